This is an optimization exercise on Yosys and OpenROAD, whose aim is small area, not a production implementation. Where RTL was checked, it was by simulation tests only, not by an equivalence proof against the original. Runs are listed by start time; runs that overlapped did not see each other's results, and the first one shown may already differ from the original design. Some runs may be left out. An edit can pass the tests and still lose a function that they never use. No functional check of the RTL was part of runs 1 to 7 and 9 to 13. The flow treats the clock pin as an ideal source, which a real chip does not have. Power is estimated from default activity; no workload was simulated.

===== design/flow/config.mk =====
export PLATFORM = sky130hd
export DESIGN_NAME = conv_layer
export DESIGN_NICKNAME = conv_layer
export VERILOG_FILES = /design/flow/design.v
export SDC_FILE = /design/flow/constraint.sdc
export NUM_CORES = 8
export LEC_CHECK = 0
export ABC_AREA = 1
export CAP_MARGIN = 20
export CORE_MARGIN = 2
export CORE_UTILIZATION = 55
export SLEW_MARGIN = 20

===== design/flow/constraint.sdc =====
create_clock -name core_clock -period 7.0 [get_ports {clk}]
set_input_delay 1.4000 -clock core_clock [delete_from_list [all_inputs] [get_ports {clk}]]
set_output_delay 1.4000 -clock core_clock [all_outputs]
set_load 0.01 [all_outputs]

===== design/flow/design.v =====
module cv_lane(clk, rst, first, s2, ld_sh, ld_out, w, one, two, neg, out);
input clk, rst, first, s2, ld_sh, ld_out;
input [15:0] w;
input [7:0] one, two, neg;
output reg [15:0] out;
reg [23:0] acc;
reg cr6;
reg cr12;
reg cr18;
reg [15:0] sh;
wire p1;
wire p2;
wire p3;
wire p4;
wire p5;
wire p6;
wire p7;
wire p8;
wire p9;
wire p10;
wire p11;
wire p12;
wire p13;
wire p14;
wire p15;
wire p16;
wire p17;
wire p18;
wire p19;
wire p20;
wire p21;
wire p22;
wire p23;
wire p24;
wire p25;
wire p26;
wire p27;
wire p28;
wire p29;
wire p30;
wire p31;
wire p32;
wire p33;
wire p34;
wire p35;
wire p36;
wire p37;
wire p38;
wire p39;
wire p40;
wire p41;
wire p42;
wire p43;
wire p44;
wire p45;
wire p46;
wire p47;
wire p48;
wire p49;
wire p50;
wire p51;
wire p52;
wire p53;
wire p54;
wire p55;
wire p56;
wire p57;
wire p58;
wire p59;
wire p60;
wire p61;
wire p62;
wire p63;
wire p64;
wire p65;
wire p66;
wire p67;
wire p68;
wire p69;
wire p70;
wire p71;
wire p72;
wire p73;
wire p74;
wire p75;
wire p76;
wire p77;
wire p78;
wire p79;
wire p80;
wire p81;
wire p82;
wire p83;
wire p84;
wire p85;
wire p86;
wire p87;
wire p88;
wire p89;
wire p90;
wire p91;
wire p92;
wire p93;
wire p94;
wire p95;
wire p96;
wire p97;
wire p98;
wire p99;
wire p100;
wire p101;
wire p102;
wire p103;
wire p104;
wire p105;
wire p106;
wire p107;
wire p108;
wire p109;
wire p110;
wire p111;
wire p112;
wire p113;
wire p114;
wire p115;
wire p116;
wire p117;
wire p118;
wire p119;
wire p120;
wire s121;
wire c122;
wire s123;
wire c124;
wire s125;
wire c126;
wire s127;
wire c128;
wire s129;
wire c130;
wire s131;
wire c132;
wire s133;
wire c134;
wire s135;
wire c136;
wire s137;
wire c138;
wire s139;
wire c140;
wire s141;
wire c142;
wire s143;
wire c144;
wire s145;
wire c146;
wire s147;
wire c148;
wire s149;
wire c150;
wire s151;
wire c152;
wire s153;
wire c154;
wire s155;
wire c156;
wire s157;
wire c158;
wire s159;
wire c160;
wire s161;
wire c162;
wire s163;
wire c164;
wire s165;
wire c166;
wire s167;
wire c168;
wire s169;
wire c170;
wire s171;
wire c172;
wire s173;
wire c174;
wire s175;
wire c176;
wire s177;
wire c178;
wire s179;
wire c180;
wire s181;
wire c182;
wire s183;
wire c184;
wire s185;
wire c186;
wire s187;
wire c188;
wire s189;
wire c190;
wire s191;
wire c192;
wire s193;
wire c194;
wire s195;
wire c196;
wire s197;
wire c198;
wire s199;
wire c200;
wire s201;
wire c202;
wire s203;
wire c204;
wire s205;
wire c206;
wire s207;
wire c208;
wire s209;
wire c210;
wire s211;
wire c212;
wire s213;
wire c214;
wire s215;
wire c216;
wire s217;
wire c218;
wire s219;
wire c220;
wire s221;
wire c222;
wire s223;
wire c224;
wire s225;
wire c226;
wire s227;
wire c228;
wire s229;
wire c230;
wire s231;
wire c232;
wire s233;
wire c234;
wire s235;
wire c236;
wire s237;
wire c238;
wire s239;
wire c240;
wire s241;
wire c242;
wire s243;
wire c244;
wire s245;
wire c246;
wire s247;
wire c248;
wire s249;
wire c250;
wire s251;
wire c252;
wire s253;
wire c254;
wire s255;
wire c256;
wire s257;
wire c258;
wire s259;
wire c260;
wire s261;
wire c262;
wire s263;
wire c264;
wire s265;
wire c266;
wire s267;
wire c268;
wire s269;
wire c270;
wire s271;
wire c272;
wire s273;
wire c274;
wire s275;
wire c276;
wire s277;
wire c278;
wire s279;
wire c280;
wire s281;
wire c282;
wire s283;
wire c284;
wire s285;
wire c286;
wire s287;
wire c288;
wire s289;
wire c290;
wire s291;
wire c292;
wire s293;
wire c294;
wire s295;
wire c296;
wire s297;
wire c298;
wire s299;
wire c300;
wire s301;
wire c302;
wire s303;
wire c304;
wire s305;
wire c306;
wire s307;
wire c308;
wire s309;
wire c310;
wire s311;
wire c312;
wire s313;
wire c314;
wire s315;
wire c316;
wire s317;
wire c318;
wire s319;
wire c320;
wire s321;
wire c322;
wire s323;
wire c324;
wire s325;
wire c326;
wire s327;
wire c328;
wire s329;
wire c330;
wire s331;
wire c332;
wire s333;
wire c334;
wire s335;
wire c336;
wire s337;
wire c338;
wire s339;
wire c340;
wire s341;
wire c342;
wire s343;
wire c344;
wire s345;
wire c346;
wire s347;
wire c348;
wire s349;
wire c350;
wire s351;
wire c352;
wire s353;
wire c354;
wire s355;
wire c356;
wire s357;
wire c358;
wire s359;
wire c360;
wire s361;
wire c362;
wire s363;
wire c364;
wire s365;
wire c366;
wire s367;
wire c368;
wire s369;
wire c370;
wire s371;
wire c372;
wire s373;
wire c374;
wire s375;
wire c376;
wire s377;
wire c378;
wire s379;
wire c380;
wire s381;
wire c382;
wire s383;
wire c384;
wire s385;
wire c386;
wire s387;
wire c388;
wire s389;
wire c390;
wire s391;
wire c392;
wire s393;
wire c394;
wire s395;
wire c396;
assign p1 = (one[0] & w[0]) ^ neg[0];
assign p2 = ((one[0] & w[1]) | (two[0] & w[0])) ^ neg[0];
assign p3 = ((one[0] & w[2]) | (two[0] & w[1])) ^ neg[0];
assign p4 = ((one[0] & w[3]) | (two[0] & w[2])) ^ neg[0];
assign p5 = ((one[0] & w[4]) | (two[0] & w[3])) ^ neg[0];
assign p6 = ((one[0] & w[5]) | (two[0] & w[4])) ^ neg[0];
assign p7 = ((one[0] & w[6]) | (two[0] & w[5])) ^ neg[0];
assign p8 = ((one[0] & w[7]) | (two[0] & w[6])) ^ neg[0];
assign p9 = ((one[0] & w[8]) | (two[0] & w[7])) ^ neg[0];
assign p10 = ((one[0] & w[9]) | (two[0] & w[8])) ^ neg[0];
assign p11 = ((one[0] & w[10]) | (two[0] & w[9])) ^ neg[0];
assign p12 = ((one[0] & w[11]) | (two[0] & w[10])) ^ neg[0];
assign p13 = ((one[0] & w[12]) | (two[0] & w[11])) ^ neg[0];
assign p14 = ((one[0] & w[13]) | (two[0] & w[12])) ^ neg[0];
assign p15 = ((one[0] & w[14]) | (two[0] & w[13])) ^ neg[0];
assign p16 = ((one[0] & w[15]) | (two[0] & w[14])) ^ neg[0];
assign p17 = ~(((one[0] & w[15]) | (two[0] & w[15])) ^ neg[0]);
assign p18 = (one[1] & w[0]) ^ neg[1];
assign p19 = ((one[1] & w[1]) | (two[1] & w[0])) ^ neg[1];
assign p20 = ((one[1] & w[2]) | (two[1] & w[1])) ^ neg[1];
assign p21 = ((one[1] & w[3]) | (two[1] & w[2])) ^ neg[1];
assign p22 = ((one[1] & w[4]) | (two[1] & w[3])) ^ neg[1];
assign p23 = ((one[1] & w[5]) | (two[1] & w[4])) ^ neg[1];
assign p24 = ((one[1] & w[6]) | (two[1] & w[5])) ^ neg[1];
assign p25 = ((one[1] & w[7]) | (two[1] & w[6])) ^ neg[1];
assign p26 = ((one[1] & w[8]) | (two[1] & w[7])) ^ neg[1];
assign p27 = ((one[1] & w[9]) | (two[1] & w[8])) ^ neg[1];
assign p28 = ((one[1] & w[10]) | (two[1] & w[9])) ^ neg[1];
assign p29 = ((one[1] & w[11]) | (two[1] & w[10])) ^ neg[1];
assign p30 = ((one[1] & w[12]) | (two[1] & w[11])) ^ neg[1];
assign p31 = ((one[1] & w[13]) | (two[1] & w[12])) ^ neg[1];
assign p32 = ((one[1] & w[14]) | (two[1] & w[13])) ^ neg[1];
assign p33 = ((one[1] & w[15]) | (two[1] & w[14])) ^ neg[1];
assign p34 = ~(((one[1] & w[15]) | (two[1] & w[15])) ^ neg[1]);
assign p35 = (one[2] & w[0]) ^ neg[2];
assign p36 = ((one[2] & w[1]) | (two[2] & w[0])) ^ neg[2];
assign p37 = ((one[2] & w[2]) | (two[2] & w[1])) ^ neg[2];
assign p38 = ((one[2] & w[3]) | (two[2] & w[2])) ^ neg[2];
assign p39 = ((one[2] & w[4]) | (two[2] & w[3])) ^ neg[2];
assign p40 = ((one[2] & w[5]) | (two[2] & w[4])) ^ neg[2];
assign p41 = ((one[2] & w[6]) | (two[2] & w[5])) ^ neg[2];
assign p42 = ((one[2] & w[7]) | (two[2] & w[6])) ^ neg[2];
assign p43 = ((one[2] & w[8]) | (two[2] & w[7])) ^ neg[2];
assign p44 = ((one[2] & w[9]) | (two[2] & w[8])) ^ neg[2];
assign p45 = ((one[2] & w[10]) | (two[2] & w[9])) ^ neg[2];
assign p46 = ((one[2] & w[11]) | (two[2] & w[10])) ^ neg[2];
assign p47 = ((one[2] & w[12]) | (two[2] & w[11])) ^ neg[2];
assign p48 = ((one[2] & w[13]) | (two[2] & w[12])) ^ neg[2];
assign p49 = ((one[2] & w[14]) | (two[2] & w[13])) ^ neg[2];
assign p50 = ((one[2] & w[15]) | (two[2] & w[14])) ^ neg[2];
assign p51 = ~(((one[2] & w[15]) | (two[2] & w[15])) ^ neg[2]);
assign p52 = (one[3] & w[0]) ^ neg[3];
assign p53 = ((one[3] & w[1]) | (two[3] & w[0])) ^ neg[3];
assign p54 = ((one[3] & w[2]) | (two[3] & w[1])) ^ neg[3];
assign p55 = ((one[3] & w[3]) | (two[3] & w[2])) ^ neg[3];
assign p56 = ((one[3] & w[4]) | (two[3] & w[3])) ^ neg[3];
assign p57 = ((one[3] & w[5]) | (two[3] & w[4])) ^ neg[3];
assign p58 = ((one[3] & w[6]) | (two[3] & w[5])) ^ neg[3];
assign p59 = ((one[3] & w[7]) | (two[3] & w[6])) ^ neg[3];
assign p60 = ((one[3] & w[8]) | (two[3] & w[7])) ^ neg[3];
assign p61 = ((one[3] & w[9]) | (two[3] & w[8])) ^ neg[3];
assign p62 = ((one[3] & w[10]) | (two[3] & w[9])) ^ neg[3];
assign p63 = ((one[3] & w[11]) | (two[3] & w[10])) ^ neg[3];
assign p64 = ((one[3] & w[12]) | (two[3] & w[11])) ^ neg[3];
assign p65 = ((one[3] & w[13]) | (two[3] & w[12])) ^ neg[3];
assign p66 = ((one[3] & w[14]) | (two[3] & w[13])) ^ neg[3];
assign p67 = ((one[3] & w[15]) | (two[3] & w[14])) ^ neg[3];
assign p68 = ~(((one[3] & w[15]) | (two[3] & w[15])) ^ neg[3]);
assign p69 = (one[4] & w[0]) ^ neg[4];
assign p70 = ((one[4] & w[1]) | (two[4] & w[0])) ^ neg[4];
assign p71 = ((one[4] & w[2]) | (two[4] & w[1])) ^ neg[4];
assign p72 = ((one[4] & w[3]) | (two[4] & w[2])) ^ neg[4];
assign p73 = ((one[4] & w[4]) | (two[4] & w[3])) ^ neg[4];
assign p74 = ((one[4] & w[5]) | (two[4] & w[4])) ^ neg[4];
assign p75 = ((one[4] & w[6]) | (two[4] & w[5])) ^ neg[4];
assign p76 = ((one[4] & w[7]) | (two[4] & w[6])) ^ neg[4];
assign p77 = ((one[4] & w[8]) | (two[4] & w[7])) ^ neg[4];
assign p78 = ((one[4] & w[9]) | (two[4] & w[8])) ^ neg[4];
assign p79 = ((one[4] & w[10]) | (two[4] & w[9])) ^ neg[4];
assign p80 = ((one[4] & w[11]) | (two[4] & w[10])) ^ neg[4];
assign p81 = ((one[4] & w[12]) | (two[4] & w[11])) ^ neg[4];
assign p82 = ((one[4] & w[13]) | (two[4] & w[12])) ^ neg[4];
assign p83 = ((one[4] & w[14]) | (two[4] & w[13])) ^ neg[4];
assign p84 = ((one[4] & w[15]) | (two[4] & w[14])) ^ neg[4];
assign p85 = (one[5] & w[0]) ^ neg[5];
assign p86 = ((one[5] & w[1]) | (two[5] & w[0])) ^ neg[5];
assign p87 = ((one[5] & w[2]) | (two[5] & w[1])) ^ neg[5];
assign p88 = ((one[5] & w[3]) | (two[5] & w[2])) ^ neg[5];
assign p89 = ((one[5] & w[4]) | (two[5] & w[3])) ^ neg[5];
assign p90 = ((one[5] & w[5]) | (two[5] & w[4])) ^ neg[5];
assign p91 = ((one[5] & w[6]) | (two[5] & w[5])) ^ neg[5];
assign p92 = ((one[5] & w[7]) | (two[5] & w[6])) ^ neg[5];
assign p93 = ((one[5] & w[8]) | (two[5] & w[7])) ^ neg[5];
assign p94 = ((one[5] & w[9]) | (two[5] & w[8])) ^ neg[5];
assign p95 = ((one[5] & w[10]) | (two[5] & w[9])) ^ neg[5];
assign p96 = ((one[5] & w[11]) | (two[5] & w[10])) ^ neg[5];
assign p97 = ((one[5] & w[12]) | (two[5] & w[11])) ^ neg[5];
assign p98 = ((one[5] & w[13]) | (two[5] & w[12])) ^ neg[5];
assign p99 = (one[6] & w[0]) ^ neg[6];
assign p100 = ((one[6] & w[1]) | (two[6] & w[0])) ^ neg[6];
assign p101 = ((one[6] & w[2]) | (two[6] & w[1])) ^ neg[6];
assign p102 = ((one[6] & w[3]) | (two[6] & w[2])) ^ neg[6];
assign p103 = ((one[6] & w[4]) | (two[6] & w[3])) ^ neg[6];
assign p104 = ((one[6] & w[5]) | (two[6] & w[4])) ^ neg[6];
assign p105 = ((one[6] & w[6]) | (two[6] & w[5])) ^ neg[6];
assign p106 = ((one[6] & w[7]) | (two[6] & w[6])) ^ neg[6];
assign p107 = ((one[6] & w[8]) | (two[6] & w[7])) ^ neg[6];
assign p108 = ((one[6] & w[9]) | (two[6] & w[8])) ^ neg[6];
assign p109 = ((one[6] & w[10]) | (two[6] & w[9])) ^ neg[6];
assign p110 = ((one[6] & w[11]) | (two[6] & w[10])) ^ neg[6];
assign p111 = (one[7] & w[0]) ^ neg[7];
assign p112 = ((one[7] & w[1]) | (two[7] & w[0])) ^ neg[7];
assign p113 = ((one[7] & w[2]) | (two[7] & w[1])) ^ neg[7];
assign p114 = ((one[7] & w[3]) | (two[7] & w[2])) ^ neg[7];
assign p115 = ((one[7] & w[4]) | (two[7] & w[3])) ^ neg[7];
assign p116 = ((one[7] & w[5]) | (two[7] & w[4])) ^ neg[7];
assign p117 = ((one[7] & w[6]) | (two[7] & w[5])) ^ neg[7];
assign p118 = ((one[7] & w[7]) | (two[7] & w[6])) ^ neg[7];
assign p119 = ((one[7] & w[8]) | (two[7] & w[7])) ^ neg[7];
assign p120 = ((one[7] & w[9]) | (two[7] & w[8])) ^ neg[7];
wire [23:0] kinit = s2 ? 24'd7929856 : 24'd2359296;
wire [23:0] accfb = first ? kinit : acc;
assign s121 = accfb[0] ^ neg[0] ^ p1;
assign c122 = (accfb[0] & neg[0]) | (accfb[0] & p1) | (neg[0] & p1);
assign s123 = accfb[1] ^ p2 ^ c122;
assign c124 = (accfb[1] & p2) | (accfb[1] & c122) | (p2 & c122);
assign s125 = accfb[2] ^ neg[1] ^ p18;
assign c126 = (accfb[2] & neg[1]) | (accfb[2] & p18) | (neg[1] & p18);
assign s127 = p3 ^ s125 ^ c124;
assign c128 = (p3 & s125) | (p3 & c124) | (s125 & c124);
assign s129 = accfb[3] ^ p19 ^ p4;
assign c130 = (accfb[3] & p19) | (accfb[3] & p4) | (p19 & p4);
assign s131 = c126 ^ s129 ^ c128;
assign c132 = (c126 & s129) | (c126 & c128) | (s129 & c128);
assign s133 = accfb[4] ^ neg[2] ^ p20;
assign c134 = (accfb[4] & neg[2]) | (accfb[4] & p20) | (neg[2] & p20);
assign s135 = p35 ^ p5 ^ c130;
assign c136 = (p35 & p5) | (p35 & c130) | (p5 & c130);
assign s137 = s133 ^ s135 ^ c132;
assign c138 = (s133 & s135) | (s133 & c132) | (s135 & c132);
assign s139 = accfb[5] ^ p21 ^ p36;
assign c140 = (accfb[5] & p21) | (accfb[5] & p36) | (p21 & p36);
assign s141 = p6 ^ c134 ^ s139;
assign c142 = (p6 & c134) | (p6 & s139) | (c134 & s139);
assign s143 = c136 ^ s141 ^ c138;
assign c144 = (c136 & s141) | (c136 & c138) | (s141 & c138);
assign s145 = (cr6 & ~first) ^ accfb[6] ^ neg[3];
assign c146 = ((cr6 & ~first) & accfb[6]) | ((cr6 & ~first) & neg[3]) | (accfb[6] & neg[3]);
assign s147 = p22 ^ p37 ^ p52;
assign c148 = (p22 & p37) | (p22 & p52) | (p37 & p52);
assign s149 = p7 ^ s145 ^ c140;
assign c150 = (p7 & s145) | (p7 & c140) | (s145 & c140);
assign s151 = s147 ^ c142 ^ s149;
assign c152 = (s147 & c142) | (s147 & s149) | (c142 & s149);
assign s153 = accfb[7] ^ p23 ^ p38;
assign c154 = (accfb[7] & p23) | (accfb[7] & p38) | (p23 & p38);
assign s155 = p53 ^ p8 ^ c146;
assign c156 = (p53 & p8) | (p53 & c146) | (p8 & c146);
assign s157 = c148 ^ s153 ^ s155;
assign c158 = (c148 & s153) | (c148 & s155) | (s153 & s155);
assign s159 = c150 ^ s157 ^ c152;
assign c160 = (c150 & s157) | (c150 & c152) | (s157 & c152);
assign s161 = accfb[8] ^ neg[4] ^ p24;
assign c162 = (accfb[8] & neg[4]) | (accfb[8] & p24) | (neg[4] & p24);
assign s163 = p39 ^ p54 ^ p69;
assign c164 = (p39 & p54) | (p39 & p69) | (p54 & p69);
assign s165 = p9 ^ c154 ^ c156;
assign c166 = (p9 & c154) | (p9 & c156) | (c154 & c156);
assign s167 = s161 ^ s163 ^ c158;
assign c168 = (s161 & s163) | (s161 & c158) | (s163 & c158);
assign s169 = s165 ^ s167 ^ c160;
assign c170 = (s165 & s167) | (s165 & c160) | (s167 & c160);
assign s171 = accfb[9] ^ p10 ^ p25;
assign c172 = (accfb[9] & p10) | (accfb[9] & p25) | (p10 & p25);
assign s173 = p40 ^ p55 ^ p70;
assign c174 = (p40 & p55) | (p40 & p70) | (p55 & p70);
assign s175 = c162 ^ c164 ^ s171;
assign c176 = (c162 & c164) | (c162 & s171) | (c164 & s171);
assign s177 = s173 ^ c166 ^ s175;
assign c178 = (s173 & c166) | (s173 & s175) | (c166 & s175);
assign s179 = c168 ^ s177 ^ c170;
assign c180 = (c168 & s177) | (c168 & c170) | (s177 & c170);
assign s181 = accfb[10] ^ neg[5] ^ p11;
assign c182 = (accfb[10] & neg[5]) | (accfb[10] & p11) | (neg[5] & p11);
assign s183 = p26 ^ p41 ^ p56;
assign c184 = (p26 & p41) | (p26 & p56) | (p41 & p56);
assign s185 = p71 ^ p85 ^ c172;
assign c186 = (p71 & p85) | (p71 & c172) | (p85 & c172);
assign s187 = c174 ^ s181 ^ s183;
assign c188 = (c174 & s181) | (c174 & s183) | (s181 & s183);
assign s189 = c176 ^ s185 ^ s187;
assign c190 = (c176 & s185) | (c176 & s187) | (s185 & s187);
assign s191 = c178 ^ s189 ^ c180;
assign c192 = (c178 & s189) | (c178 & c180) | (s189 & c180);
assign s193 = accfb[11] ^ p12 ^ p27;
assign c194 = (accfb[11] & p12) | (accfb[11] & p27) | (p12 & p27);
assign s195 = p42 ^ p57 ^ p72;
assign c196 = (p42 & p57) | (p42 & p72) | (p57 & p72);
assign s197 = p86 ^ c182 ^ c184;
assign c198 = (p86 & c182) | (p86 & c184) | (c182 & c184);
assign s199 = s193 ^ s195 ^ c186;
assign c200 = (s193 & s195) | (s193 & c186) | (s195 & c186);
assign s201 = c188 ^ s197 ^ s199;
assign c202 = (c188 & s197) | (c188 & s199) | (s197 & s199);
assign s203 = c190 ^ s201 ^ c192;
assign c204 = (c190 & s201) | (c190 & c192) | (s201 & c192);
assign s205 = (cr12 & ~first) ^ accfb[12] ^ neg[6];
assign c206 = ((cr12 & ~first) & accfb[12]) | ((cr12 & ~first) & neg[6]) | (accfb[12] & neg[6]);
assign s207 = p13 ^ p28 ^ p43;
assign c208 = (p13 & p28) | (p13 & p43) | (p28 & p43);
assign s209 = p58 ^ p73 ^ p87;
assign c210 = (p58 & p73) | (p58 & p87) | (p73 & p87);
assign s211 = p99 ^ s205 ^ c194;
assign c212 = (p99 & s205) | (p99 & c194) | (s205 & c194);
assign s213 = c196 ^ s207 ^ s209;
assign c214 = (c196 & s207) | (c196 & s209) | (s207 & s209);
assign s215 = c198 ^ s211 ^ s213;
assign c216 = (c198 & s211) | (c198 & s213) | (s211 & s213);
assign s217 = c200 ^ s215 ^ c202;
assign c218 = (c200 & s215) | (c200 & c202) | (s215 & c202);
assign s219 = accfb[13] ^ p100 ^ p14;
assign c220 = (accfb[13] & p100) | (accfb[13] & p14) | (p100 & p14);
assign s221 = p29 ^ p44 ^ p59;
assign c222 = (p29 & p44) | (p29 & p59) | (p44 & p59);
assign s223 = p74 ^ p88 ^ c206;
assign c224 = (p74 & p88) | (p74 & c206) | (p88 & c206);
assign s225 = c208 ^ c210 ^ s219;
assign c226 = (c208 & c210) | (c208 & s219) | (c210 & s219);
assign s227 = s221 ^ s223 ^ c212;
assign c228 = (s221 & s223) | (s221 & c212) | (s223 & c212);
assign s229 = c214 ^ s225 ^ s227;
assign c230 = (c214 & s225) | (c214 & s227) | (s225 & s227);
assign s231 = c216 ^ s229 ^ c218;
assign c232 = (c216 & s229) | (c216 & c218) | (s229 & c218);
assign s233 = accfb[14] ^ neg[7] ^ p101;
assign c234 = (accfb[14] & neg[7]) | (accfb[14] & p101) | (neg[7] & p101);
assign s235 = p111 ^ p15 ^ p30;
assign c236 = (p111 & p15) | (p111 & p30) | (p15 & p30);
assign s237 = p45 ^ p60 ^ p75;
assign c238 = (p45 & p60) | (p45 & p75) | (p60 & p75);
assign s239 = p89 ^ c220 ^ c222;
assign c240 = (p89 & c220) | (p89 & c222) | (c220 & c222);
assign s241 = c224 ^ s233 ^ s235;
assign c242 = (c224 & s233) | (c224 & s235) | (s233 & s235);
assign s243 = s237 ^ c226 ^ s239;
assign c244 = (s237 & c226) | (s237 & s239) | (c226 & s239);
assign s245 = s241 ^ c228 ^ s243;
assign c246 = (s241 & c228) | (s241 & s243) | (c228 & s243);
assign s247 = c230 ^ s245 ^ c232;
assign c248 = (c230 & s245) | (c230 & c232) | (s245 & c232);
assign s249 = accfb[15] ^ p102 ^ p112;
assign c250 = (accfb[15] & p102) | (accfb[15] & p112) | (p102 & p112);
assign s251 = p16 ^ p31 ^ p46;
assign c252 = (p16 & p31) | (p16 & p46) | (p31 & p46);
assign s253 = p61 ^ p76 ^ p90;
assign c254 = (p61 & p76) | (p61 & p90) | (p76 & p90);
assign s255 = c234 ^ c236 ^ c238;
assign c256 = (c234 & c236) | (c234 & c238) | (c236 & c238);
assign s257 = s249 ^ s251 ^ s253;
assign c258 = (s249 & s251) | (s249 & s253) | (s251 & s253);
assign s259 = c240 ^ c242 ^ s255;
assign c260 = (c240 & c242) | (c240 & s255) | (c242 & s255);
assign s261 = s257 ^ c244 ^ s259;
assign c262 = (s257 & c244) | (s257 & s259) | (c244 & s259);
assign s263 = c246 ^ s261 ^ c248;
assign c264 = (c246 & s261) | (c246 & c248) | (s261 & c248);
assign s265 = accfb[16] ^ p103 ^ p113;
assign c266 = (accfb[16] & p103) | (accfb[16] & p113) | (p103 & p113);
assign s267 = p17 ^ p32 ^ p47;
assign c268 = (p17 & p32) | (p17 & p47) | (p32 & p47);
assign s269 = p62 ^ p77 ^ p91;
assign c270 = (p62 & p77) | (p62 & p91) | (p77 & p91);
assign s271 = c250 ^ c252 ^ c254;
assign c272 = (c250 & c252) | (c250 & c254) | (c252 & c254);
assign s273 = s265 ^ s267 ^ s269;
assign c274 = (s265 & s267) | (s265 & s269) | (s267 & s269);
assign s275 = c256 ^ c258 ^ s271;
assign c276 = (c256 & c258) | (c256 & s271) | (c258 & s271);
assign s277 = s273 ^ c260 ^ s275;
assign c278 = (s273 & c260) | (s273 & s275) | (c260 & s275);
assign s279 = c262 ^ s277 ^ c264;
assign c280 = (c262 & s277) | (c262 & c264) | (s277 & c264);
assign s281 = accfb[17] ^ p104 ^ p114;
assign c282 = (accfb[17] & p104) | (accfb[17] & p114) | (p104 & p114);
assign s283 = p33 ^ p48 ^ p63;
assign c284 = (p33 & p48) | (p33 & p63) | (p48 & p63);
assign s285 = p78 ^ p92 ^ c266;
assign c286 = (p78 & p92) | (p78 & c266) | (p92 & c266);
assign s287 = c268 ^ c270 ^ s281;
assign c288 = (c268 & c270) | (c268 & s281) | (c270 & s281);
assign s289 = s283 ^ c272 ^ c274;
assign c290 = (s283 & c272) | (s283 & c274) | (c272 & c274);
assign s291 = s285 ^ s287 ^ c276;
assign c292 = (s285 & s287) | (s285 & c276) | (s287 & c276);
assign s293 = s289 ^ c278 ^ s291;
assign c294 = (s289 & c278) | (s289 & s291) | (c278 & s291);
assign s295 = (cr18 & ~first) ^ accfb[18] ^ p105;
assign c296 = ((cr18 & ~first) & accfb[18]) | ((cr18 & ~first) & p105) | (accfb[18] & p105);
assign s297 = p115 ^ p34 ^ p49;
assign c298 = (p115 & p34) | (p115 & p49) | (p34 & p49);
assign s299 = p64 ^ p79 ^ p93;
assign c300 = (p64 & p79) | (p64 & p93) | (p79 & p93);
assign s301 = c282 ^ c284 ^ s295;
assign c302 = (c282 & c284) | (c282 & s295) | (c284 & s295);
assign s303 = s297 ^ s299 ^ c286;
assign c304 = (s297 & s299) | (s297 & c286) | (s299 & c286);
assign s305 = c288 ^ s301 ^ c290;
assign c306 = (c288 & s301) | (c288 & c290) | (s301 & c290);
assign s307 = s303 ^ c292 ^ s305;
assign c308 = (s303 & c292) | (s303 & s305) | (c292 & s305);
assign s309 = accfb[19] ^ p106 ^ p116;
assign c310 = (accfb[19] & p106) | (accfb[19] & p116) | (p106 & p116);
assign s311 = p50 ^ p65 ^ p80;
assign c312 = (p50 & p65) | (p50 & p80) | (p65 & p80);
assign s313 = p94 ^ c296 ^ c298;
assign c314 = (p94 & c296) | (p94 & c298) | (c296 & c298);
assign s315 = c300 ^ s309 ^ s311;
assign c316 = (c300 & s309) | (c300 & s311) | (s309 & s311);
assign s317 = c302 ^ s313 ^ s315;
assign c318 = (c302 & s313) | (c302 & s315) | (s313 & s315);
assign s319 = c304 ^ s317 ^ c306;
assign c320 = (c304 & s317) | (c304 & c306) | (s317 & c306);
assign s321 = accfb[20] ^ p107 ^ p117;
assign c322 = (accfb[20] & p107) | (accfb[20] & p117) | (p107 & p117);
assign s323 = p51 ^ p66 ^ p81;
assign c324 = (p51 & p66) | (p51 & p81) | (p66 & p81);
assign s325 = p95 ^ c310 ^ c312;
assign c326 = (p95 & c310) | (p95 & c312) | (c310 & c312);
assign s327 = s321 ^ s323 ^ c314;
assign c328 = (s321 & s323) | (s321 & c314) | (s323 & c314);
assign s329 = c316 ^ s325 ^ s327;
assign c330 = (c316 & s325) | (c316 & s327) | (s325 & s327);
assign s331 = c318 ^ s329 ^ c320;
assign c332 = (c318 & s329) | (c318 & c320) | (s329 & c320);
assign s333 = accfb[21] ^ p108 ^ p118;
assign c334 = (accfb[21] & p108) | (accfb[21] & p118) | (p108 & p118);
assign s335 = p67 ^ p82 ^ p96;
assign c336 = (p67 & p82) | (p67 & p96) | (p82 & p96);
assign s337 = c322 ^ c324 ^ s333;
assign c338 = (c322 & c324) | (c322 & s333) | (c324 & s333);
assign s339 = s335 ^ c326 ^ s337;
assign c340 = (s335 & c326) | (s335 & s337) | (c326 & s337);
assign s341 = c328 ^ s339 ^ c330;
assign c342 = (c328 & s339) | (c328 & c330) | (s339 & c330);
assign s343 = accfb[22] ^ p109 ^ p119;
assign c344 = (accfb[22] & p109) | (accfb[22] & p119) | (p109 & p119);
assign s345 = p68 ^ p83 ^ p97;
assign c346 = (p68 & p83) | (p68 & p97) | (p83 & p97);
assign s347 = c334 ^ c336 ^ s343;
assign c348 = (c334 & c336) | (c334 & s343) | (c336 & s343);
assign s349 = s345 ^ c338 ^ s347;
assign c350 = (s345 & c338) | (s345 & s347) | (c338 & s347);
assign s351 = c340 ^ s349 ^ c342;
assign c352 = (c340 & s349) | (c340 & c342) | (s349 & c342);
assign s353 = accfb[23] ^ p110 ^ p120;
assign c354 = (accfb[23] & p110) | (accfb[23] & p120) | (p110 & p120);
assign s355 = p84 ^ p98 ^ c344;
assign c356 = (p84 & p98) | (p84 & c344) | (p98 & c344);
assign s357 = c346 ^ s353 ^ c348;
assign c358 = (c346 & s353) | (c346 & c348) | (s353 & c348);
assign s359 = s355 ^ c350 ^ s357;
assign c360 = (s355 & c350) | (s355 & s357) | (c350 & s357);
wire cin6 = 1'b0;
assign s361 = c144 ^ s151;
assign c362 = c144 & s151;
assign s363 = s159 ^ c362;
assign c364 = s159 & c362;
assign s365 = s169 ^ c364;
assign c366 = s169 & c364;
assign s367 = s179 ^ c366;
assign c368 = s179 & c366;
assign s369 = s191 ^ c368;
assign c370 = s191 & c368;
assign s371 = s203 ^ c370;
assign c372 = s203 & c370;
wire cin12 = c372;
assign s373 = c204 ^ s217;
assign c374 = c204 & s217;
assign s375 = s231 ^ c374;
assign c376 = s231 & c374;
assign s377 = s247 ^ c376;
assign c378 = s247 & c376;
assign s379 = s263 ^ c378;
assign c380 = s263 & c378;
assign s381 = s279 ^ c380;
assign c382 = s279 & c380;
assign s383 = c280 ^ s293 ^ c382;
assign c384 = (c280 & s293) | (c280 & c382) | (s293 & c382);
wire cin18 = c384;
assign s385 = c294 ^ s307;
assign c386 = c294 & s307;
assign s387 = c308 ^ s319 ^ c386;
assign c388 = (c308 & s319) | (c308 & c386) | (s319 & c386);
assign s389 = s331 ^ c388;
assign c390 = s331 & c388;
assign s391 = c332 ^ s341 ^ c390;
assign c392 = (c332 & s341) | (c332 & c390) | (s341 & c390);
assign s393 = s351 ^ c392;
assign c394 = s351 & c392;
assign s395 = c352 ^ s359 ^ c394;
assign c396 = (c352 & s359) | (c352 & c394) | (s359 & c394);
wire [23:0] sum = {s395, s393, s391, s389, s387, s385, s383, s381, s379, s377, s375, s373, s371, s369, s367, s365, s363, s361, s143, s137, s131, s127, s123, s121};
wire [23:0] full = acc + ({24'd0, cr6} << 6) + ({24'd0, cr12} << 12) + ({24'd0, cr18} << 18);
always @(posedge clk) begin
  acc <= sum;
  cr6 <= cin6;
  cr12 <= cin12;
  cr18 <= cin18;
  if (ld_sh) sh <= full[23:8];
  if (!rst) out <= 16'd0;
  else if (ld_out) out <= sh;
end
endmodule
module conv_layer(out, activations, weights, clk, rst);
output [255:0] out;
input [63:0] activations;
input [63:0] weights;
input clk, rst;
reg [63:0] a_r, w_r;
reg [6:0] c;
reg s1, s2, v;
always @(posedge clk) begin
  a_r <= activations;
  w_r <= weights;
  s2 <= s1;
  if (!rst) begin
    c <= 7'd0;
    s1 <= 1'b1;
    v <= 1'b0;
  end else begin
    c <= (c == 7'd107) ? 7'd0 : c + 7'd1;
    s1 <= 1'b0;
    if (c == 7'd107) v <= 1'b1;
  end
end
wire first = (c == 7'd0) | s2;
wire ld_sh = (c == 7'd0);
wire ld_out = (c == 7'd6) & v;
wire [7:0] one [0:3];
wire [7:0] two [0:3];
wire [7:0] neg [0:3];
genvar p, f, j;
generate
for (p = 0; p < 4; p = p + 1) begin : enc
  wire [16:0] ax = {a_r[16*p +: 16], 1'b0};
  for (j = 0; j < 8; j = j + 1) begin : dig
    assign one[p][j] = ax[2*j+1] ^ ax[2*j];
    assign two[p][j] = (ax[2*j+2] & ~ax[2*j+1] & ~ax[2*j]) | (~ax[2*j+2] & ax[2*j+1] & ax[2*j]);
    assign neg[p][j] = ax[2*j+2];
  end
end
for (f = 0; f < 4; f = f + 1) begin : fl
  for (p = 0; p < 4; p = p + 1) begin : px
    cv_lane lane (.clk(clk), .rst(rst), .first(first), .s2(s2), .ld_sh(ld_sh), .ld_out(ld_out),
                  .w(w_r[16*f +: 16]), .one(one[p]), .two(two[p]), .neg(neg[p]),
                  .out(out[16*(4*f+p) +: 16]));
  end
end
endgenerate
endmodule

===== design/flow/run.sh =====
#!/bin/bash
# synth_recipe.tcl (not shown) runs the flow's synth.tcl, then flattens the netlist and writes it again
# the make line also repeats each setting of config.mk as NAME=value (left out here)
make -C /OpenROAD-flow-scripts/flow DESIGN_CONFIG=/design/flow/config.mk WORK_HOME=/design/flow/orfs CLKGATE_MAP_FILE= SYNTH_SCRIPT=/design/flow/synth_recipe.tcl finish

==> results of run 1 <==
report_power, final:
group,total (mW),internal (mW),switching [mW]
logic,48.4,20.0,28.4
clock network,7.25,4.22,3.03
registers,11.3,9.81,1.47
total,66.9,34.0,32.9
state kept, by name (all words and copies together), names as in the netlist:
signal and count:
fl.px.lane.cr12 16, s1 1, s2 1, v 1, fl.px.lane.out 256, fl.px.lane.cr18 16, fl.px.lane.acc 384, fl.px.lane.sh 256
a_r 64, w_r 64, c 7
per-stage QoR:
stage	instances	utilization
after detailed placement	15470	0.5965
after floorplan	12620	-
after CTS	15710	0.6178
after global placement	15470	0.5965
after global routing	15720	0.6182
final	15740	0.6184
worst max-delay path, cell delays in order, from the launching register on:
cell      delay [ns]
dfxtp_1         0.41
inv_2           0.60
buf_4           0.52
o22ai_1         0.20
xor2_1          0.20
fa_1            0.51
fa_1            0.51
fa_1            0.48
fa_1            0.55
inv_1           0.06
fa_1            0.43
ha_1            0.22
fa_1            0.42
ha_1            0.24
fa_1            0.44
ha_1            0.28
inv_1           0.08
nand2_1         0.05
nand2_1         0.08
inv_1           0.04
nand2_1         0.07
nand3b_1        0.08
nand2_1         0.10
inv_1           0.04
nand2_1         0.05
nand2_1         0.04
final timing paths:
kind | cells past startpoint | endpoint | from
worst max-delay path | 25 | fl[0].px[1].lane.acc[23] | w_r[10]
worst min-delay path | 0 | s2 | s1
worst max register to register | 25 | fl[0].px[1].lane.acc[23] | w_r[10]
worst min register to register | 0 | s2 | s1
cell families after synthesis:
kind of cell    Yosys count  share of synthesized area
fa+ha+maj              2147                     0.3479
xor+xnor               1998                     0.1493
simple gates           2048                    0.07162
compound gates         2188                     0.1176
mux                      12                   0.001152
buf+inv                3165                     0.1087
flops                  1066                     0.2038
layout by cell type, fill, tap and decap left out, types with 13 or more instances in the layout:
cell | netlist | layout
nand4_1 | 15 | 15
o21ai_0 | 355 | 354
a21oi_1 | 75 | 75
nand3b_1 | 22 | 22
dfxtp_2 | 0 | 22
diode_2 | 0 | 31
buf_12 | 0 | 100
xnor2_1 | 70 | 70
clkbuf_1 | 421 | 18
clkdlybuf4s50_1 | 0 | 384
nor2_1 | 869 | 868
clkinv_2 | 0 | 18
nand2_1 | 877 | 854
inv_2 | 71 | 83
dfxtp_1 | 810 | 788
ha_1 | 291 | 291
fa_1 | 1856 | 1856
nand3_1 | 167 | 167
clkbuf_8 | 0 | 15
nand2_2 | 32 | 52
o21ai_1 | 32 | 23
bufinv_16 | 0 | 13
o22ai_1 | 1555 | 1555
o22ai_2 | 101 | 101
a31oi_1 | 46 | 46
nor3_1 | 18 | 18
buf_4 | 35 | 582
clkbuf_16 | 0 | 136
clkinv_1 | 15 | 21
inv_1 | 2024 | 2012
edfxtp_1 | 256 | 256
xor2_1 | 1927 | 1926
timing repair:
action,in CTS,in global routing
hold buffers,0,0
gates resized for setup,0,5
setup endpoints to repair,0,9
setup buffers,0,1
routing by layer:
| layer | track usage | share of wire | up-vias |
|---|---|---|---|
| li1 | - | - | 40240 |
| met1 | 0.5723 | 0.38 | 48410 |
| met2 | 0.6132 | 0.41 | 6847 |
| met3 | 0.1524 | 0.14 | 1610 |
| met4 | 0.2329 | 0.065 | 36 |
| met5 | 0.002855 | 0.00069 | - |
layout make-up:
| type | instances | area [sq um] | area share |
|---|---|---|---|
| multi-input cells | 8394 | 80850 | 0.6165 |
| flip-flops and latches | 1066 | 23930 | 0.1825 |
| repair buffers | 1068 | 10240 | 0.07807 |
| inverters | 2122 | 8008 | 0.06105 |
| clock buffers | 168 | 3664 | 0.02793 |
| well taps | 2821 | 3530 | 0.02691 |
| clock inverters | 72 | 853.3 | 0.006506 |
| diodes | 31 | 77.57 | 0.0005915 |
==> reports/qor.yml, run 1 <==
fp.dieArea_sq_um: 216900
grt_max_degree: 150
viasPerCell: 6.171
grt-ovfl-total: 0
yosysWarnings: 2
drv_cap: 0
coreArea_sq_um: 212100
status: "finished clean"
grt_pass1_wl_microns: 680300
finalCritPeriodShare: 0.9752
async_reset_ff_frac: 0
synth_top_area_cell: "fa_1"
crit_arrival_ns: 7.53
syn_inst: 12620
layout-drive-gt1-share: 0.09612
regToRegSetupSlack_ns: 0.17
die_h_microns: 465.8
placed_area_sq_um: 126500
synth_edf_count: 256
finalWorstSetupSlack_ns: 0.1738
synth.top_cell.area_share: 0.3168
crit_path_max_fanout: 17
grt_use_total: 0.4303
insertion_delay_ns: 0.83
drtIter0Drc: 11960
yosys.cell_types.count: 51
synth_area_per_cell_sq_um: 9.290
final_cell_area_sq_um: 131200
worst_pin_slew_ns: 1.298
ys_seq_elements: 1066
p_per_area_nw_per_um2: 510.0
synth_most_common_cell: "inv_1"
gp_congestion: 1.021
die_w_microns: 465.8
critPathLaunchType: "register"
finalHoldViolCount: 0
ir_drop_mv: 0.5192
hold_ws_ns: 0.3420
cts.clk_slew.worst_paths_ns: 0.06
ant_nets: 0
initial_core_util: 0.5529
slew_headroom: 0.1286
fin_tns_setup_ns: 0
critical_path_class: "reg -> reg"
syn-cell-area_sq_um: 117300
synthFlopType: "dfxtp_1"
antenna_found_initial: 43
yosys-top-cells-area: "fa_1 32%, xor2_1 14%, dfxtp_1 14%"
synthToLayoutAreaGrowth_pct: 11.84
placementRows: 169
fmax_ghz: 0.1465
p_leak_nw: 59.44
root_buffer: "clkbuf_16"
finalSetupViolCount: 0
cp-end-kind: "register"
numCtsBuffers: 131
drcViolationCount: 0
period_minus_slack_ns: 6.826
finalWirelength_microns: 465600
yosysSeqAreaShare: 0.2038
wl_per_cell_microns: 29.57
cts_sinks: 1066
slew_viol_final: 0
grt_pass1_vias: 99780
hpwl_microns: 347900
drt_first_pass_iters: 25
io_buffers: 385
fin_skew_ns: 0.03557
post-place-ws_ns: 0.2696
nFillCells: 18040
fin_nets: 15060
io_pins: 386
htree_levels: 4
totalPowerFinal_mw: 66.89
hold_path.class: "reg -> reg"
cp.required_ns: 7.71
cts_tree: "done"
cts.path.max_buffers: 3
yosys-top-cells-count: "2024 x inv_1, 1927 x xor2_1, 1856 x fa_1, 1555 x o22ai_1, 877 x nand2_1"
rsz0062_at_grt: "false"
vias: 97140
==> run 2, diff against run 1 <==
==> design/flow/design.v (replaced) <==
module cv_fa(a, b, c, s, co);
input a, b, c;
output s, co;
assign s = a ^ b ^ c;
assign co = (a & b) | (a & c) | (b & c);
endmodule
module cv_ha(a, b, s, co);
input a, b;
output s, co;
assign s = a ^ b;
assign co = a & b;
endmodule
module cv_pp(on, tn, wn, wm1n, neg, p);
input on, tn, wn, wm1n, neg;
output p;
assign p = ~((on | wn) & (tn | wm1n)) ^ neg;
endmodule
module cv_pp1(an, wn, neg, p);
input an, wn, neg;
output p;
assign p = ~(an | wn) ^ neg;
endmodule
module cv_mac(wn, onen, twon, nzn, neg, negn, accfb, crfb, sum, cout);
input [15:0] wn;
input [7:0] onen, twon, nzn, neg, negn;
input [23:0] accfb;
input [2:0] crfb;
output [23:0] sum;
output [2:0] cout;
wire p1;
wire p2;
wire p3;
wire p4;
wire p5;
wire p6;
wire p7;
wire p8;
wire p9;
wire p10;
wire p11;
wire p12;
wire p13;
wire p14;
wire p15;
wire p16;
wire p17;
wire p18;
wire p19;
wire p20;
wire p21;
wire p22;
wire p23;
wire p24;
wire p25;
wire p26;
wire p27;
wire p28;
wire p29;
wire p30;
wire p31;
wire p32;
wire p33;
wire p34;
wire p35;
wire p36;
wire p37;
wire p38;
wire p39;
wire p40;
wire p41;
wire p42;
wire p43;
wire p44;
wire p45;
wire p46;
wire p47;
wire p48;
wire p49;
wire p50;
wire p51;
wire p52;
wire p53;
wire p54;
wire p55;
wire p56;
wire p57;
wire p58;
wire p59;
wire p60;
wire p61;
wire p62;
wire p63;
wire p64;
wire p65;
wire p66;
wire p67;
wire p68;
wire p69;
wire p70;
wire p71;
wire p72;
wire p73;
wire p74;
wire p75;
wire p76;
wire p77;
wire p78;
wire p79;
wire p80;
wire p81;
wire p82;
wire p83;
wire p84;
wire p85;
wire p86;
wire p87;
wire p88;
wire p89;
wire p90;
wire p91;
wire p92;
wire p93;
wire p94;
wire p95;
wire p96;
wire p97;
wire p98;
wire p99;
wire p100;
wire p101;
wire p102;
wire p103;
wire p104;
wire p105;
wire p106;
wire p107;
wire p108;
wire p109;
wire p110;
wire p111;
wire p112;
wire p113;
wire p114;
wire p115;
wire p116;
wire p117;
wire p118;
wire p119;
wire p120;
wire s121;
wire c122;
wire s123;
wire c124;
wire s125;
wire c126;
wire s127;
wire c128;
wire s129;
wire c130;
wire s131;
wire c132;
wire s133;
wire c134;
wire s135;
wire c136;
wire s137;
wire c138;
wire s139;
wire c140;
wire s141;
wire c142;
wire s143;
wire c144;
wire s145;
wire c146;
wire s147;
wire c148;
wire s149;
wire c150;
wire s151;
wire c152;
wire s153;
wire c154;
wire s155;
wire c156;
wire s157;
wire c158;
wire s159;
wire c160;
wire s161;
wire c162;
wire s163;
wire c164;
wire s165;
wire c166;
wire s167;
wire c168;
wire s169;
wire c170;
wire s171;
wire c172;
wire s173;
wire c174;
wire s175;
wire c176;
wire s177;
wire c178;
wire s179;
wire c180;
wire s181;
wire c182;
wire s183;
wire c184;
wire s185;
wire c186;
wire s187;
wire c188;
wire s189;
wire c190;
wire s191;
wire c192;
wire s193;
wire c194;
wire s195;
wire c196;
wire s197;
wire c198;
wire s199;
wire c200;
wire s201;
wire c202;
wire s203;
wire c204;
wire s205;
wire c206;
wire s207;
wire c208;
wire s209;
wire c210;
wire s211;
wire c212;
wire s213;
wire c214;
wire s215;
wire c216;
wire s217;
wire c218;
wire s219;
wire c220;
wire s221;
wire c222;
wire s223;
wire c224;
wire s225;
wire c226;
wire s227;
wire c228;
wire s229;
wire c230;
wire s231;
wire c232;
wire s233;
wire c234;
wire s235;
wire c236;
wire s237;
wire c238;
wire s239;
wire c240;
wire s241;
wire c242;
wire s243;
wire c244;
wire s245;
wire c246;
wire s247;
wire c248;
wire s249;
wire c250;
wire s251;
wire c252;
wire s253;
wire c254;
wire s255;
wire c256;
wire s257;
wire c258;
wire s259;
wire c260;
wire s261;
wire c262;
wire s263;
wire c264;
wire s265;
wire c266;
wire s267;
wire c268;
wire s269;
wire c270;
wire s271;
wire c272;
wire s273;
wire c274;
wire s275;
wire c276;
wire s277;
wire c278;
wire s279;
wire c280;
wire s281;
wire c282;
wire s283;
wire c284;
wire s285;
wire c286;
wire s287;
wire c288;
wire s289;
wire c290;
wire s291;
wire c292;
wire s293;
wire c294;
wire s295;
wire c296;
wire s297;
wire c298;
wire s299;
wire c300;
wire s301;
wire c302;
wire s303;
wire c304;
wire s305;
wire c306;
wire s307;
wire c308;
wire s309;
wire c310;
wire s311;
wire c312;
wire s313;
wire c314;
wire s315;
wire c316;
wire s317;
wire c318;
wire s319;
wire c320;
wire s321;
wire c322;
wire s323;
wire c324;
wire s325;
wire c326;
wire s327;
wire c328;
wire s329;
wire c330;
wire s331;
wire c332;
wire s333;
wire c334;
wire s335;
wire c336;
wire s337;
wire c338;
wire s339;
wire c340;
wire s341;
wire c342;
wire s343;
wire c344;
wire s345;
wire c346;
wire s347;
wire c348;
wire s349;
wire c350;
wire s351;
wire c352;
wire s353;
wire c354;
wire s355;
wire c356;
wire s357;
wire c358;
wire s359;
wire c360;
wire s361;
wire c362;
wire s363;
wire c364;
wire s365;
wire c366;
wire s367;
wire c368;
wire s369;
wire c370;
wire s371;
wire c372;
wire s373;
wire c374;
wire s375;
wire c376;
wire s377;
wire c378;
wire s379;
wire c380;
wire s381;
wire c382;
wire s383;
wire c384;
wire s385;
wire c386;
wire s387;
wire c388;
wire s389;
wire c390;
wire s391;
wire c392;
wire s393;
wire c394;
wire s395;
wire c396;
cv_pp1 up1 (.an(onen[0]), .wn(wn[0]), .neg(neg[0]), .p(p1));
cv_pp up2 (.on(onen[0]), .tn(twon[0]), .wn(wn[1]), .wm1n(wn[0]), .neg(neg[0]), .p(p2));
cv_pp up3 (.on(onen[0]), .tn(twon[0]), .wn(wn[2]), .wm1n(wn[1]), .neg(neg[0]), .p(p3));
cv_pp up4 (.on(onen[0]), .tn(twon[0]), .wn(wn[3]), .wm1n(wn[2]), .neg(neg[0]), .p(p4));
cv_pp up5 (.on(onen[0]), .tn(twon[0]), .wn(wn[4]), .wm1n(wn[3]), .neg(neg[0]), .p(p5));
cv_pp up6 (.on(onen[0]), .tn(twon[0]), .wn(wn[5]), .wm1n(wn[4]), .neg(neg[0]), .p(p6));
cv_pp up7 (.on(onen[0]), .tn(twon[0]), .wn(wn[6]), .wm1n(wn[5]), .neg(neg[0]), .p(p7));
cv_pp up8 (.on(onen[0]), .tn(twon[0]), .wn(wn[7]), .wm1n(wn[6]), .neg(neg[0]), .p(p8));
cv_pp up9 (.on(onen[0]), .tn(twon[0]), .wn(wn[8]), .wm1n(wn[7]), .neg(neg[0]), .p(p9));
cv_pp up10 (.on(onen[0]), .tn(twon[0]), .wn(wn[9]), .wm1n(wn[8]), .neg(neg[0]), .p(p10));
cv_pp up11 (.on(onen[0]), .tn(twon[0]), .wn(wn[10]), .wm1n(wn[9]), .neg(neg[0]), .p(p11));
cv_pp up12 (.on(onen[0]), .tn(twon[0]), .wn(wn[11]), .wm1n(wn[10]), .neg(neg[0]), .p(p12));
cv_pp up13 (.on(onen[0]), .tn(twon[0]), .wn(wn[12]), .wm1n(wn[11]), .neg(neg[0]), .p(p13));
cv_pp up14 (.on(onen[0]), .tn(twon[0]), .wn(wn[13]), .wm1n(wn[12]), .neg(neg[0]), .p(p14));
cv_pp up15 (.on(onen[0]), .tn(twon[0]), .wn(wn[14]), .wm1n(wn[13]), .neg(neg[0]), .p(p15));
cv_pp up16 (.on(onen[0]), .tn(twon[0]), .wn(wn[15]), .wm1n(wn[14]), .neg(neg[0]), .p(p16));
cv_pp1 up17 (.an(nzn[0]), .wn(wn[15]), .neg(negn[0]), .p(p17));
cv_pp1 up18 (.an(onen[1]), .wn(wn[0]), .neg(neg[1]), .p(p18));
cv_pp up19 (.on(onen[1]), .tn(twon[1]), .wn(wn[1]), .wm1n(wn[0]), .neg(neg[1]), .p(p19));
cv_pp up20 (.on(onen[1]), .tn(twon[1]), .wn(wn[2]), .wm1n(wn[1]), .neg(neg[1]), .p(p20));
cv_pp up21 (.on(onen[1]), .tn(twon[1]), .wn(wn[3]), .wm1n(wn[2]), .neg(neg[1]), .p(p21));
cv_pp up22 (.on(onen[1]), .tn(twon[1]), .wn(wn[4]), .wm1n(wn[3]), .neg(neg[1]), .p(p22));
cv_pp up23 (.on(onen[1]), .tn(twon[1]), .wn(wn[5]), .wm1n(wn[4]), .neg(neg[1]), .p(p23));
cv_pp up24 (.on(onen[1]), .tn(twon[1]), .wn(wn[6]), .wm1n(wn[5]), .neg(neg[1]), .p(p24));
cv_pp up25 (.on(onen[1]), .tn(twon[1]), .wn(wn[7]), .wm1n(wn[6]), .neg(neg[1]), .p(p25));
cv_pp up26 (.on(onen[1]), .tn(twon[1]), .wn(wn[8]), .wm1n(wn[7]), .neg(neg[1]), .p(p26));
cv_pp up27 (.on(onen[1]), .tn(twon[1]), .wn(wn[9]), .wm1n(wn[8]), .neg(neg[1]), .p(p27));
cv_pp up28 (.on(onen[1]), .tn(twon[1]), .wn(wn[10]), .wm1n(wn[9]), .neg(neg[1]), .p(p28));
cv_pp up29 (.on(onen[1]), .tn(twon[1]), .wn(wn[11]), .wm1n(wn[10]), .neg(neg[1]), .p(p29));
cv_pp up30 (.on(onen[1]), .tn(twon[1]), .wn(wn[12]), .wm1n(wn[11]), .neg(neg[1]), .p(p30));
cv_pp up31 (.on(onen[1]), .tn(twon[1]), .wn(wn[13]), .wm1n(wn[12]), .neg(neg[1]), .p(p31));
cv_pp up32 (.on(onen[1]), .tn(twon[1]), .wn(wn[14]), .wm1n(wn[13]), .neg(neg[1]), .p(p32));
cv_pp up33 (.on(onen[1]), .tn(twon[1]), .wn(wn[15]), .wm1n(wn[14]), .neg(neg[1]), .p(p33));
cv_pp1 up34 (.an(nzn[1]), .wn(wn[15]), .neg(negn[1]), .p(p34));
cv_pp1 up35 (.an(onen[2]), .wn(wn[0]), .neg(neg[2]), .p(p35));
cv_pp up36 (.on(onen[2]), .tn(twon[2]), .wn(wn[1]), .wm1n(wn[0]), .neg(neg[2]), .p(p36));
cv_pp up37 (.on(onen[2]), .tn(twon[2]), .wn(wn[2]), .wm1n(wn[1]), .neg(neg[2]), .p(p37));
cv_pp up38 (.on(onen[2]), .tn(twon[2]), .wn(wn[3]), .wm1n(wn[2]), .neg(neg[2]), .p(p38));
cv_pp up39 (.on(onen[2]), .tn(twon[2]), .wn(wn[4]), .wm1n(wn[3]), .neg(neg[2]), .p(p39));
cv_pp up40 (.on(onen[2]), .tn(twon[2]), .wn(wn[5]), .wm1n(wn[4]), .neg(neg[2]), .p(p40));
cv_pp up41 (.on(onen[2]), .tn(twon[2]), .wn(wn[6]), .wm1n(wn[5]), .neg(neg[2]), .p(p41));
cv_pp up42 (.on(onen[2]), .tn(twon[2]), .wn(wn[7]), .wm1n(wn[6]), .neg(neg[2]), .p(p42));
cv_pp up43 (.on(onen[2]), .tn(twon[2]), .wn(wn[8]), .wm1n(wn[7]), .neg(neg[2]), .p(p43));
cv_pp up44 (.on(onen[2]), .tn(twon[2]), .wn(wn[9]), .wm1n(wn[8]), .neg(neg[2]), .p(p44));
cv_pp up45 (.on(onen[2]), .tn(twon[2]), .wn(wn[10]), .wm1n(wn[9]), .neg(neg[2]), .p(p45));
cv_pp up46 (.on(onen[2]), .tn(twon[2]), .wn(wn[11]), .wm1n(wn[10]), .neg(neg[2]), .p(p46));
cv_pp up47 (.on(onen[2]), .tn(twon[2]), .wn(wn[12]), .wm1n(wn[11]), .neg(neg[2]), .p(p47));
cv_pp up48 (.on(onen[2]), .tn(twon[2]), .wn(wn[13]), .wm1n(wn[12]), .neg(neg[2]), .p(p48));
cv_pp up49 (.on(onen[2]), .tn(twon[2]), .wn(wn[14]), .wm1n(wn[13]), .neg(neg[2]), .p(p49));
cv_pp up50 (.on(onen[2]), .tn(twon[2]), .wn(wn[15]), .wm1n(wn[14]), .neg(neg[2]), .p(p50));
cv_pp1 up51 (.an(nzn[2]), .wn(wn[15]), .neg(negn[2]), .p(p51));
cv_pp1 up52 (.an(onen[3]), .wn(wn[0]), .neg(neg[3]), .p(p52));
cv_pp up53 (.on(onen[3]), .tn(twon[3]), .wn(wn[1]), .wm1n(wn[0]), .neg(neg[3]), .p(p53));
cv_pp up54 (.on(onen[3]), .tn(twon[3]), .wn(wn[2]), .wm1n(wn[1]), .neg(neg[3]), .p(p54));
cv_pp up55 (.on(onen[3]), .tn(twon[3]), .wn(wn[3]), .wm1n(wn[2]), .neg(neg[3]), .p(p55));
cv_pp up56 (.on(onen[3]), .tn(twon[3]), .wn(wn[4]), .wm1n(wn[3]), .neg(neg[3]), .p(p56));
cv_pp up57 (.on(onen[3]), .tn(twon[3]), .wn(wn[5]), .wm1n(wn[4]), .neg(neg[3]), .p(p57));
cv_pp up58 (.on(onen[3]), .tn(twon[3]), .wn(wn[6]), .wm1n(wn[5]), .neg(neg[3]), .p(p58));
cv_pp up59 (.on(onen[3]), .tn(twon[3]), .wn(wn[7]), .wm1n(wn[6]), .neg(neg[3]), .p(p59));
cv_pp up60 (.on(onen[3]), .tn(twon[3]), .wn(wn[8]), .wm1n(wn[7]), .neg(neg[3]), .p(p60));
cv_pp up61 (.on(onen[3]), .tn(twon[3]), .wn(wn[9]), .wm1n(wn[8]), .neg(neg[3]), .p(p61));
cv_pp up62 (.on(onen[3]), .tn(twon[3]), .wn(wn[10]), .wm1n(wn[9]), .neg(neg[3]), .p(p62));
cv_pp up63 (.on(onen[3]), .tn(twon[3]), .wn(wn[11]), .wm1n(wn[10]), .neg(neg[3]), .p(p63));
cv_pp up64 (.on(onen[3]), .tn(twon[3]), .wn(wn[12]), .wm1n(wn[11]), .neg(neg[3]), .p(p64));
cv_pp up65 (.on(onen[3]), .tn(twon[3]), .wn(wn[13]), .wm1n(wn[12]), .neg(neg[3]), .p(p65));
cv_pp up66 (.on(onen[3]), .tn(twon[3]), .wn(wn[14]), .wm1n(wn[13]), .neg(neg[3]), .p(p66));
cv_pp up67 (.on(onen[3]), .tn(twon[3]), .wn(wn[15]), .wm1n(wn[14]), .neg(neg[3]), .p(p67));
cv_pp1 up68 (.an(nzn[3]), .wn(wn[15]), .neg(negn[3]), .p(p68));
cv_pp1 up69 (.an(onen[4]), .wn(wn[0]), .neg(neg[4]), .p(p69));
cv_pp up70 (.on(onen[4]), .tn(twon[4]), .wn(wn[1]), .wm1n(wn[0]), .neg(neg[4]), .p(p70));
cv_pp up71 (.on(onen[4]), .tn(twon[4]), .wn(wn[2]), .wm1n(wn[1]), .neg(neg[4]), .p(p71));
cv_pp up72 (.on(onen[4]), .tn(twon[4]), .wn(wn[3]), .wm1n(wn[2]), .neg(neg[4]), .p(p72));
cv_pp up73 (.on(onen[4]), .tn(twon[4]), .wn(wn[4]), .wm1n(wn[3]), .neg(neg[4]), .p(p73));
cv_pp up74 (.on(onen[4]), .tn(twon[4]), .wn(wn[5]), .wm1n(wn[4]), .neg(neg[4]), .p(p74));
cv_pp up75 (.on(onen[4]), .tn(twon[4]), .wn(wn[6]), .wm1n(wn[5]), .neg(neg[4]), .p(p75));
cv_pp up76 (.on(onen[4]), .tn(twon[4]), .wn(wn[7]), .wm1n(wn[6]), .neg(neg[4]), .p(p76));
cv_pp up77 (.on(onen[4]), .tn(twon[4]), .wn(wn[8]), .wm1n(wn[7]), .neg(neg[4]), .p(p77));
cv_pp up78 (.on(onen[4]), .tn(twon[4]), .wn(wn[9]), .wm1n(wn[8]), .neg(neg[4]), .p(p78));
cv_pp up79 (.on(onen[4]), .tn(twon[4]), .wn(wn[10]), .wm1n(wn[9]), .neg(neg[4]), .p(p79));
cv_pp up80 (.on(onen[4]), .tn(twon[4]), .wn(wn[11]), .wm1n(wn[10]), .neg(neg[4]), .p(p80));
cv_pp up81 (.on(onen[4]), .tn(twon[4]), .wn(wn[12]), .wm1n(wn[11]), .neg(neg[4]), .p(p81));
cv_pp up82 (.on(onen[4]), .tn(twon[4]), .wn(wn[13]), .wm1n(wn[12]), .neg(neg[4]), .p(p82));
cv_pp up83 (.on(onen[4]), .tn(twon[4]), .wn(wn[14]), .wm1n(wn[13]), .neg(neg[4]), .p(p83));
cv_pp up84 (.on(onen[4]), .tn(twon[4]), .wn(wn[15]), .wm1n(wn[14]), .neg(neg[4]), .p(p84));
cv_pp1 up85 (.an(onen[5]), .wn(wn[0]), .neg(neg[5]), .p(p85));
cv_pp up86 (.on(onen[5]), .tn(twon[5]), .wn(wn[1]), .wm1n(wn[0]), .neg(neg[5]), .p(p86));
cv_pp up87 (.on(onen[5]), .tn(twon[5]), .wn(wn[2]), .wm1n(wn[1]), .neg(neg[5]), .p(p87));
cv_pp up88 (.on(onen[5]), .tn(twon[5]), .wn(wn[3]), .wm1n(wn[2]), .neg(neg[5]), .p(p88));
cv_pp up89 (.on(onen[5]), .tn(twon[5]), .wn(wn[4]), .wm1n(wn[3]), .neg(neg[5]), .p(p89));
cv_pp up90 (.on(onen[5]), .tn(twon[5]), .wn(wn[5]), .wm1n(wn[4]), .neg(neg[5]), .p(p90));
cv_pp up91 (.on(onen[5]), .tn(twon[5]), .wn(wn[6]), .wm1n(wn[5]), .neg(neg[5]), .p(p91));
cv_pp up92 (.on(onen[5]), .tn(twon[5]), .wn(wn[7]), .wm1n(wn[6]), .neg(neg[5]), .p(p92));
cv_pp up93 (.on(onen[5]), .tn(twon[5]), .wn(wn[8]), .wm1n(wn[7]), .neg(neg[5]), .p(p93));
cv_pp up94 (.on(onen[5]), .tn(twon[5]), .wn(wn[9]), .wm1n(wn[8]), .neg(neg[5]), .p(p94));
cv_pp up95 (.on(onen[5]), .tn(twon[5]), .wn(wn[10]), .wm1n(wn[9]), .neg(neg[5]), .p(p95));
cv_pp up96 (.on(onen[5]), .tn(twon[5]), .wn(wn[11]), .wm1n(wn[10]), .neg(neg[5]), .p(p96));
cv_pp up97 (.on(onen[5]), .tn(twon[5]), .wn(wn[12]), .wm1n(wn[11]), .neg(neg[5]), .p(p97));
cv_pp up98 (.on(onen[5]), .tn(twon[5]), .wn(wn[13]), .wm1n(wn[12]), .neg(neg[5]), .p(p98));
cv_pp1 up99 (.an(onen[6]), .wn(wn[0]), .neg(neg[6]), .p(p99));
cv_pp up100 (.on(onen[6]), .tn(twon[6]), .wn(wn[1]), .wm1n(wn[0]), .neg(neg[6]), .p(p100));
cv_pp up101 (.on(onen[6]), .tn(twon[6]), .wn(wn[2]), .wm1n(wn[1]), .neg(neg[6]), .p(p101));
cv_pp up102 (.on(onen[6]), .tn(twon[6]), .wn(wn[3]), .wm1n(wn[2]), .neg(neg[6]), .p(p102));
cv_pp up103 (.on(onen[6]), .tn(twon[6]), .wn(wn[4]), .wm1n(wn[3]), .neg(neg[6]), .p(p103));
cv_pp up104 (.on(onen[6]), .tn(twon[6]), .wn(wn[5]), .wm1n(wn[4]), .neg(neg[6]), .p(p104));
cv_pp up105 (.on(onen[6]), .tn(twon[6]), .wn(wn[6]), .wm1n(wn[5]), .neg(neg[6]), .p(p105));
cv_pp up106 (.on(onen[6]), .tn(twon[6]), .wn(wn[7]), .wm1n(wn[6]), .neg(neg[6]), .p(p106));
cv_pp up107 (.on(onen[6]), .tn(twon[6]), .wn(wn[8]), .wm1n(wn[7]), .neg(neg[6]), .p(p107));
cv_pp up108 (.on(onen[6]), .tn(twon[6]), .wn(wn[9]), .wm1n(wn[8]), .neg(neg[6]), .p(p108));
cv_pp up109 (.on(onen[6]), .tn(twon[6]), .wn(wn[10]), .wm1n(wn[9]), .neg(neg[6]), .p(p109));
cv_pp up110 (.on(onen[6]), .tn(twon[6]), .wn(wn[11]), .wm1n(wn[10]), .neg(neg[6]), .p(p110));
cv_pp1 up111 (.an(onen[7]), .wn(wn[0]), .neg(neg[7]), .p(p111));
cv_pp up112 (.on(onen[7]), .tn(twon[7]), .wn(wn[1]), .wm1n(wn[0]), .neg(neg[7]), .p(p112));
cv_pp up113 (.on(onen[7]), .tn(twon[7]), .wn(wn[2]), .wm1n(wn[1]), .neg(neg[7]), .p(p113));
cv_pp up114 (.on(onen[7]), .tn(twon[7]), .wn(wn[3]), .wm1n(wn[2]), .neg(neg[7]), .p(p114));
cv_pp up115 (.on(onen[7]), .tn(twon[7]), .wn(wn[4]), .wm1n(wn[3]), .neg(neg[7]), .p(p115));
cv_pp up116 (.on(onen[7]), .tn(twon[7]), .wn(wn[5]), .wm1n(wn[4]), .neg(neg[7]), .p(p116));
cv_pp up117 (.on(onen[7]), .tn(twon[7]), .wn(wn[6]), .wm1n(wn[5]), .neg(neg[7]), .p(p117));
cv_pp up118 (.on(onen[7]), .tn(twon[7]), .wn(wn[7]), .wm1n(wn[6]), .neg(neg[7]), .p(p118));
cv_pp up119 (.on(onen[7]), .tn(twon[7]), .wn(wn[8]), .wm1n(wn[7]), .neg(neg[7]), .p(p119));
cv_pp up120 (.on(onen[7]), .tn(twon[7]), .wn(wn[9]), .wm1n(wn[8]), .neg(neg[7]), .p(p120));
cv_fa us121 (.a(accfb[0]), .b(neg[0]), .c(p1), .s(s121), .co(c122));
cv_fa us123 (.a(accfb[1]), .b(p2), .c(c122), .s(s123), .co(c124));
cv_fa us125 (.a(accfb[2]), .b(neg[1]), .c(p18), .s(s125), .co(c126));
cv_fa us127 (.a(p3), .b(s125), .c(c124), .s(s127), .co(c128));
cv_fa us129 (.a(accfb[3]), .b(p19), .c(p4), .s(s129), .co(c130));
cv_fa us131 (.a(c126), .b(s129), .c(c128), .s(s131), .co(c132));
cv_fa us133 (.a(accfb[4]), .b(neg[2]), .c(p20), .s(s133), .co(c134));
cv_fa us135 (.a(p35), .b(p5), .c(c130), .s(s135), .co(c136));
cv_fa us137 (.a(s133), .b(s135), .c(c132), .s(s137), .co(c138));
cv_fa us139 (.a(accfb[5]), .b(p21), .c(p36), .s(s139), .co(c140));
cv_fa us141 (.a(p6), .b(c134), .c(s139), .s(s141), .co(c142));
cv_fa us143 (.a(c136), .b(s141), .c(c138), .s(s143), .co(c144));
cv_fa us145 (.a(accfb[6]), .b(crfb[0]), .c(neg[3]), .s(s145), .co(c146));
cv_fa us147 (.a(p22), .b(p37), .c(p52), .s(s147), .co(c148));
cv_fa us149 (.a(p7), .b(s145), .c(c140), .s(s149), .co(c150));
cv_fa us151 (.a(s147), .b(c142), .c(s149), .s(s151), .co(c152));
cv_fa us153 (.a(accfb[7]), .b(p23), .c(p38), .s(s153), .co(c154));
cv_fa us155 (.a(p53), .b(p8), .c(c146), .s(s155), .co(c156));
cv_fa us157 (.a(c148), .b(s153), .c(s155), .s(s157), .co(c158));
cv_fa us159 (.a(c150), .b(s157), .c(c152), .s(s159), .co(c160));
cv_fa us161 (.a(accfb[8]), .b(neg[4]), .c(p24), .s(s161), .co(c162));
cv_fa us163 (.a(p39), .b(p54), .c(p69), .s(s163), .co(c164));
cv_fa us165 (.a(p9), .b(c154), .c(c156), .s(s165), .co(c166));
cv_fa us167 (.a(s161), .b(s163), .c(c158), .s(s167), .co(c168));
cv_fa us169 (.a(s165), .b(s167), .c(c160), .s(s169), .co(c170));
cv_fa us171 (.a(accfb[9]), .b(p10), .c(p25), .s(s171), .co(c172));
cv_fa us173 (.a(p40), .b(p55), .c(p70), .s(s173), .co(c174));
cv_fa us175 (.a(c162), .b(c164), .c(s171), .s(s175), .co(c176));
cv_fa us177 (.a(s173), .b(c166), .c(s175), .s(s177), .co(c178));
cv_fa us179 (.a(c168), .b(s177), .c(c170), .s(s179), .co(c180));
cv_fa us181 (.a(accfb[10]), .b(neg[5]), .c(p11), .s(s181), .co(c182));
cv_fa us183 (.a(p26), .b(p41), .c(p56), .s(s183), .co(c184));
cv_fa us185 (.a(p71), .b(p85), .c(c172), .s(s185), .co(c186));
cv_fa us187 (.a(c174), .b(s181), .c(s183), .s(s187), .co(c188));
cv_fa us189 (.a(c176), .b(s185), .c(s187), .s(s189), .co(c190));
cv_fa us191 (.a(c178), .b(s189), .c(c180), .s(s191), .co(c192));
cv_fa us193 (.a(accfb[11]), .b(p12), .c(p27), .s(s193), .co(c194));
cv_fa us195 (.a(p42), .b(p57), .c(p72), .s(s195), .co(c196));
cv_fa us197 (.a(p86), .b(c182), .c(c184), .s(s197), .co(c198));
cv_fa us199 (.a(s193), .b(s195), .c(c186), .s(s199), .co(c200));
cv_fa us201 (.a(c188), .b(s197), .c(s199), .s(s201), .co(c202));
cv_fa us203 (.a(c190), .b(s201), .c(c192), .s(s203), .co(c204));
cv_fa us205 (.a(accfb[12]), .b(crfb[1]), .c(neg[6]), .s(s205), .co(c206));
cv_fa us207 (.a(p13), .b(p28), .c(p43), .s(s207), .co(c208));
cv_fa us209 (.a(p58), .b(p73), .c(p87), .s(s209), .co(c210));
cv_fa us211 (.a(p99), .b(s205), .c(c194), .s(s211), .co(c212));
cv_fa us213 (.a(c196), .b(s207), .c(s209), .s(s213), .co(c214));
cv_fa us215 (.a(c198), .b(s211), .c(s213), .s(s215), .co(c216));
cv_fa us217 (.a(c200), .b(s215), .c(c202), .s(s217), .co(c218));
cv_fa us219 (.a(accfb[13]), .b(p100), .c(p14), .s(s219), .co(c220));
cv_fa us221 (.a(p29), .b(p44), .c(p59), .s(s221), .co(c222));
cv_fa us223 (.a(p74), .b(p88), .c(c206), .s(s223), .co(c224));
cv_fa us225 (.a(c208), .b(c210), .c(s219), .s(s225), .co(c226));
cv_fa us227 (.a(s221), .b(s223), .c(c212), .s(s227), .co(c228));
cv_fa us229 (.a(c214), .b(s225), .c(s227), .s(s229), .co(c230));
cv_fa us231 (.a(c216), .b(s229), .c(c218), .s(s231), .co(c232));
cv_fa us233 (.a(accfb[14]), .b(neg[7]), .c(p101), .s(s233), .co(c234));
cv_fa us235 (.a(p111), .b(p15), .c(p30), .s(s235), .co(c236));
cv_fa us237 (.a(p45), .b(p60), .c(p75), .s(s237), .co(c238));
cv_fa us239 (.a(p89), .b(c220), .c(c222), .s(s239), .co(c240));
cv_fa us241 (.a(c224), .b(s233), .c(s235), .s(s241), .co(c242));
cv_fa us243 (.a(s237), .b(c226), .c(s239), .s(s243), .co(c244));
cv_fa us245 (.a(s241), .b(c228), .c(s243), .s(s245), .co(c246));
cv_fa us247 (.a(c230), .b(s245), .c(c232), .s(s247), .co(c248));
cv_fa us249 (.a(accfb[15]), .b(p102), .c(p112), .s(s249), .co(c250));
cv_fa us251 (.a(p16), .b(p31), .c(p46), .s(s251), .co(c252));
cv_fa us253 (.a(p61), .b(p76), .c(p90), .s(s253), .co(c254));
cv_fa us255 (.a(c234), .b(c236), .c(c238), .s(s255), .co(c256));
cv_fa us257 (.a(s249), .b(s251), .c(s253), .s(s257), .co(c258));
cv_fa us259 (.a(c240), .b(c242), .c(s255), .s(s259), .co(c260));
cv_fa us261 (.a(s257), .b(c244), .c(s259), .s(s261), .co(c262));
cv_fa us263 (.a(c246), .b(s261), .c(c248), .s(s263), .co(c264));
cv_fa us265 (.a(accfb[16]), .b(p103), .c(p113), .s(s265), .co(c266));
cv_fa us267 (.a(p17), .b(p32), .c(p47), .s(s267), .co(c268));
cv_fa us269 (.a(p62), .b(p77), .c(p91), .s(s269), .co(c270));
cv_fa us271 (.a(c250), .b(c252), .c(c254), .s(s271), .co(c272));
cv_fa us273 (.a(s265), .b(s267), .c(s269), .s(s273), .co(c274));
cv_fa us275 (.a(c256), .b(c258), .c(s271), .s(s275), .co(c276));
cv_fa us277 (.a(s273), .b(c260), .c(s275), .s(s277), .co(c278));
cv_fa us279 (.a(c262), .b(s277), .c(c264), .s(s279), .co(c280));
cv_fa us281 (.a(accfb[17]), .b(p104), .c(p114), .s(s281), .co(c282));
cv_fa us283 (.a(p33), .b(p48), .c(p63), .s(s283), .co(c284));
cv_fa us285 (.a(p78), .b(p92), .c(c266), .s(s285), .co(c286));
cv_fa us287 (.a(c268), .b(c270), .c(s281), .s(s287), .co(c288));
cv_fa us289 (.a(s283), .b(c272), .c(c274), .s(s289), .co(c290));
cv_fa us291 (.a(s285), .b(s287), .c(c276), .s(s291), .co(c292));
cv_fa us293 (.a(s289), .b(c278), .c(s291), .s(s293), .co(c294));
cv_fa us295 (.a(accfb[18]), .b(crfb[2]), .c(p105), .s(s295), .co(c296));
cv_fa us297 (.a(p115), .b(p34), .c(p49), .s(s297), .co(c298));
cv_fa us299 (.a(p64), .b(p79), .c(p93), .s(s299), .co(c300));
cv_fa us301 (.a(c282), .b(c284), .c(s295), .s(s301), .co(c302));
cv_fa us303 (.a(s297), .b(s299), .c(c286), .s(s303), .co(c304));
cv_fa us305 (.a(c288), .b(s301), .c(c290), .s(s305), .co(c306));
cv_fa us307 (.a(s303), .b(c292), .c(s305), .s(s307), .co(c308));
cv_fa us309 (.a(accfb[19]), .b(p106), .c(p116), .s(s309), .co(c310));
cv_fa us311 (.a(p50), .b(p65), .c(p80), .s(s311), .co(c312));
cv_fa us313 (.a(p94), .b(c296), .c(c298), .s(s313), .co(c314));
cv_fa us315 (.a(c300), .b(s309), .c(s311), .s(s315), .co(c316));
cv_fa us317 (.a(c302), .b(s313), .c(s315), .s(s317), .co(c318));
cv_fa us319 (.a(c304), .b(s317), .c(c306), .s(s319), .co(c320));
cv_fa us321 (.a(accfb[20]), .b(p107), .c(p117), .s(s321), .co(c322));
cv_fa us323 (.a(p51), .b(p66), .c(p81), .s(s323), .co(c324));
cv_fa us325 (.a(p95), .b(c310), .c(c312), .s(s325), .co(c326));
cv_fa us327 (.a(s321), .b(s323), .c(c314), .s(s327), .co(c328));
cv_fa us329 (.a(c316), .b(s325), .c(s327), .s(s329), .co(c330));
cv_fa us331 (.a(c318), .b(s329), .c(c320), .s(s331), .co(c332));
cv_fa us333 (.a(accfb[21]), .b(p108), .c(p118), .s(s333), .co(c334));
cv_fa us335 (.a(p67), .b(p82), .c(p96), .s(s335), .co(c336));
cv_fa us337 (.a(c322), .b(c324), .c(s333), .s(s337), .co(c338));
cv_fa us339 (.a(s335), .b(c326), .c(s337), .s(s339), .co(c340));
cv_fa us341 (.a(c328), .b(s339), .c(c330), .s(s341), .co(c342));
cv_fa us343 (.a(accfb[22]), .b(p109), .c(p119), .s(s343), .co(c344));
cv_fa us345 (.a(p68), .b(p83), .c(p97), .s(s345), .co(c346));
cv_fa us347 (.a(c334), .b(c336), .c(s343), .s(s347), .co(c348));
cv_fa us349 (.a(s345), .b(c338), .c(s347), .s(s349), .co(c350));
cv_fa us351 (.a(c340), .b(s349), .c(c342), .s(s351), .co(c352));
cv_fa us353 (.a(accfb[23]), .b(p110), .c(p120), .s(s353), .co(c354));
cv_fa us355 (.a(p84), .b(p98), .c(c344), .s(s355), .co(c356));
cv_fa us357 (.a(c346), .b(s353), .c(c348), .s(s357), .co(c358));
cv_fa us359 (.a(s355), .b(c350), .c(s357), .s(s359), .co(c360));
cv_ha us361 (.a(c144), .b(s151), .s(s361), .co(c362));
cv_ha us363 (.a(s159), .b(c362), .s(s363), .co(c364));
cv_ha us365 (.a(s169), .b(c364), .s(s365), .co(c366));
cv_ha us367 (.a(s179), .b(c366), .s(s367), .co(c368));
cv_ha us369 (.a(s191), .b(c368), .s(s369), .co(c370));
cv_ha us371 (.a(s203), .b(c370), .s(s371), .co(c372));
cv_ha us373 (.a(c204), .b(s217), .s(s373), .co(c374));
cv_ha us375 (.a(s231), .b(c374), .s(s375), .co(c376));
cv_ha us377 (.a(s247), .b(c376), .s(s377), .co(c378));
cv_ha us379 (.a(s263), .b(c378), .s(s379), .co(c380));
cv_ha us381 (.a(s279), .b(c380), .s(s381), .co(c382));
cv_fa us383 (.a(c280), .b(s293), .c(c382), .s(s383), .co(c384));
cv_ha us385 (.a(c294), .b(s307), .s(s385), .co(c386));
cv_fa us387 (.a(c308), .b(s319), .c(c386), .s(s387), .co(c388));
cv_ha us389 (.a(s331), .b(c388), .s(s389), .co(c390));
cv_fa us391 (.a(c332), .b(s341), .c(c390), .s(s391), .co(c392));
cv_ha us393 (.a(s351), .b(c392), .s(s393), .co(c394));
cv_fa us395 (.a(c352), .b(s359), .c(c394), .s(s395), .co(c396));
assign sum = {s395, s393, s391, s389, s387, s385, s383, s381, s379, s377, s375, s373, s371, s369, s367, s365, s363, s361, s143, s137, s131, s127, s123, s121};
assign cout = {c384, c372, 1'b0};
endmodule
module conv_layer(out, activations, weights, clk, rst);
output reg [255:0] out;
input [63:0] activations;
input [63:0] weights;
input clk, rst;
reg [63:0] a_r, w_r;
reg [6:0] c;
reg s1, s2, v;
reg [23:0] acc [0:15];
reg [2:0] cr [0:15];
reg [15:0] sh [0:15];
wire first = (c == 7'd0) | s2;    
wire ld_sh = (c == 7'd0);         
wire ld_out = (c == 7'd6) & v;    
wire [23:0] kinit = s2 ? 24'd7929856 : 24'd2359296;
always @(posedge clk) begin
  a_r <= activations;
  w_r <= weights;
  s2 <= s1;
  if (!rst) begin
    c <= 7'd0;
    s1 <= 1'b1;
    v <= 1'b0;
  end else begin
    c <= (c == 7'd107) ? 7'd0 : c + 7'd1;
    s1 <= 1'b0;
    if (c == 7'd107) v <= 1'b1;
  end
end
wire [7:0] onen [0:3];
wire [7:0] twon [0:3];
wire [7:0] neg [0:3];
wire [63:0] wn = ~w_r;
genvar p, f, j, i;
generate
for (p = 0; p < 4; p = p + 1) begin : enc
  wire [16:0] ax = {a_r[16*p +: 16], 1'b0};
  for (j = 0; j < 8; j = j + 1) begin : dig
    assign onen[p][j] = ~(ax[2*j+1] ^ ax[2*j]);
    assign twon[p][j] = ~((ax[2*j+2] & ~ax[2*j+1] & ~ax[2*j]) | (~ax[2*j+2] & ax[2*j+1] & ax[2*j]));
    assign neg[p][j] = ax[2*j+2];
  end
end
for (i = 0; i < 16; i = i + 1) begin : lane
  localparam integer F = i / 4, P = i % 4;
  wire [23:0] sum;
  wire [2:0] cout;
  wire [23:0] accfb = first ? kinit : acc[i];
  wire [2:0] crfb = first ? 3'd0 : cr[i];
  wire [23:0] full = acc[i] + ({24'd0, cr[i][0]} << 6) + ({24'd0, cr[i][1]} << 12) + ({24'd0, cr[i][2]} << 18);
  cv_mac mac (.wn(wn[16*F +: 16]), .onen(onen[P]), .twon(twon[P]), .nzn(onen[P] & twon[P]), .neg(neg[P]), .negn(~neg[P]),
              .accfb(accfb), .crfb(crfb), .sum(sum), .cout(cout));
  always @(posedge clk) begin
    acc[i] <= sum;
    cr[i] <= cout;
    if (ld_sh) sh[i] <= full[23:8];
    if (!rst) out[16*i +: 16] <= 16'd0;
    else if (ld_out) out[16*i +: 16] <= sh[i];
  end
end
endgenerate
endmodule
--- a/design/flow/config.mk
+++ b/design/flow/config.mk
@@ -7,3 +7,2 @@
 export LEC_CHECK = 0
-export ABC_AREA = 1
 export CAP_MARGIN = 20
@@ -12 +11,3 @@
 export SLEW_MARGIN = 20
+export SYNTH_HIERARCHICAL = 1
+export SYNTH_MINIMUM_KEEP_SIZE = 0
==> reports/qor.yml, run 2 <==
top_regs: "acc: 384 flops, out: 256 flops, sh: 256 flops"
busiest_layer: "met2"
fin_nets: 12640  # -16%
cts_tree: "done"
syn-cell-area_sq_um: 122000  # +4.0%
crit_arrival_ns: 7.08  # -0.45 ns
drtIter0Drc: 6022  # -50%
htree_levels: 4  # unchanged
vias: 82520  # -15%
finalSetupViolCount: 0  # unchanged
fin_skew_ns: 0.03423  # -0.001342 ns
period_minus_slack_ns: 6.327  # -0.4993 ns
postLayoutCoreUtil: 0.6285  # +0.01014
synth_area_per_cell_sq_um: 12.40  # +33%
hold_path.class: "reg -> reg"
critPathLaunchType: "register"
p_per_area_nw_per_um2: 506.7  # -0.65%
fp.dieArea_sq_um: 225500  # +4.0%
grt_pass1_wl_microns: 598700  # -12%
critical_path_class: "reg -> reg"
initial_core_util: 0.5540  # +0.001006
slew_viol_final: 0  # unchanged
drt_first_pass_iters: 6  # -76%
grt_util_met3: 0.07130  # -0.08107
placementRows: 172  # +1.8%
largest_register_ffs: 384  # unchanged
reg2reg_depth: 18  # -28%
antenna_found_initial: 10  # -77%
min_path_cells: 0  # unchanged
min_to: "s2"
hold_start: "s1"
finalCritPeriodShare: 0.9038  # -0.07133
r2r-start: "a_r[49]"
cp-end-kind: "register"
p_leak_nw: 53.07  # -11%
coreArea_sq_um: 220200  # +3.8%
ir_drop_mv: 0.5275  # +1.6%
cts_sinks: 1082  # +1.5%
worst_pin_slew_ns: 1.086  # -0.2118 ns
die_w_microns: 474.9  # +2.0%
final_cell_area_sq_um: 138400  # +5.5%
cp.required_ns: 7.75  # +0.04 ns
syn_inst: 9834  # -22%
fin_tns_setup_ns: 0  # unchanged
finalHoldViolCount: 0  # unchanged
crit_path_max_fanout: 23  # +6
post-place-ws_ns: 0.7087  # +0.4391 ns
numCtsBuffers: 137  # +4.6%
final_common_cell: "xor2_1"
grt_max_degree: 118  # -21%
rsz0062_at_grt: "false"
die_h_microns: 474.9  # +2.0%
r2r-end: "acc[15][17]"
io_pins: 386  # unchanged
slew_headroom: 0.2761  # +0.1474
layout-drive-gt1-share: 0.2918  # +0.1957
use_met2: 0.5655  # -0.04769
grt_use_met1: 0.4720  # -0.1003
grt_use_total: 0.3571  # -0.07321
yosysWarnings: 13  # +11
drcViolationCount: 0  # unchanged
viasPerCell: 6.182  # +0.19%
holdBufCountCts: 0  # unchanged
cts.clk_slew.worst_paths_ns: 0.06  # about the same
grt_pass1_vias: 91220  # -8.6%
grt-ovfl-total: 0  # unchanged
placed_area_sq_um: 133600  # +5.6%
drv_cap: 0  # unchanged
cts_resized: 0  # unchanged
postCtsSetupBuffers: 0  # unchanged
regToRegSetupSlack_ns: 0.67  # +0.50 ns
io_buffers: 385  # unchanged
finalWorstSetupSlack_ns: 0.6732  # +0.4993 ns
gp_congestion: 0.9122  # -11%
root_buffer: "clkbuf_16"
insertion_delay_ns: 0.83  # about the same
wl_per_cell_microns: 29.72  # +0.51%
top_register: "acc"
cts.path.max_buffers: 3  # unchanged
hpwl_microns: 277200  # -20%
fmax_ghz: 0.1581  # +7.9%
ant_nets: 0  # unchanged
finalWirelength_microns: 396800  # -15%
status: "finished clean"
final_cell_mix: "2002 x xor2_1, 1728 x o22ai_2, 1717 x fa_1"
synthToLayoutAreaGrowth_pct: 13.47
run 2: worst max-delay path, cell delays in order, from the launching register on:
cell,delay [ns]
dfxtp_4,0.43
xnor2_4,0.83
buf_12,0.31
o22ai_2,0.11
xor2_1,0.21
fa_2,0.43
fa_1,0.47
fa_2,0.35
fa_2,0.35
fa_2,0.35
fa_2,0.35
fa_2,0.36
fa_2,0.38
ha_4,0.18
ha_4,0.16
ha_4,0.16
ha_4,0.16
ha_4,0.15
fa_2,0.51
run 2: per-stage QoR:
stage | std cells | hold WS (ns) | total power [mW]
after floorplan | 9834 | 0.3096 | 71.33
after global placement | 13090 | 0.3131 | 61.44
after detailed placement | 13090 | 0.3138 | 62.96
after CTS | 13350 | 0.3264 | 71.31
after global routing | 13350 | 0.3293 | 78.39
final | 13350 | 0.3251 | 70.12
run 2: worst max path at each step:
stage	start	endpoint	slack [ns]
after floorplan	a_r[35]	acc[10][17]	-0.46
after global placement	a_r[49]	acc[7][17]	0.77
after detailed placement	a_r[19]	acc[1][17]	0.71
after CTS	a_r[5]	acc[8][17]	0.70
after global routing	a_r[5]	acc[8][17]	0.47
final	a_r[49]	acc[15][17]	0.67
run 2: cell type report:
| type | count | area (sq um) |
|---|---|---|
| antenna | 3 | 7.507 |
| clock buffer | 188 | 3956 |
| clock inverter | 67 | 783.3 |
| fill | 17370 | 81780 |
| inverter | 110 | 566.8 |
| multi-input combinational | 8063 | 95940 |
| sequential | 1082 | 24340 |
| tap | 2958 | 3701 |
| timing repair buffer | 877 | 9086 |
run 2: power breakdown:
part           internal (mW)  switching [mW]  leakage (nW)  total [mW]
registers               10.2            1.55          9.37        11.7
clock network           4.38            3.11          2.33        7.49
logic                   24.7            26.2          41.4        50.9
run 2: routing by layer:
metal	wire length (microns)	vias to the layer above
li1	-	34570
met1	161000	43750
met2	183900	3342
met3	29480	855
met4	22270	10
met5	75	-
==> run 3, diff against run 2 <==
==> design/flow/design.v: back to that of run 1 <==
==> design/flow/config.mk (replaced) <==
export PLATFORM = sky130hd
export DESIGN_NAME = conv_layer
export DESIGN_NICKNAME = conv_layer
export VERILOG_FILES = /design/flow/design.v
export SDC_FILE = /design/flow/constraint.sdc
export NUM_CORES = 8
export LEC_CHECK = 0
export ABC_AREA = 1
export CAP_MARGIN = 0
export CORE_MARGIN = 2
export CORE_UTILIZATION = 65
export CTS_BUF_LIST = sky130_fd_sc_hd__clkbuf_4 sky130_fd_sc_hd__clkbuf_8
export CTS_CLUSTER_SIZE = 30
export SLEW_MARGIN = 0
==> reports/qor.yml, run 3 <==
ys_seq_elements: 1066
cts.clk_slew.worst_paths_ns: 0.07  # about the same
cp-end-kind: "register"
drcViolationCount: 0  # unchanged
yosysSeqAreaShare: 0.2038
hold_path.class: "reg -> reg"
final_common_cell: "inv_1"
netSwitchingPower_mw: 32.51  # +5.5%
finalSetupViolCount: 0  # unchanged
die_h_microns: 428.8  # -9.7%
yosys-top-cells-count: "2024 x inv_1, 1927 x xor2_1, 1856 x fa_1, 1555 x o22ai_1, 877 x nand2_1"
fmax_ghz: 0.1480  # -6.4%
post-place-ws_ns: 0.3337  # -0.3749 ns
finalCritPeriodShare: 0.9654  # +0.06153
worst_pin_slew_ns: 1.291  # +0.2047 ns
rsz0062_at_grt: "false"
top_regs: "fl.px.lane.acc: 384 flops, fl.px.lane.out: 256 flops, fl.px.lane.sh: 256 flops"
layout-drive-gt1-share: 0.1017  # -0.1901
initial_core_util: 0.6559  # +0.1019
grt_use_total: 0.4778  # +0.1207
cts.path.max_buffers: 3  # unchanged
top_register: "fl.px.lane.acc"
async_reset_ff_frac: 0
grt_pass1_vias: 102000  # +12%
placed_area_sq_um: 125600  # -6.0%
synth_area_per_cell_sq_um: 9.290  # -25%
fp.dieArea_sq_um: 183800  # -18%
synthToLayoutAreaGrowth_pct: 10.72
slew_viol_final: 0  # unchanged
finalHoldViolCount: 0  # unchanged
grt-ovfl-total: 0  # unchanged
cts_sinks: 1066  # -1.5%
yosys.cell_types.count: 51
slew_headroom: 0.1367  # -0.1394
coreArea_sq_um: 178800  # -19%
drv_cap: 0  # unchanged
fin_nets: 15080  # +19%
synth_top_area_cell: "fa_1"
hpwl_microns: 322000  # +16%
synth.top_cell.area_share: 0.3168
period_minus_slack_ns: 6.758  # +0.4307 ns
syn-cell-area_sq_um: 117300  # -3.8%
antenna_found_initial: 28  # +18
drt_first_pass_iters: 10  # +4
ant_nets: 0  # unchanged
p_per_area_nw_per_um2: 507.8  # +0.22%
p_sw_frac: 0.4931  # +0.05363
yosys-top-cells-area: "fa_1 32%, xor2_1 14%, dfxtp_1 14%"
finalWirelength_microns: 438700  # +11%
insertion_delay_ns: 1.07  # +0.24 ns
power.internal_mw: 33.43  # -15%
syn_inst: 12620  # +28%
final_cell_area_sq_um: 129800  # -6.2%
ir_drop_mv: 0.6298  # +19%
crit_path_max_fanout: 56  # +140%
root_buffer: "clkbuf_8"
critPathLaunchType: "register"
largest_register_ffs: 384  # unchanged
fin_skew_ns: 0.09881  # +0.06458 ns
drtIter0Drc: 12890  # +110%
cp.required_ns: 7.94  # +0.19 ns
io_pins: 386  # unchanged
numCtsBuffers: 183  # +34%
die_w_microns: 428.8  # -9.7%
yosysWarnings: 2  # -11
finalWorstSetupSlack_ns: 0.2424  # -0.4307 ns
gp_congestion: 1.039  # +14%
htree_levels: 4  # unchanged
final_cell_mix: "2013 x inv_1, 1927 x xor2_1, 1856 x fa_1"
grt_pass1_wl_microns: 649300  # +8.4%
cts_resized: 0  # unchanged
clkPwrFrac: 0.100  # -0.007
placementRows: 155  # -9.9%
grt_max_degree: 157  # +33%
status: "finished clean"
crit_arrival_ns: 7.70  # +0.62 ns
viasPerCell: 6.410  # +3.7%
seqPwrFrac: 0.172  # +0.005
fin_tns_setup_ns: 0  # unchanged
synth_most_common_cell: "inv_1"
combPwrFrac: 0.728  # +0.002
vias: 98280  # +19%
p_leak_nw: 59.24  # +12%
holdBufCountCts: 0  # unchanged
postCtsSetupBuffers: 0  # unchanged
synthFlopType: "dfxtp_1"
synth_edf_count: 256
critical_path_class: "reg -> reg"
nFillCells: 13160  # -24%
cts_tree: "done"
io_buffers: 385  # unchanged
wl_per_cell_microns: 28.61  # -3.7%
==> run 3: cell type report <==
| class | count | area, sq um | area share |
|---|---|---|---|
| multi-input combinational | 8393 | 80840 | 0.6226 |
| sequential | 1066 | 23930 | 0.1843 |
| timing repair buffer | 1032 | 9888 | 0.07616 |
| inverter | 2122 | 8008 | 0.06167 |
| clock buffer | 290 | 3616 | 0.02785 |
| tap | 2355 | 2947 | 0.02269 |
| clock inverter | 51 | 555.5 | 0.004279 |
| antenna | 23 | 57.56 | 0.0004433 |
==> run 3: cell families (layout without fill, tap and decap cells) <==
group / after synthesis / in the layout / synth area share
buf+inv: 3165 / 3495 / 0.1087
compound gates: 2188 / 2188 / 0.1176
fa+ha+maj: 2147 / 2147 / 0.3479
simple gates: 2048 / 2048 / 0.07162
xor+xnor: 1998 / 1998 / 0.1493
flops: 1066 / 1066 / 0.2038
mux: 12 / 12 / 0.001152
other cells: 0 / 23 / 0
==> run 3: path summary, 6_finish.rpt <==
kind / from / end / slack, ns / cells past startpoint
max: a_r[16] / fl[0].px[1].lane.acc[17] / 0.24 / 18
min: s1 / s2 / 0.34 / 0
max reg2reg: a_r[16] / fl[0].px[1].lane.acc[17] / 0.24 / 18
min reg2reg: s1 / s2 / 0.34 / 0
==> run 3: critical path, cell delays in order (launching register included) <==
cell and delay (ns):
dfxtp_1 0.43, inv_1 0.27, buf_4 0.63, o22ai_1 0.28, xor2_1 0.22, fa_1 0.44
fa_1 0.42, inv_1 0.09, fa_1 0.42, fa_1 0.48, fa_1 0.49, fa_1 0.48
fa_1 0.46, fa_1 0.45, inv_1 0.10, fa_1 0.38, inv_1 0.07, ha_1 0.17
fa_1 0.41
==> run 3: metal layers <==
layer	track usage	vias to the layer above	wire (microns)
met2	0.6705	7816	178500
met1	0.6129	48280	155900
met4	0.2947	32	33670
li1	-	40250	-
met3	0.1992	1900	70290
met5	0	-	250
==> run 3: through the flow <==
stage | cells | hold slack (ns) | power [mW] | utilization
after floorplan | 12620 | 0.3096 | 43.76 | -
after global placement | 14970 | 0.3110 | 55.71 | 0.7024
after detailed placement | 14970 | 0.3183 | 58.12 | 0.7024
after CTS | 15310 | 0.3419 | 65.40 | 0.7257
after global routing | 15310 | 0.3453 | 73.69 | 0.7259
final | 15330 | 0.3396 | 65.94 | 0.7261
==> run 3: power by group through the flow <==
stage          clock network (mW)  registers (mW)  logic [mW]
2_1_floorplan                   0            10.6        33.2
3_3_place_gp                    0            11.3        44.4
3_5_place_dp                    0            11.3        46.8
4_1_cts                      6.60            11.2        47.6
5_1_grt                      6.84            11.5        55.4
6_report                     6.57            11.4        48.0
==> run 4, diff against run 3 <==
==> design/flow/design.v (replaced) <==
module cv_fa(a, b, c, s, co);
input a, b, c;
output s, co;
assign s = a ^ b ^ c;
assign co = (a & b) | (a & c) | (b & c);
endmodule
module cv_ha(a, b, s, co);
input a, b;
output s, co;
assign s = a ^ b;
assign co = a & b;
endmodule
module cv_xn(a, b, y);
input a, b;
output y;
assign y = ~(a ^ b);
endmodule
module conv_layer(out, activations, weights, clk, rst);
output reg [255:0] out;
input [63:0] activations;
input [63:0] weights;
input clk, rst;
reg [63:0] w_r;
reg [7:0] one [0:3];   
reg [7:0] two [0:3];   
reg [7:0] neg [0:3];   
reg [6:0] c;
reg s1, s2, v;
reg [23:0] acc [0:15];
reg [2:0] cr [0:15];
reg [15:0] sh [0:15];
wire first = (c == 7'd0) | s2;    
wire ld_sh = (c == 7'd0);         
wire ld_out = (c == 7'd6) & v;     
wire [23:0] kinit = s2 ? 24'd7929856 : 24'd2359296;
always @(posedge clk) begin
  w_r <= weights;
  s2 <= s1;
  if (!rst) begin
    c <= 7'd0;
    s1 <= 1'b1;
    v <= 1'b0;
  end else begin
    c <= (c == 7'd107) ? 7'd0 : c + 7'd1;
    s1 <= 1'b0;
    if (c == 7'd107) v <= 1'b1;
  end
end
wire [7:0] nz [0:3];
wire [7:0] negn [0:3];
genvar p, j, i;
generate
for (p = 0; p < 4; p = p + 1) begin : enc
  wire [16:0] ax = {activations[16*p +: 16], 1'b0};
  for (j = 0; j < 8; j = j + 1) begin : dig
    always @(posedge clk) begin
      one[p][j] <= ax[2*j+1] ^ ax[2*j];
      two[p][j] <= (ax[2*j+2] & ~ax[2*j+1] & ~ax[2*j]) | (~ax[2*j+2] & ax[2*j+1] & ax[2*j]);
      neg[p][j] <= ax[2*j+2];
    end
    assign nz[p][j] = one[p][j] | two[p][j];
    assign negn[p][j] = ~neg[p][j];
  end
end
for (i = 0; i < 16; i = i + 1) begin : lane
  localparam integer F = i / 4, P = i % 4;
  wire [15:0] w = w_r[16*F +: 16];
  wire [23:0] accfb = first ? kinit : acc[i];
  wire [2:0] crfb = first ? 3'd0 : cr[i];
  wire [23:0] sum;
  wire [2:0] cout;
  wire p1;
  wire q2;
  wire p3;
  wire q4;
  wire p5;
  wire q6;
  wire p7;
  wire q8;
  wire p9;
  wire q10;
  wire p11;
  wire q12;
  wire p13;
  wire q14;
  wire p15;
  wire q16;
  wire p17;
  wire q18;
  wire p19;
  wire q20;
  wire p21;
  wire q22;
  wire p23;
  wire q24;
  wire p25;
  wire q26;
  wire p27;
  wire q28;
  wire p29;
  wire q30;
  wire p31;
  wire q32;
  wire p33;
  wire q34;
  wire p35;
  wire q36;
  wire p37;
  wire q38;
  wire p39;
  wire q40;
  wire p41;
  wire q42;
  wire p43;
  wire q44;
  wire p45;
  wire q46;
  wire p47;
  wire q48;
  wire p49;
  wire q50;
  wire p51;
  wire q52;
  wire p53;
  wire q54;
  wire p55;
  wire q56;
  wire p57;
  wire q58;
  wire p59;
  wire q60;
  wire p61;
  wire q62;
  wire p63;
  wire q64;
  wire p65;
  wire q66;
  wire p67;
  wire q68;
  wire p69;
  wire q70;
  wire p71;
  wire q72;
  wire p73;
  wire q74;
  wire p75;
  wire q76;
  wire p77;
  wire q78;
  wire p79;
  wire q80;
  wire p81;
  wire q82;
  wire p83;
  wire q84;
  wire p85;
  wire q86;
  wire p87;
  wire q88;
  wire p89;
  wire q90;
  wire p91;
  wire q92;
  wire p93;
  wire q94;
  wire p95;
  wire q96;
  wire p97;
  wire q98;
  wire p99;
  wire q100;
  wire p101;
  wire q102;
  wire p103;
  wire q104;
  wire p105;
  wire q106;
  wire p107;
  wire q108;
  wire p109;
  wire q110;
  wire p111;
  wire q112;
  wire p113;
  wire q114;
  wire p115;
  wire q116;
  wire p117;
  wire q118;
  wire p119;
  wire q120;
  wire p121;
  wire q122;
  wire p123;
  wire q124;
  wire p125;
  wire q126;
  wire p127;
  wire q128;
  wire p129;
  wire q130;
  wire p131;
  wire q132;
  wire p133;
  wire q134;
  wire p135;
  wire q136;
  wire p137;
  wire q138;
  wire p139;
  wire q140;
  wire p141;
  wire q142;
  wire p143;
  wire q144;
  wire p145;
  wire q146;
  wire p147;
  wire q148;
  wire p149;
  wire q150;
  wire p151;
  wire q152;
  wire p153;
  wire q154;
  wire p155;
  wire q156;
  wire p157;
  wire q158;
  wire p159;
  wire q160;
  wire p161;
  wire q162;
  wire p163;
  wire q164;
  wire p165;
  wire q166;
  wire p167;
  wire q168;
  wire p169;
  wire q170;
  wire p171;
  wire q172;
  wire p173;
  wire q174;
  wire p175;
  wire q176;
  wire p177;
  wire q178;
  wire p179;
  wire q180;
  wire p181;
  wire q182;
  wire p183;
  wire q184;
  wire p185;
  wire q186;
  wire p187;
  wire q188;
  wire p189;
  wire q190;
  wire p191;
  wire q192;
  wire p193;
  wire q194;
  wire p195;
  wire q196;
  wire p197;
  wire q198;
  wire p199;
  wire q200;
  wire p201;
  wire q202;
  wire p203;
  wire q204;
  wire p205;
  wire q206;
  wire p207;
  wire q208;
  wire p209;
  wire q210;
  wire p211;
  wire q212;
  wire p213;
  wire q214;
  wire p215;
  wire q216;
  wire p217;
  wire q218;
  wire p219;
  wire q220;
  wire p221;
  wire q222;
  wire p223;
  wire q224;
  wire p225;
  wire q226;
  wire p227;
  wire q228;
  wire p229;
  wire q230;
  wire p231;
  wire q232;
  wire p233;
  wire q234;
  wire p235;
  wire q236;
  wire p237;
  wire q238;
  wire p239;
  wire q240;
  wire s241;
  wire c242;
  wire s243;
  wire c244;
  wire s245;
  wire c246;
  wire s247;
  wire c248;
  wire s249;
  wire c250;
  wire s251;
  wire c252;
  wire s253;
  wire c254;
  wire s255;
  wire c256;
  wire s257;
  wire c258;
  wire s259;
  wire c260;
  wire s261;
  wire c262;
  wire s263;
  wire c264;
  wire s265;
  wire c266;
  wire s267;
  wire c268;
  wire s269;
  wire c270;
  wire s271;
  wire c272;
  wire s273;
  wire c274;
  wire s275;
  wire c276;
  wire s277;
  wire c278;
  wire s279;
  wire c280;
  wire s281;
  wire c282;
  wire s283;
  wire c284;
  wire s285;
  wire c286;
  wire s287;
  wire c288;
  wire s289;
  wire c290;
  wire s291;
  wire c292;
  wire s293;
  wire c294;
  wire s295;
  wire c296;
  wire s297;
  wire c298;
  wire s299;
  wire c300;
  wire s301;
  wire c302;
  wire s303;
  wire c304;
  wire s305;
  wire c306;
  wire s307;
  wire c308;
  wire s309;
  wire c310;
  wire s311;
  wire c312;
  wire s313;
  wire c314;
  wire s315;
  wire c316;
  wire s317;
  wire c318;
  wire s319;
  wire c320;
  wire s321;
  wire c322;
  wire s323;
  wire c324;
  wire s325;
  wire c326;
  wire s327;
  wire c328;
  wire s329;
  wire c330;
  wire s331;
  wire c332;
  wire s333;
  wire c334;
  wire s335;
  wire c336;
  wire s337;
  wire c338;
  wire s339;
  wire c340;
  wire s341;
  wire c342;
  wire s343;
  wire c344;
  wire s345;
  wire c346;
  wire s347;
  wire c348;
  wire s349;
  wire c350;
  wire s351;
  wire c352;
  wire s353;
  wire c354;
  wire s355;
  wire c356;
  wire s357;
  wire c358;
  wire s359;
  wire c360;
  wire s361;
  wire c362;
  wire s363;
  wire c364;
  wire s365;
  wire c366;
  wire s367;
  wire c368;
  wire s369;
  wire c370;
  wire s371;
  wire c372;
  wire s373;
  wire c374;
  wire s375;
  wire c376;
  wire s377;
  wire c378;
  wire s379;
  wire c380;
  wire s381;
  wire c382;
  wire s383;
  wire c384;
  wire s385;
  wire c386;
  wire s387;
  wire c388;
  wire s389;
  wire c390;
  wire s391;
  wire c392;
  wire s393;
  wire c394;
  wire s395;
  wire c396;
  wire s397;
  wire c398;
  wire s399;
  wire c400;
  wire s401;
  wire c402;
  wire s403;
  wire c404;
  wire s405;
  wire c406;
  wire s407;
  wire c408;
  wire s409;
  wire c410;
  wire s411;
  wire c412;
  wire s413;
  wire c414;
  wire s415;
  wire c416;
  wire s417;
  wire c418;
  wire s419;
  wire c420;
  wire s421;
  wire c422;
  wire s423;
  wire c424;
  wire s425;
  wire c426;
  wire s427;
  wire c428;
  wire s429;
  wire c430;
  wire s431;
  wire c432;
  wire s433;
  wire c434;
  wire s435;
  wire c436;
  wire s437;
  wire c438;
  wire s439;
  wire c440;
  wire s441;
  wire c442;
  wire s443;
  wire c444;
  wire s445;
  wire c446;
  wire s447;
  wire c448;
  wire s449;
  wire c450;
  wire s451;
  wire c452;
  wire s453;
  wire c454;
  wire s455;
  wire c456;
  wire s457;
  wire c458;
  wire s459;
  wire c460;
  wire s461;
  wire c462;
  wire s463;
  wire c464;
  wire s465;
  wire c466;
  wire s467;
  wire c468;
  wire s469;
  wire c470;
  wire s471;
  wire c472;
  wire s473;
  wire c474;
  wire s475;
  wire c476;
  wire s477;
  wire c478;
  wire s479;
  wire c480;
  wire s481;
  wire c482;
  wire s483;
  wire c484;
  wire s485;
  wire c486;
  wire s487;
  wire c488;
  wire s489;
  wire c490;
  wire s491;
  wire c492;
  wire s493;
  wire c494;
  wire s495;
  wire c496;
  wire s497;
  wire c498;
  wire s499;
  wire c500;
  wire s501;
  wire c502;
  wire s503;
  wire c504;
  wire s505;
  wire c506;
  wire s507;
  wire c508;
  wire s509;
  wire c510;
  wire s511;
  wire c512;
  wire s513;
  wire c514;
  wire s515;
  wire c516;
  assign q2 = ~(one[P][0] & w[0]);
  cv_xn up1 (.a(q2), .b(neg[P][0]), .y(p1));
  assign q4 = ~((one[P][0] & w[1]) | (two[P][0] & w[0]));
  cv_xn up3 (.a(q4), .b(neg[P][0]), .y(p3));
  assign q6 = ~((one[P][0] & w[2]) | (two[P][0] & w[1]));
  cv_xn up5 (.a(q6), .b(neg[P][0]), .y(p5));
  assign q8 = ~((one[P][0] & w[3]) | (two[P][0] & w[2]));
  cv_xn up7 (.a(q8), .b(neg[P][0]), .y(p7));
  assign q10 = ~((one[P][0] & w[4]) | (two[P][0] & w[3]));
  cv_xn up9 (.a(q10), .b(neg[P][0]), .y(p9));
  assign q12 = ~((one[P][0] & w[5]) | (two[P][0] & w[4]));
  cv_xn up11 (.a(q12), .b(neg[P][0]), .y(p11));
  assign q14 = ~((one[P][0] & w[6]) | (two[P][0] & w[5]));
  cv_xn up13 (.a(q14), .b(neg[P][0]), .y(p13));
  assign q16 = ~((one[P][0] & w[7]) | (two[P][0] & w[6]));
  cv_xn up15 (.a(q16), .b(neg[P][0]), .y(p15));
  assign q18 = ~((one[P][0] & w[8]) | (two[P][0] & w[7]));
  cv_xn up17 (.a(q18), .b(neg[P][0]), .y(p17));
  assign q20 = ~((one[P][0] & w[9]) | (two[P][0] & w[8]));
  cv_xn up19 (.a(q20), .b(neg[P][0]), .y(p19));
  assign q22 = ~((one[P][0] & w[10]) | (two[P][0] & w[9]));
  cv_xn up21 (.a(q22), .b(neg[P][0]), .y(p21));
  assign q24 = ~((one[P][0] & w[11]) | (two[P][0] & w[10]));
  cv_xn up23 (.a(q24), .b(neg[P][0]), .y(p23));
  assign q26 = ~((one[P][0] & w[12]) | (two[P][0] & w[11]));
  cv_xn up25 (.a(q26), .b(neg[P][0]), .y(p25));
  assign q28 = ~((one[P][0] & w[13]) | (two[P][0] & w[12]));
  cv_xn up27 (.a(q28), .b(neg[P][0]), .y(p27));
  assign q30 = ~((one[P][0] & w[14]) | (two[P][0] & w[13]));
  cv_xn up29 (.a(q30), .b(neg[P][0]), .y(p29));
  assign q32 = ~((one[P][0] & w[15]) | (two[P][0] & w[14]));
  cv_xn up31 (.a(q32), .b(neg[P][0]), .y(p31));
  assign q34 = ~(nz[P][0] & w[15]);
  cv_xn up33 (.a(q34), .b(negn[P][0]), .y(p33));
  assign q36 = ~(one[P][1] & w[0]);
  cv_xn up35 (.a(q36), .b(neg[P][1]), .y(p35));
  assign q38 = ~((one[P][1] & w[1]) | (two[P][1] & w[0]));
  cv_xn up37 (.a(q38), .b(neg[P][1]), .y(p37));
  assign q40 = ~((one[P][1] & w[2]) | (two[P][1] & w[1]));
  cv_xn up39 (.a(q40), .b(neg[P][1]), .y(p39));
  assign q42 = ~((one[P][1] & w[3]) | (two[P][1] & w[2]));
  cv_xn up41 (.a(q42), .b(neg[P][1]), .y(p41));
  assign q44 = ~((one[P][1] & w[4]) | (two[P][1] & w[3]));
  cv_xn up43 (.a(q44), .b(neg[P][1]), .y(p43));
  assign q46 = ~((one[P][1] & w[5]) | (two[P][1] & w[4]));
  cv_xn up45 (.a(q46), .b(neg[P][1]), .y(p45));
  assign q48 = ~((one[P][1] & w[6]) | (two[P][1] & w[5]));
  cv_xn up47 (.a(q48), .b(neg[P][1]), .y(p47));
  assign q50 = ~((one[P][1] & w[7]) | (two[P][1] & w[6]));
  cv_xn up49 (.a(q50), .b(neg[P][1]), .y(p49));
  assign q52 = ~((one[P][1] & w[8]) | (two[P][1] & w[7]));
  cv_xn up51 (.a(q52), .b(neg[P][1]), .y(p51));
  assign q54 = ~((one[P][1] & w[9]) | (two[P][1] & w[8]));
  cv_xn up53 (.a(q54), .b(neg[P][1]), .y(p53));
  assign q56 = ~((one[P][1] & w[10]) | (two[P][1] & w[9]));
  cv_xn up55 (.a(q56), .b(neg[P][1]), .y(p55));
  assign q58 = ~((one[P][1] & w[11]) | (two[P][1] & w[10]));
  cv_xn up57 (.a(q58), .b(neg[P][1]), .y(p57));
  assign q60 = ~((one[P][1] & w[12]) | (two[P][1] & w[11]));
  cv_xn up59 (.a(q60), .b(neg[P][1]), .y(p59));
  assign q62 = ~((one[P][1] & w[13]) | (two[P][1] & w[12]));
  cv_xn up61 (.a(q62), .b(neg[P][1]), .y(p61));
  assign q64 = ~((one[P][1] & w[14]) | (two[P][1] & w[13]));
  cv_xn up63 (.a(q64), .b(neg[P][1]), .y(p63));
  assign q66 = ~((one[P][1] & w[15]) | (two[P][1] & w[14]));
  cv_xn up65 (.a(q66), .b(neg[P][1]), .y(p65));
  assign q68 = ~(nz[P][1] & w[15]);
  cv_xn up67 (.a(q68), .b(negn[P][1]), .y(p67));
  assign q70 = ~(one[P][2] & w[0]);
  cv_xn up69 (.a(q70), .b(neg[P][2]), .y(p69));
  assign q72 = ~((one[P][2] & w[1]) | (two[P][2] & w[0]));
  cv_xn up71 (.a(q72), .b(neg[P][2]), .y(p71));
  assign q74 = ~((one[P][2] & w[2]) | (two[P][2] & w[1]));
  cv_xn up73 (.a(q74), .b(neg[P][2]), .y(p73));
  assign q76 = ~((one[P][2] & w[3]) | (two[P][2] & w[2]));
  cv_xn up75 (.a(q76), .b(neg[P][2]), .y(p75));
  assign q78 = ~((one[P][2] & w[4]) | (two[P][2] & w[3]));
  cv_xn up77 (.a(q78), .b(neg[P][2]), .y(p77));
  assign q80 = ~((one[P][2] & w[5]) | (two[P][2] & w[4]));
  cv_xn up79 (.a(q80), .b(neg[P][2]), .y(p79));
  assign q82 = ~((one[P][2] & w[6]) | (two[P][2] & w[5]));
  cv_xn up81 (.a(q82), .b(neg[P][2]), .y(p81));
  assign q84 = ~((one[P][2] & w[7]) | (two[P][2] & w[6]));
  cv_xn up83 (.a(q84), .b(neg[P][2]), .y(p83));
  assign q86 = ~((one[P][2] & w[8]) | (two[P][2] & w[7]));
  cv_xn up85 (.a(q86), .b(neg[P][2]), .y(p85));
  assign q88 = ~((one[P][2] & w[9]) | (two[P][2] & w[8]));
  cv_xn up87 (.a(q88), .b(neg[P][2]), .y(p87));
  assign q90 = ~((one[P][2] & w[10]) | (two[P][2] & w[9]));
  cv_xn up89 (.a(q90), .b(neg[P][2]), .y(p89));
  assign q92 = ~((one[P][2] & w[11]) | (two[P][2] & w[10]));
  cv_xn up91 (.a(q92), .b(neg[P][2]), .y(p91));
  assign q94 = ~((one[P][2] & w[12]) | (two[P][2] & w[11]));
  cv_xn up93 (.a(q94), .b(neg[P][2]), .y(p93));
  assign q96 = ~((one[P][2] & w[13]) | (two[P][2] & w[12]));
  cv_xn up95 (.a(q96), .b(neg[P][2]), .y(p95));
  assign q98 = ~((one[P][2] & w[14]) | (two[P][2] & w[13]));
  cv_xn up97 (.a(q98), .b(neg[P][2]), .y(p97));
  assign q100 = ~((one[P][2] & w[15]) | (two[P][2] & w[14]));
  cv_xn up99 (.a(q100), .b(neg[P][2]), .y(p99));
  assign q102 = ~(nz[P][2] & w[15]);
  cv_xn up101 (.a(q102), .b(negn[P][2]), .y(p101));
  assign q104 = ~(one[P][3] & w[0]);
  cv_xn up103 (.a(q104), .b(neg[P][3]), .y(p103));
  assign q106 = ~((one[P][3] & w[1]) | (two[P][3] & w[0]));
  cv_xn up105 (.a(q106), .b(neg[P][3]), .y(p105));
  assign q108 = ~((one[P][3] & w[2]) | (two[P][3] & w[1]));
  cv_xn up107 (.a(q108), .b(neg[P][3]), .y(p107));
  assign q110 = ~((one[P][3] & w[3]) | (two[P][3] & w[2]));
  cv_xn up109 (.a(q110), .b(neg[P][3]), .y(p109));
  assign q112 = ~((one[P][3] & w[4]) | (two[P][3] & w[3]));
  cv_xn up111 (.a(q112), .b(neg[P][3]), .y(p111));
  assign q114 = ~((one[P][3] & w[5]) | (two[P][3] & w[4]));
  cv_xn up113 (.a(q114), .b(neg[P][3]), .y(p113));
  assign q116 = ~((one[P][3] & w[6]) | (two[P][3] & w[5]));
  cv_xn up115 (.a(q116), .b(neg[P][3]), .y(p115));
  assign q118 = ~((one[P][3] & w[7]) | (two[P][3] & w[6]));
  cv_xn up117 (.a(q118), .b(neg[P][3]), .y(p117));
  assign q120 = ~((one[P][3] & w[8]) | (two[P][3] & w[7]));
  cv_xn up119 (.a(q120), .b(neg[P][3]), .y(p119));
  assign q122 = ~((one[P][3] & w[9]) | (two[P][3] & w[8]));
  cv_xn up121 (.a(q122), .b(neg[P][3]), .y(p121));
  assign q124 = ~((one[P][3] & w[10]) | (two[P][3] & w[9]));
  cv_xn up123 (.a(q124), .b(neg[P][3]), .y(p123));
  assign q126 = ~((one[P][3] & w[11]) | (two[P][3] & w[10]));
  cv_xn up125 (.a(q126), .b(neg[P][3]), .y(p125));
  assign q128 = ~((one[P][3] & w[12]) | (two[P][3] & w[11]));
  cv_xn up127 (.a(q128), .b(neg[P][3]), .y(p127));
  assign q130 = ~((one[P][3] & w[13]) | (two[P][3] & w[12]));
  cv_xn up129 (.a(q130), .b(neg[P][3]), .y(p129));
  assign q132 = ~((one[P][3] & w[14]) | (two[P][3] & w[13]));
  cv_xn up131 (.a(q132), .b(neg[P][3]), .y(p131));
  assign q134 = ~((one[P][3] & w[15]) | (two[P][3] & w[14]));
  cv_xn up133 (.a(q134), .b(neg[P][3]), .y(p133));
  assign q136 = ~(nz[P][3] & w[15]);
  cv_xn up135 (.a(q136), .b(negn[P][3]), .y(p135));
  assign q138 = ~(one[P][4] & w[0]);
  cv_xn up137 (.a(q138), .b(neg[P][4]), .y(p137));
  assign q140 = ~((one[P][4] & w[1]) | (two[P][4] & w[0]));
  cv_xn up139 (.a(q140), .b(neg[P][4]), .y(p139));
  assign q142 = ~((one[P][4] & w[2]) | (two[P][4] & w[1]));
  cv_xn up141 (.a(q142), .b(neg[P][4]), .y(p141));
  assign q144 = ~((one[P][4] & w[3]) | (two[P][4] & w[2]));
  cv_xn up143 (.a(q144), .b(neg[P][4]), .y(p143));
  assign q146 = ~((one[P][4] & w[4]) | (two[P][4] & w[3]));
  cv_xn up145 (.a(q146), .b(neg[P][4]), .y(p145));
  assign q148 = ~((one[P][4] & w[5]) | (two[P][4] & w[4]));
  cv_xn up147 (.a(q148), .b(neg[P][4]), .y(p147));
  assign q150 = ~((one[P][4] & w[6]) | (two[P][4] & w[5]));
  cv_xn up149 (.a(q150), .b(neg[P][4]), .y(p149));
  assign q152 = ~((one[P][4] & w[7]) | (two[P][4] & w[6]));
  cv_xn up151 (.a(q152), .b(neg[P][4]), .y(p151));
  assign q154 = ~((one[P][4] & w[8]) | (two[P][4] & w[7]));
  cv_xn up153 (.a(q154), .b(neg[P][4]), .y(p153));
  assign q156 = ~((one[P][4] & w[9]) | (two[P][4] & w[8]));
  cv_xn up155 (.a(q156), .b(neg[P][4]), .y(p155));
  assign q158 = ~((one[P][4] & w[10]) | (two[P][4] & w[9]));
  cv_xn up157 (.a(q158), .b(neg[P][4]), .y(p157));
  assign q160 = ~((one[P][4] & w[11]) | (two[P][4] & w[10]));
  cv_xn up159 (.a(q160), .b(neg[P][4]), .y(p159));
  assign q162 = ~((one[P][4] & w[12]) | (two[P][4] & w[11]));
  cv_xn up161 (.a(q162), .b(neg[P][4]), .y(p161));
  assign q164 = ~((one[P][4] & w[13]) | (two[P][4] & w[12]));
  cv_xn up163 (.a(q164), .b(neg[P][4]), .y(p163));
  assign q166 = ~((one[P][4] & w[14]) | (two[P][4] & w[13]));
  cv_xn up165 (.a(q166), .b(neg[P][4]), .y(p165));
  assign q168 = ~((one[P][4] & w[15]) | (two[P][4] & w[14]));
  cv_xn up167 (.a(q168), .b(neg[P][4]), .y(p167));
  assign q170 = ~(one[P][5] & w[0]);
  cv_xn up169 (.a(q170), .b(neg[P][5]), .y(p169));
  assign q172 = ~((one[P][5] & w[1]) | (two[P][5] & w[0]));
  cv_xn up171 (.a(q172), .b(neg[P][5]), .y(p171));
  assign q174 = ~((one[P][5] & w[2]) | (two[P][5] & w[1]));
  cv_xn up173 (.a(q174), .b(neg[P][5]), .y(p173));
  assign q176 = ~((one[P][5] & w[3]) | (two[P][5] & w[2]));
  cv_xn up175 (.a(q176), .b(neg[P][5]), .y(p175));
  assign q178 = ~((one[P][5] & w[4]) | (two[P][5] & w[3]));
  cv_xn up177 (.a(q178), .b(neg[P][5]), .y(p177));
  assign q180 = ~((one[P][5] & w[5]) | (two[P][5] & w[4]));
  cv_xn up179 (.a(q180), .b(neg[P][5]), .y(p179));
  assign q182 = ~((one[P][5] & w[6]) | (two[P][5] & w[5]));
  cv_xn up181 (.a(q182), .b(neg[P][5]), .y(p181));
  assign q184 = ~((one[P][5] & w[7]) | (two[P][5] & w[6]));
  cv_xn up183 (.a(q184), .b(neg[P][5]), .y(p183));
  assign q186 = ~((one[P][5] & w[8]) | (two[P][5] & w[7]));
  cv_xn up185 (.a(q186), .b(neg[P][5]), .y(p185));
  assign q188 = ~((one[P][5] & w[9]) | (two[P][5] & w[8]));
  cv_xn up187 (.a(q188), .b(neg[P][5]), .y(p187));
  assign q190 = ~((one[P][5] & w[10]) | (two[P][5] & w[9]));
  cv_xn up189 (.a(q190), .b(neg[P][5]), .y(p189));
  assign q192 = ~((one[P][5] & w[11]) | (two[P][5] & w[10]));
  cv_xn up191 (.a(q192), .b(neg[P][5]), .y(p191));
  assign q194 = ~((one[P][5] & w[12]) | (two[P][5] & w[11]));
  cv_xn up193 (.a(q194), .b(neg[P][5]), .y(p193));
  assign q196 = ~((one[P][5] & w[13]) | (two[P][5] & w[12]));
  cv_xn up195 (.a(q196), .b(neg[P][5]), .y(p195));
  assign q198 = ~(one[P][6] & w[0]);
  cv_xn up197 (.a(q198), .b(neg[P][6]), .y(p197));
  assign q200 = ~((one[P][6] & w[1]) | (two[P][6] & w[0]));
  cv_xn up199 (.a(q200), .b(neg[P][6]), .y(p199));
  assign q202 = ~((one[P][6] & w[2]) | (two[P][6] & w[1]));
  cv_xn up201 (.a(q202), .b(neg[P][6]), .y(p201));
  assign q204 = ~((one[P][6] & w[3]) | (two[P][6] & w[2]));
  cv_xn up203 (.a(q204), .b(neg[P][6]), .y(p203));
  assign q206 = ~((one[P][6] & w[4]) | (two[P][6] & w[3]));
  cv_xn up205 (.a(q206), .b(neg[P][6]), .y(p205));
  assign q208 = ~((one[P][6] & w[5]) | (two[P][6] & w[4]));
  cv_xn up207 (.a(q208), .b(neg[P][6]), .y(p207));
  assign q210 = ~((one[P][6] & w[6]) | (two[P][6] & w[5]));
  cv_xn up209 (.a(q210), .b(neg[P][6]), .y(p209));
  assign q212 = ~((one[P][6] & w[7]) | (two[P][6] & w[6]));
  cv_xn up211 (.a(q212), .b(neg[P][6]), .y(p211));
  assign q214 = ~((one[P][6] & w[8]) | (two[P][6] & w[7]));
  cv_xn up213 (.a(q214), .b(neg[P][6]), .y(p213));
  assign q216 = ~((one[P][6] & w[9]) | (two[P][6] & w[8]));
  cv_xn up215 (.a(q216), .b(neg[P][6]), .y(p215));
  assign q218 = ~((one[P][6] & w[10]) | (two[P][6] & w[9]));
  cv_xn up217 (.a(q218), .b(neg[P][6]), .y(p217));
  assign q220 = ~((one[P][6] & w[11]) | (two[P][6] & w[10]));
  cv_xn up219 (.a(q220), .b(neg[P][6]), .y(p219));
  assign q222 = ~(one[P][7] & w[0]);
  cv_xn up221 (.a(q222), .b(neg[P][7]), .y(p221));
  assign q224 = ~((one[P][7] & w[1]) | (two[P][7] & w[0]));
  cv_xn up223 (.a(q224), .b(neg[P][7]), .y(p223));
  assign q226 = ~((one[P][7] & w[2]) | (two[P][7] & w[1]));
  cv_xn up225 (.a(q226), .b(neg[P][7]), .y(p225));
  assign q228 = ~((one[P][7] & w[3]) | (two[P][7] & w[2]));
  cv_xn up227 (.a(q228), .b(neg[P][7]), .y(p227));
  assign q230 = ~((one[P][7] & w[4]) | (two[P][7] & w[3]));
  cv_xn up229 (.a(q230), .b(neg[P][7]), .y(p229));
  assign q232 = ~((one[P][7] & w[5]) | (two[P][7] & w[4]));
  cv_xn up231 (.a(q232), .b(neg[P][7]), .y(p231));
  assign q234 = ~((one[P][7] & w[6]) | (two[P][7] & w[5]));
  cv_xn up233 (.a(q234), .b(neg[P][7]), .y(p233));
  assign q236 = ~((one[P][7] & w[7]) | (two[P][7] & w[6]));
  cv_xn up235 (.a(q236), .b(neg[P][7]), .y(p235));
  assign q238 = ~((one[P][7] & w[8]) | (two[P][7] & w[7]));
  cv_xn up237 (.a(q238), .b(neg[P][7]), .y(p237));
  assign q240 = ~((one[P][7] & w[9]) | (two[P][7] & w[8]));
  cv_xn up239 (.a(q240), .b(neg[P][7]), .y(p239));
  cv_fa us241 (.a(accfb[0]), .b(neg[P][0]), .c(p1), .s(s241), .co(c242));
  cv_fa us243 (.a(accfb[1]), .b(p3), .c(c242), .s(s243), .co(c244));
  cv_fa us245 (.a(accfb[2]), .b(neg[P][1]), .c(p35), .s(s245), .co(c246));
  cv_fa us247 (.a(p5), .b(s245), .c(c244), .s(s247), .co(c248));
  cv_fa us249 (.a(accfb[3]), .b(p37), .c(p7), .s(s249), .co(c250));
  cv_fa us251 (.a(c246), .b(s249), .c(c248), .s(s251), .co(c252));
  cv_fa us253 (.a(accfb[4]), .b(neg[P][2]), .c(p39), .s(s253), .co(c254));
  cv_fa us255 (.a(p69), .b(p9), .c(s253), .s(s255), .co(c256));
  cv_fa us257 (.a(c250), .b(s255), .c(c252), .s(s257), .co(c258));
  cv_fa us259 (.a(accfb[5]), .b(p11), .c(p41), .s(s259), .co(c260));
  cv_fa us261 (.a(p71), .b(c254), .c(s259), .s(s261), .co(c262));
  cv_fa us263 (.a(c256), .b(s261), .c(c258), .s(s263), .co(c264));
  cv_fa us265 (.a(accfb[6]), .b(crfb[0]), .c(neg[P][3]), .s(s265), .co(c266));
  cv_fa us267 (.a(s265), .b(p103), .c(p13), .s(s267), .co(c268));
  cv_fa us269 (.a(p43), .b(p73), .c(c260), .s(s269), .co(c270));
  cv_fa us271 (.a(s267), .b(s269), .c(c262), .s(s271), .co(c272));
  cv_fa us273 (.a(accfb[7]), .b(c266), .c(p105), .s(s273), .co(c274));
  cv_fa us275 (.a(p15), .b(p45), .c(p75), .s(s275), .co(c276));
  cv_fa us277 (.a(s273), .b(c268), .c(s275), .s(s277), .co(c278));
  cv_fa us279 (.a(c270), .b(s277), .c(c272), .s(s279), .co(c280));
  cv_fa us281 (.a(accfb[8]), .b(neg[P][4]), .c(p107), .s(s281), .co(c282));
  cv_fa us283 (.a(p137), .b(p17), .c(p47), .s(s283), .co(c284));
  cv_fa us285 (.a(p77), .b(c274), .c(s281), .s(s285), .co(c286));
  cv_fa us287 (.a(c276), .b(s283), .c(s285), .s(s287), .co(c288));
  cv_fa us289 (.a(c278), .b(s287), .c(c280), .s(s289), .co(c290));
  cv_fa us291 (.a(accfb[9]), .b(p109), .c(p139), .s(s291), .co(c292));
  cv_fa us293 (.a(p19), .b(p49), .c(p79), .s(s293), .co(c294));
  cv_fa us295 (.a(c282), .b(c284), .c(s291), .s(s295), .co(c296));
  cv_fa us297 (.a(s293), .b(c286), .c(s295), .s(s297), .co(c298));
  cv_fa us299 (.a(c288), .b(s297), .c(c290), .s(s299), .co(c300));
  cv_fa us301 (.a(accfb[10]), .b(neg[P][5]), .c(p111), .s(s301), .co(c302));
  cv_fa us303 (.a(p141), .b(p169), .c(p21), .s(s303), .co(c304));
  cv_fa us305 (.a(p51), .b(p81), .c(s301), .s(s305), .co(c306));
  cv_fa us307 (.a(c292), .b(c294), .c(s303), .s(s307), .co(c308));
  cv_fa us309 (.a(s305), .b(c296), .c(s307), .s(s309), .co(c310));
  cv_fa us311 (.a(c298), .b(s309), .c(c300), .s(s311), .co(c312));
  cv_fa us313 (.a(accfb[11]), .b(p113), .c(p143), .s(s313), .co(c314));
  cv_fa us315 (.a(p171), .b(p23), .c(p53), .s(s315), .co(c316));
  cv_fa us317 (.a(p83), .b(c302), .c(c304), .s(s317), .co(c318));
  cv_fa us319 (.a(s313), .b(s315), .c(c306), .s(s319), .co(c320));
  cv_fa us321 (.a(s317), .b(c308), .c(s319), .s(s321), .co(c322));
  cv_fa us323 (.a(c310), .b(s321), .c(c312), .s(s323), .co(c324));
  cv_fa us325 (.a(accfb[12]), .b(crfb[1]), .c(neg[P][6]), .s(s325), .co(c326));
  cv_fa us327 (.a(s325), .b(p115), .c(p145), .s(s327), .co(c328));
  cv_fa us329 (.a(p173), .b(p197), .c(p25), .s(s329), .co(c330));
  cv_fa us331 (.a(p55), .b(p85), .c(c314), .s(s331), .co(c332));
  cv_fa us333 (.a(c316), .b(s327), .c(s329), .s(s333), .co(c334));
  cv_fa us335 (.a(c318), .b(s331), .c(s333), .s(s335), .co(c336));
  cv_fa us337 (.a(c320), .b(s335), .c(c322), .s(s337), .co(c338));
  cv_fa us339 (.a(accfb[13]), .b(c326), .c(p117), .s(s339), .co(c340));
  cv_fa us341 (.a(p147), .b(p175), .c(p199), .s(s341), .co(c342));
  cv_fa us343 (.a(p27), .b(p57), .c(p87), .s(s343), .co(c344));
  cv_fa us345 (.a(s339), .b(c328), .c(c330), .s(s345), .co(c346));
  cv_fa us347 (.a(s341), .b(s343), .c(c332), .s(s347), .co(c348));
  cv_fa us349 (.a(c334), .b(s345), .c(s347), .s(s349), .co(c350));
  cv_fa us351 (.a(c336), .b(s349), .c(c338), .s(s351), .co(c352));
  cv_fa us353 (.a(accfb[14]), .b(neg[P][7]), .c(p119), .s(s353), .co(c354));
  cv_fa us355 (.a(p149), .b(p177), .c(p201), .s(s355), .co(c356));
  cv_fa us357 (.a(p221), .b(p29), .c(p59), .s(s357), .co(c358));
  cv_fa us359 (.a(p89), .b(c340), .c(s353), .s(s359), .co(c360));
  cv_fa us361 (.a(c342), .b(c344), .c(s355), .s(s361), .co(c362));
  cv_fa us363 (.a(s357), .b(s359), .c(c346), .s(s363), .co(c364));
  cv_fa us365 (.a(s361), .b(c348), .c(s363), .s(s365), .co(c366));
  cv_fa us367 (.a(c350), .b(s365), .c(c352), .s(s367), .co(c368));
  cv_fa us369 (.a(accfb[15]), .b(p121), .c(p151), .s(s369), .co(c370));
  cv_fa us371 (.a(p179), .b(p203), .c(p223), .s(s371), .co(c372));
  cv_fa us373 (.a(p31), .b(p61), .c(p91), .s(s373), .co(c374));
  cv_fa us375 (.a(c354), .b(c356), .c(c358), .s(s375), .co(c376));
  cv_fa us377 (.a(s369), .b(s371), .c(s373), .s(s377), .co(c378));
  cv_fa us379 (.a(c360), .b(c362), .c(s375), .s(s379), .co(c380));
  cv_fa us381 (.a(s377), .b(c364), .c(s379), .s(s381), .co(c382));
  cv_fa us383 (.a(c366), .b(s381), .c(c368), .s(s383), .co(c384));
  cv_fa us385 (.a(accfb[16]), .b(p123), .c(p153), .s(s385), .co(c386));
  cv_fa us387 (.a(p181), .b(p205), .c(p225), .s(s387), .co(c388));
  cv_fa us389 (.a(p33), .b(p63), .c(p93), .s(s389), .co(c390));
  cv_fa us391 (.a(c370), .b(c372), .c(c374), .s(s391), .co(c392));
  cv_fa us393 (.a(s385), .b(s387), .c(s389), .s(s393), .co(c394));
  cv_fa us395 (.a(c376), .b(c378), .c(s391), .s(s395), .co(c396));
  cv_fa us397 (.a(s393), .b(c380), .c(s395), .s(s397), .co(c398));
  cv_fa us399 (.a(c382), .b(s397), .c(c384), .s(s399), .co(c400));
  cv_fa us401 (.a(accfb[17]), .b(p125), .c(p155), .s(s401), .co(c402));
  cv_fa us403 (.a(p183), .b(p207), .c(p227), .s(s403), .co(c404));
  cv_fa us405 (.a(p65), .b(p95), .c(c386), .s(s405), .co(c406));
  cv_fa us407 (.a(c388), .b(c390), .c(s401), .s(s407), .co(c408));
  cv_fa us409 (.a(s403), .b(s405), .c(c392), .s(s409), .co(c410));
  cv_fa us411 (.a(c394), .b(s407), .c(s409), .s(s411), .co(c412));
  cv_fa us413 (.a(c396), .b(s411), .c(c398), .s(s413), .co(c414));
  cv_fa us415 (.a(accfb[18]), .b(crfb[2]), .c(p127), .s(s415), .co(c416));
  cv_fa us417 (.a(p157), .b(p185), .c(p209), .s(s417), .co(c418));
  cv_fa us419 (.a(p229), .b(p67), .c(p97), .s(s419), .co(c420));
  cv_fa us421 (.a(s415), .b(c402), .c(c404), .s(s421), .co(c422));
  cv_fa us423 (.a(s417), .b(s419), .c(c406), .s(s423), .co(c424));
  cv_fa us425 (.a(c408), .b(s421), .c(s423), .s(s425), .co(c426));
  cv_fa us427 (.a(c410), .b(s425), .c(c412), .s(s427), .co(c428));
  cv_fa us429 (.a(accfb[19]), .b(p129), .c(p159), .s(s429), .co(c430));
  cv_fa us431 (.a(p187), .b(p211), .c(p231), .s(s431), .co(c432));
  cv_fa us433 (.a(p99), .b(c416), .c(c418), .s(s433), .co(c434));
  cv_fa us435 (.a(c420), .b(s429), .c(s431), .s(s435), .co(c436));
  cv_fa us437 (.a(s433), .b(c422), .c(s435), .s(s437), .co(c438));
  cv_fa us439 (.a(c424), .b(s437), .c(c426), .s(s439), .co(c440));
  cv_fa us441 (.a(accfb[20]), .b(p101), .c(p131), .s(s441), .co(c442));
  cv_fa us443 (.a(p161), .b(p189), .c(p213), .s(s443), .co(c444));
  cv_fa us445 (.a(p233), .b(c430), .c(c432), .s(s445), .co(c446));
  cv_fa us447 (.a(s441), .b(s443), .c(c434), .s(s447), .co(c448));
  cv_fa us449 (.a(c436), .b(s445), .c(s447), .s(s449), .co(c450));
  cv_fa us451 (.a(c438), .b(s449), .c(c440), .s(s451), .co(c452));
  cv_fa us453 (.a(accfb[21]), .b(p133), .c(p163), .s(s453), .co(c454));
  cv_fa us455 (.a(p191), .b(p215), .c(p235), .s(s455), .co(c456));
  cv_fa us457 (.a(c442), .b(c444), .c(s453), .s(s457), .co(c458));
  cv_fa us459 (.a(s455), .b(c446), .c(s457), .s(s459), .co(c460));
  cv_fa us461 (.a(c448), .b(s459), .c(c450), .s(s461), .co(c462));
  cv_fa us463 (.a(accfb[22]), .b(p135), .c(p165), .s(s463), .co(c464));
  cv_fa us465 (.a(p193), .b(p217), .c(p237), .s(s465), .co(c466));
  cv_fa us467 (.a(c454), .b(c456), .c(s463), .s(s467), .co(c468));
  cv_fa us469 (.a(s465), .b(c458), .c(s467), .s(s469), .co(c470));
  cv_fa us471 (.a(c460), .b(s469), .c(c462), .s(s471), .co(c472));
  cv_fa us473 (.a(accfb[23]), .b(p167), .c(p195), .s(s473), .co(c474));
  cv_fa us475 (.a(p219), .b(p239), .c(c464), .s(s475), .co(c476));
  cv_fa us477 (.a(c466), .b(s473), .c(s475), .s(s477), .co(c478));
  cv_fa us479 (.a(c468), .b(s477), .c(c470), .s(s479), .co(c480));
  cv_ha us481 (.a(c264), .b(s271), .s(s481), .co(c482));
  cv_ha us483 (.a(s279), .b(c482), .s(s483), .co(c484));
  cv_ha us485 (.a(s289), .b(c484), .s(s485), .co(c486));
  cv_ha us487 (.a(s299), .b(c486), .s(s487), .co(c488));
  cv_ha us489 (.a(s311), .b(c488), .s(s489), .co(c490));
  cv_ha us491 (.a(s323), .b(c490), .s(s491), .co(c492));
  cv_ha us493 (.a(c324), .b(s337), .s(s493), .co(c494));
  cv_ha us495 (.a(s351), .b(c494), .s(s495), .co(c496));
  cv_ha us497 (.a(s367), .b(c496), .s(s497), .co(c498));
  cv_ha us499 (.a(s383), .b(c498), .s(s499), .co(c500));
  cv_ha us501 (.a(s399), .b(c500), .s(s501), .co(c502));
  cv_fa us503 (.a(c400), .b(s413), .c(c502), .s(s503), .co(c504));
  cv_ha us505 (.a(c414), .b(s427), .s(s505), .co(c506));
  cv_fa us507 (.a(c428), .b(s439), .c(c506), .s(s507), .co(c508));
  cv_ha us509 (.a(s451), .b(c508), .s(s509), .co(c510));
  cv_fa us511 (.a(c452), .b(s461), .c(c510), .s(s511), .co(c512));
  cv_ha us513 (.a(s471), .b(c512), .s(s513), .co(c514));
  cv_fa us515 (.a(c472), .b(s479), .c(c514), .s(s515), .co(c516));
  assign sum = {s515, s513, s511, s509, s507, s505, s503, s501, s499, s497, s495, s493, s491, s489, s487, s485, s483, s481, s263, s257, s251, s247, s243, s241};
  assign cout = {c504, c492, 1'b0};
  wire rc1;
  wire rc2;
  wire rs3;
  wire rc4;
  wire rs5;
  wire rc6;
  wire rs7;
  wire rc8;
  wire rs9;
  wire rc10;
  wire rs11;
  wire rc12;
  wire rs13;
  wire rc14;
  wire rs15;
  wire rc16;
  wire rs17;
  wire rc18;
  wire rs19;
  wire rc20;
  wire rs21;
  wire rc22;
  wire rs23;
  wire rc24;
  wire rs25;
  wire rc26;
  wire rs27;
  wire rc28;
  wire rs29;
  wire rc30;
  wire rs31;
  wire rc32;
  wire rs33;
  assign rc1 = acc[i][6] & cr[i][0];
  assign rc2 = acc[i][7] & rc1;
  cv_ha urs3 (.a(acc[i][8]), .b(rc2), .s(rs3), .co(rc4));
  cv_ha urs5 (.a(acc[i][9]), .b(rc4), .s(rs5), .co(rc6));
  cv_ha urs7 (.a(acc[i][10]), .b(rc6), .s(rs7), .co(rc8));
  cv_ha urs9 (.a(acc[i][11]), .b(rc8), .s(rs9), .co(rc10));
  cv_fa urs11 (.a(acc[i][12]), .b(rc10), .c(cr[i][1]), .s(rs11), .co(rc12));
  cv_ha urs13 (.a(acc[i][13]), .b(rc12), .s(rs13), .co(rc14));
  cv_ha urs15 (.a(acc[i][14]), .b(rc14), .s(rs15), .co(rc16));
  cv_ha urs17 (.a(acc[i][15]), .b(rc16), .s(rs17), .co(rc18));
  cv_ha urs19 (.a(acc[i][16]), .b(rc18), .s(rs19), .co(rc20));
  cv_ha urs21 (.a(acc[i][17]), .b(rc20), .s(rs21), .co(rc22));
  cv_fa urs23 (.a(acc[i][18]), .b(rc22), .c(cr[i][2]), .s(rs23), .co(rc24));
  cv_ha urs25 (.a(acc[i][19]), .b(rc24), .s(rs25), .co(rc26));
  cv_ha urs27 (.a(acc[i][20]), .b(rc26), .s(rs27), .co(rc28));
  cv_ha urs29 (.a(acc[i][21]), .b(rc28), .s(rs29), .co(rc30));
  cv_ha urs31 (.a(acc[i][22]), .b(rc30), .s(rs31), .co(rc32));
  assign rs33 = acc[i][23] ^ rc32;
  wire [15:0] full = {rs33, rs31, rs29, rs27, rs25, rs23, rs21, rs19, rs17, rs15, rs13, rs11, rs9, rs7, rs5, rs3};
  always @(posedge clk) begin
    acc[i] <= sum;
    cr[i] <= cout;
    if (ld_sh) sh[i] <= full;
    if (!rst) out[16*i +: 16] <= 16'd0;
    else if (ld_out) out[16*i +: 16] <= sh[i];
  end
end
endgenerate
endmodule
==> design/flow/config.mk (replaced) <==
export PLATFORM = sky130hd
export DESIGN_NAME = conv_layer
export DESIGN_NICKNAME = conv_layer
export VERILOG_FILES = /design/flow/design.v
export SDC_FILE = /design/flow/constraint.sdc
export NUM_CORES = 8
export LEC_CHECK = 0
export CAP_MARGIN = 10
export CORE_MARGIN = 2
export CORE_UTILIZATION = 65
export CTS_BUF_LIST = sky130_fd_sc_hd__clkbuf_8 sky130_fd_sc_hd__clkbuf_16
export CTS_CLUSTER_DIAMETER = 100
export CTS_CLUSTER_SIZE = 20
export SLEW_MARGIN = 10
export SYNTH_HIERARCHICAL = 1
export SYNTH_MINIMUM_KEEP_SIZE = 0
==> reports/qor.yml, run 4 <==
status: "finished clean"
syn-cell-area_sq_um: 113200  # -3.5%
fmax_ghz: 0.1499  # +1.3%
vias: 83140  # -15%
fin_skew_ns: 0.04135  # -0.05746 ns
finalHoldViolCount: 0  # unchanged
viasPerCell: 6.812  # +6.3%
yosys.area_share.simple: 0.04437  # -0.02725
antenna_found_initial: 35  # +25%
drt_first_pass_iters: 9  # -1
synth_edf_count: 256  # unchanged
postCtsSetupBuffers: 0  # unchanged
slew_viol_final: 0  # unchanged
crit_path_max_fanout: 83  # +48%
rsz0062_at_grt: "false"
yosys-top-cells-count: "2016 x fa_1, 1921 x xnor2_1, 1728 x a22oi_1, 842 x dfxtp_1, 688 x clkbuf_1"
grt-ovfl-total: 0  # unchanged
min_path_cells: 0  # unchanged
period_minus_slack_ns: 6.671  # -0.08618 ns
initial_core_util: 0.6524  # -0.003442
synth_top_area_cell: "fa_1"
die_w_microns: 421.2  # -1.8%
synthFlopType: "dfxtp_1"
worst_pin_slew_ns: 1.225  # -0.06593 ns
finalCritPeriodShare: 0.9531  # -0.01231
hold_start: "s1"
cts.clk_slew.worst_paths_ns: 0.10  # +0.03 ns
async_reset_ff_frac: 0  # unchanged
synth-compound-area-share: 0.1240  # +0.006480
root_buffer: "clkbuf_16"
grt_pass1_vias: 88860  # -13%
finalWirelength_microns: 387300  # -12%
p_leak_nw: 45.79  # -23%
grt_use_total: 0.4400  # -0.03786
critPathLaunchType: "register"
syn_inst: 9730  # -23%
io_buffers: 385  # unchanged
yosys.cell_types.count: 34  # -33%
cts_sinks: 1098  # +3.0%
final_cell_mix: "2016 x fa_1, 1921 x xnor2_1, 1728 x a22oi_1"
startpoint: "c[0]"
reg2reg_depth: 19  # +1
r2r-start: "c[0]"
totalPowerFinal_mw: 61.10  # -7.3%
io_pins: 386  # unchanged
critical_path_class: "reg -> reg"
nFillCells: 12550  # -4.7%
fin_tns_setup_ns: 0  # unchanged
grt_max_degree: 157  # unchanged
coreArea_sq_um: 173400  # -3.0%
numCtsBuffers: 73  # -60%
top_register: "acc"
seq_area_sq_um: 24800  # +3.6%
hold_path.class: "reg -> reg"
regToRegSetupSlack_ns: 0.33  # +0.09 ns
cts_tree: "done"
synthMuxAreaShare: 0.02265  # +0.02149
synthToLayoutAreaGrowth_pct: 9.498
die_h_microns: 421.2  # -1.8%
synth_most_common_cell: "fa_1"
drv_cap: 0  # unchanged
cts_resized: 0  # unchanged
drcViolationCount: 0  # unchanged
synth_xor_area_frac: 0.1523  # +0.002968
final_common_cell: "fa_1"
yosys-top-cells-area: "fa_1 36%, dfxtp_1 15%, xnor2_1 15%"
multi_input_area_sq_um: 84810  # +4.9%
synth-adder-area-share: 0.4048  # +0.05689
largest_register_ffs: 384  # unchanged
top_regs: "acc: 384 flops, out: 256 flops, sh: 256 flops"
wl_per_cell_microns: 31.74  # +11%
cp-end-kind: "register"
htree_levels: 3  # -1
insertion_delay_ns: 0.77  # -0.30 ns
ir_drop_mv: 0.3748  # -40%
cts.path.max_buffers: 3  # unchanged
holdBufCountCts: 0  # unchanged
yosysSeqAreaShare: 0.2169  # +0.01308
yosysWarnings: 19  # +17
layout-drive-gt1-share: 0.08099  # -0.02075
p_per_area_nw_per_um2: 493.1  # -2.9%
slew_headroom: 0.1836  # +0.04687
drtIter0Drc: 11480  # -11%
ant_nets: 0  # unchanged
crit_arrival_ns: 7.30  # -0.40 ns
finalSetupViolCount: 0  # unchanged
fin_nets: 12390  # -18%
hpwl_microns: 277600  # -14%
grt_pass1_wl_microns: 580200  # -11%
synth_top_family_by_area: "adder cells"
cp.required_ns: 7.63  # -0.31 ns
ys_seq_elements: 1098  # +3.0%
placementRows: 153  # -1.3%
synth.top_cell.area_share: 0.3567  # +0.03984
gp_congestion: 0.9685  # -6.8%
fp.dieArea_sq_um: 177400  # -3.5%
synth_area_per_cell_sq_um: 11.63  # +25%
[run 4: cell types whose count changed after synthesis, sizes merged, moves of 268 or more]
cell | previous run | this run
clkbuf | 421 | 689
xor2 | 1928 | 46
xnor2 | 70 | 1921
buf | 622 | 268
and2 | 1 | 320
o21ai | 394 | 94
a22oi | 0 | 1728
nand2 | 914 | 642
inv | 2107 | 37
nor2 | 876 | 7
o22ai | 1656 | 0
[run 4: path summary, 6_finish.rpt]
kind	end
worst min register to register	s2
worst max register to register	acc[2][17]
worst max-delay path	acc[2][17]
worst min-delay path	s2
[run 4: area by class of cell]
cell class                      count  share of cell area
Antenna cell                       15           0.0003030
Clock buffer                       75             0.01506
Clock inverter                     61            0.003605
Inverter                           37            0.001182
Multi-Input combinational cell   7669              0.6845
Sequential cell                  1098              0.2002
Tap cell                         2325             0.02348
Timing Repair Buffer              925             0.07174
[run 4: critical path, stage by stage (launching register included)]
cell     delay [ns]
dfxtp_1        0.39
inv_1          0.09
ha_1           0.27
a31oi_4        0.27
buf_12         0.36
and2_1         0.23
fa_1           0.44
fa_1           0.48
fa_1           0.52
fa_1           0.43
fa_1           0.39
fa_1           0.38
fa_1           0.39
fa_1           0.39
ha_1           0.22
ha_1           0.20
ha_1           0.19
ha_1           0.18
ha_1           0.19
fa_1           0.44
[run 4: per-module statistics from Yosys, one instance, submodules excluded]
module      times used  area, sq um  cells inside  flops+latches
cv_xn             1920        8.758             1              0
cv_ha              432        12.51             1              0
conv_layer           1        50570          5362           1098
cv_fa             2016        20.02             1              0
[run 4: layer usage]
layer	wire length, microns	global-route usage	vias to the layer above
li1	-	-	33090
met1	140700	0.5834	42450
met2	164700	0.6279	6214
met3	53740	0.1543	1362
met4	27910	0.2533	24
met5	271	0.004839	-
[run 4: metrics by stage]
stage	cells	util	hold WS [ns]	setup slack, ns	area (sq um)
2_1_floorplan	9761	-	0.3096	0.2432	113300
3_3_place_gp	12050	0.7008	0.3124	0.5022	121600
3_5_place_dp	12050	0.7008	0.3203	0.3433	121600
4_1_cts	12190	0.7142	0.3360	0.3349	123900
5_1_grt	12190	0.7142	0.3389	0.1536	123900
6_report	12210	0.7144	0.3393	0.3286	123900
[run 4: kinds of logic after synthesis]
kind of cell,count (synthesis)
AO/OA/AOI/OAI,1907
XOR/XNOR,1967
adder cells (fa/ha/maj),2451
buffers and inverters,994
flip-flops,1098
multiplexers,256
other,1
AND/OR/NAND/NOR,1056
[run 4: report_power, final]
group / internal [mW] / switching [mW]
combinational: 20.9 / 23.6
sequential: 10.3 / 1.67
clock: 2.05 / 2.59
==> run 5, diff against run 4 <==
==> design/flow/flow/run.sh (new file) <==
#!/bin/bash
# Own layout flow: the standard layout (standard.sh: ORFS synthesis through finish) with
# the smallest buffer on every port, and non-critical gates downsized after global routing.
set -euo pipefail
cd "$(dirname "$0")/.."
export BUFFER_PORTS_ARGS="-buffer_cell sky130_fd_sc_hd__buf_1"
export RECOVER_POWER=100
bash standard.sh > flow_standard.log 2>&1
==> design/flow/standard.sh (new file) <==
#!/bin/bash
# synth_recipe.tcl (not shown) runs the flow's synth.tcl, then flattens the netlist and writes it again
# the make line also repeats each setting of config.mk as NAME=value (left out here)
make -C /OpenROAD-flow-scripts/flow DESIGN_CONFIG=/design/flow/config.mk WORK_HOME=/design/flow/orfs CLKGATE_MAP_FILE= SYNTH_SCRIPT=/design/flow/synth_recipe.tcl "${@:-finish}"
removed: design/flow/run.sh
==> reports/qor.yml, run 5 <==
status: "failed layout checks"
violations: "capacitance limit, slew limit"
p_sw_frac: 0.4561  # about the same
worst-path-stages: 13  # -6
die_w_microns: 421.2  # unchanged
syn-cell-area_sq_um: 113200  # unchanged
hold_path.class: "reg -> reg"
hold_ws_ns: 0.3412  # +0.001851 ns
slew_viol_final: 469  # +469
die_h_microns: 421.2  # unchanged
netSwitchingPower_mw: 27.74  # -0.44%
finalCritPeriodShare: 0.9654  # +0.01235
totalPowerFinal_mw: 60.82  # -0.46%
htree_levels: 3  # unchanged
yosysWarnings: 19  # unchanged
p_leak_nw: 44.94  # -1.9%
postCtsSetupBuffers: 0  # unchanged
vias: 83000  # -0.16%
power.internal_mw: 33.08  # -0.47%
finalWirelength_microns: 384700  # -0.69%
grt_pass1_vias: 87990  # -0.99%
synth_most_common_cell: "fa_1"
cts.clk_slew.worst_paths_ns: 0.08  # -0.02 ns
yosysSeqAreaShare: 0.2169  # unchanged
finalSetupViolCount: 0  # unchanged
cp-end-kind: "register"
wl_per_cell_microns: 31.40  # -1.1%
fin_skew_ns: 0.03957  # -0.001789 ns
io_buffers: 385  # unchanged
crit_arrival_ns: 7.40  # +0.10 ns
cp_top_family: "adder cells"
root_buffer: "clkbuf_16"
ys_seq_elements: 1098  # unchanged
top_regs: "acc: 384 flops, out: 256 flops, sh: 256 flops"
grt-ovfl-total: 0  # unchanged
reg2reg_depth: 13  # -6
ant_nets: 0  # unchanged
yosys.cell_types.count: 34  # unchanged
hpwl_microns: 282700  # +1.9%
final_cell_area_sq_um: 121600  # -1.9%
synthToLayoutAreaGrowth_pct: 7.465
worst_pin_slew_ns: 3.307  # +2.082 ns
fin_nets: 12430  # +0.38%
drt_first_pass_iters: 8  # -1
antenna_found_initial: 28  # -20%
placementRows: 153  # unchanged
multi_input_area_sq_um: 84790  # about the same
top_register: "acc"
cp.required_ns: 7.64  # about the same
period_minus_slack_ns: 6.758  # +0.08644 ns
critPathSlowestCell: "dfxtp_1"
slew_headroom: -1.204  # -1.388
placed_cells: 12100  # +0.38%
min_path_cells: 0  # unchanged
initial_core_util: 0.6524  # unchanged
viasPerCell: 6.775  # -0.55%
async_reset_ff_frac: 0  # unchanged
grt_max_degree: 167  # +6.4%
coreArea_sq_um: 173400  # unchanged
io_pins: 386  # unchanged
cp_common_cell: "fa_1"
grt_use_total: 0.4373  # -0.002633
yosys-top-cells-count: "2016 x fa_1, 1921 x xnor2_1, 1728 x a22oi_1, 842 x dfxtp_1, 688 x clkbuf_1"
gp_congestion: 0.9816  # +1.4%
cts_sinks: 1098  # unchanged
finalHoldViolCount: 0  # unchanged
p_per_area_nw_per_um2: 500.1  # +1.4%
fmax_ghz: 0.1480  # -1.3%
drv_cap: 9  # +9
fp.dieArea_sq_um: 177400  # unchanged
placed_area_sq_um: 119400  # -1.8%
layout-drive-gt1-share: 0.08282  # +0.001827
yosys-top-cells-area: "fa_1 36%, dfxtp_1 15%, xnor2_1 15%"
finalWorstSetupSlack_ns: 0.2422  # -0.08644 ns
cts_tree: "done"
critical_path_class: "reg -> reg"
synth_top_area_cell: "fa_1"
seq_area_sq_um: 24800  # about the same
final_cell_mix: "2016 x fa_1, 1921 x xnor2_1, 1728 x a22oi_1"
grt_pass1_wl_microns: 577200  # -0.53%
synth.top_cell.area_share: 0.3567  # unchanged
path_buf_inv: 1  # -1
ir_drop_mv: 0.4417  # +18%
drtIter0Drc: 10790  # -6.0%
cts_resized: 0  # unchanged
synthFlopType: "dfxtp_1"
insertion_delay_ns: 0.77  # about the same
cts.path.max_buffers: 3  # unchanged
syn_inst: 9730  # unchanged
fin_tns_setup_ns: 0  # unchanged
cp_slowest_stage_delay_ns: 1.52  # +1.00 ns
crit_path_max_fanout: 17  # -80%
post-place-ws_ns: 0.3279  # -0.01544 ns
rsz0062_at_grt: "false"
postLayoutCoreUtil: 0.7011  # -0.01327
holdBufCountCts: 0  # unchanged
path_cells: "clkbuf_1 -> a22oi_1 -> xnor2_1 -> fa_1 -> fa_1 -> fa_1 -> fa_1 -> fa_1 -> fa_1 -> fa_1 -> fa_1 -> ha_1 -> fa_1"
drcViolationCount: 0  # unchanged
nFillCells: 12920  # +3.0%
critPathLaunchType: "register"
fin_cells: 12250  # +0.39%
numCtsBuffers: 74  # +1.4%
seqPwrFrac: 0.199  # +0.003
final_common_cell: "fa_1"
synth_edf_count: 256  # unchanged
clkPwrFrac: 0.077  # about the same
largest_register_ffs: 384  # unchanged
synth_area_per_cell_sq_um: 11.63  # unchanged
combPwrFrac: 0.724  # -0.004
-- run 5: cell counts after synthesis --
No cell type changed its count.
-- run 5: per-module statistics from Yosys, one instance, submodules excluded --
module,cells,area (sq um),times used,flops+latches
conv_layer,5362,50570,1,1098
cv_fa,1,20.02,2016,0
cv_ha,1,12.51,432,0
cv_xn,1,8.758,1920,0
-- run 5: kinds of logic (layout without fill, tap and decap cells) --
logic type	Yosys count	after routing	share of synthesized area
fa+ha+maj	2451	2451	0.4048
simple gates	1056	1056	0.04437
xor+xnor	1967	1967	0.1523
other cells	1	46	0.00003314
compound gates	1907	1907	0.1240
flops	1098	1098	0.2169
buf+inv	994	1146	0.03499
mux	256	256	0.02265
-- run 5: cell type report --
type | count | share of cell area
diodes | 14 | 0.0002881
clock buffers | 77 | 0.01566
clock inverters | 61 | 0.003642
inverters | 37 | 0.001152
multi-input cells | 7669 | 0.6972
flip-flops and latches | 1098 | 0.2039
well taps | 2325 | 0.02392
repair buffers | 971 | 0.05415
-- run 5: power by group through the flow --
stage	clock [mW]	combinational (mW)	sequential [mW]
after CTS	4.74	44.4	12.0
after global placement	0	41.6	12.2
final	4.67	44.0	12.1
after detailed placement	0	43.5	12.1
after floorplan	0	31.0	11.2
after global routing	4.93	50.9	12.2
-- run 5: worst paths after layout --
| path | slack, ns | start | endpoint |
|---|---|---|---|
| max | 0.24 | w_r[32] | acc[9][17] |
| min | 0.34 | s1 | s2 |
| max reg2reg | 0.24 | w_r[32] | acc[9][17] |
| min reg2reg | 0.34 | s1 | s2 |
-- run 5: routing by layer --
metal | wire [microns] | vias to the layer above | global-route usage | share of wire
met2 | 162600 | 6163 | 0.6214 | 0.42
met3 | 52600 | 1262 | 0.1452 | 0.14
li1 | - | 33160 | - | -
met5 | 161 | - | 0 | 0.00042
met1 | 142700 | 42400 | 0.5939 | 0.37
met4 | 26510 | 20 | 0.2386 | 0.069
==> run 6, diff against run 5 <==
==> design/flow/flow/run.sh (replaced) <==
#!/bin/bash
# Own layout flow: the standard layout (standard.sh: ORFS synthesis through finish),
# with the smallest buffer (buf_1) as the buffer on every input and output port.
set -euo pipefail
cd "$(dirname "$0")/.."
export BUFFER_PORTS_ARGS="-buffer_cell sky130_fd_sc_hd__buf_1"
bash standard.sh > flow_standard.log 2>&1
--- a/design/flow/config.mk
+++ b/design/flow/config.mk
@@ -9,3 +9,3 @@
 export CORE_MARGIN = 2
-export CORE_UTILIZATION = 65
+export CORE_UTILIZATION = 80
 export CTS_BUF_LIST = sky130_fd_sc_hd__clkbuf_8 sky130_fd_sc_hd__clkbuf_16
==> reports/qor.yml, run 6 <==
status: "finished clean"
viasPerCell: 7.337  # +8.3%
postLayoutCoreUtil: 0.8570  # +0.1559
yosysSeqAreaShare: 0.2169  # unchanged
wl_per_cell_microns: 32.16  # +2.4%
path_buf_inv: 4  # +3
worst_pin_slew_ns: 1.449  # -1.858 ns
layout-drive-gt1-share: 0.07817  # -0.004654
rsz0062_at_grt: "false"
hold_ws_ns: 0.3343  # -0.006869 ns
vias: 86300  # +4.0%
cp.required_ns: 7.64  # about the same
crit_arrival_ns: 7.40  # about the same
syn-cell-area_sq_um: 113200  # unchanged
synth_top_area_cell: "fa_1"
synth_area_per_cell_sq_um: 11.63  # unchanged
ant_nets: 0  # unchanged
cts.clk_slew.worst_paths_ns: 0.10  # +0.02 ns
placementRows: 138  # -9.8%
fin_skew_ns: 0.03924  # -0.0003234 ns
yosys-top-cells-area: "fa_1 36%, dfxtp_1 15%, xnor2_1 15%"
coreArea_sq_um: 140900  # -19%
finalSetupViolCount: 0  # unchanged
top_regs: "acc: 384 flops, out: 256 flops, sh: 256 flops"
cp_top_family: "adder cells"
cp-endpoint: "acc[3][17]"
placed_area_sq_um: 118400  # -0.81%
fmax_ghz: 0.1479  # about the same
yosysWarnings: 19  # unchanged
final_common_cell: "fa_1"
hold_path.class: "reg -> reg"
finalWorstSetupSlack_ns: 0.2408  # -0.001344 ns
die_h_microns: 380.1  # -9.8%
post-place-ws_ns: 0.2618  # -0.06615 ns
drv_cap: 0  # -9
numCtsBuffers: 71  # -4.1%
grt_pass1_vias: 93620  # +6.4%
final_cell_area_sq_um: 120700  # -0.70%
critPathLaunchType: "register"
holdBufCountCts: 0  # unchanged
io_buffers: 385  # unchanged
drcViolationCount: 0  # unchanged
yosys.cell_types.count: 34  # unchanged
synth.top_cell.area_share: 0.3567  # unchanged
io_pins: 386  # unchanged
period_minus_slack_ns: 6.759  # +0.001344 ns
startpoint: "c[0]"
drtIter0Drc: 13100  # +21%
syn_inst: 9730  # unchanged
cts_sinks: 1098  # unchanged
yosys-top-cells-count: "2016 x fa_1, 1921 x xnor2_1, 1728 x a22oi_1, 842 x dfxtp_1, 688 x clkbuf_1"
p_leak_nw: 44.72  # -0.48%
cp_slowest_stage_delay_ns: 0.54  # -0.98 ns
worst-path-stages: 18  # +5
slew_headroom: 0.03101  # +1.235
finalCritPeriodShare: 0.9656  # about the same
critPathSlowestCell: "fa_1"
drt_first_pass_iters: 13  # +5
finalHoldViolCount: 0  # unchanged
grt-ovfl-total: 0  # unchanged
grt_pass1_wl_microns: 571200  # -1.0%
top_register: "acc"
insertion_delay_ns: 0.75  # -0.02 ns
regToRegSetupSlack_ns: 0.24  # about the same
largest_register_ffs: 384  # unchanged
fin_nets: 12360  # -0.56%
cp-end-kind: "register"
ir_drop_mv: 0.4642  # +5.1%
gp_congestion: 1.022  # +4.1%
synth_edf_count: 256  # unchanged
critical_path_class: "reg -> reg"
ys_seq_elements: 1098  # unchanged
grt_use_total: 0.5303  # +0.09297
hpwl_microns: 266800  # -5.6%
htree_levels: 3  # unchanged
r2r-end: "acc[3][17]"
path_cells: "inv_1 -> ha_1 -> a31oi_4 -> buf_12 -> buf_12 -> buf_4 -> and2_1 -> fa_1 -> fa_1 -> fa_1 -> fa_1 -> fa_1 -> fa_1 -> fa_1 -> fa_1 -> fa_1 -> ha_1 -> fa_1"
p_per_area_nw_per_um2: 509.7  # +1.9%
synthToLayoutAreaGrowth_pct: 6.710
cts_resized: 0  # unchanged
root_buffer: "clkbuf_16"
cp_common_cell: "fa_1"
crit_path_max_fanout: 40  # +23
nFillCells: 7367  # -43%
postCtsSetupBuffers: 0  # unchanged
die_w_microns: 380.1  # -9.8%
async_reset_ff_frac: 0  # unchanged
synth_most_common_cell: "fa_1"
reg2reg_depth: 18  # +5
cts_tree: "done"
fp.dieArea_sq_um: 144500  # -19%
final_cell_mix: "2016 x fa_1, 1921 x xnor2_1, 1728 x a22oi_1"
finalWirelength_microns: 378300  # -1.7%
cts.path.max_buffers: 3  # unchanged
fin_tns_setup_ns: 0  # unchanged
synthFlopType: "dfxtp_1"
initial_core_util: 0.8031  # +0.1507
antenna_found_initial: 44  # +57%
grt_max_degree: 196  # +17%
slew_viol_final: 0  # -100%
r2r-start: "c[0]"
==> run 6: cell families after synthesis <==
| group | share of synthesized area |
|---|---|
| other cells | 0.00003314 |
| simple gates | 0.04437 |
| xor+xnor | 0.1523 |
| compound gates | 0.1240 |
| flops | 0.2169 |
| mux | 0.02265 |
| fa+ha+maj | 0.4048 |
| buf+inv | 0.03499 |
==> run 6: layout make-up <==
type,count,area [sq um],share of cell area
clock inverter,57,436.7,0.003616
clock buffer,73,1815,0.01504
sequential,1098,24800,0.2054
tap,1890,2365,0.01958
timing repair buffer,904,6296,0.05214
antenna,34,85.08,0.0007046
multi-input combinational,7669,84810,0.7023
inverter,37,146.4,0.001212
==> run 6: worst min path at each step <==
stage	from	end	cells after the start
6_report	s1	s2	0
2_1_floorplan	s1	s2	0
5_1_grt	s1	s2	0
4_1_cts	s1	s2	0
3_3_place_gp	s1	s2	0
3_5_place_dp	s1	s2	0
==> run 6: worst register-to-register path, cell delays in order, from the launching register on <==
cell and delay [ns]:
dfxtp_1 0.39, inv_1 0.08, ha_1 0.28, a31oi_4 0.33, buf_12 0.20, buf_12 0.23, buf_4 0.29, and2_1 0.20
fa_1 0.46, fa_1 0.51, fa_1 0.54, fa_1 0.45, fa_1 0.42, fa_1 0.39, fa_1 0.39, fa_1 0.39
fa_1 0.46, ha_1 0.23, fa_1 0.42
==> run 6: report_power, final <==
part	switching (mW)	total (mW)	internal [mW]	leakage, nW
registers	1.81	12.1	10.3	9.51
clock network	2.53	4.56	2.03	1.22
logic	23.9	44.9	21.0	34.0
==> run 6: per-layer routing <==
layer | share of wire | wire length (microns) | up-vias | GRT usage
li1 | - | - | 33050 | -
met1 | 0.31 | 117800 | 42540 | 0.6368
met2 | 0.42 | 157700 | 8092 | 0.7444
met3 | 0.16 | 61800 | 2575 | 0.2239
met4 | 0.11 | 40670 | 38 | 0.4405
met5 | 0.00080 | 304 | - | 0
==> run 6: stage by stage <==
stage | cells | total power [mW]
6_report | 11760 | 61.54
5_1_grt | 11730 | 67.72
4_1_cts | 11730 | 60.96
3_5_place_dp | 11600 | 55.71
3_3_place_gp | 11600 | 52.72
2_1_floorplan | 9761 | 42.19
==> run 6: Yosys stat by module (local to each module, per instance) <==
module      cells inside  cell area [sq um]  flops+latches
cv_fa                  1              20.02              0
conv_layer          5362              50570           1098
cv_ha                  1              12.51              0
cv_xn                  1              8.758              0
==> run 7, diff against run 6 <==
--- a/design/flow/config.mk
+++ b/design/flow/config.mk
@@ -9,3 +9,3 @@
 export CORE_MARGIN = 2
-export CORE_UTILIZATION = 80
+export CORE_UTILIZATION = 65
 export CTS_BUF_LIST = sky130_fd_sc_hd__clkbuf_8 sky130_fd_sc_hd__clkbuf_16
==> reports/qor.yml, run 7 <==
die_w_microns: 421.2  # +11%
critPathLaunchType: "register"
grt_pass1_vias: 87990  # -6.0%
finalSetupViolCount: 0  # unchanged
coreArea_sq_um: 173400  # +23%
yosysWarnings: 19  # unchanged
hold_path.class: "reg -> reg"
slew_viol_final: 0  # unchanged
yosysSeqAreaShare: 0.2169  # unchanged
fin_nets: 12430  # +0.57%
grt_use_total: 0.4373  # -0.09297
grt_pass1_wl_microns: 577200  # +1.0%
finalWirelength_microns: 384900  # +1.8%
final_cell_area_sq_um: 121800  # +0.84%
critPathSlowestCell: "fa_1"
io_pins: 386  # unchanged
cts.path.max_buffers: 3  # unchanged
cp_slowest_stage_delay_ns: 0.53  # about the same
final_common_cell: "fa_1"
ys_seq_elements: 1098  # unchanged
initial_core_util: 0.6524  # -0.1507
cts.clk_slew.worst_paths_ns: 0.08  # -0.02 ns
gp_congestion: 0.9816  # -4.0%
regToRegSetupSlack_ns: 0.32  # +0.08 ns
synthToLayoutAreaGrowth_pct: 7.609
wl_per_cell_microns: 31.42  # -2.3%
ir_drop_mv: 0.4418  # -4.8%
die_h_microns: 421.2  # +11%
fp.dieArea_sq_um: 177400  # +23%
drtIter0Drc: 11000  # -16%
drt_first_pass_iters: 7  # -6
yosys.cell_types.count: 34  # unchanged
reg2reg_depth: 18  # unchanged
top_regs: "acc: 384 flops, out: 256 flops, sh: 256 flops"
synth_top_area_cell: "fa_1"
final_cell_mix: "2016 x fa_1, 1921 x xnor2_1, 1728 x a22oi_1"
synth_edf_count: 256  # unchanged
r2r-end: "acc[3][17]"
syn_inst: 9730  # unchanged
cp_top_family: "adder cells"
hold_start: "s1"
min_path_cells: 0  # unchanged
min_to: "s2"
drv_cap: 0  # unchanged
htree_levels: 3  # unchanged
period_minus_slack_ns: 6.680  # -0.07885 ns
crit_arrival_ns: 7.31  # -0.09 ns
worst_pin_slew_ns: 1.127  # -0.3212 ns
hpwl_microns: 282700  # +6.0%
cp_common_cell: "fa_1"
drcViolationCount: 0  # unchanged
path_buf_inv: 4  # unchanged
fin_skew_ns: 0.04327  # +0.004030 ns
cts_resized: 0  # unchanged
largest_register_ffs: 384  # unchanged
syn-cell-area_sq_um: 113200  # unchanged
numCtsBuffers: 74  # +4.2%
yosys-top-cells-area: "fa_1 36%, dfxtp_1 15%, xnor2_1 15%"
placementRows: 153  # +11%
rsz0062_at_grt: "false"
synthFlopType: "dfxtp_1"
io_buffers: 385  # unchanged
synth_area_per_cell_sq_um: 11.63  # unchanged
root_buffer: "clkbuf_16"
holdBufCountCts: 0  # unchanged
grt-ovfl-total: 0  # unchanged
critical_path_class: "reg -> reg"
slew_headroom: 0.2485  # +0.2174
grt_max_degree: 167  # -15%
placed_area_sq_um: 119400  # +0.82%
post-place-ws_ns: 0.3279  # +0.06615 ns
finalCritPeriodShare: 0.9543  # -0.01126
fin_tns_setup_ns: 0  # unchanged
cp-end-kind: "register"
async_reset_ff_frac: 0  # unchanged
cts_tree: "done"
vias: 82990  # -3.8%
postCtsSetupBuffers: 0  # unchanged
r2r-start: "c[0]"
crit_path_max_fanout: 24  # -40%
p_per_area_nw_per_um2: 499.6  # -2.0%
postLayoutCoreUtil: 0.7021  # -0.1549
finalWorstSetupSlack_ns: 0.3197  # +0.07885 ns
totalPowerFinal_mw: 60.83  # -1.1%
cp.required_ns: 7.63  # about the same
p_leak_nw: 45.05  # +0.74%
yosys-top-cells-count: "2016 x fa_1, 1921 x xnor2_1, 1728 x a22oi_1, 842 x dfxtp_1, 688 x clkbuf_1"
synth.top_cell.area_share: 0.3567  # unchanged
top_register: "acc"
fmax_ghz: 0.1497  # +1.2%
ant_nets: 0  # unchanged
cts_sinks: 1098  # unchanged
status: "finished clean"
insertion_delay_ns: 0.77  # +0.02 ns
synth_most_common_cell: "fa_1"
antenna_found_initial: 27  # -39%
viasPerCell: 6.774  # -7.7%
finalHoldViolCount: 0  # unchanged
path_cells: "inv_1 -> ha_1 -> a31oi_4 -> buf_12 -> buf_12 -> buf_4 -> and2_1 -> fa_1 -> fa_1 -> fa_1 -> fa_1 -> fa_1 -> fa_1 -> fa_1 -> fa_1 -> fa_1 -> ha_1 -> fa_1"
layout-drive-gt1-share: 0.08514  # +0.006974
==> run 7: cell types whose count changed in the layout (fill, tap and decap cells not counted), moves of 3 or more <==
| cell | change |
|---|---|
| diode_2 | -20 |
| buf_4 | +74 |
| clkbuf_16 | +3 |
| buf_12 | -7 |
| clkinv_2 | -3 |
==> run 7: kinds of logic after synthesis <==
logic type / count (synthesis) / share of synthesized area
muxes: 256 / 0.02265
DFF: 1098 / 0.2169
and+or+nand+nor: 1056 / 0.04437
buffers and inverters: 994 / 0.03499
adders and majority gates: 2451 / 0.4048
xor gates and xnor gates: 1967 / 0.1523
AOI/OAI and AO/OA: 1907 / 0.1240
other: 1 / 0.00003314
==> run 7: per-layer routing <==
layer	up-vias	GRT usage	routed length (microns)
met5	-	0	133
met2	6123	0.6214	162800
met3	1289	0.1452	51910
met4	20	0.2386	26680
li1	33160	-	-
met1	42400	0.5939	143400
==> run 7: stage by stage <==
| stage | std cells | hold slack [ns] |
|---|---|---|
| floorplan | 9761 | 0.3096 |
| finish | 12250 | 0.3424 |
| global placement | 12100 | 0.3117 |
| global route | 12240 | 0.3505 |
| detailed placement | 12100 | 0.3270 |
| CTS | 12240 | 0.3403 |
==> run 7: worst reg2reg max path, delay by kind of cell, from the launching register on <==
family,cells,cell delay [ns]
adder cells (fa/ha/maj),12,4.90
buffers and inverters,4,0.86
flip-flops,1,0.39
AO/OA/AOI/OAI,1,0.23
AND/OR/NAND/NOR,1,0.19
==> run 7: cell type report <==
| cell class | instances | area (sq um) |
|---|---|---|
| multi-input combinational | 7669 | 84810 |
| fill | 12890 | 51680 |
| sequential | 1098 | 24800 |
| timing repair buffer | 971 | 6711 |
| tap | 2325 | 2909 |
| clock buffer | 77 | 1904 |
| clock inverter | 61 | 442.9 |
| inverter | 37 | 146.4 |
| antenna | 14 | 35.03 |
==> run 7: worst max path at each step <==
stage               from           to  slack [ns]  cells after the start
2_1_floorplan  neg[0][5]   acc[0][17]        0.24                     11
3_3_place_gp        c[3]  acc[14][17]        0.47                     19
3_5_place_dp        c[3]   acc[2][17]        0.33                     19
4_1_cts             c[0]   acc[3][17]        0.32                     18
5_1_grt             c[3]   acc[2][17]        0.12                     19
6_report            c[0]   acc[3][17]        0.32                     18
==> run 7: modules after synthesis (local to each module, per instance) <==
module | area (sq um) | cells inside | times used
conv_layer | 50570 | 5362 | 1
cv_fa | 20.02 | 1 | 2016
cv_ha | 12.51 | 1 | 432
cv_xn | 8.758 | 1 | 1920
==> run 7: power breakdown <==
part | switching, mW | leakage (nW) | internal (mW)
Sequential | 1.81 | 9.51 | 10.3
Combinational | 23.3 | 34.3 | 20.7
Clock | 2.62 | 1.26 | 2.06
==> run 8, diff against run 7 <==
--- a/design/flow/design.v
+++ b/design/flow/design.v
@@ -29,3 +29,3 @@
 reg [23:0] acc [0:15];
-reg [2:0] cr [0:15];
+reg [0:0] cr [0:15];
 reg [15:0] sh [0:15];
@@ -68,5 +68,5 @@
   wire [23:0] accfb = first ? kinit : acc[i];
-  wire [2:0] crfb = first ? 3'd0 : cr[i];
+  wire [0:0] crfb = first ? 1'd0 : cr[i];
   wire [23:0] sum;
-  wire [2:0] cout;
+  wire [0:0] cout;
   wire p1;
@@ -587,2 +587,4 @@
   wire c516;
+  wire s517;
+  wire c518;
   assign q2 = ~(one[P][0] & w[0]);
@@ -838,10 +840,10 @@
   cv_fa us261 (.a(p71), .b(c254), .c(s259), .s(s261), .co(c262));
-  cv_fa us263 (.a(c256), .b(s261), .c(c258), .s(s263), .co(c264));
-  cv_fa us265 (.a(accfb[6]), .b(crfb[0]), .c(neg[P][3]), .s(s265), .co(c266));
-  cv_fa us267 (.a(s265), .b(p103), .c(p13), .s(s267), .co(c268));
-  cv_fa us269 (.a(p43), .b(p73), .c(c260), .s(s269), .co(c270));
-  cv_fa us271 (.a(s267), .b(s269), .c(c262), .s(s271), .co(c272));
-  cv_fa us273 (.a(accfb[7]), .b(c266), .c(p105), .s(s273), .co(c274));
-  cv_fa us275 (.a(p15), .b(p45), .c(p75), .s(s275), .co(c276));
-  cv_fa us277 (.a(s273), .b(c268), .c(s275), .s(s277), .co(c278));
+  cv_ha us263 (.a(c256), .b(s261), .s(s263), .co(c264));
+  cv_fa us265 (.a(accfb[6]), .b(neg[P][3]), .c(p103), .s(s265), .co(c266));
+  cv_fa us267 (.a(p13), .b(p43), .c(p73), .s(s267), .co(c268));
+  cv_fa us269 (.a(s265), .b(c260), .c(s267), .s(s269), .co(c270));
+  cv_fa us271 (.a(c262), .b(s269), .c(c264), .s(s271), .co(c272));
+  cv_fa us273 (.a(accfb[7]), .b(p105), .c(p15), .s(s273), .co(c274));
+  cv_fa us275 (.a(p45), .b(p75), .c(c266), .s(s275), .co(c276));
+  cv_fa us277 (.a(c268), .b(s273), .c(s275), .s(s277), .co(c278));
   cv_fa us279 (.a(c270), .b(s277), .c(c272), .s(s279), .co(c280));
@@ -849,4 +851,4 @@
   cv_fa us283 (.a(p137), .b(p17), .c(p47), .s(s283), .co(c284));
-  cv_fa us285 (.a(p77), .b(c274), .c(s281), .s(s285), .co(c286));
-  cv_fa us287 (.a(c276), .b(s283), .c(s285), .s(s287), .co(c288));
+  cv_fa us285 (.a(p77), .b(s281), .c(c274), .s(s285), .co(c286));
+  cv_fa us287 (.a(s283), .b(c276), .c(s285), .s(s287), .co(c288));
   cv_fa us289 (.a(c278), .b(s287), .c(c280), .s(s289), .co(c290));
@@ -862,3 +864,3 @@
   cv_fa us309 (.a(s305), .b(c296), .c(s307), .s(s309), .co(c310));
-  cv_fa us311 (.a(c298), .b(s309), .c(c300), .s(s311), .co(c312));
+  cv_ha us311 (.a(c298), .b(s309), .s(s311), .co(c312));
   cv_fa us313 (.a(accfb[11]), .b(p113), .c(p143), .s(s313), .co(c314));
@@ -868,16 +870,16 @@
   cv_fa us321 (.a(s317), .b(c308), .c(s319), .s(s321), .co(c322));
-  cv_fa us323 (.a(c310), .b(s321), .c(c312), .s(s323), .co(c324));
-  cv_fa us325 (.a(accfb[12]), .b(crfb[1]), .c(neg[P][6]), .s(s325), .co(c326));
-  cv_fa us327 (.a(s325), .b(p115), .c(p145), .s(s327), .co(c328));
-  cv_fa us329 (.a(p173), .b(p197), .c(p25), .s(s329), .co(c330));
-  cv_fa us331 (.a(p55), .b(p85), .c(c314), .s(s331), .co(c332));
-  cv_fa us333 (.a(c316), .b(s327), .c(s329), .s(s333), .co(c334));
-  cv_fa us335 (.a(c318), .b(s331), .c(s333), .s(s335), .co(c336));
-  cv_fa us337 (.a(c320), .b(s335), .c(c322), .s(s337), .co(c338));
-  cv_fa us339 (.a(accfb[13]), .b(c326), .c(p117), .s(s339), .co(c340));
-  cv_fa us341 (.a(p147), .b(p175), .c(p199), .s(s341), .co(c342));
-  cv_fa us343 (.a(p27), .b(p57), .c(p87), .s(s343), .co(c344));
-  cv_fa us345 (.a(s339), .b(c328), .c(c330), .s(s345), .co(c346));
+  cv_fa us323 (.a(c310), .b(c312), .c(s321), .s(s323), .co(c324));
+  cv_fa us325 (.a(accfb[12]), .b(neg[P][6]), .c(p115), .s(s325), .co(c326));
+  cv_fa us327 (.a(p145), .b(p173), .c(p197), .s(s327), .co(c328));
+  cv_fa us329 (.a(p25), .b(p55), .c(p85), .s(s329), .co(c330));
+  cv_fa us331 (.a(s325), .b(c314), .c(c316), .s(s331), .co(c332));
+  cv_fa us333 (.a(s327), .b(s329), .c(c318), .s(s333), .co(c334));
+  cv_fa us335 (.a(s331), .b(c320), .c(s333), .s(s335), .co(c336));
+  cv_fa us337 (.a(c322), .b(s335), .c(c324), .s(s337), .co(c338));
+  cv_fa us339 (.a(accfb[13]), .b(p117), .c(p147), .s(s339), .co(c340));
+  cv_fa us341 (.a(p175), .b(p199), .c(p27), .s(s341), .co(c342));
+  cv_fa us343 (.a(p57), .b(p87), .c(c326), .s(s343), .co(c344));
+  cv_fa us345 (.a(c328), .b(c330), .c(s339), .s(s345), .co(c346));
   cv_fa us347 (.a(s341), .b(s343), .c(c332), .s(s347), .co(c348));
-  cv_fa us349 (.a(c334), .b(s345), .c(s347), .s(s349), .co(c350));
+  cv_fa us349 (.a(s345), .b(c334), .c(s347), .s(s349), .co(c350));
   cv_fa us351 (.a(c336), .b(s349), .c(c338), .s(s351), .co(c352));
@@ -886,7 +888,7 @@
   cv_fa us357 (.a(p221), .b(p29), .c(p59), .s(s357), .co(c358));
-  cv_fa us359 (.a(p89), .b(c340), .c(s353), .s(s359), .co(c360));
-  cv_fa us361 (.a(c342), .b(c344), .c(s355), .s(s361), .co(c362));
-  cv_fa us363 (.a(s357), .b(s359), .c(c346), .s(s363), .co(c364));
+  cv_fa us359 (.a(p89), .b(s353), .c(c340), .s(s359), .co(c360));
+  cv_fa us361 (.a(c342), .b(s355), .c(s357), .s(s361), .co(c362));
+  cv_fa us363 (.a(c344), .b(c346), .c(s359), .s(s363), .co(c364));
   cv_fa us365 (.a(s361), .b(c348), .c(s363), .s(s365), .co(c366));
-  cv_fa us367 (.a(c350), .b(s365), .c(c352), .s(s367), .co(c368));
+  cv_ha us367 (.a(c350), .b(s365), .s(s367), .co(c368));
   cv_fa us369 (.a(accfb[15]), .b(p121), .c(p151), .s(s369), .co(c370));
@@ -899,10 +901,10 @@
   cv_fa us383 (.a(c366), .b(s381), .c(c368), .s(s383), .co(c384));
-  cv_fa us385 (.a(accfb[16]), .b(p123), .c(p153), .s(s385), .co(c386));
-  cv_fa us387 (.a(p181), .b(p205), .c(p225), .s(s387), .co(c388));
-  cv_fa us389 (.a(p33), .b(p63), .c(p93), .s(s389), .co(c390));
-  cv_fa us391 (.a(c370), .b(c372), .c(c374), .s(s391), .co(c392));
-  cv_fa us393 (.a(s385), .b(s387), .c(s389), .s(s393), .co(c394));
-  cv_fa us395 (.a(c376), .b(c378), .c(s391), .s(s395), .co(c396));
-  cv_fa us397 (.a(s393), .b(c380), .c(s395), .s(s397), .co(c398));
-  cv_fa us399 (.a(c382), .b(s397), .c(c384), .s(s399), .co(c400));
+  cv_fa us385 (.a(accfb[16]), .b(crfb[0]), .c(p123), .s(s385), .co(c386));
+  cv_fa us387 (.a(p153), .b(p181), .c(p205), .s(s387), .co(c388));
+  cv_fa us389 (.a(p225), .b(p33), .c(p63), .s(s389), .co(c390));
+  cv_fa us391 (.a(p93), .b(s385), .c(c370), .s(s391), .co(c392));
+  cv_fa us393 (.a(c372), .b(c374), .c(s387), .s(s393), .co(c394));
+  cv_fa us395 (.a(s389), .b(c376), .c(s391), .s(s395), .co(c396));
+  cv_fa us397 (.a(c378), .b(s393), .c(c380), .s(s397), .co(c398));
+  cv_fa us399 (.a(s395), .b(s397), .c(c382), .s(s399), .co(c400));
   cv_fa us401 (.a(accfb[17]), .b(p125), .c(p155), .s(s401), .co(c402));
@@ -914,9 +916,9 @@
   cv_fa us413 (.a(c396), .b(s411), .c(c398), .s(s413), .co(c414));
-  cv_fa us415 (.a(accfb[18]), .b(crfb[2]), .c(p127), .s(s415), .co(c416));
-  cv_fa us417 (.a(p157), .b(p185), .c(p209), .s(s417), .co(c418));
-  cv_fa us419 (.a(p229), .b(p67), .c(p97), .s(s419), .co(c420));
-  cv_fa us421 (.a(s415), .b(c402), .c(c404), .s(s421), .co(c422));
-  cv_fa us423 (.a(s417), .b(s419), .c(c406), .s(s423), .co(c424));
-  cv_fa us425 (.a(c408), .b(s421), .c(s423), .s(s425), .co(c426));
-  cv_fa us427 (.a(c410), .b(s425), .c(c412), .s(s427), .co(c428));
+  cv_fa us415 (.a(accfb[18]), .b(p127), .c(p157), .s(s415), .co(c416));
+  cv_fa us417 (.a(p185), .b(p209), .c(p229), .s(s417), .co(c418));
+  cv_fa us419 (.a(p67), .b(p97), .c(c402), .s(s419), .co(c420));
+  cv_fa us421 (.a(c404), .b(s415), .c(s417), .s(s421), .co(c422));
+  cv_fa us423 (.a(c406), .b(s419), .c(c408), .s(s423), .co(c424));
+  cv_fa us425 (.a(s421), .b(c410), .c(s423), .s(s425), .co(c426));
+  cv_fa us427 (.a(c412), .b(s425), .c(c414), .s(s427), .co(c428));
   cv_fa us429 (.a(accfb[19]), .b(p129), .c(p159), .s(s429), .co(c430));
@@ -924,4 +926,4 @@
   cv_fa us433 (.a(p99), .b(c416), .c(c418), .s(s433), .co(c434));
-  cv_fa us435 (.a(c420), .b(s429), .c(s431), .s(s435), .co(c436));
-  cv_fa us437 (.a(s433), .b(c422), .c(s435), .s(s437), .co(c438));
+  cv_fa us435 (.a(s429), .b(s431), .c(c420), .s(s435), .co(c436));
+  cv_fa us437 (.a(c422), .b(s433), .c(s435), .s(s437), .co(c438));
   cv_fa us439 (.a(c424), .b(s437), .c(c426), .s(s439), .co(c440));
@@ -931,3 +933,3 @@
   cv_fa us447 (.a(s441), .b(s443), .c(c434), .s(s447), .co(c448));
-  cv_fa us449 (.a(c436), .b(s445), .c(s447), .s(s449), .co(c450));
+  cv_fa us449 (.a(s445), .b(c436), .c(s447), .s(s449), .co(c450));
   cv_fa us451 (.a(c438), .b(s449), .c(c440), .s(s451), .co(c452));
@@ -947,23 +949,24 @@
   cv_fa us479 (.a(c468), .b(s477), .c(c470), .s(s479), .co(c480));
-  cv_ha us481 (.a(c264), .b(s271), .s(s481), .co(c482));
-  cv_ha us483 (.a(s279), .b(c482), .s(s483), .co(c484));
-  cv_ha us485 (.a(s289), .b(c484), .s(s485), .co(c486));
-  cv_ha us487 (.a(s299), .b(c486), .s(s487), .co(c488));
-  cv_ha us489 (.a(s311), .b(c488), .s(s489), .co(c490));
-  cv_ha us491 (.a(s323), .b(c490), .s(s491), .co(c492));
-  cv_ha us493 (.a(c324), .b(s337), .s(s493), .co(c494));
-  cv_ha us495 (.a(s351), .b(c494), .s(s495), .co(c496));
-  cv_ha us497 (.a(s367), .b(c496), .s(s497), .co(c498));
-  cv_ha us499 (.a(s383), .b(c498), .s(s499), .co(c500));
-  cv_ha us501 (.a(s399), .b(c500), .s(s501), .co(c502));
-  cv_fa us503 (.a(c400), .b(s413), .c(c502), .s(s503), .co(c504));
-  cv_ha us505 (.a(c414), .b(s427), .s(s505), .co(c506));
-  cv_fa us507 (.a(c428), .b(s439), .c(c506), .s(s507), .co(c508));
-  cv_ha us509 (.a(s451), .b(c508), .s(s509), .co(c510));
-  cv_fa us511 (.a(c452), .b(s461), .c(c510), .s(s511), .co(c512));
-  cv_ha us513 (.a(s471), .b(c512), .s(s513), .co(c514));
-  cv_fa us515 (.a(c472), .b(s479), .c(c514), .s(s515), .co(c516));
-  assign sum = {s515, s513, s511, s509, s507, s505, s503, s501, s499, s497, s495, s493, s491, s489, s487, s485, s483, s481, s263, s257, s251, s247, s243, s241};
-  assign cout = {c504, c492, 1'b0};
-  wire rc1;
+  cv_ha us481 (.a(c258), .b(s263), .s(s481), .co(c482));
+  cv_ha us483 (.a(s271), .b(c482), .s(s483), .co(c484));
+  cv_ha us485 (.a(s279), .b(c484), .s(s485), .co(c486));
+  cv_ha us487 (.a(s289), .b(c486), .s(s487), .co(c488));
+  cv_ha us489 (.a(s299), .b(c488), .s(s489), .co(c490));
+  cv_fa us491 (.a(c300), .b(s311), .c(c490), .s(s491), .co(c492));
+  cv_ha us493 (.a(s323), .b(c492), .s(s493), .co(c494));
+  cv_ha us495 (.a(s337), .b(c494), .s(s495), .co(c496));
+  cv_ha us497 (.a(s351), .b(c496), .s(s497), .co(c498));
+  cv_fa us499 (.a(c352), .b(s367), .c(c498), .s(s499), .co(c500));
+  cv_ha us501 (.a(s383), .b(c500), .s(s501), .co(c502));
+  cv_ha us503 (.a(c384), .b(s399), .s(s503), .co(c504));
+  cv_fa us505 (.a(c400), .b(s413), .c(c504), .s(s505), .co(c506));
+  cv_ha us507 (.a(s427), .b(c506), .s(s507), .co(c508));
+  cv_fa us509 (.a(c428), .b(s439), .c(c508), .s(s509), .co(c510));
+  cv_ha us511 (.a(s451), .b(c510), .s(s511), .co(c512));
+  cv_fa us513 (.a(c452), .b(s461), .c(c512), .s(s513), .co(c514));
+  cv_ha us515 (.a(s471), .b(c514), .s(s515), .co(c516));
+  cv_fa us517 (.a(c472), .b(s479), .c(c516), .s(s517), .co(c518));
+  assign sum = {s517, s515, s513, s511, s509, s507, s505, s503, s501, s499, s497, s495, s493, s491, s489, s487, s485, s483, s481, s257, s251, s247, s243, s241};
+  assign cout = {c502};
+  wire rs1;
   wire rc2;
@@ -982,39 +985,11 @@
   wire rs15;
-  wire rc16;
-  wire rs17;
-  wire rc18;
-  wire rs19;
-  wire rc20;
-  wire rs21;
-  wire rc22;
-  wire rs23;
-  wire rc24;
-  wire rs25;
-  wire rc26;
-  wire rs27;
-  wire rc28;
-  wire rs29;
-  wire rc30;
-  wire rs31;
-  wire rc32;
-  wire rs33;
-  assign rc1 = acc[i][6] & cr[i][0];
-  assign rc2 = acc[i][7] & rc1;
-  cv_ha urs3 (.a(acc[i][8]), .b(rc2), .s(rs3), .co(rc4));
-  cv_ha urs5 (.a(acc[i][9]), .b(rc4), .s(rs5), .co(rc6));
-  cv_ha urs7 (.a(acc[i][10]), .b(rc6), .s(rs7), .co(rc8));
-  cv_ha urs9 (.a(acc[i][11]), .b(rc8), .s(rs9), .co(rc10));
-  cv_fa urs11 (.a(acc[i][12]), .b(rc10), .c(cr[i][1]), .s(rs11), .co(rc12));
-  cv_ha urs13 (.a(acc[i][13]), .b(rc12), .s(rs13), .co(rc14));
-  cv_ha urs15 (.a(acc[i][14]), .b(rc14), .s(rs15), .co(rc16));
-  cv_ha urs17 (.a(acc[i][15]), .b(rc16), .s(rs17), .co(rc18));
-  cv_ha urs19 (.a(acc[i][16]), .b(rc18), .s(rs19), .co(rc20));
-  cv_ha urs21 (.a(acc[i][17]), .b(rc20), .s(rs21), .co(rc22));
-  cv_fa urs23 (.a(acc[i][18]), .b(rc22), .c(cr[i][2]), .s(rs23), .co(rc24));
-  cv_ha urs25 (.a(acc[i][19]), .b(rc24), .s(rs25), .co(rc26));
-  cv_ha urs27 (.a(acc[i][20]), .b(rc26), .s(rs27), .co(rc28));
-  cv_ha urs29 (.a(acc[i][21]), .b(rc28), .s(rs29), .co(rc30));
-  cv_ha urs31 (.a(acc[i][22]), .b(rc30), .s(rs31), .co(rc32));
-  assign rs33 = acc[i][23] ^ rc32;
-  wire [15:0] full = {rs33, rs31, rs29, rs27, rs25, rs23, rs21, rs19, rs17, rs15, rs13, rs11, rs9, rs7, rs5, rs3};
+  cv_ha urs1 (.a(acc[i][16]), .b(cr[i][0]), .s(rs1), .co(rc2));
+  cv_ha urs3 (.a(acc[i][17]), .b(rc2), .s(rs3), .co(rc4));
+  cv_ha urs5 (.a(acc[i][18]), .b(rc4), .s(rs5), .co(rc6));
+  cv_ha urs7 (.a(acc[i][19]), .b(rc6), .s(rs7), .co(rc8));
+  cv_ha urs9 (.a(acc[i][20]), .b(rc8), .s(rs9), .co(rc10));
+  cv_ha urs11 (.a(acc[i][21]), .b(rc10), .s(rs11), .co(rc12));
+  cv_ha urs13 (.a(acc[i][22]), .b(rc12), .s(rs13), .co(rc14));
+  assign rs15 = acc[i][23] ^ rc14;
+  wire [15:0] full = {rs15, rs13, rs11, rs9, rs7, rs5, rs3, rs1, acc[i][15], acc[i][14], acc[i][13], acc[i][12], acc[i][11], acc[i][10], acc[i][9], acc[i][8]};
   always @(posedge clk) begin
==> reports/qor.yml, run 8 <==
reg2reg_depth: 21  # +3
period_minus_slack_ns: 6.794  # +0.1140 ns
fin_nets: 12190  # -1.9%
final_common_cell: "fa_1"
io_buffers: 385  # unchanged
p_per_area_nw_per_um2: 509.5  # +2.0%
top_register: "acc"
status: "finished clean"
grt_use_total: 0.4323  # -0.005003
synth_most_common_cell: "fa_1"
drt_first_pass_iters: 9  # +2
root_buffer: "clkbuf_16"
synthToLayoutAreaGrowth_pct: 8.238
hold_path.class: "reg -> reg"
die_h_microns: 417.1  # -0.97%
finalWirelength_microns: 371700  # -3.4%
htree_levels: 3  # unchanged
worst_pin_slew_ns: 1.066  # -0.06167 ns
initial_core_util: 0.6546  # +0.002236
ys_seq_elements: 1082  # -1.5%
synth_top_area_cell: "fa_1"
yosys.area_share.simple: 0.04436  # about the same
p_leak_nw: 44.20  # -1.9%
slew_viol_final: 0  # unchanged
synth.top_cell.area_share: 0.3551  # -0.001558
finalHoldViolCount: 0  # unchanged
top_regs: "acc: 384 flops, out: 256 flops, sh: 256 flops"
cts_resized: 0  # unchanged
synth_xor_area_frac: 0.1553  # +0.003032
critPathLaunchType: "register"
cp.required_ns: 7.63  # about the same
fp.dieArea_sq_um: 174000  # -1.9%
synthFlopType: "dfxtp_1"
antenna_found_initial: 17  # -37%
grt_pass1_vias: 85870  # -2.4%
syn-cell-area_sq_um: 110900  # -2.0%
finalSetupViolCount: 0  # unchanged
critical_path_class: "reg -> reg"
grt_max_degree: 160  # -4.2%
coreArea_sq_um: 169500  # -2.3%
layout-drive-gt1-share: 0.09060  # +0.005462
synth_edf_count: 256  # unchanged
drtIter0Drc: 10730  # -2.4%
synth_top_family_by_area: "adder cells"
gp_congestion: 0.9846  # +0.31%
async_reset_ff_frac: 0  # unchanged
viasPerCell: 6.775  # about the same
cp-end-kind: "register"
syn_inst: 9583  # -1.5%
finalWorstSetupSlack_ns: 0.2056  # -0.1140 ns
fin_skew_ns: 0.05526  # +0.01199 ns
die_w_microns: 417.1  # -0.97%
hpwl_microns: 268500  # -5.0%
ant_nets: 0  # unchanged
synth-adder-area-share: 0.3970  # -0.007817
vias: 81320  # -2.0%
ir_drop_mv: 0.5562  # +26%
yosys-top-cells-area: "fa_1 36%, xnor2_1 15%, dfxtp_1 15%"
post-place-ws_ns: 0.2538  # -0.07413 ns
postLayoutCoreUtil: 0.7086  # +0.006520
drv_cap: 0  # unchanged
fmax_ghz: 0.1472  # -1.7%
insertion_delay_ns: 0.76  # about the same
largest_register_ffs: 384  # unchanged
grt_pass1_wl_microns: 556700  # -3.5%
synth-compound-area-share: 0.1265  # +0.002470
placementRows: 151  # -1.3%
cts.path.max_buffers: 3  # unchanged
wl_per_cell_microns: 30.97  # -1.4%
yosys-top-cells-count: "1968 x fa_1, 1921 x xnor2_1, 1728 x a22oi_1, 826 x dfxtp_1, 677 x clkbuf_1"
totalPowerFinal_mw: 61.18  # +0.58%
drcViolationCount: 0  # unchanged
grt-ovfl-total: 0  # unchanged
cts_sinks: 1082  # -1.5%
synth_area_per_cell_sq_um: 11.58  # -0.45%
slew_headroom: 0.2872  # +0.03871
crit_path_max_fanout: 63  # +160%
synthMuxAreaShare: 0.02310  # +0.0004510
cts.clk_slew.worst_paths_ns: 0.09  # about the same
final_cell_mix: "1968 x fa_1, 1921 x xnor2_1, 1728 x a22oi_1"
min_path_cells: 0  # unchanged
yosysSeqAreaShare: 0.2183  # +0.001433
io_pins: 386  # unchanged
cts_tree: "done"
finalCritPeriodShare: 0.9706  # +0.01629
crit_arrival_ns: 7.42  # +0.11 ns
yosys.cell_types.count: 31  # -8.8%
numCtsBuffers: 70  # -5.4%
yosysWarnings: 19  # unchanged
run 8: cells by family (layout without fill, tap and decap cells):
group | count (synthesis) | in the layout
mux | 256 | 256
compound gates | 1907 | 1907
buf+inv | 992 | 1188
flops | 1082 | 1082
xor+xnor | 1967 | 1967
fa+ha+maj | 2339 | 2339
other cells | 0 | 6
simple gates | 1040 | 1040
run 8: worst max-delay path, stage by stage, from the launching register on:
cell	delay (ns)
dfxtp_1	0.39
inv_1	0.09
ha_1	0.28
a31oi_4	0.29
buf_4	0.17
buf_12	0.34
buf_4	0.33
and2_1	0.20
fa_1	0.41
fa_1	0.45
ha_1	0.21
fa_1	0.38
fa_1	0.41
fa_1	0.39
fa_1	0.45
ha_1	0.23
fa_1	0.41
ha_1	0.21
ha_1	0.18
ha_1	0.19
fa_1	0.37
ha_1	0.28
run 8: cell type report:
type                            count  area [sq um]
Fill cell                       12450         49390
Sequential cell                  1082         24480
Antenna cell                        6         15.01
Tap cell                         2218          2775
Clock buffer                       74          1818
Timing Repair Buffer             1023          7677
Multi-Input combinational cell   7509         82820
Clock inverter                     54         357.8
Inverter                           37         146.4
run 8: what timing repair did:
| action | 4_1_cts | 5_1_grt |
|---|---|---|
| endpoints found under the hold margin | 0 | 0 |
| buffers inserted | 0 | 2 |
| setup endpoints to repair | 0 | 1 |
| hold buffers | 0 | 0 |
run 8: metrics by stage:
stage	instance area, sq um	setup TNS (ns)	hold WS, ns	instances
after CTS	120100	0	0.3305	12000
after global routing	120100	-0.02477	0.3448	12000
after global placement	117900	0	0.3105	11870
after detailed placement	117900	0	0.3126	11870
after floorplan	111000	0	0.3096	9583
final	120100	0	0.3306	12000
run 8: metal layers:
| metal | GRT usage | wire length [microns] | up-vias |
|---|---|---|---|
| li1 | - | - | 32730 |
| met1 | 0.5875 | 139100 | 41590 |
| met2 | 0.6238 | 159200 | 5792 |
| met3 | 0.1358 | 49600 | 1198 |
| met4 | 0.2264 | 23790 | 6 |
| met5 | 0 | 38 | - |
run 8: modules after synthesis, one instance, submodules excluded:
module      cell area, sq um  cells inside  copies in the design
cv_ha                  12.51             1                   368
cv_xn                  8.758             1                  1920
cv_fa                  20.02             1                  1968
conv_layer             50130          5327                     1
run 8: final timing paths:
check	startpoint	end	slack (ns)
setup / recovery	c[0]	acc[15][15]	0.21
hold / removal	s1	s2	0.33
setup reg to reg	c[0]	acc[15][15]	0.21
hold reg to reg	s1	s2	0.33
run 8: where the power goes:
part | total, mW | switching, mW | internal [mW]
Clock | 4.45 | 2.48 | 1.97
Combinational | 44.8 | 23.6 | 21.1
Sequential | 12.0 | 1.85 | 10.1
Total | 61.2 | 28.0 | 33.2
==> run 9, diff against run 8 <==
--- a/design/flow/design.v
+++ b/design/flow/design.v
@@ -998,4 +998,3 @@
     if (ld_sh) sh[i] <= full;
-    if (!rst) out[16*i +: 16] <= 16'd0;
-    else if (ld_out) out[16*i +: 16] <= sh[i];
+    if (ld_out | ~rst) out[16*i +: 16] <= sh[i] & {16{rst}};
   end
==> reports/qor.yml, run 9 <==
critPathSlowestCell: "dfxtp_2"
viasPerCell: 6.986  # +3.1%
ys_seq_elements: 1082  # unchanged
htree_levels: 3  # unchanged
p_per_area_nw_per_um2: 542.7  # +6.5%
fin_tns_setup_ns: 0  # unchanged
post-place-ws_ns: 0.02028  # -0.2335 ns
status: "finished clean"
drtIter0Drc: 12560  # +17%
grt_pass1_vias: 84430  # -1.7%
cts.clk_slew.worst_paths_ns: 0.09  # about the same
drcViolationCount: 0  # unchanged
synth_edf_count: 512  # +100%
yosys.cell_types.count: 33  # +6.5%
cp-end-kind: "register"
finalHoldViolCount: 0  # unchanged
initial_core_util: 0.6528  # -0.001870
path_buf_inv: 1  # -3
io_pins: 386  # unchanged
finalCritPeriodShare: 0.9749  # +0.004290
finalWirelength_microns: 389000  # +4.6%
die_h_microns: 415.9  # -0.31%
finalSetupViolCount: 0  # unchanged
crit_path_max_fanout: 12  # -81%
async_reset_ff_frac: 0  # unchanged
insertion_delay_ns: 0.78  # +0.02 ns
crit_arrival_ns: 7.45  # +0.03 ns
yosysWarnings: 19  # unchanged
finalWorstSetupSlack_ns: 0.1756  # -0.03003 ns
synth_top_area_cell: "fa_1"
synth.top_cell.area_share: 0.3573  # +0.002212
worst_pin_slew_ns: 1.108  # +0.04200 ns
holdBufCountCts: 0  # unchanged
yosys-top-cells-area: "fa_1 36%, xnor2_1 15%, edfxtp_1 14%"
fin_skew_ns: 0.06032  # +0.005055 ns
cts_tree: "done"
fin_cells: 11420  # -4.8%
fin_nets: 11610  # -4.8%
top_register: "acc"
critPathLaunchType: "register"
largest_register_ffs: 384  # unchanged
synth_area_per_cell_sq_um: 12.23  # +5.7%
hold_path.class: "reg -> reg"
syn_inst: 9013  # -5.9%
r2r-start: "w_r[56]"
cp_slowest_stage_delay_ns: 0.96  # +0.51 ns
drt_first_pass_iters: 8  # -1
numCtsBuffers: 71  # +1.4%
hold_start: "s1"
cts_sinks: 1082  # unchanged
cp_top_family: "adder cells"
io_buffers: 385  # unchanged
path_cells: "buf_12 -> a22oi_1 -> xnor2_1 -> fa_1 -> fa_1 -> fa_1 -> fa_1 -> ha_1 -> fa_1 -> ha_1 -> fa_1 -> ha_1 -> fa_1 -> ha_1 -> fa_1 -> ha_1 -> fa_1"
vias: 79810  # -1.9%
synth_most_common_cell: "fa_1"
synthFlopType: "dfxtp_1"
period_minus_slack_ns: 6.824  # +0.03003 ns
fmax_ghz: 0.1465  # -0.44%
fp.dieArea_sq_um: 172900  # -0.61%
p_leak_nw: 43.99  # -0.48%
hpwl_microns: 265600  # -1.1%
antenna_found_initial: 8  # -9
syn-cell-area_sq_um: 110300  # -0.62%
coreArea_sq_um: 168900  # -0.33%
yosysSeqAreaShare: 0.2429  # +0.02460
final_cell_mix: "1968 x fa_1, 1921 x xnor2_1, 1728 x a22oi_1"
grt_pass1_wl_microns: 573100  # +2.9%
grt-ovfl-total: 0  # unchanged
startpoint: "w_r[56]"
wl_per_cell_microns: 34.05  # +10%
postLayoutCoreUtil: 0.7081  # about the same
rsz0062_at_grt: "false"
yosys-top-cells-count: "1968 x fa_1, 1921 x xnor2_1, 1728 x a22oi_1, 696 x clkbuf_1, 570 x dfxtp_1"
die_w_microns: 415.9  # -0.31%
cp_common_cell: "fa_1"
slew_headroom: 0.2616  # -0.02559
root_buffer: "clkbuf_16"
grt_use_total: 0.4554  # +0.02308
placed_cells: 11290  # -4.9%
grt_max_degree: 119  # -26%
critical_path_class: "reg -> reg"
gp_congestion: 0.9967  # +1.2%
top_regs: "acc: 384 flops, out: 256 flops, sh: 256 flops"
ir_drop_mv: 0.5141  # -7.6%
nFillCells: 12190  # -2.1%
placementRows: 151  # unchanged
cp.required_ns: 7.63  # about the same
slew_viol_final: 0  # unchanged
cts.path.max_buffers: 3  # unchanged
layout-drive-gt1-share: 0.08904  # -0.001561
synthToLayoutAreaGrowth_pct: 8.472
drv_cap: 0  # unchanged
final_common_cell: "fa_1"
ant_nets: 0  # unchanged
-- run 9: metrics by stage --
step	hold WS (ns)	power [mW]	cell area, sq um
global placement	0.3103	57.00	117300
floorplan	0.3096	42.94	110300
global route	0.3422	71.46	119600
CTS	0.3294	64.37	119600
finish	0.3278	64.90	119600
detailed placement	0.3126	58.90	117300
-- run 9: worst paths after layout --
check / end / slack, ns / cells past startpoint
setup / recovery: acc[13][23] / 0.18 / 17
setup reg to reg: acc[13][23] / 0.18 / 17
hold / removal: s2 / 0.33 / 0
hold reg to reg: s2 / 0.33 / 0
-- run 9: kinds of logic after synthesis --
family	Yosys count	share of synthesized area
and+or+nand+nor	781	0.04174
buffers and inverters	936	0.03208
DFF	1082	0.2429
xor gates and xnor gates	1967	0.1563
adders and majority gates	2339	0.3994
AOI/OAI and AO/OA	1908	0.1276
-- run 9: power by group --
group	leakage (nW)	switching [mW]	total [mW]	internal (mW)
registers	9.93	1.66	12.3	10.6
clock network	1.19	2.53	4.51	1.98
logic	32.9	25.9	48.1	22.2
total	44.0	30.1	64.9	34.8
-- run 9: area by class of cell --
type / instances / area (sq um) / share of cell area
diodes: 7 / 17.52 / 0.0001465
clock buffers: 74 / 1852 / 0.01548
clock inverters: 56 / 357.8 / 0.002992
inverters: 38 / 150.1 / 0.001255
multi-input cells: 6995 / 79960 / 0.6685
flip-flops and latches: 1082 / 27040 / 0.2261
well taps: 2218 / 2775 / 0.02320
repair buffers: 953 / 7452 / 0.06231
-- run 9: modules after synthesis (local to each module, per instance) --
module | flops+latches | cells inside
cv_ha | 0 | 1
cv_fa | 0 | 1
conv_layer | 1082 | 4757
cv_xn | 0 | 1
-- run 9: metal layers --
metal  GRT usage  up-vias  routed length [microns]
li1            -    31030                        -
met1      0.6496    40370                   146900
met2      0.5779     7336                   149600
met3      0.2152     1058                    68520
met4      0.2187       16                    23540
met5     0.01500        -                      386
-- run 9: what timing repair did --
action	4_1_cts	5_1_grt
setup buffers	0	1
endpoints found under the setup margin	0	28
gates resized for setup	0	3
==> run 10, diff against run 9 <==
--- a/design/flow/config.mk
+++ b/design/flow/config.mk
@@ -9,6 +9,6 @@
 export CORE_MARGIN = 2
-export CORE_UTILIZATION = 65
-export CTS_BUF_LIST = sky130_fd_sc_hd__clkbuf_8 sky130_fd_sc_hd__clkbuf_16
-export CTS_CLUSTER_DIAMETER = 100
-export CTS_CLUSTER_SIZE = 20
+export CORE_UTILIZATION = 70
+export CTS_BUF_LIST = sky130_fd_sc_hd__clkbuf_4 sky130_fd_sc_hd__clkbuf_8
+export CTS_CLUSTER_DIAMETER = 60
+export CTS_CLUSTER_SIZE = 12
 export SLEW_MARGIN = 10
==> reports/qor.yml, run 10 <==
status: "finished clean"
fin_skew_ns: 0.05030  # -0.01001 ns
top_register: "acc"
synth_area_per_cell_sq_um: 12.23  # unchanged
fin_tns_setup_ns: 0  # unchanged
nFillCells: 10310  # -15%
grt_pass1_wl_microns: 573100  # about the same
syn-cell-area_sq_um: 110300  # unchanged
worst_pin_slew_ns: 1.241  # +0.1332 ns
postCtsSetupBuffers: 0  # unchanged
cp.required_ns: 7.81  # +0.18 ns
grt_max_degree: 133  # +12%
drv_cap: 0  # unchanged
synth_most_common_cell: "fa_1"
drt_first_pass_iters: 10  # +2
finalSetupViolCount: 0  # unchanged
netSwitchingPower_mw: 30.29  # +0.67%
totalPowerFinal_mw: 65.50  # +0.93%
ir_drop_mv: 0.4326  # -16%
die_h_microns: 400.9  # -3.6%
path_cells: "inv_1 -> ha_1 -> a31oi_4 -> buf_12 -> buf_12 -> and2_1 -> fa_1 -> fa_1 -> fa_1 -> fa_1 -> ha_1 -> fa_1 -> ha_1 -> fa_1 -> ha_1 -> fa_1 -> ha_1 -> fa_1 -> ha_1 -> fa_1"
synthToLayoutAreaGrowth_pct: 8.926
cts.clk_slew.worst_paths_ns: 0.08  # about the same
drcViolationCount: 0  # unchanged
finalWorstSetupSlack_ns: 0.1294  # -0.04624 ns
placed_cells: 11140  # -1.3%
crit_arrival_ns: 7.68  # +0.23 ns
cp-end-kind: "register"
critPathSlowestCell: "fa_1"
final_common_cell: "fa_1"
placementRows: 145  # -4.0%
fin_nets: 11690  # +0.72%
ys_seq_elements: 1082  # unchanged
fin_cells: 11410  # -0.12%
grt-ovfl-total: 0  # unchanged
root_buffer: "clkbuf_8"
finalCritPeriodShare: 0.9815  # +0.006606
initial_core_util: 0.7050  # +0.05225
combPwrFrac: 0.730  # -0.012
largest_register_ffs: 384  # unchanged
final_cell_mix: "1968 x fa_1, 1921 x xnor2_1, 1728 x a22oi_1"
final_cell_area_sq_um: 120100  # +0.42%
hold_ws_ns: 0.3294  # +0.001566 ns
p_per_area_nw_per_um2: 545.4  # +0.51%
postLayoutCoreUtil: 0.7680  # +0.05987
antenna_found_initial: 8  # unchanged
rsz0062_at_grt: "false"
finalHoldViolCount: 0  # unchanged
cts_tree: "done"
finalWirelength_microns: 386400  # -0.66%
p_leak_nw: 44.34  # +0.80%
insertion_delay_ns: 0.96  # +0.18 ns
fmax_ghz: 0.1455  # -0.67%
io_buffers: 385  # unchanged
vias: 81460  # +2.1%
cts_sinks: 1082  # unchanged
slew_headroom: 0.1728  # -0.08878
die_w_microns: 400.9  # -3.6%
power.internal_mw: 35.22  # +1.2%
layout-drive-gt1-share: 0.1056  # +0.01660
yosys-top-cells-area: "fa_1 36%, xnor2_1 15%, edfxtp_1 14%"
cts.path.max_buffers: 3  # unchanged
seqPwrFrac: 0.188  # about the same
critical_path_class: "reg -> reg"
crit_path_max_fanout: 29  # +17
yosys-top-cells-count: "1968 x fa_1, 1921 x xnor2_1, 1728 x a22oi_1, 696 x clkbuf_1, 570 x dfxtp_1"
synth_top_area_cell: "fa_1"
drtIter0Drc: 13680  # +8.9%
critPathLaunchType: "register"
yosys.cell_types.count: 33  # unchanged
synth_edf_count: 512  # unchanged
slew_viol_final: 0  # unchanged
coreArea_sq_um: 156400  # -7.4%
syn_inst: 9013  # unchanged
viasPerCell: 7.140  # +2.2%
ant_nets: 0  # unchanged
p_sw_frac: 0.4624  # -0.001197
wl_per_cell_microns: 33.87  # -0.54%
cp_common_cell: "fa_1"
gp_congestion: 1.006  # +0.95%
grt_pass1_vias: 86660  # +2.6%
numCtsBuffers: 142  # +100%
async_reset_ff_frac: 0  # unchanged
yosysSeqAreaShare: 0.2429  # unchanged
synthFlopType: "dfxtp_1"
synth.top_cell.area_share: 0.3573  # unchanged
seq_area_sq_um: 27030  # about the same
cp_slowest_stage_delay_ns: 0.52  # -0.44 ns
placed_area_sq_um: 117000  # -0.26%
fp.dieArea_sq_um: 160700  # -7.1%
yosysWarnings: 19  # unchanged
grt_use_total: 0.4869  # +0.03145
hpwl_microns: 265500  # about the same
hold_path.class: "reg -> reg"
multi_input_area_sq_um: 79950  # about the same
top_regs: "acc: 384 flops, out: 256 flops, sh: 256 flops"
clkPwrFrac: 0.082  # +0.012
io_pins: 386  # unchanged
period_minus_slack_ns: 6.871  # +0.04624 ns
htree_levels: 4  # +1
post-place-ws_ns: 0.2001  # +0.1798 ns
[run 10: timing repair]
action                                 CTS  global route
endpoints found under the hold margin    0             0
gates resized for setup                  0             1
hold buffers                             0             0
setup endpoints to repair                0             2
[run 10: worst paths after layout]
kind | startpoint | endpoint | slack, ns | cells past startpoint
worst max-delay path | c[0] | acc[9][23] | 0.13 | 20
worst min-delay path | s1 | s2 | 0.33 | 0
worst max register to register | c[0] | acc[9][23] | 0.13 | 20
worst min register to register | s1 | s2 | 0.33 | 0
[run 10: worst max-delay path, delay by kind of cell, from the launching register on]
kind / cells / cell delay, ns
flip-flops: 1 / 0.38
AO/OA/AOI/OAI: 1 / 0.30
buffers and inverters: 3 / 0.44
adder cells (fa/ha/maj): 15 / 5.42
AND/OR/NAND/NOR: 1 / 0.18
[run 10: kinds of logic after synthesis]
family	count (synthesis)	share of synthesized area
simple gates	781	0.04174
xor+xnor	1967	0.1563
compound gates	1908	0.1276
flops	1082	0.2429
fa+ha+maj	2339	0.3994
buf+inv	936	0.03208
[run 10: per-module statistics from Yosys (local to each module, per instance)]
module / cell area [sq um] / times used / cells
conv_layer: 49440 / 1 / 4757
cv_fa: 20.02 / 1968 / 1
cv_ha: 12.51 / 368 / 1
cv_xn: 8.758 / 1920 / 1
[run 10: cell type report]
class,instances,share of cell area
antenna,8,0.0001667
clock buffer,186,0.01902
clock inverter,76,0.006282
inverter,38,0.001250
multi-input combinational,6995,0.6657
sequential,1082,0.2251
tap,2058,0.02144
timing repair buffer,966,0.06102
[run 10: per-layer routing]
metal / vias up / wire (microns) / track usage
met5: - / 440 / 0.01606
met4: 15 / 26260 / 0.2490
met3: 1469 / 72720 / 0.2519
met2: 7934 / 148700 / 0.6214
met1: 40810 / 138300 / 0.6723
li1: 31230 / - / -
[run 10: power by group through the flow]
stage	Combinational [mW]	Clock (mW)	Sequential, mW
2_1_floorplan	31.4	0	11.5
3_3_place_gp	44.0	0	12.3
3_5_place_dp	46.5	0	12.3
4_1_cts	47.4	5.38	12.2
5_1_grt	53.9	5.59	12.4
6_report	47.8	5.34	12.3
==> run 11, diff against run 10 <==
--- a/design/flow/design.v
+++ b/design/flow/design.v
@@ -28,2 +28,3 @@
 reg s1, s2, v;
+reg first;   
 reg [23:0] acc [0:15];
@@ -31,3 +32,2 @@
 reg [15:0] sh [0:15];
-wire first = (c == 7'd0) | s2;    
 wire ld_sh = (c == 7'd0);         
@@ -38,2 +38,3 @@
   s2 <= s1;
+  first <= !rst | (c == 7'd107) | s1;
   if (!rst) begin
@@ -829,5 +830,5 @@
   cv_xn up239 (.a(q240), .b(neg[P][7]), .y(p239));
-  cv_fa us241 (.a(accfb[0]), .b(neg[P][0]), .c(p1), .s(s241), .co(c242));
+  cv_fa us241 (.a(neg[P][0]), .b(accfb[0]), .c(p1), .s(s241), .co(c242));
   cv_fa us243 (.a(accfb[1]), .b(p3), .c(c242), .s(s243), .co(c244));
-  cv_fa us245 (.a(accfb[2]), .b(neg[P][1]), .c(p35), .s(s245), .co(c246));
+  cv_fa us245 (.a(neg[P][1]), .b(accfb[2]), .c(p35), .s(s245), .co(c246));
   cv_fa us247 (.a(p5), .b(s245), .c(c244), .s(s247), .co(c248));
@@ -835,3 +836,3 @@
   cv_fa us251 (.a(c246), .b(s249), .c(c248), .s(s251), .co(c252));
-  cv_fa us253 (.a(accfb[4]), .b(neg[P][2]), .c(p39), .s(s253), .co(c254));
+  cv_fa us253 (.a(neg[P][2]), .b(accfb[4]), .c(p39), .s(s253), .co(c254));
   cv_fa us255 (.a(p69), .b(p9), .c(s253), .s(s255), .co(c256));
@@ -841,3 +842,3 @@
   cv_ha us263 (.a(c256), .b(s261), .s(s263), .co(c264));
-  cv_fa us265 (.a(accfb[6]), .b(neg[P][3]), .c(p103), .s(s265), .co(c266));
+  cv_fa us265 (.a(neg[P][3]), .b(accfb[6]), .c(p103), .s(s265), .co(c266));
   cv_fa us267 (.a(p13), .b(p43), .c(p73), .s(s267), .co(c268));
@@ -849,3 +850,3 @@
   cv_fa us279 (.a(c270), .b(s277), .c(c272), .s(s279), .co(c280));
-  cv_fa us281 (.a(accfb[8]), .b(neg[P][4]), .c(p107), .s(s281), .co(c282));
+  cv_fa us281 (.a(neg[P][4]), .b(accfb[8]), .c(p107), .s(s281), .co(c282));
   cv_fa us283 (.a(p137), .b(p17), .c(p47), .s(s283), .co(c284));
@@ -859,3 +860,3 @@
   cv_fa us299 (.a(c288), .b(s297), .c(c290), .s(s299), .co(c300));
-  cv_fa us301 (.a(accfb[10]), .b(neg[P][5]), .c(p111), .s(s301), .co(c302));
+  cv_fa us301 (.a(neg[P][5]), .b(accfb[10]), .c(p111), .s(s301), .co(c302));
   cv_fa us303 (.a(p141), .b(p169), .c(p21), .s(s303), .co(c304));
@@ -871,3 +872,3 @@
   cv_fa us323 (.a(c310), .b(c312), .c(s321), .s(s323), .co(c324));
-  cv_fa us325 (.a(accfb[12]), .b(neg[P][6]), .c(p115), .s(s325), .co(c326));
+  cv_fa us325 (.a(neg[P][6]), .b(accfb[12]), .c(p115), .s(s325), .co(c326));
   cv_fa us327 (.a(p145), .b(p173), .c(p197), .s(s327), .co(c328));
@@ -885,3 +886,3 @@
   cv_fa us351 (.a(c336), .b(s349), .c(c338), .s(s351), .co(c352));
-  cv_fa us353 (.a(accfb[14]), .b(neg[P][7]), .c(p119), .s(s353), .co(c354));
+  cv_fa us353 (.a(neg[P][7]), .b(accfb[14]), .c(p119), .s(s353), .co(c354));
   cv_fa us355 (.a(p149), .b(p177), .c(p201), .s(s355), .co(c356));
--- a/design/flow/config.mk
+++ b/design/flow/config.mk
@@ -9,6 +9,6 @@
 export CORE_MARGIN = 2
-export CORE_UTILIZATION = 70
-export CTS_BUF_LIST = sky130_fd_sc_hd__clkbuf_4 sky130_fd_sc_hd__clkbuf_8
-export CTS_CLUSTER_DIAMETER = 60
-export CTS_CLUSTER_SIZE = 12
+export CORE_UTILIZATION = 65
+export CTS_BUF_LIST = sky130_fd_sc_hd__clkbuf_8 sky130_fd_sc_hd__clkbuf_16
+export CTS_CLUSTER_DIAMETER = 100
+export CTS_CLUSTER_SIZE = 20
 export SLEW_MARGIN = 10
==> reports/qor.yml, run 11 <==
placed_cells: 11400  # +2.3%
yosysSeqAreaShare: 0.2427  # about the same
critical_path_class: "reg -> reg"
die_h_microns: 416.2  # +3.8%
hpwl_microns: 272500  # +2.6%
cts_resized: 0  # unchanged
yosys.cell_types.count: 35  # +6.1%
largest_register_ffs: 384  # unchanged
totalPowerFinal_mw: 63.63  # -2.9%
critPathLaunchType: "register"
grt_pass1_vias: 84610  # -2.4%
synthFlopType: "dfxtp_1"
yosys-top-cells-count: "1968 x fa_1, 1921 x xnor2_1, 1728 x a22oi_1, 640 x clkbuf_1, 571 x dfxtp_1"
layout-drive-gt1-share: 0.09422  # -0.01142
fin_skew_ns: 0.05210  # +0.001798 ns
synth_area_per_cell_sq_um: 12.17  # -0.55%
wl_per_cell_microns: 33.77  # -0.30%
io_pins: 386  # unchanged
synthToLayoutAreaGrowth_pct: 8.364
crit_arrival_ns: 7.33  # -0.35 ns
finalWirelength_microns: 389600  # +0.83%
viasPerCell: 6.947  # -2.7%
power.internal_mw: 34.20  # -2.9%
yosysWarnings: 19  # unchanged
drtIter0Drc: 12990  # -5.0%
coreArea_sq_um: 169100  # +8.1%
netSwitchingPower_mw: 29.43  # -2.8%
initial_core_util: 0.6531  # -0.05190
startpoint: "w_r[2]"
postCtsSetupBuffers: 0  # unchanged
finalHoldViolCount: 0  # unchanged
grt_use_total: 0.4559  # -0.03097
vias: 80160  # -1.6%
ir_drop_mv: 0.4671  # +8.0%
yosys-top-cells-area: "fa_1 36%, xnor2_1 15%, edfxtp_1 14%"
io_buffers: 385  # unchanged
grt_max_degree: 128  # -3.8%
fin_nets: 11720  # +0.25%
cts.path.max_buffers: 3  # unchanged
insertion_delay_ns: 0.77  # -0.19 ns
p_leak_nw: 43.90  # -0.98%
placementRows: 151  # +4.1%
seqPwrFrac: 0.193  # +0.005
slew_headroom: 0.2004  # +0.02764
ys_seq_elements: 1083  # +0.092%
r2r-start: "w_r[2]"
gp_congestion: 0.9971  # -0.90%
drv_cap: 0  # unchanged
grt-ovfl-total: 0  # unchanged
ant_nets: 0  # unchanged
drcViolationCount: 0  # unchanged
cp.required_ns: 7.63  # -0.18 ns
hold_start: "s1"
cts.clk_slew.worst_paths_ns: 0.10  # +0.02 ns
cp-end-kind: "register"
final_common_cell: "fa_1"
final_cell_mix: "1968 x fa_1, 1921 x xnor2_1, 1728 x a22oi_1"
async_reset_ff_frac: 0  # unchanged
root_buffer: "clkbuf_16"
rsz0062_at_grt: "false"
fp.dieArea_sq_um: 173200  # +7.8%
hold_ws_ns: 0.3470  # +0.01761 ns
clkPwrFrac: 0.071  # -0.011
finalCritPeriodShare: 0.9569  # -0.02461
top_regs: "acc: 384 flops, out: 256 flops, sh: 256 flops"
synth_top_area_cell: "fa_1"
grt_pass1_wl_microns: 573800  # +0.12%
cts_tree: "done"
htree_levels: 3  # -1
die_w_microns: 416.2  # +3.8%
p_per_area_nw_per_um2: 531.6  # -2.5%
postLayoutCoreUtil: 0.7078  # -0.06020
status: "finished clean"
slew_viol_final: 0  # unchanged
antenna_found_initial: 19  # +11
syn-cell-area_sq_um: 110400  # +0.17%
top_register: "acc"
holdBufCountCts: 0  # unchanged
drt_first_pass_iters: 7  # -3
synth_most_common_cell: "fa_1"
finalSetupViolCount: 0  # unchanged
numCtsBuffers: 72  # -49%
fmax_ghz: 0.1493  # +2.6%
cts_sinks: 1083  # +0.092%
period_minus_slack_ns: 6.698  # -0.1723 ns
hold_path.class: "reg -> reg"
synth.top_cell.area_share: 0.3567  # -0.0005910
fin_cells: 11540  # +1.1%
synth_edf_count: 512  # unchanged
worst_pin_slew_ns: 1.187  # -0.05400 ns
crit_path_max_fanout: 15  # -48%
p_sw_frac: 0.4625  # about the same
combPwrFrac: 0.736  # +0.006
syn_inst: 9078  # +0.72%
==> run 11: cell types whose count changed in the layout (fill, tap and decap cells not counted), sizes merged, moves of 14 or more <==
cell      change
nor2b       +305
and2        -304
clkbuf      -113
o21ai        +81
inv          +77
a21o         -64
buf          +33
or2          +17
clkinv       -16
nand2b       -16
a21oi        -15
clkinvlp     -14
==> run 11: final timing paths <==
| check | end | slack, ns | depth (start not counted) |
|---|---|---|---|
| max | acc[3][23] | 0.30 | 16 |
| max reg2reg | acc[3][23] | 0.30 | 16 |
| min reg2reg | s2 | 0.35 | 0 |
| min | s2 | 0.35 | 0 |
==> run 11: final cells by class <==
| type | instances | area [sq um] |
|---|---|---|
| multi-input cells | 6998 | 79800 |
| fillers | 12170 | 49420 |
| flip-flops and latches | 1083 | 27060 |
| repair buffers | 999 | 7460 |
| well taps | 2218 | 2775 |
| clock buffers | 73 | 1827 |
| inverters | 100 | 375.4 |
| clock inverters | 55 | 349.1 |
| diodes | 12 | 30.03 |
==> run 11: power groups by stage <==
stage          clock network [mW]  logic (mW)  registers (mW)
2_1_floorplan                   0        30.6            11.5
3_3_place_gp                    0        43.5            12.3
3_5_place_dp                    0        45.5            12.3
4_1_cts                      4.56        46.6            12.2
5_1_grt                      4.72        53.0            12.4
6_report                     4.51        46.8            12.3
==> run 11: cell families after synthesis <==
kind of cell             Yosys count  share of synthesized area
AND/OR/NAND/NOR                  785                    0.04183
AO/OA/AOI/OAI                   1907                     0.1257
flip-flops                      1083                     0.2427
adder cells (fa/ha/maj)         2339                     0.3988
buffers and inverters            997                    0.03496
XOR/XNOR                        1967                     0.1560
==> run 11: critical path, stage by stage (launching register included) <==
cell and delay (ns):
dfxtp_2 0.94, buf_4 0.35, a22oi_1 0.12, xnor2_1 0.22, fa_1 0.48, fa_1 0.44
fa_1 0.55, fa_1 0.44, fa_1 0.40, ha_1 0.22, fa_1 0.49, ha_1 0.24
fa_1 0.42, ha_1 0.23, fa_1 0.37, ha_1 0.20, fa_1 0.42
==> run 11: per-stage QoR <==
step	worst slack, ns	TNS (ns)	instance area (sq um)
global route	0.1977	0	119700
detailed placement	0.4546	0	117500
finish	0.3017	0	119700
floorplan	-0.7865	-201.35	110500
CTS	0.4458	0	119600
global placement	0.5351	0	117500
==> run 11: Yosys stat by module (local to each module, per instance) <==
module / flip-flops and latches / copies in the design / cell area (sq um)
cv_fa: 0 / 1968 / 20.02
cv_ha: 0 / 368 / 12.51
conv_layer: 1083 / 1 / 49620
cv_xn: 0 / 1920 / 8.758
==> run 11: routing by layer <==
layer | vias up | track usage | part of all wire
li1 | 31260 | - | -
met1 | 40590 | 0.6514 | 0.38
met2 | 7152 | 0.5800 | 0.39
met3 | 1133 | 0.2046 | 0.17
met4 | 16 | 0.2332 | 0.065
met5 | - | 0.006113 | 0.00059
==> run 12, diff against run 11 <==
==> design/flow/design.v (replaced) <==
module cv_fa(a, b, c, s, co);
input a, b, c;
output s, co;
assign s = a ^ b ^ c;
assign co = (a & b) | (a & c) | (b & c);
endmodule
module cv_ha(a, b, s, co);
input a, b;
output s, co;
assign s = a ^ b;
assign co = a & b;
endmodule
module cv_x(a, b, y);
input a, b;
output y;
assign y = a ^ b;
endmodule
module conv_layer(out, activations, weights, clk, rst);
output reg [255:0] out;
input [63:0] activations;
input [63:0] weights;
input clk, rst;
reg [63:0] w_r;
reg [17:1] w3_r [0:3];
reg [6:0] s1 [0:3];    
reg [6:0] s2 [0:3];    
reg [6:0] s3 [0:3];    
reg [3:0] one7, two7, neg7, negn7;   
reg [6:0] c;
reg r1, r2, v;
reg first;   
reg [23:0] acc [0:15];
reg [0:0] cr [0:15];
reg [15:0] shn [0:15];
wire ld_sh = (c == 7'd0);         
wire ld_out = (c == 7'd6) & v;    
wire [23:0] kinit = r2 ? 24'd333177 : 24'd11468836;
always @(posedge clk) begin
  w_r <= weights;
  r2 <= r1;
  first <= !rst | (c == 7'd107) | r1;
  if (!rst) begin
    c <= 7'd0;
    r1 <= 1'b1;
    v <= 1'b0;
  end else begin
    c <= (c == 7'd107) ? 7'd0 : c + 7'd1;
    r1 <= 1'b0;
    if (c == 7'd107) v <= 1'b1;
  end
end
genvar p, f, j, i;
generate
for (f = 0; f < 4; f = f + 1) begin : tw
  wire [17:0] wx = {{2{weights[16*f+15]}}, weights[16*f +: 16]};
  wire [17:0] w3 = wx + {wx[16:0], 1'b0};
  always @(posedge clk) w3_r[f] <= w3[17:1];
end
for (p = 0; p < 4; p = p + 1) begin : enc
  wire [15:0] a = activations[16*p +: 16];
  for (j = 0; j < 7; j = j + 1) begin : dig
    always @(posedge clk) begin
      s1[p][j] <= ~a[2*j+1] & a[2*j];
      s2[p][j] <= a[2*j+1] & ~a[2*j];
      s3[p][j] <= a[2*j+1] & a[2*j];
    end
  end
  always @(posedge clk) begin
    one7[p] <= a[14];
    two7[p] <= a[15] & ~a[14];
    neg7[p] <= a[15];
    negn7[p] <= ~a[15];
  end
end
for (i = 0; i < 16; i = i + 1) begin : lane
  localparam integer F = i / 4, P = i % 4;
  wire [15:0] w = w_r[16*F +: 16];
  wire [17:1] w3 = w3_r[F];
  wire [23:0] accfb = first ? ~kinit : acc[i];
  wire [0:0] crfb = first ? {1{1'b1}} : cr[i];
  wire [23:0] sum;
  wire [0:0] cout;
  wire p1;
  wire p2;
  wire p3;
  wire p4;
  wire p5;
  wire p6;
  wire p7;
  wire p8;
  wire p9;
  wire p10;
  wire p11;
  wire p12;
  wire p13;
  wire p14;
  wire p15;
  wire p16;
  wire p17;
  wire p18;
  wire p19;
  wire p20;
  wire p21;
  wire p22;
  wire p23;
  wire p24;
  wire p25;
  wire p26;
  wire p27;
  wire p28;
  wire p29;
  wire p30;
  wire p31;
  wire p32;
  wire p33;
  wire p34;
  wire p35;
  wire p36;
  wire p37;
  wire p38;
  wire p39;
  wire p40;
  wire p41;
  wire p42;
  wire p43;
  wire p44;
  wire p45;
  wire p46;
  wire p47;
  wire p48;
  wire p49;
  wire p50;
  wire p51;
  wire p52;
  wire p53;
  wire p54;
  wire p55;
  wire p56;
  wire p57;
  wire p58;
  wire p59;
  wire p60;
  wire p61;
  wire p62;
  wire p63;
  wire p64;
  wire p65;
  wire p66;
  wire p67;
  wire p68;
  wire p69;
  wire p70;
  wire p71;
  wire p72;
  wire p73;
  wire p74;
  wire p75;
  wire p76;
  wire p77;
  wire p78;
  wire p79;
  wire p80;
  wire p81;
  wire p82;
  wire p83;
  wire p84;
  wire p85;
  wire p86;
  wire p87;
  wire p88;
  wire p89;
  wire p90;
  wire p91;
  wire p92;
  wire p93;
  wire p94;
  wire p95;
  wire p96;
  wire p97;
  wire p98;
  wire p99;
  wire p100;
  wire p101;
  wire p102;
  wire p103;
  wire p104;
  wire p105;
  wire p106;
  wire p107;
  wire p108;
  wire p109;
  wire p110;
  wire p111;
  wire p112;
  wire p113;
  wire p114;
  wire p115;
  wire q116;
  wire p117;
  wire q118;
  wire p119;
  wire q120;
  wire p121;
  wire q122;
  wire p123;
  wire q124;
  wire p125;
  wire q126;
  wire p127;
  wire q128;
  wire p129;
  wire q130;
  wire p131;
  wire q132;
  wire p133;
  wire q134;
  wire s135;
  wire c136;
  wire s137;
  wire c138;
  wire s139;
  wire c140;
  wire s141;
  wire c142;
  wire s143;
  wire c144;
  wire s145;
  wire c146;
  wire s147;
  wire c148;
  wire s149;
  wire c150;
  wire s151;
  wire c152;
  wire s153;
  wire c154;
  wire s155;
  wire c156;
  wire s157;
  wire c158;
  wire s159;
  wire c160;
  wire s161;
  wire c162;
  wire s163;
  wire c164;
  wire s165;
  wire c166;
  wire s167;
  wire c168;
  wire s169;
  wire c170;
  wire s171;
  wire c172;
  wire s173;
  wire c174;
  wire s175;
  wire c176;
  wire s177;
  wire c178;
  wire s179;
  wire c180;
  wire s181;
  wire c182;
  wire s183;
  wire c184;
  wire s185;
  wire c186;
  wire s187;
  wire c188;
  wire s189;
  wire c190;
  wire s191;
  wire c192;
  wire s193;
  wire c194;
  wire s195;
  wire c196;
  wire s197;
  wire c198;
  wire s199;
  wire c200;
  wire s201;
  wire c202;
  wire s203;
  wire c204;
  wire s205;
  wire c206;
  wire s207;
  wire c208;
  wire s209;
  wire c210;
  wire s211;
  wire c212;
  wire s213;
  wire c214;
  wire s215;
  wire c216;
  wire s217;
  wire c218;
  wire s219;
  wire c220;
  wire s221;
  wire c222;
  wire s223;
  wire c224;
  wire s225;
  wire c226;
  wire s227;
  wire c228;
  wire s229;
  wire c230;
  wire s231;
  wire c232;
  wire s233;
  wire c234;
  wire s235;
  wire c236;
  wire s237;
  wire c238;
  wire s239;
  wire c240;
  wire s241;
  wire c242;
  wire s243;
  wire c244;
  wire s245;
  wire c246;
  wire s247;
  wire c248;
  wire s249;
  wire c250;
  wire s251;
  wire c252;
  wire s253;
  wire c254;
  wire s255;
  wire c256;
  wire s257;
  wire c258;
  wire s259;
  wire c260;
  wire s261;
  wire c262;
  wire s263;
  wire c264;
  wire s265;
  wire c266;
  wire s267;
  wire c268;
  wire s269;
  wire c270;
  wire s271;
  wire c272;
  wire s273;
  wire c274;
  wire s275;
  wire c276;
  wire s277;
  wire c278;
  wire s279;
  wire c280;
  wire s281;
  wire c282;
  wire s283;
  wire c284;
  wire s285;
  wire c286;
  wire s287;
  wire c288;
  wire s289;
  wire c290;
  wire s291;
  wire c292;
  wire s293;
  wire c294;
  wire s295;
  wire c296;
  wire s297;
  wire c298;
  wire s299;
  wire c300;
  wire s301;
  wire c302;
  wire s303;
  wire c304;
  wire s305;
  wire c306;
  wire s307;
  wire c308;
  wire s309;
  wire c310;
  wire s311;
  wire c312;
  wire s313;
  wire c314;
  wire s315;
  wire c316;
  wire s317;
  wire c318;
  wire s319;
  wire c320;
  wire s321;
  wire c322;
  wire s323;
  wire c324;
  wire s325;
  wire c326;
  wire s327;
  wire c328;
  wire s329;
  wire c330;
  wire s331;
  wire c332;
  wire s333;
  wire c334;
  wire s335;
  wire c336;
  wire s337;
  wire c338;
  wire s339;
  wire c340;
  wire s341;
  wire c342;
  wire s343;
  wire c344;
  wire s345;
  wire c346;
  wire s347;
  wire c348;
  wire s349;
  wire c350;
  wire s351;
  wire c352;
  wire s353;
  wire c354;
  wire s355;
  wire c356;
  wire s357;
  wire c358;
  wire s359;
  wire c360;
  wire s361;
  wire c362;
  wire s363;
  wire c364;
  wire s365;
  wire c366;
  wire s367;
  wire c368;
  wire s369;
  wire c370;
  wire s371;
  wire c372;
  wire s373;
  wire c374;
  wire s375;
  wire c376;
  wire s377;
  wire c378;
  wire s379;
  wire c380;
  wire s381;
  wire c382;
  wire s383;
  wire c384;
  wire s385;
  wire c386;
  wire s387;
  wire c388;
  wire s389;
  wire c390;
  wire s391;
  wire c392;
  wire s393;
  wire c394;
  assign p1 = ~((s1[P][0] & w[0]) | (s3[P][0] & w[0]));
  assign p2 = ~((s1[P][0] & w[1]) | (s2[P][0] & w[0]) | (s3[P][0] & w3[1]));
  assign p3 = ~((s1[P][0] & w[2]) | (s2[P][0] & w[1]) | (s3[P][0] & w3[2]));
  assign p4 = ~((s1[P][0] & w[3]) | (s2[P][0] & w[2]) | (s3[P][0] & w3[3]));
  assign p5 = ~((s1[P][0] & w[4]) | (s2[P][0] & w[3]) | (s3[P][0] & w3[4]));
  assign p6 = ~((s1[P][0] & w[5]) | (s2[P][0] & w[4]) | (s3[P][0] & w3[5]));
  assign p7 = ~((s1[P][0] & w[6]) | (s2[P][0] & w[5]) | (s3[P][0] & w3[6]));
  assign p8 = ~((s1[P][0] & w[7]) | (s2[P][0] & w[6]) | (s3[P][0] & w3[7]));
  assign p9 = ~((s1[P][0] & w[8]) | (s2[P][0] & w[7]) | (s3[P][0] & w3[8]));
  assign p10 = ~((s1[P][0] & w[9]) | (s2[P][0] & w[8]) | (s3[P][0] & w3[9]));
  assign p11 = ~((s1[P][0] & w[10]) | (s2[P][0] & w[9]) | (s3[P][0] & w3[10]));
  assign p12 = ~((s1[P][0] & w[11]) | (s2[P][0] & w[10]) | (s3[P][0] & w3[11]));
  assign p13 = ~((s1[P][0] & w[12]) | (s2[P][0] & w[11]) | (s3[P][0] & w3[12]));
  assign p14 = ~((s1[P][0] & w[13]) | (s2[P][0] & w[12]) | (s3[P][0] & w3[13]));
  assign p15 = ~((s1[P][0] & w[14]) | (s2[P][0] & w[13]) | (s3[P][0] & w3[14]));
  assign p16 = ~((s1[P][0] & w[15]) | (s2[P][0] & w[14]) | (s3[P][0] & w3[15]));
  assign p17 = ~((s1[P][0] & w[15]) | (s2[P][0] & w[15]) | (s3[P][0] & w3[16]));
  assign p18 = (s1[P][0] & w[15]) | (s2[P][0] & w[15]) | (s3[P][0] & w3[17]);
  assign p19 = ~((s1[P][1] & w[0]) | (s3[P][1] & w[0]));
  assign p20 = ~((s1[P][1] & w[1]) | (s2[P][1] & w[0]) | (s3[P][1] & w3[1]));
  assign p21 = ~((s1[P][1] & w[2]) | (s2[P][1] & w[1]) | (s3[P][1] & w3[2]));
  assign p22 = ~((s1[P][1] & w[3]) | (s2[P][1] & w[2]) | (s3[P][1] & w3[3]));
  assign p23 = ~((s1[P][1] & w[4]) | (s2[P][1] & w[3]) | (s3[P][1] & w3[4]));
  assign p24 = ~((s1[P][1] & w[5]) | (s2[P][1] & w[4]) | (s3[P][1] & w3[5]));
  assign p25 = ~((s1[P][1] & w[6]) | (s2[P][1] & w[5]) | (s3[P][1] & w3[6]));
  assign p26 = ~((s1[P][1] & w[7]) | (s2[P][1] & w[6]) | (s3[P][1] & w3[7]));
  assign p27 = ~((s1[P][1] & w[8]) | (s2[P][1] & w[7]) | (s3[P][1] & w3[8]));
  assign p28 = ~((s1[P][1] & w[9]) | (s2[P][1] & w[8]) | (s3[P][1] & w3[9]));
  assign p29 = ~((s1[P][1] & w[10]) | (s2[P][1] & w[9]) | (s3[P][1] & w3[10]));
  assign p30 = ~((s1[P][1] & w[11]) | (s2[P][1] & w[10]) | (s3[P][1] & w3[11]));
  assign p31 = ~((s1[P][1] & w[12]) | (s2[P][1] & w[11]) | (s3[P][1] & w3[12]));
  assign p32 = ~((s1[P][1] & w[13]) | (s2[P][1] & w[12]) | (s3[P][1] & w3[13]));
  assign p33 = ~((s1[P][1] & w[14]) | (s2[P][1] & w[13]) | (s3[P][1] & w3[14]));
  assign p34 = ~((s1[P][1] & w[15]) | (s2[P][1] & w[14]) | (s3[P][1] & w3[15]));
  assign p35 = ~((s1[P][1] & w[15]) | (s2[P][1] & w[15]) | (s3[P][1] & w3[16]));
  assign p36 = (s1[P][1] & w[15]) | (s2[P][1] & w[15]) | (s3[P][1] & w3[17]);
  assign p37 = ~((s1[P][2] & w[0]) | (s3[P][2] & w[0]));
  assign p38 = ~((s1[P][2] & w[1]) | (s2[P][2] & w[0]) | (s3[P][2] & w3[1]));
  assign p39 = ~((s1[P][2] & w[2]) | (s2[P][2] & w[1]) | (s3[P][2] & w3[2]));
  assign p40 = ~((s1[P][2] & w[3]) | (s2[P][2] & w[2]) | (s3[P][2] & w3[3]));
  assign p41 = ~((s1[P][2] & w[4]) | (s2[P][2] & w[3]) | (s3[P][2] & w3[4]));
  assign p42 = ~((s1[P][2] & w[5]) | (s2[P][2] & w[4]) | (s3[P][2] & w3[5]));
  assign p43 = ~((s1[P][2] & w[6]) | (s2[P][2] & w[5]) | (s3[P][2] & w3[6]));
  assign p44 = ~((s1[P][2] & w[7]) | (s2[P][2] & w[6]) | (s3[P][2] & w3[7]));
  assign p45 = ~((s1[P][2] & w[8]) | (s2[P][2] & w[7]) | (s3[P][2] & w3[8]));
  assign p46 = ~((s1[P][2] & w[9]) | (s2[P][2] & w[8]) | (s3[P][2] & w3[9]));
  assign p47 = ~((s1[P][2] & w[10]) | (s2[P][2] & w[9]) | (s3[P][2] & w3[10]));
  assign p48 = ~((s1[P][2] & w[11]) | (s2[P][2] & w[10]) | (s3[P][2] & w3[11]));
  assign p49 = ~((s1[P][2] & w[12]) | (s2[P][2] & w[11]) | (s3[P][2] & w3[12]));
  assign p50 = ~((s1[P][2] & w[13]) | (s2[P][2] & w[12]) | (s3[P][2] & w3[13]));
  assign p51 = ~((s1[P][2] & w[14]) | (s2[P][2] & w[13]) | (s3[P][2] & w3[14]));
  assign p52 = ~((s1[P][2] & w[15]) | (s2[P][2] & w[14]) | (s3[P][2] & w3[15]));
  assign p53 = ~((s1[P][2] & w[15]) | (s2[P][2] & w[15]) | (s3[P][2] & w3[16]));
  assign p54 = (s1[P][2] & w[15]) | (s2[P][2] & w[15]) | (s3[P][2] & w3[17]);
  assign p55 = ~((s1[P][3] & w[0]) | (s3[P][3] & w[0]));
  assign p56 = ~((s1[P][3] & w[1]) | (s2[P][3] & w[0]) | (s3[P][3] & w3[1]));
  assign p57 = ~((s1[P][3] & w[2]) | (s2[P][3] & w[1]) | (s3[P][3] & w3[2]));
  assign p58 = ~((s1[P][3] & w[3]) | (s2[P][3] & w[2]) | (s3[P][3] & w3[3]));
  assign p59 = ~((s1[P][3] & w[4]) | (s2[P][3] & w[3]) | (s3[P][3] & w3[4]));
  assign p60 = ~((s1[P][3] & w[5]) | (s2[P][3] & w[4]) | (s3[P][3] & w3[5]));
  assign p61 = ~((s1[P][3] & w[6]) | (s2[P][3] & w[5]) | (s3[P][3] & w3[6]));
  assign p62 = ~((s1[P][3] & w[7]) | (s2[P][3] & w[6]) | (s3[P][3] & w3[7]));
  assign p63 = ~((s1[P][3] & w[8]) | (s2[P][3] & w[7]) | (s3[P][3] & w3[8]));
  assign p64 = ~((s1[P][3] & w[9]) | (s2[P][3] & w[8]) | (s3[P][3] & w3[9]));
  assign p65 = ~((s1[P][3] & w[10]) | (s2[P][3] & w[9]) | (s3[P][3] & w3[10]));
  assign p66 = ~((s1[P][3] & w[11]) | (s2[P][3] & w[10]) | (s3[P][3] & w3[11]));
  assign p67 = ~((s1[P][3] & w[12]) | (s2[P][3] & w[11]) | (s3[P][3] & w3[12]));
  assign p68 = ~((s1[P][3] & w[13]) | (s2[P][3] & w[12]) | (s3[P][3] & w3[13]));
  assign p69 = ~((s1[P][3] & w[14]) | (s2[P][3] & w[13]) | (s3[P][3] & w3[14]));
  assign p70 = ~((s1[P][3] & w[15]) | (s2[P][3] & w[14]) | (s3[P][3] & w3[15]));
  assign p71 = ~((s1[P][3] & w[15]) | (s2[P][3] & w[15]) | (s3[P][3] & w3[16]));
  assign p72 = (s1[P][3] & w[15]) | (s2[P][3] & w[15]) | (s3[P][3] & w3[17]);
  assign p73 = ~((s1[P][4] & w[0]) | (s3[P][4] & w[0]));
  assign p74 = ~((s1[P][4] & w[1]) | (s2[P][4] & w[0]) | (s3[P][4] & w3[1]));
  assign p75 = ~((s1[P][4] & w[2]) | (s2[P][4] & w[1]) | (s3[P][4] & w3[2]));
  assign p76 = ~((s1[P][4] & w[3]) | (s2[P][4] & w[2]) | (s3[P][4] & w3[3]));
  assign p77 = ~((s1[P][4] & w[4]) | (s2[P][4] & w[3]) | (s3[P][4] & w3[4]));
  assign p78 = ~((s1[P][4] & w[5]) | (s2[P][4] & w[4]) | (s3[P][4] & w3[5]));
  assign p79 = ~((s1[P][4] & w[6]) | (s2[P][4] & w[5]) | (s3[P][4] & w3[6]));
  assign p80 = ~((s1[P][4] & w[7]) | (s2[P][4] & w[6]) | (s3[P][4] & w3[7]));
  assign p81 = ~((s1[P][4] & w[8]) | (s2[P][4] & w[7]) | (s3[P][4] & w3[8]));
  assign p82 = ~((s1[P][4] & w[9]) | (s2[P][4] & w[8]) | (s3[P][4] & w3[9]));
  assign p83 = ~((s1[P][4] & w[10]) | (s2[P][4] & w[9]) | (s3[P][4] & w3[10]));
  assign p84 = ~((s1[P][4] & w[11]) | (s2[P][4] & w[10]) | (s3[P][4] & w3[11]));
  assign p85 = ~((s1[P][4] & w[12]) | (s2[P][4] & w[11]) | (s3[P][4] & w3[12]));
  assign p86 = ~((s1[P][4] & w[13]) | (s2[P][4] & w[12]) | (s3[P][4] & w3[13]));
  assign p87 = ~((s1[P][4] & w[14]) | (s2[P][4] & w[13]) | (s3[P][4] & w3[14]));
  assign p88 = ~((s1[P][4] & w[15]) | (s2[P][4] & w[14]) | (s3[P][4] & w3[15]));
  assign p89 = ~((s1[P][5] & w[0]) | (s3[P][5] & w[0]));
  assign p90 = ~((s1[P][5] & w[1]) | (s2[P][5] & w[0]) | (s3[P][5] & w3[1]));
  assign p91 = ~((s1[P][5] & w[2]) | (s2[P][5] & w[1]) | (s3[P][5] & w3[2]));
  assign p92 = ~((s1[P][5] & w[3]) | (s2[P][5] & w[2]) | (s3[P][5] & w3[3]));
  assign p93 = ~((s1[P][5] & w[4]) | (s2[P][5] & w[3]) | (s3[P][5] & w3[4]));
  assign p94 = ~((s1[P][5] & w[5]) | (s2[P][5] & w[4]) | (s3[P][5] & w3[5]));
  assign p95 = ~((s1[P][5] & w[6]) | (s2[P][5] & w[5]) | (s3[P][5] & w3[6]));
  assign p96 = ~((s1[P][5] & w[7]) | (s2[P][5] & w[6]) | (s3[P][5] & w3[7]));
  assign p97 = ~((s1[P][5] & w[8]) | (s2[P][5] & w[7]) | (s3[P][5] & w3[8]));
  assign p98 = ~((s1[P][5] & w[9]) | (s2[P][5] & w[8]) | (s3[P][5] & w3[9]));
  assign p99 = ~((s1[P][5] & w[10]) | (s2[P][5] & w[9]) | (s3[P][5] & w3[10]));
  assign p100 = ~((s1[P][5] & w[11]) | (s2[P][5] & w[10]) | (s3[P][5] & w3[11]));
  assign p101 = ~((s1[P][5] & w[12]) | (s2[P][5] & w[11]) | (s3[P][5] & w3[12]));
  assign p102 = ~((s1[P][5] & w[13]) | (s2[P][5] & w[12]) | (s3[P][5] & w3[13]));
  assign p103 = ~((s1[P][6] & w[0]) | (s3[P][6] & w[0]));
  assign p104 = ~((s1[P][6] & w[1]) | (s2[P][6] & w[0]) | (s3[P][6] & w3[1]));
  assign p105 = ~((s1[P][6] & w[2]) | (s2[P][6] & w[1]) | (s3[P][6] & w3[2]));
  assign p106 = ~((s1[P][6] & w[3]) | (s2[P][6] & w[2]) | (s3[P][6] & w3[3]));
  assign p107 = ~((s1[P][6] & w[4]) | (s2[P][6] & w[3]) | (s3[P][6] & w3[4]));
  assign p108 = ~((s1[P][6] & w[5]) | (s2[P][6] & w[4]) | (s3[P][6] & w3[5]));
  assign p109 = ~((s1[P][6] & w[6]) | (s2[P][6] & w[5]) | (s3[P][6] & w3[6]));
  assign p110 = ~((s1[P][6] & w[7]) | (s2[P][6] & w[6]) | (s3[P][6] & w3[7]));
  assign p111 = ~((s1[P][6] & w[8]) | (s2[P][6] & w[7]) | (s3[P][6] & w3[8]));
  assign p112 = ~((s1[P][6] & w[9]) | (s2[P][6] & w[8]) | (s3[P][6] & w3[9]));
  assign p113 = ~((s1[P][6] & w[10]) | (s2[P][6] & w[9]) | (s3[P][6] & w3[10]));
  assign p114 = ~((s1[P][6] & w[11]) | (s2[P][6] & w[10]) | (s3[P][6] & w3[11]));
  assign q116 = ~(one7[P] & w[0]);
  cv_x up115 (.a(q116), .b(neg7[P]), .y(p115));
  assign q118 = ~((one7[P] & w[1]) | (two7[P] & w[0]));
  cv_x up117 (.a(q118), .b(neg7[P]), .y(p117));
  assign q120 = ~((one7[P] & w[2]) | (two7[P] & w[1]));
  cv_x up119 (.a(q120), .b(neg7[P]), .y(p119));
  assign q122 = ~((one7[P] & w[3]) | (two7[P] & w[2]));
  cv_x up121 (.a(q122), .b(neg7[P]), .y(p121));
  assign q124 = ~((one7[P] & w[4]) | (two7[P] & w[3]));
  cv_x up123 (.a(q124), .b(neg7[P]), .y(p123));
  assign q126 = ~((one7[P] & w[5]) | (two7[P] & w[4]));
  cv_x up125 (.a(q126), .b(neg7[P]), .y(p125));
  assign q128 = ~((one7[P] & w[6]) | (two7[P] & w[5]));
  cv_x up127 (.a(q128), .b(neg7[P]), .y(p127));
  assign q130 = ~((one7[P] & w[7]) | (two7[P] & w[6]));
  cv_x up129 (.a(q130), .b(neg7[P]), .y(p129));
  assign q132 = ~((one7[P] & w[8]) | (two7[P] & w[7]));
  cv_x up131 (.a(q132), .b(neg7[P]), .y(p131));
  assign q134 = ~((one7[P] & w[9]) | (two7[P] & w[8]));
  cv_x up133 (.a(q134), .b(neg7[P]), .y(p133));
  cv_fa us135 (.a(accfb[2]), .b(p19), .c(p3), .s(s135), .co(c136));
  cv_fa us137 (.a(accfb[3]), .b(p20), .c(p4), .s(s137), .co(c138));
  cv_fa us139 (.a(accfb[4]), .b(p21), .c(p37), .s(s139), .co(c140));
  cv_fa us141 (.a(p5), .b(c138), .c(s139), .s(s141), .co(c142));
  cv_fa us143 (.a(accfb[5]), .b(p22), .c(p38), .s(s143), .co(c144));
  cv_fa us145 (.a(p6), .b(c140), .c(s143), .s(s145), .co(c146));
  cv_fa us147 (.a(accfb[6]), .b(p23), .c(p39), .s(s147), .co(c148));
  cv_fa us149 (.a(p55), .b(p7), .c(c144), .s(s149), .co(c150));
  cv_fa us151 (.a(s147), .b(s149), .c(c146), .s(s151), .co(c152));
  cv_fa us153 (.a(accfb[7]), .b(p24), .c(p40), .s(s153), .co(c154));
  cv_fa us155 (.a(p56), .b(p8), .c(c148), .s(s155), .co(c156));
  cv_fa us157 (.a(s153), .b(c150), .c(s155), .s(s157), .co(c158));
  cv_fa us159 (.a(accfb[8]), .b(p25), .c(p41), .s(s159), .co(c160));
  cv_fa us161 (.a(p57), .b(p73), .c(p9), .s(s161), .co(c162));
  cv_fa us163 (.a(c154), .b(s159), .c(s161), .s(s163), .co(c164));
  cv_fa us165 (.a(c156), .b(s163), .c(c158), .s(s165), .co(c166));
  cv_fa us167 (.a(accfb[9]), .b(p10), .c(p26), .s(s167), .co(c168));
  cv_fa us169 (.a(p42), .b(p58), .c(p74), .s(s169), .co(c170));
  cv_fa us171 (.a(c160), .b(c162), .c(s167), .s(s171), .co(c172));
  cv_fa us173 (.a(s169), .b(c164), .c(s171), .s(s173), .co(c174));
  cv_fa us175 (.a(accfb[10]), .b(p11), .c(p27), .s(s175), .co(c176));
  cv_fa us177 (.a(p43), .b(p59), .c(p75), .s(s177), .co(c178));
  cv_fa us179 (.a(p89), .b(c168), .c(c170), .s(s179), .co(c180));
  cv_fa us181 (.a(s175), .b(s177), .c(c172), .s(s181), .co(c182));
  cv_fa us183 (.a(s179), .b(s181), .c(c174), .s(s183), .co(c184));
  cv_fa us185 (.a(accfb[11]), .b(p12), .c(p28), .s(s185), .co(c186));
  cv_fa us187 (.a(p44), .b(p60), .c(p76), .s(s187), .co(c188));
  cv_fa us189 (.a(p90), .b(c176), .c(c178), .s(s189), .co(c190));
  cv_fa us191 (.a(s185), .b(s187), .c(c180), .s(s191), .co(c192));
  cv_fa us193 (.a(s189), .b(c182), .c(s191), .s(s193), .co(c194));
  cv_fa us195 (.a(accfb[12]), .b(p103), .c(p13), .s(s195), .co(c196));
  cv_fa us197 (.a(p29), .b(p45), .c(p61), .s(s197), .co(c198));
  cv_fa us199 (.a(p77), .b(p91), .c(c186), .s(s199), .co(c200));
  cv_fa us201 (.a(c188), .b(s195), .c(s197), .s(s201), .co(c202));
  cv_fa us203 (.a(s199), .b(c190), .c(s201), .s(s203), .co(c204));
  cv_fa us205 (.a(c192), .b(s203), .c(c194), .s(s205), .co(c206));
  cv_fa us207 (.a(accfb[13]), .b(p104), .c(p14), .s(s207), .co(c208));
  cv_fa us209 (.a(p30), .b(p46), .c(p62), .s(s209), .co(c210));
  cv_fa us211 (.a(p78), .b(p92), .c(c196), .s(s211), .co(c212));
  cv_fa us213 (.a(c198), .b(s207), .c(s209), .s(s213), .co(c214));
  cv_fa us215 (.a(c200), .b(s211), .c(c202), .s(s215), .co(c216));
  cv_fa us217 (.a(s213), .b(s215), .c(c204), .s(s217), .co(c218));
  cv_fa us219 (.a(negn7[P]), .b(accfb[14]), .c(p105), .s(s219), .co(c220));
  cv_fa us221 (.a(p15), .b(p31), .c(p47), .s(s221), .co(c222));
  cv_fa us223 (.a(p63), .b(p79), .c(p93), .s(s223), .co(c224));
  cv_fa us225 (.a(p115), .b(s219), .c(c208), .s(s225), .co(c226));
  cv_fa us227 (.a(c210), .b(s221), .c(s223), .s(s227), .co(c228));
  cv_fa us229 (.a(c212), .b(s225), .c(c214), .s(s229), .co(c230));
  cv_fa us231 (.a(s227), .b(c216), .c(s229), .s(s231), .co(c232));
  cv_fa us233 (.a(accfb[15]), .b(p106), .c(p16), .s(s233), .co(c234));
  cv_fa us235 (.a(p32), .b(p48), .c(p64), .s(s235), .co(c236));
  cv_fa us237 (.a(p80), .b(p94), .c(p117), .s(s237), .co(c238));
  cv_fa us239 (.a(c220), .b(c222), .c(c224), .s(s239), .co(c240));
  cv_fa us241 (.a(s233), .b(s235), .c(s237), .s(s241), .co(c242));
  cv_fa us243 (.a(c226), .b(c228), .c(s239), .s(s243), .co(c244));
  cv_fa us245 (.a(s241), .b(c230), .c(s243), .s(s245), .co(c246));
  cv_fa us247 (.a(accfb[16]), .b(crfb[0]), .c(p107), .s(s247), .co(c248));
  cv_fa us249 (.a(p17), .b(p33), .c(p49), .s(s249), .co(c250));
  cv_fa us251 (.a(p65), .b(p81), .c(p95), .s(s251), .co(c252));
  cv_fa us253 (.a(p119), .b(s247), .c(c234), .s(s253), .co(c254));
  cv_fa us255 (.a(c236), .b(s249), .c(s251), .s(s255), .co(c256));
  cv_fa us257 (.a(c238), .b(c240), .c(s253), .s(s257), .co(c258));
  cv_fa us259 (.a(s255), .b(c242), .c(c244), .s(s259), .co(c260));
  cv_fa us261 (.a(s257), .b(s259), .c(c246), .s(s261), .co(c262));
  cv_fa us263 (.a(accfb[17]), .b(p108), .c(p18), .s(s263), .co(c264));
  cv_fa us265 (.a(p34), .b(p50), .c(p66), .s(s265), .co(c266));
  cv_fa us267 (.a(p82), .b(p96), .c(p121), .s(s267), .co(c268));
  cv_fa us269 (.a(c248), .b(c250), .c(c252), .s(s269), .co(c270));
  cv_fa us271 (.a(s263), .b(s265), .c(s267), .s(s271), .co(c272));
  cv_fa us273 (.a(c254), .b(c256), .c(s269), .s(s273), .co(c274));
  cv_fa us275 (.a(s271), .b(c258), .c(s273), .s(s275), .co(c276));
  cv_fa us277 (.a(c260), .b(s275), .c(c262), .s(s277), .co(c278));
  cv_fa us279 (.a(accfb[18]), .b(p109), .c(p35), .s(s279), .co(c280));
  cv_fa us281 (.a(p51), .b(p67), .c(p83), .s(s281), .co(c282));
  cv_fa us283 (.a(p97), .b(p123), .c(c264), .s(s283), .co(c284));
  cv_fa us285 (.a(c266), .b(s279), .c(s281), .s(s285), .co(c286));
  cv_fa us287 (.a(c268), .b(s283), .c(c270), .s(s287), .co(c288));
  cv_fa us289 (.a(s285), .b(c272), .c(s287), .s(s289), .co(c290));
  cv_fa us291 (.a(c274), .b(s289), .c(c276), .s(s291), .co(c292));
  cv_fa us293 (.a(accfb[19]), .b(p110), .c(p36), .s(s293), .co(c294));
  cv_fa us295 (.a(p52), .b(p68), .c(p84), .s(s295), .co(c296));
  cv_fa us297 (.a(p98), .b(p125), .c(c280), .s(s297), .co(c298));
  cv_fa us299 (.a(c282), .b(s293), .c(s295), .s(s299), .co(c300));
  cv_fa us301 (.a(c284), .b(s297), .c(c286), .s(s301), .co(c302));
  cv_fa us303 (.a(s299), .b(c288), .c(s301), .s(s303), .co(c304));
  cv_fa us305 (.a(c290), .b(s303), .c(c292), .s(s305), .co(c306));
  cv_fa us307 (.a(accfb[20]), .b(p111), .c(p53), .s(s307), .co(c308));
  cv_fa us309 (.a(p69), .b(p85), .c(p99), .s(s309), .co(c310));
  cv_fa us311 (.a(p127), .b(c294), .c(c296), .s(s311), .co(c312));
  cv_fa us313 (.a(s307), .b(s309), .c(c298), .s(s313), .co(c314));
  cv_fa us315 (.a(c300), .b(s311), .c(s313), .s(s315), .co(c316));
  cv_fa us317 (.a(c302), .b(s315), .c(c304), .s(s317), .co(c318));
  cv_fa us319 (.a(accfb[21]), .b(p100), .c(p112), .s(s319), .co(c320));
  cv_fa us321 (.a(p54), .b(p70), .c(p86), .s(s321), .co(c322));
  cv_fa us323 (.a(p129), .b(c308), .c(c310), .s(s323), .co(c324));
  cv_fa us325 (.a(s319), .b(s321), .c(c312), .s(s325), .co(c326));
  cv_fa us327 (.a(s323), .b(c314), .c(s325), .s(s327), .co(c328));
  cv_fa us329 (.a(c316), .b(s327), .c(c318), .s(s329), .co(c330));
  cv_fa us331 (.a(accfb[22]), .b(p101), .c(p113), .s(s331), .co(c332));
  cv_fa us333 (.a(p71), .b(p87), .c(p131), .s(s333), .co(c334));
  cv_fa us335 (.a(c320), .b(c322), .c(s331), .s(s335), .co(c336));
  cv_fa us337 (.a(s333), .b(c324), .c(s335), .s(s337), .co(c338));
  cv_fa us339 (.a(c326), .b(s337), .c(c328), .s(s339), .co(c340));
  cv_fa us341 (.a(accfb[23]), .b(p102), .c(p114), .s(s341), .co(c342));
  cv_fa us343 (.a(p72), .b(p88), .c(p133), .s(s343), .co(c344));
  cv_fa us345 (.a(c332), .b(s341), .c(c334), .s(s345), .co(c346));
  cv_fa us347 (.a(s343), .b(c336), .c(s345), .s(s347), .co(c348));
  cv_fa us349 (.a(c338), .b(s347), .c(c340), .s(s349), .co(c350));
  cv_ha us351 (.a(p1), .b(accfb[0]), .s(s351), .co(c352));
  cv_fa us353 (.a(p2), .b(accfb[1]), .c(c352), .s(s353), .co(c354));
  cv_ha us355 (.a(s135), .b(c354), .s(s355), .co(c356));
  cv_fa us357 (.a(c136), .b(s137), .c(c356), .s(s357), .co(c358));
  cv_ha us359 (.a(s141), .b(c358), .s(s359), .co(c360));
  cv_fa us361 (.a(c142), .b(s145), .c(c360), .s(s361), .co(c362));
  cv_ha us363 (.a(s151), .b(c362), .s(s363), .co(c364));
  cv_fa us365 (.a(c152), .b(s157), .c(c364), .s(s365), .co(c366));
  cv_ha us367 (.a(s165), .b(c366), .s(s367), .co(c368));
  cv_fa us369 (.a(c166), .b(s173), .c(c368), .s(s369), .co(c370));
  cv_ha us371 (.a(s183), .b(c370), .s(s371), .co(c372));
  cv_fa us373 (.a(c184), .b(s193), .c(c372), .s(s373), .co(c374));
  cv_ha us375 (.a(s205), .b(c374), .s(s375), .co(c376));
  cv_fa us377 (.a(c206), .b(s217), .c(c376), .s(s377), .co(c378));
  cv_fa us379 (.a(c218), .b(s231), .c(c378), .s(s379), .co(c380));
  cv_fa us381 (.a(c232), .b(s245), .c(c380), .s(s381), .co(c382));
  cv_ha us383 (.a(c278), .b(s291), .s(s383), .co(c384));
  cv_ha us385 (.a(s305), .b(c384), .s(s385), .co(c386));
  cv_fa us387 (.a(c306), .b(s317), .c(c386), .s(s387), .co(c388));
  cv_ha us389 (.a(s329), .b(c388), .s(s389), .co(c390));
  cv_fa us391 (.a(c330), .b(s339), .c(c390), .s(s391), .co(c392));
  cv_ha us393 (.a(s349), .b(c392), .s(s393), .co(c394));
  assign sum = {s393, s391, s389, s387, s385, s383, s277, s261, s381, s379, s377, s375, s373, s371, s369, s367, s365, s363, s361, s359, s357, s355, s353, s351};
  assign cout = {c382};
  wire [23:0] full = ~acc[i] + ({24'd0, ~cr[i][0]} << 16);
  always @(posedge clk) begin
    acc[i] <= sum;
    cr[i] <= cout;
    if (ld_sh) shn[i] <= ~full[23:8];
    if (ld_out | ~rst) out[16*i +: 16] <= ~shn[i] & {16{rst}};
  end
end
endgenerate
endmodule
--- a/design/flow/config.mk
+++ b/design/flow/config.mk
@@ -9,3 +9,3 @@
 export CORE_MARGIN = 2
-export CORE_UTILIZATION = 65
+export CORE_UTILIZATION = 50
 export CTS_BUF_LIST = sky130_fd_sc_hd__clkbuf_8 sky130_fd_sc_hd__clkbuf_16
@@ -13,2 +13,3 @@
 export CTS_CLUSTER_SIZE = 20
+export PLACE_DENSITY = 0.52
 export SLEW_MARGIN = 10
==> reports/qor.yml, run 12 <==
ys_seq_elements: 1151  # +6.3%
yosys-top-cells-count: "1908 x fa_1, 1584 x a222oi_1, 1119 x clkbuf_1, 639 x dfxtp_1, 512 x edfxtp_1"
placed_area_sq_um: 109200  # -7.1%
placementRows: 166  # +9.9%
initial_core_util: 0.5025  # -0.1506
cts.path.max_buffers: 3  # unchanged
synthFlopType: "dfxtp_1"
fmax_ghz: 0.1489  # -0.26%
grt_use_total: 0.4634  # +0.007528
seqPwrFrac: 0.257  # +0.064
fin_tns_setup_ns: 0  # unchanged
htree_levels: 3  # unchanged
fin_skew_ns: 0.05339  # +0.001293 ns
postLayoutCoreUtil: 0.5480  # -0.1597
crit_path_max_fanout: 12  # -3
final_common_cell: "fa_1"
root_buffer: "clkbuf_16"
vias: 86660  # +8.1%
cp.required_ns: 7.67  # +0.04 ns
io_buffers: 385  # unchanged
synth_edf_count: 512  # unchanged
layout-drive-gt1-share: 0.1393  # +0.04512
final_cell_mix: "1908 x fa_1, 1584 x a222oi_1, 558 x buf_4"
drtIter0Drc: 26620  # +100%
violations: "capacitance limit, slew limit"
wl_per_cell_microns: 44.49  # +32%
cts.clk_slew.worst_paths_ns: 0.09  # about the same
status: "failed layout checks"
fin_nets: 10480  # -11%
path_cells: "buf_4 -> a222oi_1 -> fa_1 -> ha_1 -> fa_1 -> ha_1 -> fa_1 -> ha_1 -> fa_1 -> ha_1 -> fa_1 -> ha_1 -> fa_1 -> ha_1 -> fa_1 -> fa_1 -> fa_1"
combPwrFrac: 0.644  # -0.092
cp_common_cell: "fa_1"
p_per_area_nw_per_um2: 469.9  # -12%
nFillCells: 17270  # +42%
drcViolationCount: 0  # unchanged
insertion_delay_ns: 0.81  # +0.04 ns
ir_drop_mv: 0.3917  # -16%
critical_path_class: "reg -> reg"
finalWorstSetupSlack_ns: 0.2840  # -0.01769 ns
yosys-top-cells-area: "fa_1 37%, a222oi_1 15%, edfxtp_1 15%"
numCtsBuffers: 82  # +14%
fin_cells: 10990  # -4.7%
cts_tree: "done"
grt_max_degree: 127  # -0.78%
slew_headroom: -0.005481  # -0.2059
top_regs: "acc: 384 flops, out: 256 flops, shn: 256 flops"
cp_slowest_stage_delay_ns: 1.17  # +0.23 ns
synth.top_cell.area_share: 0.3719  # +0.01517
critPathSlowestCell: "dfxtp_1"
reg2reg_depth: 17  # +1
die_w_microns: 457.2  # +9.9%
p_sw_frac: 0.4690  # +0.006522
r2r-end: "acc[14][15]"
synth_area_per_cell_sq_um: 12.34  # +1.4%
syn-cell-area_sq_um: 102700  # -7.0%
grt_pass1_vias: 89230  # +5.5%
r2r-start: "w3_r[3][1]"
totalPowerFinal_mw: 52.63  # -17%
synthToLayoutAreaGrowth_pct: 9.050
yosysWarnings: 14  # -5
final_cell_area_sq_um: 112000  # -6.4%
coreArea_sq_um: 204400  # +21%
async_reset_ff_frac: 0  # unchanged
period_minus_slack_ns: 6.716  # +0.01769 ns
clkPwrFrac: 0.099  # +0.028
worst_pin_slew_ns: 1.506  # +0.3193 ns
holdBufCountCts: 0  # unchanged
regToRegSetupSlack_ns: 0.28  # -0.02 ns
gp_congestion: 1.002  # +0.48%
fp.dieArea_sq_um: 209100  # +21%
drt_first_pass_iters: 23  # +16
io_pins: 386  # unchanged
hold_ws_ns: 0.3641  # +0.01705 ns
rsz0062_at_grt: "false"
hpwl_microns: 333500  # +22%
grt-ovfl-total: 0  # unchanged
grt_pass1_wl_microns: 685500  # +19%
top_register: "acc"
power.internal_mw: 27.94  # -18%
cts_sinks: 1151  # +6.3%
finalCritPeriodShare: 0.9594  # +0.002528
slew_viol_final: 9  # +9
ant_nets: 0  # unchanged
yosysSeqAreaShare: 0.2742  # +0.03153
synth_top_area_cell: "fa_1"
min_path_cells: 0  # unchanged
antenna_found_initial: 68  # +49
viasPerCell: 7.884  # +13%
p_leak_nw: 39.15  # -11%
finalHoldViolCount: 0  # unchanged
hold_path.class: "reg -> reg"
crit_arrival_ns: 7.39  # +0.06 ns
cp-end-kind: "register"
die_h_microns: 457.2  # +9.9%
largest_register_ffs: 384  # unchanged
netSwitchingPower_mw: 24.68  # -16%
min_to: "r2"
syn_inst: 8324  # -8.3%
finalWirelength_microns: 489100  # +26%
synth_most_common_cell: "fa_1"
critPathLaunchType: "register"
postCtsSetupBuffers: 0  # unchanged
post-place-ws_ns: 0.4438  # -0.01080 ns
hold_start: "r1"
drv_cap: 1  # +1
cts_resized: 0  # unchanged
placed_cells: 10770  # -5.5%
finalSetupViolCount: 0  # unchanged
yosys.cell_types.count: 64  # +83%
==> run 12: cell types whose count changed after synthesis, sizes merged, moves of 228 or more <==
| cell | previous run | this run |
|---|---|---|
| clkbuf | 643 | 1119 |
| and2 | 256 | 28 |
| nor2 | 6 | 344 |
| xnor2 | 1921 | 112 |
| a222oi | 0 | 1584 |
| a22oi | 1728 | 209 |
==> run 12: kinds of logic (layout without fill, tap and decap cells) <==
kind of cell / count (synthesis) / after routing / share of synthesized area
simple gates: 898 / 898 / 0.04422
other cells: 0 / 66 / 0
fa+ha+maj: 2179 / 2179 / 0.4049
xor+xnor: 308 / 308 / 0.02627
compound gates: 2231 / 2231 / 0.1934
buf+inv: 1557 / 1472 / 0.05694
flops: 1151 / 1151 / 0.2742
==> run 12: final cells by class <==
cell class                      count  area [sq um]  area share
Tap cell                         2688          3363     0.03003
Sequential cell                  1151         28420      0.2538
Clock inverter                     69         563.0    0.005027
Clock buffer                       85          2105     0.01879
Inverter                          277          1047    0.009350
Multi-Input combinational cell   5616         68740      0.6137
Antenna cell                       66         165.2    0.001475
Timing Repair Buffer             1041          7596     0.06782
==> run 12: power groups by stage <==
| stage | Combinational [mW] | Clock (mW) | Sequential, mW |
|---|---|---|---|
| after detailed placement | 32.9 | 0 | 13.4 |
| after floorplan | 22.3 | 0 | 11.6 |
| after global routing | 38.7 | 5.50 | 13.5 |
| final | 33.9 | 5.22 | 13.5 |
| after CTS | 33.6 | 5.30 | 13.3 |
| after global placement | 32.6 | 0 | 13.4 |
==> run 12: worst max-delay path by stage <==
stage,startpoint,cells after the start,end,slack [ns]
finish,w3_r[3][1],17,acc[14][15],0.28
global route,w3_r[3][1],17,acc[14][15],0.24
floorplan,c[6],2,shn[0][0],-0.79
detailed placement,w3_r[3][1],17,acc[14][15],0.44
global placement,w_r[16],16,acc[5][15],0.50
CTS,w3_r[3][1],17,acc[14][15],0.42
==> run 12: critical path: cells and delay by family, from the launching register on <==
kind,cells,cell delay (ns)
flops,1,1.17
fa+ha+maj,15,4.89
buf+inv,1,0.38
compound gates,1,0.15
==> run 12: Yosys stat by module (local to each module, per instance) <==
module | cells inside | flip-flops and latches | cell area, sq um
conv_layer | 6084 | 1151 | 60990
cv_fa | 1 | 0 | 20.02
cv_ha | 1 | 0 | 12.51
cv_x | 1 | 0 | 8.758
==> run 12: layer usage <==
metal,GRT usage,part of all wire,vias to the layer above
met5,0.03421,0.0011,-
met4,0.3055,0.087,37
met3,0.2529,0.18,2232
met2,0.6049,0.39,9292
met1,0.5824,0.35,43640
li1,-,-,31460
==> run 13, diff against run 12 <==
==> design/flow/flow/run.sh (replaced) <==
#!/bin/bash
# Own layout flow: the standard layout (standard.sh: ORFS synthesis through finish), with
# - the smallest buffer (buf_1) as the buffer on every input and output port, and
# - one site of placement padding on each side of every a222oi cell (flow/pad.tcl, sourced
#   before each detailed placement), for pin access.
set -euo pipefail
cd "$(dirname "$0")/.."
export BUFFER_PORTS_ARGS="-buffer_cell sky130_fd_sc_hd__buf_1"
pad="$PWD/flow/pad.tcl"
export PRE_DETAIL_PLACE_TCL="$pad" PRE_CTS_TCL="$pad" PRE_GLOBAL_ROUTE_TCL="$pad"
export PRE_REPAIR_TIMING_POST_PLACE_TCL="$pad"
bash standard.sh > flow_standard.log 2>&1
==> design/flow/flow/pad.tcl (new file) <==
# One free site on each side of every a222oi cell, whose six inputs sit in one row of pins,
# so that the router can reach them. Sourced before each detailed placement.
set_placement_padding -masters sky130_fd_sc_hd__a222oi_1 -left 1 -right 1
--- a/design/flow/config.mk
+++ b/design/flow/config.mk
@@ -13,3 +13,3 @@
 export CTS_CLUSTER_SIZE = 20
-export PLACE_DENSITY = 0.52
+export PLACE_DENSITY = 0.55
 export SLEW_MARGIN = 10
==> reports/qor.yml, run 13 <==
yosys-top-cells-count: "1908 x fa_1, 1584 x a222oi_1, 1119 x clkbuf_1, 639 x dfxtp_1, 512 x edfxtp_1"
antenna_found_initial: 64
async_reset_ff_frac: 0  # unchanged
placementRows: 166  # unchanged
synth_area_per_cell_sq_um: 12.34  # unchanged
gp_congestion: 1.024  # +2.2%
synth_edf_count: 512  # unchanged
io_pins: 386  # unchanged
yosysSeqAreaShare: 0.2742  # unchanged
cts_sinks: 1151  # unchanged
cts_resized: 0  # unchanged
io_buffers: 385  # unchanged
synth.top_cell.area_share: 0.3719  # unchanged
syn_inst: 8324  # unchanged
synthFlopType: "dfxtp_1"
ys_seq_elements: 1151  # unchanged
syn-cell-area_sq_um: 102700  # unchanged
status: "stopped before the end"
haltStage: "global routing"
synth_most_common_cell: "fa_1"
error_message: "[ERROR DPL-0033] detailed placement checks failed during check placement."
synth_top_area_cell: "fa_1"
yosysWarnings: 14  # unchanged
post-place-ws_ns: 0.6590  # +0.2152 ns
die_h_microns: 457.2  # unchanged
postCtsSetupBuffers: 0  # unchanged
die_w_microns: 457.2  # unchanged
hpwl_microns: 334800  # +0.39%
grt_max_degree: 126
initial_core_util: 0.5025  # unchanged
numCtsBuffers: 81  # -1.2%
yosys.cell_types.count: 64  # unchanged
holdBufCountCts: 0  # unchanged
yosys-top-cells-area: "fa_1 37%, a222oi_1 15%, edfxtp_1 15%"
[run 13: metrics by stage]
step	std cells	area (sq um)	hold WS, ns
2_1_floorplan	8324	102700	0.3251
3_3_place_gp	10780	109300	0.3500
3_5_place_dp	10780	109300	0.3413
4_1_cts	10930	112000	0.3559
[run 13: power by group through the flow]
stage | logic (mW) | clock network (mW) | registers, mW
2_1_floorplan | 22.3 | 0 | 11.6
3_3_place_gp | 32.5 | 0 | 13.3
3_5_place_dp | 33.0 | 0 | 13.3
4_1_cts | 33.5 | 5.26 | 13.2
[run 13: how the worst min path moves through the flow]
| stage | startpoint | end | slack, ns |
|---|---|---|---|
| 2_1_floorplan | r1 | r2 | 0.33 |
| 3_3_place_gp | r1 | r2 | 0.35 |
| 3_5_place_dp | r1 | r2 | 0.34 |
| 4_1_cts | r1 | r2 | 0.36 |
[run 13: per-module statistics from Yosys, one instance, submodules excluded]
module	area, sq um	copies in the design
conv_layer	60990	1
cv_fa	20.02	1904
cv_ha	12.51	176
cv_x	8.758	160
[run 13: logic make-up after synthesis]
kind of cell               Yosys count  synth area share
buffers and inverters             1557           0.05694
and+or+nand+nor                    898           0.04422
DFF                               1151            0.2742
xor gates and xnor gates           308           0.02627
AOI/OAI and AO/OA                 2231            0.1934
adders and majority gates         2179            0.4049
==> run 14, diff against run 13 <==
==> design/flow/design.v (replaced) <==
module cv_fa(a, b, c, s, co);
input a, b, c;
output s, co;
assign s = a ^ b ^ c;
assign co = (a & b) | (a & c) | (b & c);
endmodule
module cv_ha(a, b, s, co);
input a, b;
output s, co;
assign s = a ^ b;
assign co = a & b;
endmodule
module cv_ao22(a, b, c, d, y);
input a, b, c, d;
output y;
assign y = (a & b) | (c & d);
endmodule
module cv_x(a, b, y);
input a, b;
output y;
assign y = a ^ b;
endmodule
module conv_layer(out, activations, weights, clk, rst);
output reg [255:0] out;
input [63:0] activations;
input [63:0] weights;
input clk, rst;
reg [63:0] w_r;
reg [17:1] w3_r [0:3];
reg [6:0] s1 [0:3];    
reg [6:0] s2 [0:3];    
reg [6:0] s3 [0:3];    
reg [3:0] one7, two7, neg7, negn7;   
reg [6:0] c;
reg r1, r2, v;
reg first;   
reg [23:0] acc [0:15];
reg [0:0] cr [0:15];
reg [15:0] shn [0:15];
wire ld_sh = (c == 7'd0);         
wire ld_out = (c == 7'd6) & v;    
wire [23:0] kinit = r2 ? 24'd333177 : 24'd11468836;
always @(posedge clk) begin
  w_r <= weights;
  r2 <= r1;
  first <= !rst | (c == 7'd107) | r1;
  if (!rst) begin
    c <= 7'd0;
    r1 <= 1'b1;
    v <= 1'b0;
  end else begin
    c <= (c == 7'd107) ? 7'd0 : c + 7'd1;
    r1 <= 1'b0;
    if (c == 7'd107) v <= 1'b1;
  end
end
genvar p, f, j, i;
generate
for (f = 0; f < 4; f = f + 1) begin : tw
  wire [17:0] wx = {{2{weights[16*f+15]}}, weights[16*f +: 16]};
  wire [17:0] w3 = wx + {wx[16:0], 1'b0};
  always @(posedge clk) w3_r[f] <= w3[17:1];
end
for (p = 0; p < 4; p = p + 1) begin : enc
  wire [15:0] a = activations[16*p +: 16];
  for (j = 0; j < 7; j = j + 1) begin : dig
    always @(posedge clk) begin
      s1[p][j] <= ~a[2*j+1] & a[2*j];
      s2[p][j] <= a[2*j+1] & ~a[2*j];
      s3[p][j] <= a[2*j+1] & a[2*j];
    end
  end
  always @(posedge clk) begin
    one7[p] <= a[14];
    two7[p] <= a[15] & ~a[14];
    neg7[p] <= a[15];
    negn7[p] <= ~a[15];
  end
end
for (i = 0; i < 16; i = i + 1) begin : lane
  localparam integer F = i / 4, P = i % 4;
  wire [15:0] w = w_r[16*F +: 16];
  wire [17:1] w3 = w3_r[F];
  wire [23:0] accfb = first ? ~kinit : acc[i];
  wire [0:0] crfb = first ? {1{1'b1}} : cr[i];
  wire [23:0] sum;
  wire [0:0] cout;
  wire p1;
  wire p2;
  wire t3;
  wire p4;
  wire t5;
  wire p6;
  wire t7;
  wire p8;
  wire t9;
  wire p10;
  wire t11;
  wire p12;
  wire t13;
  wire p14;
  wire t15;
  wire p16;
  wire t17;
  wire p18;
  wire t19;
  wire p20;
  wire t21;
  wire p22;
  wire t23;
  wire p24;
  wire t25;
  wire p26;
  wire t27;
  wire p28;
  wire t29;
  wire p30;
  wire t31;
  wire p32;
  wire t33;
  wire p34;
  wire p35;
  wire p36;
  wire t37;
  wire p38;
  wire t39;
  wire p40;
  wire t41;
  wire p42;
  wire t43;
  wire p44;
  wire t45;
  wire p46;
  wire t47;
  wire p48;
  wire t49;
  wire p50;
  wire t51;
  wire p52;
  wire t53;
  wire p54;
  wire t55;
  wire p56;
  wire t57;
  wire p58;
  wire t59;
  wire p60;
  wire t61;
  wire p62;
  wire t63;
  wire p64;
  wire t65;
  wire p66;
  wire t67;
  wire p68;
  wire p69;
  wire p70;
  wire t71;
  wire p72;
  wire t73;
  wire p74;
  wire t75;
  wire p76;
  wire t77;
  wire p78;
  wire t79;
  wire p80;
  wire t81;
  wire p82;
  wire t83;
  wire p84;
  wire t85;
  wire p86;
  wire t87;
  wire p88;
  wire t89;
  wire p90;
  wire t91;
  wire p92;
  wire t93;
  wire p94;
  wire t95;
  wire p96;
  wire t97;
  wire p98;
  wire t99;
  wire p100;
  wire t101;
  wire p102;
  wire p103;
  wire p104;
  wire t105;
  wire p106;
  wire t107;
  wire p108;
  wire t109;
  wire p110;
  wire t111;
  wire p112;
  wire t113;
  wire p114;
  wire t115;
  wire p116;
  wire t117;
  wire p118;
  wire t119;
  wire p120;
  wire t121;
  wire p122;
  wire t123;
  wire p124;
  wire t125;
  wire p126;
  wire t127;
  wire p128;
  wire t129;
  wire p130;
  wire t131;
  wire p132;
  wire t133;
  wire p134;
  wire t135;
  wire p136;
  wire p137;
  wire p138;
  wire t139;
  wire p140;
  wire t141;
  wire p142;
  wire t143;
  wire p144;
  wire t145;
  wire p146;
  wire t147;
  wire p148;
  wire t149;
  wire p150;
  wire t151;
  wire p152;
  wire t153;
  wire p154;
  wire t155;
  wire p156;
  wire t157;
  wire p158;
  wire t159;
  wire p160;
  wire t161;
  wire p162;
  wire t163;
  wire p164;
  wire t165;
  wire p166;
  wire t167;
  wire p168;
  wire p169;
  wire t170;
  wire p171;
  wire t172;
  wire p173;
  wire t174;
  wire p175;
  wire t176;
  wire p177;
  wire t178;
  wire p179;
  wire t180;
  wire p181;
  wire t182;
  wire p183;
  wire t184;
  wire p185;
  wire t186;
  wire p187;
  wire t188;
  wire p189;
  wire t190;
  wire p191;
  wire t192;
  wire p193;
  wire t194;
  wire p195;
  wire p196;
  wire t197;
  wire p198;
  wire t199;
  wire p200;
  wire t201;
  wire p202;
  wire t203;
  wire p204;
  wire t205;
  wire p206;
  wire t207;
  wire p208;
  wire t209;
  wire p210;
  wire t211;
  wire p212;
  wire t213;
  wire p214;
  wire t215;
  wire p216;
  wire t217;
  wire p218;
  wire q219;
  wire p220;
  wire q221;
  wire p222;
  wire q223;
  wire p224;
  wire q225;
  wire p226;
  wire q227;
  wire p228;
  wire q229;
  wire p230;
  wire q231;
  wire p232;
  wire q233;
  wire p234;
  wire q235;
  wire p236;
  wire q237;
  wire s238;
  wire c239;
  wire s240;
  wire c241;
  wire s242;
  wire c243;
  wire s244;
  wire c245;
  wire s246;
  wire c247;
  wire s248;
  wire c249;
  wire s250;
  wire c251;
  wire s252;
  wire c253;
  wire s254;
  wire c255;
  wire s256;
  wire c257;
  wire s258;
  wire c259;
  wire s260;
  wire c261;
  wire s262;
  wire c263;
  wire s264;
  wire c265;
  wire s266;
  wire c267;
  wire s268;
  wire c269;
  wire s270;
  wire c271;
  wire s272;
  wire c273;
  wire s274;
  wire c275;
  wire s276;
  wire c277;
  wire s278;
  wire c279;
  wire s280;
  wire c281;
  wire s282;
  wire c283;
  wire s284;
  wire c285;
  wire s286;
  wire c287;
  wire s288;
  wire c289;
  wire s290;
  wire c291;
  wire s292;
  wire c293;
  wire s294;
  wire c295;
  wire s296;
  wire c297;
  wire s298;
  wire c299;
  wire s300;
  wire c301;
  wire s302;
  wire c303;
  wire s304;
  wire c305;
  wire s306;
  wire c307;
  wire s308;
  wire c309;
  wire s310;
  wire c311;
  wire s312;
  wire c313;
  wire s314;
  wire c315;
  wire s316;
  wire c317;
  wire s318;
  wire c319;
  wire s320;
  wire c321;
  wire s322;
  wire c323;
  wire s324;
  wire c325;
  wire s326;
  wire c327;
  wire s328;
  wire c329;
  wire s330;
  wire c331;
  wire s332;
  wire c333;
  wire s334;
  wire c335;
  wire s336;
  wire c337;
  wire s338;
  wire c339;
  wire s340;
  wire c341;
  wire s342;
  wire c343;
  wire s344;
  wire c345;
  wire s346;
  wire c347;
  wire s348;
  wire c349;
  wire s350;
  wire c351;
  wire s352;
  wire c353;
  wire s354;
  wire c355;
  wire s356;
  wire c357;
  wire s358;
  wire c359;
  wire s360;
  wire c361;
  wire s362;
  wire c363;
  wire s364;
  wire c365;
  wire s366;
  wire c367;
  wire s368;
  wire c369;
  wire s370;
  wire c371;
  wire s372;
  wire c373;
  wire s374;
  wire c375;
  wire s376;
  wire c377;
  wire s378;
  wire c379;
  wire s380;
  wire c381;
  wire s382;
  wire c383;
  wire s384;
  wire c385;
  wire s386;
  wire c387;
  wire s388;
  wire c389;
  wire s390;
  wire c391;
  wire s392;
  wire c393;
  wire s394;
  wire c395;
  wire s396;
  wire c397;
  wire s398;
  wire c399;
  wire s400;
  wire c401;
  wire s402;
  wire c403;
  wire s404;
  wire c405;
  wire s406;
  wire c407;
  wire s408;
  wire c409;
  wire s410;
  wire c411;
  wire s412;
  wire c413;
  wire s414;
  wire c415;
  wire s416;
  wire c417;
  wire s418;
  wire c419;
  wire s420;
  wire c421;
  wire s422;
  wire c423;
  wire s424;
  wire c425;
  wire s426;
  wire c427;
  wire s428;
  wire c429;
  wire s430;
  wire c431;
  wire s432;
  wire c433;
  wire s434;
  wire c435;
  wire s436;
  wire c437;
  wire s438;
  wire c439;
  wire s440;
  wire c441;
  wire s442;
  wire c443;
  wire s444;
  wire c445;
  wire s446;
  wire c447;
  wire s448;
  wire c449;
  wire s450;
  wire c451;
  wire s452;
  wire c453;
  wire s454;
  wire c455;
  wire s456;
  wire c457;
  wire s458;
  wire c459;
  wire s460;
  wire c461;
  wire s462;
  wire c463;
  wire s464;
  wire c465;
  wire s466;
  wire c467;
  wire s468;
  wire c469;
  wire s470;
  wire c471;
  wire s472;
  wire c473;
  wire s474;
  wire c475;
  wire s476;
  wire c477;
  wire s478;
  wire c479;
  wire s480;
  wire c481;
  wire s482;
  wire c483;
  wire s484;
  wire c485;
  wire s486;
  wire c487;
  wire s488;
  wire c489;
  wire s490;
  wire c491;
  wire s492;
  wire c493;
  wire s494;
  wire c495;
  wire s496;
  wire c497;
  assign p1 = ~((s1[P][0] & w[0]) | (s3[P][0] & w[0]));
  cv_ao22 ut3 (.a(s1[P][0]), .b(w[1]), .c(s2[P][0]), .d(w[0]), .y(t3));
  assign p2 = ~((s3[P][0] & w3[1]) | t3);
  cv_ao22 ut5 (.a(s1[P][0]), .b(w[2]), .c(s2[P][0]), .d(w[1]), .y(t5));
  assign p4 = ~((s3[P][0] & w3[2]) | t5);
  cv_ao22 ut7 (.a(s1[P][0]), .b(w[3]), .c(s2[P][0]), .d(w[2]), .y(t7));
  assign p6 = ~((s3[P][0] & w3[3]) | t7);
  cv_ao22 ut9 (.a(s1[P][0]), .b(w[4]), .c(s2[P][0]), .d(w[3]), .y(t9));
  assign p8 = ~((s3[P][0] & w3[4]) | t9);
  cv_ao22 ut11 (.a(s1[P][0]), .b(w[5]), .c(s2[P][0]), .d(w[4]), .y(t11));
  assign p10 = ~((s3[P][0] & w3[5]) | t11);
  cv_ao22 ut13 (.a(s1[P][0]), .b(w[6]), .c(s2[P][0]), .d(w[5]), .y(t13));
  assign p12 = ~((s3[P][0] & w3[6]) | t13);
  cv_ao22 ut15 (.a(s1[P][0]), .b(w[7]), .c(s2[P][0]), .d(w[6]), .y(t15));
  assign p14 = ~((s3[P][0] & w3[7]) | t15);
  cv_ao22 ut17 (.a(s1[P][0]), .b(w[8]), .c(s2[P][0]), .d(w[7]), .y(t17));
  assign p16 = ~((s3[P][0] & w3[8]) | t17);
  cv_ao22 ut19 (.a(s1[P][0]), .b(w[9]), .c(s2[P][0]), .d(w[8]), .y(t19));
  assign p18 = ~((s3[P][0] & w3[9]) | t19);
  cv_ao22 ut21 (.a(s1[P][0]), .b(w[10]), .c(s2[P][0]), .d(w[9]), .y(t21));
  assign p20 = ~((s3[P][0] & w3[10]) | t21);
  cv_ao22 ut23 (.a(s1[P][0]), .b(w[11]), .c(s2[P][0]), .d(w[10]), .y(t23));
  assign p22 = ~((s3[P][0] & w3[11]) | t23);
  cv_ao22 ut25 (.a(s1[P][0]), .b(w[12]), .c(s2[P][0]), .d(w[11]), .y(t25));
  assign p24 = ~((s3[P][0] & w3[12]) | t25);
  cv_ao22 ut27 (.a(s1[P][0]), .b(w[13]), .c(s2[P][0]), .d(w[12]), .y(t27));
  assign p26 = ~((s3[P][0] & w3[13]) | t27);
  cv_ao22 ut29 (.a(s1[P][0]), .b(w[14]), .c(s2[P][0]), .d(w[13]), .y(t29));
  assign p28 = ~((s3[P][0] & w3[14]) | t29);
  cv_ao22 ut31 (.a(s1[P][0]), .b(w[15]), .c(s2[P][0]), .d(w[14]), .y(t31));
  assign p30 = ~((s3[P][0] & w3[15]) | t31);
  cv_ao22 ut33 (.a(s1[P][0]), .b(w[15]), .c(s2[P][0]), .d(w[15]), .y(t33));
  assign p32 = ~((s3[P][0] & w3[16]) | t33);
  assign p34 = (s1[P][0] & w[15]) | (s2[P][0] & w[15]) | (s3[P][0] & w3[17]);
  assign p35 = ~((s1[P][1] & w[0]) | (s3[P][1] & w[0]));
  cv_ao22 ut37 (.a(s1[P][1]), .b(w[1]), .c(s2[P][1]), .d(w[0]), .y(t37));
  assign p36 = ~((s3[P][1] & w3[1]) | t37);
  cv_ao22 ut39 (.a(s1[P][1]), .b(w[2]), .c(s2[P][1]), .d(w[1]), .y(t39));
  assign p38 = ~((s3[P][1] & w3[2]) | t39);
  cv_ao22 ut41 (.a(s1[P][1]), .b(w[3]), .c(s2[P][1]), .d(w[2]), .y(t41));
  assign p40 = ~((s3[P][1] & w3[3]) | t41);
  cv_ao22 ut43 (.a(s1[P][1]), .b(w[4]), .c(s2[P][1]), .d(w[3]), .y(t43));
  assign p42 = ~((s3[P][1] & w3[4]) | t43);
  cv_ao22 ut45 (.a(s1[P][1]), .b(w[5]), .c(s2[P][1]), .d(w[4]), .y(t45));
  assign p44 = ~((s3[P][1] & w3[5]) | t45);
  cv_ao22 ut47 (.a(s1[P][1]), .b(w[6]), .c(s2[P][1]), .d(w[5]), .y(t47));
  assign p46 = ~((s3[P][1] & w3[6]) | t47);
  cv_ao22 ut49 (.a(s1[P][1]), .b(w[7]), .c(s2[P][1]), .d(w[6]), .y(t49));
  assign p48 = ~((s3[P][1] & w3[7]) | t49);
  cv_ao22 ut51 (.a(s1[P][1]), .b(w[8]), .c(s2[P][1]), .d(w[7]), .y(t51));
  assign p50 = ~((s3[P][1] & w3[8]) | t51);
  cv_ao22 ut53 (.a(s1[P][1]), .b(w[9]), .c(s2[P][1]), .d(w[8]), .y(t53));
  assign p52 = ~((s3[P][1] & w3[9]) | t53);
  cv_ao22 ut55 (.a(s1[P][1]), .b(w[10]), .c(s2[P][1]), .d(w[9]), .y(t55));
  assign p54 = ~((s3[P][1] & w3[10]) | t55);
  cv_ao22 ut57 (.a(s1[P][1]), .b(w[11]), .c(s2[P][1]), .d(w[10]), .y(t57));
  assign p56 = ~((s3[P][1] & w3[11]) | t57);
  cv_ao22 ut59 (.a(s1[P][1]), .b(w[12]), .c(s2[P][1]), .d(w[11]), .y(t59));
  assign p58 = ~((s3[P][1] & w3[12]) | t59);
  cv_ao22 ut61 (.a(s1[P][1]), .b(w[13]), .c(s2[P][1]), .d(w[12]), .y(t61));
  assign p60 = ~((s3[P][1] & w3[13]) | t61);
  cv_ao22 ut63 (.a(s1[P][1]), .b(w[14]), .c(s2[P][1]), .d(w[13]), .y(t63));
  assign p62 = ~((s3[P][1] & w3[14]) | t63);
  cv_ao22 ut65 (.a(s1[P][1]), .b(w[15]), .c(s2[P][1]), .d(w[14]), .y(t65));
  assign p64 = ~((s3[P][1] & w3[15]) | t65);
  cv_ao22 ut67 (.a(s1[P][1]), .b(w[15]), .c(s2[P][1]), .d(w[15]), .y(t67));
  assign p66 = ~((s3[P][1] & w3[16]) | t67);
  assign p68 = (s1[P][1] & w[15]) | (s2[P][1] & w[15]) | (s3[P][1] & w3[17]);
  assign p69 = ~((s1[P][2] & w[0]) | (s3[P][2] & w[0]));
  cv_ao22 ut71 (.a(s1[P][2]), .b(w[1]), .c(s2[P][2]), .d(w[0]), .y(t71));
  assign p70 = ~((s3[P][2] & w3[1]) | t71);
  cv_ao22 ut73 (.a(s1[P][2]), .b(w[2]), .c(s2[P][2]), .d(w[1]), .y(t73));
  assign p72 = ~((s3[P][2] & w3[2]) | t73);
  cv_ao22 ut75 (.a(s1[P][2]), .b(w[3]), .c(s2[P][2]), .d(w[2]), .y(t75));
  assign p74 = ~((s3[P][2] & w3[3]) | t75);
  cv_ao22 ut77 (.a(s1[P][2]), .b(w[4]), .c(s2[P][2]), .d(w[3]), .y(t77));
  assign p76 = ~((s3[P][2] & w3[4]) | t77);
  cv_ao22 ut79 (.a(s1[P][2]), .b(w[5]), .c(s2[P][2]), .d(w[4]), .y(t79));
  assign p78 = ~((s3[P][2] & w3[5]) | t79);
  cv_ao22 ut81 (.a(s1[P][2]), .b(w[6]), .c(s2[P][2]), .d(w[5]), .y(t81));
  assign p80 = ~((s3[P][2] & w3[6]) | t81);
  cv_ao22 ut83 (.a(s1[P][2]), .b(w[7]), .c(s2[P][2]), .d(w[6]), .y(t83));
  assign p82 = ~((s3[P][2] & w3[7]) | t83);
  cv_ao22 ut85 (.a(s1[P][2]), .b(w[8]), .c(s2[P][2]), .d(w[7]), .y(t85));
  assign p84 = ~((s3[P][2] & w3[8]) | t85);
  cv_ao22 ut87 (.a(s1[P][2]), .b(w[9]), .c(s2[P][2]), .d(w[8]), .y(t87));
  assign p86 = ~((s3[P][2] & w3[9]) | t87);
  cv_ao22 ut89 (.a(s1[P][2]), .b(w[10]), .c(s2[P][2]), .d(w[9]), .y(t89));
  assign p88 = ~((s3[P][2] & w3[10]) | t89);
  cv_ao22 ut91 (.a(s1[P][2]), .b(w[11]), .c(s2[P][2]), .d(w[10]), .y(t91));
  assign p90 = ~((s3[P][2] & w3[11]) | t91);
  cv_ao22 ut93 (.a(s1[P][2]), .b(w[12]), .c(s2[P][2]), .d(w[11]), .y(t93));
  assign p92 = ~((s3[P][2] & w3[12]) | t93);
  cv_ao22 ut95 (.a(s1[P][2]), .b(w[13]), .c(s2[P][2]), .d(w[12]), .y(t95));
  assign p94 = ~((s3[P][2] & w3[13]) | t95);
  cv_ao22 ut97 (.a(s1[P][2]), .b(w[14]), .c(s2[P][2]), .d(w[13]), .y(t97));
  assign p96 = ~((s3[P][2] & w3[14]) | t97);
  cv_ao22 ut99 (.a(s1[P][2]), .b(w[15]), .c(s2[P][2]), .d(w[14]), .y(t99));
  assign p98 = ~((s3[P][2] & w3[15]) | t99);
  cv_ao22 ut101 (.a(s1[P][2]), .b(w[15]), .c(s2[P][2]), .d(w[15]), .y(t101));
  assign p100 = ~((s3[P][2] & w3[16]) | t101);
  assign p102 = (s1[P][2] & w[15]) | (s2[P][2] & w[15]) | (s3[P][2] & w3[17]);
  assign p103 = ~((s1[P][3] & w[0]) | (s3[P][3] & w[0]));
  cv_ao22 ut105 (.a(s1[P][3]), .b(w[1]), .c(s2[P][3]), .d(w[0]), .y(t105));
  assign p104 = ~((s3[P][3] & w3[1]) | t105);
  cv_ao22 ut107 (.a(s1[P][3]), .b(w[2]), .c(s2[P][3]), .d(w[1]), .y(t107));
  assign p106 = ~((s3[P][3] & w3[2]) | t107);
  cv_ao22 ut109 (.a(s1[P][3]), .b(w[3]), .c(s2[P][3]), .d(w[2]), .y(t109));
  assign p108 = ~((s3[P][3] & w3[3]) | t109);
  cv_ao22 ut111 (.a(s1[P][3]), .b(w[4]), .c(s2[P][3]), .d(w[3]), .y(t111));
  assign p110 = ~((s3[P][3] & w3[4]) | t111);
  cv_ao22 ut113 (.a(s1[P][3]), .b(w[5]), .c(s2[P][3]), .d(w[4]), .y(t113));
  assign p112 = ~((s3[P][3] & w3[5]) | t113);
  cv_ao22 ut115 (.a(s1[P][3]), .b(w[6]), .c(s2[P][3]), .d(w[5]), .y(t115));
  assign p114 = ~((s3[P][3] & w3[6]) | t115);
  cv_ao22 ut117 (.a(s1[P][3]), .b(w[7]), .c(s2[P][3]), .d(w[6]), .y(t117));
  assign p116 = ~((s3[P][3] & w3[7]) | t117);
  cv_ao22 ut119 (.a(s1[P][3]), .b(w[8]), .c(s2[P][3]), .d(w[7]), .y(t119));
  assign p118 = ~((s3[P][3] & w3[8]) | t119);
  cv_ao22 ut121 (.a(s1[P][3]), .b(w[9]), .c(s2[P][3]), .d(w[8]), .y(t121));
  assign p120 = ~((s3[P][3] & w3[9]) | t121);
  cv_ao22 ut123 (.a(s1[P][3]), .b(w[10]), .c(s2[P][3]), .d(w[9]), .y(t123));
  assign p122 = ~((s3[P][3] & w3[10]) | t123);
  cv_ao22 ut125 (.a(s1[P][3]), .b(w[11]), .c(s2[P][3]), .d(w[10]), .y(t125));
  assign p124 = ~((s3[P][3] & w3[11]) | t125);
  cv_ao22 ut127 (.a(s1[P][3]), .b(w[12]), .c(s2[P][3]), .d(w[11]), .y(t127));
  assign p126 = ~((s3[P][3] & w3[12]) | t127);
  cv_ao22 ut129 (.a(s1[P][3]), .b(w[13]), .c(s2[P][3]), .d(w[12]), .y(t129));
  assign p128 = ~((s3[P][3] & w3[13]) | t129);
  cv_ao22 ut131 (.a(s1[P][3]), .b(w[14]), .c(s2[P][3]), .d(w[13]), .y(t131));
  assign p130 = ~((s3[P][3] & w3[14]) | t131);
  cv_ao22 ut133 (.a(s1[P][3]), .b(w[15]), .c(s2[P][3]), .d(w[14]), .y(t133));
  assign p132 = ~((s3[P][3] & w3[15]) | t133);
  cv_ao22 ut135 (.a(s1[P][3]), .b(w[15]), .c(s2[P][3]), .d(w[15]), .y(t135));
  assign p134 = ~((s3[P][3] & w3[16]) | t135);
  assign p136 = (s1[P][3] & w[15]) | (s2[P][3] & w[15]) | (s3[P][3] & w3[17]);
  assign p137 = ~((s1[P][4] & w[0]) | (s3[P][4] & w[0]));
  cv_ao22 ut139 (.a(s1[P][4]), .b(w[1]), .c(s2[P][4]), .d(w[0]), .y(t139));
  assign p138 = ~((s3[P][4] & w3[1]) | t139);
  cv_ao22 ut141 (.a(s1[P][4]), .b(w[2]), .c(s2[P][4]), .d(w[1]), .y(t141));
  assign p140 = ~((s3[P][4] & w3[2]) | t141);
  cv_ao22 ut143 (.a(s1[P][4]), .b(w[3]), .c(s2[P][4]), .d(w[2]), .y(t143));
  assign p142 = ~((s3[P][4] & w3[3]) | t143);
  cv_ao22 ut145 (.a(s1[P][4]), .b(w[4]), .c(s2[P][4]), .d(w[3]), .y(t145));
  assign p144 = ~((s3[P][4] & w3[4]) | t145);
  cv_ao22 ut147 (.a(s1[P][4]), .b(w[5]), .c(s2[P][4]), .d(w[4]), .y(t147));
  assign p146 = ~((s3[P][4] & w3[5]) | t147);
  cv_ao22 ut149 (.a(s1[P][4]), .b(w[6]), .c(s2[P][4]), .d(w[5]), .y(t149));
  assign p148 = ~((s3[P][4] & w3[6]) | t149);
  cv_ao22 ut151 (.a(s1[P][4]), .b(w[7]), .c(s2[P][4]), .d(w[6]), .y(t151));
  assign p150 = ~((s3[P][4] & w3[7]) | t151);
  cv_ao22 ut153 (.a(s1[P][4]), .b(w[8]), .c(s2[P][4]), .d(w[7]), .y(t153));
  assign p152 = ~((s3[P][4] & w3[8]) | t153);
  cv_ao22 ut155 (.a(s1[P][4]), .b(w[9]), .c(s2[P][4]), .d(w[8]), .y(t155));
  assign p154 = ~((s3[P][4] & w3[9]) | t155);
  cv_ao22 ut157 (.a(s1[P][4]), .b(w[10]), .c(s2[P][4]), .d(w[9]), .y(t157));
  assign p156 = ~((s3[P][4] & w3[10]) | t157);
  cv_ao22 ut159 (.a(s1[P][4]), .b(w[11]), .c(s2[P][4]), .d(w[10]), .y(t159));
  assign p158 = ~((s3[P][4] & w3[11]) | t159);
  cv_ao22 ut161 (.a(s1[P][4]), .b(w[12]), .c(s2[P][4]), .d(w[11]), .y(t161));
  assign p160 = ~((s3[P][4] & w3[12]) | t161);
  cv_ao22 ut163 (.a(s1[P][4]), .b(w[13]), .c(s2[P][4]), .d(w[12]), .y(t163));
  assign p162 = ~((s3[P][4] & w3[13]) | t163);
  cv_ao22 ut165 (.a(s1[P][4]), .b(w[14]), .c(s2[P][4]), .d(w[13]), .y(t165));
  assign p164 = ~((s3[P][4] & w3[14]) | t165);
  cv_ao22 ut167 (.a(s1[P][4]), .b(w[15]), .c(s2[P][4]), .d(w[14]), .y(t167));
  assign p166 = ~((s3[P][4] & w3[15]) | t167);
  assign p168 = ~((s1[P][5] & w[0]) | (s3[P][5] & w[0]));
  cv_ao22 ut170 (.a(s1[P][5]), .b(w[1]), .c(s2[P][5]), .d(w[0]), .y(t170));
  assign p169 = ~((s3[P][5] & w3[1]) | t170);
  cv_ao22 ut172 (.a(s1[P][5]), .b(w[2]), .c(s2[P][5]), .d(w[1]), .y(t172));
  assign p171 = ~((s3[P][5] & w3[2]) | t172);
  cv_ao22 ut174 (.a(s1[P][5]), .b(w[3]), .c(s2[P][5]), .d(w[2]), .y(t174));
  assign p173 = ~((s3[P][5] & w3[3]) | t174);
  cv_ao22 ut176 (.a(s1[P][5]), .b(w[4]), .c(s2[P][5]), .d(w[3]), .y(t176));
  assign p175 = ~((s3[P][5] & w3[4]) | t176);
  cv_ao22 ut178 (.a(s1[P][5]), .b(w[5]), .c(s2[P][5]), .d(w[4]), .y(t178));
  assign p177 = ~((s3[P][5] & w3[5]) | t178);
  cv_ao22 ut180 (.a(s1[P][5]), .b(w[6]), .c(s2[P][5]), .d(w[5]), .y(t180));
  assign p179 = ~((s3[P][5] & w3[6]) | t180);
  cv_ao22 ut182 (.a(s1[P][5]), .b(w[7]), .c(s2[P][5]), .d(w[6]), .y(t182));
  assign p181 = ~((s3[P][5] & w3[7]) | t182);
  cv_ao22 ut184 (.a(s1[P][5]), .b(w[8]), .c(s2[P][5]), .d(w[7]), .y(t184));
  assign p183 = ~((s3[P][5] & w3[8]) | t184);
  cv_ao22 ut186 (.a(s1[P][5]), .b(w[9]), .c(s2[P][5]), .d(w[8]), .y(t186));
  assign p185 = ~((s3[P][5] & w3[9]) | t186);
  cv_ao22 ut188 (.a(s1[P][5]), .b(w[10]), .c(s2[P][5]), .d(w[9]), .y(t188));
  assign p187 = ~((s3[P][5] & w3[10]) | t188);
  cv_ao22 ut190 (.a(s1[P][5]), .b(w[11]), .c(s2[P][5]), .d(w[10]), .y(t190));
  assign p189 = ~((s3[P][5] & w3[11]) | t190);
  cv_ao22 ut192 (.a(s1[P][5]), .b(w[12]), .c(s2[P][5]), .d(w[11]), .y(t192));
  assign p191 = ~((s3[P][5] & w3[12]) | t192);
  cv_ao22 ut194 (.a(s1[P][5]), .b(w[13]), .c(s2[P][5]), .d(w[12]), .y(t194));
  assign p193 = ~((s3[P][5] & w3[13]) | t194);
  assign p195 = ~((s1[P][6] & w[0]) | (s3[P][6] & w[0]));
  cv_ao22 ut197 (.a(s1[P][6]), .b(w[1]), .c(s2[P][6]), .d(w[0]), .y(t197));
  assign p196 = ~((s3[P][6] & w3[1]) | t197);
  cv_ao22 ut199 (.a(s1[P][6]), .b(w[2]), .c(s2[P][6]), .d(w[1]), .y(t199));
  assign p198 = ~((s3[P][6] & w3[2]) | t199);
  cv_ao22 ut201 (.a(s1[P][6]), .b(w[3]), .c(s2[P][6]), .d(w[2]), .y(t201));
  assign p200 = ~((s3[P][6] & w3[3]) | t201);
  cv_ao22 ut203 (.a(s1[P][6]), .b(w[4]), .c(s2[P][6]), .d(w[3]), .y(t203));
  assign p202 = ~((s3[P][6] & w3[4]) | t203);
  cv_ao22 ut205 (.a(s1[P][6]), .b(w[5]), .c(s2[P][6]), .d(w[4]), .y(t205));
  assign p204 = ~((s3[P][6] & w3[5]) | t205);
  cv_ao22 ut207 (.a(s1[P][6]), .b(w[6]), .c(s2[P][6]), .d(w[5]), .y(t207));
  assign p206 = ~((s3[P][6] & w3[6]) | t207);
  cv_ao22 ut209 (.a(s1[P][6]), .b(w[7]), .c(s2[P][6]), .d(w[6]), .y(t209));
  assign p208 = ~((s3[P][6] & w3[7]) | t209);
  cv_ao22 ut211 (.a(s1[P][6]), .b(w[8]), .c(s2[P][6]), .d(w[7]), .y(t211));
  assign p210 = ~((s3[P][6] & w3[8]) | t211);
  cv_ao22 ut213 (.a(s1[P][6]), .b(w[9]), .c(s2[P][6]), .d(w[8]), .y(t213));
  assign p212 = ~((s3[P][6] & w3[9]) | t213);
  cv_ao22 ut215 (.a(s1[P][6]), .b(w[10]), .c(s2[P][6]), .d(w[9]), .y(t215));
  assign p214 = ~((s3[P][6] & w3[10]) | t215);
  cv_ao22 ut217 (.a(s1[P][6]), .b(w[11]), .c(s2[P][6]), .d(w[10]), .y(t217));
  assign p216 = ~((s3[P][6] & w3[11]) | t217);
  assign q219 = ~(one7[P] & w[0]);
  cv_x up218 (.a(q219), .b(neg7[P]), .y(p218));
  assign q221 = ~((one7[P] & w[1]) | (two7[P] & w[0]));
  cv_x up220 (.a(q221), .b(neg7[P]), .y(p220));
  assign q223 = ~((one7[P] & w[2]) | (two7[P] & w[1]));
  cv_x up222 (.a(q223), .b(neg7[P]), .y(p222));
  assign q225 = ~((one7[P] & w[3]) | (two7[P] & w[2]));
  cv_x up224 (.a(q225), .b(neg7[P]), .y(p224));
  assign q227 = ~((one7[P] & w[4]) | (two7[P] & w[3]));
  cv_x up226 (.a(q227), .b(neg7[P]), .y(p226));
  assign q229 = ~((one7[P] & w[5]) | (two7[P] & w[4]));
  cv_x up228 (.a(q229), .b(neg7[P]), .y(p228));
  assign q231 = ~((one7[P] & w[6]) | (two7[P] & w[5]));
  cv_x up230 (.a(q231), .b(neg7[P]), .y(p230));
  assign q233 = ~((one7[P] & w[7]) | (two7[P] & w[6]));
  cv_x up232 (.a(q233), .b(neg7[P]), .y(p232));
  assign q235 = ~((one7[P] & w[8]) | (two7[P] & w[7]));
  cv_x up234 (.a(q235), .b(neg7[P]), .y(p234));
  assign q237 = ~((one7[P] & w[9]) | (two7[P] & w[8]));
  cv_x up236 (.a(q237), .b(neg7[P]), .y(p236));
  cv_fa us238 (.a(accfb[2]), .b(p35), .c(p4), .s(s238), .co(c239));
  cv_fa us240 (.a(accfb[3]), .b(p36), .c(p6), .s(s240), .co(c241));
  cv_fa us242 (.a(accfb[4]), .b(p38), .c(p69), .s(s242), .co(c243));
  cv_fa us244 (.a(p8), .b(c241), .c(s242), .s(s244), .co(c245));
  cv_fa us246 (.a(accfb[5]), .b(p10), .c(p40), .s(s246), .co(c247));
  cv_fa us248 (.a(p70), .b(c243), .c(s246), .s(s248), .co(c249));
  cv_fa us250 (.a(accfb[6]), .b(p103), .c(p12), .s(s250), .co(c251));
  cv_fa us252 (.a(p42), .b(p72), .c(c247), .s(s252), .co(c253));
  cv_fa us254 (.a(s250), .b(s252), .c(c249), .s(s254), .co(c255));
  cv_fa us256 (.a(accfb[7]), .b(p104), .c(p14), .s(s256), .co(c257));
  cv_fa us258 (.a(p44), .b(p74), .c(c251), .s(s258), .co(c259));
  cv_fa us260 (.a(s256), .b(c253), .c(s258), .s(s260), .co(c261));
  cv_fa us262 (.a(accfb[8]), .b(p106), .c(p137), .s(s262), .co(c263));
  cv_fa us264 (.a(p16), .b(p46), .c(p76), .s(s264), .co(c265));
  cv_fa us266 (.a(c257), .b(s262), .c(s264), .s(s266), .co(c267));
  cv_fa us268 (.a(c259), .b(s266), .c(c261), .s(s268), .co(c269));
  cv_fa us270 (.a(accfb[9]), .b(p108), .c(p138), .s(s270), .co(c271));
  cv_fa us272 (.a(p18), .b(p48), .c(p78), .s(s272), .co(c273));
  cv_fa us274 (.a(c263), .b(c265), .c(s270), .s(s274), .co(c275));
  cv_fa us276 (.a(s272), .b(c267), .c(s274), .s(s276), .co(c277));
  cv_fa us278 (.a(accfb[10]), .b(p110), .c(p140), .s(s278), .co(c279));
  cv_fa us280 (.a(p168), .b(p20), .c(p50), .s(s280), .co(c281));
  cv_fa us282 (.a(p80), .b(c271), .c(c273), .s(s282), .co(c283));
  cv_fa us284 (.a(s278), .b(s280), .c(c275), .s(s284), .co(c285));
  cv_fa us286 (.a(s282), .b(s284), .c(c277), .s(s286), .co(c287));
  cv_fa us288 (.a(accfb[11]), .b(p112), .c(p142), .s(s288), .co(c289));
  cv_fa us290 (.a(p169), .b(p22), .c(p52), .s(s290), .co(c291));
  cv_fa us292 (.a(p82), .b(c279), .c(c281), .s(s292), .co(c293));
  cv_fa us294 (.a(s288), .b(s290), .c(c283), .s(s294), .co(c295));
  cv_fa us296 (.a(s292), .b(c285), .c(s294), .s(s296), .co(c297));
  cv_fa us298 (.a(accfb[12]), .b(p114), .c(p144), .s(s298), .co(c299));
  cv_fa us300 (.a(p171), .b(p195), .c(p24), .s(s300), .co(c301));
  cv_fa us302 (.a(p54), .b(p84), .c(c289), .s(s302), .co(c303));
  cv_fa us304 (.a(c291), .b(s298), .c(s300), .s(s304), .co(c305));
  cv_fa us306 (.a(s302), .b(c293), .c(s304), .s(s306), .co(c307));
  cv_fa us308 (.a(c295), .b(s306), .c(c297), .s(s308), .co(c309));
  cv_fa us310 (.a(accfb[13]), .b(p116), .c(p146), .s(s310), .co(c311));
  cv_fa us312 (.a(p173), .b(p196), .c(p26), .s(s312), .co(c313));
  cv_fa us314 (.a(p56), .b(p86), .c(c299), .s(s314), .co(c315));
  cv_fa us316 (.a(c301), .b(s310), .c(s312), .s(s316), .co(c317));
  cv_fa us318 (.a(c303), .b(s314), .c(c305), .s(s318), .co(c319));
  cv_fa us320 (.a(s316), .b(s318), .c(c307), .s(s320), .co(c321));
  cv_fa us322 (.a(negn7[P]), .b(accfb[14]), .c(p118), .s(s322), .co(c323));
  cv_fa us324 (.a(p148), .b(p175), .c(p198), .s(s324), .co(c325));
  cv_fa us326 (.a(p28), .b(p58), .c(p88), .s(s326), .co(c327));
  cv_fa us328 (.a(p218), .b(s322), .c(c311), .s(s328), .co(c329));
  cv_fa us330 (.a(c313), .b(s324), .c(s326), .s(s330), .co(c331));
  cv_fa us332 (.a(c315), .b(s328), .c(c317), .s(s332), .co(c333));
  cv_fa us334 (.a(s330), .b(c319), .c(s332), .s(s334), .co(c335));
  cv_fa us336 (.a(accfb[15]), .b(p120), .c(p150), .s(s336), .co(c337));
  cv_fa us338 (.a(p177), .b(p200), .c(p30), .s(s338), .co(c339));
  cv_fa us340 (.a(p60), .b(p90), .c(p220), .s(s340), .co(c341));
  cv_fa us342 (.a(c323), .b(c325), .c(c327), .s(s342), .co(c343));
  cv_fa us344 (.a(s336), .b(s338), .c(s340), .s(s344), .co(c345));
  cv_fa us346 (.a(c329), .b(c331), .c(s342), .s(s346), .co(c347));
  cv_fa us348 (.a(s344), .b(c333), .c(s346), .s(s348), .co(c349));
  cv_fa us350 (.a(accfb[16]), .b(crfb[0]), .c(p122), .s(s350), .co(c351));
  cv_fa us352 (.a(p152), .b(p179), .c(p202), .s(s352), .co(c353));
  cv_fa us354 (.a(p32), .b(p62), .c(p92), .s(s354), .co(c355));
  cv_fa us356 (.a(p222), .b(s350), .c(c337), .s(s356), .co(c357));
  cv_fa us358 (.a(c339), .b(s352), .c(s354), .s(s358), .co(c359));
  cv_fa us360 (.a(c341), .b(c343), .c(s356), .s(s360), .co(c361));
  cv_fa us362 (.a(s358), .b(c345), .c(c347), .s(s362), .co(c363));
  cv_fa us364 (.a(s360), .b(s362), .c(c349), .s(s364), .co(c365));
  cv_fa us366 (.a(accfb[17]), .b(p124), .c(p154), .s(s366), .co(c367));
  cv_fa us368 (.a(p181), .b(p204), .c(p34), .s(s368), .co(c369));
  cv_fa us370 (.a(p64), .b(p94), .c(p224), .s(s370), .co(c371));
  cv_fa us372 (.a(c351), .b(c353), .c(c355), .s(s372), .co(c373));
  cv_fa us374 (.a(s366), .b(s368), .c(s370), .s(s374), .co(c375));
  cv_fa us376 (.a(c357), .b(c359), .c(s372), .s(s376), .co(c377));
  cv_fa us378 (.a(s374), .b(c361), .c(s376), .s(s378), .co(c379));
  cv_fa us380 (.a(c363), .b(s378), .c(c365), .s(s380), .co(c381));
  cv_fa us382 (.a(accfb[18]), .b(p126), .c(p156), .s(s382), .co(c383));
  cv_fa us384 (.a(p183), .b(p206), .c(p66), .s(s384), .co(c385));
  cv_fa us386 (.a(p96), .b(p226), .c(c367), .s(s386), .co(c387));
  cv_fa us388 (.a(c369), .b(s382), .c(s384), .s(s388), .co(c389));
  cv_fa us390 (.a(c371), .b(s386), .c(c373), .s(s390), .co(c391));
  cv_fa us392 (.a(s388), .b(c375), .c(s390), .s(s392), .co(c393));
  cv_fa us394 (.a(c377), .b(s392), .c(c379), .s(s394), .co(c395));
  cv_fa us396 (.a(accfb[19]), .b(p128), .c(p158), .s(s396), .co(c397));
  cv_fa us398 (.a(p185), .b(p208), .c(p68), .s(s398), .co(c399));
  cv_fa us400 (.a(p98), .b(p228), .c(c383), .s(s400), .co(c401));
  cv_fa us402 (.a(c385), .b(s396), .c(s398), .s(s402), .co(c403));
  cv_fa us404 (.a(c387), .b(s400), .c(c389), .s(s404), .co(c405));
  cv_fa us406 (.a(s402), .b(c391), .c(s404), .s(s406), .co(c407));
  cv_fa us408 (.a(c393), .b(s406), .c(c395), .s(s408), .co(c409));
  cv_fa us410 (.a(accfb[20]), .b(p100), .c(p130), .s(s410), .co(c411));
  cv_fa us412 (.a(p160), .b(p187), .c(p210), .s(s412), .co(c413));
  cv_fa us414 (.a(p230), .b(c397), .c(c399), .s(s414), .co(c415));
  cv_fa us416 (.a(s410), .b(s412), .c(c401), .s(s416), .co(c417));
  cv_fa us418 (.a(c403), .b(s414), .c(s416), .s(s418), .co(c419));
  cv_fa us420 (.a(c405), .b(s418), .c(c407), .s(s420), .co(c421));
  cv_fa us422 (.a(accfb[21]), .b(p102), .c(p132), .s(s422), .co(c423));
  cv_fa us424 (.a(p162), .b(p189), .c(p212), .s(s424), .co(c425));
  cv_fa us426 (.a(p232), .b(c411), .c(c413), .s(s426), .co(c427));
  cv_fa us428 (.a(s422), .b(s424), .c(c415), .s(s428), .co(c429));
  cv_fa us430 (.a(s426), .b(c417), .c(s428), .s(s430), .co(c431));
  cv_fa us432 (.a(c419), .b(s430), .c(c421), .s(s432), .co(c433));
  cv_fa us434 (.a(accfb[22]), .b(p134), .c(p164), .s(s434), .co(c435));
  cv_fa us436 (.a(p191), .b(p214), .c(p234), .s(s436), .co(c437));
  cv_fa us438 (.a(c423), .b(c425), .c(s434), .s(s438), .co(c439));
  cv_fa us440 (.a(s436), .b(c427), .c(s438), .s(s440), .co(c441));
  cv_fa us442 (.a(c429), .b(s440), .c(c431), .s(s442), .co(c443));
  cv_fa us444 (.a(accfb[23]), .b(p136), .c(p166), .s(s444), .co(c445));
  cv_fa us446 (.a(p193), .b(p216), .c(p236), .s(s446), .co(c447));
  cv_fa us448 (.a(c435), .b(s444), .c(c437), .s(s448), .co(c449));
  cv_fa us450 (.a(s446), .b(c439), .c(s448), .s(s450), .co(c451));
  cv_fa us452 (.a(c441), .b(s450), .c(c443), .s(s452), .co(c453));
  cv_ha us454 (.a(p1), .b(accfb[0]), .s(s454), .co(c455));
  cv_fa us456 (.a(p2), .b(accfb[1]), .c(c455), .s(s456), .co(c457));
  cv_ha us458 (.a(s238), .b(c457), .s(s458), .co(c459));
  cv_fa us460 (.a(c239), .b(s240), .c(c459), .s(s460), .co(c461));
  cv_ha us462 (.a(s244), .b(c461), .s(s462), .co(c463));
  cv_fa us464 (.a(c245), .b(s248), .c(c463), .s(s464), .co(c465));
  cv_ha us466 (.a(s254), .b(c465), .s(s466), .co(c467));
  cv_fa us468 (.a(c255), .b(s260), .c(c467), .s(s468), .co(c469));
  cv_ha us470 (.a(s268), .b(c469), .s(s470), .co(c471));
  cv_fa us472 (.a(c269), .b(s276), .c(c471), .s(s472), .co(c473));
  cv_ha us474 (.a(s286), .b(c473), .s(s474), .co(c475));
  cv_fa us476 (.a(c287), .b(s296), .c(c475), .s(s476), .co(c477));
  cv_ha us478 (.a(s308), .b(c477), .s(s478), .co(c479));
  cv_fa us480 (.a(c309), .b(s320), .c(c479), .s(s480), .co(c481));
  cv_fa us482 (.a(c321), .b(s334), .c(c481), .s(s482), .co(c483));
  cv_fa us484 (.a(c335), .b(s348), .c(c483), .s(s484), .co(c485));
  cv_ha us486 (.a(c381), .b(s394), .s(s486), .co(c487));
  cv_ha us488 (.a(s408), .b(c487), .s(s488), .co(c489));
  cv_fa us490 (.a(c409), .b(s420), .c(c489), .s(s490), .co(c491));
  cv_ha us492 (.a(s432), .b(c491), .s(s492), .co(c493));
  cv_fa us494 (.a(c433), .b(s442), .c(c493), .s(s494), .co(c495));
  cv_ha us496 (.a(s452), .b(c495), .s(s496), .co(c497));
  assign sum = {s496, s494, s492, s490, s488, s486, s380, s364, s484, s482, s480, s478, s476, s474, s472, s470, s468, s466, s464, s462, s460, s458, s456, s454};
  assign cout = {c485};
  wire [23:0] full = ~acc[i] + ({24'd0, ~cr[i][0]} << 16);
  always @(posedge clk) begin
    acc[i] <= sum;
    cr[i] <= cout;
    if (ld_sh) shn[i] <= ~full[23:8];
    if (ld_out | ~rst) out[16*i +: 16] <= ~shn[i] & {16{rst}};
  end
end
endgenerate
endmodule
==> design/flow/flow/run.sh (replaced) <==
#!/bin/bash
# Own layout flow: the standard layout (standard.sh: ORFS synthesis through finish),
# with the smallest buffer (buf_1) as the buffer on every input and output port.
set -euo pipefail
cd "$(dirname "$0")/.."
export BUFFER_PORTS_ARGS="-buffer_cell sky130_fd_sc_hd__buf_1"
bash standard.sh > flow_standard.log 2>&1
--- a/design/flow/config.mk
+++ b/design/flow/config.mk
@@ -9,3 +9,3 @@
 export CORE_MARGIN = 2
-export CORE_UTILIZATION = 50
+export CORE_UTILIZATION = 65
 export CTS_BUF_LIST = sky130_fd_sc_hd__clkbuf_8 sky130_fd_sc_hd__clkbuf_16
@@ -13,3 +13,2 @@
 export CTS_CLUSTER_SIZE = 20
-export PLACE_DENSITY = 0.55
 export SLEW_MARGIN = 10
removed: design/flow/flow/pad.tcl
==> reports/qor.yml, run 14 <==
final_cell_mix: "1908 x fa_1, 1685 x a21oi_1, 1648 x a22o_1"
initial_core_util: 0.6542  # +0.1516
synth_most_common_cell: "fa_1"
async_reset_ff_frac: 0  # unchanged
gp_congestion: 0.9957  # -2.8%
io_buffers: 385  # unchanged
ys_seq_elements: 1151  # unchanged
antenna_found_initial: 29
finalWirelength_microns: 407300
critical_path_class: "reg -> reg"
crit_path_max_fanout: 21
die_w_microns: 408.5  # -11%
grt_pass1_vias: 94060
synth_edf_count: 512  # unchanged
cts_sinks: 1151  # unchanged
yosysSeqAreaShare: 0.2648  # -0.009417
p_leak_nw: 43.66
fin_tns_setup_ns: 0
grt_use_total: 0.4898
fmax_ghz: 0.1555
coreArea_sq_um: 162600
period_minus_slack_ns: 6.429
clkPwrFrac: 0.094
top_register: "acc"
hold_ws_ns: 0.4026
holdBufCountCts: 0  # unchanged
synth.top_cell.area_share: 0.3591  # -0.01277
drv_cap: 0
layout-drive-gt1-share: 0.1124
syn_inst: 9254  # +11%
yosys-top-cells-area: "fa_1 36%, edfxtp_1 14%, a22o_1 14%"
insertion_delay_ns: 0.79
drtIter0Drc: 14130
hold_path.class: "reg -> reg"
vias: 90320
combPwrFrac: 0.648
root_buffer: "clkbuf_16"
synth_top_area_cell: "fa_1"
grt_pass1_wl_microns: 606500
grt-ovfl-total: 0
p_sw_frac: 0.4533
cp-end-kind: "register"
cp.required_ns: 7.61
cts.clk_slew.worst_paths_ns: 0.10
status: "finished clean"
final_cell_area_sq_um: 116900
rsz0062_at_grt: "false"
critPathLaunchType: "register"
postCtsSetupBuffers: 0  # unchanged
die_h_microns: 408.5  # -11%
cts.path.max_buffers: 3
slew_viol_final: 0
synthFlopType: "dfxtp_1"
slew_headroom: 0.1150
synthToLayoutAreaGrowth_pct: 9.947
viasPerCell: 7.488
yosys.cell_types.count: 63  # -1.6%
fp.dieArea_sq_um: 166900
cts_resized: 0  # unchanged
p_per_area_nw_per_um2: 434.4
netSwitchingPower_mw: 23.03
io_pins: 386  # unchanged
synth_area_per_cell_sq_um: 11.49  # -6.9%
hpwl_microns: 282800  # -16%
power.internal_mw: 27.77
final_common_cell: "fa_1"
cts_tree: "done"
finalSetupViolCount: 0
finalCritPeriodShare: 0.9185
fin_skew_ns: 0.07209
numCtsBuffers: 75  # -7.4%
drt_first_pass_iters: 10
placed_area_sq_um: 114500  # +4.7%
drcViolationCount: 0
yosysWarnings: 21  # +7
finalHoldViolCount: 0
syn-cell-area_sq_um: 106400  # +3.6%
largest_register_ffs: 384
placementRows: 148  # -11%
ant_nets: 0
worst_pin_slew_ns: 1.318
top_regs: "acc: 384 flops, out: 256 flops, shn: 256 flops"
grt_max_degree: 132
crit_arrival_ns: 7.04
htree_levels: 3
fin_nets: 12120
postLayoutCoreUtil: 0.7192
ir_drop_mv: 0.5234
seqPwrFrac: 0.258
wl_per_cell_microns: 33.77
yosys-top-cells-count: "1908 x fa_1, 1685 x a21oi_1, 1648 x a22o_1, 639 x dfxtp_1, 512 x edfxtp_1"
==> run 14: metal layers <==
| layer | global-route usage | vias to the layer above | wire, microns |
|---|---|---|---|
| met1 | 0.6171 | 44180 | 135800 |
| li1 | - | 34900 | - |
| met3 | 0.1847 | 2504 | 63820 |
| met2 | 0.6954 | 8701 | 169800 |
| met4 | 0.3521 | 36 | 37540 |
| met5 | 0.002299 | - | 305 |
==> run 14: layout make-up <==
type,count,area (sq um)
clock buffers,81,2004
fillers,11710,45650
multi-input cells,7274,75190
flip-flops and latches,1151,28380
clock inverters,58,386.6
repair buffers,1036,7183
inverters,276,1044
well taps,2175,2721
diodes,12,30.03
==> run 14: path summary, 6_finish.rpt <==
check         from         end  slack, ns  cells after the start
max          first  acc[4][15]       0.57                     19
min             r1          r2       0.40                      0
max reg2reg  first  acc[4][15]       0.57                     19
min reg2reg     r1          r2       0.40                      0
==> run 14: kinds of logic (layout without fill, tap and decap cells) <==
group / Yosys count / count (layout) / share of synthesized area
adders and majority gates: 2179 / 2179 / 0.3910
muxes: 1 / 1 / 0.00009412
and+or+nand+nor: 910 / 910 / 0.04328
DFF: 1151 / 1151 / 0.2648
buffers and inverters: 829 / 1451 / 0.02926
other: 0 / 12 / 0
AOI/OAI and AO/OA: 3881 / 3881 / 0.2466
xor gates and xnor gates: 303 / 303 / 0.02495
==> run 14: stage by stage <==
step	std cells	setup WS, ns	power [mW]
4_1_cts	12050	0.6278	50.42
5_1_grt	12050	0.3428	55.70
3_3_place_gp	11910	0.7694	43.75
2_1_floorplan	9254	-0.8721	34.06
6_report	12060	0.5705	50.80
3_5_place_dp	11910	0.6864	45.12
==> run 14: worst max-delay path, cell delays in order, from the launching register on <==
cell and delay [ns]:
dfxtp_4 0.46, nand2b_4 0.26, buf_4 0.34, o21ai_0 0.16, ha_1 0.23, fa_1 0.38, ha_1 0.21, fa_1 0.38
ha_1 0.21, fa_1 0.41, ha_1 0.22, fa_1 0.41, ha_1 0.22, fa_1 0.38, ha_1 0.20, fa_1 0.36
ha_1 0.20, fa_1 0.38, fa_1 0.38, fa_1 0.43
==> run 14: power groups by stage <==
stage	logic (mW)	registers, mW	clock network [mW]
CTS	32.7	12.9	4.82
global placement	30.8	13.0	0
detailed placement	32.1	13.0	0
floorplan	22.1	12.0	0
global route	37.5	13.2	5.03
finish	32.9	13.1	4.79
==> run 14: per-module statistics from Yosys (local to each module, per instance) <==
module,flip-flops and latches,cells
conv_layer,1151,5366
cv_fa,0,1
cv_ha,0,1
cv_ao22,0,1
cv_x,0,1
==> run 15, diff against run 14 <==
--- a/design/flow/design.v
+++ b/design/flow/design.v
@@ -1 +1,6 @@
+module cv_ao22(a, b, c, d, y);
+input a, b, c, d;
+output y;
+assign y = (a & b) | (c & d);
+endmodule
 module cv_fa(a, b, c, s, co);
@@ -12,6 +17,16 @@
 endmodule
-module cv_ao22(a, b, c, d, y);
-input a, b, c, d;
+module cv_and2(a, b, y);
+input a, b;
 output y;
-assign y = (a & b) | (c & d);
+assign y = a & b;
+endmodule
+module cv_or2(a, b, y);
+input a, b;
+output y;
+assign y = a | b;
+endmodule
+module cv_a21o(a, b, c, y);
+input a, b, c;
+output y;
+assign y = (a & b) | c;
 endmodule
@@ -35,3 +50,5 @@
 reg r1, r2, v;
-reg first;   
+reg first;    
+reg firstn;   
+reg first8;   
 reg [23:0] acc [0:15];
@@ -41,3 +58,2 @@
 wire ld_out = (c == 7'd6) & v;    
-wire [23:0] kinit = r2 ? 24'd333177 : 24'd11468836;
 always @(posedge clk) begin
@@ -46,2 +62,4 @@
   first <= !rst | (c == 7'd107) | r1;
+  firstn <= ~(!rst | (c == 7'd107) | r1);
+  first8 <= (!rst | (c == 7'd107)) & ~r1;
   if (!rst) begin
@@ -83,4 +101,29 @@
   wire [17:1] w3 = w3_r[F];
-  wire [23:0] accfb = first ? ~kinit : acc[i];
-  wire [0:0] crfb = first ? {1{1'b1}} : cr[i];
+  wire [23:0] accfb;
+  wire [0:0] crfb;
+  cv_a21o ug0 (.a(acc[i][0]), .b(firstn), .c(first8), .y(accfb[0]));
+  cv_or2 ug1 (.a(acc[i][1]), .b(first), .y(accfb[1]));
+  cv_a21o ug2 (.a(acc[i][2]), .b(firstn), .c(r2), .y(accfb[2]));
+  cv_a21o ug3 (.a(acc[i][3]), .b(firstn), .c(first8), .y(accfb[3]));
+  cv_a21o ug4 (.a(acc[i][4]), .b(firstn), .c(first8), .y(accfb[4]));
+  cv_and2 ug5 (.a(acc[i][5]), .b(firstn), .y(accfb[5]));
+  cv_a21o ug6 (.a(acc[i][6]), .b(firstn), .c(first8), .y(accfb[6]));
+  cv_or2 ug7 (.a(acc[i][7]), .b(first), .y(accfb[7]));
+  cv_a21o ug8 (.a(acc[i][8]), .b(firstn), .c(first8), .y(accfb[8]));
+  cv_or2 ug9 (.a(acc[i][9]), .b(first), .y(accfb[9]));
+  cv_a21o ug10 (.a(acc[i][10]), .b(firstn), .c(first8), .y(accfb[10]));
+  cv_or2 ug11 (.a(acc[i][11]), .b(first), .y(accfb[11]));
+  cv_a21o ug12 (.a(acc[i][12]), .b(firstn), .c(first8), .y(accfb[12]));
+  cv_or2 ug13 (.a(acc[i][13]), .b(first), .y(accfb[13]));
+  cv_or2 ug14 (.a(acc[i][14]), .b(first), .y(accfb[14]));
+  cv_or2 ug15 (.a(acc[i][15]), .b(first), .y(accfb[15]));
+  cv_and2 ug16 (.a(acc[i][16]), .b(firstn), .y(accfb[16]));
+  cv_a21o ug17 (.a(acc[i][17]), .b(firstn), .c(r2), .y(accfb[17]));
+  cv_and2 ug18 (.a(acc[i][18]), .b(firstn), .y(accfb[18]));
+  cv_a21o ug19 (.a(acc[i][19]), .b(firstn), .c(r2), .y(accfb[19]));
+  cv_or2 ug20 (.a(acc[i][20]), .b(first), .y(accfb[20]));
+  cv_a21o ug21 (.a(acc[i][21]), .b(firstn), .c(r2), .y(accfb[21]));
+  cv_or2 ug22 (.a(acc[i][22]), .b(first), .y(accfb[22]));
+  cv_a21o ug23 (.a(acc[i][23]), .b(firstn), .c(r2), .y(accfb[23]));
+  cv_or2 ugc0 (.a(cr[i][0]), .b(first), .y(crfb[0]));
   wire [23:0] sum;
==> reports/qor.yml, run 15 <==
postCtsSetupBuffers: 0  # unchanged
slew_viol_final: 23  # +23
cp_common_cell: "fa_1"
synth_area_per_cell_sq_um: 11.78  # +2.5%
final_cell_area_sq_um: 117800  # +0.76%
cts_resized: 0  # unchanged
viasPerCell: 8.153  # +8.9%
finalCritPeriodShare: 0.9217  # +0.003220
placed_area_sq_um: 115300  # +0.73%
finalHoldViolCount: 0  # unchanged
hold_start: "r1"
finalWirelength_microns: 494900  # +21%
syn_inst: 8990  # -2.9%
placementRows: 148  # unchanged
root_buffer: "clkbuf_16"
gp_congestion: 1.082  # +8.6%
numCtsBuffers: 73  # -2.7%
synth-adder-area-share: 0.3927  # +0.001723
path_cells: "buf_4 -> or2_1 -> fa_1 -> fa_1 -> fa_1 -> fa_1 -> fa_1 -> fa_1 -> ha_1 -> fa_1 -> ha_1 -> fa_1 -> ha_1"
period_minus_slack_ns: 6.452  # +0.02254 ns
grt_pass1_vias: 96730  # +2.8%
slew_headroom: -0.009466  # -0.1245
coreArea_sq_um: 162200  # -0.23%
initial_core_util: 0.6528  # -0.001383
cts.path.max_buffers: 3  # unchanged
die_h_microns: 407.6  # -0.22%
cp-end-kind: "register"
fin_cells: 11970  # -0.75%
vias: 97610  # +8.1%
totalPowerFinal_mw: 53.61  # +5.5%
synth_top_area_cell: "fa_1"
antenna_found_initial: 52  # +79%
synthFlopType: "dfxtp_1"
finalSetupViolCount: 0  # unchanged
crit_path_max_fanout: 46  # +120%
grt-ovfl-total: 0  # unchanged
top_register: "acc"
cts.clk_slew.worst_paths_ns: 0.10  # about the same
layout-drive-gt1-share: 0.1008  # -0.01158
synth.top_cell.area_share: 0.3607  # +0.001583
drt_first_pass_iters: 17  # +7
synth_top_family_by_area: "adder cells"
synth-compound-area-share: 0.2529  # +0.006333
cp_slowest_stage_delay_ns: 1.02  # +0.56 ns
drcViolationCount: 0  # unchanged
syn-cell-area_sq_um: 105900  # -0.44%
htree_levels: 3  # unchanged
critPathSlowestCell: "dfxtp_4"
synth_edf_count: 512  # unchanged
p_leak_nw: 44.50  # +1.9%
insertion_delay_ns: 0.80  # about the same
rsz0062_at_grt: "false"
violations: "capacitance limit, slew limit"
fin_tns_setup_ns: 0  # unchanged
yosysWarnings: 21  # unchanged
yosys-top-cells-area: "fa_1 36%, edfxtp_1 15%, a22o_1 14%"
fin_skew_ns: 0.06182  # -0.01028 ns
grt_max_degree: 142  # +7.6%
hold_path.class: "reg -> reg"
grt_pass1_wl_microns: 696900  # +15%
nFillCells: 11300  # -3.5%
cts_tree: "done"
final_cell_mix: "1908 x fa_1, 1688 x a21oi_1, 1648 x a22o_1"
io_pins: 386  # unchanged
synth_most_common_cell: "fa_1"
cp.required_ns: 7.64  # +0.03 ns
final_common_cell: "fa_1"
post-place-ws_ns: 0.7042  # +0.01780 ns
async_reset_ff_frac: 0  # unchanged
hpwl_microns: 328800  # +16%
die_w_microns: 407.6  # -0.22%
drtIter0Drc: 20650  # +46%
yosys.area_share.simple: 0.04186  # -0.001416
yosys.cell_types.count: 54  # -14%
largest_register_ffs: 384  # unchanged
p_per_area_nw_per_um2: 455.0  # +4.7%
drv_cap: 3  # +3
wl_per_cell_microns: 41.33  # +22%
postLayoutCoreUtil: 0.7264  # +0.007133
startpoint: "first"
ys_seq_elements: 1153  # +0.17%
fin_nets: 11960  # -1.3%
critPathLaunchType: "register"
synth_xor_area_frac: 0.02531  # +0.0003581
yosysSeqAreaShare: 0.2664  # +0.001545
grt_use_total: 0.5921  # +0.1023
finalWorstSetupSlack_ns: 0.5480  # -0.02254 ns
hold_ws_ns: 0.3600  # -0.04255 ns
placed_cells: 11750  # -1.3%
cts_sinks: 1153  # +0.17%
ir_drop_mv: 0.3818  # -27%
ant_nets: 0  # unchanged
fmax_ghz: 0.1550  # -0.35%
fp.dieArea_sq_um: 166200  # -0.44%
critical_path_class: "reg -> reg"
worst_pin_slew_ns: 1.514  # +0.1962 ns
top_regs: "acc: 384 flops, out: 256 flops, shn: 256 flops"
status: "failed layout checks"
io_buffers: 385  # unchanged
yosys-top-cells-count: "1908 x fa_1, 1688 x a21oi_1, 1648 x a22o_1, 641 x dfxtp_1, 512 x edfxtp_1"
holdBufCountCts: 0  # unchanged
crit_arrival_ns: 7.09  # +0.05 ns
r2r-start: "first"
synthMuxAreaShare: 0  # -0.00009411
synthToLayoutAreaGrowth_pct: 11.27
-- run 15: cell count changes after synthesis, moves of 8 or more --
cell      delta
a21o_1     +194
o21ai_0    -180
inv_1      -175
or2_2      -162
or2_1      +159
clkbuf_1    -57
xor2_1      +48
and2_1      +45
xnor2_1     -45
nor2b_1     -34
nor2_1      -16
buf_1       -10
nor3_1       -8
-- run 15: layout make-up --
| class | instances | area (sq um) | area share |
|---|---|---|---|
| Clock inverter | 55 | 320.3 | 0.002718 |
| Sequential cell | 1153 | 28460 | 0.2416 |
| Timing Repair Buffer | 1073 | 8262 | 0.07012 |
| Antenna cell | 86 | 215.2 | 0.001826 |
| Inverter | 101 | 386.6 | 0.003281 |
| Tap cell | 2175 | 2721 | 0.02310 |
| Clock buffer | 79 | 1954 | 0.01659 |
| Multi-Input combinational cell | 7250 | 75510 | 0.6408 |
-- run 15: logic make-up (layout without fill, tap and decap cells) --
logic type	Yosys count	after routing
AOI/OAI and AO/OA	3891	3891
adders and majority gates	2179	2179
DFF	1153	1153
and+or+nand+nor	874	874
buffers and inverters	587	1308
xor gates and xnor gates	306	306
other	0	86
-- run 15: Yosys stat by module (local to each module, per instance) --
| module | cell area [sq um] | cells inside |
|---|---|---|
| cv_ao22 | 8.758 | 1 |
| cv_or2 | 6.256 | 1 |
| cv_fa | 20.02 | 1 |
| conv_layer | 47000 | 4702 |
| cv_x | 8.758 | 1 |
| cv_a21o | 7.507 | 1 |
| cv_and2 | 6.256 | 1 |
| cv_ha | 12.51 | 1 |
-- run 15: worst paths after layout --
kind                  to  slack (ns)  cells past startpoint
max          acc[10][23]        0.55                     13
min                   r2        0.36                      0
max reg2reg  acc[10][23]        0.55                     13
min reg2reg           r2        0.36                      0
-- run 15: report_power, final --
group          internal [mW]  switching, mW  leakage [nW]
Clock                   2.06           2.67          1.25
Combinational           15.5           19.8          32.7
Sequential              10.7           2.94          10.5
Total                   28.2           25.4          44.5
-- run 15: layer usage --
layer,wire [microns],GRT usage
met5,2419,0.09655
met4,54080,0.4520
met3,100300,0.3893
met2,179400,0.7285
met1,158700,0.7133
-- run 15: worst max-delay path: cells and delay by family (launching register included) --
kind | cells | cell delay, ns
fa+ha+maj | 11 | 4.20
buf+inv | 1 | 0.80
flops | 1 | 1.02
simple gates | 1 | 0.23

## separate check: timing with driven ports
In the flow no input, the clock included, has a driving cell. The finished layouts below were timed again as built, in two steps.
Step 1 sets driving cells, clkbuf_16 on the clock port and buf_2 on the other inputs (assumed; they add their load-dependent delay and slew).
Step 2 adds t to the input delays and takes it off the output delays; t is the mean of the earliest and latest rising clock arrival at the registers after step 1. Input paths then give back, and output paths get back, about the clock's delay inside the block.
Three values: ideal ports, drivers, drivers and shift; two values: the first two.
run	t (ns)	setup slack, ns	pins driven straight from the clock port
run 1	0.910	0.174 / 0.174 / 0.174	1
run 2	0.907	0.673 / 0.673 / 0.673	1
run 3	1.115	0.242 / 0.242 / 0.242	1
run 4	0.839	0.329 / 0.329 / 0.329	1
run 5	0.845	0.242 / 0.242 / 0.217	1
run 6	0.822	0.241 / 0.241 / 0.241	1
run 7	0.847	0.320 / 0.320 / 0.320	1
run 8	0.832	0.206 / 0.206 / 0.206	1
run 9	0.847	0.176 / 0.176 / 0.176	1
run 10	1.017	0.129 / 0.129 / 0.129	1
run 11	0.836	0.302 / 0.302 / 0.302	1
run 12	0.881	0.284 / 0.284 / 0.284	1
run 14	0.846	0.571 / 0.571 / 0.571	1
run 15	0.871	0.548 / 0.548 / 0.548	1
The setup slack of run 5, which loses most, moves by 0.000 ns with the drivers and by -0.025 ns with both steps.
